Context: an optimization exercise on an open-source flow, tuned for small area and a short achievable clock period. The choices shown serve that exercise and are no tape-out recipe.
RTL that was checked went through simulation tests only; none was proved equivalent to the original.
Order is by start time. A run may have started before the one above it ended, and the first run may already hold edits.
Not every run is shown, and edits may drop behaviour that the tests do not exercise.
For runs 1 to 5, 11, 12 and 15 to 17, only the layout was checked, not whether the RTL still works.
Power figures rest on the tool's default switching activity, not on a simulated workload.

### design/flow/run.sh
#!/bin/bash
# synth_recipe.tcl (not shown) runs the flow's synth.tcl, then flattens the netlist and writes it again
# the make line also repeats each setting of config.mk as NAME=value (left out here)
make -C /OpenROAD-flow-scripts/flow DESIGN_CONFIG=/design/flow/config.mk WORK_HOME=/design/flow/orfs CLKGATE_MAP_FILE= SYNTH_SCRIPT=/design/flow/synth_recipe.tcl finish
### design/flow/config.mk
export PLATFORM = sky130hd
export DESIGN_NAME = ChecksumRTL_noparam
export DESIGN_NICKNAME = ChecksumRTL_noparam
export VERILOG_FILES = /design/flow/design.v
export SDC_FILE = /design/flow/constraint.sdc
export NUM_CORES = 4
export LEC_CHECK = 0
export CAP_MARGIN = 20
export CORE_MARGIN = 2
export CORE_UTILIZATION = 40
export SLEW_MARGIN = 20
### design/flow/constraint.sdc
create_clock -name core_clock -period 16.0 [get_ports {clk}]
set_input_delay 3.2000 -clock core_clock [delete_from_list [all_inputs] [get_ports {clk}]]
set_output_delay 3.2000 -clock core_clock [all_outputs]
set_load 0.01 [all_outputs]
### design/flow/design.v
module PipeQueue1EntryRTL__EntryType_Bits128
(
  input  logic [0:0] clk ,
  output logic [0:0] count ,
  input  logic [0:0] reset ,
  input logic [0:0] deq__en  ,
  output logic [0:0] deq__rdy  ,
  output logic [127:0] deq__ret  ,
  input logic [0:0] enq__en  ,
  input logic [127:0] enq__msg  ,
  output logic [0:0] enq__rdy  
);
  logic [127:0] entry;
  logic [0:0] full;
  always_comb begin : _lambda__s_in_q_q_deq_rdy
    deq__rdy = full & ( ~reset );
  end
  always_comb begin : _lambda__s_in_q_q_enq_rdy
    enq__rdy = ( ~reset ) & ( ( ~full ) | deq__en );
  end
  always_ff @(posedge clk) begin : ff_pipe1
    full <= ( ~reset ) & ( enq__en | ( full & ( ~deq__en ) ) );
    if ( enq__en ) begin
      entry <= enq__msg;
    end
  end
  assign count = full;
  assign deq__ret = entry;
endmodule
module PipeQueueRTL__EntryType_Bits128__num_entries_1
(
  input  logic [0:0] clk ,
  output logic [0:0] count ,
  input  logic [0:0] reset ,
  input logic [0:0] deq__en  ,
  output logic [0:0] deq__rdy  ,
  output logic [127:0] deq__ret  ,
  input logic [0:0] enq__en  ,
  input logic [127:0] enq__msg  ,
  output logic [0:0] enq__rdy  
);
  logic [0:0] q__clk;
  logic [0:0] q__count;
  logic [0:0] q__reset;
  logic [0:0] q__deq__en;
  logic [0:0] q__deq__rdy;
  logic [127:0] q__deq__ret;
  logic [0:0] q__enq__en;
  logic [127:0] q__enq__msg;
  logic [0:0] q__enq__rdy;
  PipeQueue1EntryRTL__EntryType_Bits128 q
  (
    .clk( q__clk ),
    .count( q__count ),
    .reset( q__reset ),
    .deq__en( q__deq__en ),
    .deq__rdy( q__deq__rdy ),
    .deq__ret( q__deq__ret ),
    .enq__en( q__enq__en ),
    .enq__msg( q__enq__msg ),
    .enq__rdy( q__enq__rdy )
  );
  assign q__clk = clk;
  assign q__reset = reset;
  assign q__enq__en = enq__en;
  assign q__enq__msg = enq__msg;
  assign enq__rdy = q__enq__rdy;
  assign q__deq__en = deq__en;
  assign deq__rdy = q__deq__rdy;
  assign deq__ret = q__deq__ret;
  assign count = q__count;
endmodule
module StepUnit_noparam
(
  input  logic [0:0] clk ,
  input  logic [0:0] reset ,
  input  logic [31:0] sum1_in ,
  output logic [31:0] sum1_out ,
  input  logic [31:0] sum2_in ,
  output logic [31:0] sum2_out ,
  input  logic [15:0] word_in 
);
  logic [31:0] __tmpvar__up_step_temp1;
  logic [31:0] __tmpvar__up_step_temp2;
  always_comb begin : up_step
    __tmpvar__up_step_temp1 = { { 16 { 1'b0 } }, word_in } + sum1_in;
    sum1_out = __tmpvar__up_step_temp1 & 32'd65535;
    __tmpvar__up_step_temp2 = sum1_out + sum2_in;
    sum2_out = __tmpvar__up_step_temp2 & 32'd65535;
  end
endmodule
module ChecksumRTL_noparam
(
  input  logic [0:0] clk ,
  input  logic [0:0] reset ,
  input logic [0:0] recv__en  ,
  input logic [127:0] recv__msg  ,
  output logic [0:0] recv__rdy  ,
  output logic [0:0] send__en  ,
  output logic [31:0] send__msg  ,
  input logic [0:0] send__rdy  
);
  logic [31:0] sum1;
  logic [31:0] sum2;
  logic [15:0] words [0:7];
  logic [0:0] in_q__clk;
  logic [0:0] in_q__count;
  logic [0:0] in_q__reset;
  logic [0:0] in_q__deq__en;
  logic [0:0] in_q__deq__rdy;
  logic [127:0] in_q__deq__ret;
  logic [0:0] in_q__enq__en;
  logic [127:0] in_q__enq__msg;
  logic [0:0] in_q__enq__rdy;
  PipeQueueRTL__EntryType_Bits128__num_entries_1 in_q
  (
    .clk( in_q__clk ),
    .count( in_q__count ),
    .reset( in_q__reset ),
    .deq__en( in_q__deq__en ),
    .deq__rdy( in_q__deq__rdy ),
    .deq__ret( in_q__deq__ret ),
    .enq__en( in_q__enq__en ),
    .enq__msg( in_q__enq__msg ),
    .enq__rdy( in_q__enq__rdy )
  );
  logic [0:0] steps__clk [0:7];
  logic [0:0] steps__reset [0:7];
  logic [31:0] steps__sum1_in [0:7];
  logic [31:0] steps__sum1_out [0:7];
  logic [31:0] steps__sum2_in [0:7];
  logic [31:0] steps__sum2_out [0:7];
  logic [15:0] steps__word_in [0:7];
  StepUnit_noparam steps__0
  (
    .clk( steps__clk[0] ),
    .reset( steps__reset[0] ),
    .sum1_in( steps__sum1_in[0] ),
    .sum1_out( steps__sum1_out[0] ),
    .sum2_in( steps__sum2_in[0] ),
    .sum2_out( steps__sum2_out[0] ),
    .word_in( steps__word_in[0] )
  );
  StepUnit_noparam steps__1
  (
    .clk( steps__clk[1] ),
    .reset( steps__reset[1] ),
    .sum1_in( steps__sum1_in[1] ),
    .sum1_out( steps__sum1_out[1] ),
    .sum2_in( steps__sum2_in[1] ),
    .sum2_out( steps__sum2_out[1] ),
    .word_in( steps__word_in[1] )
  );
  StepUnit_noparam steps__2
  (
    .clk( steps__clk[2] ),
    .reset( steps__reset[2] ),
    .sum1_in( steps__sum1_in[2] ),
    .sum1_out( steps__sum1_out[2] ),
    .sum2_in( steps__sum2_in[2] ),
    .sum2_out( steps__sum2_out[2] ),
    .word_in( steps__word_in[2] )
  );
  StepUnit_noparam steps__3
  (
    .clk( steps__clk[3] ),
    .reset( steps__reset[3] ),
    .sum1_in( steps__sum1_in[3] ),
    .sum1_out( steps__sum1_out[3] ),
    .sum2_in( steps__sum2_in[3] ),
    .sum2_out( steps__sum2_out[3] ),
    .word_in( steps__word_in[3] )
  );
  StepUnit_noparam steps__4
  (
    .clk( steps__clk[4] ),
    .reset( steps__reset[4] ),
    .sum1_in( steps__sum1_in[4] ),
    .sum1_out( steps__sum1_out[4] ),
    .sum2_in( steps__sum2_in[4] ),
    .sum2_out( steps__sum2_out[4] ),
    .word_in( steps__word_in[4] )
  );
  StepUnit_noparam steps__5
  (
    .clk( steps__clk[5] ),
    .reset( steps__reset[5] ),
    .sum1_in( steps__sum1_in[5] ),
    .sum1_out( steps__sum1_out[5] ),
    .sum2_in( steps__sum2_in[5] ),
    .sum2_out( steps__sum2_out[5] ),
    .word_in( steps__word_in[5] )
  );
  StepUnit_noparam steps__6
  (
    .clk( steps__clk[6] ),
    .reset( steps__reset[6] ),
    .sum1_in( steps__sum1_in[6] ),
    .sum1_out( steps__sum1_out[6] ),
    .sum2_in( steps__sum2_in[6] ),
    .sum2_out( steps__sum2_out[6] ),
    .word_in( steps__word_in[6] )
  );
  StepUnit_noparam steps__7
  (
    .clk( steps__clk[7] ),
    .reset( steps__reset[7] ),
    .sum1_in( steps__sum1_in[7] ),
    .sum1_out( steps__sum1_out[7] ),
    .sum2_in( steps__sum2_in[7] ),
    .sum2_out( steps__sum2_out[7] ),
    .word_in( steps__word_in[7] )
  );
  logic [0:0] __tmpvar__up_rtl_send_go;
  always_comb begin : up_rtl_send
    __tmpvar__up_rtl_send_go = in_q__deq__rdy & send__rdy;
    send__en = __tmpvar__up_rtl_send_go;
    in_q__deq__en = __tmpvar__up_rtl_send_go;
  end
  always_comb begin : up_rtl_sum
    send__msg = ( sum2 << 5'd16 ) | sum1;
  end
  assign in_q__clk = clk;
  assign in_q__reset = reset;
  assign steps__clk[0] = clk;
  assign steps__reset[0] = reset;
  assign steps__clk[1] = clk;
  assign steps__reset[1] = reset;
  assign steps__clk[2] = clk;
  assign steps__reset[2] = reset;
  assign steps__clk[3] = clk;
  assign steps__reset[3] = reset;
  assign steps__clk[4] = clk;
  assign steps__reset[4] = reset;
  assign steps__clk[5] = clk;
  assign steps__reset[5] = reset;
  assign steps__clk[6] = clk;
  assign steps__reset[6] = reset;
  assign steps__clk[7] = clk;
  assign steps__reset[7] = reset;
  assign in_q__enq__en = recv__en;
  assign in_q__enq__msg = recv__msg;
  assign recv__rdy = in_q__enq__rdy;
  assign words[0] = in_q__deq__ret[15:0];
  assign words[1] = in_q__deq__ret[31:16];
  assign words[2] = in_q__deq__ret[47:32];
  assign words[3] = in_q__deq__ret[63:48];
  assign words[4] = in_q__deq__ret[79:64];
  assign words[5] = in_q__deq__ret[95:80];
  assign words[6] = in_q__deq__ret[111:96];
  assign words[7] = in_q__deq__ret[127:112];
  assign steps__word_in[0] = words[0];
  assign steps__sum1_in[0] = 32'd0;
  assign steps__sum2_in[0] = 32'd0;
  assign steps__word_in[1] = words[1];
  assign steps__sum1_in[1] = steps__sum1_out[0];
  assign steps__sum2_in[1] = steps__sum2_out[0];
  assign steps__word_in[2] = words[2];
  assign steps__sum1_in[2] = steps__sum1_out[1];
  assign steps__sum2_in[2] = steps__sum2_out[1];
  assign steps__word_in[3] = words[3];
  assign steps__sum1_in[3] = steps__sum1_out[2];
  assign steps__sum2_in[3] = steps__sum2_out[2];
  assign steps__word_in[4] = words[4];
  assign steps__sum1_in[4] = steps__sum1_out[3];
  assign steps__sum2_in[4] = steps__sum2_out[3];
  assign steps__word_in[5] = words[5];
  assign steps__sum1_in[5] = steps__sum1_out[4];
  assign steps__sum2_in[5] = steps__sum2_out[4];
  assign steps__word_in[6] = words[6];
  assign steps__sum1_in[6] = steps__sum1_out[5];
  assign steps__sum2_in[6] = steps__sum2_out[5];
  assign steps__word_in[7] = words[7];
  assign steps__sum1_in[7] = steps__sum1_out[6];
  assign steps__sum2_in[7] = steps__sum2_out[6];
  assign sum1 = steps__sum1_out[7];
  assign sum2 = steps__sum2_out[7];
endmodule
==> run notes, run 1 <==
CTS buffer count 17; final worst-path cycle share 95.84%; placer congestion estimate 0.8278; Worst Path Max Fanout 6; grt ovf 0; worst skew pair latency 0.43 ns; Layout Nets 1602; Remaining DRCs 0; sequential-to-total area share from yosys stat 33.78%; drt first-iter violations 409; WP data arrival 12.14 ns; crit path time final 15.34 ns; Syn Inst Count 1064; register area 3864 µm²; commonest non-fill, non-tap cell in the layout inv_1; clock sinks 129; max_cap viols 0; Synth top area share 33.60%; CP max stage delay 0.59 ns; Avg Inst Size Synth 10.75 µm²; DR vias/cell 4.917; worst setup path class reg2out; share of cells above drive strength 1 4.992%; Cell variety after synth 63; hold_buf cts 0; Synthesized Nets 1417; CP required 12.80 ns; largest net degree at the start of global routing 73; Core ar. 27930 µm²; multi-input logic area 6953 µm²; f_max 65.21 MHz; Max-Slew Margin vs Limit 34.66%; setup_tns 0 ns; io pins 166; #FFs+latches synth 129; Slew @ Worst Pin 0.9800 ns; WL per Instance 16.27 µm; Detail Route Antenna Nets 0; drt pass-1 iters 4; first-pass GRT wire length 42420 µm; Most used DFF post-synth edfxtp_1; Post-Syn Area 11440 µm²; critical path launch point type register; Crit. End Element output port; Buffers on Ports 165; CP max stage cell or4b_1; HPWL Detailed 21560 µm; CTS clock-pin slew for the worst setup and hold paths 0.06 ns; final setup vio count 0; initial antenna violation count 0; Cell Rows 61; drt total wl 26680 µm; Synth area leaders edfxtp_1 34%, fa_1 16%, ha_1 14%; most frequent cells in the layout 183 x inv_1, 163 x clkdlybuf4s50_1, 128 x ha_1, 128 x edfxtp_1, 92 x fa_1; FFs w/ async S/R, synth 0%; Root Buffer clkbuf_16; Layout fillers 2607; number of synthesized flops with an enable pin 128; most used cell, CP ha_1; Die Area 29970 µm²; diode count 0; htree depth 4; GRT Overall Usage 18.31%; CTS tree done; clk_skew 0 ns; area grow syn2layout 24.59%; DIE WIDTH 173.1 µm; Warnings, synthesis 17; worst hold path type reg2reg; Initial Util 40.95%; Pins Over Slew Limit 0; Via Count 8064; Synth area leader edfxtp_1; clock buffer depth 2; status complete, no violations; vias in the first global route 8210; final hold viol count 0; Die Ht 173.1 µm
worst max-delay path: cells and delay by family (launching register included):
family,cells,cell delay [ns]
xor+xnor,5,0.80
simple gates,13,2.56
compound gates,15,2.87
buf+inv,4,0.45
mux,3,0.42
flops,1,0.40
fa+ha+maj,11,4.22
layout make-up:
class	count	area share [%]
Multi-Input combinational cell	751	48.79
Tap cell	378	3.319
Inverter	183	4.820
Sequential cell	129	27.11
Timing Repair Buffer	167	11.69
Clock buffer	18	3.011
Clock inverter	14	1.255
through the flow:
stage	std cells	utilization, %	hold WS (ns)	cell area [µm²]	worst slack (ns)
floorplan	1064	-	0.5679	11440	2.074
global placement	1607	48.56	0.5857	13560	0.8331
detailed placement	1607	48.56	0.6003	13560	0.5457
CTS	1639	50.73	0.6113	14170	0.07910
global route	1640	51.02	0.6362	14250	-0.03027
finish	1640	51.02	0.6082	14250	0.6650
layer usage:
metal | wire (µm) | global-route usage, % | part of all wire, %
met1 | 11760 | 22.73 | 44
met2 | 13730 | 32.98 | 51
met3 | 965 | 3.452 | 3.6
met4 | 233 | 4.061 | 0.87
met5 | 0 | 0 | 0
path summary, 6_finish.rpt:
check	from	to	slack, ns	cells after the start
worst min-delay path	in_q.q.full$_DFF_P_	in_q.q.full$_DFF_P_	0.61	3
worst min register to register	in_q.q.full$_DFF_P_	in_q.q.full$_DFF_P_	0.61	3
worst max register to register	in_q.q.full$_DFF_P_	in_q.q.full$_DFF_P_	15.28	3
worst max-delay path	in_q.q.entry[0]$_DFFE_PP_	send__msg[31]	0.66	51
logic make-up (layout without fill, tap and decap cells):
group                      after synthesis  in the layout  synth area share (%)
muxes                                    7              7                0.6344
and+or+nand+nor                        206            206                 8.827
adders and majority gates              221            221                 30.21
AOI/OAI and AO/OA                      210            210                 12.20
DFF                                    129            129                 33.78
xor gates and xnor gates               107            107                 8.313
buffers and inverters                  184            382                 6.038
cell usage after synthesis, drive strengths merged, types with 3 or more instances:
master  instances
or3             3
nand4           4
or4             3
a21oi          55
inv           183
a21o           23
o21a           10
nand2b         10
a21boi         16
nand3          12
xor2           34
and3            4
nor3b           3
nor4            3
fa             92
nand3b          3
a31oi           6
xnor2          72
a211oi          6
nor2b          22
edfxtp        128
o31a            3
o21bai          7
ha            129
o31ai           4
nor3           18
o21ai          55
or2             7
a221oi          3
mux2i           5
nand2          38
nor2           69
o41ai           4
registers in the layout, indices dropped and copies added (netlist names):
signal	count
in_q.q.entry	128
in_q.q.full	1
what timing repair did:
item	in CTS	in global routing
endpoints found under the hold margin	0	0
buffers inserted	0	1
endpoints found under the setup margin	1	2
pin swaps	0	3
gates resized for setup	1	15
Power of run 1 is not shown: default switching activity piles up to over one toggle a cycle in this logic, so the estimate is an artifact.
==> run 2: changes to the inputs <==
==> design/flow/design.v (replaced) <==
module ChecksumRTL_noparam
(
  input  logic [0:0] clk ,
  input  logic [0:0] reset ,
  input  logic [0:0] recv__en  ,
  input  logic [127:0] recv__msg  ,
  output logic [0:0] recv__rdy  ,
  output logic [0:0] send__en  ,
  output logic [31:0] send__msg  ,
  input  logic [0:0] send__rdy
);
  logic [0:0]  full;
  logic [15:0] sum1_q, sum2_q;
  logic [15:0] s1, s2;
  always_comb begin
    s1 = 16'd0;
    s2 = 16'd0;
    for (int k = 0; k < 8; k = k + 1) begin
      s1 = s1 + recv__msg[16*k +: 16];
      s2 = s2 + s1;
    end
  end
  assign send__en  = full & ~reset & send__rdy;
  assign recv__rdy = ~reset & (~full | send__en);
  always_ff @(posedge clk) begin
    full <= ~reset & (recv__en | (full & ~send__en));
    if (recv__en) begin
      sum1_q <= s1;
      sum2_q <= s2;
    end
  end
  assign send__msg = {sum2_q, sum1_q};
endmodule
==> run 2 against run 1 <==
  * Worst setup slack better by 0.28 ns
  * Register-to-register slack hardly changed
  * Largest cell class unchanged
  * Global-route usage is 2.7 points higher
  * Count of clock-buffer cells in the layout is 12 lower
  * Design area is 25% lower
  * Sequential cell count is 96 lower
  * Synthesized cell count is 8.5% lower
  * Fmax is 1.8% higher
  * Die area is 25% lower
==> run notes, run 2 <==
final setup vio count 0 (unchanged); max_cap viols 0 (unchanged); Core ar. 20960 µm² (-25%); HPWL Detailed 19630 µm (-9.0%); largest net degree at the start of global routing 34 (-53%); Die Ht 149.7 µm (-14%); worst setup path class in2reg; CP max stage cell fa_1; Synth area leader fa_1; Cell variety after synth 55 (-13%); Pins Over Slew Limit 0 (unchanged); R2R depth 3 (unchanged); DR vias/cell 4.978 (+1.2%); CTS tree done; fin worst setup slack 0.9401 ns (+0.2752 ns); number of synthesized flops with an enable pin 32 (-75%); Die Area 22420 µm² (-25%); Reg-to-Reg Start full$_DFF_P_; Worst path depth 49 (-3.9%); Detail Route Antenna Nets 0 (unchanged); delay-heaviest family, CP adder cells; Crit. End Element register; vias in the first global route 7262 (-12%); initial antenna violation count 0 (unchanged); GRT Overall Usage 21.06% (+2.7 points); Reg-to-Reg End full$_DFF_P_; clock sinks 33 (-74%); CP max stage delay 0.49 ns (-0.10 ns); hold_buf cts 0 (unchanged); #FFs+latches synth 33 (-74%); Synth top cells by count 190 x inv_1, 129 x ha_1, 92 x fa_1, 84 x xnor2_1, 67 x nor2_1; commonest non-fill, non-tap cell in the layout inv_1; setup_tns 0 ns (unchanged); slack of the worst reg-to-reg path 15.29 ns (about the same); Post-CTS Setup Bufs 0 (unchanged); status complete, no violations; DIE WIDTH 149.7 µm (-14%); Synthesized Nets 1327 (-6.4%); io pins 166 (unchanged); Most used DFF post-synth edfxtp_1; top-count cell post-synth inv_1; Remaining DRCs 0 (unchanged); Slew @ Worst Pin 0.9158 ns (-0.06428 ns); clock buffer depth 2 (unchanged); drt first-iter violations 242 (-41%); final worst-path cycle share 94.12% (-1.7 points); worst skew pair latency 0.29 ns (-0.14 ns); crit path time final 15.06 ns (-0.2752 ns); Post-Place Setup Slack 0.5726 ns (+0.02692 ns); CTS clock-pin slew for the worst setup and hold paths 0.06 ns (about the same); CTS buffer count 5 (-12); clk_skew 0 ns (unchanged); top flop regs sum1_q x16, sum2_q x16, full x1; drt total wl 22190 µm (-17%); Via Count 7074 (-12%); most frequent cells in the layout 190 x inv_1, 164 x clkdlybuf4s50_1, 129 x ha_1, 92 x fa_1, 84 x xnor2_1; most used cell, CP xnor2_1; Worst Path Max Fanout 7 (+1); Syn Inst Count 974 (-8.5%); final hold viol count 0 (unchanged); CP startpoint recv__msg[0]; share of cells above drive strength 1 2.356% (-2.6 points); grt ovf 0 (unchanged); worst path bufs/invs 3 (-1); CP required 16.04 ns (+3.24 ns); drt pass-1 iters 4 (unchanged); Avg Inst Size Synth 8.722 µm² (-19%); Max-Slew Margin vs Limit 38.95% (+4.3 points); FFs w/ async S/R, synth 0% (unchanged); area grow syn2layout 25.10%; Buffers on Ports 165 (unchanged); f_max 66.40 MHz (+1.8%); RSZ-0062 raised after global routing false; placer congestion estimate 0.8546 (+3.2%); Warnings, synthesis 1 (-16); CP endpoint sum2_q[15]$_DFFE_PP_; sequential-to-total area share from yosys stat 11.55% (-22 points); WL per Instance 15.61 µm (-4.0%); Cell Rows 53 (-13%); WP data arrival 15.10 ns (+2.96 ns); Layout Nets 1498 (-6.5%); worst hold path type reg2reg; Synth area leaders fa_1 22%, ha_1 19%, edfxtp_1 11%; Post-Syn Area 8496 µm² (-26%); Initial Util 40.54% (-0.41 points); Root Buffer clkbuf_16; Synth top area share 21.68% (-12 points); critical path launch point type primary input; htree depth 2 (-2); diode count 0 (unchanged); first-pass GRT wire length 36180 µm (-15%)
run 2: changes by cell type in the layout (fill, tap and decap cells not counted), sizes merged, moves of 5 or more:
cell / delta
and3: +5
o211ai: +7
nand2b: -6
edfxtp: -96
o21ai: -5
nor2b: -7
xor2: -8
xnor2: +13
clkbuf: -12
nor3: +9
nand2: +13
run 2: cell families after synthesis:
family / share of synthesized area [%]
adder cells (fa/ha/maj): 40.68
multiplexers: 0.2357
buffers and inverters: 8.439
AO/OA/AOI/OAI: 15.41
XOR/XNOR: 12.06
AND/OR/NAND/NOR: 11.63
flip-flops: 11.55
run 2: per-layer routing:
metal,track usage [%],vias to the layer above,wire (µm),share of wire (%)
li1,-,3590,-,-
met1,26.78,3283,9676,44
met2,37.34,176,10920,49
met3,2.744,25,1061,4.8
met4,6.179,0,532,2.4
met5,0,-,0,0
run 2: stage by stage:
stage | cell area, µm² | std cells | utilization, % | hold WS (ns)
after CTS | 10620 | 1421 | 50.69 | 0.6040
after global placement | 10480 | 1413 | 50.02 | 0.5850
after floorplan | 8496 | 974 | - | 0.5679
after detailed placement | 10480 | 1413 | 50.02 | 0.5940
after global routing | 10630 | 1421 | 50.72 | 0.6470
final | 10630 | 1421 | 50.72 | 0.6027
run 2: cell type report:
type	instances	area (µm²)
Timing Repair Buffer	165	1647
Tap cell	275	344.1
Fill cell	2015	10330
Sequential cell	33	980.9
Inverter	190	713.2
Multi-Input combinational cell	750	6804
Clock inverter	2	10.01
Clock buffer	6	128.9
run 2: worst min path at each step:
stage | endpoint | from | cells past startpoint | slack [ns]
2_1_floorplan | full$_DFF_P_ | full$_DFF_P_ | 3 | 0.57
3_3_place_gp | full$_DFF_P_ | full$_DFF_P_ | 3 | 0.59
3_5_place_dp | full$_DFF_P_ | full$_DFF_P_ | 3 | 0.59
4_1_cts | full$_DFF_P_ | full$_DFF_P_ | 3 | 0.60
5_1_grt | full$_DFF_P_ | full$_DFF_P_ | 3 | 0.65
6_report | full$_DFF_P_ | full$_DFF_P_ | 3 | 0.60
run 2: worst reg2reg max path: cells and delay by family, from the launching register on:
family           cells  cell delay [ns]
AND/OR/NAND/NOR      3             0.34
flip-flops           1             0.32
run 2: repair_timing:
action,in CTS,in global routing
resized for setup,0,2
endpoints found under the setup margin,0,1
endpoints found under the hold margin,0,0
Power of run 2 is left out for the same reason.
==> run 3: changes to the inputs <==
==> design/flow/design.v (replaced) <==
module ChecksumRTL_noparam
(
  input  logic [0:0] clk ,
  input  logic [0:0] reset ,
  input  logic [0:0] recv__en  ,
  input  logic [127:0] recv__msg  ,
  output logic [0:0] recv__rdy  ,
  output logic [0:0] send__en  ,
  output logic [31:0] send__msg  ,
  input  logic [0:0] send__rdy
);
  logic [0:0]  full;
  logic [15:0] sum1_q, sum2_q;
  wire a_s1, a_c2;
  assign a_s1 = recv__msg[0] ^ recv__msg[16] ^ recv__msg[32];
  assign a_c2 = (recv__msg[0] & recv__msg[16]) | (recv__msg[0] & recv__msg[32]) | (recv__msg[16] & recv__msg[32]);
  wire a_s3, a_c4;
  assign a_s3 = recv__msg[48] ^ recv__msg[64] ^ recv__msg[80];
  assign a_c4 = (recv__msg[48] & recv__msg[64]) | (recv__msg[48] & recv__msg[80]) | (recv__msg[64] & recv__msg[80]);
  wire a_s5, a_c6;
  assign a_s5 = recv__msg[96] ^ recv__msg[112] ^ a_s1;
  assign a_c6 = (recv__msg[96] & recv__msg[112]) | (recv__msg[96] & a_s1) | (recv__msg[112] & a_s1);
  wire a_s7, a_c8;
  assign a_s7 = recv__msg[1] ^ recv__msg[17] ^ recv__msg[33];
  assign a_c8 = (recv__msg[1] & recv__msg[17]) | (recv__msg[1] & recv__msg[33]) | (recv__msg[17] & recv__msg[33]);
  wire a_s9, a_c10;
  assign a_s9 = recv__msg[49] ^ recv__msg[65] ^ recv__msg[81];
  assign a_c10 = (recv__msg[49] & recv__msg[65]) | (recv__msg[49] & recv__msg[81]) | (recv__msg[65] & recv__msg[81]);
  wire a_s11, a_c12;
  assign a_s11 = recv__msg[97] ^ recv__msg[113] ^ a_c2;
  assign a_c12 = (recv__msg[97] & recv__msg[113]) | (recv__msg[97] & a_c2) | (recv__msg[113] & a_c2);
  wire a_s13, a_c14;
  assign a_s13 = a_c4 ^ a_s7 ^ a_s9;
  assign a_c14 = (a_c4 & a_s7) | (a_c4 & a_s9) | (a_s7 & a_s9);
  wire a_s15, a_c16;
  assign a_s15 = a_c6 ^ a_s11 ^ a_s13;
  assign a_c16 = (a_c6 & a_s11) | (a_c6 & a_s13) | (a_s11 & a_s13);
  wire a_s17, a_c18;
  assign a_s17 = recv__msg[2] ^ recv__msg[18] ^ recv__msg[34];
  assign a_c18 = (recv__msg[2] & recv__msg[18]) | (recv__msg[2] & recv__msg[34]) | (recv__msg[18] & recv__msg[34]);
  wire a_s19, a_c20;
  assign a_s19 = recv__msg[50] ^ recv__msg[66] ^ recv__msg[82];
  assign a_c20 = (recv__msg[50] & recv__msg[66]) | (recv__msg[50] & recv__msg[82]) | (recv__msg[66] & recv__msg[82]);
  wire a_s21, a_c22;
  assign a_s21 = recv__msg[98] ^ recv__msg[114] ^ a_c8;
  assign a_c22 = (recv__msg[98] & recv__msg[114]) | (recv__msg[98] & a_c8) | (recv__msg[114] & a_c8);
  wire a_s23, a_c24;
  assign a_s23 = a_c10 ^ a_s17 ^ a_s19;
  assign a_c24 = (a_c10 & a_s17) | (a_c10 & a_s19) | (a_s17 & a_s19);
  wire a_s25, a_c26;
  assign a_s25 = a_c12 ^ a_c14 ^ a_s21;
  assign a_c26 = (a_c12 & a_c14) | (a_c12 & a_s21) | (a_c14 & a_s21);
  wire a_s27, a_c28;
  assign a_s27 = a_s23 ^ a_c16 ^ a_s25;
  assign a_c28 = (a_s23 & a_c16) | (a_s23 & a_s25) | (a_c16 & a_s25);
  wire a_s29, a_c30;
  assign a_s29 = recv__msg[3] ^ recv__msg[19] ^ recv__msg[35];
  assign a_c30 = (recv__msg[3] & recv__msg[19]) | (recv__msg[3] & recv__msg[35]) | (recv__msg[19] & recv__msg[35]);
  wire a_s31, a_c32;
  assign a_s31 = recv__msg[51] ^ recv__msg[67] ^ recv__msg[83];
  assign a_c32 = (recv__msg[51] & recv__msg[67]) | (recv__msg[51] & recv__msg[83]) | (recv__msg[67] & recv__msg[83]);
  wire a_s33, a_c34;
  assign a_s33 = recv__msg[99] ^ recv__msg[115] ^ a_c18;
  assign a_c34 = (recv__msg[99] & recv__msg[115]) | (recv__msg[99] & a_c18) | (recv__msg[115] & a_c18);
  wire a_s35, a_c36;
  assign a_s35 = a_c20 ^ a_s29 ^ a_s31;
  assign a_c36 = (a_c20 & a_s29) | (a_c20 & a_s31) | (a_s29 & a_s31);
  wire a_s37, a_c38;
  assign a_s37 = a_c22 ^ a_c24 ^ a_s33;
  assign a_c38 = (a_c22 & a_c24) | (a_c22 & a_s33) | (a_c24 & a_s33);
  wire a_s39, a_c40;
  assign a_s39 = a_s35 ^ a_c26 ^ a_s37;
  assign a_c40 = (a_s35 & a_c26) | (a_s35 & a_s37) | (a_c26 & a_s37);
  wire a_s41, a_c42;
  assign a_s41 = recv__msg[4] ^ recv__msg[20] ^ recv__msg[36];
  assign a_c42 = (recv__msg[4] & recv__msg[20]) | (recv__msg[4] & recv__msg[36]) | (recv__msg[20] & recv__msg[36]);
  wire a_s43, a_c44;
  assign a_s43 = recv__msg[52] ^ recv__msg[68] ^ recv__msg[84];
  assign a_c44 = (recv__msg[52] & recv__msg[68]) | (recv__msg[52] & recv__msg[84]) | (recv__msg[68] & recv__msg[84]);
  wire a_s45, a_c46;
  assign a_s45 = recv__msg[100] ^ recv__msg[116] ^ a_c30;
  assign a_c46 = (recv__msg[100] & recv__msg[116]) | (recv__msg[100] & a_c30) | (recv__msg[116] & a_c30);
  wire a_s47, a_c48;
  assign a_s47 = a_c32 ^ a_s41 ^ a_s43;
  assign a_c48 = (a_c32 & a_s41) | (a_c32 & a_s43) | (a_s41 & a_s43);
  wire a_s49, a_c50;
  assign a_s49 = a_c34 ^ a_c36 ^ a_s45;
  assign a_c50 = (a_c34 & a_c36) | (a_c34 & a_s45) | (a_c36 & a_s45);
  wire a_s51, a_c52;
  assign a_s51 = a_s47 ^ a_c38 ^ a_s49;
  assign a_c52 = (a_s47 & a_c38) | (a_s47 & a_s49) | (a_c38 & a_s49);
  wire a_s53, a_c54;
  assign a_s53 = recv__msg[5] ^ recv__msg[21] ^ recv__msg[37];
  assign a_c54 = (recv__msg[5] & recv__msg[21]) | (recv__msg[5] & recv__msg[37]) | (recv__msg[21] & recv__msg[37]);
  wire a_s55, a_c56;
  assign a_s55 = recv__msg[53] ^ recv__msg[69] ^ recv__msg[85];
  assign a_c56 = (recv__msg[53] & recv__msg[69]) | (recv__msg[53] & recv__msg[85]) | (recv__msg[69] & recv__msg[85]);
  wire a_s57, a_c58;
  assign a_s57 = recv__msg[101] ^ recv__msg[117] ^ a_c42;
  assign a_c58 = (recv__msg[101] & recv__msg[117]) | (recv__msg[101] & a_c42) | (recv__msg[117] & a_c42);
  wire a_s59, a_c60;
  assign a_s59 = a_c44 ^ a_s53 ^ a_s55;
  assign a_c60 = (a_c44 & a_s53) | (a_c44 & a_s55) | (a_s53 & a_s55);
  wire a_s61, a_c62;
  assign a_s61 = a_c46 ^ a_c48 ^ a_s57;
  assign a_c62 = (a_c46 & a_c48) | (a_c46 & a_s57) | (a_c48 & a_s57);
  wire a_s63, a_c64;
  assign a_s63 = a_s59 ^ a_c50 ^ a_s61;
  assign a_c64 = (a_s59 & a_c50) | (a_s59 & a_s61) | (a_c50 & a_s61);
  wire a_s65, a_c66;
  assign a_s65 = recv__msg[6] ^ recv__msg[22] ^ recv__msg[38];
  assign a_c66 = (recv__msg[6] & recv__msg[22]) | (recv__msg[6] & recv__msg[38]) | (recv__msg[22] & recv__msg[38]);
  wire a_s67, a_c68;
  assign a_s67 = recv__msg[54] ^ recv__msg[70] ^ recv__msg[86];
  assign a_c68 = (recv__msg[54] & recv__msg[70]) | (recv__msg[54] & recv__msg[86]) | (recv__msg[70] & recv__msg[86]);
  wire a_s69, a_c70;
  assign a_s69 = recv__msg[102] ^ recv__msg[118] ^ a_c54;
  assign a_c70 = (recv__msg[102] & recv__msg[118]) | (recv__msg[102] & a_c54) | (recv__msg[118] & a_c54);
  wire a_s71, a_c72;
  assign a_s71 = a_c56 ^ a_s65 ^ a_s67;
  assign a_c72 = (a_c56 & a_s65) | (a_c56 & a_s67) | (a_s65 & a_s67);
  wire a_s73, a_c74;
  assign a_s73 = a_c58 ^ a_c60 ^ a_s69;
  assign a_c74 = (a_c58 & a_c60) | (a_c58 & a_s69) | (a_c60 & a_s69);
  wire a_s75, a_c76;
  assign a_s75 = a_s71 ^ a_c62 ^ a_s73;
  assign a_c76 = (a_s71 & a_c62) | (a_s71 & a_s73) | (a_c62 & a_s73);
  wire a_s77, a_c78;
  assign a_s77 = recv__msg[7] ^ recv__msg[23] ^ recv__msg[39];
  assign a_c78 = (recv__msg[7] & recv__msg[23]) | (recv__msg[7] & recv__msg[39]) | (recv__msg[23] & recv__msg[39]);
  wire a_s79, a_c80;
  assign a_s79 = recv__msg[55] ^ recv__msg[71] ^ recv__msg[87];
  assign a_c80 = (recv__msg[55] & recv__msg[71]) | (recv__msg[55] & recv__msg[87]) | (recv__msg[71] & recv__msg[87]);
  wire a_s81, a_c82;
  assign a_s81 = recv__msg[103] ^ recv__msg[119] ^ a_c66;
  assign a_c82 = (recv__msg[103] & recv__msg[119]) | (recv__msg[103] & a_c66) | (recv__msg[119] & a_c66);
  wire a_s83, a_c84;
  assign a_s83 = a_c68 ^ a_s77 ^ a_s79;
  assign a_c84 = (a_c68 & a_s77) | (a_c68 & a_s79) | (a_s77 & a_s79);
  wire a_s85, a_c86;
  assign a_s85 = a_c70 ^ a_c72 ^ a_s81;
  assign a_c86 = (a_c70 & a_c72) | (a_c70 & a_s81) | (a_c72 & a_s81);
  wire a_s87, a_c88;
  assign a_s87 = a_s83 ^ a_c74 ^ a_s85;
  assign a_c88 = (a_s83 & a_c74) | (a_s83 & a_s85) | (a_c74 & a_s85);
  wire a_s89, a_c90;
  assign a_s89 = recv__msg[8] ^ recv__msg[24] ^ recv__msg[40];
  assign a_c90 = (recv__msg[8] & recv__msg[24]) | (recv__msg[8] & recv__msg[40]) | (recv__msg[24] & recv__msg[40]);
  wire a_s91, a_c92;
  assign a_s91 = recv__msg[56] ^ recv__msg[72] ^ recv__msg[88];
  assign a_c92 = (recv__msg[56] & recv__msg[72]) | (recv__msg[56] & recv__msg[88]) | (recv__msg[72] & recv__msg[88]);
  wire a_s93, a_c94;
  assign a_s93 = recv__msg[104] ^ recv__msg[120] ^ a_c78;
  assign a_c94 = (recv__msg[104] & recv__msg[120]) | (recv__msg[104] & a_c78) | (recv__msg[120] & a_c78);
  wire a_s95, a_c96;
  assign a_s95 = a_c80 ^ a_s89 ^ a_s91;
  assign a_c96 = (a_c80 & a_s89) | (a_c80 & a_s91) | (a_s89 & a_s91);
  wire a_s97, a_c98;
  assign a_s97 = a_c82 ^ a_c84 ^ a_s93;
  assign a_c98 = (a_c82 & a_c84) | (a_c82 & a_s93) | (a_c84 & a_s93);
  wire a_s99, a_c100;
  assign a_s99 = a_s95 ^ a_c86 ^ a_s97;
  assign a_c100 = (a_s95 & a_c86) | (a_s95 & a_s97) | (a_c86 & a_s97);
  wire a_s101, a_c102;
  assign a_s101 = recv__msg[9] ^ recv__msg[25] ^ recv__msg[41];
  assign a_c102 = (recv__msg[9] & recv__msg[25]) | (recv__msg[9] & recv__msg[41]) | (recv__msg[25] & recv__msg[41]);
  wire a_s103, a_c104;
  assign a_s103 = recv__msg[57] ^ recv__msg[73] ^ recv__msg[89];
  assign a_c104 = (recv__msg[57] & recv__msg[73]) | (recv__msg[57] & recv__msg[89]) | (recv__msg[73] & recv__msg[89]);
  wire a_s105, a_c106;
  assign a_s105 = recv__msg[105] ^ recv__msg[121] ^ a_c90;
  assign a_c106 = (recv__msg[105] & recv__msg[121]) | (recv__msg[105] & a_c90) | (recv__msg[121] & a_c90);
  wire a_s107, a_c108;
  assign a_s107 = a_c92 ^ a_s101 ^ a_s103;
  assign a_c108 = (a_c92 & a_s101) | (a_c92 & a_s103) | (a_s101 & a_s103);
  wire a_s109, a_c110;
  assign a_s109 = a_c94 ^ a_c96 ^ a_s105;
  assign a_c110 = (a_c94 & a_c96) | (a_c94 & a_s105) | (a_c96 & a_s105);
  wire a_s111, a_c112;
  assign a_s111 = a_s107 ^ a_c98 ^ a_s109;
  assign a_c112 = (a_s107 & a_c98) | (a_s107 & a_s109) | (a_c98 & a_s109);
  wire a_s113, a_c114;
  assign a_s113 = recv__msg[10] ^ recv__msg[26] ^ recv__msg[42];
  assign a_c114 = (recv__msg[10] & recv__msg[26]) | (recv__msg[10] & recv__msg[42]) | (recv__msg[26] & recv__msg[42]);
  wire a_s115, a_c116;
  assign a_s115 = recv__msg[58] ^ recv__msg[74] ^ recv__msg[90];
  assign a_c116 = (recv__msg[58] & recv__msg[74]) | (recv__msg[58] & recv__msg[90]) | (recv__msg[74] & recv__msg[90]);
  wire a_s117, a_c118;
  assign a_s117 = recv__msg[106] ^ recv__msg[122] ^ a_c102;
  assign a_c118 = (recv__msg[106] & recv__msg[122]) | (recv__msg[106] & a_c102) | (recv__msg[122] & a_c102);
  wire a_s119, a_c120;
  assign a_s119 = a_c104 ^ a_s113 ^ a_s115;
  assign a_c120 = (a_c104 & a_s113) | (a_c104 & a_s115) | (a_s113 & a_s115);
  wire a_s121, a_c122;
  assign a_s121 = a_c106 ^ a_c108 ^ a_s117;
  assign a_c122 = (a_c106 & a_c108) | (a_c106 & a_s117) | (a_c108 & a_s117);
  wire a_s123, a_c124;
  assign a_s123 = a_s119 ^ a_c110 ^ a_s121;
  assign a_c124 = (a_s119 & a_c110) | (a_s119 & a_s121) | (a_c110 & a_s121);
  wire a_s125, a_c126;
  assign a_s125 = recv__msg[11] ^ recv__msg[27] ^ recv__msg[43];
  assign a_c126 = (recv__msg[11] & recv__msg[27]) | (recv__msg[11] & recv__msg[43]) | (recv__msg[27] & recv__msg[43]);
  wire a_s127, a_c128;
  assign a_s127 = recv__msg[59] ^ recv__msg[75] ^ recv__msg[91];
  assign a_c128 = (recv__msg[59] & recv__msg[75]) | (recv__msg[59] & recv__msg[91]) | (recv__msg[75] & recv__msg[91]);
  wire a_s129, a_c130;
  assign a_s129 = recv__msg[107] ^ recv__msg[123] ^ a_c114;
  assign a_c130 = (recv__msg[107] & recv__msg[123]) | (recv__msg[107] & a_c114) | (recv__msg[123] & a_c114);
  wire a_s131, a_c132;
  assign a_s131 = a_c116 ^ a_s125 ^ a_s127;
  assign a_c132 = (a_c116 & a_s125) | (a_c116 & a_s127) | (a_s125 & a_s127);
  wire a_s133, a_c134;
  assign a_s133 = a_c118 ^ a_c120 ^ a_s129;
  assign a_c134 = (a_c118 & a_c120) | (a_c118 & a_s129) | (a_c120 & a_s129);
  wire a_s135, a_c136;
  assign a_s135 = a_s131 ^ a_c122 ^ a_s133;
  assign a_c136 = (a_s131 & a_c122) | (a_s131 & a_s133) | (a_c122 & a_s133);
  wire a_s137, a_c138;
  assign a_s137 = recv__msg[12] ^ recv__msg[28] ^ recv__msg[44];
  assign a_c138 = (recv__msg[12] & recv__msg[28]) | (recv__msg[12] & recv__msg[44]) | (recv__msg[28] & recv__msg[44]);
  wire a_s139, a_c140;
  assign a_s139 = recv__msg[60] ^ recv__msg[76] ^ recv__msg[92];
  assign a_c140 = (recv__msg[60] & recv__msg[76]) | (recv__msg[60] & recv__msg[92]) | (recv__msg[76] & recv__msg[92]);
  wire a_s141, a_c142;
  assign a_s141 = recv__msg[108] ^ recv__msg[124] ^ a_c126;
  assign a_c142 = (recv__msg[108] & recv__msg[124]) | (recv__msg[108] & a_c126) | (recv__msg[124] & a_c126);
  wire a_s143, a_c144;
  assign a_s143 = a_c128 ^ a_s137 ^ a_s139;
  assign a_c144 = (a_c128 & a_s137) | (a_c128 & a_s139) | (a_s137 & a_s139);
  wire a_s145, a_c146;
  assign a_s145 = a_c130 ^ a_c132 ^ a_s141;
  assign a_c146 = (a_c130 & a_c132) | (a_c130 & a_s141) | (a_c132 & a_s141);
  wire a_s147, a_c148;
  assign a_s147 = a_s143 ^ a_c134 ^ a_s145;
  assign a_c148 = (a_s143 & a_c134) | (a_s143 & a_s145) | (a_c134 & a_s145);
  wire a_s149, a_c150;
  assign a_s149 = recv__msg[13] ^ recv__msg[29] ^ recv__msg[45];
  assign a_c150 = (recv__msg[13] & recv__msg[29]) | (recv__msg[13] & recv__msg[45]) | (recv__msg[29] & recv__msg[45]);
  wire a_s151, a_c152;
  assign a_s151 = recv__msg[61] ^ recv__msg[77] ^ recv__msg[93];
  assign a_c152 = (recv__msg[61] & recv__msg[77]) | (recv__msg[61] & recv__msg[93]) | (recv__msg[77] & recv__msg[93]);
  wire a_s153, a_c154;
  assign a_s153 = recv__msg[109] ^ recv__msg[125] ^ a_c138;
  assign a_c154 = (recv__msg[109] & recv__msg[125]) | (recv__msg[109] & a_c138) | (recv__msg[125] & a_c138);
  wire a_s155, a_c156;
  assign a_s155 = a_c140 ^ a_s149 ^ a_s151;
  assign a_c156 = (a_c140 & a_s149) | (a_c140 & a_s151) | (a_s149 & a_s151);
  wire a_s157, a_c158;
  assign a_s157 = a_c142 ^ a_c144 ^ a_s153;
  assign a_c158 = (a_c142 & a_c144) | (a_c142 & a_s153) | (a_c144 & a_s153);
  wire a_s159, a_c160;
  assign a_s159 = a_s155 ^ a_c146 ^ a_s157;
  assign a_c160 = (a_s155 & a_c146) | (a_s155 & a_s157) | (a_c146 & a_s157);
  wire a_s161, a_c162;
  assign a_s161 = recv__msg[14] ^ recv__msg[30] ^ recv__msg[46];
  assign a_c162 = (recv__msg[14] & recv__msg[30]) | (recv__msg[14] & recv__msg[46]) | (recv__msg[30] & recv__msg[46]);
  wire a_s163, a_c164;
  assign a_s163 = recv__msg[62] ^ recv__msg[78] ^ recv__msg[94];
  assign a_c164 = (recv__msg[62] & recv__msg[78]) | (recv__msg[62] & recv__msg[94]) | (recv__msg[78] & recv__msg[94]);
  wire a_s165, a_c166;
  assign a_s165 = recv__msg[110] ^ recv__msg[126] ^ a_c150;
  assign a_c166 = (recv__msg[110] & recv__msg[126]) | (recv__msg[110] & a_c150) | (recv__msg[126] & a_c150);
  wire a_s167, a_c168;
  assign a_s167 = a_c152 ^ a_s161 ^ a_s163;
  assign a_c168 = (a_c152 & a_s161) | (a_c152 & a_s163) | (a_s161 & a_s163);
  wire a_s169, a_c170;
  assign a_s169 = a_c154 ^ a_c156 ^ a_s165;
  assign a_c170 = (a_c154 & a_c156) | (a_c154 & a_s165) | (a_c156 & a_s165);
  wire a_s171, a_c172;
  assign a_s171 = a_s167 ^ a_c158 ^ a_s169;
  assign a_c172 = (a_s167 & a_c158) | (a_s167 & a_s169) | (a_c158 & a_s169);
  wire a_s173;
  assign a_s173 = recv__msg[15] ^ recv__msg[31] ^ recv__msg[47];
  wire a_s174;
  assign a_s174 = recv__msg[63] ^ recv__msg[79] ^ recv__msg[95];
  wire a_s175;
  assign a_s175 = recv__msg[111] ^ recv__msg[127] ^ a_c162;
  wire a_s176;
  assign a_s176 = a_c164 ^ a_s173 ^ a_s174;
  wire a_s177;
  assign a_s177 = a_c166 ^ a_c168 ^ a_s175;
  wire a_s178;
  assign a_s178 = a_s176 ^ a_c170 ^ a_s177;
  wire b_s179, b_c180;
  assign b_s179 = recv__msg[16] ^ recv__msg[48] ^ recv__msg[80];
  assign b_c180 = (recv__msg[16] & recv__msg[48]) | (recv__msg[16] & recv__msg[80]) | (recv__msg[48] & recv__msg[80]);
  wire b_s181, b_c182;
  assign b_s181 = recv__msg[16] ^ recv__msg[32] ^ recv__msg[80];
  assign b_c182 = (recv__msg[16] & recv__msg[32]) | (recv__msg[16] & recv__msg[80]) | (recv__msg[32] & recv__msg[80]);
  wire b_s183, b_c184;
  assign b_s183 = recv__msg[96] ^ recv__msg[17] ^ recv__msg[49];
  assign b_c184 = (recv__msg[96] & recv__msg[17]) | (recv__msg[96] & recv__msg[49]) | (recv__msg[17] & recv__msg[49]);
  wire b_s185, b_c186;
  assign b_s185 = recv__msg[81] ^ recv__msg[113] ^ b_c180;
  assign b_c186 = (recv__msg[81] & recv__msg[113]) | (recv__msg[81] & b_c180) | (recv__msg[113] & b_c180);
  wire b_s187, b_c188;
  assign b_s187 = b_s181 ^ b_s183 ^ b_s185;
  assign b_c188 = (b_s181 & b_s183) | (b_s181 & b_s185) | (b_s183 & b_s185);
  wire b_s189, b_c190;
  assign b_s189 = recv__msg[16] ^ recv__msg[32] ^ recv__msg[48];
  assign b_c190 = (recv__msg[16] & recv__msg[32]) | (recv__msg[16] & recv__msg[48]) | (recv__msg[32] & recv__msg[48]);
  wire b_s191, b_c192;
  assign b_s191 = recv__msg[64] ^ recv__msg[17] ^ recv__msg[33];
  assign b_c192 = (recv__msg[64] & recv__msg[17]) | (recv__msg[64] & recv__msg[33]) | (recv__msg[17] & recv__msg[33]);
  wire b_s193, b_c194;
  assign b_s193 = recv__msg[81] ^ recv__msg[97] ^ recv__msg[18];
  assign b_c194 = (recv__msg[81] & recv__msg[97]) | (recv__msg[81] & recv__msg[18]) | (recv__msg[97] & recv__msg[18]);
  wire b_s195, b_c196;
  assign b_s195 = recv__msg[50] ^ recv__msg[82] ^ recv__msg[114];
  assign b_c196 = (recv__msg[50] & recv__msg[82]) | (recv__msg[50] & recv__msg[114]) | (recv__msg[82] & recv__msg[114]);
  wire b_s197, b_c198;
  assign b_s197 = b_c182 ^ b_c184 ^ b_s189;
  assign b_c198 = (b_c182 & b_c184) | (b_c182 & b_s189) | (b_c184 & b_s189);
  wire b_s199, b_c200;
  assign b_s199 = b_s191 ^ b_s193 ^ b_s195;
  assign b_c200 = (b_s191 & b_s193) | (b_s191 & b_s195) | (b_s193 & b_s195);
  wire b_s201, b_c202;
  assign b_s201 = b_c186 ^ b_s197 ^ b_s199;
  assign b_c202 = (b_c186 & b_s197) | (b_c186 & b_s199) | (b_s197 & b_s199);
  wire b_s203, b_c204;
  assign b_s203 = recv__msg[0] ^ recv__msg[17] ^ recv__msg[33];
  assign b_c204 = (recv__msg[0] & recv__msg[17]) | (recv__msg[0] & recv__msg[33]) | (recv__msg[17] & recv__msg[33]);
  wire b_s205, b_c206;
  assign b_s205 = recv__msg[49] ^ recv__msg[65] ^ recv__msg[18];
  assign b_c206 = (recv__msg[49] & recv__msg[65]) | (recv__msg[49] & recv__msg[18]) | (recv__msg[65] & recv__msg[18]);
  wire b_s207, b_c208;
  assign b_s207 = recv__msg[34] ^ recv__msg[82] ^ recv__msg[98];
  assign b_c208 = (recv__msg[34] & recv__msg[82]) | (recv__msg[34] & recv__msg[98]) | (recv__msg[82] & recv__msg[98]);
  wire b_s209, b_c210;
  assign b_s209 = recv__msg[19] ^ recv__msg[51] ^ recv__msg[83];
  assign b_c210 = (recv__msg[19] & recv__msg[51]) | (recv__msg[19] & recv__msg[83]) | (recv__msg[51] & recv__msg[83]);
  wire b_s211, b_c212;
  assign b_s211 = recv__msg[115] ^ b_c190 ^ b_c192;
  assign b_c212 = (recv__msg[115] & b_c190) | (recv__msg[115] & b_c192) | (b_c190 & b_c192);
  wire b_s213, b_c214;
  assign b_s213 = b_c194 ^ b_c196 ^ b_s203;
  assign b_c214 = (b_c194 & b_c196) | (b_c194 & b_s203) | (b_c196 & b_s203);
  wire b_s215, b_c216;
  assign b_s215 = b_s205 ^ b_s207 ^ b_s209;
  assign b_c216 = (b_s205 & b_s207) | (b_s205 & b_s209) | (b_s207 & b_s209);
  wire b_s217, b_c218;
  assign b_s217 = b_c198 ^ b_c200 ^ b_s211;
  assign b_c218 = (b_c198 & b_c200) | (b_c198 & b_s211) | (b_c200 & b_s211);
  wire b_s219, b_c220;
  assign b_s219 = b_s213 ^ b_s215 ^ b_c202;
  assign b_c220 = (b_s213 & b_s215) | (b_s213 & b_c202) | (b_s215 & b_c202);
  wire b_s221, b_c222;
  assign b_s221 = recv__msg[1] ^ recv__msg[18] ^ recv__msg[34];
  assign b_c222 = (recv__msg[1] & recv__msg[18]) | (recv__msg[1] & recv__msg[34]) | (recv__msg[18] & recv__msg[34]);
  wire b_s223, b_c224;
  assign b_s223 = recv__msg[50] ^ recv__msg[66] ^ recv__msg[19];
  assign b_c224 = (recv__msg[50] & recv__msg[66]) | (recv__msg[50] & recv__msg[19]) | (recv__msg[66] & recv__msg[19]);
  wire b_s225, b_c226;
  assign b_s225 = recv__msg[35] ^ recv__msg[83] ^ recv__msg[99];
  assign b_c226 = (recv__msg[35] & recv__msg[83]) | (recv__msg[35] & recv__msg[99]) | (recv__msg[83] & recv__msg[99]);
  wire b_s227, b_c228;
  assign b_s227 = recv__msg[20] ^ recv__msg[52] ^ recv__msg[84];
  assign b_c228 = (recv__msg[20] & recv__msg[52]) | (recv__msg[20] & recv__msg[84]) | (recv__msg[52] & recv__msg[84]);
  wire b_s229, b_c230;
  assign b_s229 = recv__msg[116] ^ b_c204 ^ b_c206;
  assign b_c230 = (recv__msg[116] & b_c204) | (recv__msg[116] & b_c206) | (b_c204 & b_c206);
  wire b_s231, b_c232;
  assign b_s231 = b_c208 ^ b_c210 ^ b_s221;
  assign b_c232 = (b_c208 & b_c210) | (b_c208 & b_s221) | (b_c210 & b_s221);
  wire b_s233, b_c234;
  assign b_s233 = b_s223 ^ b_s225 ^ b_s227;
  assign b_c234 = (b_s223 & b_s225) | (b_s223 & b_s227) | (b_s225 & b_s227);
  wire b_s235, b_c236;
  assign b_s235 = b_c212 ^ b_c214 ^ b_c216;
  assign b_c236 = (b_c212 & b_c214) | (b_c212 & b_c216) | (b_c214 & b_c216);
  wire b_s237, b_c238;
  assign b_s237 = b_s229 ^ b_s231 ^ b_s233;
  assign b_c238 = (b_s229 & b_s231) | (b_s229 & b_s233) | (b_s231 & b_s233);
  wire b_s239, b_c240;
  assign b_s239 = b_c218 ^ b_s235 ^ b_s237;
  assign b_c240 = (b_c218 & b_s235) | (b_c218 & b_s237) | (b_s235 & b_s237);
  wire b_s241, b_c242;
  assign b_s241 = recv__msg[2] ^ recv__msg[19] ^ recv__msg[35];
  assign b_c242 = (recv__msg[2] & recv__msg[19]) | (recv__msg[2] & recv__msg[35]) | (recv__msg[19] & recv__msg[35]);
  wire b_s243, b_c244;
  assign b_s243 = recv__msg[51] ^ recv__msg[67] ^ recv__msg[20];
  assign b_c244 = (recv__msg[51] & recv__msg[67]) | (recv__msg[51] & recv__msg[20]) | (recv__msg[67] & recv__msg[20]);
  wire b_s245, b_c246;
  assign b_s245 = recv__msg[36] ^ recv__msg[84] ^ recv__msg[100];
  assign b_c246 = (recv__msg[36] & recv__msg[84]) | (recv__msg[36] & recv__msg[100]) | (recv__msg[84] & recv__msg[100]);
  wire b_s247, b_c248;
  assign b_s247 = recv__msg[21] ^ recv__msg[53] ^ recv__msg[85];
  assign b_c248 = (recv__msg[21] & recv__msg[53]) | (recv__msg[21] & recv__msg[85]) | (recv__msg[53] & recv__msg[85]);
  wire b_s249, b_c250;
  assign b_s249 = recv__msg[117] ^ b_c222 ^ b_c224;
  assign b_c250 = (recv__msg[117] & b_c222) | (recv__msg[117] & b_c224) | (b_c222 & b_c224);
  wire b_s251, b_c252;
  assign b_s251 = b_c226 ^ b_c228 ^ b_s241;
  assign b_c252 = (b_c226 & b_c228) | (b_c226 & b_s241) | (b_c228 & b_s241);
  wire b_s253, b_c254;
  assign b_s253 = b_s243 ^ b_s245 ^ b_s247;
  assign b_c254 = (b_s243 & b_s245) | (b_s243 & b_s247) | (b_s245 & b_s247);
  wire b_s255, b_c256;
  assign b_s255 = b_c230 ^ b_c232 ^ b_c234;
  assign b_c256 = (b_c230 & b_c232) | (b_c230 & b_c234) | (b_c232 & b_c234);
  wire b_s257, b_c258;
  assign b_s257 = b_s249 ^ b_s251 ^ b_s253;
  assign b_c258 = (b_s249 & b_s251) | (b_s249 & b_s253) | (b_s251 & b_s253);
  wire b_s259, b_c260;
  assign b_s259 = b_c236 ^ b_c238 ^ b_s255;
  assign b_c260 = (b_c236 & b_c238) | (b_c236 & b_s255) | (b_c238 & b_s255);
  wire b_s261, b_c262;
  assign b_s261 = b_s257 ^ b_s259 ^ b_c240;
  assign b_c262 = (b_s257 & b_s259) | (b_s257 & b_c240) | (b_s259 & b_c240);
  wire b_s263, b_c264;
  assign b_s263 = recv__msg[3] ^ recv__msg[20] ^ recv__msg[36];
  assign b_c264 = (recv__msg[3] & recv__msg[20]) | (recv__msg[3] & recv__msg[36]) | (recv__msg[20] & recv__msg[36]);
  wire b_s265, b_c266;
  assign b_s265 = recv__msg[52] ^ recv__msg[68] ^ recv__msg[21];
  assign b_c266 = (recv__msg[52] & recv__msg[68]) | (recv__msg[52] & recv__msg[21]) | (recv__msg[68] & recv__msg[21]);
  wire b_s267, b_c268;
  assign b_s267 = recv__msg[37] ^ recv__msg[85] ^ recv__msg[101];
  assign b_c268 = (recv__msg[37] & recv__msg[85]) | (recv__msg[37] & recv__msg[101]) | (recv__msg[85] & recv__msg[101]);
  wire b_s269, b_c270;
  assign b_s269 = recv__msg[22] ^ recv__msg[54] ^ recv__msg[86];
  assign b_c270 = (recv__msg[22] & recv__msg[54]) | (recv__msg[22] & recv__msg[86]) | (recv__msg[54] & recv__msg[86]);
  wire b_s271, b_c272;
  assign b_s271 = recv__msg[118] ^ b_c242 ^ b_c244;
  assign b_c272 = (recv__msg[118] & b_c242) | (recv__msg[118] & b_c244) | (b_c242 & b_c244);
  wire b_s273, b_c274;
  assign b_s273 = b_c246 ^ b_c248 ^ b_s263;
  assign b_c274 = (b_c246 & b_c248) | (b_c246 & b_s263) | (b_c248 & b_s263);
  wire b_s275, b_c276;
  assign b_s275 = b_s265 ^ b_s267 ^ b_s269;
  assign b_c276 = (b_s265 & b_s267) | (b_s265 & b_s269) | (b_s267 & b_s269);
  wire b_s277, b_c278;
  assign b_s277 = b_c250 ^ b_c252 ^ b_c254;
  assign b_c278 = (b_c250 & b_c252) | (b_c250 & b_c254) | (b_c252 & b_c254);
  wire b_s279, b_c280;
  assign b_s279 = b_s271 ^ b_s273 ^ b_s275;
  assign b_c280 = (b_s271 & b_s273) | (b_s271 & b_s275) | (b_s273 & b_s275);
  wire b_s281, b_c282;
  assign b_s281 = b_c256 ^ b_c258 ^ b_s277;
  assign b_c282 = (b_c256 & b_c258) | (b_c256 & b_s277) | (b_c258 & b_s277);
  wire b_s283, b_c284;
  assign b_s283 = b_s279 ^ b_c260 ^ b_s281;
  assign b_c284 = (b_s279 & b_c260) | (b_s279 & b_s281) | (b_c260 & b_s281);
  wire b_s285, b_c286;
  assign b_s285 = recv__msg[4] ^ recv__msg[21] ^ recv__msg[37];
  assign b_c286 = (recv__msg[4] & recv__msg[21]) | (recv__msg[4] & recv__msg[37]) | (recv__msg[21] & recv__msg[37]);
  wire b_s287, b_c288;
  assign b_s287 = recv__msg[53] ^ recv__msg[69] ^ recv__msg[22];
  assign b_c288 = (recv__msg[53] & recv__msg[69]) | (recv__msg[53] & recv__msg[22]) | (recv__msg[69] & recv__msg[22]);
  wire b_s289, b_c290;
  assign b_s289 = recv__msg[38] ^ recv__msg[86] ^ recv__msg[102];
  assign b_c290 = (recv__msg[38] & recv__msg[86]) | (recv__msg[38] & recv__msg[102]) | (recv__msg[86] & recv__msg[102]);
  wire b_s291, b_c292;
  assign b_s291 = recv__msg[23] ^ recv__msg[55] ^ recv__msg[87];
  assign b_c292 = (recv__msg[23] & recv__msg[55]) | (recv__msg[23] & recv__msg[87]) | (recv__msg[55] & recv__msg[87]);
  wire b_s293, b_c294;
  assign b_s293 = recv__msg[119] ^ b_c264 ^ b_c266;
  assign b_c294 = (recv__msg[119] & b_c264) | (recv__msg[119] & b_c266) | (b_c264 & b_c266);
  wire b_s295, b_c296;
  assign b_s295 = b_c268 ^ b_c270 ^ b_s285;
  assign b_c296 = (b_c268 & b_c270) | (b_c268 & b_s285) | (b_c270 & b_s285);
  wire b_s297, b_c298;
  assign b_s297 = b_s287 ^ b_s289 ^ b_s291;
  assign b_c298 = (b_s287 & b_s289) | (b_s287 & b_s291) | (b_s289 & b_s291);
  wire b_s299, b_c300;
  assign b_s299 = b_c272 ^ b_c274 ^ b_c276;
  assign b_c300 = (b_c272 & b_c274) | (b_c272 & b_c276) | (b_c274 & b_c276);
  wire b_s301, b_c302;
  assign b_s301 = b_s293 ^ b_s295 ^ b_s297;
  assign b_c302 = (b_s293 & b_s295) | (b_s293 & b_s297) | (b_s295 & b_s297);
  wire b_s303, b_c304;
  assign b_s303 = b_c278 ^ b_c280 ^ b_s299;
  assign b_c304 = (b_c278 & b_c280) | (b_c278 & b_s299) | (b_c280 & b_s299);
  wire b_s305, b_c306;
  assign b_s305 = b_s301 ^ b_c282 ^ b_s303;
  assign b_c306 = (b_s301 & b_c282) | (b_s301 & b_s303) | (b_c282 & b_s303);
  wire b_s307, b_c308;
  assign b_s307 = recv__msg[5] ^ recv__msg[22] ^ recv__msg[38];
  assign b_c308 = (recv__msg[5] & recv__msg[22]) | (recv__msg[5] & recv__msg[38]) | (recv__msg[22] & recv__msg[38]);
  wire b_s309, b_c310;
  assign b_s309 = recv__msg[54] ^ recv__msg[70] ^ recv__msg[23];
  assign b_c310 = (recv__msg[54] & recv__msg[70]) | (recv__msg[54] & recv__msg[23]) | (recv__msg[70] & recv__msg[23]);
  wire b_s311, b_c312;
  assign b_s311 = recv__msg[39] ^ recv__msg[87] ^ recv__msg[103];
  assign b_c312 = (recv__msg[39] & recv__msg[87]) | (recv__msg[39] & recv__msg[103]) | (recv__msg[87] & recv__msg[103]);
  wire b_s313, b_c314;
  assign b_s313 = recv__msg[24] ^ recv__msg[56] ^ recv__msg[88];
  assign b_c314 = (recv__msg[24] & recv__msg[56]) | (recv__msg[24] & recv__msg[88]) | (recv__msg[56] & recv__msg[88]);
  wire b_s315, b_c316;
  assign b_s315 = recv__msg[120] ^ b_c286 ^ b_c288;
  assign b_c316 = (recv__msg[120] & b_c286) | (recv__msg[120] & b_c288) | (b_c286 & b_c288);
  wire b_s317, b_c318;
  assign b_s317 = b_c290 ^ b_c292 ^ b_s307;
  assign b_c318 = (b_c290 & b_c292) | (b_c290 & b_s307) | (b_c292 & b_s307);
  wire b_s319, b_c320;
  assign b_s319 = b_s309 ^ b_s311 ^ b_s313;
  assign b_c320 = (b_s309 & b_s311) | (b_s309 & b_s313) | (b_s311 & b_s313);
  wire b_s321, b_c322;
  assign b_s321 = b_c294 ^ b_c296 ^ b_c298;
  assign b_c322 = (b_c294 & b_c296) | (b_c294 & b_c298) | (b_c296 & b_c298);
  wire b_s323, b_c324;
  assign b_s323 = b_s315 ^ b_s317 ^ b_s319;
  assign b_c324 = (b_s315 & b_s317) | (b_s315 & b_s319) | (b_s317 & b_s319);
  wire b_s325, b_c326;
  assign b_s325 = b_c300 ^ b_c302 ^ b_s321;
  assign b_c326 = (b_c300 & b_c302) | (b_c300 & b_s321) | (b_c302 & b_s321);
  wire b_s327, b_c328;
  assign b_s327 = b_s323 ^ b_c304 ^ b_s325;
  assign b_c328 = (b_s323 & b_c304) | (b_s323 & b_s325) | (b_c304 & b_s325);
  wire b_s329, b_c330;
  assign b_s329 = recv__msg[6] ^ recv__msg[23] ^ recv__msg[39];
  assign b_c330 = (recv__msg[6] & recv__msg[23]) | (recv__msg[6] & recv__msg[39]) | (recv__msg[23] & recv__msg[39]);
  wire b_s331, b_c332;
  assign b_s331 = recv__msg[55] ^ recv__msg[71] ^ recv__msg[24];
  assign b_c332 = (recv__msg[55] & recv__msg[71]) | (recv__msg[55] & recv__msg[24]) | (recv__msg[71] & recv__msg[24]);
  wire b_s333, b_c334;
  assign b_s333 = recv__msg[40] ^ recv__msg[88] ^ recv__msg[104];
  assign b_c334 = (recv__msg[40] & recv__msg[88]) | (recv__msg[40] & recv__msg[104]) | (recv__msg[88] & recv__msg[104]);
  wire b_s335, b_c336;
  assign b_s335 = recv__msg[25] ^ recv__msg[57] ^ recv__msg[89];
  assign b_c336 = (recv__msg[25] & recv__msg[57]) | (recv__msg[25] & recv__msg[89]) | (recv__msg[57] & recv__msg[89]);
  wire b_s337, b_c338;
  assign b_s337 = recv__msg[121] ^ b_c308 ^ b_c310;
  assign b_c338 = (recv__msg[121] & b_c308) | (recv__msg[121] & b_c310) | (b_c308 & b_c310);
  wire b_s339, b_c340;
  assign b_s339 = b_c312 ^ b_c314 ^ b_s329;
  assign b_c340 = (b_c312 & b_c314) | (b_c312 & b_s329) | (b_c314 & b_s329);
  wire b_s341, b_c342;
  assign b_s341 = b_s331 ^ b_s333 ^ b_s335;
  assign b_c342 = (b_s331 & b_s333) | (b_s331 & b_s335) | (b_s333 & b_s335);
  wire b_s343, b_c344;
  assign b_s343 = b_c316 ^ b_c318 ^ b_c320;
  assign b_c344 = (b_c316 & b_c318) | (b_c316 & b_c320) | (b_c318 & b_c320);
  wire b_s345, b_c346;
  assign b_s345 = b_s337 ^ b_s339 ^ b_s341;
  assign b_c346 = (b_s337 & b_s339) | (b_s337 & b_s341) | (b_s339 & b_s341);
  wire b_s347, b_c348;
  assign b_s347 = b_c322 ^ b_c324 ^ b_s343;
  assign b_c348 = (b_c322 & b_c324) | (b_c322 & b_s343) | (b_c324 & b_s343);
  wire b_s349, b_c350;
  assign b_s349 = b_s345 ^ b_c326 ^ b_s347;
  assign b_c350 = (b_s345 & b_c326) | (b_s345 & b_s347) | (b_c326 & b_s347);
  wire b_s351, b_c352;
  assign b_s351 = recv__msg[7] ^ recv__msg[24] ^ recv__msg[40];
  assign b_c352 = (recv__msg[7] & recv__msg[24]) | (recv__msg[7] & recv__msg[40]) | (recv__msg[24] & recv__msg[40]);
  wire b_s353, b_c354;
  assign b_s353 = recv__msg[56] ^ recv__msg[72] ^ recv__msg[25];
  assign b_c354 = (recv__msg[56] & recv__msg[72]) | (recv__msg[56] & recv__msg[25]) | (recv__msg[72] & recv__msg[25]);
  wire b_s355, b_c356;
  assign b_s355 = recv__msg[41] ^ recv__msg[89] ^ recv__msg[105];
  assign b_c356 = (recv__msg[41] & recv__msg[89]) | (recv__msg[41] & recv__msg[105]) | (recv__msg[89] & recv__msg[105]);
  wire b_s357, b_c358;
  assign b_s357 = recv__msg[26] ^ recv__msg[58] ^ recv__msg[90];
  assign b_c358 = (recv__msg[26] & recv__msg[58]) | (recv__msg[26] & recv__msg[90]) | (recv__msg[58] & recv__msg[90]);
  wire b_s359, b_c360;
  assign b_s359 = recv__msg[122] ^ b_c330 ^ b_c332;
  assign b_c360 = (recv__msg[122] & b_c330) | (recv__msg[122] & b_c332) | (b_c330 & b_c332);
  wire b_s361, b_c362;
  assign b_s361 = b_c334 ^ b_c336 ^ b_s351;
  assign b_c362 = (b_c334 & b_c336) | (b_c334 & b_s351) | (b_c336 & b_s351);
  wire b_s363, b_c364;
  assign b_s363 = b_s353 ^ b_s355 ^ b_s357;
  assign b_c364 = (b_s353 & b_s355) | (b_s353 & b_s357) | (b_s355 & b_s357);
  wire b_s365, b_c366;
  assign b_s365 = b_c338 ^ b_c340 ^ b_c342;
  assign b_c366 = (b_c338 & b_c340) | (b_c338 & b_c342) | (b_c340 & b_c342);
  wire b_s367, b_c368;
  assign b_s367 = b_s359 ^ b_s361 ^ b_s363;
  assign b_c368 = (b_s359 & b_s361) | (b_s359 & b_s363) | (b_s361 & b_s363);
  wire b_s369, b_c370;
  assign b_s369 = b_c344 ^ b_c346 ^ b_s365;
  assign b_c370 = (b_c344 & b_c346) | (b_c344 & b_s365) | (b_c346 & b_s365);
  wire b_s371, b_c372;
  assign b_s371 = b_s367 ^ b_c348 ^ b_s369;
  assign b_c372 = (b_s367 & b_c348) | (b_s367 & b_s369) | (b_c348 & b_s369);
  wire b_s373, b_c374;
  assign b_s373 = recv__msg[8] ^ recv__msg[25] ^ recv__msg[41];
  assign b_c374 = (recv__msg[8] & recv__msg[25]) | (recv__msg[8] & recv__msg[41]) | (recv__msg[25] & recv__msg[41]);
  wire b_s375, b_c376;
  assign b_s375 = recv__msg[57] ^ recv__msg[73] ^ recv__msg[26];
  assign b_c376 = (recv__msg[57] & recv__msg[73]) | (recv__msg[57] & recv__msg[26]) | (recv__msg[73] & recv__msg[26]);
  wire b_s377, b_c378;
  assign b_s377 = recv__msg[42] ^ recv__msg[90] ^ recv__msg[106];
  assign b_c378 = (recv__msg[42] & recv__msg[90]) | (recv__msg[42] & recv__msg[106]) | (recv__msg[90] & recv__msg[106]);
  wire b_s379, b_c380;
  assign b_s379 = recv__msg[27] ^ recv__msg[59] ^ recv__msg[91];
  assign b_c380 = (recv__msg[27] & recv__msg[59]) | (recv__msg[27] & recv__msg[91]) | (recv__msg[59] & recv__msg[91]);
  wire b_s381, b_c382;
  assign b_s381 = recv__msg[123] ^ b_c352 ^ b_c354;
  assign b_c382 = (recv__msg[123] & b_c352) | (recv__msg[123] & b_c354) | (b_c352 & b_c354);
  wire b_s383, b_c384;
  assign b_s383 = b_c356 ^ b_c358 ^ b_s373;
  assign b_c384 = (b_c356 & b_c358) | (b_c356 & b_s373) | (b_c358 & b_s373);
  wire b_s385, b_c386;
  assign b_s385 = b_s375 ^ b_s377 ^ b_s379;
  assign b_c386 = (b_s375 & b_s377) | (b_s375 & b_s379) | (b_s377 & b_s379);
  wire b_s387, b_c388;
  assign b_s387 = b_c360 ^ b_c362 ^ b_c364;
  assign b_c388 = (b_c360 & b_c362) | (b_c360 & b_c364) | (b_c362 & b_c364);
  wire b_s389, b_c390;
  assign b_s389 = b_s381 ^ b_s383 ^ b_s385;
  assign b_c390 = (b_s381 & b_s383) | (b_s381 & b_s385) | (b_s383 & b_s385);
  wire b_s391, b_c392;
  assign b_s391 = b_c366 ^ b_c368 ^ b_s387;
  assign b_c392 = (b_c366 & b_c368) | (b_c366 & b_s387) | (b_c368 & b_s387);
  wire b_s393, b_c394;
  assign b_s393 = b_s389 ^ b_c370 ^ b_s391;
  assign b_c394 = (b_s389 & b_c370) | (b_s389 & b_s391) | (b_c370 & b_s391);
  wire b_s395, b_c396;
  assign b_s395 = recv__msg[9] ^ recv__msg[26] ^ recv__msg[42];
  assign b_c396 = (recv__msg[9] & recv__msg[26]) | (recv__msg[9] & recv__msg[42]) | (recv__msg[26] & recv__msg[42]);
  wire b_s397, b_c398;
  assign b_s397 = recv__msg[58] ^ recv__msg[74] ^ recv__msg[27];
  assign b_c398 = (recv__msg[58] & recv__msg[74]) | (recv__msg[58] & recv__msg[27]) | (recv__msg[74] & recv__msg[27]);
  wire b_s399, b_c400;
  assign b_s399 = recv__msg[43] ^ recv__msg[91] ^ recv__msg[107];
  assign b_c400 = (recv__msg[43] & recv__msg[91]) | (recv__msg[43] & recv__msg[107]) | (recv__msg[91] & recv__msg[107]);
  wire b_s401, b_c402;
  assign b_s401 = recv__msg[28] ^ recv__msg[60] ^ recv__msg[92];
  assign b_c402 = (recv__msg[28] & recv__msg[60]) | (recv__msg[28] & recv__msg[92]) | (recv__msg[60] & recv__msg[92]);
  wire b_s403, b_c404;
  assign b_s403 = recv__msg[124] ^ b_c374 ^ b_c376;
  assign b_c404 = (recv__msg[124] & b_c374) | (recv__msg[124] & b_c376) | (b_c374 & b_c376);
  wire b_s405, b_c406;
  assign b_s405 = b_c378 ^ b_c380 ^ b_s395;
  assign b_c406 = (b_c378 & b_c380) | (b_c378 & b_s395) | (b_c380 & b_s395);
  wire b_s407, b_c408;
  assign b_s407 = b_s397 ^ b_s399 ^ b_s401;
  assign b_c408 = (b_s397 & b_s399) | (b_s397 & b_s401) | (b_s399 & b_s401);
  wire b_s409, b_c410;
  assign b_s409 = b_c382 ^ b_c384 ^ b_c386;
  assign b_c410 = (b_c382 & b_c384) | (b_c382 & b_c386) | (b_c384 & b_c386);
  wire b_s411, b_c412;
  assign b_s411 = b_s403 ^ b_s405 ^ b_s407;
  assign b_c412 = (b_s403 & b_s405) | (b_s403 & b_s407) | (b_s405 & b_s407);
  wire b_s413, b_c414;
  assign b_s413 = b_c388 ^ b_c390 ^ b_s409;
  assign b_c414 = (b_c388 & b_c390) | (b_c388 & b_s409) | (b_c390 & b_s409);
  wire b_s415, b_c416;
  assign b_s415 = b_s411 ^ b_c392 ^ b_s413;
  assign b_c416 = (b_s411 & b_c392) | (b_s411 & b_s413) | (b_c392 & b_s413);
  wire b_s417, b_c418;
  assign b_s417 = recv__msg[10] ^ recv__msg[27] ^ recv__msg[43];
  assign b_c418 = (recv__msg[10] & recv__msg[27]) | (recv__msg[10] & recv__msg[43]) | (recv__msg[27] & recv__msg[43]);
  wire b_s419, b_c420;
  assign b_s419 = recv__msg[59] ^ recv__msg[75] ^ recv__msg[28];
  assign b_c420 = (recv__msg[59] & recv__msg[75]) | (recv__msg[59] & recv__msg[28]) | (recv__msg[75] & recv__msg[28]);
  wire b_s421, b_c422;
  assign b_s421 = recv__msg[44] ^ recv__msg[92] ^ recv__msg[108];
  assign b_c422 = (recv__msg[44] & recv__msg[92]) | (recv__msg[44] & recv__msg[108]) | (recv__msg[92] & recv__msg[108]);
  wire b_s423, b_c424;
  assign b_s423 = recv__msg[29] ^ recv__msg[61] ^ recv__msg[93];
  assign b_c424 = (recv__msg[29] & recv__msg[61]) | (recv__msg[29] & recv__msg[93]) | (recv__msg[61] & recv__msg[93]);
  wire b_s425, b_c426;
  assign b_s425 = recv__msg[125] ^ b_c396 ^ b_c398;
  assign b_c426 = (recv__msg[125] & b_c396) | (recv__msg[125] & b_c398) | (b_c396 & b_c398);
  wire b_s427, b_c428;
  assign b_s427 = b_c400 ^ b_c402 ^ b_s417;
  assign b_c428 = (b_c400 & b_c402) | (b_c400 & b_s417) | (b_c402 & b_s417);
  wire b_s429, b_c430;
  assign b_s429 = b_s419 ^ b_s421 ^ b_s423;
  assign b_c430 = (b_s419 & b_s421) | (b_s419 & b_s423) | (b_s421 & b_s423);
  wire b_s431, b_c432;
  assign b_s431 = b_c404 ^ b_c406 ^ b_c408;
  assign b_c432 = (b_c404 & b_c406) | (b_c404 & b_c408) | (b_c406 & b_c408);
  wire b_s433, b_c434;
  assign b_s433 = b_s425 ^ b_s427 ^ b_s429;
  assign b_c434 = (b_s425 & b_s427) | (b_s425 & b_s429) | (b_s427 & b_s429);
  wire b_s435, b_c436;
  assign b_s435 = b_c410 ^ b_c412 ^ b_s431;
  assign b_c436 = (b_c410 & b_c412) | (b_c410 & b_s431) | (b_c412 & b_s431);
  wire b_s437, b_c438;
  assign b_s437 = b_s433 ^ b_c414 ^ b_s435;
  assign b_c438 = (b_s433 & b_c414) | (b_s433 & b_s435) | (b_c414 & b_s435);
  wire b_s439, b_c440;
  assign b_s439 = recv__msg[11] ^ recv__msg[28] ^ recv__msg[44];
  assign b_c440 = (recv__msg[11] & recv__msg[28]) | (recv__msg[11] & recv__msg[44]) | (recv__msg[28] & recv__msg[44]);
  wire b_s441, b_c442;
  assign b_s441 = recv__msg[60] ^ recv__msg[76] ^ recv__msg[29];
  assign b_c442 = (recv__msg[60] & recv__msg[76]) | (recv__msg[60] & recv__msg[29]) | (recv__msg[76] & recv__msg[29]);
  wire b_s443, b_c444;
  assign b_s443 = recv__msg[45] ^ recv__msg[93] ^ recv__msg[109];
  assign b_c444 = (recv__msg[45] & recv__msg[93]) | (recv__msg[45] & recv__msg[109]) | (recv__msg[93] & recv__msg[109]);
  wire b_s445, b_c446;
  assign b_s445 = recv__msg[30] ^ recv__msg[62] ^ recv__msg[94];
  assign b_c446 = (recv__msg[30] & recv__msg[62]) | (recv__msg[30] & recv__msg[94]) | (recv__msg[62] & recv__msg[94]);
  wire b_s447, b_c448;
  assign b_s447 = recv__msg[126] ^ b_c418 ^ b_c420;
  assign b_c448 = (recv__msg[126] & b_c418) | (recv__msg[126] & b_c420) | (b_c418 & b_c420);
  wire b_s449, b_c450;
  assign b_s449 = b_c422 ^ b_c424 ^ b_s439;
  assign b_c450 = (b_c422 & b_c424) | (b_c422 & b_s439) | (b_c424 & b_s439);
  wire b_s451, b_c452;
  assign b_s451 = b_s441 ^ b_s443 ^ b_s445;
  assign b_c452 = (b_s441 & b_s443) | (b_s441 & b_s445) | (b_s443 & b_s445);
  wire b_s453, b_c454;
  assign b_s453 = b_c426 ^ b_c428 ^ b_c430;
  assign b_c454 = (b_c426 & b_c428) | (b_c426 & b_c430) | (b_c428 & b_c430);
  wire b_s455, b_c456;
  assign b_s455 = b_s447 ^ b_s449 ^ b_s451;
  assign b_c456 = (b_s447 & b_s449) | (b_s447 & b_s451) | (b_s449 & b_s451);
  wire b_s457, b_c458;
  assign b_s457 = b_c432 ^ b_c434 ^ b_s453;
  assign b_c458 = (b_c432 & b_c434) | (b_c432 & b_s453) | (b_c434 & b_s453);
  wire b_s459, b_c460;
  assign b_s459 = b_s455 ^ b_c436 ^ b_s457;
  assign b_c460 = (b_s455 & b_c436) | (b_s455 & b_s457) | (b_c436 & b_s457);
  wire b_s461;
  assign b_s461 = recv__msg[12] ^ recv__msg[29] ^ recv__msg[45];
  wire b_s462;
  assign b_s462 = recv__msg[61] ^ recv__msg[77] ^ recv__msg[30];
  wire b_s463;
  assign b_s463 = recv__msg[46] ^ recv__msg[94] ^ recv__msg[110];
  wire b_s464;
  assign b_s464 = recv__msg[31] ^ recv__msg[63] ^ recv__msg[95];
  wire b_s465;
  assign b_s465 = recv__msg[127] ^ b_c440 ^ b_c442;
  wire b_s466;
  assign b_s466 = b_c444 ^ b_c446 ^ b_s461;
  wire b_s467;
  assign b_s467 = b_s462 ^ b_s463 ^ b_s464;
  wire b_s468;
  assign b_s468 = b_c448 ^ b_c450 ^ b_c452;
  wire b_s469;
  assign b_s469 = b_s465 ^ b_s466 ^ b_s467;
  wire b_s470;
  assign b_s470 = b_c454 ^ b_c456 ^ b_s468;
  wire b_s471;
  assign b_s471 = b_s469 ^ b_c458 ^ b_s470;
  wire [15:0] s1_a = {a_c172, a_c160, a_c148, a_c136, a_c124, a_c112, a_c100, a_c88, a_c76, a_c64, a_c52, a_c40, a_c28, a_s27, a_s15, a_s3};
  wire [15:0] s1_b = {a_s178, a_s171, a_s159, a_s147, a_s135, a_s123, a_s111, a_s99, a_s87, a_s75, a_s63, a_s51, a_s39, 1'b0, 1'b0, a_s5};
  wire [15:0] s1_r;
  assign s1_r = s1_a + s1_b;
  wire [15:0] s2_a = {b_c460, b_c438, b_c416, b_c394, b_c372, b_c350, b_c328, b_c306, b_c284, b_c262, b_s261, b_c220, b_s217, b_c188, b_s187, recv__msg[112]};
  wire [15:0] s2_b = {b_s471, b_s459, b_s437, b_s415, b_s393, b_s371, b_s349, b_s327, b_s305, b_s283, 1'b0, b_s239, b_s219, b_s201, 1'b0, b_s179};
  wire [15:0] s2_r;
  assign s2_r = s2_a + s2_b;
  assign send__en  = full & ~reset & send__rdy;
  assign recv__rdy = ~reset & (~full | send__en);
  always_ff @(posedge clk) begin
    full <= ~reset & (recv__en | (full & ~send__en));
    if (recv__en) begin
      sum1_q <= s1_r;
      sum2_q <= s2_r;
    end
  end
  assign send__msg = {sum2_q, sum1_q};
endmodule
==> run 3 against run 2 <==
  * Synthesized cell count shrank 26%
  * Utilization grew 1.2 points
  * Global-route usage shrank 4.8 points
  * Sequential cell count is the same
  * Highest routed layer unchanged
  * Via count shrank 29%
  * Count of clock-buffer cells in the layout shrank 1
  * Non-clock buffer count grew 1
  * Critical path depth shrank 34
  * Fmax grew 87%
  * Still clean on timing, DRC and antenna
  * Cell count shrank 19%
  * Sequential share of layout area grew 0.41 points
  * Critical path type unchanged
  * First-iteration DRC count shrank 57%
==> run notes, run 3 <==
status complete, no violations; HPWL Detailed 16160 µm (-18%); Avg Inst Size Synth 11.23 µm² (+29%); Remaining DRCs 0 (unchanged); final worst-path cycle share 50.28% (-44 points); share of cells above drive strength 1 1.573% (-0.78 points); Initial Util 41.06% (+0.52 points); DIE WIDTH 145.8 µm (-2.6%); Post-Syn Area 8044 µm² (-5.3%); crit-path cells clkdlybuf4s50_1, inv_1, fa_1, fa_1, fa_1, inv_1, fa_1, fa_1, ha_1, and4b_1, a221oi_2, a21boi_1, a221oi_2, o21ai_1, xnor2_1; WP data arrival 8.06 ns (-7.04 ns); sequential-to-total area share from yosys stat 12.19% (+0.65 points); CP max stage cell clkdlybuf4s50_1; hold_buf cts 0 (unchanged); Post-CTS Setup Bufs 0 (unchanged); RSZ-0062 raised after global routing false; slack of the worst reg-to-reg path 15.31 ns (+0.02 ns); Layout Nets 1277 (-15%); Pins Over Slew Limit 0 (unchanged); CP endpoint sum2_q[15]$_DFFE_PP_; number of synthesized flops with an enable pin 32 (unchanged); diode count 0 (unchanged); htree depth 2 (unchanged); setup_tns 0 ns (unchanged); worst skew pair latency 0.27 ns (-0.02 ns); Root Buffer clkbuf_16; io pins 166 (unchanged); drt first-iter violations 104 (-57%); CTS clock-pin slew for the worst setup and hold paths 0.05 ns (about the same); drt total wl 16790 µm (-24%); commonest non-fill, non-tap cell in the layout inv_1; R2R depth 3 (unchanged); Max-Slew Margin vs Limit 71.63% (+33 points); first-pass GRT wire length 27880 µm (-23%); Layout fillers 1770 (-12%); CP required 16.02 ns (-0.02 ns); largest net degree at the start of global routing 34 (unchanged); Synth top area share 56.49% (+35 points); multi-input logic area 6027 µm² (-11%); Crit. End Element register; cell depth of the worst hold path 3 (unchanged); clk_skew 0 ns (unchanged); Core ar. 19590 µm² (-6.5%); clock buffer depth 2 (unchanged); placer congestion estimate 0.8099 (-5.2%); worst hold path type reg2reg; WL per Instance 14.54 µm (-6.9%); DR vias/cell 4.351 (-13%); fin worst setup slack 7.955 ns (+7.015 ns); most frequent cells in the layout 276 x inv_1, 227 x fa_1, 165 x clkdlybuf4s50_1, 45 x xnor2_1, 32 x edfxtp_1; Post-Place Setup Slack 7.665 ns (+7.092 ns); Synthesized Nets 1104 (-17%); final core utilization 51.93% (+1.2 points); Buffers on Ports 165 (unchanged); Synth area leaders fa_1 56%, inv_1 13%, edfxtp_1 12%; GRT Overall Usage 16.29% (-4.8 points); Die Ht 145.8 µm (-2.6%); final setup vio count 0 (unchanged); f_max 124.3 MHz (+87%); Cell variety after synth 39 (-29%); Slew @ Worst Pin 0.4256 ns (-0.4902 ns); area grow syn2layout 26.46%; Reg-to-Reg End full$_DFF_P_; Synth top cells by count 276 x inv_1, 227 x fa_1, 45 x xnor2_1, 32 x edfxtp_1, 29 x ha_1; Worst Path Max Fanout 5 (-2); CTS tree done; Most used DFF post-synth edfxtp_1; Reg-to-Reg Start full$_DFF_P_; Synth area leader fa_1; max_cap viols 0 (unchanged); final hold viol count 0 (unchanged); most used cell, CP fa_1; #FFs+latches synth 33 (unchanged); crit path time final 8.045 ns (-7.015 ns); Detail Route Antenna Nets 0 (unchanged); FFs w/ async S/R, synth 0% (unchanged); worst setup path class in2reg; critical path launch point type primary input; CP startpoint recv__msg[21]; Cell Rows 51 (-3.8%); CP max stage delay 0.61 ns (+0.12 ns); initial antenna violation count 0 (unchanged); drt pass-1 iters 4 (unchanged); Resize count post-CTS 0 (unchanged); CTS buffer count 5 (unchanged); vias in the first global route 5608 (-23%); top-count cell post-synth inv_1; Via Count 5025 (-29%); register area 980.9 µm² (unchanged); Syn Inst Count 716 (-26%); top flop regs sum1_q x16, sum2_q x16, full x1; clock sinks 33 (unchanged); grt ovf 0 (unchanged); Die Area 21260 µm² (-5.2%); Warnings, synthesis 1 (unchanged)
[run 3: layout make-up]
class	instances	area share, %
multi-input combinational	407	59.25
timing repair buffer	166	16.31
inverter	276	10.18
sequential	33	9.643
tap	265	3.260
clock buffer	5	1.230
clock inverter	3	0.1230
[run 3: logic make-up after synthesis]
logic type / count (synthesis) / synth area share (%)
AOI/OAI and AO/OA: 50 / 4.775
xor gates and xnor gates: 57 / 6.206
adders and majority gates: 256 / 61.00
buffers and inverters: 276 / 12.88
DFF: 33 / 12.19
and+or+nand+nor: 44 / 2.940
[run 3: stage by stage]
step                hold slack (ns)  cell area [µm²]  std cells
floorplan                    0.5679             8044        716
global placement             0.5851            10030       1147
detailed placement           0.6036            10030       1147
CTS                          0.6104            10170       1155
global route                 0.6281            10170       1155
finish                       0.6048            10170       1155
[run 3: worst max-delay path: cells and delay by family]
family / cells / cell delay, ns
xor+xnor: 1 / 0.13
buf+inv: 3 / 0.76
compound gates: 4 / 0.92
simple gates: 1 / 0.26
fa+ha+maj: 6 / 2.79
[run 3: per-layer routing]
metal	wire length, µm	vias up	part of all wire [%]	GRT usage, %
met4	101	0	0.60	1.618
met3	752	9	4.5	2.571
met1	7405	2517	44	22.32
li1	-	2383	-	-
met5	0	-	0	0
met2	8529	116	51	28.49
[run 3: worst min-delay path by stage]
stage	from	endpoint	slack (ns)
2_1_floorplan	full$_DFF_P_	full$_DFF_P_	0.57
3_3_place_gp	full$_DFF_P_	full$_DFF_P_	0.59
3_5_place_dp	full$_DFF_P_	full$_DFF_P_	0.60
4_1_cts	full$_DFF_P_	full$_DFF_P_	0.61
5_1_grt	full$_DFF_P_	full$_DFF_P_	0.63
6_report	full$_DFF_P_	full$_DFF_P_	0.60
Power of run 3 is not shown: the default activity estimate is doubtful for this run.
## Run 4: large edit since run 3, in outline
design/flow/design.v: 747 -> 703 lines; modules unchanged: 0
  ChecksumRTL_noparam: edited, 747 -> 703 lines, shown in part
==> module ChecksumRTL_noparam, changes in run 4, first 25 of 725 lines <==
@@ -284,214 +284,214 @@
   wire b_s179, b_c180;
-  assign b_s179 = recv__msg[16] ^ recv__msg[48] ^ recv__msg[80];
-  assign b_c180 = (recv__msg[16] & recv__msg[48]) | (recv__msg[16] & recv__msg[80]) | (recv__msg[48] & recv__msg[80]);
+  assign b_s179 = recv__msg[48] ^ recv__msg[112] ^ ~recv__msg[16];
+  assign b_c180 = (recv__msg[48] & recv__msg[112]) | (recv__msg[48] & ~recv__msg[16]) | (recv__msg[112] & ~recv__msg[16]);
   wire b_s181, b_c182;
-  assign b_s181 = recv__msg[16] ^ recv__msg[32] ^ recv__msg[80];
-  assign b_c182 = (recv__msg[16] & recv__msg[32]) | (recv__msg[16] & recv__msg[80]) | (recv__msg[32] & recv__msg[80]);
+  assign b_s181 = recv__msg[96] ^ recv__msg[49] ^ recv__msg[113];
+  assign b_c182 = (recv__msg[96] & recv__msg[49]) | (recv__msg[96] & recv__msg[113]) | (recv__msg[49] & recv__msg[113]);
   wire b_s183, b_c184;
-  assign b_s183 = recv__msg[96] ^ recv__msg[17] ^ recv__msg[49];
-  assign b_c184 = (recv__msg[96] & recv__msg[17]) | (recv__msg[96] & recv__msg[49]) | (recv__msg[17] & recv__msg[49]);
+  assign b_s183 = ~recv__msg[17] ^ ~recv__msg[81] ^ ~recv__msg[32];
+  assign b_c184 = (~recv__msg[17] & ~recv__msg[81]) | (~recv__msg[17] & ~recv__msg[32]) | (~recv__msg[81] & ~recv__msg[32]);
   wire b_s185, b_c186;
-  assign b_s185 = recv__msg[81] ^ recv__msg[113] ^ b_c180;
-  assign b_c186 = (recv__msg[81] & recv__msg[113]) | (recv__msg[81] & b_c180) | (recv__msg[113] & b_c180);
+  assign b_s185 = b_c180 ^ b_s181 ^ b_s183;
+  assign b_c186 = (b_c180 & b_s181) | (b_c180 & b_s183) | (b_s181 & b_s183);
   wire b_s187, b_c188;
-  assign b_s187 = b_s181 ^ b_s183 ^ b_s185;
-  assign b_c188 = (b_s181 & b_s183) | (b_s181 & b_s185) | (b_s183 & b_s185);
+  assign b_s187 = recv__msg[48] ^ recv__msg[64] ^ recv__msg[80];
==> run 4 against run 3 <==
  * Global-route usage grew 1.3 points
  * Count of clock-buffer cells in the layout grew 1
  * Still clean
  * Worst hold slack is essentially flat
  * Critical endpoint unchanged
  * Register-to-register slack is essentially flat
  * Area after synthesis shrank 9.8%
  * Worst setup slack gained 0.21 ns
  * Utilization grew 0.25 points
==> run notes, run 4 <==
most frequent cells in the layout 237 x inv_1, 174 x fa_1, 165 x clkdlybuf4s50_1, 55 x xnor2_1, 34 x ha_1; worst setup path class in2reg; cell depth of the worst hold path 3 (unchanged); register area 980.9 µm² (unchanged); WL per Instance 14.65 µm (+0.77%); vias in the first global route 5777 (+3.0%); clk_skew 0 ns (unchanged); CTS buffer count 5 (unchanged); io pins 166 (unchanged); Pins Over Slew Limit 0 (unchanged); f_max 127.6 MHz (+2.7%); crit path time final 7.837 ns (-0.2082 ns); hold_buf cts 0 (unchanged); Synth top cells by count 237 x inv_1, 174 x fa_1, 55 x xnor2_1, 34 x ha_1, 32 x edfxtp_1; Post-Syn Area 7256 µm² (-9.8%); critical path launch point type primary input; CTS clock-pin slew for the worst setup and hold paths 0.05 ns (about the same); Initial Util 40.53% (-0.53 points); Synth area leader fa_1; Warnings, synthesis 1 (unchanged); area grow syn2layout 28.73%; Worst Path Max Fanout 4 (-1); Die Area 19230 µm² (-9.5%); CTS tree done; Root Buffer clkbuf_16; commonest non-fill, non-tap cell in the layout inv_1; Most used DFF post-synth edfxtp_1; initial antenna violation count 0 (unchanged); share of cells above drive strength 1 2.336% (+0.76 points); Syn Inst Count 682 (-4.7%); sequential-to-total area share from yosys stat 13.52% (+1.3 points); GRT Overall Usage 17.55% (+1.3 points); Buffers on Ports 165 (unchanged); diode count 0 (unchanged); htree depth 2 (unchanged); Synth top area share 48.01% (-8.5 points); clock buffer depth 2 (unchanged); Layout fillers 1644 (-7.1%); #FFs+latches synth 33 (unchanged); largest net degree at the start of global routing 34 (unchanged); Post-CTS Setup Bufs 0 (unchanged); grt ovf 0 (unchanged); Cell Rows 49 (-3.9%); R2R depth 3 (unchanged); CP required 16.02 ns (about the same); final hold viol count 0 (unchanged); worst hold path type reg2reg; top-count cell post-synth inv_1; FFs w/ async S/R, synth 0% (unchanged); Avg Inst Size Synth 10.64 µm² (-5.3%); max_cap viols 0 (unchanged); first-pass GRT wire length 27740 µm (-0.52%); status complete, no violations; DR vias/cell 4.500 (+3.4%); Layout Nets 1195 (-6.4%); Crit. End Element register; top flop regs sum1_q x16, sum2_q x16, full x1; Die Ht 138.7 µm (-4.9%); drt first-iter violations 98 (-5.8%); drt total wl 15890 µm (-5.3%); final worst-path cycle share 48.98% (-1.3 points); final setup vio count 0 (unchanged); RSZ-0062 raised after global routing false; placer congestion estimate 0.8192 (+1.1%); Synth area leaders fa_1 48%, edfxtp_1 13%, inv_1 12%; Core ar. 17900 µm² (-8.6%); Max-Slew Margin vs Limit 71.52% (-0.11 points); Cell variety after synth 43 (+10%); Remaining DRCs 0 (unchanged); HPWL Detailed 14990 µm (-7.3%); drt pass-1 iters 4 (unchanged); Detail Route Antenna Nets 0 (unchanged); number of synthesized flops with an enable pin 32 (unchanged); Synthesized Nets 1022 (-7.4%); worst skew pair latency 0.26 ns (about the same); DIE WIDTH 138.7 µm (-4.9%); WP data arrival 7.85 ns (-0.21 ns); Slew @ Worst Pin 0.4165 ns (-0.009086 ns); setup_tns 0 ns (unchanged); clock sinks 33 (unchanged); Resize count post-CTS 0 (unchanged); Via Count 4882 (-2.8%); multi-input logic area 5385 µm² (-11%)
[run 4: cell count changes in the layout (fill, tap and decap cells not counted), moves of 5 or more]
| cell | previous run | this run |
|---|---|---|
| fa_1 | 227 | 174 |
| inv_1 | 276 | 237 |
| a21oi_1 | 8 | 19 |
| o21ai_0 | 1 | 12 |
| xnor2_1 | 45 | 55 |
| nand2b_1 | 1 | 7 |
| o21bai_1 | 1 | 7 |
| ha_1 | 29 | 34 |
| xor2_1 | 12 | 17 |
[run 4: metal layers]
metal	GRT usage (%)	up-vias	share of wire [%]
met1	23.02	2404	43
met2	32.49	117	52
met3	2.244	10	3.9
li1	-	2351	-
met4	1.595	0	0.50
met5	0	-	0
[run 4: final cells by class]
| cell class | count | area share (%) |
|---|---|---|
| Tap cell | 229 | 3.068 |
| Sequential cell | 33 | 10.50 |
| Inverter | 237 | 9.524 |
| Timing Repair Buffer | 166 | 17.76 |
| Clock inverter | 2 | 0.1072 |
| Multi-Input combinational cell | 412 | 57.66 |
| Clock buffer | 6 | 1.380 |
[run 4: cell families after synthesis]
group	count (synthesis)	synth area share, %
buffers and inverters	237	12.26
adders and majority gates	209	54.01
AOI/OAI and AO/OA	79	7.657
xor gates and xnor gates	72	8.691
and+or+nand+nor	52	3.863
DFF	33	13.52
[run 4: worst paths after layout]
path                       from                   end  slack, ns
setup / recovery  recv__msg[50]  sum2_q[15]$_DFFE_PP_       8.16
hold / removal     full$_DFF_P_          full$_DFF_P_       0.60
setup reg to reg   full$_DFF_P_          full$_DFF_P_      15.31
hold reg to reg    full$_DFF_P_          full$_DFF_P_       0.60
[run 4: metrics by stage]
stage / setup slack [ns] / area [µm²] / hold slack [ns] / instances / util, %
after CTS: 8.177 / 9340 / 0.6094 / 1085 / 52.17
after global placement: 7.997 / 9201 / 0.5849 / 1077 / 51.40
after floorplan: 8.748 / 7256 / 0.5679 / 682 / -
after detailed placement: 7.905 / 9201 / 0.5996 / 1077 / 51.40
final: 8.163 / 9340 / 0.6046 / 1085 / 52.17
after global routing: 7.928 / 9340 / 0.6363 / 1085 / 52.17
[run 4: critical path, stage by stage]
cell and delay, ns:
clkdlybuf4s50_1 0.49, fa_1 0.65, inv_1 0.09, fa_1 0.54, inv_1 0.06, fa_1 0.50, fa_1 0.46, fa_1 0.43
ha_1 0.38, a31oi_1 0.32, a31oi_1 0.16, o31ai_1 0.30, o21ai_1 0.13, xnor2_1 0.13
Power of run 4 is not shown: the default activity estimate is doubtful for this run.
==> run 5: changes to the inputs <==
==> design/flow/design.v (replaced) <==
module ChecksumRTL_noparam
(
  input  logic [0:0] clk ,
  input  logic [0:0] reset ,
  input  logic [0:0] recv__en  ,
  input  logic [127:0] recv__msg  ,
  output logic [0:0] recv__rdy  ,
  output logic [0:0] send__en  ,
  output logic [31:0] send__msg  ,
  input  logic [0:0] send__rdy
);
  logic [0:0]  full;
  logic [15:0] sum1_q, sum2_q;
  wire a_s1, a_c2;
  csa_fa u_a_s1 (.a(recv__msg[0]), .b(recv__msg[16]), .c(recv__msg[32]), .s(a_s1), .co(a_c2));
  wire a_s3, a_c4;
  csa_fa u_a_s3 (.a(recv__msg[48]), .b(recv__msg[64]), .c(recv__msg[80]), .s(a_s3), .co(a_c4));
  wire a_s5, a_c6;
  csa_fa u_a_s5 (.a(recv__msg[96]), .b(recv__msg[112]), .c(a_s1), .s(a_s5), .co(a_c6));
  wire a_s7, a_c8;
  csa_fa u_a_s7 (.a(recv__msg[1]), .b(recv__msg[17]), .c(recv__msg[33]), .s(a_s7), .co(a_c8));
  wire a_s9, a_c10;
  csa_fa u_a_s9 (.a(recv__msg[49]), .b(recv__msg[65]), .c(recv__msg[81]), .s(a_s9), .co(a_c10));
  wire a_s11, a_c12;
  csa_fa u_a_s11 (.a(recv__msg[97]), .b(recv__msg[113]), .c(a_c2), .s(a_s11), .co(a_c12));
  wire a_s13, a_c14;
  csa_fa u_a_s13 (.a(a_c4), .b(a_s7), .c(a_s9), .s(a_s13), .co(a_c14));
  wire a_s15, a_c16;
  csa_fa u_a_s15 (.a(a_c6), .b(a_s11), .c(a_s13), .s(a_s15), .co(a_c16));
  wire a_s17, a_c18;
  csa_fa u_a_s17 (.a(recv__msg[2]), .b(recv__msg[18]), .c(recv__msg[34]), .s(a_s17), .co(a_c18));
  wire a_s19, a_c20;
  csa_fa u_a_s19 (.a(recv__msg[50]), .b(recv__msg[66]), .c(recv__msg[82]), .s(a_s19), .co(a_c20));
  wire a_s21, a_c22;
  csa_fa u_a_s21 (.a(recv__msg[98]), .b(recv__msg[114]), .c(a_c8), .s(a_s21), .co(a_c22));
  wire a_s23, a_c24;
  csa_fa u_a_s23 (.a(a_c10), .b(a_s17), .c(a_s19), .s(a_s23), .co(a_c24));
  wire a_s25, a_c26;
  csa_fa u_a_s25 (.a(a_c12), .b(a_c14), .c(a_s21), .s(a_s25), .co(a_c26));
  wire a_s27, a_c28;
  csa_fa u_a_s27 (.a(a_s23), .b(a_c16), .c(a_s25), .s(a_s27), .co(a_c28));
  wire a_s29, a_c30;
  csa_fa u_a_s29 (.a(recv__msg[3]), .b(recv__msg[19]), .c(recv__msg[35]), .s(a_s29), .co(a_c30));
  wire a_s31, a_c32;
  csa_fa u_a_s31 (.a(recv__msg[51]), .b(recv__msg[67]), .c(recv__msg[83]), .s(a_s31), .co(a_c32));
  wire a_s33, a_c34;
  csa_fa u_a_s33 (.a(recv__msg[99]), .b(recv__msg[115]), .c(a_c18), .s(a_s33), .co(a_c34));
  wire a_s35, a_c36;
  csa_fa u_a_s35 (.a(a_c20), .b(a_s29), .c(a_s31), .s(a_s35), .co(a_c36));
  wire a_s37, a_c38;
  csa_fa u_a_s37 (.a(a_c22), .b(a_c24), .c(a_s33), .s(a_s37), .co(a_c38));
  wire a_s39, a_c40;
  csa_fa u_a_s39 (.a(a_s35), .b(a_c26), .c(a_s37), .s(a_s39), .co(a_c40));
  wire a_s41, a_c42;
  csa_fa u_a_s41 (.a(recv__msg[4]), .b(recv__msg[20]), .c(recv__msg[36]), .s(a_s41), .co(a_c42));
  wire a_s43, a_c44;
  csa_fa u_a_s43 (.a(recv__msg[52]), .b(recv__msg[68]), .c(recv__msg[84]), .s(a_s43), .co(a_c44));
  wire a_s45, a_c46;
  csa_fa u_a_s45 (.a(recv__msg[100]), .b(recv__msg[116]), .c(a_c30), .s(a_s45), .co(a_c46));
  wire a_s47, a_c48;
  csa_fa u_a_s47 (.a(a_c32), .b(a_s41), .c(a_s43), .s(a_s47), .co(a_c48));
  wire a_s49, a_c50;
  csa_fa u_a_s49 (.a(a_c34), .b(a_c36), .c(a_s45), .s(a_s49), .co(a_c50));
  wire a_s51, a_c52;
  csa_fa u_a_s51 (.a(a_s47), .b(a_c38), .c(a_s49), .s(a_s51), .co(a_c52));
  wire a_s53, a_c54;
  csa_fa u_a_s53 (.a(recv__msg[5]), .b(recv__msg[21]), .c(recv__msg[37]), .s(a_s53), .co(a_c54));
  wire a_s55, a_c56;
  csa_fa u_a_s55 (.a(recv__msg[53]), .b(recv__msg[69]), .c(recv__msg[85]), .s(a_s55), .co(a_c56));
  wire a_s57, a_c58;
  csa_fa u_a_s57 (.a(recv__msg[101]), .b(recv__msg[117]), .c(a_c42), .s(a_s57), .co(a_c58));
  wire a_s59, a_c60;
  csa_fa u_a_s59 (.a(a_c44), .b(a_s53), .c(a_s55), .s(a_s59), .co(a_c60));
  wire a_s61, a_c62;
  csa_fa u_a_s61 (.a(a_c46), .b(a_c48), .c(a_s57), .s(a_s61), .co(a_c62));
  wire a_s63, a_c64;
  csa_fa u_a_s63 (.a(a_s59), .b(a_c50), .c(a_s61), .s(a_s63), .co(a_c64));
  wire a_s65, a_c66;
  csa_fa u_a_s65 (.a(recv__msg[6]), .b(recv__msg[22]), .c(recv__msg[38]), .s(a_s65), .co(a_c66));
  wire a_s67, a_c68;
  csa_fa u_a_s67 (.a(recv__msg[54]), .b(recv__msg[70]), .c(recv__msg[86]), .s(a_s67), .co(a_c68));
  wire a_s69, a_c70;
  csa_fa u_a_s69 (.a(recv__msg[102]), .b(recv__msg[118]), .c(a_c54), .s(a_s69), .co(a_c70));
  wire a_s71, a_c72;
  csa_fa u_a_s71 (.a(a_c56), .b(a_s65), .c(a_s67), .s(a_s71), .co(a_c72));
  wire a_s73, a_c74;
  csa_fa u_a_s73 (.a(a_c58), .b(a_c60), .c(a_s69), .s(a_s73), .co(a_c74));
  wire a_s75, a_c76;
  csa_fa u_a_s75 (.a(a_s71), .b(a_c62), .c(a_s73), .s(a_s75), .co(a_c76));
  wire a_s77, a_c78;
  csa_fa u_a_s77 (.a(recv__msg[7]), .b(recv__msg[23]), .c(recv__msg[39]), .s(a_s77), .co(a_c78));
  wire a_s79, a_c80;
  csa_fa u_a_s79 (.a(recv__msg[55]), .b(recv__msg[71]), .c(recv__msg[87]), .s(a_s79), .co(a_c80));
  wire a_s81, a_c82;
  csa_fa u_a_s81 (.a(recv__msg[103]), .b(recv__msg[119]), .c(a_c66), .s(a_s81), .co(a_c82));
  wire a_s83, a_c84;
  csa_fa u_a_s83 (.a(a_c68), .b(a_s77), .c(a_s79), .s(a_s83), .co(a_c84));
  wire a_s85, a_c86;
  csa_fa u_a_s85 (.a(a_c70), .b(a_c72), .c(a_s81), .s(a_s85), .co(a_c86));
  wire a_s87, a_c88;
  csa_fa u_a_s87 (.a(a_s83), .b(a_c74), .c(a_s85), .s(a_s87), .co(a_c88));
  wire a_s89, a_c90;
  csa_fa u_a_s89 (.a(recv__msg[8]), .b(recv__msg[24]), .c(recv__msg[40]), .s(a_s89), .co(a_c90));
  wire a_s91, a_c92;
  csa_fa u_a_s91 (.a(recv__msg[56]), .b(recv__msg[72]), .c(recv__msg[88]), .s(a_s91), .co(a_c92));
  wire a_s93, a_c94;
  csa_fa u_a_s93 (.a(recv__msg[104]), .b(recv__msg[120]), .c(a_c78), .s(a_s93), .co(a_c94));
  wire a_s95, a_c96;
  csa_fa u_a_s95 (.a(a_c80), .b(a_s89), .c(a_s91), .s(a_s95), .co(a_c96));
  wire a_s97, a_c98;
  csa_fa u_a_s97 (.a(a_c82), .b(a_c84), .c(a_s93), .s(a_s97), .co(a_c98));
  wire a_s99, a_c100;
  csa_fa u_a_s99 (.a(a_s95), .b(a_c86), .c(a_s97), .s(a_s99), .co(a_c100));
  wire a_s101, a_c102;
  csa_fa u_a_s101 (.a(recv__msg[9]), .b(recv__msg[25]), .c(recv__msg[41]), .s(a_s101), .co(a_c102));
  wire a_s103, a_c104;
  csa_fa u_a_s103 (.a(recv__msg[57]), .b(recv__msg[73]), .c(recv__msg[89]), .s(a_s103), .co(a_c104));
  wire a_s105, a_c106;
  csa_fa u_a_s105 (.a(recv__msg[105]), .b(recv__msg[121]), .c(a_c90), .s(a_s105), .co(a_c106));
  wire a_s107, a_c108;
  csa_fa u_a_s107 (.a(a_c92), .b(a_s101), .c(a_s103), .s(a_s107), .co(a_c108));
  wire a_s109, a_c110;
  csa_fa u_a_s109 (.a(a_c94), .b(a_c96), .c(a_s105), .s(a_s109), .co(a_c110));
  wire a_s111, a_c112;
  csa_fa u_a_s111 (.a(a_s107), .b(a_c98), .c(a_s109), .s(a_s111), .co(a_c112));
  wire a_s113, a_c114;
  csa_fa u_a_s113 (.a(recv__msg[10]), .b(recv__msg[26]), .c(recv__msg[42]), .s(a_s113), .co(a_c114));
  wire a_s115, a_c116;
  csa_fa u_a_s115 (.a(recv__msg[58]), .b(recv__msg[74]), .c(recv__msg[90]), .s(a_s115), .co(a_c116));
  wire a_s117, a_c118;
  csa_fa u_a_s117 (.a(recv__msg[106]), .b(recv__msg[122]), .c(a_c102), .s(a_s117), .co(a_c118));
  wire a_s119, a_c120;
  csa_fa u_a_s119 (.a(a_c104), .b(a_s113), .c(a_s115), .s(a_s119), .co(a_c120));
  wire a_s121, a_c122;
  csa_fa u_a_s121 (.a(a_c106), .b(a_c108), .c(a_s117), .s(a_s121), .co(a_c122));
  wire a_s123, a_c124;
  csa_fa u_a_s123 (.a(a_s119), .b(a_c110), .c(a_s121), .s(a_s123), .co(a_c124));
  wire a_s125, a_c126;
  csa_fa u_a_s125 (.a(recv__msg[11]), .b(recv__msg[27]), .c(recv__msg[43]), .s(a_s125), .co(a_c126));
  wire a_s127, a_c128;
  csa_fa u_a_s127 (.a(recv__msg[59]), .b(recv__msg[75]), .c(recv__msg[91]), .s(a_s127), .co(a_c128));
  wire a_s129, a_c130;
  csa_fa u_a_s129 (.a(recv__msg[107]), .b(recv__msg[123]), .c(a_c114), .s(a_s129), .co(a_c130));
  wire a_s131, a_c132;
  csa_fa u_a_s131 (.a(a_c116), .b(a_s125), .c(a_s127), .s(a_s131), .co(a_c132));
  wire a_s133, a_c134;
  csa_fa u_a_s133 (.a(a_c118), .b(a_c120), .c(a_s129), .s(a_s133), .co(a_c134));
  wire a_s135, a_c136;
  csa_fa u_a_s135 (.a(a_s131), .b(a_c122), .c(a_s133), .s(a_s135), .co(a_c136));
  wire a_s137, a_c138;
  csa_fa u_a_s137 (.a(recv__msg[12]), .b(recv__msg[28]), .c(recv__msg[44]), .s(a_s137), .co(a_c138));
  wire a_s139, a_c140;
  csa_fa u_a_s139 (.a(recv__msg[60]), .b(recv__msg[76]), .c(recv__msg[92]), .s(a_s139), .co(a_c140));
  wire a_s141, a_c142;
  csa_fa u_a_s141 (.a(recv__msg[108]), .b(recv__msg[124]), .c(a_c126), .s(a_s141), .co(a_c142));
  wire a_s143, a_c144;
  csa_fa u_a_s143 (.a(a_c128), .b(a_s137), .c(a_s139), .s(a_s143), .co(a_c144));
  wire a_s145, a_c146;
  csa_fa u_a_s145 (.a(a_c130), .b(a_c132), .c(a_s141), .s(a_s145), .co(a_c146));
  wire a_s147, a_c148;
  csa_fa u_a_s147 (.a(a_s143), .b(a_c134), .c(a_s145), .s(a_s147), .co(a_c148));
  wire a_s149, a_c150;
  csa_fa u_a_s149 (.a(recv__msg[13]), .b(recv__msg[29]), .c(recv__msg[45]), .s(a_s149), .co(a_c150));
  wire a_s151, a_c152;
  csa_fa u_a_s151 (.a(recv__msg[61]), .b(recv__msg[77]), .c(recv__msg[93]), .s(a_s151), .co(a_c152));
  wire a_s153, a_c154;
  csa_fa u_a_s153 (.a(recv__msg[109]), .b(recv__msg[125]), .c(a_c138), .s(a_s153), .co(a_c154));
  wire a_s155, a_c156;
  csa_fa u_a_s155 (.a(a_c140), .b(a_s149), .c(a_s151), .s(a_s155), .co(a_c156));
  wire a_s157, a_c158;
  csa_fa u_a_s157 (.a(a_c142), .b(a_c144), .c(a_s153), .s(a_s157), .co(a_c158));
  wire a_s159, a_c160;
  csa_fa u_a_s159 (.a(a_s155), .b(a_c146), .c(a_s157), .s(a_s159), .co(a_c160));
  wire a_s161, a_c162;
  csa_fa u_a_s161 (.a(recv__msg[14]), .b(recv__msg[30]), .c(recv__msg[46]), .s(a_s161), .co(a_c162));
  wire a_s163, a_c164;
  csa_fa u_a_s163 (.a(recv__msg[62]), .b(recv__msg[78]), .c(recv__msg[94]), .s(a_s163), .co(a_c164));
  wire a_s165, a_c166;
  csa_fa u_a_s165 (.a(recv__msg[110]), .b(recv__msg[126]), .c(a_c150), .s(a_s165), .co(a_c166));
  wire a_s167, a_c168;
  csa_fa u_a_s167 (.a(a_c152), .b(a_s161), .c(a_s163), .s(a_s167), .co(a_c168));
  wire a_s169, a_c170;
  csa_fa u_a_s169 (.a(a_c154), .b(a_c156), .c(a_s165), .s(a_s169), .co(a_c170));
  wire a_s171, a_c172;
  csa_fa u_a_s171 (.a(a_s167), .b(a_c158), .c(a_s169), .s(a_s171), .co(a_c172));
  wire a_s173;
  assign a_s173 = recv__msg[15] ^ recv__msg[31] ^ recv__msg[47];
  wire a_s174;
  assign a_s174 = recv__msg[63] ^ recv__msg[79] ^ recv__msg[95];
  wire a_s175;
  assign a_s175 = recv__msg[111] ^ recv__msg[127] ^ a_c162;
  wire a_s176;
  assign a_s176 = a_c164 ^ a_s173 ^ a_s174;
  wire a_s177;
  assign a_s177 = a_c166 ^ a_c168 ^ a_s175;
  wire a_s178;
  assign a_s178 = a_s176 ^ a_c170 ^ a_s177;
  wire b_s179, b_c180;
  csa_fa u_b_s179 (.a(recv__msg[48]), .b(recv__msg[112]), .c(~recv__msg[16]), .s(b_s179), .co(b_c180));
  wire b_s181, b_c182;
  csa_fa u_b_s181 (.a(recv__msg[96]), .b(recv__msg[49]), .c(recv__msg[113]), .s(b_s181), .co(b_c182));
  wire b_s183, b_c184;
  csa_fa u_b_s183 (.a(~recv__msg[17]), .b(~recv__msg[81]), .c(~recv__msg[32]), .s(b_s183), .co(b_c184));
  wire b_s185, b_c186;
  csa_fa u_b_s185 (.a(b_c180), .b(b_s181), .c(b_s183), .s(b_s185), .co(b_c186));
  wire b_s187, b_c188;
  csa_fa u_b_s187 (.a(recv__msg[48]), .b(recv__msg[64]), .c(recv__msg[80]), .s(b_s187), .co(b_c188));
  wire b_s189, b_c190;
  csa_fa u_b_s189 (.a(recv__msg[97]), .b(recv__msg[50]), .c(recv__msg[114]), .s(b_s189), .co(b_c190));
  wire b_s191, b_c192;
  csa_fa u_b_s191 (.a(~recv__msg[18]), .b(~recv__msg[82]), .c(~recv__msg[33]), .s(b_s191), .co(b_c192));
  wire b_s193, b_c194;
  csa_fa u_b_s193 (.a(1'b1), .b(b_c182), .c(b_c184), .s(b_s193), .co(b_c194));
  wire b_s195, b_c196;
  csa_fa u_b_s195 (.a(b_s187), .b(b_s189), .c(b_s191), .s(b_s195), .co(b_c196));
  wire b_s197, b_c198;
  csa_fa u_b_s197 (.a(b_c186), .b(b_s193), .c(b_s195), .s(b_s197), .co(b_c198));
  wire b_s199, b_c200;
  csa_fa u_b_s199 (.a(recv__msg[0]), .b(recv__msg[16]), .c(recv__msg[32]), .s(b_s199), .co(b_c200));
  wire b_s201, b_c202;
  csa_fa u_b_s201 (.a(recv__msg[49]), .b(recv__msg[65]), .c(recv__msg[81]), .s(b_s201), .co(b_c202));
  wire b_s203, b_c204;
  csa_fa u_b_s203 (.a(recv__msg[98]), .b(recv__msg[51]), .c(recv__msg[115]), .s(b_s203), .co(b_c204));
  wire b_s205, b_c206;
  csa_fa u_b_s205 (.a(~recv__msg[19]), .b(~recv__msg[83]), .c(~recv__msg[34]), .s(b_s205), .co(b_c206));
  wire b_s207, b_c208;
  csa_fa u_b_s207 (.a(b_c188), .b(b_c190), .c(b_c192), .s(b_s207), .co(b_c208));
  wire b_s209, b_c210;
  csa_fa u_b_s209 (.a(b_s199), .b(b_s201), .c(b_s203), .s(b_s209), .co(b_c210));
  wire b_s211, b_c212;
  csa_fa u_b_s211 (.a(b_s205), .b(b_c194), .c(b_c196), .s(b_s211), .co(b_c212));
  wire b_s213, b_c214;
  csa_fa u_b_s213 (.a(b_s207), .b(b_s209), .c(b_c198), .s(b_s213), .co(b_c214));
  wire b_s215, b_c216;
  csa_fa u_b_s215 (.a(recv__msg[1]), .b(recv__msg[17]), .c(recv__msg[33]), .s(b_s215), .co(b_c216));
  wire b_s217, b_c218;
  csa_fa u_b_s217 (.a(recv__msg[50]), .b(recv__msg[66]), .c(recv__msg[82]), .s(b_s217), .co(b_c218));
  wire b_s219, b_c220;
  csa_fa u_b_s219 (.a(recv__msg[99]), .b(recv__msg[52]), .c(recv__msg[116]), .s(b_s219), .co(b_c220));
  wire b_s221, b_c222;
  csa_fa u_b_s221 (.a(~recv__msg[20]), .b(~recv__msg[84]), .c(~recv__msg[35]), .s(b_s221), .co(b_c222));
  wire b_s223, b_c224;
  csa_fa u_b_s223 (.a(b_c200), .b(b_c202), .c(b_c204), .s(b_s223), .co(b_c224));
  wire b_s225, b_c226;
  csa_fa u_b_s225 (.a(b_c206), .b(b_s215), .c(b_s217), .s(b_s225), .co(b_c226));
  wire b_s227, b_c228;
  csa_fa u_b_s227 (.a(b_s219), .b(b_s221), .c(b_c208), .s(b_s227), .co(b_c228));
  wire b_s229, b_c230;
  csa_fa u_b_s229 (.a(b_c210), .b(b_s223), .c(b_s225), .s(b_s229), .co(b_c230));
  wire b_s231, b_c232;
  csa_fa u_b_s231 (.a(b_c212), .b(b_s227), .c(b_s229), .s(b_s231), .co(b_c232));
  wire b_s233, b_c234;
  csa_fa u_b_s233 (.a(recv__msg[2]), .b(recv__msg[18]), .c(recv__msg[34]), .s(b_s233), .co(b_c234));
  wire b_s235, b_c236;
  csa_fa u_b_s235 (.a(recv__msg[51]), .b(recv__msg[67]), .c(recv__msg[83]), .s(b_s235), .co(b_c236));
  wire b_s237, b_c238;
  csa_fa u_b_s237 (.a(recv__msg[100]), .b(recv__msg[53]), .c(recv__msg[117]), .s(b_s237), .co(b_c238));
  wire b_s239, b_c240;
  csa_fa u_b_s239 (.a(~recv__msg[21]), .b(~recv__msg[85]), .c(~recv__msg[36]), .s(b_s239), .co(b_c240));
  wire b_s241, b_c242;
  csa_fa u_b_s241 (.a(b_c216), .b(b_c218), .c(b_c220), .s(b_s241), .co(b_c242));
  wire b_s243, b_c244;
  csa_fa u_b_s243 (.a(b_c222), .b(b_s233), .c(b_s235), .s(b_s243), .co(b_c244));
  wire b_s245, b_c246;
  csa_fa u_b_s245 (.a(b_s237), .b(b_s239), .c(b_c224), .s(b_s245), .co(b_c246));
  wire b_s247, b_c248;
  csa_fa u_b_s247 (.a(b_c226), .b(b_s241), .c(b_s243), .s(b_s247), .co(b_c248));
  wire b_s249, b_c250;
  csa_fa u_b_s249 (.a(b_c228), .b(b_s245), .c(b_c230), .s(b_s249), .co(b_c250));
  wire b_s251, b_c252;
  csa_fa u_b_s251 (.a(b_s247), .b(b_s249), .c(b_c232), .s(b_s251), .co(b_c252));
  wire b_s253, b_c254;
  csa_fa u_b_s253 (.a(recv__msg[3]), .b(recv__msg[19]), .c(recv__msg[35]), .s(b_s253), .co(b_c254));
  wire b_s255, b_c256;
  csa_fa u_b_s255 (.a(recv__msg[52]), .b(recv__msg[68]), .c(recv__msg[84]), .s(b_s255), .co(b_c256));
  wire b_s257, b_c258;
  csa_fa u_b_s257 (.a(recv__msg[101]), .b(recv__msg[54]), .c(recv__msg[118]), .s(b_s257), .co(b_c258));
  wire b_s259, b_c260;
  csa_fa u_b_s259 (.a(~recv__msg[22]), .b(~recv__msg[86]), .c(~recv__msg[37]), .s(b_s259), .co(b_c260));
  wire b_s261, b_c262;
  csa_fa u_b_s261 (.a(b_c234), .b(b_c236), .c(b_c238), .s(b_s261), .co(b_c262));
  wire b_s263, b_c264;
  csa_fa u_b_s263 (.a(b_c240), .b(b_s253), .c(b_s255), .s(b_s263), .co(b_c264));
  wire b_s265, b_c266;
  csa_fa u_b_s265 (.a(b_s257), .b(b_s259), .c(b_c242), .s(b_s265), .co(b_c266));
  wire b_s267, b_c268;
  csa_fa u_b_s267 (.a(b_c244), .b(b_s261), .c(b_s263), .s(b_s267), .co(b_c268));
  wire b_s269, b_c270;
  csa_fa u_b_s269 (.a(b_c246), .b(b_s265), .c(b_c248), .s(b_s269), .co(b_c270));
  wire b_s271, b_c272;
  csa_fa u_b_s271 (.a(b_s267), .b(b_c250), .c(b_s269), .s(b_s271), .co(b_c272));
  wire b_s273, b_c274;
  csa_fa u_b_s273 (.a(recv__msg[4]), .b(recv__msg[20]), .c(recv__msg[36]), .s(b_s273), .co(b_c274));
  wire b_s275, b_c276;
  csa_fa u_b_s275 (.a(recv__msg[53]), .b(recv__msg[69]), .c(recv__msg[85]), .s(b_s275), .co(b_c276));
  wire b_s277, b_c278;
  csa_fa u_b_s277 (.a(recv__msg[102]), .b(recv__msg[55]), .c(recv__msg[119]), .s(b_s277), .co(b_c278));
  wire b_s279, b_c280;
  csa_fa u_b_s279 (.a(~recv__msg[23]), .b(~recv__msg[87]), .c(~recv__msg[38]), .s(b_s279), .co(b_c280));
  wire b_s281, b_c282;
  csa_fa u_b_s281 (.a(b_c254), .b(b_c256), .c(b_c258), .s(b_s281), .co(b_c282));
  wire b_s283, b_c284;
  csa_fa u_b_s283 (.a(b_c260), .b(b_s273), .c(b_s275), .s(b_s283), .co(b_c284));
  wire b_s285, b_c286;
  csa_fa u_b_s285 (.a(b_s277), .b(b_s279), .c(b_c262), .s(b_s285), .co(b_c286));
  wire b_s287, b_c288;
  csa_fa u_b_s287 (.a(b_c264), .b(b_s281), .c(b_s283), .s(b_s287), .co(b_c288));
  wire b_s289, b_c290;
  csa_fa u_b_s289 (.a(b_c266), .b(b_s285), .c(b_c268), .s(b_s289), .co(b_c290));
  wire b_s291, b_c292;
  csa_fa u_b_s291 (.a(b_s287), .b(b_c270), .c(b_s289), .s(b_s291), .co(b_c292));
  wire b_s293, b_c294;
  csa_fa u_b_s293 (.a(recv__msg[5]), .b(recv__msg[21]), .c(recv__msg[37]), .s(b_s293), .co(b_c294));
  wire b_s295, b_c296;
  csa_fa u_b_s295 (.a(recv__msg[54]), .b(recv__msg[70]), .c(recv__msg[86]), .s(b_s295), .co(b_c296));
  wire b_s297, b_c298;
  csa_fa u_b_s297 (.a(recv__msg[103]), .b(recv__msg[56]), .c(recv__msg[120]), .s(b_s297), .co(b_c298));
  wire b_s299, b_c300;
  csa_fa u_b_s299 (.a(~recv__msg[24]), .b(~recv__msg[88]), .c(~recv__msg[39]), .s(b_s299), .co(b_c300));
  wire b_s301, b_c302;
  csa_fa u_b_s301 (.a(b_c274), .b(b_c276), .c(b_c278), .s(b_s301), .co(b_c302));
  wire b_s303, b_c304;
  csa_fa u_b_s303 (.a(b_c280), .b(b_s293), .c(b_s295), .s(b_s303), .co(b_c304));
  wire b_s305, b_c306;
  csa_fa u_b_s305 (.a(b_s297), .b(b_s299), .c(b_c282), .s(b_s305), .co(b_c306));
  wire b_s307, b_c308;
  csa_fa u_b_s307 (.a(b_c284), .b(b_s301), .c(b_s303), .s(b_s307), .co(b_c308));
  wire b_s309, b_c310;
  csa_fa u_b_s309 (.a(b_c286), .b(b_s305), .c(b_c288), .s(b_s309), .co(b_c310));
  wire b_s311, b_c312;
  csa_fa u_b_s311 (.a(b_s307), .b(b_c290), .c(b_s309), .s(b_s311), .co(b_c312));
  wire b_s313, b_c314;
  csa_fa u_b_s313 (.a(recv__msg[6]), .b(recv__msg[22]), .c(recv__msg[38]), .s(b_s313), .co(b_c314));
  wire b_s315, b_c316;
  csa_fa u_b_s315 (.a(recv__msg[55]), .b(recv__msg[71]), .c(recv__msg[87]), .s(b_s315), .co(b_c316));
  wire b_s317, b_c318;
  csa_fa u_b_s317 (.a(recv__msg[104]), .b(recv__msg[57]), .c(recv__msg[121]), .s(b_s317), .co(b_c318));
  wire b_s319, b_c320;
  csa_fa u_b_s319 (.a(~recv__msg[25]), .b(~recv__msg[89]), .c(~recv__msg[40]), .s(b_s319), .co(b_c320));
  wire b_s321, b_c322;
  csa_fa u_b_s321 (.a(b_c294), .b(b_c296), .c(b_c298), .s(b_s321), .co(b_c322));
  wire b_s323, b_c324;
  csa_fa u_b_s323 (.a(b_c300), .b(b_s313), .c(b_s315), .s(b_s323), .co(b_c324));
  wire b_s325, b_c326;
  csa_fa u_b_s325 (.a(b_s317), .b(b_s319), .c(b_c302), .s(b_s325), .co(b_c326));
  wire b_s327, b_c328;
  csa_fa u_b_s327 (.a(b_c304), .b(b_s321), .c(b_s323), .s(b_s327), .co(b_c328));
  wire b_s329, b_c330;
  csa_fa u_b_s329 (.a(b_c306), .b(b_s325), .c(b_c308), .s(b_s329), .co(b_c330));
  wire b_s331, b_c332;
  csa_fa u_b_s331 (.a(b_s327), .b(b_c310), .c(b_s329), .s(b_s331), .co(b_c332));
  wire b_s333, b_c334;
  csa_fa u_b_s333 (.a(recv__msg[7]), .b(recv__msg[23]), .c(recv__msg[39]), .s(b_s333), .co(b_c334));
  wire b_s335, b_c336;
  csa_fa u_b_s335 (.a(recv__msg[56]), .b(recv__msg[72]), .c(recv__msg[88]), .s(b_s335), .co(b_c336));
  wire b_s337, b_c338;
  csa_fa u_b_s337 (.a(recv__msg[105]), .b(recv__msg[58]), .c(recv__msg[122]), .s(b_s337), .co(b_c338));
  wire b_s339, b_c340;
  csa_fa u_b_s339 (.a(~recv__msg[26]), .b(~recv__msg[90]), .c(~recv__msg[41]), .s(b_s339), .co(b_c340));
  wire b_s341, b_c342;
  csa_fa u_b_s341 (.a(b_c314), .b(b_c316), .c(b_c318), .s(b_s341), .co(b_c342));
  wire b_s343, b_c344;
  csa_fa u_b_s343 (.a(b_c320), .b(b_s333), .c(b_s335), .s(b_s343), .co(b_c344));
  wire b_s345, b_c346;
  csa_fa u_b_s345 (.a(b_s337), .b(b_s339), .c(b_c322), .s(b_s345), .co(b_c346));
  wire b_s347, b_c348;
  csa_fa u_b_s347 (.a(b_c324), .b(b_s341), .c(b_s343), .s(b_s347), .co(b_c348));
  wire b_s349, b_c350;
  csa_fa u_b_s349 (.a(b_c326), .b(b_s345), .c(b_c328), .s(b_s349), .co(b_c350));
  wire b_s351, b_c352;
  csa_fa u_b_s351 (.a(b_s347), .b(b_c330), .c(b_s349), .s(b_s351), .co(b_c352));
  wire b_s353, b_c354;
  csa_fa u_b_s353 (.a(recv__msg[8]), .b(recv__msg[24]), .c(recv__msg[40]), .s(b_s353), .co(b_c354));
  wire b_s355, b_c356;
  csa_fa u_b_s355 (.a(recv__msg[57]), .b(recv__msg[73]), .c(recv__msg[89]), .s(b_s355), .co(b_c356));
  wire b_s357, b_c358;
  csa_fa u_b_s357 (.a(recv__msg[106]), .b(recv__msg[59]), .c(recv__msg[123]), .s(b_s357), .co(b_c358));
  wire b_s359, b_c360;
  csa_fa u_b_s359 (.a(~recv__msg[27]), .b(~recv__msg[91]), .c(~recv__msg[42]), .s(b_s359), .co(b_c360));
  wire b_s361, b_c362;
  csa_fa u_b_s361 (.a(b_c334), .b(b_c336), .c(b_c338), .s(b_s361), .co(b_c362));
  wire b_s363, b_c364;
  csa_fa u_b_s363 (.a(b_c340), .b(b_s353), .c(b_s355), .s(b_s363), .co(b_c364));
  wire b_s365, b_c366;
  csa_fa u_b_s365 (.a(b_s357), .b(b_s359), .c(b_c342), .s(b_s365), .co(b_c366));
  wire b_s367, b_c368;
  csa_fa u_b_s367 (.a(b_c344), .b(b_s361), .c(b_s363), .s(b_s367), .co(b_c368));
  wire b_s369, b_c370;
  csa_fa u_b_s369 (.a(b_c346), .b(b_s365), .c(b_c348), .s(b_s369), .co(b_c370));
  wire b_s371, b_c372;
  csa_fa u_b_s371 (.a(b_s367), .b(b_c350), .c(b_s369), .s(b_s371), .co(b_c372));
  wire b_s373, b_c374;
  csa_fa u_b_s373 (.a(recv__msg[9]), .b(recv__msg[25]), .c(recv__msg[41]), .s(b_s373), .co(b_c374));
  wire b_s375, b_c376;
  csa_fa u_b_s375 (.a(recv__msg[58]), .b(recv__msg[74]), .c(recv__msg[90]), .s(b_s375), .co(b_c376));
  wire b_s377, b_c378;
  csa_fa u_b_s377 (.a(recv__msg[107]), .b(recv__msg[60]), .c(recv__msg[124]), .s(b_s377), .co(b_c378));
  wire b_s379, b_c380;
  csa_fa u_b_s379 (.a(~recv__msg[28]), .b(~recv__msg[92]), .c(~recv__msg[43]), .s(b_s379), .co(b_c380));
  wire b_s381, b_c382;
  csa_fa u_b_s381 (.a(b_c354), .b(b_c356), .c(b_c358), .s(b_s381), .co(b_c382));
  wire b_s383, b_c384;
  csa_fa u_b_s383 (.a(b_c360), .b(b_s373), .c(b_s375), .s(b_s383), .co(b_c384));
  wire b_s385, b_c386;
  csa_fa u_b_s385 (.a(b_s377), .b(b_s379), .c(b_c362), .s(b_s385), .co(b_c386));
  wire b_s387, b_c388;
  csa_fa u_b_s387 (.a(b_c364), .b(b_s381), .c(b_s383), .s(b_s387), .co(b_c388));
  wire b_s389, b_c390;
  csa_fa u_b_s389 (.a(b_c366), .b(b_s385), .c(b_c368), .s(b_s389), .co(b_c390));
  wire b_s391, b_c392;
  csa_fa u_b_s391 (.a(b_s387), .b(b_c370), .c(b_s389), .s(b_s391), .co(b_c392));
  wire b_s393, b_c394;
  csa_fa u_b_s393 (.a(recv__msg[10]), .b(recv__msg[26]), .c(recv__msg[42]), .s(b_s393), .co(b_c394));
  wire b_s395, b_c396;
  csa_fa u_b_s395 (.a(recv__msg[59]), .b(recv__msg[75]), .c(recv__msg[91]), .s(b_s395), .co(b_c396));
  wire b_s397, b_c398;
  csa_fa u_b_s397 (.a(recv__msg[108]), .b(recv__msg[61]), .c(recv__msg[125]), .s(b_s397), .co(b_c398));
  wire b_s399, b_c400;
  csa_fa u_b_s399 (.a(~recv__msg[29]), .b(~recv__msg[93]), .c(~recv__msg[44]), .s(b_s399), .co(b_c400));
  wire b_s401, b_c402;
  csa_fa u_b_s401 (.a(b_c374), .b(b_c376), .c(b_c378), .s(b_s401), .co(b_c402));
  wire b_s403, b_c404;
  csa_fa u_b_s403 (.a(b_c380), .b(b_s393), .c(b_s395), .s(b_s403), .co(b_c404));
  wire b_s405, b_c406;
  csa_fa u_b_s405 (.a(b_s397), .b(b_s399), .c(b_c382), .s(b_s405), .co(b_c406));
  wire b_s407, b_c408;
  csa_fa u_b_s407 (.a(b_c384), .b(b_s401), .c(b_s403), .s(b_s407), .co(b_c408));
  wire b_s409, b_c410;
  csa_fa u_b_s409 (.a(b_c386), .b(b_s405), .c(b_c388), .s(b_s409), .co(b_c410));
  wire b_s411, b_c412;
  csa_fa u_b_s411 (.a(b_s407), .b(b_c390), .c(b_s409), .s(b_s411), .co(b_c412));
  wire b_s413, b_c414;
  csa_fa u_b_s413 (.a(recv__msg[11]), .b(recv__msg[27]), .c(recv__msg[43]), .s(b_s413), .co(b_c414));
  wire b_s415, b_c416;
  csa_fa u_b_s415 (.a(recv__msg[60]), .b(recv__msg[76]), .c(recv__msg[92]), .s(b_s415), .co(b_c416));
  wire b_s417, b_c418;
  csa_fa u_b_s417 (.a(recv__msg[109]), .b(recv__msg[62]), .c(recv__msg[126]), .s(b_s417), .co(b_c418));
  wire b_s419, b_c420;
  csa_fa u_b_s419 (.a(~recv__msg[30]), .b(~recv__msg[94]), .c(~recv__msg[45]), .s(b_s419), .co(b_c420));
  wire b_s421, b_c422;
  csa_fa u_b_s421 (.a(b_c394), .b(b_c396), .c(b_c398), .s(b_s421), .co(b_c422));
  wire b_s423, b_c424;
  csa_fa u_b_s423 (.a(b_c400), .b(b_s413), .c(b_s415), .s(b_s423), .co(b_c424));
  wire b_s425, b_c426;
  csa_fa u_b_s425 (.a(b_s417), .b(b_s419), .c(b_c402), .s(b_s425), .co(b_c426));
  wire b_s427, b_c428;
  csa_fa u_b_s427 (.a(b_c404), .b(b_s421), .c(b_s423), .s(b_s427), .co(b_c428));
  wire b_s429, b_c430;
  csa_fa u_b_s429 (.a(b_c406), .b(b_s425), .c(b_c408), .s(b_s429), .co(b_c430));
  wire b_s431, b_c432;
  csa_fa u_b_s431 (.a(b_s427), .b(b_c410), .c(b_s429), .s(b_s431), .co(b_c432));
  wire b_s433;
  assign b_s433 = recv__msg[12] ^ recv__msg[28] ^ recv__msg[44];
  wire b_s434;
  assign b_s434 = recv__msg[61] ^ recv__msg[77] ^ recv__msg[93];
  wire b_s435;
  assign b_s435 = recv__msg[110] ^ recv__msg[63] ^ recv__msg[127];
  wire b_s436;
  assign b_s436 = ~recv__msg[31] ^ ~recv__msg[95] ^ ~recv__msg[46];
  wire b_s437;
  assign b_s437 = b_c414 ^ b_c416 ^ b_c418;
  wire b_s438;
  assign b_s438 = b_c420 ^ b_s433 ^ b_s434;
  wire b_s439;
  assign b_s439 = b_s435 ^ b_s436 ^ b_c422;
  wire b_s440;
  assign b_s440 = b_c424 ^ b_s437 ^ b_s438;
  wire b_s441;
  assign b_s441 = b_c426 ^ b_s439 ^ b_c428;
  wire b_s442;
  assign b_s442 = b_s440 ^ b_c430 ^ b_s441;
  wire [15:0] s1_a = {a_c172, a_c160, a_c148, a_c136, a_c124, a_c112, a_c100, a_c88, a_c76, a_c64, a_c52, a_c40, a_c28, a_s27, a_s15, a_s3};
  wire [15:0] s1_b = {a_s178, a_s171, a_s159, a_s147, a_s135, a_s123, a_s111, a_s99, a_s87, a_s75, a_s63, a_s51, a_s39, 1'b0, 1'b0, a_s5};
  wire [15:0] s1_r;
  assign s1_r = s1_a + s1_b;
  wire [15:0] s2_a = {b_c432, b_c412, b_c392, b_c372, b_c352, b_c332, b_c312, b_c292, b_c272, b_c252, b_s251, b_c214, b_s211, b_s197, b_s185, ~recv__msg[80]};
  wire [15:0] s2_b = {b_s442, b_s431, b_s411, b_s391, b_s371, b_s351, b_s331, b_s311, b_s291, b_s271, 1'b0, b_s231, b_s213, 1'b0, 1'b0, b_s179};
  wire [15:0] s2_r;
  assign s2_r = s2_a + s2_b;
  assign send__en  = full & ~reset & send__rdy;
  assign recv__rdy = ~reset & (~full | send__en);
  always_ff @(posedge clk) begin
    full <= ~reset & (recv__en | (full & ~send__en));
    if (recv__en) begin
      sum1_q <= s1_r;
      sum2_q <= s2_r;
    end
  end
  assign send__msg = {sum2_q, sum1_q};
endmodule
module csa_fa (input logic a, input logic b, input logic c, output logic s, output logic co);
  assign s  = a ^ b ^ c;
  assign co = (a & b) | (a & c) | (b & c);
endmodule
--- a/design/flow/config.mk
+++ b/design/flow/config.mk
@@ -11 +11,2 @@
 export SLEW_MARGIN = 20
+export SYNTH_HIERARCHICAL = 1
==> run 5 against run 4 <==
  * Largest cell class unchanged
  * Register-to-register slack barely moved
  * Still clean
  * Critical path type unchanged
  * Highest routed layer unchanged
  * Sequential share of layout area rose by 0.45 points
  * Critical endpoint unchanged
  * Count of clock-buffer cells in the layout rose by 1
==> run notes, run 5 <==
Synth area leader fa_1; commonest non-fill, non-tap cell in the layout fa_1; Max-Slew Margin vs Limit 45.12% (-26 points); drt total wl 17120 µm (+7.7%); Slew @ Worst Pin 0.8232 ns (+0.4068 ns); clock sinks 33 (unchanged); Reg-to-Reg End full$_DFF_P_; Core ar. 16700 µm² (-6.7%); CTS buffer count 5 (unchanged); Via Count 4280 (-12%); CTS clock-pin slew for the worst setup and hold paths 0.06 ns (about the same); DIE WIDTH 135.2 µm (-2.5%); htree depth 2 (unchanged); WHS Endpoint full$_DFF_P_; Pins Over Slew Limit 0 (unchanged); status complete, no violations; Synth top cells by count 213 x fa_1, 49 x inv_1, 49 x xnor2_1, 32 x edfxtp_1, 27 x ha_1; setup_tns 0 ns (unchanged); Reg-to-Reg Start full$_DFF_P_; Initial Util 41.24% (+0.71 points); fin worst setup slack 8.236 ns (+0.07258 ns); grt ovf 0 (unchanged); final setup vio count 0 (unchanged); largest net degree at the start of global routing 34 (unchanged); Most used DFF post-synth edfxtp_1; Synth top area share 61.91% (+14 points); clk_skew 0 ns (unchanged); hold_buf cts 0 (unchanged); CP required 16.03 ns (about the same); Warnings, synthesis 7 (+6); most frequent cells in the layout 213 x fa_1, 164 x clkdlybuf4s50_1, 49 x inv_1, 49 x xnor2_1, 32 x edfxtp_1; GRT Overall Usage 20.52% (+3.0 points); clock buffer depth 2 (unchanged); PwrDens 232.8 nW/µm²; Cell variety after synth 44 (+2.3%); worst setup path class in2reg; slack of the worst reg-to-reg path 15.30 ns (about the same); Post-Place Setup Slack 7.895 ns (-0.009800 ns); DR vias/cell 4.948 (+10%); sequential-to-total area share from yosys stat 14.24% (+0.72 points); Buffers on Ports 165 (unchanged); WHS 0.6012 ns (-0.003397 ns); Resize count post-CTS 0 (unchanged); Detail Route Antenna Nets 0 (unchanged); cell depth of the worst hold path 3 (unchanged); WL per Instance 19.79 µm (+35%); WP data arrival 7.80 ns (-0.05 ns); top-count cell post-synth fa_1; drt first-iter violations 152 (+55%); share of cells above drive strength 1 2.946% (+0.61 points); crit path time final 7.764 ns (-0.07258 ns); Cell Rows 47 (-4.1%); Die Area 18290 µm² (-4.9%); Synthesized Nets 847 (-17%); Power Total 2.085 mW; #FFs+latches synth 33 (unchanged); drt pass-1 iters 4 (unchanged); Root Buffer clkbuf_16; final core utilization 53.63% (+1.5 points); Die Ht 135.2 µm (-2.5%); vias in the first global route 5183 (-10%); io pins 166 (unchanged); CTS tree done; first-pass GRT wire length 27410 µm (-1.2%); critical path launch point type primary input; final worst-path cycle share 48.53% (-0.45 points); Post-CTS Setup Bufs 0 (unchanged); initial antenna violation count 0 (unchanged); number of synthesized flops with an enable pin 32 (unchanged); worst hold path type reg2reg; Avg Inst Size Synth 14.50 µm² (+36%); f_max 128.8 MHz (+0.93%); Worst Min Path Start full$_DFF_P_; top flop regs sum1_q x16, sum2_q x16, full x1; Pleak 3.482 nW; RSZ-0062 raised after global routing false; Worst Path Max Fanout 4 (unchanged); Layout Nets 1016 (-15%); max_cap viols 0 (unchanged); Remaining DRCs 0 (unchanged); diode count 0 (unchanged); FFs w/ async S/R, synth 0% (unchanged); Syn Inst Count 475 (-30%); HPWL Detailed 16220 µm (+8.2%); final hold viol count 0 (unchanged); R2R depth 3 (unchanged); worst skew pair latency 0.29 ns (+0.03 ns); placer congestion estimate 0.9273 (+13%); Post-Syn Area 6888 µm² (-5.1%); peak supply drop 0.1764 mV; Synth area leaders fa_1 62%, edfxtp_1 14%, xnor2_1 6.2%; Crit. End Element register; area grow syn2layout 30.03%
==> run 5: final cells by class <==
class / count / area (µm²)
Timing Repair Buffer: 165 / 1647
Inverter: 49 / 183.9
Multi-Input combinational cell: 390 / 5712
Fill cell: 1409 / 7745
Clock buffer: 7 / 152.6
Clock inverter: 1 / 5.005
Tap cell: 220 / 275.3
Sequential cell: 33 / 980.9
==> run 5: worst max path at each step <==
| stage | cells after the start | endpoint | start |
|---|---|---|---|
| 3_3_place_gp | 14 | sum2_q[12]$_DFFE_PP_ | recv__msg[22] |
| 2_1_floorplan | 12 | sum2_q[15]$_DFFE_PP_ | recv__msg[25] |
| 4_1_cts | 13 | sum2_q[15]$_DFFE_PP_ | recv__msg[25] |
| 6_report | 13 | sum2_q[15]$_DFFE_PP_ | recv__msg[25] |
| 3_5_place_dp | 13 | sum2_q[15]$_DFFE_PP_ | recv__msg[25] |
| 5_1_grt | 13 | sum2_q[15]$_DFFE_PP_ | recv__msg[25] |
==> run 5: per-module statistics from Yosys (local to each module, per instance) <==
module	times used	cells
csa_fa	213	1
ChecksumRTL_noparam	1	262
==> run 5: logic make-up (layout without fill, tap and decap cells) <==
kind of cell / Yosys count / in the layout / share of synthesized area (%)
adders and majority gates: 240 / 240 / 66.81
AOI/OAI and AO/OA: 59 / 59 / 6.285
xor gates and xnor gates: 59 / 59 / 7.502
buffers and inverters: 52 / 222 / 2.834
DFF: 33 / 33 / 14.24
and+or+nand+nor: 30 / 30 / 2.125
other: 1 / 1 / 0.05444
muxes: 1 / 1 / 0.1453
==> run 5: worst max-delay path: stages <==
cell	delay, ns
clkdlybuf4s50_1	0.57
inv_1	0.09
fa_1	0.46
fa_1	0.47
fa_1	0.44
fa_1	0.51
fa_1	0.42
ha_1	0.33
a21oi_1	0.28
or2b_1	0.26
or4_4	0.50
a31oi_4	0.17
xnor2_1	0.09
==> run 5: stage by stage <==
step | std cells | cell area (µm²)
2_1_floorplan | 475 | 6888
3_3_place_gp | 857 | 8798
3_5_place_dp | 857 | 8798
4_1_cts | 865 | 8956
5_1_grt | 865 | 8956
6_report | 865 | 8956
==> run 5: routing by layer <==
layer	vias to the layer above	global-route usage, %	wire length (µm)
met4	0	4.282	242
met3	13	3.217	947
li1	1871	-	-
met1	2239	26.25	6908
met5	-	0	0
met2	157	37.11	9023
==> run 5: report_power, final <==
group / internal (mW) / switching, mW
sequential: 0.243 / 0.0114
combinational: 0.841 / 0.884
clock: 0.0659 / 0.0384
total: 1.15 / 0.934
## Run 6: large edit since run 5, in outline
design/flow/design.v: 494 -> 719 lines; modules unchanged: 1
  ChecksumRTL_noparam: edited, 490 -> 715 lines, shown in part
==> module ChecksumRTL_noparam as of run 6, first 40 of 715 lines <==
module ChecksumRTL_noparam
(
  input  logic [0:0] clk ,
  input  logic [0:0] reset ,
  input  logic [0:0] recv__en  ,
  input  logic [127:0] recv__msg  ,
  output logic [0:0] recv__rdy  ,
  output logic [0:0] send__en  ,
  output logic [31:0] send__msg  ,
  input  logic [0:0] send__rdy
);
  logic [0:0]  full;
  logic [15:0] sum1_q, sum2_q;
  wire s1, c2;
  csa_fa u_s1 (.a(recv__msg[0]), .b(recv__msg[16]), .c(recv__msg[32]), .s(s1), .co(c2));
  wire s3, c4;
  csa_fa u_s3 (.a(recv__msg[1]), .b(recv__msg[17]), .c(recv__msg[33]), .s(s3), .co(c4));
  wire s5, c6;
  csa_fa u_s5 (.a(recv__msg[2]), .b(recv__msg[18]), .c(recv__msg[34]), .s(s5), .co(c6));
  wire s7, c8;
  csa_fa u_s7 (.a(recv__msg[3]), .b(recv__msg[19]), .c(recv__msg[35]), .s(s7), .co(c8));
  wire s9, c10;
  csa_fa u_s9 (.a(recv__msg[4]), .b(recv__msg[20]), .c(recv__msg[36]), .s(s9), .co(c10));
  wire s11, c12;
  csa_fa u_s11 (.a(recv__msg[5]), .b(recv__msg[21]), .c(recv__msg[37]), .s(s11), .co(c12));
  wire s13, c14;
  csa_fa u_s13 (.a(recv__msg[6]), .b(recv__msg[22]), .c(recv__msg[38]), .s(s13), .co(c14));
  wire s15, c16;
  csa_fa u_s15 (.a(recv__msg[7]), .b(recv__msg[23]), .c(recv__msg[39]), .s(s15), .co(c16));
  wire s17, c18;
  csa_fa u_s17 (.a(recv__msg[8]), .b(recv__msg[24]), .c(recv__msg[40]), .s(s17), .co(c18));
  wire s19, c20;
  csa_fa u_s19 (.a(recv__msg[9]), .b(recv__msg[25]), .c(recv__msg[41]), .s(s19), .co(c20));
  wire s21, c22;
  csa_fa u_s21 (.a(recv__msg[10]), .b(recv__msg[26]), .c(recv__msg[42]), .s(s21), .co(c22));
  wire s23, c24;
  csa_fa u_s23 (.a(recv__msg[11]), .b(recv__msg[27]), .c(recv__msg[43]), .s(s23), .co(c24));
  wire s25, c26;
  csa_fa u_s25 (.a(recv__msg[12]), .b(recv__msg[28]), .c(recv__msg[44]), .s(s25), .co(c26));
  wire s27, c28;
==> run 6 against run 5 <==
  * Via count shrank 12%
  * Die area is 8.9% lower
  * Worst setup slack gained 0.17 ns
  * Global-route usage down 2.5 points
  * Worst hold slack gained 0.0088 ns
  * Critical path type unchanged
==> run notes, run 6 <==
drt first-iter violations 103 (-32%); clock buffer depth 2 (unchanged); Initial Util 41.01% (-0.23 points); Synth area leader fa_1; Synth top cells by count 191 x fa_1, 54 x inv_1, 36 x xnor2_1, 32 x edfxtp_1, 30 x ha_1; Resize count post-CTS 0 (unchanged); hold_buf cts 0 (unchanged); Syn Inst Count 434 (-8.6%); crit-path cells clkdlybuf4s50_1, fa_1, fa_1, inv_1, fa_1, inv_1, fa_1, fa_1, ha_1, o21a_1, o2111ai_1, a21oi_1, a21bo_2, a311oi_2, xor2_1; Max-Slew Margin vs Limit 72.23% (+27 points); Post-Syn Area 6257 µm² (-9.2%); top flop regs sum1_q x16, sum2_q x16, full x1; final setup vio count 0 (unchanged); WP data arrival 7.61 ns (-0.19 ns); CP startpoint recv__msg[21]; CTS buffer count 5 (unchanged); crit path time final 7.592 ns (-0.1720 ns); Layout Nets 960 (-5.5%); first-pass GRT wire length 23050 µm (-16%); drt pass-1 iters 4 (unchanged); f_max 131.7 MHz (+2.3%); Synth top area share 61.11% (-0.80 points); Remaining DRCs 0 (unchanged); top-count cell post-synth fa_1; status complete, no violations; clk_skew 0 ns (unchanged); CP required 16.02 ns (about the same); vias in the first global route 4728 (-8.8%); Detail Route Antenna Nets 0 (unchanged); Cell Rows 45 (-4.3%); slack of the worst reg-to-reg path 15.30 ns (about the same); Buffers on Ports 165 (unchanged); Most used DFF post-synth edfxtp_1; critical path launch point type primary input; Slew @ Worst Pin 0.4165 ns (-0.4067 ns); most frequent cells in the layout 191 x fa_1, 165 x clkdlybuf4s50_1, 54 x inv_1, 36 x xnor2_1, 32 x edfxtp_1; initial antenna violation count 0 (unchanged); RSZ-0062 raised after global routing false; placer congestion estimate 0.7999 (-14%); Reg-to-Reg Start full$_DFF_P_; Die Ht 129.1 µm (-4.6%); worst setup path class in2reg; CP max stage cell fa_1; Via Count 3780 (-12%); largest net degree at the start of global routing 34 (unchanged); number of synthesized flops with an enable pin 32 (unchanged); CTS clock-pin slew for the worst setup and hold paths 0.05 ns (about the same); share of cells above drive strength 1 3.125% (+0.18 points); worst skew pair latency 0.27 ns (-0.02 ns); CP max stage delay 0.56 ns (about the same); final worst-path cycle share 47.45% (-1.1 points); FFs w/ async S/R, synth 0% (unchanged); max_cap viols 0 (unchanged); Worst Path Max Fanout 5 (+1); area grow syn2layout 33.09%; Synthesized Nets 787 (-7.1%); most used cell, CP fa_1; clock sinks 33 (unchanged); Worst Min Path Start full$_DFF_P_; Warnings, synthesis 7 (unchanged); DIE WIDTH 129.1 µm (-4.6%); Avg Inst Size Synth 14.42 µm² (-0.57%); Root Buffer clkbuf_16; setup_tns 0 ns (unchanged); sequential-to-total area share from yosys stat 15.68% (+1.4 points); htree depth 2 (unchanged); diode count 0 (unchanged); HPWL Detailed 13090 µm (-19%); Synth area leaders fa_1 61%, edfxtp_1 15%, ha_1 6.0%; Die Area 16660 µm² (-8.9%); DR vias/cell 4.615 (-6.7%); worst hold path type reg2reg; WL per Instance 16.60 µm (-16%); GRT Overall Usage 17.99% (-2.5 points); Core ar. 15260 µm² (-8.6%); commonest non-fill, non-tap cell in the layout fa_1; CTS tree done; #FFs+latches synth 33 (unchanged); io pins 166 (unchanged); final hold viol count 0 (unchanged); drt total wl 13600 µm (-21%); Pins Over Slew Limit 0 (unchanged); grt ovf 0 (unchanged); Crit. End Element register; Cell variety after synth 37 (-16%); Post-CTS Setup Bufs 0 (unchanged)
==> run 6: cell count changes in the layout (fill, tap and decap cells not counted), moves of 5 or more <==
cell and delta:
fa_1 -22, a21o_1 -7, inv_1 +5, xnor2_1 -13, nor2_1 +9, a21oi_1 -10
==> run 6: stage by stage <==
step / utilization (%) / area, µm² / setup WS [ns] / hold slack (ns) / cells
final: 54.58 / 8328 / 8.408 / 0.6099 / 819
after global routing: 54.58 / 8328 / 8.197 / 0.6645 / 819
after CTS: 54.58 / 8328 / 8.370 / 0.6164 / 819
after detailed placement: 53.61 / 8180 / 8.086 / 0.6090 / 811
after global placement: 53.61 / 8180 / 8.122 / 0.5855 / 811
after floorplan: - / 6257 / 8.871 / 0.5679 / 434
==> run 6: final cells by class <==
class / instances / area, µm²
clock inverter: 3 / 22.52
sequential: 33 / 980.9
fill: 1295 / 6930
multi-input combinational: 347 / 5074
timing repair buffer: 166 / 1659
tap: 211 / 264.0
inverter: 54 / 202.7
clock buffer: 5 / 125.1
==> run 6: routing by layer <==
metal | wire [µm] | track usage, % | vias to the layer above
met5 | 0 | 0 | -
li1 | - | - | 1727
met4 | 128 | 2.430 | 0
met2 | 7145 | 33.30 | 122
met1 | 5645 | 23.17 | 1920
met3 | 679 | 2.601 | 11
==> run 6: worst max-delay path: cells and delay by family <==
family          cells  cell delay [ns]
compound gates      5             0.91
xor+xnor            1             0.10
fa+ha+maj           6             2.71
buf+inv             3             0.68
==> run 6: worst paths after layout <==
kind	to	cells past startpoint
hold / removal	full$_DFF_P_	3
setup / recovery	sum2_q[15]$_DFFE_PP_	15
setup reg to reg	full$_DFF_P_	3
hold reg to reg	full$_DFF_P_	3
==> run 6: cells by family (layout without fill, tap and decap cells) <==
logic type | after synthesis | count (layout) | synth area share (%)
flops | 33 | 33 | 15.68
compound gates | 33 | 33 | 3.999
buf+inv | 54 | 228 | 3.239
xor+xnor | 45 | 45 | 6.299
simple gates | 48 | 48 | 3.680
fa+ha+maj | 221 | 221 | 67.11
==> run 6: Yosys stat by module, one instance, submodules excluded <==
module / flops+latches / cells / times used
ChecksumRTL_noparam: 33 / 247 / 1
csa_fa: 0 / 1 / 187
Power of run 6 is not shown: the default activity estimate is doubtful for this run.
==> run 7: changes to the inputs <==
--- a/design/flow/config.mk
+++ b/design/flow/config.mk
@@ -7,2 +7,3 @@
 export LEC_CHECK = 0
+export ABC_AREA = 1
 export CAP_MARGIN = 20
@@ -10,2 +11,3 @@
 export CORE_UTILIZATION = 40
+export CTS_BUF_LIST = sky130_fd_sc_hd__clkbuf_4
 export SLEW_MARGIN = 20
==> run 7 against run 6 <==
  * Still clean
  * Sequential cell count unchanged
  * Via count up 18%
  * Critical path depth fell by 11
  * Count of clock-buffer cells in the layout up 1
  * Sequential share of layout area is 0.50 points lower
  * Critical endpoint is now recv__rdy[0]
==> run notes, run 7 <==
Pins Over Slew Limit 0 (unchanged); Synth top cells by count 191 x fa_1, 115 x nand2_1, 112 x inv_1, 32 x edfxtp_1, 30 x ha_1; fin worst setup slack 8.374 ns (-0.03357 ns); number of synthesized flops with an enable pin 32 (unchanged); Slew @ Worst Pin 0.4748 ns (+0.05832 ns); first-pass GRT wire length 26720 µm (+16%); Post-Syn Area 6710 µm² (+7.2%); top flop regs sum1_q x16, sum2_q x16, full x1; cell depth of the worst hold path 2 (-1); Most used DFF post-synth edfxtp_1; vias in the first global route 5308 (+12%); drt total wl 15420 µm (+13%); Root Buffer clkbuf_4; max_cap viols 0 (unchanged); Buffers on Ports 165 (unchanged); io pins 166 (unchanged); most frequent cells in the layout 191 x fa_1, 165 x clkdlybuf4s50_1, 115 x nand2_1, 112 x inv_1, 32 x edfxtp_1; largest net degree at the start of global routing 34 (unchanged); Synth top area share 56.98% (-4.1 points); share of cells above drive strength 1 1.708% (-1.4 points); HPWL Detailed 14810 µm (+13%); slack of the worst reg-to-reg path 15.36 ns (+0.06 ns); final setup vio count 0 (unchanged); Syn Inst Count 587 (+35%); Post-CTS Setup Bufs 0 (unchanged); RSZ-0062 raised after global routing false; DIE WIDTH 133.5 µm (+3.4%); worst skew pair latency 0.32 ns (+0.05 ns); Via Count 4452 (+18%); area grow syn2layout 29.65%; register area 980.9 µm² (unchanged); Core ar. 16470 µm² (+7.9%); Synthesized Nets 940 (+19%); placer congestion estimate 0.8254 (+3.2%); commonest non-fill, non-tap cell in the layout fa_1; CTS tree done; Reg-to-Reg End full$_DFF_P_; CTS clock-pin slew for the worst setup and hold paths 0.10 ns (+0.05 ns); CP required 12.80 ns (-3.22 ns); Max-Slew Margin vs Limit 68.01% (-4.2 points); WHS 0.5149 ns (-0.09500 ns); clk_skew 0 ns (unchanged); Synth area leader fa_1; DR vias/cell 4.538 (-1.7%); Cell variety after synth 24 (-35%); top-count cell post-synth fa_1; grt ovf 0 (unchanged); f_max 131.1 MHz (-0.44%); CTS buffer count 5 (unchanged); WP data arrival 4.43 ns (-3.18 ns); Placed Instances 973 (+20%); Synth area leaders fa_1 57%, edfxtp_1 14%, nand2_1 6.4%; GRT Overall Usage 18.97% (+0.97 points); hold_buf cts 0 (unchanged); Layout fillers 1441 (+11%); diode count 0 (unchanged); Worst Min Path Start full$_DFF_P_; Remaining DRCs 0 (unchanged); worst setup path class in2out; final non-filler cell total 981 (+20%); Detail Route Antenna Nets 0 (unchanged); Cell Rows 47 (+4.4%); initial antenna violation count 0 (unchanged); Initial Util 40.75% (-0.26 points); Worst Path Max Fanout 2 (-3); clock buffer depth 2 (unchanged); crit path time final 7.626 ns (+0.03357 ns); drt first-iter violations 123 (+19%); htree depth 2 (unchanged); WL per Instance 15.72 µm (-5.3%); drt pass-1 iters 4 (unchanged); Layout Nets 1113 (+16%); Reg-to-Reg Start full$_DFF_P_; worst hold path type reg2reg; Die Ht 133.5 µm (+3.4%); Resize count post-CTS 0 (unchanged); FFs w/ async S/R, synth 0% (unchanged); sequential-to-total area share from yosys stat 14.62% (-1.1 points); Die Area 17830 µm² (+7.0%); Crit. End Element output port; Avg Inst Size Synth 11.43 µm² (-21%); WHS Endpoint full$_DFF_P_; critical path launch point type primary input; multi-input logic area 5309 µm² (+4.6%); final worst-path cycle share 47.66% (+0.21 points); final hold viol count 0 (unchanged); R2R depth 2 (-1); status complete, no violations; Post-Place Setup Slack 8.171 ns (+0.08504 ns); Warnings, synthesis 7 (unchanged); setup_tns 0 ns (unchanged); #FFs+latches synth 33 (unchanged); clock sinks 33 (unchanged)
## run 7: how the worst max path moves through the flow
stage	to	from	slack [ns]	depth (start not counted)
2_1_floorplan	sum2_q[8]$_DFFE_PP_	recv__msg[2]	8.91	13
6_report	recv__rdy[0]	send__rdy[0]	8.37	4
4_1_cts	recv__rdy[0]	send__rdy[0]	8.35	4
3_5_place_dp	sum2_q[9]$_DFFE_PP_	recv__msg[52]	8.17	14
3_3_place_gp	sum2_q[8]$_DFFE_PP_	recv__msg[18]	8.23	14
5_1_grt	recv__rdy[0]	send__rdy[0]	8.28	4
## run 7: logic make-up (layout without fill, tap and decap cells)
kind of cell | Yosys count | count (layout) | share of synthesized area (%)
fa+ha+maj | 221 | 221 | 62.58
flops | 33 | 33 | 14.62
simple gates | 161 | 161 | 9.733
xor+xnor | 30 | 30 | 3.916
compound gates | 30 | 30 | 2.890
buf+inv | 112 | 286 | 6.265
## run 7: layout make-up
class / count / area share [%]
timing repair buffer: 166 / 19.07
tap: 220 / 3.164
sequential: 33 / 11.28
clock inverter: 2 / 0.1151
clock buffer: 6 / 0.5178
inverter: 112 / 4.832
multi-input combinational: 442 / 61.02
## run 7: modules after synthesis (local to each module, per instance)
module	cells inside	cell area (µm²)	times used
csa_fa	1	20.02	187
ChecksumRTL_noparam	400	2967	1
## run 7: routing by layer
layer	GRT usage (%)	wire [µm]
met5	0	0
met4	2.128	97
met3	1.636	532
met2	33.71	7839
met1	26.44	6949
## run 7: metrics by stage
step / cell area [µm²] / utilization [%]
after global placement: 8645 / 52.50
after global routing: 8700 / 52.83
after detailed placement: 8645 / 52.50
final: 8700 / 52.83
after floorplan: 6710 / -
after CTS: 8700 / 52.83
## run 7: worst max-delay path, stage by stage
cell	delay [ns]
clkdlybuf4s50_1	0.50
inv_1	0.06
a21oi_1	0.11
clkdlybuf4s50_1	0.55
Power of run 7 is not shown: the default activity estimate is doubtful for this run.
==> run 8: changes to the inputs <==
--- a/design/flow/config.mk
+++ b/design/flow/config.mk
@@ -7,3 +7,2 @@
 export LEC_CHECK = 0
-export ABC_AREA = 1
 export CAP_MARGIN = 20
==> run 8 against run 7 <==
  * Fmax is 0.78% higher
  * Utilization increased by 1.2 points
  * Worst hold slack improved by 0.10 ns
  * Synthesized cell count shrank 26%
  * Non-clock buffer count unchanged
  * Count of clock-buffer cells in the layout down 1
  * Sequential cell count unchanged
  * Wire length down 12%
  * Cell count is 17% lower
  * Global-route usage shrank 1.0 points
  * Critical endpoint unchanged
==> run notes, run 8 <==
critical path launch point type primary input; CP startpoint send__rdy[0]; CP endpoint recv__rdy[0]; worst setup path class in2out; Synth top cells by count 191 x fa_1, 54 x inv_1, 36 x xnor2_1, 32 x edfxtp_1, 30 x ha_1; register area 980.9 µm² (unchanged); htree depth 2 (unchanged); top-count cell post-synth fa_1; RSZ-0062 raised after global routing false; CTS buffer count 5 (unchanged); Cell variety after synth 37 (+54%); worst hold path type reg2reg; CTS tree done; Root Buffer clkbuf_4; WL per Instance 16.60 µm (+5.6%); drt pass-1 iters 4 (unchanged); largest family of logic cells by synthesized area adder cells; Synth top area share 61.11% (+4.1 points); Worst Path Max Fanout 2 (unchanged); most frequent cells in the layout 191 x fa_1, 165 x clkdlybuf4s50_1, 54 x inv_1, 36 x xnor2_1, 32 x edfxtp_1; Resize count post-CTS 0 (unchanged); Die Ht 129.1 µm (-3.3%); DIE WIDTH 129.1 µm (-3.3%); fin area 8240 µm² (-5.3%); Most used DFF post-synth edfxtp_1; Reg-to-Reg Start full$_DFF_P_; share of cells above drive strength 1 3.125% (+1.4 points); Remaining DRCs 0 (unchanged); Max-Slew Margin vs Limit 72.20% (+4.2 points); worst path bufs/invs 2 (-1); status complete, no violations; Core ar. 15260 µm² (-7.3%); drt total wl 13600 µm (-12%); vias in the first global route 4730 (-11%); Layout Nets 960 (-14%); diode count 0 (unchanged); Synth area leaders fa_1 61%, edfxtp_1 15%, ha_1 6.0%; clk_skew 0 ns (unchanged); top flop regs sum1_q x16, sum2_q x16, full x1; sequential-to-total area share from yosys stat 15.68% (+1.1 points); delay-heaviest family, CP buffers and inverters; Initial Util 41.01% (+0.26 points); WP data arrival 4.37 ns (-0.06 ns); Pins Over Slew Limit 0 (unchanged); Cell Rows 45 (-4.3%); Layout fillers 1302 (-9.6%); simple-gate share of the synthesized area 3.679% (-6.1 points); clock sinks 33 (unchanged); adder-cell share of the synthesized area 67.11% (+4.5 points); Post-CTS Setup Bufs 0 (unchanged); CP max stage cell clkdlybuf4s50_1; GRT Overall Usage 17.96% (-1.0 points); CP required 12.80 ns (about the same); Synth Area in XOR/XNOR 6.299% (+2.4 points); #FFs+latches synth 33 (unchanged); Syn Inst Count 434 (-26%); FFs w/ async S/R, synth 0% (unchanged); largest net degree at the start of global routing 34 (unchanged); Crit. End Element output port; commonest non-fill, non-tap cell in the layout fa_1; final hold viol count 0 (unchanged); placer congestion estimate 0.7999 (-3.1%); most used cell, CP clkdlybuf4s50_1; Reg-to-Reg End full$_DFF_P_; Post-Syn Area 6257 µm² (-6.7%); fraction of the mapped netlist area in compound gates 3.999% (+1.1 points); Synth area leader fa_1; slack of the worst reg-to-reg path 15.29 ns (-0.07 ns); WHS 0.6172 ns (+0.1023 ns); grt ovf 0 (unchanged); Buffers on Ports 165 (unchanged); Avg Inst Size Synth 14.42 µm² (+26%); Warnings, synthesis 7 (unchanged); f_max 132.2 MHz (+0.78%); Placement Cell Area 8180 µm² (-5.4%); DR vias/cell 4.639 (+2.2%); mux share of post-synthesis cell area 0% (unchanged); drt first-iter violations 77 (-37%); final worst-path cycle share 47.29% (-0.37 points); Via Count 3799 (-15%); multi-input logic area 5074 µm² (-4.4%); HPWL Detailed 13090 µm (-12%); first-pass GRT wire length 23050 µm (-14%); area grow syn2layout 31.69%; initial antenna violation count 0 (unchanged); io pins 166 (unchanged); worst skew pair latency 0.33 ns (about the same); crit path time final 7.567 ns (-0.05924 ns); hold_buf cts 0 (unchanged); Detail Route Antenna Nets 0 (unchanged); Slew @ Worst Pin 0.4169 ns (-0.05789 ns); Synthesized Nets 787 (-16%); CP max stage delay 0.54 ns (about the same); final setup vio count 0 (unchanged); max_cap viols 0 (unchanged); crit-path cells clkdlybuf4s50_1, nor2b_1, nor2_1, clkdlybuf4s50_1; clock buffer depth 2 (unchanged); CTS clock-pin slew for the worst setup and hold paths 0.10 ns (about the same); number of synthesized flops with an enable pin 32 (unchanged); Die Area 16660 µm² (-6.6%); Worst path depth 4 (unchanged); setup_tns 0 ns (unchanged); R2R depth 3 (+1)
==> run 8: final cells by class <==
| class | count | share of cell area [%] |
|---|---|---|
| clock buffers | 5 | 0.4555 |
| clock inverters | 3 | 0.2733 |
| inverters | 54 | 2.460 |
| multi-input cells | 347 | 61.57 |
| flip-flops and latches | 33 | 11.90 |
| well taps | 211 | 3.204 |
| repair buffers | 166 | 20.13 |
==> run 8: how the worst min path moves through the flow <==
stage          slack, ns    startpoint           end  cells after the start
2_1_floorplan       0.57  full$_DFF_P_  full$_DFF_P_                      3
3_3_place_gp        0.59  full$_DFF_P_  full$_DFF_P_                      3
3_5_place_dp        0.61  full$_DFF_P_  full$_DFF_P_                      3
4_1_cts             0.62  full$_DFF_P_  full$_DFF_P_                      3
5_1_grt             0.67  full$_DFF_P_  full$_DFF_P_                      3
6_report            0.62  full$_DFF_P_  full$_DFF_P_                      3
==> run 8: Yosys stat by module (local to each module, per instance) <==
| module | copies in the design | cell area [µm²] |
|---|---|---|
| csa_fa | 187 | 20.02 |
| ChecksumRTL_noparam | 1 | 2514 |
==> run 8: kinds of logic after synthesis <==
group,count (synthesis)
AOI/OAI and AO/OA,33
xor gates and xnor gates,45
adders and majority gates,221
buffers and inverters,54
DFF,33
and+or+nand+nor,48
==> run 8: routing by layer <==
layer  vias to the layer above  track usage, %  part of all wire [%]
met5                         -               0                     0
met4                         0           2.430                  0.98
met3                        12           2.642                   5.0
met2                       123           33.30                    52
met1                      1938           23.03                    42
li1                       1726               -                     -
==> run 8: stage by stage <==
| step | cells | setup slack [ns] | util [%] |
|---|---|---|---|
| floorplan | 434 | 8.871 | - |
| finish | 819 | 8.433 | 54.01 |
| global route | 819 | 8.298 | 54.01 |
| global placement | 811 | 8.122 | 53.61 |
| detailed placement | 811 | 8.086 | 53.61 |
| CTS | 819 | 8.413 | 54.01 |
==> run 8: worst register-to-register path: cells and delay by family (launching register included) <==
| kind | cells | cell delay, ns |
|---|---|---|
| DFF | 1 | 0.33 |
| and+or+nand+nor | 3 | 0.33 |
Power of run 8 is not shown: the default activity estimate is doubtful for this run.
==> run 9: changes to the inputs <==
--- a/design/flow/config.mk
+++ b/design/flow/config.mk
@@ -10,3 +10,5 @@
 export CORE_UTILIZATION = 40
-export CTS_BUF_LIST = sky130_fd_sc_hd__clkbuf_4
+export CTS_BUF_LIST = sky130_fd_sc_hd__clkbuf_8
+export CTS_CLUSTER_DIAMETER = 200
+export CTS_CLUSTER_SIZE = 40
 export SLEW_MARGIN = 20
==> run 9 against run 8 <==
  * Worst hold slack worse by 0.0051 ns
  * Sequential share of layout area about the same
  * Non-clock buffer count unchanged
  * Worst setup slack worse by 0.016 ns
  * Count of clock-buffer cells in the layout unchanged
  * Design area up 0.38%
  * Die area unchanged
  * Critical endpoint is now sum2_q[15]$_DFFE_PP_
==> run notes, run 9 <==
status complete, no violations; Warnings, synthesis 7 (unchanged); hold_buf cts 0 (unchanged); Post-Syn Area 6257 µm² (unchanged); Max-Slew Margin vs Limit 72.29% (+0.084 points); R2R depth 3 (unchanged); Via Count 3769 (-0.79%); #FFs+latches synth 33 (unchanged); Pins Over Slew Limit 0 (unchanged); FFs w/ async S/R, synth 0% (unchanged); Remaining DRCs 0 (unchanged); Cell variety after synth 37 (unchanged); max_cap viols 0 (unchanged); area grow syn2layout 32.19%; Crit. End Element register; crit path time final 7.583 ns (+0.01617 ns); clock sinks 33 (unchanged); Cell Rows 45 (unchanged); htree depth 2 (unchanged); most used cell, CP fa_1; worst skew pair latency 0.28 ns (-0.05 ns); Slew @ Worst Pin 0.4157 ns (-0.001260 ns); critical path launch point type primary input; Worst Path Max Fanout 5 (+3); CP max stage delay 0.56 ns (+0.02 ns); Synth area leader fa_1; top flop regs sum1_q x16, sum2_q x16, full x1; Placement Cell Area 8180 µm² (unchanged); Root Buffer clkbuf_8; GRT Overall Usage 17.97% (about the same); WL per Instance 16.61 µm (about the same); vias in the first global route 4729 (-0.021%); worst path bufs/invs 3 (+1); slack of the worst reg-to-reg path 15.30 ns (about the same); Detail Route Antenna Nets 0 (unchanged); sequential-to-total area share from yosys stat 15.68% (unchanged); Die Ht 129.1 µm (unchanged); placer congestion estimate 0.7999 (unchanged); worst hold path type reg2reg; final hold viol count 0 (unchanged); initial antenna violation count 0 (unchanged); drt first-iter violations 85 (+10%); drt pass-1 iters 4 (unchanged); clk_skew 0 ns (unchanged); Layout fillers 1302 (unchanged); Initial Util 41.01% (unchanged); RSZ-0062 raised after global routing false; Synth top area share 61.11% (unchanged); CTS clock-pin slew for the worst setup and hold paths 0.07 ns (-0.03 ns); final setup vio count 0 (unchanged); diode count 0 (unchanged); HPWL Detailed 13090 µm (unchanged); number of synthesized flops with an enable pin 32 (unchanged); share of cells above drive strength 1 3.125% (unchanged); Reg-to-Reg End full$_DFF_P_; most frequent cells in the layout 191 x fa_1, 165 x clkdlybuf4s50_1, 54 x inv_1, 36 x xnor2_1, 32 x edfxtp_1; Synthesized Nets 787 (unchanged); Die Area 16660 µm² (unchanged); Avg Inst Size Synth 14.42 µm² (unchanged); first-pass GRT wire length 23040 µm (about the same); WP data arrival 7.62 ns (+3.25 ns); io pins 166 (unchanged); DIE WIDTH 129.1 µm (unchanged); Worst Min Path Start full$_DFF_P_; setup_tns 0 ns (unchanged); delay-heaviest family, CP adder cells; DR vias/cell 4.602 (-0.79%); final core utilization 54.21% (+0.20 points); Resize count post-CTS 0 (unchanged); Buffers on Ports 165 (unchanged); Most used DFF post-synth edfxtp_1; worst setup path class in2reg; crit-path cells clkdlybuf4s50_1, fa_1, fa_1, inv_1, fa_1, inv_1, fa_1, fa_1, ha_1, o21a_1, o2111ai_1, a21oi_1, a21bo_2, a311oi_2, xor2_1; Synth area leaders fa_1 61%, edfxtp_1 15%, ha_1 6.0%; commonest non-fill, non-tap cell in the layout fa_1; Syn Inst Count 434 (unchanged); Layout Nets 960 (unchanged); CP required 16.03 ns (+3.23 ns); f_max 131.9 MHz (-0.21%); Core ar. 15260 µm² (unchanged); clock buffer depth 2 (unchanged); top-count cell post-synth fa_1; CTS buffer count 5 (unchanged); Synth top cells by count 191 x fa_1, 54 x inv_1, 36 x xnor2_1, 32 x edfxtp_1, 30 x ha_1; largest net degree at the start of global routing 34 (unchanged); drt total wl 13600 µm (about the same); WHS Endpoint full$_DFF_P_; Post-CTS Setup Bufs 0 (unchanged); fin area 8272 µm² (+0.38%); grt ovf 0 (unchanged); CP max stage cell fa_1; Reg-to-Reg Start full$_DFF_P_; CTS tree done; final worst-path cycle share 47.39% (+0.10 points); cell depth of the worst hold path 3 (unchanged)
run 9: cell counts after synthesis:
Identical to the previous run, type by type.
run 9: area by class of cell:
type | count | area, µm² | area share [%]
Timing Repair Buffer | 166 | 1659 | 20.06
Sequential cell | 33 | 980.9 | 11.86
Clock buffer | 5 | 68.82 | 0.8319
Inverter | 54 | 202.7 | 2.450
Multi-Input combinational cell | 347 | 5074 | 61.34
Clock inverter | 3 | 22.52 | 0.2723
Tap cell | 211 | 264.0 | 3.192
run 9: layer usage:
| layer | share of wire, % | track usage, % |
|---|---|---|
| met1 | 42 | 23.08 |
| met2 | 52 | 33.30 |
| met3 | 4.9 | 2.601 |
| met4 | 0.94 | 2.430 |
| met5 | 0 | 0 |
run 9: worst max-delay path by stage:
stage                   from                   end  slack (ns)  cells past startpoint
4_1_cts        recv__msg[21]  sum2_q[15]$_DFFE_PP_        8.39                     15
5_1_grt        recv__msg[21]  sum2_q[15]$_DFFE_PP_        8.22                     15
3_3_place_gp   recv__msg[21]  sum2_q[15]$_DFFE_PP_        8.12                     13
3_5_place_dp   recv__msg[21]  sum2_q[15]$_DFFE_PP_        8.09                     15
6_report       recv__msg[21]  sum2_q[15]$_DFFE_PP_        8.42                     15
2_1_floorplan   recv__msg[5]  sum2_q[15]$_DFFE_PP_        8.87                     12
run 9: through the flow:
stage,worst slack [ns],cells,hold slack (ns)
2_1_floorplan,8.871,434,0.5679
3_3_place_gp,8.122,811,0.5855
3_5_place_dp,8.086,811,0.6090
4_1_cts,8.388,819,0.6189
5_1_grt,8.219,819,0.6676
6_report,8.417,819,0.6121
run 9: tightest hold or removal path: stages (launching register included):
cell	delay, ns
dfxtp_1	0.31
nor2b_1	0.14
nor2_1	0.09
nor2_1	0.04
run 9: kinds of logic after synthesis:
logic type | share of synthesized area (%)
adder cells (fa/ha/maj) | 67.11
buffers and inverters | 3.239
AND/OR/NAND/NOR | 3.680
XOR/XNOR | 6.299
AO/OA/AOI/OAI | 3.999
flip-flops | 15.68
run 9: per-module statistics from Yosys (local to each module, per instance):
module / cell area (µm²) / cells inside / flops+latches
csa_fa: 20.02 / 1 / 0
ChecksumRTL_noparam: 2514 / 247 / 33
Power of run 9 is not shown: the default activity estimate is doubtful for this run.
==> run 10: too many edits to list; what changed since run 9 <==
design/flow/design.v: 719 -> 710 lines; modules unchanged: 1
  ChecksumRTL_noparam: edited, 715 -> 706 lines, shown in part
==> module ChecksumRTL_noparam, changes in run 10, first 27 of 1026 lines <==
@@ -46,85 +46,117 @@
   wire s32, c33;
-  csa_fa u_s32 (.a(recv__msg[48]), .b(recv__msg[64]), .c(recv__msg[80]), .s(s32), .co(c33));
+  csa_fa u_s32 (.a(recv__msg[48]), .b(recv__msg[80]), .c(recv__msg[112]), .s(s32), .co(c33));
   wire s34, c35;
-  csa_fa u_s34 (.a(recv__msg[49]), .b(recv__msg[65]), .c(recv__msg[81]), .s(s34), .co(c35));
+  csa_fa u_s34 (.a(recv__msg[49]), .b(recv__msg[81]), .c(recv__msg[113]), .s(s34), .co(c35));
   wire s36, c37;
-  csa_fa u_s36 (.a(recv__msg[50]), .b(recv__msg[66]), .c(recv__msg[82]), .s(s36), .co(c37));
+  csa_fa u_s36 (.a(recv__msg[50]), .b(recv__msg[82]), .c(recv__msg[114]), .s(s36), .co(c37));
   wire s38, c39;
-  csa_fa u_s38 (.a(recv__msg[51]), .b(recv__msg[67]), .c(recv__msg[83]), .s(s38), .co(c39));
+  csa_fa u_s38 (.a(recv__msg[51]), .b(recv__msg[83]), .c(recv__msg[115]), .s(s38), .co(c39));
   wire s40, c41;
-  csa_fa u_s40 (.a(recv__msg[52]), .b(recv__msg[68]), .c(recv__msg[84]), .s(s40), .co(c41));
+  csa_fa u_s40 (.a(recv__msg[52]), .b(recv__msg[84]), .c(recv__msg[116]), .s(s40), .co(c41));
   wire s42, c43;
-  csa_fa u_s42 (.a(recv__msg[53]), .b(recv__msg[69]), .c(recv__msg[85]), .s(s42), .co(c43));
+  csa_fa u_s42 (.a(recv__msg[53]), .b(recv__msg[85]), .c(recv__msg[117]), .s(s42), .co(c43));
   wire s44, c45;
-  csa_fa u_s44 (.a(recv__msg[54]), .b(recv__msg[70]), .c(recv__msg[86]), .s(s44), .co(c45));
+  csa_fa u_s44 (.a(recv__msg[54]), .b(recv__msg[86]), .c(recv__msg[118]), .s(s44), .co(c45));
   wire s46, c47;
-  csa_fa u_s46 (.a(recv__msg[55]), .b(recv__msg[71]), .c(recv__msg[87]), .s(s46), .co(c47));
+  csa_fa u_s46 (.a(recv__msg[55]), .b(recv__msg[87]), .c(recv__msg[119]), .s(s46), .co(c47));
   wire s48, c49;
-  csa_fa u_s48 (.a(recv__msg[56]), .b(recv__msg[72]), .c(recv__msg[88]), .s(s48), .co(c49));
--- a/design/flow/config.mk
+++ b/design/flow/config.mk
@@ -10,5 +10,3 @@
 export CORE_UTILIZATION = 40
-export CTS_BUF_LIST = sky130_fd_sc_hd__clkbuf_8
-export CTS_CLUSTER_DIAMETER = 200
-export CTS_CLUSTER_SIZE = 40
+export CTS_BUF_LIST = sky130_fd_sc_hd__clkbuf_4
 export SLEW_MARGIN = 20
==> run 10 against run 9 <==
  * Still clean on timing, DRC and antenna
  * Non-clock buffer count stayed put
  * Sequential share of layout area is 0.29 points higher
  * Wire length hardly changed
  * Fmax is 0.42% higher
  * Worst hold slack worse by 0.0010 ns
  * Area after synthesis is 2.1% lower
  * Worst setup slack better by 0.032 ns
  * Global-route usage is 0.39 points higher
  * Register-to-register slack hardly changed
  * First-iteration DRC count is 1.2% lower
  * Sequential cell count stayed put
==> run notes, run 10 <==
status complete, no violations; CTS buffer count 5 (unchanged); Cell variety after synth 30 (-19%); Core ar. 15090 µm² (-1.1%); commonest non-fill, non-tap cell in the layout fa_1; clock sinks 33 (unchanged); GRT Overall Usage 18.36% (+0.39 points); busiest grt layer met2; DIE WIDTH 127.7 µm (-1.0%); final non-filler cell total 768 (-6.2%); fin worst setup slack 8.449 ns (+0.03174 ns); clock buffer depth 2 (unchanged); Synth area leader fa_1; number of synthesized flops with an enable pin 32 (unchanged); max_cap viols 0 (unchanged); initial antenna violation count 0 (unchanged); Synth area leaders fa_1 62%, edfxtp_1 16%, ha_1 5.7%; Post-CTS Setup Bufs 0 (unchanged); worst hold path type reg2reg; placer congestion estimate 0.8385 (+4.8%); Syn Inst Count 406 (-6.5%); Cell Rows 45 (unchanged); sequential-to-total area share from yosys stat 16.02% (+0.34 points); f_max 132.4 MHz (+0.42%); worst setup path class in2out; cell depth of the worst hold path 3 (unchanged); Reg-to-Reg Start full$_DFF_P_; Layout Nets 930 (-3.1%); WP data arrival 4.35 ns (-3.27 ns); final worst-path cycle share 47.19% (-0.20 points); crit path time final 7.551 ns (-0.03174 ns); Slew @ Worst Pin 0.4766 ns (+0.06090 ns); hold_buf cts 0 (unchanged); final setup vio count 0 (unchanged); Buffers on Ports 165 (unchanged); Root Buffer clkbuf_4; Max-Slew Margin vs Limit 68.08% (-4.2 points); Synth top area share 62.44% (+1.3 points); grt ovf 0 (unchanged); diode count 0 (unchanged); first-pass GRT wire length 23100 µm (+0.27%); Internal 1.003 mW; Sw Pwr 0.8038 mW; Sw Ratio 44.50%; Reg-to-Reg End full$_DFF_P_; Most used DFF post-synth edfxtp_1; Pleak 3.143 nW; worst skew pair latency 0.32 ns (+0.04 ns); slack of the worst reg-to-reg path 15.30 ns (about the same); area grow syn2layout 31.83%; GR Util met1 23.99% (+0.90 points); Clock power frac 2.5%; critical path launch point type primary input; Placed Instances 760 (-6.3%); top-count cell post-synth fa_1; RSZ-0062 raised after global routing false; Die Ht 127.7 µm (-1.0%); Synth top cells by count 191 x fa_1, 45 x inv_1, 38 x xnor2_1, 32 x edfxtp_1, 28 x ha_1; drt first-iter violations 84 (-1.2%); CP required 12.80 ns (-3.23 ns); HPWL Detailed 13230 µm (+1.1%); WHS Endpoint full$_DFF_P_; io pins 166 (unchanged); Crit. End Element output port; drt total wl 13600 µm (about the same); CTS clock-pin slew for the worst setup and hold paths 0.10 ns (+0.03 ns); Worst Path Max Fanout 2 (-3); vias in the first global route 4591 (-2.9%); top flop regs sum1_q x16, sum2_q x16, full x1; Die Area 16310 µm² (-2.1%); htree depth 2 (unchanged); Synthesized Nets 757 (-3.8%); logic gate share of total power 83.1%; drt pass-1 iters 4 (unchanged); Resize count post-CTS 0 (unchanged); final hold viol count 0 (unchanged); Remaining DRCs 0 (unchanged); setup_tns 0 ns (unchanged); Detail Route Antenna Nets 0 (unchanged); Initial Util 40.58% (-0.43 points); clk_skew 0 ns (unchanged); peak supply drop 0.09968 mV; sequential power share 14.4%; Warnings, synthesis 7 (unchanged); largest net degree at the start of global routing 34 (unchanged); met2 Use GR 33.88% (+0.58 points); DR vias/cell 4.723 (+2.6%); GR Util met3 2.379% (-0.22 points); Via Count 3627 (-3.8%); R2R depth 3 (unchanged); most frequent cells in the layout 191 x fa_1, 165 x clkdlybuf4s50_1, 45 x inv_1, 38 x xnor2_1, 32 x edfxtp_1; Layout fillers 1282 (-1.5%); Pins Over Slew Limit 0 (unchanged); Post-Syn Area 6123 µm² (-2.1%); #FFs+latches synth 33 (unchanged); WL per Instance 17.71 µm (+6.7%); share of cells above drive strength 1 2.759% (-0.37 points); final core utilization 53.50% (-0.71 points); PwrDens 223.8 nW/µm²; Post-Place Setup Slack 8.119 ns (+0.03365 ns); CTS tree done; FFs w/ async S/R, synth 0% (unchanged); Avg Inst Size Synth 15.08 µm² (+4.6%); Worst Min Path Start full$_DFF_P_
run 10: changes by cell type after synthesis, sizes merged, moves of 3 or more:
cell	change
a21o	+6
inv	-9
nand2	-6
nand3	-3
nor2	-5
nor3	-3
o21a	-3
o21ai	-3
or2	-3
xor2	+3
run 10: cells by family after synthesis:
family	count (synthesis)	synth area share (%)
buffers and inverters	45	2.758
flip-flops	33	16.02
XOR/XNOR	50	7.152
AND/OR/NAND/NOR	29	2.472
AO/OA/AOI/OAI	30	3.433
adder cells (fa/ha/maj)	219	68.17
run 10: routing by layer:
layer | share of wire, % | up-vias
li1 | - | 1635
met1 | 42 | 1867
met2 | 53 | 117
met3 | 4.4 | 8
met4 | 0.60 | 0
met5 | 0 | -
run 10: worst max-delay path by stage:
| stage | start | end | depth (start not counted) |
|---|---|---|---|
| 2_1_floorplan | recv__msg[3] | sum1_q[8]$_DFFE_PP_ | 13 |
| 3_3_place_gp | recv__msg[20] | sum1_q[8]$_DFFE_PP_ | 14 |
| 3_5_place_dp | recv__msg[50] | sum1_q[8]$_DFFE_PP_ | 14 |
| 4_1_cts | send__rdy[0] | recv__rdy[0] | 4 |
| 5_1_grt | recv__msg[19] | sum1_q[8]$_DFFE_PP_ | 14 |
| 6_report | send__rdy[0] | recv__rdy[0] | 4 |
run 10: worst max-delay path, stage by stage:
cell,delay [ns]
clkdlybuf4s50_1,0.47
nor2b_1,0.06
nor2_1,0.08
clkdlybuf4s50_1,0.54
run 10: area by class of cell:
type                       count  area [µm²]  share of cell area (%)
tap                          188       235.2                   2.914
inverter                      45       168.9                   2.092
clock buffer                   5       37.54                  0.4650
multi-input combinational    328        4974                   61.61
timing repair buffer         166        1659                   20.55
clock inverter                 3       17.52                  0.2170
sequential                    33       980.9                   12.15
run 10: power groups by stage:
stage,Sequential [mW],Combinational [mW],Clock (mW)
2_1_floorplan,0.282,1.08,0
3_3_place_gp,0.263,1.50,0
3_5_place_dp,0.263,1.53,0
4_1_cts,0.261,1.53,0.0468
5_1_grt,0.265,1.72,0.0515
6_report,0.260,1.50,0.0446
run 10: Yosys stat by module (local to each module, per instance):
module | cells inside | copies in the design | flip-flops and latches | cell area [µm²]
csa_fa | 1 | 187 | 0 | 20.02
ChecksumRTL_noparam | 219 | 1 | 33 | 2380
run 10: metrics by stage:
| stage | hold WS [ns] | cell area (µm²) | total power [mW] |
|---|---|---|---|
| 2_1_floorplan | 0.5679 | 6123 | 1.360 |
| 3_3_place_gp | 0.5863 | 8018 | 1.760 |
| 3_5_place_dp | 0.6029 | 8018 | 1.790 |
| 4_1_cts | 0.6172 | 8073 | 1.840 |
| 5_1_grt | 0.6966 | 8073 | 2.040 |
| 6_report | 0.6111 | 8073 | 1.807 |
--- run 11: outline of the changes from run 10 ---
design/flow/design.v: 710 -> 858 lines; modules unchanged: 1
  ChecksumRTL_noparam: edited, 706 -> 854 lines, shown in part
==> module ChecksumRTL_noparam as of run 11, first 40 of 854 lines <==
module ChecksumRTL_noparam
(
  input  logic [0:0] clk ,
  input  logic [0:0] reset ,
  input  logic [0:0] recv__en  ,
  input  logic [127:0] recv__msg  ,
  output logic [0:0] recv__rdy  ,
  output logic [0:0] send__en  ,
  output logic [31:0] send__msg  ,
  input  logic [0:0] send__rdy
);
  logic [0:0]  full;
  logic [15:0] sum1_q, sum2_q;
  wire s1, c2;
  csa_fa u_s1 (.a(recv__msg[0]), .b(recv__msg[16]), .c(recv__msg[32]), .s(s1), .co(c2));
  wire s3, c4;
  csa_fa u_s3 (.a(recv__msg[1]), .b(recv__msg[17]), .c(recv__msg[33]), .s(s3), .co(c4));
  wire s5, c6;
  csa_fa u_s5 (.a(recv__msg[2]), .b(recv__msg[18]), .c(recv__msg[34]), .s(s5), .co(c6));
  wire s7, c8;
  csa_fa u_s7 (.a(recv__msg[3]), .b(recv__msg[19]), .c(recv__msg[35]), .s(s7), .co(c8));
  wire s9, c10;
  csa_fa u_s9 (.a(recv__msg[4]), .b(recv__msg[20]), .c(recv__msg[36]), .s(s9), .co(c10));
  wire s11, c12;
  csa_fa u_s11 (.a(recv__msg[5]), .b(recv__msg[21]), .c(recv__msg[37]), .s(s11), .co(c12));
  wire s13, c14;
  csa_fa u_s13 (.a(recv__msg[6]), .b(recv__msg[22]), .c(recv__msg[38]), .s(s13), .co(c14));
  wire s15, c16;
  csa_fa u_s15 (.a(recv__msg[7]), .b(recv__msg[23]), .c(recv__msg[39]), .s(s15), .co(c16));
  wire s17, c18;
  csa_fa u_s17 (.a(recv__msg[8]), .b(recv__msg[24]), .c(recv__msg[40]), .s(s17), .co(c18));
  wire s19, c20;
  csa_fa u_s19 (.a(recv__msg[9]), .b(recv__msg[25]), .c(recv__msg[41]), .s(s19), .co(c20));
  wire s21, c22;
  csa_fa u_s21 (.a(recv__msg[10]), .b(recv__msg[26]), .c(recv__msg[42]), .s(s21), .co(c22));
  wire s23, c24;
  csa_fa u_s23 (.a(recv__msg[11]), .b(recv__msg[27]), .c(recv__msg[43]), .s(s23), .co(c24));
  wire s25, c26;
  csa_fa u_s25 (.a(recv__msg[12]), .b(recv__msg[28]), .c(recv__msg[44]), .s(s25), .co(c26));
  wire s27, c28;
==> run 11 against run 10 <==
  * Power decreased by 2.2%
  * Non-clock buffer count unchanged
  * Worst setup slack got worse by 0.11 ns
  * Die area fell by 1.3%
  * Register-to-register slack barely moved
  * Count of clock-buffer cells in the layout is the same
  * Synthesized cell count fell by 4.7%
  * Sequential cell count did not move
  * Area after synthesis shrank 1.4%
  * Critical endpoint is now sum2_q[15]$_DFFE_PP_
  * Largest cell class unchanged
==> run notes, run 11 <==
status complete, no violations; worst path bufs/invs 1 (-1); WHS 0.6137 ns (+0.002639 ns); Detail Route Antenna Nets 0 (unchanged); crit-path cells clkdlybuf4s50_1, fa_1, fa_1, fa_1, fa_1, fa_1, ha_1, a21o_1, a21o_1, a221o_1, a221oi_2, xnor2_1; fin worst setup slack 8.340 ns (-0.1084 ns); Warnings, synthesis 7 (unchanged); Die Ht 126.9 µm (-0.67%); most frequent cells in the layout 191 x fa_1, 165 x clkdlybuf4s50_1, 34 x inv_1, 34 x xnor2_1, 32 x edfxtp_1; worst skew pair latency 0.33 ns (about the same); sequential-to-total area share from yosys stat 16.25% (+0.23 points); Post-Syn Area 6038 µm² (-1.4%); slack of the worst reg-to-reg path 15.29 ns (about the same); setup_tns 0 ns (unchanged); area grow syn2layout 32.59%; htree depth 2 (unchanged); crit path time final 7.660 ns (+0.1084 ns); CP max stage cell fa_1; io pins 166 (unchanged); FFs w/ async S/R, synth 0% (unchanged); Post-Place Setup Slack 7.951 ns (-0.1680 ns); first-pass GRT wire length 22990 µm (-0.48%); DIE WIDTH 126.9 µm (-0.67%); Placement Cell Area 7928 µm² (-1.1%); Syn Inst Count 387 (-4.7%); hold_buf cts 0 (unchanged); Post-CTS Setup Bufs 0 (unchanged); Resize count post-CTS 0 (unchanged); clock buffer depth 2 (unchanged); Power Total 1.768 mW (-2.2%); worst setup path class in2reg; Synth area leader fa_1; grt ovf 0 (unchanged); Remaining DRCs 0 (unchanged); peak supply drop 0.1037 mV (+4.0%); clk_skew 0 ns (unchanged); WP data arrival 7.74 ns (+3.39 ns); top-count cell post-synth fa_1; Layout Nets 911 (-2.0%); share of cells above drive strength 1 2.496% (-0.26 points); critical path launch point type primary input; drt first-iter violations 82 (-2.4%); Synth top area share 63.32% (+0.88 points); final core utilization 54.67% (+1.2 points); Avg Inst Size Synth 15.60 µm² (+3.5%); Most used DFF post-synth edfxtp_1; number of synthesized flops with an enable pin 32 (unchanged); Cell variety after synth 31 (+3.3%); Pleak 3.083 nW (-1.9%); CP required 16.08 ns (+3.28 ns); drt total wl 13660 µm (+0.41%); fin area 8006 µm² (-0.82%); largest net degree at the start of global routing 34 (unchanged); CTS tree done; Cell Rows 44 (-2.2%); Die Area 16090 µm² (-1.3%); WL per Instance 18.33 µm (+3.5%); DR vias/cell 4.854 (+2.8%); HPWL Detailed 13220 µm (about the same); Buffers on Ports 165 (unchanged); drt pass-1 iters 4 (unchanged); final setup vio count 0 (unchanged); Synth area leaders fa_1 63%, edfxtp_1 16%, ha_1 5.8%; initial antenna violation count 0 (unchanged); top flop regs sum1_q x16, sum2_q x16, full x1; f_max 130.6 MHz (-1.4%); PwrDens 220.8 nW/µm² (-1.3%); Via Count 3616 (-0.30%); final non-filler cell total 745 (-3.0%); Worst Path Max Fanout 5 (+3); final hold viol count 0 (unchanged); Synth top cells by count 191 x fa_1, 34 x inv_1, 34 x xnor2_1, 32 x edfxtp_1, 28 x ha_1; #FFs+latches synth 33 (unchanged); Synthesized Nets 738 (-2.5%); Slew @ Worst Pin 0.4082 ns (-0.06840 ns); Layout fillers 1198 (-6.6%); clock sinks 33 (unchanged); vias in the first global route 4488 (-2.2%); most used cell, CP fa_1; Crit. End Element register; RSZ-0062 raised after global routing false; CTS clock-pin slew for the worst setup and hold paths 0.10 ns (about the same); Core ar. 14640 µm² (-3.0%); delay-heaviest family, CP adder cells; placer congestion estimate 0.8292 (-1.1%); commonest non-fill, non-tap cell in the layout fa_1; CP max stage delay 0.66 ns (+0.12 ns); Pins Over Slew Limit 0 (unchanged); GRT Overall Usage 18.48% (+0.12 points); final worst-path cycle share 47.87% (+0.68 points); max_cap viols 0 (unchanged); Placed Instances 737 (-3.0%); Max-Slew Margin vs Limit 72.79% (+4.7 points); worst hold path type reg2reg; Root Buffer clkbuf_4; diode count 0 (unchanged); CTS buffer count 5 (unchanged); Initial Util 41.23% (+0.65 points)
## run 11: cell count changes after synthesis, moves of 3 or more
cell     before  now
nand4_1       3    0
nor2_1       12    7
inv_1        45   34
xor2_1       12   15
nand3_1       1    4
xnor2_1      38   34
## run 11: logic make-up (layout without fill, tap and decap cells)
logic type	after synthesis	in the layout	share of synthesized area (%)
adders and majority gates	219	219	69.13
xor gates and xnor gates	49	49	7.107
buffers and inverters	34	208	2.114
DFF	33	33	16.25
AOI/OAI and AO/OA	32	32	3.792
and+or+nand+nor	20	20	1.617
## run 11: cell type report
| type | count | area (µm²) | area share [%] |
|---|---|---|---|
| clock buffers | 5 | 37.54 | 0.4688 |
| clock inverters | 3 | 41.29 | 0.5157 |
| inverters | 34 | 127.6 | 1.594 |
| multi-input cells | 320 | 4930 | 61.57 |
| flip-flops and latches | 33 | 980.9 | 12.25 |
| well taps | 184 | 230.2 | 2.875 |
| repair buffers | 166 | 1659 | 20.72 |
## run 11: worst paths after layout
kind | endpoint | startpoint | cells after the start
worst max-delay path | sum2_q[15]$_DFFE_PP_ | recv__msg[56] | 12
worst min-delay path | full$_DFF_P_ | full$_DFF_P_ | 3
worst max register to register | full$_DFF_P_ | full$_DFF_P_ | 3
worst min register to register | full$_DFF_P_ | full$_DFF_P_ | 3
## run 11: routing by layer
| metal | part of all wire [%] | global-route usage (%) | vias up | wire (µm) |
|---|---|---|---|---|
| met3 | 3.9 | 2.024 | 14 | 536 |
| met5 | 0 | 0 | - | 0 |
| met1 | 42 | 24.31 | 1884 | 5693 |
| li1 | - | - | 1598 | - |
| met2 | 54 | 34.28 | 120 | 7322 |
| met4 | 0.78 | 2.004 | 0 | 106 |
## run 11: Yosys stat by module, one instance, submodules excluded
| module | flops+latches | area [µm²] |
|---|---|---|
| ChecksumRTL_noparam | 33 | 2295 |
| csa_fa | 0 | 20.02 |
## run 11: power by group
group | total [mW] | internal (mW) | switching (mW)
combinational | 1.45 | 0.714 | 0.732
clock | 0.0615 | 0.0323 | 0.0292
sequential | 0.260 | 0.245 | 0.0144
total | 1.77 | 0.992 | 0.776
## run 11: worst min-delay path, stage by stage (launching register included)
cell and delay, ns:
dfxtp_1 0.32, nor2b_1 0.13, nor2_1 0.08, nor2_1 0.04
==> run 12: changes to the inputs <==
==> design/flow/design.v (replaced) <==
module ChecksumRTL_noparam
(
  input  logic [0:0] clk ,
  input  logic [0:0] reset ,
  input  logic [0:0] recv__en  ,
  input  logic [127:0] recv__msg  ,
  output logic [0:0] recv__rdy  ,
  output logic [0:0] send__en  ,
  output logic [31:0] send__msg  ,
  input  logic [0:0] send__rdy
);
  logic [0:0]  full;
  logic [15:0] sum1_q, sum2_q;
  wire s1, c2;
  csa_fa u_s1 (.a(recv__msg[0]), .b(recv__msg[16]), .c(recv__msg[32]), .s(s1), .co(c2));
  wire s3, c4;
  csa_fa u_s3 (.a(recv__msg[1]), .b(recv__msg[17]), .c(recv__msg[33]), .s(s3), .co(c4));
  wire s5, c6;
  csa_fa u_s5 (.a(recv__msg[2]), .b(recv__msg[18]), .c(recv__msg[34]), .s(s5), .co(c6));
  wire s7, c8;
  csa_fa u_s7 (.a(recv__msg[3]), .b(recv__msg[19]), .c(recv__msg[35]), .s(s7), .co(c8));
  wire s9, c10;
  csa_fa u_s9 (.a(recv__msg[4]), .b(recv__msg[20]), .c(recv__msg[36]), .s(s9), .co(c10));
  wire s11, c12;
  csa_fa u_s11 (.a(recv__msg[5]), .b(recv__msg[21]), .c(recv__msg[37]), .s(s11), .co(c12));
  wire s13, c14;
  csa_fa u_s13 (.a(recv__msg[6]), .b(recv__msg[22]), .c(recv__msg[38]), .s(s13), .co(c14));
  wire s15, c16;
  csa_fa u_s15 (.a(recv__msg[7]), .b(recv__msg[23]), .c(recv__msg[39]), .s(s15), .co(c16));
  wire s17, c18;
  csa_fa u_s17 (.a(recv__msg[8]), .b(recv__msg[24]), .c(recv__msg[40]), .s(s17), .co(c18));
  wire s19, c20;
  csa_fa u_s19 (.a(recv__msg[9]), .b(recv__msg[25]), .c(recv__msg[41]), .s(s19), .co(c20));
  wire s21, c22;
  csa_fa u_s21 (.a(recv__msg[10]), .b(recv__msg[26]), .c(recv__msg[42]), .s(s21), .co(c22));
  wire s23, c24;
  csa_fa u_s23 (.a(recv__msg[11]), .b(recv__msg[27]), .c(recv__msg[43]), .s(s23), .co(c24));
  wire s25, c26;
  csa_fa u_s25 (.a(recv__msg[12]), .b(recv__msg[28]), .c(recv__msg[44]), .s(s25), .co(c26));
  wire s27, c28;
  csa_fa u_s27 (.a(recv__msg[13]), .b(recv__msg[29]), .c(recv__msg[45]), .s(s27), .co(c28));
  wire s29, c30;
  csa_fa u_s29 (.a(recv__msg[14]), .b(recv__msg[30]), .c(recv__msg[46]), .s(s29), .co(c30));
  wire s31;
  assign s31 = recv__msg[15] ^ recv__msg[31] ^ recv__msg[47];
  wire s32, c33;
  csa_fa u_s32 (.a(recv__msg[48]), .b(recv__msg[80]), .c(recv__msg[112]), .s(s32), .co(c33));
  wire s34, c35;
  csa_fa u_s34 (.a(recv__msg[49]), .b(recv__msg[81]), .c(recv__msg[113]), .s(s34), .co(c35));
  wire s36, c37;
  csa_fa u_s36 (.a(recv__msg[50]), .b(recv__msg[82]), .c(recv__msg[114]), .s(s36), .co(c37));
  wire s38, c39;
  csa_fa u_s38 (.a(recv__msg[51]), .b(recv__msg[83]), .c(recv__msg[115]), .s(s38), .co(c39));
  wire s40, c41;
  csa_fa u_s40 (.a(recv__msg[52]), .b(recv__msg[84]), .c(recv__msg[116]), .s(s40), .co(c41));
  wire s42, c43;
  csa_fa u_s42 (.a(recv__msg[53]), .b(recv__msg[85]), .c(recv__msg[117]), .s(s42), .co(c43));
  wire s44, c45;
  csa_fa u_s44 (.a(recv__msg[54]), .b(recv__msg[86]), .c(recv__msg[118]), .s(s44), .co(c45));
  wire s46, c47;
  csa_fa u_s46 (.a(recv__msg[55]), .b(recv__msg[87]), .c(recv__msg[119]), .s(s46), .co(c47));
  wire s48, c49;
  csa_fa u_s48 (.a(recv__msg[56]), .b(recv__msg[88]), .c(recv__msg[120]), .s(s48), .co(c49));
  wire s50, c51;
  csa_fa u_s50 (.a(recv__msg[57]), .b(recv__msg[89]), .c(recv__msg[121]), .s(s50), .co(c51));
  wire s52, c53;
  csa_fa u_s52 (.a(recv__msg[58]), .b(recv__msg[90]), .c(recv__msg[122]), .s(s52), .co(c53));
  wire s54, c55;
  csa_fa u_s54 (.a(recv__msg[59]), .b(recv__msg[91]), .c(recv__msg[123]), .s(s54), .co(c55));
  wire s56, c57;
  csa_fa u_s56 (.a(recv__msg[60]), .b(recv__msg[92]), .c(recv__msg[124]), .s(s56), .co(c57));
  wire s58, c59;
  csa_fa u_s58 (.a(recv__msg[61]), .b(recv__msg[93]), .c(recv__msg[125]), .s(s58), .co(c59));
  wire s60, c61;
  csa_fa u_s60 (.a(recv__msg[62]), .b(recv__msg[94]), .c(recv__msg[126]), .s(s60), .co(c61));
  wire s62;
  assign s62 = recv__msg[63] ^ recv__msg[95] ^ recv__msg[127];
  wire ni63;
  assign ni63 = ~recv__msg[16];
  wire ni64;
  assign ni64 = ~recv__msg[17];
  wire ni65;
  assign ni65 = ~recv__msg[18];
  wire ni66;
  assign ni66 = ~recv__msg[19];
  wire ni67;
  assign ni67 = ~recv__msg[20];
  wire ni68;
  assign ni68 = ~recv__msg[21];
  wire ni69;
  assign ni69 = ~recv__msg[22];
  wire ni70;
  assign ni70 = ~recv__msg[23];
  wire ni71;
  assign ni71 = ~recv__msg[24];
  wire ni72;
  assign ni72 = ~recv__msg[25];
  wire ni73;
  assign ni73 = ~recv__msg[26];
  wire ni74;
  assign ni74 = ~recv__msg[27];
  wire ni75;
  assign ni75 = ~recv__msg[28];
  wire ni76;
  assign ni76 = ~recv__msg[29];
  wire ni77;
  assign ni77 = ~recv__msg[30];
  wire ni78;
  assign ni78 = ~recv__msg[31];
  wire ni79;
  assign ni79 = ~recv__msg[32];
  wire ni80;
  assign ni80 = ~recv__msg[33];
  wire ni81;
  assign ni81 = ~recv__msg[34];
  wire ni82;
  assign ni82 = ~recv__msg[35];
  wire ni83;
  assign ni83 = ~recv__msg[36];
  wire ni84;
  assign ni84 = ~recv__msg[37];
  wire ni85;
  assign ni85 = ~recv__msg[38];
  wire ni86;
  assign ni86 = ~recv__msg[39];
  wire ni87;
  assign ni87 = ~recv__msg[40];
  wire ni88;
  assign ni88 = ~recv__msg[41];
  wire ni89;
  assign ni89 = ~recv__msg[42];
  wire ni90;
  assign ni90 = ~recv__msg[43];
  wire ni91;
  assign ni91 = ~recv__msg[44];
  wire ni92;
  assign ni92 = ~recv__msg[45];
  wire ni93;
  assign ni93 = ~recv__msg[46];
  wire ni94;
  assign ni94 = ~recv__msg[47];
  wire s95, c96;
  csa_fa u_s95 (.a(recv__msg[64]), .b(recv__msg[96]), .c(s1), .s(s95), .co(c96));
  wire s97, c98;
  csa_fa u_s97 (.a(recv__msg[65]), .b(recv__msg[97]), .c(c2), .s(s97), .co(c98));
  wire s99, c100;
  csa_fa u_s99 (.a(c33), .b(s3), .c(s34), .s(s99), .co(c100));
  wire s101, c102;
  csa_fa u_s101 (.a(c96), .b(s97), .c(s99), .s(s101), .co(c102));
  wire s103, c104;
  csa_fa u_s103 (.a(recv__msg[66]), .b(recv__msg[98]), .c(c4), .s(s103), .co(c104));
  wire s105, c106;
  csa_fa u_s105 (.a(c35), .b(s5), .c(s36), .s(s105), .co(c106));
  wire s107, c108;
  csa_fa u_s107 (.a(c98), .b(c100), .c(s103), .s(s107), .co(c108));
  wire s109, c110;
  csa_fa u_s109 (.a(s105), .b(c102), .c(s107), .s(s109), .co(c110));
  wire s111, c112;
  csa_fa u_s111 (.a(recv__msg[67]), .b(recv__msg[99]), .c(c6), .s(s111), .co(c112));
  wire s113, c114;
  csa_fa u_s113 (.a(c37), .b(s7), .c(s38), .s(s113), .co(c114));
  wire s115, c116;
  csa_fa u_s115 (.a(c104), .b(c106), .c(s111), .s(s115), .co(c116));
  wire s117, c118;
  csa_fa u_s117 (.a(s113), .b(c108), .c(s115), .s(s117), .co(c118));
  wire s119, c120;
  csa_fa u_s119 (.a(recv__msg[68]), .b(recv__msg[100]), .c(c8), .s(s119), .co(c120));
  wire s121, c122;
  csa_fa u_s121 (.a(c39), .b(s9), .c(s40), .s(s121), .co(c122));
  wire s123, c124;
  csa_fa u_s123 (.a(c112), .b(c114), .c(s119), .s(s123), .co(c124));
  wire s125, c126;
  csa_fa u_s125 (.a(s121), .b(c116), .c(s123), .s(s125), .co(c126));
  wire s127, c128;
  csa_fa u_s127 (.a(recv__msg[69]), .b(recv__msg[101]), .c(c10), .s(s127), .co(c128));
  wire s129, c130;
  csa_fa u_s129 (.a(c41), .b(s11), .c(s42), .s(s129), .co(c130));
  wire s131, c132;
  csa_fa u_s131 (.a(c120), .b(c122), .c(s127), .s(s131), .co(c132));
  wire s133, c134;
  csa_fa u_s133 (.a(s129), .b(c124), .c(s131), .s(s133), .co(c134));
  wire s135, c136;
  csa_fa u_s135 (.a(recv__msg[70]), .b(recv__msg[102]), .c(c12), .s(s135), .co(c136));
  wire s137, c138;
  csa_fa u_s137 (.a(c43), .b(s13), .c(s44), .s(s137), .co(c138));
  wire s139, c140;
  csa_fa u_s139 (.a(c128), .b(c130), .c(s135), .s(s139), .co(c140));
  wire s141, c142;
  csa_fa u_s141 (.a(s137), .b(c132), .c(s139), .s(s141), .co(c142));
  wire s143, c144;
  csa_fa u_s143 (.a(recv__msg[71]), .b(recv__msg[103]), .c(c14), .s(s143), .co(c144));
  wire s145, c146;
  csa_fa u_s145 (.a(c45), .b(s15), .c(s46), .s(s145), .co(c146));
  wire s147, c148;
  csa_fa u_s147 (.a(c136), .b(c138), .c(s143), .s(s147), .co(c148));
  wire s149, c150;
  csa_fa u_s149 (.a(s145), .b(c140), .c(s147), .s(s149), .co(c150));
  wire s151, c152;
  csa_fa u_s151 (.a(recv__msg[72]), .b(recv__msg[104]), .c(c16), .s(s151), .co(c152));
  wire s153, c154;
  csa_fa u_s153 (.a(c47), .b(s17), .c(s48), .s(s153), .co(c154));
  wire s155, c156;
  csa_fa u_s155 (.a(c144), .b(c146), .c(s151), .s(s155), .co(c156));
  wire s157, c158;
  csa_fa u_s157 (.a(s153), .b(c148), .c(s155), .s(s157), .co(c158));
  wire s159, c160;
  csa_fa u_s159 (.a(recv__msg[73]), .b(recv__msg[105]), .c(c18), .s(s159), .co(c160));
  wire s161, c162;
  csa_fa u_s161 (.a(c49), .b(s19), .c(s50), .s(s161), .co(c162));
  wire s163, c164;
  csa_fa u_s163 (.a(c152), .b(c154), .c(s159), .s(s163), .co(c164));
  wire s165, c166;
  csa_fa u_s165 (.a(s161), .b(c156), .c(s163), .s(s165), .co(c166));
  wire s167, c168;
  csa_fa u_s167 (.a(recv__msg[74]), .b(recv__msg[106]), .c(c20), .s(s167), .co(c168));
  wire s169, c170;
  csa_fa u_s169 (.a(c51), .b(s21), .c(s52), .s(s169), .co(c170));
  wire s171, c172;
  csa_fa u_s171 (.a(c160), .b(c162), .c(s167), .s(s171), .co(c172));
  wire s173, c174;
  csa_fa u_s173 (.a(s169), .b(c164), .c(s171), .s(s173), .co(c174));
  wire s175, c176;
  csa_fa u_s175 (.a(recv__msg[75]), .b(recv__msg[107]), .c(c22), .s(s175), .co(c176));
  wire s177, c178;
  csa_fa u_s177 (.a(c53), .b(s23), .c(s54), .s(s177), .co(c178));
  wire s179, c180;
  csa_fa u_s179 (.a(c168), .b(c170), .c(s175), .s(s179), .co(c180));
  wire s181, c182;
  csa_fa u_s181 (.a(s177), .b(c172), .c(s179), .s(s181), .co(c182));
  wire s183, c184;
  csa_fa u_s183 (.a(recv__msg[76]), .b(recv__msg[108]), .c(c24), .s(s183), .co(c184));
  wire s185, c186;
  csa_fa u_s185 (.a(c55), .b(s25), .c(s56), .s(s185), .co(c186));
  wire s187, c188;
  csa_fa u_s187 (.a(c176), .b(c178), .c(s183), .s(s187), .co(c188));
  wire s189, c190;
  csa_fa u_s189 (.a(s185), .b(c180), .c(s187), .s(s189), .co(c190));
  wire s191, c192;
  csa_fa u_s191 (.a(recv__msg[77]), .b(recv__msg[109]), .c(c26), .s(s191), .co(c192));
  wire s193, c194;
  csa_fa u_s193 (.a(c57), .b(s27), .c(s58), .s(s193), .co(c194));
  wire s195, c196;
  csa_fa u_s195 (.a(c184), .b(c186), .c(s191), .s(s195), .co(c196));
  wire s197, c198;
  csa_fa u_s197 (.a(s193), .b(c188), .c(s195), .s(s197), .co(c198));
  wire s199, c200;
  csa_fa u_s199 (.a(recv__msg[78]), .b(recv__msg[110]), .c(c28), .s(s199), .co(c200));
  wire s201, c202;
  csa_fa u_s201 (.a(c59), .b(s29), .c(s60), .s(s201), .co(c202));
  wire s203, c204;
  csa_fa u_s203 (.a(c192), .b(c194), .c(s199), .s(s203), .co(c204));
  wire s205, c206;
  csa_fa u_s205 (.a(s201), .b(c196), .c(s203), .s(s205), .co(c206));
  wire s207;
  assign s207 = recv__msg[79] ^ recv__msg[111] ^ c30;
  wire s208;
  assign s208 = c61 ^ s31 ^ s62;
  wire s209;
  assign s209 = c200 ^ c202 ^ s207;
  wire s210;
  assign s210 = s208 ^ c204 ^ s209;
  wire x211, x212;
  assign x211 = (s32) & (s95); assign x212 = (s32) ^ (s95);
  wire x213, x214;
  assign x213 = (c110) & (s117); assign x214 = (c110) ^ (s117);
  wire x215, x216;
  assign x215 = (c118) & (s125); assign x216 = (c118) ^ (s125);
  wire x217, x218;
  assign x217 = (c126) & (s133); assign x218 = (c126) ^ (s133);
  wire x219, x220;
  assign x219 = (c134) & (s141); assign x220 = (c134) ^ (s141);
  wire x221, x222;
  assign x221 = (c142) & (s149); assign x222 = (c142) ^ (s149);
  wire x223, x224;
  assign x223 = (c150) & (s157); assign x224 = (c150) ^ (s157);
  wire x225, x226;
  assign x225 = (c158) & (s165); assign x226 = (c158) ^ (s165);
  wire x227, x228;
  assign x227 = (c166) & (s173); assign x228 = (c166) ^ (s173);
  wire x229, x230;
  assign x229 = (c174) & (s181); assign x230 = (c174) ^ (s181);
  wire x231, x232;
  assign x231 = (c182) & (s189); assign x232 = (c182) ^ (s189);
  wire x233, x234;
  assign x233 = (c190) & (s197); assign x234 = (c190) ^ (s197);
  wire x235, x236;
  assign x235 = (c198) & (s205); assign x236 = (c198) ^ (s205);
  wire x237;
  assign x237 = (c206) ^ (s210);
  wire x238;
  assign x238 = ~((s101) & (x211));
  wire x239;
  assign x239 = ~((x214) & (s109));
  wire x240;
  assign x240 = ~(((x218) & (x215)) | (x217));
  wire x241;
  assign x241 = ~((x218) & (x216));
  wire x242;
  assign x242 = ~(((x222) & (x219)) | (x221));
  wire x243;
  assign x243 = ~((x222) & (x220));
  wire x244;
  assign x244 = ~(((x226) & (x223)) | (x225));
  wire x245;
  assign x245 = ~((x226) & (x224));
  wire x246;
  assign x246 = ~(((x230) & (x227)) | (x229));
  wire x247;
  assign x247 = ~((x230) & (x228));
  wire x248;
  assign x248 = ~(((x234) & (x231)) | (x233));
  wire x249;
  assign x249 = ~((x234) & (x232));
  wire x250;
  assign x250 = ~(x213);
  wire x251;
  assign x251 = ~(((x239) | (x238)) & (x250));
  wire x252;
  assign x252 = ~(((x243) | (x240)) & (x242));
  wire x253;
  assign x253 = ~((x243) | (x241));
  wire x254;
  assign x254 = ~(((x247) | (x244)) & (x246));
  wire x255;
  assign x255 = ~((x247) | (x245));
  wire x256;
  assign x256 = ~(((x253) & (x251)) | (x252));
  wire x257;
  assign x257 = ~(x256);
  wire x258;
  assign x258 = ~(((x255) & (x257)) | (x254));
  wire x259;
  assign x259 = ~(x251);
  wire x260;
  assign x260 = ~(((x241) | (x259)) & (x240));
  wire x261;
  assign x261 = ~(((x245) | (x256)) & (x244));
  wire x262;
  assign x262 = ~(((x249) | (x258)) & (x248));
  wire x263;
  assign x263 = (s109) & ~(x238);
  wire x264;
  assign x264 = ~(((x216) & (x251)) | (x215));
  wire x265;
  assign x265 = ~(((x220) & (x260)) | (x219));
  wire x266;
  assign x266 = ~(x256);
  wire x267;
  assign x267 = ~(((x224) & (x266)) | (x223));
  wire x268;
  assign x268 = ~(((x228) & (x261)) | (x227));
  wire x269;
  assign x269 = ~(x258);
  wire x270;
  assign x270 = ~(((x232) & (x269)) | (x231));
  wire x271;
  assign x271 = ~(((x236) & (x262)) | (x235));
  wire x272;
  assign x272 = (s101) ^ (x211);
  wire x273;
  assign x273 = ~((s109) ^ (x238));
  wire x274;
  assign x274 = (x214) ^ (x263);
  wire x275;
  assign x275 = (x216) ^ (x251);
  wire x276;
  assign x276 = ~((x218) ^ (x264));
  wire x277;
  assign x277 = (x220) ^ (x260);
  wire x278;
  assign x278 = ~((x222) ^ (x265));
  wire x279;
  assign x279 = ~((x224) ^ (x256));
  wire x280;
  assign x280 = ~((x226) ^ (x267));
  wire x281;
  assign x281 = (x228) ^ (x261);
  wire x282;
  assign x282 = ~((x230) ^ (x268));
  wire x283;
  assign x283 = ~((x232) ^ (x258));
  wire x284;
  assign x284 = ~((x234) ^ (x270));
  wire x285;
  assign x285 = (x236) ^ (x262);
  wire x286;
  assign x286 = ~((x237) ^ (x271));
  wire [15:0] s1_r;
  assign s1_r[0] = x212;
  assign s1_r[1] = x272;
  assign s1_r[2] = x273;
  assign s1_r[3] = x274;
  assign s1_r[4] = x275;
  assign s1_r[5] = x276;
  assign s1_r[6] = x277;
  assign s1_r[7] = x278;
  assign s1_r[8] = x279;
  assign s1_r[9] = x280;
  assign s1_r[10] = x281;
  assign s1_r[11] = x282;
  assign s1_r[12] = x283;
  assign s1_r[13] = x284;
  assign s1_r[14] = x285;
  assign s1_r[15] = x286;
  wire s287;
  assign s287 = ni63 ^ s32;
  wire c288;
  assign c288 = ni63 | s32;
  wire s289, c290;
  csa_fa u_s289 (.a(recv__msg[80]), .b(recv__msg[96]), .c(ni64), .s(s289), .co(c290));
  wire s291, c292;
  csa_fa u_s291 (.a(ni79), .b(c33), .c(s34), .s(s291), .co(c292));
  wire s293, c294;
  csa_fa u_s293 (.a(s289), .b(c288), .c(s291), .s(s293), .co(c294));
  wire s295, c296;
  csa_fa u_s295 (.a(recv__msg[48]), .b(recv__msg[64]), .c(recv__msg[81]), .s(s295), .co(c296));
  wire s297, c298;
  csa_fa u_s297 (.a(recv__msg[97]), .b(ni65), .c(ni80), .s(s297), .co(c298));
  wire s299, c300;
  csa_fa u_s299 (.a(c35), .b(s36), .c(s295), .s(s299), .co(c300));
  wire s301, c302;
  csa_fa u_s301 (.a(c290), .b(s297), .c(c292), .s(s301), .co(c302));
  wire s303, c304;
  csa_fa u_s303 (.a(s299), .b(c294), .c(s301), .s(s303), .co(c304));
  wire s305, c306;
  csa_fa u_s305 (.a(recv__msg[49]), .b(recv__msg[65]), .c(recv__msg[82]), .s(s305), .co(c306));
  wire s307, c308;
  csa_fa u_s307 (.a(recv__msg[98]), .b(ni66), .c(ni81), .s(s307), .co(c308));
  wire s309, c310;
  csa_fa u_s309 (.a(c37), .b(c296), .c(s1), .s(s309), .co(c310));
  wire s311, c312;
  csa_fa u_s311 (.a(s38), .b(s305), .c(c298), .s(s311), .co(c312));
  wire s313, c314;
  csa_fa u_s313 (.a(s307), .b(c300), .c(s309), .s(s313), .co(c314));
  wire s315, c316;
  csa_fa u_s315 (.a(s311), .b(c302), .c(s313), .s(s315), .co(c316));
  wire s317, c318;
  csa_fa u_s317 (.a(recv__msg[50]), .b(recv__msg[66]), .c(recv__msg[83]), .s(s317), .co(c318));
  wire s319, c320;
  csa_fa u_s319 (.a(recv__msg[99]), .b(ni67), .c(ni82), .s(s319), .co(c320));
  wire s321, c322;
  csa_fa u_s321 (.a(c2), .b(c39), .c(c306), .s(s321), .co(c322));
  wire s323, c324;
  csa_fa u_s323 (.a(s3), .b(s40), .c(s317), .s(s323), .co(c324));
  wire s325, c326;
  csa_fa u_s325 (.a(c308), .b(s319), .c(c310), .s(s325), .co(c326));
  wire s327, c328;
  csa_fa u_s327 (.a(s321), .b(c312), .c(s323), .s(s327), .co(c328));
  wire s329, c330;
  csa_fa u_s329 (.a(c314), .b(s325), .c(s327), .s(s329), .co(c330));
  wire s331, c332;
  csa_fa u_s331 (.a(recv__msg[51]), .b(recv__msg[67]), .c(recv__msg[84]), .s(s331), .co(c332));
  wire s333, c334;
  csa_fa u_s333 (.a(recv__msg[100]), .b(ni68), .c(ni83), .s(s333), .co(c334));
  wire s335, c336;
  csa_fa u_s335 (.a(c4), .b(c41), .c(c318), .s(s335), .co(c336));
  wire s337, c338;
  csa_fa u_s337 (.a(s5), .b(s42), .c(s331), .s(s337), .co(c338));
  wire s339, c340;
  csa_fa u_s339 (.a(c320), .b(s333), .c(c322), .s(s339), .co(c340));
  wire s341, c342;
  csa_fa u_s341 (.a(c324), .b(s335), .c(s337), .s(s341), .co(c342));
  wire s343, c344;
  csa_fa u_s343 (.a(c326), .b(s339), .c(c328), .s(s343), .co(c344));
  wire s345, c346;
  csa_fa u_s345 (.a(s341), .b(c330), .c(s343), .s(s345), .co(c346));
  wire s347, c348;
  csa_fa u_s347 (.a(recv__msg[52]), .b(recv__msg[68]), .c(recv__msg[85]), .s(s347), .co(c348));
  wire s349, c350;
  csa_fa u_s349 (.a(recv__msg[101]), .b(ni69), .c(ni84), .s(s349), .co(c350));
  wire s351, c352;
  csa_fa u_s351 (.a(c6), .b(c43), .c(c332), .s(s351), .co(c352));
  wire s353, c354;
  csa_fa u_s353 (.a(s7), .b(s44), .c(s347), .s(s353), .co(c354));
  wire s355, c356;
  csa_fa u_s355 (.a(c334), .b(s349), .c(c336), .s(s355), .co(c356));
  wire s357, c358;
  csa_fa u_s357 (.a(c338), .b(s351), .c(s353), .s(s357), .co(c358));
  wire s359, c360;
  csa_fa u_s359 (.a(c340), .b(s355), .c(c342), .s(s359), .co(c360));
  wire s361, c362;
  csa_fa u_s361 (.a(s357), .b(c344), .c(s359), .s(s361), .co(c362));
  wire s363, c364;
  csa_fa u_s363 (.a(recv__msg[53]), .b(recv__msg[69]), .c(recv__msg[86]), .s(s363), .co(c364));
  wire s365, c366;
  csa_fa u_s365 (.a(recv__msg[102]), .b(ni70), .c(ni85), .s(s365), .co(c366));
  wire s367, c368;
  csa_fa u_s367 (.a(c8), .b(c45), .c(c348), .s(s367), .co(c368));
  wire s369, c370;
  csa_fa u_s369 (.a(s9), .b(s46), .c(s363), .s(s369), .co(c370));
  wire s371, c372;
  csa_fa u_s371 (.a(c350), .b(s365), .c(c352), .s(s371), .co(c372));
  wire s373, c374;
  csa_fa u_s373 (.a(c354), .b(s367), .c(s369), .s(s373), .co(c374));
  wire s375, c376;
  csa_fa u_s375 (.a(c356), .b(s371), .c(c358), .s(s375), .co(c376));
  wire s377, c378;
  csa_fa u_s377 (.a(s373), .b(c360), .c(s375), .s(s377), .co(c378));
  wire s379, c380;
  csa_fa u_s379 (.a(recv__msg[54]), .b(recv__msg[70]), .c(recv__msg[87]), .s(s379), .co(c380));
  wire s381, c382;
  csa_fa u_s381 (.a(recv__msg[103]), .b(ni71), .c(ni86), .s(s381), .co(c382));
  wire s383, c384;
  csa_fa u_s383 (.a(c10), .b(c47), .c(c364), .s(s383), .co(c384));
  wire s385, c386;
  csa_fa u_s385 (.a(s11), .b(s48), .c(s379), .s(s385), .co(c386));
  wire s387, c388;
  csa_fa u_s387 (.a(c366), .b(s381), .c(c368), .s(s387), .co(c388));
  wire s389, c390;
  csa_fa u_s389 (.a(c370), .b(s383), .c(s385), .s(s389), .co(c390));
  wire s391, c392;
  csa_fa u_s391 (.a(c372), .b(s387), .c(c374), .s(s391), .co(c392));
  wire s393, c394;
  csa_fa u_s393 (.a(s389), .b(c376), .c(s391), .s(s393), .co(c394));
  wire s395, c396;
  csa_fa u_s395 (.a(recv__msg[55]), .b(recv__msg[71]), .c(recv__msg[88]), .s(s395), .co(c396));
  wire s397, c398;
  csa_fa u_s397 (.a(recv__msg[104]), .b(ni72), .c(ni87), .s(s397), .co(c398));
  wire s399, c400;
  csa_fa u_s399 (.a(c12), .b(c49), .c(c380), .s(s399), .co(c400));
  wire s401, c402;
  csa_fa u_s401 (.a(s13), .b(s50), .c(s395), .s(s401), .co(c402));
  wire s403, c404;
  csa_fa u_s403 (.a(c382), .b(s397), .c(c384), .s(s403), .co(c404));
  wire s405, c406;
  csa_fa u_s405 (.a(c386), .b(s399), .c(s401), .s(s405), .co(c406));
  wire s407, c408;
  csa_fa u_s407 (.a(c388), .b(s403), .c(c390), .s(s407), .co(c408));
  wire s409, c410;
  csa_fa u_s409 (.a(s405), .b(c392), .c(s407), .s(s409), .co(c410));
  wire s411, c412;
  csa_fa u_s411 (.a(recv__msg[56]), .b(recv__msg[72]), .c(recv__msg[89]), .s(s411), .co(c412));
  wire s413, c414;
  csa_fa u_s413 (.a(recv__msg[105]), .b(ni73), .c(ni88), .s(s413), .co(c414));
  wire s415, c416;
  csa_fa u_s415 (.a(c14), .b(c51), .c(c396), .s(s415), .co(c416));
  wire s417, c418;
  csa_fa u_s417 (.a(s15), .b(s52), .c(s411), .s(s417), .co(c418));
  wire s419, c420;
  csa_fa u_s419 (.a(c398), .b(s413), .c(c400), .s(s419), .co(c420));
  wire s421, c422;
  csa_fa u_s421 (.a(c402), .b(s415), .c(s417), .s(s421), .co(c422));
  wire s423, c424;
  csa_fa u_s423 (.a(c404), .b(s419), .c(c406), .s(s423), .co(c424));
  wire s425, c426;
  csa_fa u_s425 (.a(s421), .b(c408), .c(s423), .s(s425), .co(c426));
  wire s427, c428;
  csa_fa u_s427 (.a(recv__msg[57]), .b(recv__msg[73]), .c(recv__msg[90]), .s(s427), .co(c428));
  wire s429, c430;
  csa_fa u_s429 (.a(recv__msg[106]), .b(ni74), .c(ni89), .s(s429), .co(c430));
  wire s431, c432;
  csa_fa u_s431 (.a(c16), .b(c53), .c(c412), .s(s431), .co(c432));
  wire s433, c434;
  csa_fa u_s433 (.a(s17), .b(s54), .c(s427), .s(s433), .co(c434));
  wire s435, c436;
  csa_fa u_s435 (.a(c414), .b(s429), .c(c416), .s(s435), .co(c436));
  wire s437, c438;
  csa_fa u_s437 (.a(c418), .b(s431), .c(s433), .s(s437), .co(c438));
  wire s439, c440;
  csa_fa u_s439 (.a(c420), .b(s435), .c(c422), .s(s439), .co(c440));
  wire s441, c442;
  csa_fa u_s441 (.a(s437), .b(c424), .c(s439), .s(s441), .co(c442));
  wire s443, c444;
  csa_fa u_s443 (.a(recv__msg[58]), .b(recv__msg[74]), .c(recv__msg[91]), .s(s443), .co(c444));
  wire s445, c446;
  csa_fa u_s445 (.a(recv__msg[107]), .b(ni75), .c(ni90), .s(s445), .co(c446));
  wire s447, c448;
  csa_fa u_s447 (.a(c18), .b(c55), .c(c428), .s(s447), .co(c448));
  wire s449, c450;
  csa_fa u_s449 (.a(s19), .b(s56), .c(s443), .s(s449), .co(c450));
  wire s451, c452;
  csa_fa u_s451 (.a(c430), .b(s445), .c(c432), .s(s451), .co(c452));
  wire s453, c454;
  csa_fa u_s453 (.a(c434), .b(s447), .c(s449), .s(s453), .co(c454));
  wire s455, c456;
  csa_fa u_s455 (.a(c436), .b(s451), .c(c438), .s(s455), .co(c456));
  wire s457, c458;
  csa_fa u_s457 (.a(s453), .b(c440), .c(s455), .s(s457), .co(c458));
  wire s459, c460;
  csa_fa u_s459 (.a(recv__msg[59]), .b(recv__msg[75]), .c(recv__msg[92]), .s(s459), .co(c460));
  wire s461, c462;
  csa_fa u_s461 (.a(recv__msg[108]), .b(ni76), .c(ni91), .s(s461), .co(c462));
  wire s463, c464;
  csa_fa u_s463 (.a(c20), .b(c57), .c(c444), .s(s463), .co(c464));
  wire s465, c466;
  csa_fa u_s465 (.a(s21), .b(s58), .c(s459), .s(s465), .co(c466));
  wire s467, c468;
  csa_fa u_s467 (.a(c446), .b(s461), .c(c448), .s(s467), .co(c468));
  wire s469, c470;
  csa_fa u_s469 (.a(c450), .b(s463), .c(s465), .s(s469), .co(c470));
  wire s471, c472;
  csa_fa u_s471 (.a(c452), .b(s467), .c(c454), .s(s471), .co(c472));
  wire s473, c474;
  csa_fa u_s473 (.a(s469), .b(c456), .c(s471), .s(s473), .co(c474));
  wire s475, c476;
  csa_fa u_s475 (.a(recv__msg[60]), .b(recv__msg[76]), .c(recv__msg[93]), .s(s475), .co(c476));
  wire s477, c478;
  csa_fa u_s477 (.a(recv__msg[109]), .b(ni77), .c(ni92), .s(s477), .co(c478));
  wire s479, c480;
  csa_fa u_s479 (.a(c22), .b(c59), .c(c460), .s(s479), .co(c480));
  wire s481, c482;
  csa_fa u_s481 (.a(s23), .b(s60), .c(s475), .s(s481), .co(c482));
  wire s483, c484;
  csa_fa u_s483 (.a(c462), .b(s477), .c(c464), .s(s483), .co(c484));
  wire s485, c486;
  csa_fa u_s485 (.a(c466), .b(s479), .c(s481), .s(s485), .co(c486));
  wire s487, c488;
  csa_fa u_s487 (.a(c468), .b(s483), .c(c470), .s(s487), .co(c488));
  wire s489, c490;
  csa_fa u_s489 (.a(s485), .b(c472), .c(s487), .s(s489), .co(c490));
  wire s491;
  assign s491 = recv__msg[61] ^ recv__msg[77] ^ recv__msg[94];
  wire s492;
  assign s492 = recv__msg[110] ^ ni78 ^ ni93;
  wire s493;
  assign s493 = c24 ^ c61 ^ c476;
  wire s494;
  assign s494 = s25 ^ s62 ^ s491;
  wire s495;
  assign s495 = c478 ^ s492 ^ c480;
  wire s496;
  assign s496 = c482 ^ s493 ^ s494;
  wire s497;
  assign s497 = c484 ^ s495 ^ c486;
  wire s498;
  assign s498 = s496 ^ c488 ^ s497;
  wire x499, x500;
  assign x499 = (c304) & (s315); assign x500 = (c304) ^ (s315);
  wire x501, x502;
  assign x501 = (c316) & (s329); assign x502 = (c316) ^ (s329);
  wire x503, x504;
  assign x503 = (c346) & (s361); assign x504 = (c346) ^ (s361);
  wire x505, x506;
  assign x505 = (c362) & (s377); assign x506 = (c362) ^ (s377);
  wire x507, x508;
  assign x507 = (c378) & (s393); assign x508 = (c378) ^ (s393);
  wire x509, x510;
  assign x509 = (c394) & (s409); assign x510 = (c394) ^ (s409);
  wire x511, x512;
  assign x511 = (c410) & (s425); assign x512 = (c410) ^ (s425);
  wire x513, x514;
  assign x513 = (c426) & (s441); assign x514 = (c426) ^ (s441);
  wire x515, x516;
  assign x515 = (c442) & (s457); assign x516 = (c442) ^ (s457);
  wire x517, x518;
  assign x517 = (c458) & (s473); assign x518 = (c458) ^ (s473);
  wire x519, x520;
  assign x519 = (c474) & (s489); assign x520 = (c474) ^ (s489);
  wire x521;
  assign x521 = (c490) ^ (s498);
  wire x522;
  assign x522 = ~((x500) & (s303));
  wire x523;
  assign x523 = ~((s345) & (x501));
  wire x524;
  assign x524 = ~((s345) & (x502));
  wire x525;
  assign x525 = ~(((x506) & (x503)) | (x505));
  wire x526;
  assign x526 = ~((x506) & (x504));
  wire x527;
  assign x527 = ~(((x510) & (x507)) | (x509));
  wire x528;
  assign x528 = ~((x510) & (x508));
  wire x529;
  assign x529 = ~(((x514) & (x511)) | (x513));
  wire x530;
  assign x530 = ~((x514) & (x512));
  wire x531;
  assign x531 = ~(((x518) & (x515)) | (x517));
  wire x532;
  assign x532 = ~((x518) & (x516));
  wire x533;
  assign x533 = ~(x522);
  wire x534;
  assign x534 = ~(((x533) & (s293)) | (x499));
  wire x535;
  assign x535 = ~(((x526) | (x523)) & (x525));
  wire x536;
  assign x536 = ~((x526) | (x524));
  wire x537;
  assign x537 = ~(((x530) | (x527)) & (x529));
  wire x538;
  assign x538 = ~((x530) | (x528));
  wire x539;
  assign x539 = ~(x534);
  wire x540;
  assign x540 = ~(((x536) & (x539)) | (x535));
  wire x541;
  assign x541 = ~(x540);
  wire x542;
  assign x542 = ~(((x538) & (x541)) | (x537));
  wire x543;
  assign x543 = ~(((x524) | (x534)) & (x523));
  wire x544;
  assign x544 = ~(((x528) | (x540)) & (x527));
  wire x545;
  assign x545 = ~(((x532) | (x542)) & (x531));
  wire x546;
  assign x546 = ~((s303) & (s293));
  wire x547;
  assign x547 = ~(x534);
  wire x548;
  assign x548 = ~(((x502) & (x547)) | (x501));
  wire x549;
  assign x549 = ~(((x504) & (x543)) | (x503));
  wire x550;
  assign x550 = ~(x540);
  wire x551;
  assign x551 = ~(((x508) & (x550)) | (x507));
  wire x552;
  assign x552 = ~(((x512) & (x544)) | (x511));
  wire x553;
  assign x553 = ~(x542);
  wire x554;
  assign x554 = ~(((x516) & (x553)) | (x515));
  wire x555;
  assign x555 = ~(((x520) & (x545)) | (x519));
  wire x556;
  assign x556 = ~(s287);
  wire x557;
  assign x557 = ~(s293);
  wire x558;
  assign x558 = (s303) ^ (s293);
  wire x559;
  assign x559 = ~((x500) ^ (x546));
  wire x560;
  assign x560 = ~((x502) ^ (x534));
  wire x561;
  assign x561 = ~((s345) ^ (x548));
  wire x562;
  assign x562 = (x504) ^ (x543);
  wire x563;
  assign x563 = ~((x506) ^ (x549));
  wire x564;
  assign x564 = ~((x508) ^ (x540));
  wire x565;
  assign x565 = ~((x510) ^ (x551));
  wire x566;
  assign x566 = (x512) ^ (x544);
  wire x567;
  assign x567 = ~((x514) ^ (x552));
  wire x568;
  assign x568 = ~((x516) ^ (x542));
  wire x569;
  assign x569 = ~((x518) ^ (x554));
  wire x570;
  assign x570 = (x520) ^ (x545);
  wire x571;
  assign x571 = ~((x521) ^ (x555));
  wire [15:0] s2_r;
  assign s2_r[0] = x556;
  assign s2_r[1] = x557;
  assign s2_r[2] = x558;
  assign s2_r[3] = x559;
  assign s2_r[4] = x560;
  assign s2_r[5] = x561;
  assign s2_r[6] = x562;
  assign s2_r[7] = x563;
  assign s2_r[8] = x564;
  assign s2_r[9] = x565;
  assign s2_r[10] = x566;
  assign s2_r[11] = x567;
  assign s2_r[12] = x568;
  assign s2_r[13] = x569;
  assign s2_r[14] = x570;
  assign s2_r[15] = x571;
  assign send__en  = full & ~reset & send__rdy;
  assign recv__rdy = ~reset & (~full | send__en);
  always_ff @(posedge clk) begin
    full <= ~reset & (recv__en | (full & ~send__en));
    if (recv__en) begin
      sum1_q <= s1_r;
      sum2_q <= s2_r;
    end
  end
  assign send__msg = {sum2_q, sum1_q};
endmodule
module csa_fa (input logic a, input logic b, input logic c, output logic s, output logic co);
  assign s  = a ^ b ^ c;
  assign co = (a & b) | (a & c) | (b & c);
endmodule
==> run 12 against run 11 <==
  * First-iteration DRC count grew 1.2%
  * Design area about the same
  * Power shrank 3.7%
  * Non-clock buffer count unchanged
  * Sequential cell count stayed put
  * Utilization barely moved
  * Synthesized cell count decreased by 2.1%
  * Wire length fell by 1.7%
  * Critical path type unchanged
  * Largest power group unchanged
  * Highest routed layer unchanged
==> run notes, run 12 <==
GRT Overall Usage 18.05% (-0.43 points); critical path launch point type primary input; Die Area 16080 µm² (-0.10%); Resize count post-CTS 0 (unchanged); Root Buffer clkbuf_4; Synth top area share 66.04% (+2.7 points); top-count cell post-synth fa_1; initial antenna violation count 0 (unchanged); Avg Inst Size Synth 15.92 µm² (+2.0%); WHS Endpoint full$_DFF_P_; Layout Nets 909 (-0.22%); DIE WIDTH 126.8 µm (about the same); Worst Path Max Fanout 4 (-1); CP max stage delay 0.65 ns (about the same); share of cells above drive strength 1 2.170% (-0.33 points); placer congestion estimate 0.8021 (-3.3%); Synthesized Nets 736 (-0.27%); worst setup path class in2reg; Cell variety after synth 22 (-29%); crit path time final 8.329 ns (+0.6699 ns); Crit. End Element register; most frequent cells in the layout 199 x fa_1, 165 x clkdlybuf4s50_1, 33 x inv_1, 32 x edfxtp_1, 28 x xnor2_1; largest net degree at the start of global routing 34 (unchanged); CP max stage cell fa_1; Layout fillers 1249 (+4.3%); CTS clock-pin slew for the worst setup and hold paths 0.11 ns (about the same); sequential-to-total area share from yosys stat 16.26% (+0.017 points); number of synthesized flops with an enable pin 32 (unchanged); Via Count 3459 (-4.3%); register area 980.9 µm² (unchanged); WP data arrival 8.42 ns (+0.68 ns); Max-Slew Margin vs Limit 71.55% (-1.2 points); grt ovf 0 (unchanged); Reg-to-Reg Start full$_DFF_P_; Initial Util 41.19% (-0.043 points); Cell Rows 44 (unchanged); Syn Inst Count 379 (-2.1%); Die Ht 126.8 µm (about the same); Detail Route Antenna Nets 0 (unchanged); Synth area leaders fa_1 66%, edfxtp_1 16%, ha_1 5.4%; CTS buffer count 5 (unchanged); Pins Over Slew Limit 0 (unchanged); Post-CTS Setup Bufs 0 (unchanged); FFs w/ async S/R, synth 0% (unchanged); Placed Instances 729 (-1.1%); CP required 16.09 ns (about the same); PwrDens 212.8 nW/µm² (-3.6%); clock buffer depth 2 (unchanged); CTS tree done; fin worst setup slack 7.671 ns (-0.6699 ns); worst skew pair latency 0.32 ns (about the same); Worst Min Path Start full$_DFF_P_; htree depth 2 (unchanged); final hold viol count 0 (unchanged); first-pass GRT wire length 22470 µm (-2.3%); worst hold path type reg2reg; drt pass-1 iters 4 (unchanged); Pleak 3.079 nW (-0.12%); final non-filler cell total 737 (-1.1%); top flop regs sum1_q x16, sum2_q x16, full x1; Core ar. 14640 µm² (unchanged); area grow syn2layout 32.63% (about the same); commonest non-fill, non-tap cell in the layout fa_1; drt first-iter violations 83 (+1.2%); hold_buf cts 0 (unchanged); RSZ-0062 raised after global routing false; WL per Instance 18.22 µm (-0.62%); diode count 0 (unchanged); clock sinks 33 (unchanged); vias in the first global route 4450 (-0.85%); R2R depth 3 (unchanged); WHS 0.6073 ns (-0.006410 ns); Warnings, synthesis 7 (unchanged); DR vias/cell 4.693 (-3.3%); #FFs+latches synth 33 (unchanged); Reg-to-Reg End full$_DFF_P_; slack of the worst reg-to-reg path 15.31 ns (+0.02 ns); Synth top cells by count 199 x fa_1, 33 x inv_1, 32 x edfxtp_1, 28 x xnor2_1, 26 x ha_1; cell depth of the worst hold path 3 (unchanged); Synth area leader fa_1; HPWL Detailed 13060 µm (-1.2%); clk_skew 0 ns (unchanged); io pins 166 (unchanged); most used cell, CP fa_1; Most used DFF post-synth edfxtp_1; final worst-path cycle share 52.06% (+4.2 points); setup_tns 0 ns (unchanged); peak supply drop 0.1232 mV (+19%); drt total wl 13430 µm (-1.7%); multi-input logic area 4927 µm² (about the same); max_cap viols 0 (unchanged); Remaining DRCs 0 (unchanged); Buffers on Ports 165 (unchanged); final setup vio count 0 (unchanged); crit-path cells clkdlybuf4s50_1, fa_1, fa_1, fa_1, fa_1, fa_1, ha_1, a21o_1, a21o_1, a211oi_1, a21oi_1, fa_1, xnor2_1, xnor2_1, xnor2_1, xnor2_1, xnor2_1; f_max 120.1 MHz (-8.0%); Slew @ Worst Pin 0.4268 ns (+0.01859 ns); status complete, no violations; Post-Syn Area 6032 µm² (-0.10%); Post-Place Setup Slack 7.306 ns (-0.6454 ns)
-- run 12: changes by cell type after synthesis, sizes merged, moves of 2 or more --
cell	before	now
a21o	5	3
ha	28	26
nand3	4	1
a31oi	3	0
o21a	2	0
xnor2	34	28
nand2	3	5
nor2b	1	3
a41oi	2	0
fa	191	199
nor3	1	3
nand2b	0	2
-- run 12: logic make-up (layout without fill, tap and decap cells) --
kind of cell             count (synthesis)  count (layout)  synth area share (%)
AO/OA/AOI/OAI                           21              21                 2.137
XOR/XNOR                                42              42                 6.098
adder cells (fa/ha/maj)                225             225                 71.44
buffers and inverters                   33             207                 2.054
flip-flops                              33              33                 16.26
AND/OR/NAND/NOR                         25              25                 2.012
-- run 12: report_power, final --
part / switching, mW / total (mW) / internal [mW]
Combinational: 0.698 / 1.38 / 0.685
Clock: 0.0280 / 0.0623 / 0.0342
Sequential: 0.0122 / 0.257 / 0.245
-- run 12: cell type report --
type                    count  share of cell area, %
multi-input cells         313                  61.59
clock buffers               6                 0.5630
inverters                  33                  1.548
flip-flops and latches     33                  12.26
well taps                 184                  2.878
clock inverters             2                 0.4223
repair buffers            166                  20.74
-- run 12: worst max path at each step --
stage | slack (ns) | from | to
3_5_place_dp | 7.31 | recv__msg[55] | sum2_q[15]$_DFFE_PP_
5_1_grt | 7.43 | recv__msg[55] | sum2_q[15]$_DFFE_PP_
6_report | 7.67 | recv__msg[56] | sum2_q[15]$_DFFE_PP_
2_1_floorplan | 8.07 | recv__msg[4] | sum2_q[15]$_DFFE_PP_
4_1_cts | 7.67 | recv__msg[55] | sum2_q[15]$_DFFE_PP_
3_3_place_gp | 7.35 | recv__msg[56] | sum2_q[15]$_DFFE_PP_
-- run 12: worst max-delay path, delay by kind of cell --
kind	cells	cell delay [ns]
compound gates	4	0.83
xor+xnor	5	0.73
fa+ha+maj	7	3.18
buf+inv	1	0.48
-- run 12: per-module statistics from Yosys, one instance, submodules excluded --
module | copies in the design | cell area, µm² | cells inside | flops+latches
csa_fa | 187 | 20.02 | 1 | 0
ChecksumRTL_noparam | 1 | 2288 | 192 | 33
-- run 12: metal layers --
layer / GRT usage [%] / up-vias / routed length (µm)
li1: - / 1547 / -
met1: 23.02 / 1797 / 5394
met2: 33.93 / 108 / 7285
met3: 2.699 / 7 / 692
met4: 1.616 / 0 / 56
met5: 0 / - / 0
-- run 12: through the flow --
step	area [µm²]	power (mW)	utilization (%)
2_1_floorplan	6032	1.247	-
3_3_place_gp	7921	1.652	54.09
3_5_place_dp	7921	1.674	54.09
4_1_cts	8000	1.741	54.63
5_1_grt	8000	1.925	54.63
6_report	8000	1.703	54.63
==> run 13: changes to the inputs <==
==> design/flow/design.v: back to that of run 10 <==
--- a/design/flow/config.mk
+++ b/design/flow/config.mk
@@ -9,3 +9,3 @@
 export CORE_MARGIN = 2
-export CORE_UTILIZATION = 40
+export CORE_UTILIZATION = 60
 export CTS_BUF_LIST = sky130_fd_sc_hd__clkbuf_4
==> run 13 against run 12 <==
  * Clock skew unchanged
  * First-iteration DRC count up 54%
  * Count of clock-buffer cells in the layout stayed put
  * Critical path depth is 13 lower
  * Non-clock buffer count is the same
  * Wire length up 3.8%
  * Global-route usage up 9.8 points
  * Area after synthesis up 1.5%
  * Clock power fell by 24%
==> run notes, run 13 <==
status complete, no violations; Synth top area share 62.44% (-3.6 points); Cell Rows 36 (-18%); Post-Place Setup Slack 8.116 ns (+0.8104 ns); Worst Path Max Fanout 2 (-2); PwrDens 228.0 nW/µm² (+7.1%); placer congestion estimate 0.9026 (+13%); sequential-to-total area share from yosys stat 16.02% (-0.24 points); Layout Nets 930 (+2.3%); fin worst setup slack 8.430 ns (+0.7597 ns); htree depth 2 (unchanged); Synth top cells by count 191 x fa_1, 45 x inv_1, 38 x xnor2_1, 32 x edfxtp_1, 28 x ha_1; CP startpoint send__rdy[0]; hold_buf cts 0 (unchanged); setup_tns 0 ns (unchanged); Max-Slew Margin vs Limit 68.31% (-3.2 points); CP endpoint recv__rdy[0]; most frequent cells in the layout 191 x fa_1, 165 x clkdlybuf4s50_1, 45 x inv_1, 38 x xnor2_1, 32 x edfxtp_1; crit path time final 7.570 ns (-0.7597 ns); Root Buffer clkbuf_4; GRT Overall Usage 27.83% (+9.8 points); Resize count post-CTS 0 (unchanged); Pins Over Slew Limit 0 (unchanged); Via Count 3775 (+9.1%); DR vias/cell 5.295 (+13%); Pleak 3.147 nW (+2.2%); DIE WIDTH 105.0 µm (-17%); Die Ht 105.0 µm (-17%); Buffers on Ports 165 (unchanged); Die Area 11030 µm² (-31%); critical path launch point type primary input; CP required 12.80 ns (-3.29 ns); Synth area leaders fa_1 62%, edfxtp_1 16%, ha_1 5.7%; Synthesized Nets 757 (+2.9%); Detail Route Antenna Nets 0 (unchanged); drt first-iter violations 128 (+54%); Syn Inst Count 406 (+7.1%); fin area 8004 µm² (about the same); CP max stage cell clkdlybuf4s50_1; Crit. End Element output port; f_max 132.1 MHz (+10%); WP data arrival 4.37 ns (-4.05 ns); Initial Util 62.36% (+21 points); Core ar. 9819 µm² (-33%); drt total wl 13940 µm (+3.8%); Slew @ Worst Pin 0.4731 ns (+0.04630 ns); crit-path cells clkdlybuf4s50_1, nor2b_1, nor2_1, clkdlybuf4s50_1; vias in the first global route 4701 (+5.6%); Reg-to-Reg End full$_DFF_P_; CTS clock-pin slew for the worst setup and hold paths 0.10 ns (about the same); area grow syn2layout 30.71%; grt ovf 0 (unchanged); R2R depth 3 (unchanged); WHS 0.6154 ns (+0.008061 ns); WL per Instance 19.55 µm (+7.3%); worst hold path type reg2reg; peak supply drop 0.1807 mV (+47%); Post-Syn Area 6123 µm² (+1.5%); first-pass GRT wire length 23190 µm (+3.2%); worst setup path class in2out; final hold viol count 0 (unchanged); final setup vio count 0 (unchanged); clk_skew 0 ns (unchanged); slack of the worst reg-to-reg path 15.29 ns (-0.02 ns); CTS tree done; Avg Inst Size Synth 15.08 µm² (-5.2%); HPWL Detailed 13320 µm (+1.9%); #FFs+latches synth 33 (unchanged); Post-CTS Setup Bufs 0 (unchanged); Synth area leader fa_1; Placement Cell Area 7949 µm² (+0.35%); drt pass-1 iters 4 (unchanged); commonest non-fill, non-tap cell in the layout fa_1; top flop regs sum1_q x16, sum2_q x16, full x1; Reg-to-Reg Start full$_DFF_P_; initial antenna violation count 0 (unchanged); number of synthesized flops with an enable pin 32 (unchanged); Warnings, synthesis 7 (unchanged); max_cap viols 0 (unchanged); top-count cell post-synth fa_1; clock buffer depth 2 (unchanged); RSZ-0062 raised after global routing false; CP max stage delay 0.54 ns (-0.11 ns); CTS buffer count 5 (unchanged); io pins 166 (unchanged); Most used DFF post-synth edfxtp_1; final core utilization 81.51% (+27 points); largest net degree at the start of global routing 34 (unchanged); diode count 0 (unchanged); final worst-path cycle share 47.31% (-4.7 points); worst skew pair latency 0.32 ns (about the same); FFs w/ async S/R, synth 0% (unchanged); share of cells above drive strength 1 2.759% (+0.59 points); clock sinks 33 (unchanged); Cell variety after synth 30 (+36%); Remaining DRCs 0 (unchanged); most used cell, CP clkdlybuf4s50_1
-- run 13: changes by cell type in the layout (fill, tap and decap cells not counted), moves of 4 or more --
cell / delta
inv_1: +12
xnor2_1: +10
fa_1: -8
nor2_1: +4
-- run 13: final cells by class --
cell class                      count  area (µm²)
Sequential cell                    33       980.9
Inverter                           45       168.9
Tap cell                          133       166.4
Clock buffer                        6       45.04
Clock inverter                      2       10.01
Timing Repair Buffer              166        1659
Fill cell                         604        1815
Multi-Input combinational cell    328        4974
-- run 13: worst min-delay path by stage --
stage	from	end	slack, ns	cells after the start
2_1_floorplan	full$_DFF_P_	full$_DFF_P_	0.57	3
3_3_place_gp	full$_DFF_P_	full$_DFF_P_	0.58	3
3_5_place_dp	full$_DFF_P_	full$_DFF_P_	0.60	3
4_1_cts	full$_DFF_P_	full$_DFF_P_	0.62	3
5_1_grt	full$_DFF_P_	full$_DFF_P_	0.65	3
6_report	full$_DFF_P_	full$_DFF_P_	0.62	3
-- run 13: cell families after synthesis --
kind of cell | synth area share (%)
flip-flops | 16.02
adder cells (fa/ha/maj) | 68.17
XOR/XNOR | 7.152
buffers and inverters | 2.758
AO/OA/AOI/OAI | 3.433
AND/OR/NAND/NOR | 2.472
-- run 13: per-layer routing --
metal	track usage, %	routed length (µm)	up-vias
met5	0	0	-
met3	4.304	713	23
met1	32.33	5035	1977
met4	7.333	352	0
met2	53.34	7837	140
li1	-	-	1635
-- run 13: Yosys stat by module (local to each module, per instance) --
module	flops+latches	copies in the design	cell area [µm²]
csa_fa	0	187	20.02
ChecksumRTL_noparam	33	1	2380
-- run 13: per-stage QoR --
| step | std cells | total power [mW] |
|---|---|---|
| global route | 713 | 2.021 |
| global placement | 705 | 1.717 |
| floorplan | 406 | 1.360 |
| CTS | 713 | 1.833 |
| finish | 713 | 1.825 |
| detailed placement | 705 | 1.780 |
-- run 13: worst max-delay path, delay by kind of cell --
kind	cells	cell delay, ns
buffers and inverters	2	1.02
AND/OR/NAND/NOR	2	0.14
-- run 13: power breakdown --
group          internal [mW]  switching [mW]  leakage, nW
logic                  0.743           0.775         2.79
registers              0.246          0.0134        0.322
clock network         0.0185          0.0289       0.0354
total                   1.01           0.817         3.15
==> run 14: changes to the inputs <==
--- a/design/flow/config.mk
+++ b/design/flow/config.mk
@@ -9,3 +9,3 @@
 export CORE_MARGIN = 2
-export CORE_UTILIZATION = 60
+export CORE_UTILIZATION = 75
 export CTS_BUF_LIST = sky130_fd_sc_hd__clkbuf_4
==> run 14 against run 13 <==
  * The run now fails in 3_3_place_gp
  * Area after synthesis unchanged
  * Synthesized cell count unchanged
==> run notes, run 14 <==
status aborted with a tool error; Halt Stage 3_3_place_gp; Run Error [ERROR GPL-0301] Utilization 103.736 % exceeds 100%.; Cell variety after synth 30 (unchanged); Initial Util 78.43% (+16 points); FFs w/ async S/R, synth 0% (unchanged); Synthesized Nets 757 (unchanged); number of synthesized flops with an enable pin 32 (unchanged); DIE WIDTH 94.36 µm (-10%); Post-Syn Area 6123 µm² (unchanged); sequential-to-total area share from yosys stat 16.02% (unchanged); Die Ht 94.36 µm (-10%); Synth area leaders fa_1 62%, edfxtp_1 16%, ha_1 5.7%; Synth area leader fa_1; Synth top area share 62.44% (unchanged); Avg Inst Size Synth 15.08 µm² (unchanged); #FFs+latches synth 33 (unchanged); Syn Inst Count 406 (unchanged); top-count cell post-synth fa_1; Warnings, synthesis 7 (unchanged); Cell Rows 32 (-11%); Buffers on Ports 165 (unchanged); Most used DFF post-synth edfxtp_1; io pins 166 (unchanged); Synth top cells by count 191 x fa_1, 45 x inv_1, 38 x xnor2_1, 32 x edfxtp_1, 28 x ha_1
-- run 14: cell counts after synthesis --
No cell type changed its count.
-- run 14: kinds of logic after synthesis --
| group | synth area share (%) |
|---|---|
| and+or+nand+nor | 2.472 |
| buffers and inverters | 2.758 |
| adders and majority gates | 68.17 |
| DFF | 16.02 |
| xor gates and xnor gates | 7.152 |
| AOI/OAI and AO/OA | 3.433 |
-- run 14: per-module statistics from Yosys, one instance, submodules excluded --
module | copies in the design | flops+latches | cell area [µm²]
ChecksumRTL_noparam | 1 | 33 | 2380
csa_fa | 187 | 0 | 20.02
==> run 15: changes to the inputs <==
==> design/flow/design.v (replaced) <==
module ChecksumRTL_noparam
(
  input  logic [0:0] clk ,
  input  logic [0:0] reset ,
  input  logic [0:0] recv__en  ,
  input  logic [127:0] recv__msg  ,
  output logic [0:0] recv__rdy  ,
  output logic [0:0] send__en  ,
  output logic [31:0] send__msg  ,
  input  logic [0:0] send__rdy
);
  logic [0:0]  full;
  logic [15:0] sum1_q, sum2_q;
  wire s1, c2;
  csa_fa u_s1 (.a(recv__msg[0]), .b(recv__msg[16]), .c(recv__msg[32]), .s(s1), .co(c2));
  wire s3, c4;
  csa_fa u_s3 (.a(recv__msg[1]), .b(recv__msg[17]), .c(recv__msg[33]), .s(s3), .co(c4));
  wire s5, c6;
  csa_fa u_s5 (.a(recv__msg[2]), .b(recv__msg[18]), .c(recv__msg[34]), .s(s5), .co(c6));
  wire s7, c8;
  csa_fa u_s7 (.a(recv__msg[3]), .b(recv__msg[19]), .c(recv__msg[35]), .s(s7), .co(c8));
  wire s9, c10;
  csa_fa u_s9 (.a(recv__msg[4]), .b(recv__msg[20]), .c(recv__msg[36]), .s(s9), .co(c10));
  wire s11, c12;
  csa_fa u_s11 (.a(recv__msg[5]), .b(recv__msg[21]), .c(recv__msg[37]), .s(s11), .co(c12));
  wire s13, c14;
  csa_fa u_s13 (.a(recv__msg[6]), .b(recv__msg[22]), .c(recv__msg[38]), .s(s13), .co(c14));
  wire s15, c16;
  csa_fa u_s15 (.a(recv__msg[7]), .b(recv__msg[23]), .c(recv__msg[39]), .s(s15), .co(c16));
  wire s17, c18;
  csa_fa u_s17 (.a(recv__msg[8]), .b(recv__msg[24]), .c(recv__msg[40]), .s(s17), .co(c18));
  wire s19, c20;
  csa_fa u_s19 (.a(recv__msg[9]), .b(recv__msg[25]), .c(recv__msg[41]), .s(s19), .co(c20));
  wire s21, c22;
  csa_fa u_s21 (.a(recv__msg[10]), .b(recv__msg[26]), .c(recv__msg[42]), .s(s21), .co(c22));
  wire s23, c24;
  csa_fa u_s23 (.a(recv__msg[11]), .b(recv__msg[27]), .c(recv__msg[43]), .s(s23), .co(c24));
  wire s25, c26;
  csa_fa u_s25 (.a(recv__msg[12]), .b(recv__msg[28]), .c(recv__msg[44]), .s(s25), .co(c26));
  wire s27, c28;
  csa_fa u_s27 (.a(recv__msg[13]), .b(recv__msg[29]), .c(recv__msg[45]), .s(s27), .co(c28));
  wire s29, c30;
  csa_fa u_s29 (.a(recv__msg[14]), .b(recv__msg[30]), .c(recv__msg[46]), .s(s29), .co(c30));
  wire s31;
  assign s31 = recv__msg[15] ^ recv__msg[31] ^ recv__msg[47];
  wire s32, c33;
  csa_fa u_s32 (.a(recv__msg[48]), .b(recv__msg[80]), .c(recv__msg[112]), .s(s32), .co(c33));
  wire s34, c35;
  csa_fa u_s34 (.a(recv__msg[49]), .b(recv__msg[81]), .c(recv__msg[113]), .s(s34), .co(c35));
  wire s36, c37;
  csa_fa u_s36 (.a(recv__msg[50]), .b(recv__msg[82]), .c(recv__msg[114]), .s(s36), .co(c37));
  wire s38, c39;
  csa_fa u_s38 (.a(recv__msg[51]), .b(recv__msg[83]), .c(recv__msg[115]), .s(s38), .co(c39));
  wire s40, c41;
  csa_fa u_s40 (.a(recv__msg[52]), .b(recv__msg[84]), .c(recv__msg[116]), .s(s40), .co(c41));
  wire s42, c43;
  csa_fa u_s42 (.a(recv__msg[53]), .b(recv__msg[85]), .c(recv__msg[117]), .s(s42), .co(c43));
  wire s44, c45;
  csa_fa u_s44 (.a(recv__msg[54]), .b(recv__msg[86]), .c(recv__msg[118]), .s(s44), .co(c45));
  wire s46, c47;
  csa_fa u_s46 (.a(recv__msg[55]), .b(recv__msg[87]), .c(recv__msg[119]), .s(s46), .co(c47));
  wire s48, c49;
  csa_fa u_s48 (.a(recv__msg[56]), .b(recv__msg[88]), .c(recv__msg[120]), .s(s48), .co(c49));
  wire s50, c51;
  csa_fa u_s50 (.a(recv__msg[57]), .b(recv__msg[89]), .c(recv__msg[121]), .s(s50), .co(c51));
  wire s52, c53;
  csa_fa u_s52 (.a(recv__msg[58]), .b(recv__msg[90]), .c(recv__msg[122]), .s(s52), .co(c53));
  wire s54, c55;
  csa_fa u_s54 (.a(recv__msg[59]), .b(recv__msg[91]), .c(recv__msg[123]), .s(s54), .co(c55));
  wire s56, c57;
  csa_fa u_s56 (.a(recv__msg[60]), .b(recv__msg[92]), .c(recv__msg[124]), .s(s56), .co(c57));
  wire s58, c59;
  csa_fa u_s58 (.a(recv__msg[61]), .b(recv__msg[93]), .c(recv__msg[125]), .s(s58), .co(c59));
  wire s60, c61;
  csa_fa u_s60 (.a(recv__msg[62]), .b(recv__msg[94]), .c(recv__msg[126]), .s(s60), .co(c61));
  wire s62;
  assign s62 = recv__msg[63] ^ recv__msg[95] ^ recv__msg[127];
  wire ni63;
  assign ni63 = ~recv__msg[16];
  wire ni64;
  assign ni64 = ~recv__msg[17];
  wire ni65;
  assign ni65 = ~recv__msg[18];
  wire ni66;
  assign ni66 = ~recv__msg[19];
  wire ni67;
  assign ni67 = ~recv__msg[20];
  wire ni68;
  assign ni68 = ~recv__msg[21];
  wire ni69;
  assign ni69 = ~recv__msg[22];
  wire ni70;
  assign ni70 = ~recv__msg[23];
  wire ni71;
  assign ni71 = ~recv__msg[24];
  wire ni72;
  assign ni72 = ~recv__msg[25];
  wire ni73;
  assign ni73 = ~recv__msg[26];
  wire ni74;
  assign ni74 = ~recv__msg[27];
  wire ni75;
  assign ni75 = ~recv__msg[28];
  wire ni76;
  assign ni76 = ~recv__msg[29];
  wire ni77;
  assign ni77 = ~recv__msg[30];
  wire ni78;
  assign ni78 = ~recv__msg[31];
  wire ni79;
  assign ni79 = ~recv__msg[32];
  wire ni80;
  assign ni80 = ~recv__msg[33];
  wire ni81;
  assign ni81 = ~recv__msg[34];
  wire ni82;
  assign ni82 = ~recv__msg[35];
  wire ni83;
  assign ni83 = ~recv__msg[36];
  wire ni84;
  assign ni84 = ~recv__msg[37];
  wire ni85;
  assign ni85 = ~recv__msg[38];
  wire ni86;
  assign ni86 = ~recv__msg[39];
  wire ni87;
  assign ni87 = ~recv__msg[40];
  wire ni88;
  assign ni88 = ~recv__msg[41];
  wire ni89;
  assign ni89 = ~recv__msg[42];
  wire ni90;
  assign ni90 = ~recv__msg[43];
  wire ni91;
  assign ni91 = ~recv__msg[44];
  wire ni92;
  assign ni92 = ~recv__msg[45];
  wire ni93;
  assign ni93 = ~recv__msg[46];
  wire ni94;
  assign ni94 = ~recv__msg[47];
  wire s95, c96;
  csa_fa u_s95 (.a(recv__msg[64]), .b(recv__msg[96]), .c(s1), .s(s95), .co(c96));
  wire s97, c98;
  csa_fa u_s97 (.a(recv__msg[65]), .b(recv__msg[97]), .c(c2), .s(s97), .co(c98));
  wire s99, c100;
  csa_fa u_s99 (.a(c33), .b(s3), .c(s34), .s(s99), .co(c100));
  wire s101, c102;
  csa_fa u_s101 (.a(c96), .b(s97), .c(s99), .s(s101), .co(c102));
  wire s103, c104;
  csa_fa u_s103 (.a(recv__msg[66]), .b(recv__msg[98]), .c(c4), .s(s103), .co(c104));
  wire s105, c106;
  csa_fa u_s105 (.a(c35), .b(s5), .c(s36), .s(s105), .co(c106));
  wire s107, c108;
  csa_fa u_s107 (.a(c98), .b(c100), .c(s103), .s(s107), .co(c108));
  wire s109, c110;
  csa_fa u_s109 (.a(s105), .b(c102), .c(s107), .s(s109), .co(c110));
  wire s111, c112;
  csa_fa u_s111 (.a(recv__msg[67]), .b(recv__msg[99]), .c(c6), .s(s111), .co(c112));
  wire s113, c114;
  csa_fa u_s113 (.a(c37), .b(s7), .c(s38), .s(s113), .co(c114));
  wire s115, c116;
  csa_fa u_s115 (.a(c104), .b(c106), .c(s111), .s(s115), .co(c116));
  wire s117, c118;
  csa_fa u_s117 (.a(s113), .b(c108), .c(s115), .s(s117), .co(c118));
  wire s119, c120;
  csa_fa u_s119 (.a(recv__msg[68]), .b(recv__msg[100]), .c(c8), .s(s119), .co(c120));
  wire s121, c122;
  csa_fa u_s121 (.a(c39), .b(s9), .c(s40), .s(s121), .co(c122));
  wire s123, c124;
  csa_fa u_s123 (.a(c112), .b(c114), .c(s119), .s(s123), .co(c124));
  wire s125, c126;
  csa_fa u_s125 (.a(s121), .b(c116), .c(s123), .s(s125), .co(c126));
  wire s127, c128;
  csa_fa u_s127 (.a(recv__msg[69]), .b(recv__msg[101]), .c(c10), .s(s127), .co(c128));
  wire s129, c130;
  csa_fa u_s129 (.a(c41), .b(s11), .c(s42), .s(s129), .co(c130));
  wire s131, c132;
  csa_fa u_s131 (.a(c120), .b(c122), .c(s127), .s(s131), .co(c132));
  wire s133, c134;
  csa_fa u_s133 (.a(s129), .b(c124), .c(s131), .s(s133), .co(c134));
  wire s135, c136;
  csa_fa u_s135 (.a(recv__msg[70]), .b(recv__msg[102]), .c(c12), .s(s135), .co(c136));
  wire s137, c138;
  csa_fa u_s137 (.a(c43), .b(s13), .c(s44), .s(s137), .co(c138));
  wire s139, c140;
  csa_fa u_s139 (.a(c128), .b(c130), .c(s135), .s(s139), .co(c140));
  wire s141, c142;
  csa_fa u_s141 (.a(s137), .b(c132), .c(s139), .s(s141), .co(c142));
  wire s143, c144;
  csa_fa u_s143 (.a(recv__msg[71]), .b(recv__msg[103]), .c(c14), .s(s143), .co(c144));
  wire s145, c146;
  csa_fa u_s145 (.a(c45), .b(s15), .c(s46), .s(s145), .co(c146));
  wire s147, c148;
  csa_fa u_s147 (.a(c136), .b(c138), .c(s143), .s(s147), .co(c148));
  wire s149, c150;
  csa_fa u_s149 (.a(s145), .b(c140), .c(s147), .s(s149), .co(c150));
  wire s151, c152;
  csa_fa u_s151 (.a(recv__msg[72]), .b(recv__msg[104]), .c(c16), .s(s151), .co(c152));
  wire s153, c154;
  csa_fa u_s153 (.a(c47), .b(s17), .c(s48), .s(s153), .co(c154));
  wire s155, c156;
  csa_fa u_s155 (.a(c144), .b(c146), .c(s151), .s(s155), .co(c156));
  wire s157, c158;
  csa_fa u_s157 (.a(s153), .b(c148), .c(s155), .s(s157), .co(c158));
  wire s159, c160;
  csa_fa u_s159 (.a(recv__msg[73]), .b(recv__msg[105]), .c(c18), .s(s159), .co(c160));
  wire s161, c162;
  csa_fa u_s161 (.a(c49), .b(s19), .c(s50), .s(s161), .co(c162));
  wire s163, c164;
  csa_fa u_s163 (.a(c152), .b(c154), .c(s159), .s(s163), .co(c164));
  wire s165, c166;
  csa_fa u_s165 (.a(s161), .b(c156), .c(s163), .s(s165), .co(c166));
  wire s167, c168;
  csa_fa u_s167 (.a(recv__msg[74]), .b(recv__msg[106]), .c(c20), .s(s167), .co(c168));
  wire s169, c170;
  csa_fa u_s169 (.a(c51), .b(s21), .c(s52), .s(s169), .co(c170));
  wire s171, c172;
  csa_fa u_s171 (.a(c160), .b(c162), .c(s167), .s(s171), .co(c172));
  wire s173, c174;
  csa_fa u_s173 (.a(s169), .b(c164), .c(s171), .s(s173), .co(c174));
  wire s175, c176;
  csa_fa u_s175 (.a(recv__msg[75]), .b(recv__msg[107]), .c(c22), .s(s175), .co(c176));
  wire s177, c178;
  csa_fa u_s177 (.a(c53), .b(s23), .c(s54), .s(s177), .co(c178));
  wire s179, c180;
  csa_fa u_s179 (.a(c168), .b(c170), .c(s175), .s(s179), .co(c180));
  wire s181, c182;
  csa_fa u_s181 (.a(s177), .b(c172), .c(s179), .s(s181), .co(c182));
  wire s183, c184;
  csa_fa u_s183 (.a(recv__msg[76]), .b(recv__msg[108]), .c(c24), .s(s183), .co(c184));
  wire s185, c186;
  csa_fa u_s185 (.a(c55), .b(s25), .c(s56), .s(s185), .co(c186));
  wire s187, c188;
  csa_fa u_s187 (.a(c176), .b(c178), .c(s183), .s(s187), .co(c188));
  wire s189, c190;
  csa_fa u_s189 (.a(s185), .b(c180), .c(s187), .s(s189), .co(c190));
  wire s191, c192;
  csa_fa u_s191 (.a(recv__msg[77]), .b(recv__msg[109]), .c(c26), .s(s191), .co(c192));
  wire s193, c194;
  csa_fa u_s193 (.a(c57), .b(s27), .c(s58), .s(s193), .co(c194));
  wire s195, c196;
  csa_fa u_s195 (.a(c184), .b(c186), .c(s191), .s(s195), .co(c196));
  wire s197, c198;
  csa_fa u_s197 (.a(s193), .b(c188), .c(s195), .s(s197), .co(c198));
  wire s199, c200;
  csa_fa u_s199 (.a(recv__msg[78]), .b(recv__msg[110]), .c(c28), .s(s199), .co(c200));
  wire s201, c202;
  csa_fa u_s201 (.a(c59), .b(s29), .c(s60), .s(s201), .co(c202));
  wire s203, c204;
  csa_fa u_s203 (.a(c192), .b(c194), .c(s199), .s(s203), .co(c204));
  wire s205, c206;
  csa_fa u_s205 (.a(s201), .b(c196), .c(s203), .s(s205), .co(c206));
  wire s207;
  assign s207 = recv__msg[79] ^ recv__msg[111] ^ c30;
  wire s208;
  assign s208 = c61 ^ s31 ^ s62;
  wire s209;
  assign s209 = c200 ^ c202 ^ s207;
  wire s210;
  assign s210 = s208 ^ c204 ^ s209;
  wire [15:0] s1_a = {c206, c198, c190, c182, c174, c166, c158, c150, c142, c134, c126, c118, c110, s109, s101, s32};
  wire [15:0] s1_b = {s210, s205, s197, s189, s181, s173, s165, s157, s149, s141, s133, s125, s117, 1'b0, 1'b0, s95};
  wire [15:0] s1_r = s1_a + s1_b;
  wire s211;
  assign s211 = ni63 ^ s32;
  wire c212;
  assign c212 = ni63 | s32;
  wire s213, c214;
  csa_fa u_s213 (.a(recv__msg[80]), .b(recv__msg[96]), .c(ni64), .s(s213), .co(c214));
  wire s215, c216;
  csa_fa u_s215 (.a(ni79), .b(c33), .c(s34), .s(s215), .co(c216));
  wire s217, c218;
  csa_fa u_s217 (.a(s213), .b(c212), .c(s215), .s(s217), .co(c218));
  wire s219, c220;
  csa_fa u_s219 (.a(recv__msg[48]), .b(recv__msg[64]), .c(recv__msg[81]), .s(s219), .co(c220));
  wire s221, c222;
  csa_fa u_s221 (.a(recv__msg[97]), .b(ni65), .c(ni80), .s(s221), .co(c222));
  wire s223, c224;
  csa_fa u_s223 (.a(c35), .b(s36), .c(s219), .s(s223), .co(c224));
  wire s225, c226;
  csa_fa u_s225 (.a(c214), .b(s221), .c(c216), .s(s225), .co(c226));
  wire s227, c228;
  csa_fa u_s227 (.a(s223), .b(c218), .c(s225), .s(s227), .co(c228));
  wire s229, c230;
  csa_fa u_s229 (.a(recv__msg[49]), .b(recv__msg[65]), .c(recv__msg[82]), .s(s229), .co(c230));
  wire s231, c232;
  csa_fa u_s231 (.a(recv__msg[98]), .b(ni66), .c(ni81), .s(s231), .co(c232));
  wire s233, c234;
  csa_fa u_s233 (.a(c37), .b(c220), .c(s1), .s(s233), .co(c234));
  wire s235, c236;
  csa_fa u_s235 (.a(s38), .b(s229), .c(c222), .s(s235), .co(c236));
  wire s237, c238;
  csa_fa u_s237 (.a(s231), .b(c224), .c(s233), .s(s237), .co(c238));
  wire s239, c240;
  csa_fa u_s239 (.a(s235), .b(c226), .c(s237), .s(s239), .co(c240));
  wire s241, c242;
  csa_fa u_s241 (.a(recv__msg[50]), .b(recv__msg[66]), .c(recv__msg[83]), .s(s241), .co(c242));
  wire s243, c244;
  csa_fa u_s243 (.a(recv__msg[99]), .b(ni67), .c(ni82), .s(s243), .co(c244));
  wire s245, c246;
  csa_fa u_s245 (.a(c2), .b(c39), .c(c230), .s(s245), .co(c246));
  wire s247, c248;
  csa_fa u_s247 (.a(s3), .b(s40), .c(s241), .s(s247), .co(c248));
  wire s249, c250;
  csa_fa u_s249 (.a(c232), .b(s243), .c(c234), .s(s249), .co(c250));
  wire s251, c252;
  csa_fa u_s251 (.a(s245), .b(c236), .c(s247), .s(s251), .co(c252));
  wire s253, c254;
  csa_fa u_s253 (.a(c238), .b(s249), .c(s251), .s(s253), .co(c254));
  wire s255, c256;
  csa_fa u_s255 (.a(recv__msg[51]), .b(recv__msg[67]), .c(recv__msg[84]), .s(s255), .co(c256));
  wire s257, c258;
  csa_fa u_s257 (.a(recv__msg[100]), .b(ni68), .c(ni83), .s(s257), .co(c258));
  wire s259, c260;
  csa_fa u_s259 (.a(c4), .b(c41), .c(c242), .s(s259), .co(c260));
  wire s261, c262;
  csa_fa u_s261 (.a(s5), .b(s42), .c(s255), .s(s261), .co(c262));
  wire s263, c264;
  csa_fa u_s263 (.a(c244), .b(s257), .c(c246), .s(s263), .co(c264));
  wire s265, c266;
  csa_fa u_s265 (.a(c248), .b(s259), .c(s261), .s(s265), .co(c266));
  wire s267, c268;
  csa_fa u_s267 (.a(c250), .b(s263), .c(c252), .s(s267), .co(c268));
  wire s269, c270;
  csa_fa u_s269 (.a(s265), .b(c254), .c(s267), .s(s269), .co(c270));
  wire s271, c272;
  csa_fa u_s271 (.a(recv__msg[52]), .b(recv__msg[68]), .c(recv__msg[85]), .s(s271), .co(c272));
  wire s273, c274;
  csa_fa u_s273 (.a(recv__msg[101]), .b(ni69), .c(ni84), .s(s273), .co(c274));
  wire s275, c276;
  csa_fa u_s275 (.a(c6), .b(c43), .c(c256), .s(s275), .co(c276));
  wire s277, c278;
  csa_fa u_s277 (.a(s7), .b(s44), .c(s271), .s(s277), .co(c278));
  wire s279, c280;
  csa_fa u_s279 (.a(c258), .b(s273), .c(c260), .s(s279), .co(c280));
  wire s281, c282;
  csa_fa u_s281 (.a(c262), .b(s275), .c(s277), .s(s281), .co(c282));
  wire s283, c284;
  csa_fa u_s283 (.a(c264), .b(s279), .c(c266), .s(s283), .co(c284));
  wire s285, c286;
  csa_fa u_s285 (.a(s281), .b(c268), .c(s283), .s(s285), .co(c286));
  wire s287, c288;
  csa_fa u_s287 (.a(recv__msg[53]), .b(recv__msg[69]), .c(recv__msg[86]), .s(s287), .co(c288));
  wire s289, c290;
  csa_fa u_s289 (.a(recv__msg[102]), .b(ni70), .c(ni85), .s(s289), .co(c290));
  wire s291, c292;
  csa_fa u_s291 (.a(c8), .b(c45), .c(c272), .s(s291), .co(c292));
  wire s293, c294;
  csa_fa u_s293 (.a(s9), .b(s46), .c(s287), .s(s293), .co(c294));
  wire s295, c296;
  csa_fa u_s295 (.a(c274), .b(s289), .c(c276), .s(s295), .co(c296));
  wire s297, c298;
  csa_fa u_s297 (.a(c278), .b(s291), .c(s293), .s(s297), .co(c298));
  wire s299, c300;
  csa_fa u_s299 (.a(c280), .b(s295), .c(c282), .s(s299), .co(c300));
  wire s301, c302;
  csa_fa u_s301 (.a(s297), .b(c284), .c(s299), .s(s301), .co(c302));
  wire s303, c304;
  csa_fa u_s303 (.a(recv__msg[54]), .b(recv__msg[70]), .c(recv__msg[87]), .s(s303), .co(c304));
  wire s305, c306;
  csa_fa u_s305 (.a(recv__msg[103]), .b(ni71), .c(ni86), .s(s305), .co(c306));
  wire s307, c308;
  csa_fa u_s307 (.a(c10), .b(c47), .c(c288), .s(s307), .co(c308));
  wire s309, c310;
  csa_fa u_s309 (.a(s11), .b(s48), .c(s303), .s(s309), .co(c310));
  wire s311, c312;
  csa_fa u_s311 (.a(c290), .b(s305), .c(c292), .s(s311), .co(c312));
  wire s313, c314;
  csa_fa u_s313 (.a(c294), .b(s307), .c(s309), .s(s313), .co(c314));
  wire s315, c316;
  csa_fa u_s315 (.a(c296), .b(s311), .c(c298), .s(s315), .co(c316));
  wire s317, c318;
  csa_fa u_s317 (.a(s313), .b(c300), .c(s315), .s(s317), .co(c318));
  wire s319, c320;
  csa_fa u_s319 (.a(recv__msg[55]), .b(recv__msg[71]), .c(recv__msg[88]), .s(s319), .co(c320));
  wire s321, c322;
  csa_fa u_s321 (.a(recv__msg[104]), .b(ni72), .c(ni87), .s(s321), .co(c322));
  wire s323, c324;
  csa_fa u_s323 (.a(c12), .b(c49), .c(c304), .s(s323), .co(c324));
  wire s325, c326;
  csa_fa u_s325 (.a(s13), .b(s50), .c(s319), .s(s325), .co(c326));
  wire s327, c328;
  csa_fa u_s327 (.a(c306), .b(s321), .c(c308), .s(s327), .co(c328));
  wire s329, c330;
  csa_fa u_s329 (.a(c310), .b(s323), .c(s325), .s(s329), .co(c330));
  wire s331, c332;
  csa_fa u_s331 (.a(c312), .b(s327), .c(c314), .s(s331), .co(c332));
  wire s333, c334;
  csa_fa u_s333 (.a(s329), .b(c316), .c(s331), .s(s333), .co(c334));
  wire s335, c336;
  csa_fa u_s335 (.a(recv__msg[56]), .b(recv__msg[72]), .c(recv__msg[89]), .s(s335), .co(c336));
  wire s337, c338;
  csa_fa u_s337 (.a(recv__msg[105]), .b(ni73), .c(ni88), .s(s337), .co(c338));
  wire s339, c340;
  csa_fa u_s339 (.a(c14), .b(c51), .c(c320), .s(s339), .co(c340));
  wire s341, c342;
  csa_fa u_s341 (.a(s15), .b(s52), .c(s335), .s(s341), .co(c342));
  wire s343, c344;
  csa_fa u_s343 (.a(c322), .b(s337), .c(c324), .s(s343), .co(c344));
  wire s345, c346;
  csa_fa u_s345 (.a(c326), .b(s339), .c(s341), .s(s345), .co(c346));
  wire s347, c348;
  csa_fa u_s347 (.a(c328), .b(s343), .c(c330), .s(s347), .co(c348));
  wire s349, c350;
  csa_fa u_s349 (.a(s345), .b(c332), .c(s347), .s(s349), .co(c350));
  wire s351, c352;
  csa_fa u_s351 (.a(recv__msg[57]), .b(recv__msg[73]), .c(recv__msg[90]), .s(s351), .co(c352));
  wire s353, c354;
  csa_fa u_s353 (.a(recv__msg[106]), .b(ni74), .c(ni89), .s(s353), .co(c354));
  wire s355, c356;
  csa_fa u_s355 (.a(c16), .b(c53), .c(c336), .s(s355), .co(c356));
  wire s357, c358;
  csa_fa u_s357 (.a(s17), .b(s54), .c(s351), .s(s357), .co(c358));
  wire s359, c360;
  csa_fa u_s359 (.a(c338), .b(s353), .c(c340), .s(s359), .co(c360));
  wire s361, c362;
  csa_fa u_s361 (.a(c342), .b(s355), .c(s357), .s(s361), .co(c362));
  wire s363, c364;
  csa_fa u_s363 (.a(c344), .b(s359), .c(c346), .s(s363), .co(c364));
  wire s365, c366;
  csa_fa u_s365 (.a(s361), .b(c348), .c(s363), .s(s365), .co(c366));
  wire s367, c368;
  csa_fa u_s367 (.a(recv__msg[58]), .b(recv__msg[74]), .c(recv__msg[91]), .s(s367), .co(c368));
  wire s369, c370;
  csa_fa u_s369 (.a(recv__msg[107]), .b(ni75), .c(ni90), .s(s369), .co(c370));
  wire s371, c372;
  csa_fa u_s371 (.a(c18), .b(c55), .c(c352), .s(s371), .co(c372));
  wire s373, c374;
  csa_fa u_s373 (.a(s19), .b(s56), .c(s367), .s(s373), .co(c374));
  wire s375, c376;
  csa_fa u_s375 (.a(c354), .b(s369), .c(c356), .s(s375), .co(c376));
  wire s377, c378;
  csa_fa u_s377 (.a(c358), .b(s371), .c(s373), .s(s377), .co(c378));
  wire s379, c380;
  csa_fa u_s379 (.a(c360), .b(s375), .c(c362), .s(s379), .co(c380));
  wire s381, c382;
  csa_fa u_s381 (.a(s377), .b(c364), .c(s379), .s(s381), .co(c382));
  wire s383, c384;
  csa_fa u_s383 (.a(recv__msg[59]), .b(recv__msg[75]), .c(recv__msg[92]), .s(s383), .co(c384));
  wire s385, c386;
  csa_fa u_s385 (.a(recv__msg[108]), .b(ni76), .c(ni91), .s(s385), .co(c386));
  wire s387, c388;
  csa_fa u_s387 (.a(c20), .b(c57), .c(c368), .s(s387), .co(c388));
  wire s389, c390;
  csa_fa u_s389 (.a(s21), .b(s58), .c(s383), .s(s389), .co(c390));
  wire s391, c392;
  csa_fa u_s391 (.a(c370), .b(s385), .c(c372), .s(s391), .co(c392));
  wire s393, c394;
  csa_fa u_s393 (.a(c374), .b(s387), .c(s389), .s(s393), .co(c394));
  wire s395, c396;
  csa_fa u_s395 (.a(c376), .b(s391), .c(c378), .s(s395), .co(c396));
  wire s397, c398;
  csa_fa u_s397 (.a(s393), .b(c380), .c(s395), .s(s397), .co(c398));
  wire s399, c400;
  csa_fa u_s399 (.a(recv__msg[60]), .b(recv__msg[76]), .c(recv__msg[93]), .s(s399), .co(c400));
  wire s401, c402;
  csa_fa u_s401 (.a(recv__msg[109]), .b(ni77), .c(ni92), .s(s401), .co(c402));
  wire s403, c404;
  csa_fa u_s403 (.a(c22), .b(c59), .c(c384), .s(s403), .co(c404));
  wire s405, c406;
  csa_fa u_s405 (.a(s23), .b(s60), .c(s399), .s(s405), .co(c406));
  wire s407, c408;
  csa_fa u_s407 (.a(c386), .b(s401), .c(c388), .s(s407), .co(c408));
  wire s409, c410;
  csa_fa u_s409 (.a(c390), .b(s403), .c(s405), .s(s409), .co(c410));
  wire s411, c412;
  csa_fa u_s411 (.a(c392), .b(s407), .c(c394), .s(s411), .co(c412));
  wire s413, c414;
  csa_fa u_s413 (.a(s409), .b(c396), .c(s411), .s(s413), .co(c414));
  wire s415;
  assign s415 = recv__msg[61] ^ recv__msg[77] ^ recv__msg[94];
  wire s416;
  assign s416 = recv__msg[110] ^ ni78 ^ ni93;
  wire s417;
  assign s417 = c24 ^ c61 ^ c400;
  wire s418;
  assign s418 = s25 ^ s62 ^ s415;
  wire s419;
  assign s419 = c402 ^ s416 ^ c404;
  wire s420;
  assign s420 = c406 ^ s417 ^ s418;
  wire s421;
  assign s421 = c408 ^ s419 ^ c410;
  wire s422;
  assign s422 = s420 ^ c412 ^ s421;
  wire [15:0] s2_a = {c414, c398, c382, c366, c350, c334, c318, c302, c286, c270, s269, c240, c228, s227, s217, ~s211};
  wire [15:0] s2_b = {s422, s413, s397, s381, s365, s349, s333, s317, s301, s285, 1'b0, s253, s239, 1'b0, 1'b1, 1'b0};
  wire [15:0] s2_r = s2_a + s2_b;
  assign send__en  = full & ~reset & send__rdy;
  assign recv__rdy = ~reset & (~full | send__en);
  always_ff @(posedge clk) begin
    full <= ~reset & (recv__en | (full & ~send__en));
    if (recv__en) begin
      sum1_q <= s1_r;
      sum2_q <= s2_r;
    end
  end
  assign send__msg = {sum2_q, sum1_q};
endmodule
module csa_fa (input logic a, input logic b, input logic c, output logic s, output logic co);
  assign s  = a ^ b ^ c;
  assign co = (a & b) | (a & c) | (b & c);
endmodule
--- a/design/flow/config.mk
+++ b/design/flow/config.mk
@@ -9,3 +9,3 @@
 export CORE_MARGIN = 2
-export CORE_UTILIZATION = 75
+export CORE_UTILIZATION = 40
 export CTS_BUF_LIST = sky130_fd_sc_hd__clkbuf_4
==> run 15 against run 14 <==
  * Area after synthesis is 1.2% higher
  * Synthesized cell count is 4.4% higher
  * Now clean on timing, DRC and antenna
==> run notes, run 15 <==
#FFs+latches synth 33 (unchanged); most frequent cells in the layout 187 x fa_1, 165 x clkdlybuf4s50_1, 40 x xnor2_1, 35 x inv_1, 32 x edfxtp_1; DIE WIDTH 128.5 µm (+36%); Buffers on Ports 165 (unchanged); number of synthesized flops with an enable pin 32 (unchanged); Die Ht 128.5 µm (+36%); Most used DFF post-synth edfxtp_1; area grow syn2layout 31.83%; slack of the worst reg-to-reg path 15.31 ns; DR vias/cell 4.892; CP max stage delay 0.63 ns; Layout fillers 1279; HPWL Detailed 13390 µm; Layout Nets 943; Synth top cells by count 187 x fa_1, 40 x xnor2_1, 35 x inv_1, 32 x edfxtp_1, 27 x ha_1; initial antenna violation count 0; sequential-to-total area share from yosys stat 15.82% (-0.20 points); crit-path cells clkdlybuf4s50_1, fa_1, fa_1, fa_1, fa_1, fa_1, ha_1, and3_4, a22o_1, a311o_2, nand3_1, o21ai_0, xnor2_1; share of cells above drive strength 1 2.341%; most used cell, CP fa_1; setup_tns 0 ns; final worst-path cycle share 47.41%; Root Buffer clkbuf_4; CTS buffer count 5; Crit. End Element register; Resize count post-CTS 0; hold_buf cts 0; GRT Overall Usage 18.67%; top-count cell post-synth fa_1; worst skew pair latency 0.32 ns; Post-CTS Setup Bufs 0; worst setup path class in2reg; clock buffer depth 2; worst path bufs/invs 1; Core ar. 15150 µm²; CTS clock-pin slew for the worst setup and hold paths 0.10 ns; vias in the first global route 4748; clock sinks 33; multi-input logic area 5087 µm²; Slew @ Worst Pin 0.6341 ns; Warnings, synthesis 7 (unchanged); final hold viol count 0; drt pass-1 iters 4; Cell variety after synth 36 (+20%); WL per Instance 17.78 µm; Placement Cell Area 8094 µm²; Synth area leader fa_1; register area 980.9 µm²; drt total wl 13980 µm; commonest non-fill, non-tap cell in the layout fa_1; Detail Route Antenna Nets 0; Avg Inst Size Synth 14.62 µm² (-3.1%); Placed Instances 778; CP required 16.08 ns; grt ovf 0; largest net degree at the start of global routing 34; Synthesized Nets 770 (+1.7%); CP startpoint recv__msg[55]; Synth area leaders fa_1 60%, edfxtp_1 15%, xnor2_1 5.7%; Worst Min Path Start full$_DFF_P_; final setup vio count 0; Synth top area share 60.38% (-2.1 points); diode count 0; Via Count 3845; f_max 131.8 MHz; Cell Rows 45 (+41%); CTS tree done; first-pass GRT wire length 23870 µm; CP max stage cell fa_1; delay-heaviest family, CP adder cells; final non-filler cell total 786; crit path time final 7.585 ns; io pins 166 (unchanged); WHS 0.6040 ns; Initial Util 40.93% (-37 points); htree depth 2; Die Area 16510 µm²; WP data arrival 7.66 ns; RSZ-0062 raised after global routing false; Worst Path Max Fanout 4; Syn Inst Count 424 (+4.4%); Post-Syn Area 6200 µm² (+1.2%); Reg-to-Reg Start full$_DFF_P_; Pins Over Slew Limit 0; fin area 8173 µm²; placer congestion estimate 0.8581; status complete, no violations; top flop regs sum1_q x16, sum2_q x16, full x1; FFs w/ async S/R, synth 0% (unchanged); critical path launch point type primary input; Remaining DRCs 0; Max-Slew Margin vs Limit 56.64%; worst hold path type reg2reg; drt first-iter violations 161; clk_skew 0 ns; max_cap viols 0
==> run 15: tightest hold or removal path: stages (launching register included) <==
cell     delay, ns
dfxtp_1       0.32
nor2b_1       0.13
nor2_1        0.08
nor2_1        0.04
==> run 15: modules after synthesis, one instance, submodules excluded <==
module,flip-flops and latches,area [µm²],times used
ChecksumRTL_noparam,33,2456,1
csa_fa,0,20.02,187
==> run 15: layer usage <==
layer / share of wire, % / global-route usage [%]
met1: 41 / 24.04
met2: 53 / 34.11
met3: 4.1 / 2.245
met4: 2.3 / 4.156
met5: 0 / 0
==> run 15: final cells by class <==
class | instances | share of cell area, %
Tap cell | 188 | 2.878
Clock inverter | 2 | 0.4133
Timing Repair Buffer | 166 | 20.30
Inverter | 35 | 1.607
Sequential cell | 33 | 12.00
Multi-Input combinational cell | 356 | 62.25
Clock buffer | 6 | 0.5511
==> run 15: through the flow <==
| step | utilization (%) | worst slack, ns |
|---|---|---|
| after CTS | 53.96 | 8.377 |
| final | 53.96 | 8.415 |
| after floorplan | - | 8.762 |
| after global placement | 53.44 | 8.056 |
| after global routing | 53.96 | 8.247 |
| after detailed placement | 53.44 | 8.014 |
==> run 15: path summary, 6_finish.rpt <==
path / to / cells after the start
hold reg to reg: full$_DFF_P_ / 3
setup reg to reg: full$_DFF_P_ / 3
hold / removal: full$_DFF_P_ / 3
setup / recovery: sum2_q[15]$_DFFE_PP_ / 13
==> run 15: cells by family (layout without fill, tap and decap cells) <==
logic type      Yosys count  count (layout)  share of synthesized area (%)
fa+ha+maj               214             214                          65.83
compound gates           53              53                          5.853
xor+xnor                 52              52                          7.346
simple gates             37              37                          3.027
buf+inv                  35             209                          2.119
flops                    33              33                          15.82
Power of run 15 is not shown: the default activity estimate is doubtful for this run.
==> run 16: changes to the inputs <==
--- a/design/flow/design.v
+++ b/design/flow/design.v
@@ -261,230 +261,410 @@
   assign s210 = s208 ^ c204 ^ s209;
-  wire [15:0] s1_a = {c206, c198, c190, c182, c174, c166, c158, c150, c142, c134, c126, c118, c110, s109, s101, s32};
-  wire [15:0] s1_b = {s210, s205, s197, s189, s181, s173, s165, s157, s149, s141, s133, s125, s117, 1'b0, 1'b0, s95};
-  wire [15:0] s1_r = s1_a + s1_b;
-  wire s211;
-  assign s211 = ni63 ^ s32;
-  wire c212;
-  assign c212 = ni63 | s32;
-  wire s213, c214;
-  csa_fa u_s213 (.a(recv__msg[80]), .b(recv__msg[96]), .c(ni64), .s(s213), .co(c214));
-  wire s215, c216;
-  csa_fa u_s215 (.a(ni79), .b(c33), .c(s34), .s(s215), .co(c216));
-  wire s217, c218;
-  csa_fa u_s217 (.a(s213), .b(c212), .c(s215), .s(s217), .co(c218));
-  wire s219, c220;
-  csa_fa u_s219 (.a(recv__msg[48]), .b(recv__msg[64]), .c(recv__msg[81]), .s(s219), .co(c220));
-  wire s221, c222;
-  csa_fa u_s221 (.a(recv__msg[97]), .b(ni65), .c(ni80), .s(s221), .co(c222));
-  wire s223, c224;
-  csa_fa u_s223 (.a(c35), .b(s36), .c(s219), .s(s223), .co(c224));
-  wire s225, c226;
-  csa_fa u_s225 (.a(c214), .b(s221), .c(c216), .s(s225), .co(c226));
-  wire s227, c228;
-  csa_fa u_s227 (.a(s223), .b(c218), .c(s225), .s(s227), .co(c228));
-  wire s229, c230;
-  csa_fa u_s229 (.a(recv__msg[49]), .b(recv__msg[65]), .c(recv__msg[82]), .s(s229), .co(c230));
-  wire s231, c232;
-  csa_fa u_s231 (.a(recv__msg[98]), .b(ni66), .c(ni81), .s(s231), .co(c232));
-  wire s233, c234;
-  csa_fa u_s233 (.a(c37), .b(c220), .c(s1), .s(s233), .co(c234));
-  wire s235, c236;
-  csa_fa u_s235 (.a(s38), .b(s229), .c(c222), .s(s235), .co(c236));
-  wire s237, c238;
-  csa_fa u_s237 (.a(s231), .b(c224), .c(s233), .s(s237), .co(c238));
-  wire s239, c240;
-  csa_fa u_s239 (.a(s235), .b(c226), .c(s237), .s(s239), .co(c240));
+  wire g211, p212;
+  csa_ha u_g211 (.a(s32), .b(s95), .g(g211), .p(p212));
+  wire g213, p214;
+  csa_ha u_g213 (.a(c110), .b(s117), .g(g213), .p(p214));
+  wire g215, p216;
+  csa_ha u_g215 (.a(c118), .b(s125), .g(g215), .p(p216));
+  wire g217, p218;
+  csa_ha u_g217 (.a(c126), .b(s133), .g(g217), .p(p218));
+  wire g219, p220;
+  csa_ha u_g219 (.a(c134), .b(s141), .g(g219), .p(p220));
+  wire g221, p222;
+  csa_ha u_g221 (.a(c142), .b(s149), .g(g221), .p(p222));
+  wire g223, p224;
+  csa_ha u_g223 (.a(c150), .b(s157), .g(g223), .p(p224));
+  wire g225, p226;
+  csa_ha u_g225 (.a(c158), .b(s165), .g(g225), .p(p226));
+  wire g227, p228;
+  csa_ha u_g227 (.a(c166), .b(s173), .g(g227), .p(p228));
+  wire g229, p230;
+  csa_ha u_g229 (.a(c174), .b(s181), .g(g229), .p(p230));
+  wire g231, p232;
+  csa_ha u_g231 (.a(c182), .b(s189), .g(g231), .p(p232));
+  wire g233, p234;
+  csa_ha u_g233 (.a(c190), .b(s197), .g(g233), .p(p234));
+  wire g235, p236;
+  csa_ha u_g235 (.a(c198), .b(s205), .g(g235), .p(p236));
+  wire g237, p238;
+  csa_ha u_g237 (.a(c206), .b(s210), .g(g237), .p(p238));
+  wire [15:0] s1_p = {p238, p236, p234, p232, p230, p228, p226, p224, p222, p220, p218, p216, p214, s109, s101, p212};
+  wire s1_G1_1 = 1'b0 | (s1_p[1] & g211);
+  wire s1_G1_3 = g213 | (s1_p[3] & 1'b0);
+  wire s1_P1_3 = s1_p[3] & s1_p[2];
+  wire s1_G1_5 = g217 | (s1_p[5] & g215);
+  wire s1_P1_5 = s1_p[5] & s1_p[4];
+  wire s1_G1_7 = g221 | (s1_p[7] & g219);
+  wire s1_P1_7 = s1_p[7] & s1_p[6];
+  wire s1_G1_9 = g225 | (s1_p[9] & g223);
+  wire s1_P1_9 = s1_p[9] & s1_p[8];
+  wire s1_G1_11 = g229 | (s1_p[11] & g227);
+  wire s1_P1_11 = s1_p[11] & s1_p[10];
+  wire s1_G1_13 = g233 | (s1_p[13] & g231);
+  wire s1_P1_13 = s1_p[13] & s1_p[12];
+  wire s1_G1_15 = g237 | (s1_p[15] & g235);
+  wire s1_P1_15 = s1_p[15] & s1_p[14];
+  wire s1_G2_2 = 1'b0 | (s1_p[2] & s1_G1_1);
+  wire s1_G2_3 = s1_G1_3 | (s1_P1_3 & s1_G1_1);
+  wire s1_G2_6 = g219 | (s1_p[6] & s1_G1_5);
+  wire s1_P2_6 = s1_p[6] & s1_P1_5;
+  wire s1_G2_7 = s1_G1_7 | (s1_P1_7 & s1_G1_5);
+  wire s1_P2_7 = s1_P1_7 & s1_P1_5;
+  wire s1_G2_10 = g227 | (s1_p[10] & s1_G1_9);
+  wire s1_P2_10 = s1_p[10] & s1_P1_9;
+  wire s1_G2_11 = s1_G1_11 | (s1_P1_11 & s1_G1_9);
+  wire s1_P2_11 = s1_P1_11 & s1_P1_9;
+  wire s1_G2_14 = g235 | (s1_p[14] & s1_G1_13);
+  wire s1_P2_14 = s1_p[14] & s1_P1_13;
+  wire s1_G2_15 = s1_G1_15 | (s1_P1_15 & s1_G1_13);
+  wire s1_P2_15 = s1_P1_15 & s1_P1_13;
+  wire s1_G3_4 = g215 | (s1_p[4] & s1_G2_3);
+  wire s1_G3_5 = s1_G1_5 | (s1_P1_5 & s1_G2_3);
+  wire s1_G3_6 = s1_G2_6 | (s1_P2_6 & s1_G2_3);
+  wire s1_G3_7 = s1_G2_7 | (s1_P2_7 & s1_G2_3);
+  wire s1_G3_12 = g231 | (s1_p[12] & s1_G2_11);
+  wire s1_P3_12 = s1_p[12] & s1_P2_11;
+  wire s1_G3_13 = s1_G1_13 | (s1_P1_13 & s1_G2_11);
+  wire s1_P3_13 = s1_P1_13 & s1_P2_11;
+  wire s1_G3_14 = s1_G2_14 | (s1_P2_14 & s1_G2_11);
+  wire s1_P3_14 = s1_P2_14 & s1_P2_11;
+  wire s1_G3_15 = s1_G2_15 | (s1_P2_15 & s1_G2_11);
+  wire s1_P3_15 = s1_P2_15 & s1_P2_11;
+  wire s1_G4_8 = g223 | (s1_p[8] & s1_G3_7);
+  wire s1_G4_9 = s1_G1_9 | (s1_P1_9 & s1_G3_7);
+  wire s1_G4_10 = s1_G2_10 | (s1_P2_10 & s1_G3_7);
+  wire s1_G4_11 = s1_G2_11 | (s1_P2_11 & s1_G3_7);
+  wire s1_G4_12 = s1_G3_12 | (s1_P3_12 & s1_G3_7);
+  wire s1_G4_13 = s1_G3_13 | (s1_P3_13 & s1_G3_7);
+  wire s1_G4_14 = s1_G3_14 | (s1_P3_14 & s1_G3_7);
+  wire s1_G4_15 = s1_G3_15 | (s1_P3_15 & s1_G3_7);
+  wire [15:0] s1_r;
+  assign s1_r[0] = s1_p[0];
+  assign s1_r[1] = s1_p[1] ^ g211;
+  assign s1_r[2] = s1_p[2] ^ s1_G1_1;
+  assign s1_r[3] = s1_p[3] ^ s1_G2_2;
+  assign s1_r[4] = s1_p[4] ^ s1_G2_3;
+  assign s1_r[5] = s1_p[5] ^ s1_G3_4;
+  assign s1_r[6] = s1_p[6] ^ s1_G3_5;
+  assign s1_r[7] = s1_p[7] ^ s1_G3_6;
+  assign s1_r[8] = s1_p[8] ^ s1_G3_7;
+  assign s1_r[9] = s1_p[9] ^ s1_G4_8;
+  assign s1_r[10] = s1_p[10] ^ s1_G4_9;
+  assign s1_r[11] = s1_p[11] ^ s1_G4_10;
+  assign s1_r[12] = s1_p[12] ^ s1_G4_11;
+  assign s1_r[13] = s1_p[13] ^ s1_G4_12;
+  assign s1_r[14] = s1_p[14] ^ s1_G4_13;
+  assign s1_r[15] = s1_p[15] ^ s1_G4_14;
+  wire s239;
+  assign s239 = ni63 ^ s32;
+  wire c240;
+  assign c240 = ni63 | s32;
   wire s241, c242;
-  csa_fa u_s241 (.a(recv__msg[50]), .b(recv__msg[66]), .c(recv__msg[83]), .s(s241), .co(c242));
+  csa_fa u_s241 (.a(recv__msg[80]), .b(recv__msg[96]), .c(ni64), .s(s241), .co(c242));
   wire s243, c244;
-  csa_fa u_s243 (.a(recv__msg[99]), .b(ni67), .c(ni82), .s(s243), .co(c244));
+  csa_fa u_s243 (.a(ni79), .b(c33), .c(s34), .s(s243), .co(c244));
   wire s245, c246;
-  csa_fa u_s245 (.a(c2), .b(c39), .c(c230), .s(s245), .co(c246));
+  csa_fa u_s245 (.a(s241), .b(c240), .c(s243), .s(s245), .co(c246));
   wire s247, c248;
-  csa_fa u_s247 (.a(s3), .b(s40), .c(s241), .s(s247), .co(c248));
+  csa_fa u_s247 (.a(recv__msg[48]), .b(recv__msg[64]), .c(recv__msg[81]), .s(s247), .co(c248));
   wire s249, c250;
-  csa_fa u_s249 (.a(c232), .b(s243), .c(c234), .s(s249), .co(c250));
+  csa_fa u_s249 (.a(recv__msg[97]), .b(ni65), .c(ni80), .s(s249), .co(c250));
   wire s251, c252;
-  csa_fa u_s251 (.a(s245), .b(c236), .c(s247), .s(s251), .co(c252));
+  csa_fa u_s251 (.a(c35), .b(s36), .c(s247), .s(s251), .co(c252));
   wire s253, c254;
-  csa_fa u_s253 (.a(c238), .b(s249), .c(s251), .s(s253), .co(c254));
+  csa_fa u_s253 (.a(c242), .b(s249), .c(c244), .s(s253), .co(c254));
   wire s255, c256;
-  csa_fa u_s255 (.a(recv__msg[51]), .b(recv__msg[67]), .c(recv__msg[84]), .s(s255), .co(c256));
+  csa_fa u_s255 (.a(s251), .b(c246), .c(s253), .s(s255), .co(c256));
   wire s257, c258;
-  csa_fa u_s257 (.a(recv__msg[100]), .b(ni68), .c(ni83), .s(s257), .co(c258));
+  csa_fa u_s257 (.a(recv__msg[49]), .b(recv__msg[65]), .c(recv__msg[82]), .s(s257), .co(c258));
   wire s259, c260;
-  csa_fa u_s259 (.a(c4), .b(c41), .c(c242), .s(s259), .co(c260));
+  csa_fa u_s259 (.a(recv__msg[98]), .b(ni66), .c(ni81), .s(s259), .co(c260));
   wire s261, c262;
-  csa_fa u_s261 (.a(s5), .b(s42), .c(s255), .s(s261), .co(c262));
+  csa_fa u_s261 (.a(c37), .b(c248), .c(s1), .s(s261), .co(c262));
   wire s263, c264;
-  csa_fa u_s263 (.a(c244), .b(s257), .c(c246), .s(s263), .co(c264));
+  csa_fa u_s263 (.a(s38), .b(s257), .c(c250), .s(s263), .co(c264));
   wire s265, c266;
-  csa_fa u_s265 (.a(c248), .b(s259), .c(s261), .s(s265), .co(c266));
+  csa_fa u_s265 (.a(s259), .b(c252), .c(s261), .s(s265), .co(c266));
   wire s267, c268;
-  csa_fa u_s267 (.a(c250), .b(s263), .c(c252), .s(s267), .co(c268));
+  csa_fa u_s267 (.a(s263), .b(c254), .c(s265), .s(s267), .co(c268));
   wire s269, c270;
-  csa_fa u_s269 (.a(s265), .b(c254), .c(s267), .s(s269), .co(c270));
+  csa_fa u_s269 (.a(recv__msg[50]), .b(recv__msg[66]), .c(recv__msg[83]), .s(s269), .co(c270));
   wire s271, c272;
-  csa_fa u_s271 (.a(recv__msg[52]), .b(recv__msg[68]), .c(recv__msg[85]), .s(s271), .co(c272));
+  csa_fa u_s271 (.a(recv__msg[99]), .b(ni67), .c(ni82), .s(s271), .co(c272));
   wire s273, c274;
-  csa_fa u_s273 (.a(recv__msg[101]), .b(ni69), .c(ni84), .s(s273), .co(c274));
+  csa_fa u_s273 (.a(c2), .b(c39), .c(c258), .s(s273), .co(c274));
   wire s275, c276;
-  csa_fa u_s275 (.a(c6), .b(c43), .c(c256), .s(s275), .co(c276));
+  csa_fa u_s275 (.a(s3), .b(s40), .c(s269), .s(s275), .co(c276));
   wire s277, c278;
-  csa_fa u_s277 (.a(s7), .b(s44), .c(s271), .s(s277), .co(c278));
+  csa_fa u_s277 (.a(c260), .b(s271), .c(c262), .s(s277), .co(c278));
   wire s279, c280;
-  csa_fa u_s279 (.a(c258), .b(s273), .c(c260), .s(s279), .co(c280));
+  csa_fa u_s279 (.a(s273), .b(c264), .c(s275), .s(s279), .co(c280));
   wire s281, c282;
-  csa_fa u_s281 (.a(c262), .b(s275), .c(s277), .s(s281), .co(c282));
+  csa_fa u_s281 (.a(c266), .b(s277), .c(s279), .s(s281), .co(c282));
   wire s283, c284;
-  csa_fa u_s283 (.a(c264), .b(s279), .c(c266), .s(s283), .co(c284));
+  csa_fa u_s283 (.a(recv__msg[51]), .b(recv__msg[67]), .c(recv__msg[84]), .s(s283), .co(c284));
   wire s285, c286;
-  csa_fa u_s285 (.a(s281), .b(c268), .c(s283), .s(s285), .co(c286));
+  csa_fa u_s285 (.a(recv__msg[100]), .b(ni68), .c(ni83), .s(s285), .co(c286));
   wire s287, c288;
-  csa_fa u_s287 (.a(recv__msg[53]), .b(recv__msg[69]), .c(recv__msg[86]), .s(s287), .co(c288));
+  csa_fa u_s287 (.a(c4), .b(c41), .c(c270), .s(s287), .co(c288));
   wire s289, c290;
-  csa_fa u_s289 (.a(recv__msg[102]), .b(ni70), .c(ni85), .s(s289), .co(c290));
+  csa_fa u_s289 (.a(s5), .b(s42), .c(s283), .s(s289), .co(c290));
   wire s291, c292;
-  csa_fa u_s291 (.a(c8), .b(c45), .c(c272), .s(s291), .co(c292));
+  csa_fa u_s291 (.a(c272), .b(s285), .c(c274), .s(s291), .co(c292));
   wire s293, c294;
-  csa_fa u_s293 (.a(s9), .b(s46), .c(s287), .s(s293), .co(c294));
+  csa_fa u_s293 (.a(c276), .b(s287), .c(s289), .s(s293), .co(c294));
   wire s295, c296;
-  csa_fa u_s295 (.a(c274), .b(s289), .c(c276), .s(s295), .co(c296));
+  csa_fa u_s295 (.a(c278), .b(s291), .c(c280), .s(s295), .co(c296));
   wire s297, c298;
-  csa_fa u_s297 (.a(c278), .b(s291), .c(s293), .s(s297), .co(c298));
+  csa_fa u_s297 (.a(s293), .b(c282), .c(s295), .s(s297), .co(c298));
   wire s299, c300;
-  csa_fa u_s299 (.a(c280), .b(s295), .c(c282), .s(s299), .co(c300));
+  csa_fa u_s299 (.a(recv__msg[52]), .b(recv__msg[68]), .c(recv__msg[85]), .s(s299), .co(c300));
   wire s301, c302;
-  csa_fa u_s301 (.a(s297), .b(c284), .c(s299), .s(s301), .co(c302));
+  csa_fa u_s301 (.a(recv__msg[101]), .b(ni69), .c(ni84), .s(s301), .co(c302));
   wire s303, c304;
-  csa_fa u_s303 (.a(recv__msg[54]), .b(recv__msg[70]), .c(recv__msg[87]), .s(s303), .co(c304));
+  csa_fa u_s303 (.a(c6), .b(c43), .c(c284), .s(s303), .co(c304));
   wire s305, c306;
-  csa_fa u_s305 (.a(recv__msg[103]), .b(ni71), .c(ni86), .s(s305), .co(c306));
+  csa_fa u_s305 (.a(s7), .b(s44), .c(s299), .s(s305), .co(c306));
   wire s307, c308;
-  csa_fa u_s307 (.a(c10), .b(c47), .c(c288), .s(s307), .co(c308));
+  csa_fa u_s307 (.a(c286), .b(s301), .c(c288), .s(s307), .co(c308));
   wire s309, c310;
-  csa_fa u_s309 (.a(s11), .b(s48), .c(s303), .s(s309), .co(c310));
+  csa_fa u_s309 (.a(c290), .b(s303), .c(s305), .s(s309), .co(c310));
   wire s311, c312;
-  csa_fa u_s311 (.a(c290), .b(s305), .c(c292), .s(s311), .co(c312));
+  csa_fa u_s311 (.a(c292), .b(s307), .c(c294), .s(s311), .co(c312));
   wire s313, c314;
-  csa_fa u_s313 (.a(c294), .b(s307), .c(s309), .s(s313), .co(c314));
+  csa_fa u_s313 (.a(s309), .b(c296), .c(s311), .s(s313), .co(c314));
   wire s315, c316;
-  csa_fa u_s315 (.a(c296), .b(s311), .c(c298), .s(s315), .co(c316));
+  csa_fa u_s315 (.a(recv__msg[53]), .b(recv__msg[69]), .c(recv__msg[86]), .s(s315), .co(c316));
   wire s317, c318;
-  csa_fa u_s317 (.a(s313), .b(c300), .c(s315), .s(s317), .co(c318));
+  csa_fa u_s317 (.a(recv__msg[102]), .b(ni70), .c(ni85), .s(s317), .co(c318));
   wire s319, c320;
-  csa_fa u_s319 (.a(recv__msg[55]), .b(recv__msg[71]), .c(recv__msg[88]), .s(s319), .co(c320));
+  csa_fa u_s319 (.a(c8), .b(c45), .c(c300), .s(s319), .co(c320));
   wire s321, c322;
-  csa_fa u_s321 (.a(recv__msg[104]), .b(ni72), .c(ni87), .s(s321), .co(c322));
+  csa_fa u_s321 (.a(s9), .b(s46), .c(s315), .s(s321), .co(c322));
   wire s323, c324;
-  csa_fa u_s323 (.a(c12), .b(c49), .c(c304), .s(s323), .co(c324));
+  csa_fa u_s323 (.a(c302), .b(s317), .c(c304), .s(s323), .co(c324));
   wire s325, c326;
-  csa_fa u_s325 (.a(s13), .b(s50), .c(s319), .s(s325), .co(c326));
+  csa_fa u_s325 (.a(c306), .b(s319), .c(s321), .s(s325), .co(c326));
   wire s327, c328;
-  csa_fa u_s327 (.a(c306), .b(s321), .c(c308), .s(s327), .co(c328));
+  csa_fa u_s327 (.a(c308), .b(s323), .c(c310), .s(s327), .co(c328));
   wire s329, c330;
-  csa_fa u_s329 (.a(c310), .b(s323), .c(s325), .s(s329), .co(c330));
+  csa_fa u_s329 (.a(s325), .b(c312), .c(s327), .s(s329), .co(c330));
   wire s331, c332;
-  csa_fa u_s331 (.a(c312), .b(s327), .c(c314), .s(s331), .co(c332));
+  csa_fa u_s331 (.a(recv__msg[54]), .b(recv__msg[70]), .c(recv__msg[87]), .s(s331), .co(c332));
   wire s333, c334;
-  csa_fa u_s333 (.a(s329), .b(c316), .c(s331), .s(s333), .co(c334));
+  csa_fa u_s333 (.a(recv__msg[103]), .b(ni71), .c(ni86), .s(s333), .co(c334));
   wire s335, c336;
-  csa_fa u_s335 (.a(recv__msg[56]), .b(recv__msg[72]), .c(recv__msg[89]), .s(s335), .co(c336));
+  csa_fa u_s335 (.a(c10), .b(c47), .c(c316), .s(s335), .co(c336));
   wire s337, c338;
-  csa_fa u_s337 (.a(recv__msg[105]), .b(ni73), .c(ni88), .s(s337), .co(c338));
+  csa_fa u_s337 (.a(s11), .b(s48), .c(s331), .s(s337), .co(c338));
   wire s339, c340;
-  csa_fa u_s339 (.a(c14), .b(c51), .c(c320), .s(s339), .co(c340));
+  csa_fa u_s339 (.a(c318), .b(s333), .c(c320), .s(s339), .co(c340));
   wire s341, c342;
-  csa_fa u_s341 (.a(s15), .b(s52), .c(s335), .s(s341), .co(c342));
+  csa_fa u_s341 (.a(c322), .b(s335), .c(s337), .s(s341), .co(c342));
   wire s343, c344;
-  csa_fa u_s343 (.a(c322), .b(s337), .c(c324), .s(s343), .co(c344));
+  csa_fa u_s343 (.a(c324), .b(s339), .c(c326), .s(s343), .co(c344));
   wire s345, c346;
-  csa_fa u_s345 (.a(c326), .b(s339), .c(s341), .s(s345), .co(c346));
+  csa_fa u_s345 (.a(s341), .b(c328), .c(s343), .s(s345), .co(c346));
   wire s347, c348;
-  csa_fa u_s347 (.a(c328), .b(s343), .c(c330), .s(s347), .co(c348));
+  csa_fa u_s347 (.a(recv__msg[55]), .b(recv__msg[71]), .c(recv__msg[88]), .s(s347), .co(c348));
   wire s349, c350;
-  csa_fa u_s349 (.a(s345), .b(c332), .c(s347), .s(s349), .co(c350));
+  csa_fa u_s349 (.a(recv__msg[104]), .b(ni72), .c(ni87), .s(s349), .co(c350));
   wire s351, c352;
-  csa_fa u_s351 (.a(recv__msg[57]), .b(recv__msg[73]), .c(recv__msg[90]), .s(s351), .co(c352));
+  csa_fa u_s351 (.a(c12), .b(c49), .c(c332), .s(s351), .co(c352));
   wire s353, c354;
-  csa_fa u_s353 (.a(recv__msg[106]), .b(ni74), .c(ni89), .s(s353), .co(c354));
+  csa_fa u_s353 (.a(s13), .b(s50), .c(s347), .s(s353), .co(c354));
   wire s355, c356;
-  csa_fa u_s355 (.a(c16), .b(c53), .c(c336), .s(s355), .co(c356));
+  csa_fa u_s355 (.a(c334), .b(s349), .c(c336), .s(s355), .co(c356));
   wire s357, c358;
-  csa_fa u_s357 (.a(s17), .b(s54), .c(s351), .s(s357), .co(c358));
+  csa_fa u_s357 (.a(c338), .b(s351), .c(s353), .s(s357), .co(c358));
   wire s359, c360;
-  csa_fa u_s359 (.a(c338), .b(s353), .c(c340), .s(s359), .co(c360));
+  csa_fa u_s359 (.a(c340), .b(s355), .c(c342), .s(s359), .co(c360));
   wire s361, c362;
-  csa_fa u_s361 (.a(c342), .b(s355), .c(s357), .s(s361), .co(c362));
+  csa_fa u_s361 (.a(s357), .b(c344), .c(s359), .s(s361), .co(c362));
   wire s363, c364;
-  csa_fa u_s363 (.a(c344), .b(s359), .c(c346), .s(s363), .co(c364));
+  csa_fa u_s363 (.a(recv__msg[56]), .b(recv__msg[72]), .c(recv__msg[89]), .s(s363), .co(c364));
   wire s365, c366;
-  csa_fa u_s365 (.a(s361), .b(c348), .c(s363), .s(s365), .co(c366));
+  csa_fa u_s365 (.a(recv__msg[105]), .b(ni73), .c(ni88), .s(s365), .co(c366));
   wire s367, c368;
-  csa_fa u_s367 (.a(recv__msg[58]), .b(recv__msg[74]), .c(recv__msg[91]), .s(s367), .co(c368));
+  csa_fa u_s367 (.a(c14), .b(c51), .c(c348), .s(s367), .co(c368));
   wire s369, c370;
-  csa_fa u_s369 (.a(recv__msg[107]), .b(ni75), .c(ni90), .s(s369), .co(c370));
+  csa_fa u_s369 (.a(s15), .b(s52), .c(s363), .s(s369), .co(c370));
   wire s371, c372;
-  csa_fa u_s371 (.a(c18), .b(c55), .c(c352), .s(s371), .co(c372));
+  csa_fa u_s371 (.a(c350), .b(s365), .c(c352), .s(s371), .co(c372));
   wire s373, c374;
-  csa_fa u_s373 (.a(s19), .b(s56), .c(s367), .s(s373), .co(c374));
+  csa_fa u_s373 (.a(c354), .b(s367), .c(s369), .s(s373), .co(c374));
   wire s375, c376;
-  csa_fa u_s375 (.a(c354), .b(s369), .c(c356), .s(s375), .co(c376));
+  csa_fa u_s375 (.a(c356), .b(s371), .c(c358), .s(s375), .co(c376));
   wire s377, c378;
-  csa_fa u_s377 (.a(c358), .b(s371), .c(s373), .s(s377), .co(c378));
+  csa_fa u_s377 (.a(s373), .b(c360), .c(s375), .s(s377), .co(c378));
   wire s379, c380;
-  csa_fa u_s379 (.a(c360), .b(s375), .c(c362), .s(s379), .co(c380));
+  csa_fa u_s379 (.a(recv__msg[57]), .b(recv__msg[73]), .c(recv__msg[90]), .s(s379), .co(c380));
   wire s381, c382;
-  csa_fa u_s381 (.a(s377), .b(c364), .c(s379), .s(s381), .co(c382));
+  csa_fa u_s381 (.a(recv__msg[106]), .b(ni74), .c(ni89), .s(s381), .co(c382));
   wire s383, c384;
-  csa_fa u_s383 (.a(recv__msg[59]), .b(recv__msg[75]), .c(recv__msg[92]), .s(s383), .co(c384));
+  csa_fa u_s383 (.a(c16), .b(c53), .c(c364), .s(s383), .co(c384));
   wire s385, c386;
-  csa_fa u_s385 (.a(recv__msg[108]), .b(ni76), .c(ni91), .s(s385), .co(c386));
+  csa_fa u_s385 (.a(s17), .b(s54), .c(s379), .s(s385), .co(c386));
   wire s387, c388;
-  csa_fa u_s387 (.a(c20), .b(c57), .c(c368), .s(s387), .co(c388));
+  csa_fa u_s387 (.a(c366), .b(s381), .c(c368), .s(s387), .co(c388));
   wire s389, c390;
-  csa_fa u_s389 (.a(s21), .b(s58), .c(s383), .s(s389), .co(c390));
+  csa_fa u_s389 (.a(c370), .b(s383), .c(s385), .s(s389), .co(c390));
   wire s391, c392;
-  csa_fa u_s391 (.a(c370), .b(s385), .c(c372), .s(s391), .co(c392));
+  csa_fa u_s391 (.a(c372), .b(s387), .c(c374), .s(s391), .co(c392));
   wire s393, c394;
-  csa_fa u_s393 (.a(c374), .b(s387), .c(s389), .s(s393), .co(c394));
+  csa_fa u_s393 (.a(s389), .b(c376), .c(s391), .s(s393), .co(c394));
   wire s395, c396;
-  csa_fa u_s395 (.a(c376), .b(s391), .c(c378), .s(s395), .co(c396));
+  csa_fa u_s395 (.a(recv__msg[58]), .b(recv__msg[74]), .c(recv__msg[91]), .s(s395), .co(c396));
   wire s397, c398;
-  csa_fa u_s397 (.a(s393), .b(c380), .c(s395), .s(s397), .co(c398));
+  csa_fa u_s397 (.a(recv__msg[107]), .b(ni75), .c(ni90), .s(s397), .co(c398));
   wire s399, c400;
-  csa_fa u_s399 (.a(recv__msg[60]), .b(recv__msg[76]), .c(recv__msg[93]), .s(s399), .co(c400));
+  csa_fa u_s399 (.a(c18), .b(c55), .c(c380), .s(s399), .co(c400));
   wire s401, c402;
-  csa_fa u_s401 (.a(recv__msg[109]), .b(ni77), .c(ni92), .s(s401), .co(c402));
+  csa_fa u_s401 (.a(s19), .b(s56), .c(s395), .s(s401), .co(c402));
   wire s403, c404;
-  csa_fa u_s403 (.a(c22), .b(c59), .c(c384), .s(s403), .co(c404));
+  csa_fa u_s403 (.a(c382), .b(s397), .c(c384), .s(s403), .co(c404));
   wire s405, c406;
-  csa_fa u_s405 (.a(s23), .b(s60), .c(s399), .s(s405), .co(c406));
+  csa_fa u_s405 (.a(c386), .b(s399), .c(s401), .s(s405), .co(c406));
   wire s407, c408;
-  csa_fa u_s407 (.a(c386), .b(s401), .c(c388), .s(s407), .co(c408));
+  csa_fa u_s407 (.a(c388), .b(s403), .c(c390), .s(s407), .co(c408));
   wire s409, c410;
-  csa_fa u_s409 (.a(c390), .b(s403), .c(s405), .s(s409), .co(c410));
+  csa_fa u_s409 (.a(s405), .b(c392), .c(s407), .s(s409), .co(c410));
   wire s411, c412;
-  csa_fa u_s411 (.a(c392), .b(s407), .c(c394), .s(s411), .co(c412));
+  csa_fa u_s411 (.a(recv__msg[59]), .b(recv__msg[75]), .c(recv__msg[92]), .s(s411), .co(c412));
   wire s413, c414;
-  csa_fa u_s413 (.a(s409), .b(c396), .c(s411), .s(s413), .co(c414));
-  wire s415;
-  assign s415 = recv__msg[61] ^ recv__msg[77] ^ recv__msg[94];
-  wire s416;
-  assign s416 = recv__msg[110] ^ ni78 ^ ni93;
-  wire s417;
-  assign s417 = c24 ^ c61 ^ c400;
-  wire s418;
-  assign s418 = s25 ^ s62 ^ s415;
-  wire s419;
-  assign s419 = c402 ^ s416 ^ c404;
-  wire s420;
-  assign s420 = c406 ^ s417 ^ s418;
-  wire s421;
-  assign s421 = c408 ^ s419 ^ c410;
-  wire s422;
-  assign s422 = s420 ^ c412 ^ s421;
-  wire [15:0] s2_a = {c414, c398, c382, c366, c350, c334, c318, c302, c286, c270, s269, c240, c228, s227, s217, ~s211};
-  wire [15:0] s2_b = {s422, s413, s397, s381, s365, s349, s333, s317, s301, s285, 1'b0, s253, s239, 1'b0, 1'b1, 1'b0};
-  wire [15:0] s2_r = s2_a + s2_b;
+  csa_fa u_s413 (.a(recv__msg[108]), .b(ni76), .c(ni91), .s(s413), .co(c414));
+  wire s415, c416;
+  csa_fa u_s415 (.a(c20), .b(c57), .c(c396), .s(s415), .co(c416));
+  wire s417, c418;
+  csa_fa u_s417 (.a(s21), .b(s58), .c(s411), .s(s417), .co(c418));
+  wire s419, c420;
+  csa_fa u_s419 (.a(c398), .b(s413), .c(c400), .s(s419), .co(c420));
+  wire s421, c422;
+  csa_fa u_s421 (.a(c402), .b(s415), .c(s417), .s(s421), .co(c422));
+  wire s423, c424;
+  csa_fa u_s423 (.a(c404), .b(s419), .c(c406), .s(s423), .co(c424));
+  wire s425, c426;
+  csa_fa u_s425 (.a(s421), .b(c408), .c(s423), .s(s425), .co(c426));
+  wire s427, c428;
+  csa_fa u_s427 (.a(recv__msg[60]), .b(recv__msg[76]), .c(recv__msg[93]), .s(s427), .co(c428));
+  wire s429, c430;
+  csa_fa u_s429 (.a(recv__msg[109]), .b(ni77), .c(ni92), .s(s429), .co(c430));
+  wire s431, c432;
+  csa_fa u_s431 (.a(c22), .b(c59), .c(c412), .s(s431), .co(c432));
+  wire s433, c434;
+  csa_fa u_s433 (.a(s23), .b(s60), .c(s427), .s(s433), .co(c434));
+  wire s435, c436;
+  csa_fa u_s435 (.a(c414), .b(s429), .c(c416), .s(s435), .co(c436));
+  wire s437, c438;
+  csa_fa u_s437 (.a(c418), .b(s431), .c(s433), .s(s437), .co(c438));
+  wire s439, c440;
+  csa_fa u_s439 (.a(c420), .b(s435), .c(c422), .s(s439), .co(c440));
+  wire s441, c442;
+  csa_fa u_s441 (.a(s437), .b(c424), .c(s439), .s(s441), .co(c442));
+  wire s443;
+  assign s443 = recv__msg[61] ^ recv__msg[77] ^ recv__msg[94];
+  wire s444;
+  assign s444 = recv__msg[110] ^ ni78 ^ ni93;
+  wire s445;
+  assign s445 = c24 ^ c61 ^ c428;
+  wire s446;
+  assign s446 = s25 ^ s62 ^ s443;
+  wire s447;
+  assign s447 = c430 ^ s444 ^ c432;
+  wire s448;
+  assign s448 = c434 ^ s445 ^ s446;
+  wire s449;
+  assign s449 = c436 ^ s447 ^ c438;
+  wire s450;
+  assign s450 = s448 ^ c440 ^ s449;
+  wire g451, p452;
+  csa_ha u_g451 (.a(c256), .b(s267), .g(g451), .p(p452));
+  wire g453, p454;
+  csa_ha u_g453 (.a(c268), .b(s281), .g(g453), .p(p454));
+  wire g455, p456;
+  csa_ha u_g455 (.a(c298), .b(s313), .g(g455), .p(p456));
+  wire g457, p458;
+  csa_ha u_g457 (.a(c314), .b(s329), .g(g457), .p(p458));
+  wire g459, p460;
+  csa_ha u_g459 (.a(c330), .b(s345), .g(g459), .p(p460));
+  wire g461, p462;
+  csa_ha u_g461 (.a(c346), .b(s361), .g(g461), .p(p462));
+  wire g463, p464;
+  csa_ha u_g463 (.a(c362), .b(s377), .g(g463), .p(p464));
+  wire g465, p466;
+  csa_ha u_g465 (.a(c378), .b(s393), .g(g465), .p(p466));
+  wire g467, p468;
+  csa_ha u_g467 (.a(c394), .b(s409), .g(g467), .p(p468));
+  wire g469, p470;
+  csa_ha u_g469 (.a(c410), .b(s425), .g(g469), .p(p470));
+  wire g471, p472;
+  csa_ha u_g471 (.a(c426), .b(s441), .g(g471), .p(p472));
+  wire g473, p474;
+  csa_ha u_g473 (.a(c442), .b(s450), .g(g473), .p(p474));
+  wire [15:0] s2_p = {p474, p472, p470, p468, p466, p464, p462, p460, p458, p456, s297, p454, p452, s255, ~(s245), ~s239};
+  wire s2_G1_1 = s245 | (s2_p[1] & 1'b0);
+  wire s2_G1_3 = g451 | (s2_p[3] & 1'b0);
+  wire s2_P1_3 = s2_p[3] & s2_p[2];
+  wire s2_G1_5 = 1'b0 | (s2_p[5] & g453);
+  wire s2_P1_5 = s2_p[5] & s2_p[4];
+  wire s2_G1_7 = g457 | (s2_p[7] & g455);
+  wire s2_P1_7 = s2_p[7] & s2_p[6];
+  wire s2_G1_9 = g461 | (s2_p[9] & g459);
+  wire s2_P1_9 = s2_p[9] & s2_p[8];
+  wire s2_G1_11 = g465 | (s2_p[11] & g463);
+  wire s2_P1_11 = s2_p[11] & s2_p[10];
+  wire s2_G1_13 = g469 | (s2_p[13] & g467);
+  wire s2_P1_13 = s2_p[13] & s2_p[12];
+  wire s2_G1_15 = g473 | (s2_p[15] & g471);
+  wire s2_P1_15 = s2_p[15] & s2_p[14];
+  wire s2_G2_2 = 1'b0 | (s2_p[2] & s2_G1_1);
+  wire s2_G2_3 = s2_G1_3 | (s2_P1_3 & s2_G1_1);
+  wire s2_G2_6 = g455 | (s2_p[6] & s2_G1_5);
+  wire s2_P2_6 = s2_p[6] & s2_P1_5;
+  wire s2_G2_7 = s2_G1_7 | (s2_P1_7 & s2_G1_5);
+  wire s2_P2_7 = s2_P1_7 & s2_P1_5;
+  wire s2_G2_10 = g463 | (s2_p[10] & s2_G1_9);
+  wire s2_P2_10 = s2_p[10] & s2_P1_9;
+  wire s2_G2_11 = s2_G1_11 | (s2_P1_11 & s2_G1_9);
+  wire s2_P2_11 = s2_P1_11 & s2_P1_9;
+  wire s2_G2_14 = g471 | (s2_p[14] & s2_G1_13);
+  wire s2_P2_14 = s2_p[14] & s2_P1_13;
+  wire s2_G2_15 = s2_G1_15 | (s2_P1_15 & s2_G1_13);
+  wire s2_P2_15 = s2_P1_15 & s2_P1_13;
+  wire s2_G3_4 = g453 | (s2_p[4] & s2_G2_3);
+  wire s2_G3_5 = s2_G1_5 | (s2_P1_5 & s2_G2_3);
+  wire s2_G3_6 = s2_G2_6 | (s2_P2_6 & s2_G2_3);
+  wire s2_G3_7 = s2_G2_7 | (s2_P2_7 & s2_G2_3);
+  wire s2_G3_12 = g467 | (s2_p[12] & s2_G2_11);
+  wire s2_P3_12 = s2_p[12] & s2_P2_11;
+  wire s2_G3_13 = s2_G1_13 | (s2_P1_13 & s2_G2_11);
+  wire s2_P3_13 = s2_P1_13 & s2_P2_11;
+  wire s2_G3_14 = s2_G2_14 | (s2_P2_14 & s2_G2_11);
+  wire s2_P3_14 = s2_P2_14 & s2_P2_11;
+  wire s2_G3_15 = s2_G2_15 | (s2_P2_15 & s2_G2_11);
+  wire s2_P3_15 = s2_P2_15 & s2_P2_11;
+  wire s2_G4_8 = g459 | (s2_p[8] & s2_G3_7);
+  wire s2_G4_9 = s2_G1_9 | (s2_P1_9 & s2_G3_7);
+  wire s2_G4_10 = s2_G2_10 | (s2_P2_10 & s2_G3_7);
+  wire s2_G4_11 = s2_G2_11 | (s2_P2_11 & s2_G3_7);
+  wire s2_G4_12 = s2_G3_12 | (s2_P3_12 & s2_G3_7);
+  wire s2_G4_13 = s2_G3_13 | (s2_P3_13 & s2_G3_7);
+  wire s2_G4_14 = s2_G3_14 | (s2_P3_14 & s2_G3_7);
+  wire s2_G4_15 = s2_G3_15 | (s2_P3_15 & s2_G3_7);
+  wire [15:0] s2_r;
+  assign s2_r[0] = s2_p[0];
+  assign s2_r[1] = s2_p[1] ^ 1'b0;
+  assign s2_r[2] = s2_p[2] ^ s2_G1_1;
+  assign s2_r[3] = s2_p[3] ^ s2_G2_2;
+  assign s2_r[4] = s2_p[4] ^ s2_G2_3;
+  assign s2_r[5] = s2_p[5] ^ s2_G3_4;
+  assign s2_r[6] = s2_p[6] ^ s2_G3_5;
+  assign s2_r[7] = s2_p[7] ^ s2_G3_6;
+  assign s2_r[8] = s2_p[8] ^ s2_G3_7;
+  assign s2_r[9] = s2_p[9] ^ s2_G4_8;
+  assign s2_r[10] = s2_p[10] ^ s2_G4_9;
+  assign s2_r[11] = s2_p[11] ^ s2_G4_10;
+  assign s2_r[12] = s2_p[12] ^ s2_G4_11;
+  assign s2_r[13] = s2_p[13] ^ s2_G4_12;
+  assign s2_r[14] = s2_p[14] ^ s2_G4_13;
+  assign s2_r[15] = s2_p[15] ^ s2_G4_14;
   assign send__en  = full & ~reset & send__rdy;
@@ -504 +684,5 @@
 endmodule
+module csa_ha (input logic a, input logic b, output logic g, output logic p);
+  assign g = a & b;
+  assign p = a ^ b;
+endmodule
==> run 16 against run 15 <==
  * Utilization down 0.45 points
  * Still clean
  * Count of clock-buffer cells in the layout is 1 lower
  * Highest routed layer unchanged
  * First-iteration DRC count shrank 33%
  * Register-to-register slack about the same
  * Area after synthesis is 1.1% lower
  * Die area down 1.1%
  * Largest cell class unchanged
  * Sequential share of layout area grew 0.15 points
  * Worst hold slack lost 0.0073 ns
  * Worst setup slack worse by 0.0098 ns
  * Global-route usage about the same
  * Via count shrank 4.3%
  * Fmax decreased by 0.13%
==> run notes, run 16 <==
DR vias/cell 4.787 (-2.1%); worst skew pair latency 0.31 ns (about the same); Avg Inst Size Synth 15.03 µm² (+2.8%); io pins 166 (unchanged); top-count cell post-synth fa_1; worst path bufs/invs 2 (+1); Core ar. 15090 µm² (-0.37%); commonest non-fill, non-tap cell in the layout fa_1; Resize count post-CTS 0 (unchanged); HPWL Detailed 13380 µm (about the same); Post-Syn Area 6132 µm² (-1.1%); Post-CTS Setup Bufs 0 (unchanged); Synth top cells by count 187 x fa_1, 36 x inv_1, 35 x xnor2_1, 34 x ha_1, 32 x edfxtp_1; vias in the first global route 4712 (-0.76%); status complete, no violations; CP max stage cell clkdlybuf4s50_1; RSZ-0062 raised after global routing false; CP max stage delay 0.53 ns (-0.10 ns); max_cap viols 0 (unchanged); first-pass GRT wire length 23690 µm (-0.75%); Slew @ Worst Pin 0.4567 ns (-0.1773 ns); Buffers on Ports 165 (unchanged); WP data arrival 4.40 ns (-3.26 ns); Worst Path Max Fanout 3 (-1); CTS clock-pin slew for the worst setup and hold paths 0.08 ns (-0.02 ns); delay-heaviest family, CP buffers and inverters; Cell Rows 45 (unchanged); FFs w/ async S/R, synth 0% (unchanged); setup_tns 0 ns (unchanged); Cell variety after synth 39 (+8.3%); Reg-to-Reg End full$_DFF_P_; most used cell, CP clkdlybuf4s50_1; largest net degree at the start of global routing 34 (unchanged); Max-Slew Margin vs Limit 69.55% (+13 points); worst setup path class in2out; hold_buf cts 0 (unchanged); clock sinks 33 (unchanged); drt pass-1 iters 4 (unchanged); cell depth of the worst hold path 3 (unchanged); number of synthesized flops with an enable pin 32 (unchanged); top flop regs sum1_q x16, sum2_q x16, full x1; placer congestion estimate 0.8509 (-0.84%); Most used DFF post-synth edfxtp_1; Synth area leaders fa_1 61%, edfxtp_1 16%, ha_1 6.9%; crit path time final 7.595 ns (+0.009820 ns); GRT Overall Usage 18.71% (+0.035 points); clock buffer depth 2 (unchanged); CTS tree done; Synth top area share 61.05% (+0.67 points); R2R depth 3 (unchanged); worst hold path type reg2reg; grt ovf 0 (unchanged); final setup vio count 0 (unchanged); CP startpoint reset[0]; Die Ht 127.8 µm (-0.53%); Initial Util 40.64% (-0.30 points); CP required 12.80 ns (-3.28 ns); most frequent cells in the layout 187 x fa_1, 165 x clkdlybuf4s50_1, 36 x inv_1, 35 x xnor2_1, 34 x ha_1; Pins Over Slew Limit 0 (unchanged); CP endpoint send__en[0]; Placement Cell Area 8026 µm² (-0.83%); critical path launch point type primary input; final hold viol count 0 (unchanged); Via Count 3681 (-4.3%); drt first-iter violations 108 (-33%); final worst-path cycle share 47.47% (+0.061 points); DIE WIDTH 127.8 µm (-0.53%); Remaining DRCs 0 (unchanged); Reg-to-Reg Start full$_DFF_P_; area grow syn2layout 31.69%; fin area 8075 µm² (-1.2%); crit-path cells clkdlybuf4s50_1, and3b_1, clkdlybuf4s50_1; Root Buffer clkbuf_4; #FFs+latches synth 33 (unchanged); Synth area leader fa_1; Worst path depth 3 (-10); Layout Nets 934 (-0.95%); Synthesized Nets 761 (-1.2%); diode count 0 (unchanged); slack of the worst reg-to-reg path 15.32 ns (about the same); initial antenna violation count 0 (unchanged); clk_skew 0 ns (unchanged); htree depth 2 (unchanged); Detail Route Antenna Nets 0 (unchanged); WL per Instance 17.99 µm (+1.2%); Warnings, synthesis 7 (unchanged); share of cells above drive strength 1 2.065% (-0.28 points); drt total wl 13840 µm (-1.0%); Syn Inst Count 408 (-3.8%); f_max 131.7 MHz (-0.13%); Die Area 16340 µm² (-1.1%); Crit. End Element output port; CTS buffer count 5 (unchanged); sequential-to-total area share from yosys stat 16.00% (+0.17 points)
run 16: cell types whose count changed in the layout (fill, tap and decap cells not counted), moves of 3 or more:
cell / before / now
a211oi_1: 5 / 2
a21o_1: 10 / 3
ha_1: 27 / 34
nand2_1: 6 / 2
nand2b_1: 5 / 2
nor2_1: 11 / 16
nor3_1: 4 / 1
o21ai_0: 10 / 1
xnor2_1: 40 / 35
xor2_1: 12 / 9
run 16: layout make-up:
| cell class | instances | area (µm²) |
|---|---|---|
| Clock inverter | 2 | 11.26 |
| Sequential cell | 33 | 980.9 |
| Inverter | 38 | 142.6 |
| Clock buffer | 5 | 37.54 |
| Tap cell | 188 | 235.2 |
| Fill cell | 1279 | 7014 |
| Timing Repair Buffer | 166 | 1659 |
| Multi-Input combinational cell | 337 | 5009 |
run 16: kinds of logic (layout without fill, tap and decap cells):
logic type / Yosys count / in the layout / synth area share [%]
XOR/XNOR: 44 / 44 / 6.284
buffers and inverters: 38 / 211 / 2.326
AO/OA/AOI/OAI: 36 / 36 / 4.387
adder cells (fa/ha/maj): 221 / 221 / 67.99
AND/OR/NAND/NOR: 36 / 36 / 3.020
flip-flops: 33 / 33 / 16.00
run 16: how the worst min path moves through the flow:
stage | from | endpoint | slack [ns]
5_1_grt | full$_DFF_P_ | full$_DFF_P_ | 0.64
3_5_place_dp | full$_DFF_P_ | full$_DFF_P_ | 0.59
6_report | full$_DFF_P_ | full$_DFF_P_ | 0.60
3_3_place_gp | full$_DFF_P_ | full$_DFF_P_ | 0.58
2_1_floorplan | full$_DFF_P_ | full$_DFF_P_ | 0.56
4_1_cts | full$_DFF_P_ | full$_DFF_P_ | 0.61
run 16: worst reg2reg max path: cells and delay by family (launching register included):
family | cells | cell delay, ns
AND/OR/NAND/NOR | 3 | 0.30
flip-flops | 1 | 0.32
run 16: per-module statistics from Yosys (local to each module, per instance):
| module | copies in the design | cells inside | flops+latches |
|---|---|---|---|
| ChecksumRTL_noparam | 1 | 195 | 33 |
| csa_fa | 187 | 1 | 0 |
| csa_ha | 26 | 1 | 0 |
run 16: metrics by stage:
stage | cells | hold WS [ns] | util (%) | setup WS, ns
after detailed placement | 762 | 0.5912 | 53.19 | 8.146
after global placement | 762 | 0.5797 | 53.19 | 8.221
after global routing | 769 | 0.6394 | 53.52 | 8.254
after floorplan | 408 | 0.5627 | - | 9.025
after CTS | 769 | 0.6060 | 53.52 | 8.393
final | 769 | 0.5967 | 53.52 | 8.405
run 16: routing by layer:
metal / wire (µm) / track usage (%) / vias to the layer above
met1: 6019 / 25.39 / 1895
met3: 524 / 1.711 / 4
met5: 0 / 0 / -
li1: - / - / 1669
met4: 42 / 1.745 / 0
met2: 7248 / 34.19 / 113
Power of run 16 is not shown: the default activity estimate is doubtful for this run.
==> run 17: changes to the inputs <==
--- a/design/flow/design.v
+++ b/design/flow/design.v
@@ -261,215 +261,215 @@
   assign s210 = s208 ^ c204 ^ s209;
-  wire g211, p212;
-  csa_ha u_g211 (.a(s32), .b(s95), .g(g211), .p(p212));
-  wire g213, p214;
-  csa_ha u_g213 (.a(c110), .b(s117), .g(g213), .p(p214));
-  wire g215, p216;
-  csa_ha u_g215 (.a(c118), .b(s125), .g(g215), .p(p216));
-  wire g217, p218;
-  csa_ha u_g217 (.a(c126), .b(s133), .g(g217), .p(p218));
-  wire g219, p220;
-  csa_ha u_g219 (.a(c134), .b(s141), .g(g219), .p(p220));
-  wire g221, p222;
-  csa_ha u_g221 (.a(c142), .b(s149), .g(g221), .p(p222));
-  wire g223, p224;
-  csa_ha u_g223 (.a(c150), .b(s157), .g(g223), .p(p224));
-  wire g225, p226;
-  csa_ha u_g225 (.a(c158), .b(s165), .g(g225), .p(p226));
-  wire g227, p228;
-  csa_ha u_g227 (.a(c166), .b(s173), .g(g227), .p(p228));
-  wire g229, p230;
-  csa_ha u_g229 (.a(c174), .b(s181), .g(g229), .p(p230));
-  wire g231, p232;
-  csa_ha u_g231 (.a(c182), .b(s189), .g(g231), .p(p232));
-  wire g233, p234;
-  csa_ha u_g233 (.a(c190), .b(s197), .g(g233), .p(p234));
-  wire g235, p236;
-  csa_ha u_g235 (.a(c198), .b(s205), .g(g235), .p(p236));
-  wire g237, p238;
-  csa_ha u_g237 (.a(c206), .b(s210), .g(g237), .p(p238));
-  wire [15:0] s1_p = {p238, p236, p234, p232, p230, p228, p226, p224, p222, p220, p218, p216, p214, s109, s101, p212};
-  wire s1_G1_1 = 1'b0 | (s1_p[1] & g211);
-  wire s1_G1_3 = g213 | (s1_p[3] & 1'b0);
-  wire s1_P1_3 = s1_p[3] & s1_p[2];
-  wire s1_G1_5 = g217 | (s1_p[5] & g215);
-  wire s1_P1_5 = s1_p[5] & s1_p[4];
-  wire s1_G1_7 = g221 | (s1_p[7] & g219);
-  wire s1_P1_7 = s1_p[7] & s1_p[6];
-  wire s1_G1_9 = g225 | (s1_p[9] & g223);
-  wire s1_P1_9 = s1_p[9] & s1_p[8];
-  wire s1_G1_11 = g229 | (s1_p[11] & g227);
-  wire s1_P1_11 = s1_p[11] & s1_p[10];
-  wire s1_G1_13 = g233 | (s1_p[13] & g231);
-  wire s1_P1_13 = s1_p[13] & s1_p[12];
-  wire s1_G1_15 = g237 | (s1_p[15] & g235);
-  wire s1_P1_15 = s1_p[15] & s1_p[14];
-  wire s1_G2_2 = 1'b0 | (s1_p[2] & s1_G1_1);
-  wire s1_G2_3 = s1_G1_3 | (s1_P1_3 & s1_G1_1);
-  wire s1_G2_6 = g219 | (s1_p[6] & s1_G1_5);
-  wire s1_P2_6 = s1_p[6] & s1_P1_5;
-  wire s1_G2_7 = s1_G1_7 | (s1_P1_7 & s1_G1_5);
-  wire s1_P2_7 = s1_P1_7 & s1_P1_5;
-  wire s1_G2_10 = g227 | (s1_p[10] & s1_G1_9);
-  wire s1_P2_10 = s1_p[10] & s1_P1_9;
-  wire s1_G2_11 = s1_G1_11 | (s1_P1_11 & s1_G1_9);
-  wire s1_P2_11 = s1_P1_11 & s1_P1_9;
-  wire s1_G2_14 = g235 | (s1_p[14] & s1_G1_13);
-  wire s1_P2_14 = s1_p[14] & s1_P1_13;
-  wire s1_G2_15 = s1_G1_15 | (s1_P1_15 & s1_G1_13);
-  wire s1_P2_15 = s1_P1_15 & s1_P1_13;
-  wire s1_G3_4 = g215 | (s1_p[4] & s1_G2_3);
-  wire s1_G3_5 = s1_G1_5 | (s1_P1_5 & s1_G2_3);
-  wire s1_G3_6 = s1_G2_6 | (s1_P2_6 & s1_G2_3);
-  wire s1_G3_7 = s1_G2_7 | (s1_P2_7 & s1_G2_3);
-  wire s1_G3_12 = g231 | (s1_p[12] & s1_G2_11);
-  wire s1_P3_12 = s1_p[12] & s1_P2_11;
-  wire s1_G3_13 = s1_G1_13 | (s1_P1_13 & s1_G2_11);
-  wire s1_P3_13 = s1_P1_13 & s1_P2_11;
-  wire s1_G3_14 = s1_G2_14 | (s1_P2_14 & s1_G2_11);
-  wire s1_P3_14 = s1_P2_14 & s1_P2_11;
-  wire s1_G3_15 = s1_G2_15 | (s1_P2_15 & s1_G2_11);
-  wire s1_P3_15 = s1_P2_15 & s1_P2_11;
-  wire s1_G4_8 = g223 | (s1_p[8] & s1_G3_7);
-  wire s1_G4_9 = s1_G1_9 | (s1_P1_9 & s1_G3_7);
-  wire s1_G4_10 = s1_G2_10 | (s1_P2_10 & s1_G3_7);
-  wire s1_G4_11 = s1_G2_11 | (s1_P2_11 & s1_G3_7);
-  wire s1_G4_12 = s1_G3_12 | (s1_P3_12 & s1_G3_7);
-  wire s1_G4_13 = s1_G3_13 | (s1_P3_13 & s1_G3_7);
-  wire s1_G4_14 = s1_G3_14 | (s1_P3_14 & s1_G3_7);
-  wire s1_G4_15 = s1_G3_15 | (s1_P3_15 & s1_G3_7);
+  wire x211, x212;
+  assign x211 = (s32) & (s95); assign x212 = (s32) ^ (s95);
+  wire x213, x214;
+  assign x213 = (c110) & (s117); assign x214 = (c110) ^ (s117);
+  wire x215, x216;
+  assign x215 = (c118) & (s125); assign x216 = (c118) ^ (s125);
+  wire x217, x218;
+  assign x217 = (c126) & (s133); assign x218 = (c126) ^ (s133);
+  wire x219, x220;
+  assign x219 = (c134) & (s141); assign x220 = (c134) ^ (s141);
+  wire x221, x222;
+  assign x221 = (c142) & (s149); assign x222 = (c142) ^ (s149);
+  wire x223, x224;
+  assign x223 = (c150) & (s157); assign x224 = (c150) ^ (s157);
+  wire x225, x226;
+  assign x225 = (c158) & (s165); assign x226 = (c158) ^ (s165);
+  wire x227, x228;
+  assign x227 = (c166) & (s173); assign x228 = (c166) ^ (s173);
+  wire x229, x230;
+  assign x229 = (c174) & (s181); assign x230 = (c174) ^ (s181);
+  wire x231, x232;
+  assign x231 = (c182) & (s189); assign x232 = (c182) ^ (s189);
+  wire x233, x234;
+  assign x233 = (c190) & (s197); assign x234 = (c190) ^ (s197);
+  wire x235, x236;
+  assign x235 = (c198) & (s205); assign x236 = (c198) ^ (s205);
+  wire x237;
+  assign x237 = (c206) ^ (s210);
+  wire x238;
+  assign x238 = ~((s101) & (x211));
+  wire x239;
+  assign x239 = ~((x214) & (s109));
+  wire x240;
+  assign x240 = ~(((x218) & (x215)) | (x217));
+  wire x241;
+  assign x241 = ~((x218) & (x216));
+  wire x242;
+  assign x242 = ~(((x222) & (x219)) | (x221));
+  wire x243;
+  assign x243 = ~((x222) & (x220));
+  wire x244;
+  assign x244 = ~(((x226) & (x223)) | (x225));
+  wire x245;
+  assign x245 = ~((x226) & (x224));
+  wire x246;
+  assign x246 = ~(((x230) & (x227)) | (x229));
+  wire x247;
+  assign x247 = ~((x230) & (x228));
+  wire x248;
+  assign x248 = ~(((x234) & (x231)) | (x233));
+  wire x249;
+  assign x249 = ~((x234) & (x232));
+  wire x250;
+  assign x250 = ~(x213);
+  wire x251;
+  assign x251 = ~(((x239) | (x238)) & (x250));
+  wire x252;
+  assign x252 = ~(((x243) | (x240)) & (x242));
+  wire x253;
+  assign x253 = ~((x243) | (x241));
+  wire x254;
+  assign x254 = ~(((x247) | (x244)) & (x246));
+  wire x255;
+  assign x255 = ~((x247) | (x245));
+  wire x256;
+  assign x256 = ~(((x253) & (x251)) | (x252));
+  wire x257;
+  assign x257 = ~(x256);
+  wire x258;
+  assign x258 = ~(((x255) & (x257)) | (x254));
+  wire x259;
+  assign x259 = ~(x251);
+  wire x260;
+  assign x260 = ~(((x241) | (x259)) & (x240));
+  wire x261;
+  assign x261 = ~(((x245) | (x256)) & (x244));
+  wire x262;
+  assign x262 = ~(((x249) | (x258)) & (x248));
+  wire x263;
+  assign x263 = (s109) & ~(x238);
+  wire x264;
+  assign x264 = ~(((x216) & (x251)) | (x215));
+  wire x265;
+  assign x265 = ~(((x220) & (x260)) | (x219));
+  wire x266;
+  assign x266 = ~(x256);
+  wire x267;
+  assign x267 = ~(((x224) & (x266)) | (x223));
+  wire x268;
+  assign x268 = ~(((x228) & (x261)) | (x227));
+  wire x269;
+  assign x269 = ~(x258);
+  wire x270;
+  assign x270 = ~(((x232) & (x269)) | (x231));
+  wire x271;
+  assign x271 = ~(((x236) & (x262)) | (x235));
+  wire x272;
+  assign x272 = (s101) ^ (x211);
+  wire x273;
+  assign x273 = ~((s109) ^ (x238));
+  wire x274;
+  assign x274 = (x214) ^ (x263);
+  wire x275;
+  assign x275 = (x216) ^ (x251);
+  wire x276;
+  assign x276 = ~((x218) ^ (x264));
+  wire x277;
+  assign x277 = (x220) ^ (x260);
+  wire x278;
+  assign x278 = ~((x222) ^ (x265));
+  wire x279;
+  assign x279 = ~((x224) ^ (x256));
+  wire x280;
+  assign x280 = ~((x226) ^ (x267));
+  wire x281;
+  assign x281 = (x228) ^ (x261);
+  wire x282;
+  assign x282 = ~((x230) ^ (x268));
+  wire x283;
+  assign x283 = ~((x232) ^ (x258));
+  wire x284;
+  assign x284 = ~((x234) ^ (x270));
+  wire x285;
+  assign x285 = (x236) ^ (x262);
+  wire x286;
+  assign x286 = ~((x237) ^ (x271));
   wire [15:0] s1_r;
-  assign s1_r[0] = s1_p[0];
-  assign s1_r[1] = s1_p[1] ^ g211;
-  assign s1_r[2] = s1_p[2] ^ s1_G1_1;
-  assign s1_r[3] = s1_p[3] ^ s1_G2_2;
-  assign s1_r[4] = s1_p[4] ^ s1_G2_3;
-  assign s1_r[5] = s1_p[5] ^ s1_G3_4;
-  assign s1_r[6] = s1_p[6] ^ s1_G3_5;
-  assign s1_r[7] = s1_p[7] ^ s1_G3_6;
-  assign s1_r[8] = s1_p[8] ^ s1_G3_7;
-  assign s1_r[9] = s1_p[9] ^ s1_G4_8;
-  assign s1_r[10] = s1_p[10] ^ s1_G4_9;
-  assign s1_r[11] = s1_p[11] ^ s1_G4_10;
-  assign s1_r[12] = s1_p[12] ^ s1_G4_11;
-  assign s1_r[13] = s1_p[13] ^ s1_G4_12;
-  assign s1_r[14] = s1_p[14] ^ s1_G4_13;
-  assign s1_r[15] = s1_p[15] ^ s1_G4_14;
-  wire s239;
-  assign s239 = ni63 ^ s32;
-  wire c240;
-  assign c240 = ni63 | s32;
-  wire s241, c242;
-  csa_fa u_s241 (.a(recv__msg[80]), .b(recv__msg[96]), .c(ni64), .s(s241), .co(c242));
-  wire s243, c244;
-  csa_fa u_s243 (.a(ni79), .b(c33), .c(s34), .s(s243), .co(c244));
-  wire s245, c246;
-  csa_fa u_s245 (.a(s241), .b(c240), .c(s243), .s(s245), .co(c246));
-  wire s247, c248;
-  csa_fa u_s247 (.a(recv__msg[48]), .b(recv__msg[64]), .c(recv__msg[81]), .s(s247), .co(c248));
-  wire s249, c250;
-  csa_fa u_s249 (.a(recv__msg[97]), .b(ni65), .c(ni80), .s(s249), .co(c250));
-  wire s251, c252;
-  csa_fa u_s251 (.a(c35), .b(s36), .c(s247), .s(s251), .co(c252));
-  wire s253, c254;
-  csa_fa u_s253 (.a(c242), .b(s249), .c(c244), .s(s253), .co(c254));
-  wire s255, c256;
-  csa_fa u_s255 (.a(s251), .b(c246), .c(s253), .s(s255), .co(c256));
-  wire s257, c258;
-  csa_fa u_s257 (.a(recv__msg[49]), .b(recv__msg[65]), .c(recv__msg[82]), .s(s257), .co(c258));
-  wire s259, c260;
-  csa_fa u_s259 (.a(recv__msg[98]), .b(ni66), .c(ni81), .s(s259), .co(c260));
-  wire s261, c262;
-  csa_fa u_s261 (.a(c37), .b(c248), .c(s1), .s(s261), .co(c262));
-  wire s263, c264;
-  csa_fa u_s263 (.a(s38), .b(s257), .c(c250), .s(s263), .co(c264));
-  wire s265, c266;
-  csa_fa u_s265 (.a(s259), .b(c252), .c(s261), .s(s265), .co(c266));
-  wire s267, c268;
-  csa_fa u_s267 (.a(s263), .b(c254), .c(s265), .s(s267), .co(c268));
-  wire s269, c270;
-  csa_fa u_s269 (.a(recv__msg[50]), .b(recv__msg[66]), .c(recv__msg[83]), .s(s269), .co(c270));
-  wire s271, c272;
-  csa_fa u_s271 (.a(recv__msg[99]), .b(ni67), .c(ni82), .s(s271), .co(c272));
-  wire s273, c274;
-  csa_fa u_s273 (.a(c2), .b(c39), .c(c258), .s(s273), .co(c274));
-  wire s275, c276;
-  csa_fa u_s275 (.a(s3), .b(s40), .c(s269), .s(s275), .co(c276));
-  wire s277, c278;
-  csa_fa u_s277 (.a(c260), .b(s271), .c(c262), .s(s277), .co(c278));
-  wire s279, c280;
-  csa_fa u_s279 (.a(s273), .b(c264), .c(s275), .s(s279), .co(c280));
-  wire s281, c282;
-  csa_fa u_s281 (.a(c266), .b(s277), .c(s279), .s(s281), .co(c282));
-  wire s283, c284;
-  csa_fa u_s283 (.a(recv__msg[51]), .b(recv__msg[67]), .c(recv__msg[84]), .s(s283), .co(c284));
-  wire s285, c286;
-  csa_fa u_s285 (.a(recv__msg[100]), .b(ni68), .c(ni83), .s(s285), .co(c286));
-  wire s287, c288;
-  csa_fa u_s287 (.a(c4), .b(c41), .c(c270), .s(s287), .co(c288));
+  assign s1_r[0] = x212;
+  assign s1_r[1] = x272;
+  assign s1_r[2] = x273;
+  assign s1_r[3] = x274;
+  assign s1_r[4] = x275;
+  assign s1_r[5] = x276;
+  assign s1_r[6] = x277;
+  assign s1_r[7] = x278;
+  assign s1_r[8] = x279;
+  assign s1_r[9] = x280;
+  assign s1_r[10] = x281;
+  assign s1_r[11] = x282;
+  assign s1_r[12] = x283;
+  assign s1_r[13] = x284;
+  assign s1_r[14] = x285;
+  assign s1_r[15] = x286;
+  wire s287;
+  assign s287 = ni63 ^ s32;
+  wire c288;
+  assign c288 = ni63 | s32;
   wire s289, c290;
-  csa_fa u_s289 (.a(s5), .b(s42), .c(s283), .s(s289), .co(c290));
+  csa_fa u_s289 (.a(recv__msg[80]), .b(recv__msg[96]), .c(ni64), .s(s289), .co(c290));
   wire s291, c292;
-  csa_fa u_s291 (.a(c272), .b(s285), .c(c274), .s(s291), .co(c292));
+  csa_fa u_s291 (.a(ni79), .b(c33), .c(s34), .s(s291), .co(c292));
   wire s293, c294;
-  csa_fa u_s293 (.a(c276), .b(s287), .c(s289), .s(s293), .co(c294));
+  csa_fa u_s293 (.a(s289), .b(c288), .c(s291), .s(s293), .co(c294));
   wire s295, c296;
-  csa_fa u_s295 (.a(c278), .b(s291), .c(c280), .s(s295), .co(c296));
+  csa_fa u_s295 (.a(recv__msg[48]), .b(recv__msg[64]), .c(recv__msg[81]), .s(s295), .co(c296));
   wire s297, c298;
-  csa_fa u_s297 (.a(s293), .b(c282), .c(s295), .s(s297), .co(c298));
+  csa_fa u_s297 (.a(recv__msg[97]), .b(ni65), .c(ni80), .s(s297), .co(c298));
   wire s299, c300;
-  csa_fa u_s299 (.a(recv__msg[52]), .b(recv__msg[68]), .c(recv__msg[85]), .s(s299), .co(c300));
+  csa_fa u_s299 (.a(c35), .b(s36), .c(s295), .s(s299), .co(c300));
   wire s301, c302;
-  csa_fa u_s301 (.a(recv__msg[101]), .b(ni69), .c(ni84), .s(s301), .co(c302));
+  csa_fa u_s301 (.a(c290), .b(s297), .c(c292), .s(s301), .co(c302));
   wire s303, c304;
-  csa_fa u_s303 (.a(c6), .b(c43), .c(c284), .s(s303), .co(c304));
+  csa_fa u_s303 (.a(s299), .b(c294), .c(s301), .s(s303), .co(c304));
   wire s305, c306;
-  csa_fa u_s305 (.a(s7), .b(s44), .c(s299), .s(s305), .co(c306));
+  csa_fa u_s305 (.a(recv__msg[49]), .b(recv__msg[65]), .c(recv__msg[82]), .s(s305), .co(c306));
   wire s307, c308;
-  csa_fa u_s307 (.a(c286), .b(s301), .c(c288), .s(s307), .co(c308));
+  csa_fa u_s307 (.a(recv__msg[98]), .b(ni66), .c(ni81), .s(s307), .co(c308));
   wire s309, c310;
-  csa_fa u_s309 (.a(c290), .b(s303), .c(s305), .s(s309), .co(c310));
+  csa_fa u_s309 (.a(c37), .b(c296), .c(s1), .s(s309), .co(c310));
   wire s311, c312;
-  csa_fa u_s311 (.a(c292), .b(s307), .c(c294), .s(s311), .co(c312));
+  csa_fa u_s311 (.a(s38), .b(s305), .c(c298), .s(s311), .co(c312));
   wire s313, c314;
-  csa_fa u_s313 (.a(s309), .b(c296), .c(s311), .s(s313), .co(c314));
+  csa_fa u_s313 (.a(s307), .b(c300), .c(s309), .s(s313), .co(c314));
   wire s315, c316;
-  csa_fa u_s315 (.a(recv__msg[53]), .b(recv__msg[69]), .c(recv__msg[86]), .s(s315), .co(c316));
+  csa_fa u_s315 (.a(s311), .b(c302), .c(s313), .s(s315), .co(c316));
   wire s317, c318;
-  csa_fa u_s317 (.a(recv__msg[102]), .b(ni70), .c(ni85), .s(s317), .co(c318));
+  csa_fa u_s317 (.a(recv__msg[50]), .b(recv__msg[66]), .c(recv__msg[83]), .s(s317), .co(c318));
   wire s319, c320;
-  csa_fa u_s319 (.a(c8), .b(c45), .c(c300), .s(s319), .co(c320));
+  csa_fa u_s319 (.a(recv__msg[99]), .b(ni67), .c(ni82), .s(s319), .co(c320));
   wire s321, c322;
-  csa_fa u_s321 (.a(s9), .b(s46), .c(s315), .s(s321), .co(c322));
+  csa_fa u_s321 (.a(c2), .b(c39), .c(c306), .s(s321), .co(c322));
   wire s323, c324;
-  csa_fa u_s323 (.a(c302), .b(s317), .c(c304), .s(s323), .co(c324));
+  csa_fa u_s323 (.a(s3), .b(s40), .c(s317), .s(s323), .co(c324));
   wire s325, c326;
-  csa_fa u_s325 (.a(c306), .b(s319), .c(s321), .s(s325), .co(c326));
+  csa_fa u_s325 (.a(c308), .b(s319), .c(c310), .s(s325), .co(c326));
   wire s327, c328;
-  csa_fa u_s327 (.a(c308), .b(s323), .c(c310), .s(s327), .co(c328));
+  csa_fa u_s327 (.a(s321), .b(c312), .c(s323), .s(s327), .co(c328));
   wire s329, c330;
-  csa_fa u_s329 (.a(s325), .b(c312), .c(s327), .s(s329), .co(c330));
+  csa_fa u_s329 (.a(c314), .b(s325), .c(s327), .s(s329), .co(c330));
   wire s331, c332;
-  csa_fa u_s331 (.a(recv__msg[54]), .b(recv__msg[70]), .c(recv__msg[87]), .s(s331), .co(c332));
+  csa_fa u_s331 (.a(recv__msg[51]), .b(recv__msg[67]), .c(recv__msg[84]), .s(s331), .co(c332));
   wire s333, c334;
-  csa_fa u_s333 (.a(recv__msg[103]), .b(ni71), .c(ni86), .s(s333), .co(c334));
+  csa_fa u_s333 (.a(recv__msg[100]), .b(ni68), .c(ni83), .s(s333), .co(c334));
   wire s335, c336;
-  csa_fa u_s335 (.a(c10), .b(c47), .c(c316), .s(s335), .co(c336));
+  csa_fa u_s335 (.a(c4), .b(c41), .c(c318), .s(s335), .co(c336));
   wire s337, c338;
-  csa_fa u_s337 (.a(s11), .b(s48), .c(s331), .s(s337), .co(c338));
+  csa_fa u_s337 (.a(s5), .b(s42), .c(s331), .s(s337), .co(c338));
   wire s339, c340;
-  csa_fa u_s339 (.a(c318), .b(s333), .c(c320), .s(s339), .co(c340));
+  csa_fa u_s339 (.a(c320), .b(s333), .c(c322), .s(s339), .co(c340));
   wire s341, c342;
-  csa_fa u_s341 (.a(c322), .b(s335), .c(s337), .s(s341), .co(c342));
+  csa_fa u_s341 (.a(c324), .b(s335), .c(s337), .s(s341), .co(c342));
   wire s343, c344;
-  csa_fa u_s343 (.a(c324), .b(s339), .c(c326), .s(s343), .co(c344));
+  csa_fa u_s343 (.a(c326), .b(s339), .c(c328), .s(s343), .co(c344));
   wire s345, c346;
-  csa_fa u_s345 (.a(s341), .b(c328), .c(s343), .s(s345), .co(c346));
+  csa_fa u_s345 (.a(s341), .b(c330), .c(s343), .s(s345), .co(c346));
   wire s347, c348;
-  csa_fa u_s347 (.a(recv__msg[55]), .b(recv__msg[71]), .c(recv__msg[88]), .s(s347), .co(c348));
+  csa_fa u_s347 (.a(recv__msg[52]), .b(recv__msg[68]), .c(recv__msg[85]), .s(s347), .co(c348));
   wire s349, c350;
-  csa_fa u_s349 (.a(recv__msg[104]), .b(ni72), .c(ni87), .s(s349), .co(c350));
+  csa_fa u_s349 (.a(recv__msg[101]), .b(ni69), .c(ni84), .s(s349), .co(c350));
   wire s351, c352;
-  csa_fa u_s351 (.a(c12), .b(c49), .c(c332), .s(s351), .co(c352));
+  csa_fa u_s351 (.a(c6), .b(c43), .c(c332), .s(s351), .co(c352));
   wire s353, c354;
-  csa_fa u_s353 (.a(s13), .b(s50), .c(s347), .s(s353), .co(c354));
+  csa_fa u_s353 (.a(s7), .b(s44), .c(s347), .s(s353), .co(c354));
   wire s355, c356;
@@ -483,9 +483,9 @@
   wire s363, c364;
-  csa_fa u_s363 (.a(recv__msg[56]), .b(recv__msg[72]), .c(recv__msg[89]), .s(s363), .co(c364));
+  csa_fa u_s363 (.a(recv__msg[53]), .b(recv__msg[69]), .c(recv__msg[86]), .s(s363), .co(c364));
   wire s365, c366;
-  csa_fa u_s365 (.a(recv__msg[105]), .b(ni73), .c(ni88), .s(s365), .co(c366));
+  csa_fa u_s365 (.a(recv__msg[102]), .b(ni70), .c(ni85), .s(s365), .co(c366));
   wire s367, c368;
-  csa_fa u_s367 (.a(c14), .b(c51), .c(c348), .s(s367), .co(c368));
+  csa_fa u_s367 (.a(c8), .b(c45), .c(c348), .s(s367), .co(c368));
   wire s369, c370;
-  csa_fa u_s369 (.a(s15), .b(s52), .c(s363), .s(s369), .co(c370));
+  csa_fa u_s369 (.a(s9), .b(s46), .c(s363), .s(s369), .co(c370));
   wire s371, c372;
@@ -499,9 +499,9 @@
   wire s379, c380;
-  csa_fa u_s379 (.a(recv__msg[57]), .b(recv__msg[73]), .c(recv__msg[90]), .s(s379), .co(c380));
+  csa_fa u_s379 (.a(recv__msg[54]), .b(recv__msg[70]), .c(recv__msg[87]), .s(s379), .co(c380));
   wire s381, c382;
-  csa_fa u_s381 (.a(recv__msg[106]), .b(ni74), .c(ni89), .s(s381), .co(c382));
+  csa_fa u_s381 (.a(recv__msg[103]), .b(ni71), .c(ni86), .s(s381), .co(c382));
   wire s383, c384;
-  csa_fa u_s383 (.a(c16), .b(c53), .c(c364), .s(s383), .co(c384));
+  csa_fa u_s383 (.a(c10), .b(c47), .c(c364), .s(s383), .co(c384));
   wire s385, c386;
-  csa_fa u_s385 (.a(s17), .b(s54), .c(s379), .s(s385), .co(c386));
+  csa_fa u_s385 (.a(s11), .b(s48), .c(s379), .s(s385), .co(c386));
   wire s387, c388;
@@ -515,9 +515,9 @@
   wire s395, c396;
-  csa_fa u_s395 (.a(recv__msg[58]), .b(recv__msg[74]), .c(recv__msg[91]), .s(s395), .co(c396));
+  csa_fa u_s395 (.a(recv__msg[55]), .b(recv__msg[71]), .c(recv__msg[88]), .s(s395), .co(c396));
   wire s397, c398;
-  csa_fa u_s397 (.a(recv__msg[107]), .b(ni75), .c(ni90), .s(s397), .co(c398));
+  csa_fa u_s397 (.a(recv__msg[104]), .b(ni72), .c(ni87), .s(s397), .co(c398));
   wire s399, c400;
-  csa_fa u_s399 (.a(c18), .b(c55), .c(c380), .s(s399), .co(c400));
+  csa_fa u_s399 (.a(c12), .b(c49), .c(c380), .s(s399), .co(c400));
   wire s401, c402;
-  csa_fa u_s401 (.a(s19), .b(s56), .c(s395), .s(s401), .co(c402));
+  csa_fa u_s401 (.a(s13), .b(s50), .c(s395), .s(s401), .co(c402));
   wire s403, c404;
@@ -531,9 +531,9 @@
   wire s411, c412;
-  csa_fa u_s411 (.a(recv__msg[59]), .b(recv__msg[75]), .c(recv__msg[92]), .s(s411), .co(c412));
+  csa_fa u_s411 (.a(recv__msg[56]), .b(recv__msg[72]), .c(recv__msg[89]), .s(s411), .co(c412));
   wire s413, c414;
-  csa_fa u_s413 (.a(recv__msg[108]), .b(ni76), .c(ni91), .s(s413), .co(c414));
+  csa_fa u_s413 (.a(recv__msg[105]), .b(ni73), .c(ni88), .s(s413), .co(c414));
   wire s415, c416;
-  csa_fa u_s415 (.a(c20), .b(c57), .c(c396), .s(s415), .co(c416));
+  csa_fa u_s415 (.a(c14), .b(c51), .c(c396), .s(s415), .co(c416));
   wire s417, c418;
-  csa_fa u_s417 (.a(s21), .b(s58), .c(s411), .s(s417), .co(c418));
+  csa_fa u_s417 (.a(s15), .b(s52), .c(s411), .s(s417), .co(c418));
   wire s419, c420;
@@ -547,9 +547,9 @@
   wire s427, c428;
-  csa_fa u_s427 (.a(recv__msg[60]), .b(recv__msg[76]), .c(recv__msg[93]), .s(s427), .co(c428));
+  csa_fa u_s427 (.a(recv__msg[57]), .b(recv__msg[73]), .c(recv__msg[90]), .s(s427), .co(c428));
   wire s429, c430;
-  csa_fa u_s429 (.a(recv__msg[109]), .b(ni77), .c(ni92), .s(s429), .co(c430));
+  csa_fa u_s429 (.a(recv__msg[106]), .b(ni74), .c(ni89), .s(s429), .co(c430));
   wire s431, c432;
-  csa_fa u_s431 (.a(c22), .b(c59), .c(c412), .s(s431), .co(c432));
+  csa_fa u_s431 (.a(c16), .b(c53), .c(c412), .s(s431), .co(c432));
   wire s433, c434;
-  csa_fa u_s433 (.a(s23), .b(s60), .c(s427), .s(s433), .co(c434));
+  csa_fa u_s433 (.a(s17), .b(s54), .c(s427), .s(s433), .co(c434));
   wire s435, c436;
@@ -562,57 +562,117 @@
   csa_fa u_s441 (.a(s437), .b(c424), .c(s439), .s(s441), .co(c442));
-  wire s443;
-  assign s443 = recv__msg[61] ^ recv__msg[77] ^ recv__msg[94];
-  wire s444;
-  assign s444 = recv__msg[110] ^ ni78 ^ ni93;
-  wire s445;
-  assign s445 = c24 ^ c61 ^ c428;
-  wire s446;
-  assign s446 = s25 ^ s62 ^ s443;
-  wire s447;
-  assign s447 = c430 ^ s444 ^ c432;
-  wire s448;
-  assign s448 = c434 ^ s445 ^ s446;
-  wire s449;
-  assign s449 = c436 ^ s447 ^ c438;
-  wire s450;
-  assign s450 = s448 ^ c440 ^ s449;
-  wire g451, p452;
-  csa_ha u_g451 (.a(c256), .b(s267), .g(g451), .p(p452));
-  wire g453, p454;
-  csa_ha u_g453 (.a(c268), .b(s281), .g(g453), .p(p454));
-  wire g455, p456;
-  csa_ha u_g455 (.a(c298), .b(s313), .g(g455), .p(p456));
-  wire g457, p458;
-  csa_ha u_g457 (.a(c314), .b(s329), .g(g457), .p(p458));
-  wire g459, p460;
-  csa_ha u_g459 (.a(c330), .b(s345), .g(g459), .p(p460));
-  wire g461, p462;
-  csa_ha u_g461 (.a(c346), .b(s361), .g(g461), .p(p462));
-  wire g463, p464;
-  csa_ha u_g463 (.a(c362), .b(s377), .g(g463), .p(p464));
-  wire g465, p466;
-  csa_ha u_g465 (.a(c378), .b(s393), .g(g465), .p(p466));
-  wire g467, p468;
-  csa_ha u_g467 (.a(c394), .b(s409), .g(g467), .p(p468));
-  wire g469, p470;
-  csa_ha u_g469 (.a(c410), .b(s425), .g(g469), .p(p470));
-  wire g471, p472;
-  csa_ha u_g471 (.a(c426), .b(s441), .g(g471), .p(p472));
-  wire g473, p474;
-  csa_ha u_g473 (.a(c442), .b(s450), .g(g473), .p(p474));
-  wire [15:0] s2_p = {p474, p472, p470, p468, p466, p464, p462, p460, p458, p456, s297, p454, p452, s255, ~(s245), ~s239};
-  wire s2_G1_1 = s245 | (s2_p[1] & 1'b0);
-  wire s2_G1_3 = g451 | (s2_p[3] & 1'b0);
+  wire s443, c444;
+  csa_fa u_s443 (.a(recv__msg[58]), .b(recv__msg[74]), .c(recv__msg[91]), .s(s443), .co(c444));
+  wire s445, c446;
+  csa_fa u_s445 (.a(recv__msg[107]), .b(ni75), .c(ni90), .s(s445), .co(c446));
+  wire s447, c448;
+  csa_fa u_s447 (.a(c18), .b(c55), .c(c428), .s(s447), .co(c448));
+  wire s449, c450;
+  csa_fa u_s449 (.a(s19), .b(s56), .c(s443), .s(s449), .co(c450));
+  wire s451, c452;
+  csa_fa u_s451 (.a(c430), .b(s445), .c(c432), .s(s451), .co(c452));
+  wire s453, c454;
+  csa_fa u_s453 (.a(c434), .b(s447), .c(s449), .s(s453), .co(c454));
+  wire s455, c456;
+  csa_fa u_s455 (.a(c436), .b(s451), .c(c438), .s(s455), .co(c456));
+  wire s457, c458;
+  csa_fa u_s457 (.a(s453), .b(c440), .c(s455), .s(s457), .co(c458));
+  wire s459, c460;
+  csa_fa u_s459 (.a(recv__msg[59]), .b(recv__msg[75]), .c(recv__msg[92]), .s(s459), .co(c460));
+  wire s461, c462;
+  csa_fa u_s461 (.a(recv__msg[108]), .b(ni76), .c(ni91), .s(s461), .co(c462));
+  wire s463, c464;
+  csa_fa u_s463 (.a(c20), .b(c57), .c(c444), .s(s463), .co(c464));
+  wire s465, c466;
+  csa_fa u_s465 (.a(s21), .b(s58), .c(s459), .s(s465), .co(c466));
+  wire s467, c468;
+  csa_fa u_s467 (.a(c446), .b(s461), .c(c448), .s(s467), .co(c468));
+  wire s469, c470;
+  csa_fa u_s469 (.a(c450), .b(s463), .c(s465), .s(s469), .co(c470));
+  wire s471, c472;
+  csa_fa u_s471 (.a(c452), .b(s467), .c(c454), .s(s471), .co(c472));
+  wire s473, c474;
+  csa_fa u_s473 (.a(s469), .b(c456), .c(s471), .s(s473), .co(c474));
+  wire s475, c476;
+  csa_fa u_s475 (.a(recv__msg[60]), .b(recv__msg[76]), .c(recv__msg[93]), .s(s475), .co(c476));
+  wire s477, c478;
+  csa_fa u_s477 (.a(recv__msg[109]), .b(ni77), .c(ni92), .s(s477), .co(c478));
+  wire s479, c480;
+  csa_fa u_s479 (.a(c22), .b(c59), .c(c460), .s(s479), .co(c480));
+  wire s481, c482;
+  csa_fa u_s481 (.a(s23), .b(s60), .c(s475), .s(s481), .co(c482));
+  wire s483, c484;
+  csa_fa u_s483 (.a(c462), .b(s477), .c(c464), .s(s483), .co(c484));
+  wire s485, c486;
+  csa_fa u_s485 (.a(c466), .b(s479), .c(s481), .s(s485), .co(c486));
+  wire s487, c488;
+  csa_fa u_s487 (.a(c468), .b(s483), .c(c470), .s(s487), .co(c488));
+  wire s489, c490;
+  csa_fa u_s489 (.a(s485), .b(c472), .c(s487), .s(s489), .co(c490));
+  wire s491;
+  assign s491 = recv__msg[61] ^ recv__msg[77] ^ recv__msg[94];
+  wire s492;
+  assign s492 = recv__msg[110] ^ ni78 ^ ni93;
+  wire s493;
+  assign s493 = c24 ^ c61 ^ c476;
+  wire s494;
+  assign s494 = s25 ^ s62 ^ s491;
+  wire s495;
+  assign s495 = c478 ^ s492 ^ c480;
+  wire s496;
+  assign s496 = c482 ^ s493 ^ s494;
+  wire s497;
+  assign s497 = c484 ^ s495 ^ c486;
+  wire s498;
+  assign s498 = s496 ^ c488 ^ s497;
+  wire g499, p500;
+  assign g499 = c304 & s315;
+  assign p500 = c304 ^ s315;
+  wire g501, p502;
+  assign g501 = c316 & s329;
+  assign p502 = c316 ^ s329;
+  wire g503, p504;
+  assign g503 = c346 & s361;
+  assign p504 = c346 ^ s361;
+  wire g505, p506;
+  assign g505 = c362 & s377;
+  assign p506 = c362 ^ s377;
+  wire g507, p508;
+  assign g507 = c378 & s393;
+  assign p508 = c378 ^ s393;
+  wire g509, p510;
+  assign g509 = c394 & s409;
+  assign p510 = c394 ^ s409;
+  wire g511, p512;
+  assign g511 = c410 & s425;
+  assign p512 = c410 ^ s425;
+  wire g513, p514;
+  assign g513 = c426 & s441;
+  assign p514 = c426 ^ s441;
+  wire g515, p516;
+  assign g515 = c442 & s457;
+  assign p516 = c442 ^ s457;
+  wire g517, p518;
+  assign g517 = c458 & s473;
+  assign p518 = c458 ^ s473;
+  wire g519, p520;
+  assign g519 = c474 & s489;
+  assign p520 = c474 ^ s489;
+  wire g521, p522;
+  assign g521 = c490 & s498;
+  assign p522 = c490 ^ s498;
+  wire [15:0] s2_p = {p522, p520, p518, p516, p514, p512, p510, p508, p506, p504, s345, p502, p500, s303, ~(s293), ~s287};
+  wire s2_G1_1 = s293 | (s2_p[1] & 1'b0);
+  wire s2_G1_3 = g499 | (s2_p[3] & 1'b0);
   wire s2_P1_3 = s2_p[3] & s2_p[2];
-  wire s2_G1_5 = 1'b0 | (s2_p[5] & g453);
+  wire s2_G1_5 = 1'b0 | (s2_p[5] & g501);
   wire s2_P1_5 = s2_p[5] & s2_p[4];
-  wire s2_G1_7 = g457 | (s2_p[7] & g455);
+  wire s2_G1_7 = g505 | (s2_p[7] & g503);
   wire s2_P1_7 = s2_p[7] & s2_p[6];
-  wire s2_G1_9 = g461 | (s2_p[9] & g459);
+  wire s2_G1_9 = g509 | (s2_p[9] & g507);
   wire s2_P1_9 = s2_p[9] & s2_p[8];
-  wire s2_G1_11 = g465 | (s2_p[11] & g463);
+  wire s2_G1_11 = g513 | (s2_p[11] & g511);
   wire s2_P1_11 = s2_p[11] & s2_p[10];
-  wire s2_G1_13 = g469 | (s2_p[13] & g467);
+  wire s2_G1_13 = g517 | (s2_p[13] & g515);
   wire s2_P1_13 = s2_p[13] & s2_p[12];
-  wire s2_G1_15 = g473 | (s2_p[15] & g471);
+  wire s2_G1_15 = g521 | (s2_p[15] & g519);
   wire s2_P1_15 = s2_p[15] & s2_p[14];
@@ -620,3 +680,3 @@
   wire s2_G2_3 = s2_G1_3 | (s2_P1_3 & s2_G1_1);
-  wire s2_G2_6 = g455 | (s2_p[6] & s2_G1_5);
+  wire s2_G2_6 = g503 | (s2_p[6] & s2_G1_5);
   wire s2_P2_6 = s2_p[6] & s2_P1_5;
@@ -624,3 +684,3 @@
   wire s2_P2_7 = s2_P1_7 & s2_P1_5;
-  wire s2_G2_10 = g463 | (s2_p[10] & s2_G1_9);
+  wire s2_G2_10 = g511 | (s2_p[10] & s2_G1_9);
   wire s2_P2_10 = s2_p[10] & s2_P1_9;
@@ -628,3 +688,3 @@
   wire s2_P2_11 = s2_P1_11 & s2_P1_9;
-  wire s2_G2_14 = g471 | (s2_p[14] & s2_G1_13);
+  wire s2_G2_14 = g519 | (s2_p[14] & s2_G1_13);
   wire s2_P2_14 = s2_p[14] & s2_P1_13;
@@ -632,3 +692,3 @@
   wire s2_P2_15 = s2_P1_15 & s2_P1_13;
-  wire s2_G3_4 = g453 | (s2_p[4] & s2_G2_3);
+  wire s2_G3_4 = g501 | (s2_p[4] & s2_G2_3);
   wire s2_G3_5 = s2_G1_5 | (s2_P1_5 & s2_G2_3);
@@ -636,3 +696,3 @@
   wire s2_G3_7 = s2_G2_7 | (s2_P2_7 & s2_G2_3);
-  wire s2_G3_12 = g467 | (s2_p[12] & s2_G2_11);
+  wire s2_G3_12 = g515 | (s2_p[12] & s2_G2_11);
   wire s2_P3_12 = s2_p[12] & s2_P2_11;
@@ -644,3 +704,3 @@
   wire s2_P3_15 = s2_P2_15 & s2_P2_11;
-  wire s2_G4_8 = g459 | (s2_p[8] & s2_G3_7);
+  wire s2_G4_8 = g507 | (s2_p[8] & s2_G3_7);
   wire s2_G4_9 = s2_G1_9 | (s2_P1_9 & s2_G3_7);
@@ -684,5 +744 @@
 endmodule
-module csa_ha (input logic a, input logic b, output logic g, output logic p);
-  assign g = a & b;
-  assign p = a ^ b;
-endmodule
==> run 17 against run 16 <==
  * Cell count shrank 2.1%
  * Worst setup slack lost 0.46 ns
  * Sequential share of layout area is essentially flat
  * Fmax shrank 5.7%
  * Worst hold slack gained 0.023 ns
  * Wire length shrank 2.4%
  * Register-to-register slack lost 0.03 ns
  * Clock skew is the same
  * Area after synthesis shrank 0.75%
  * Critical endpoint is now sum1_q[15]$_DFFE_PP_
==> run notes, run 17 <==
vias in the first global route 4552 (-3.4%); sequential-to-total area share from yosys stat 16.12% (+0.12 points); CTS tree done; final worst-path cycle share 50.32% (+2.9 points); Warnings, synthesis 7 (unchanged); crit path time final 8.051 ns (+0.4560 ns); most frequent cells in the layout 195 x fa_1, 165 x clkdlybuf4s50_1, 40 x inv_1, 33 x xnor2_1, 32 x edfxtp_1; diode count 0 (unchanged); largest net degree at the start of global routing 34 (unchanged); Synth top cells by count 195 x fa_1, 40 x inv_1, 33 x xnor2_1, 32 x edfxtp_1, 27 x ha_1; Worst Min Path Start full$_DFF_P_; DIE WIDTH 127.3 µm (-0.37%); number of synthesized flops with an enable pin 32 (unchanged); Worst Path Max Fanout 2 (-1); CTS clock-pin slew for the worst setup and hold paths 0.10 ns (+0.02 ns); Cell Rows 45 (unchanged); Die Area 16220 µm² (-0.73%); top flop regs sum1_q x16, sum2_q x16, full x1; clock buffer depth 2 (unchanged); Root Buffer clkbuf_4; Reg-to-Reg End full$_DFF_P_; Placed Instances 745 (-2.2%); Most used DFF post-synth edfxtp_1; Die Ht 127.3 µm (-0.37%); slack of the worst reg-to-reg path 15.29 ns (-0.03 ns); CP required 16.08 ns (+3.28 ns); Core ar. 15030 µm² (-0.37%); Post-Syn Area 6086 µm² (-0.75%); Slew @ Worst Pin 0.4161 ns (-0.04068 ns); Via Count 3572 (-3.0%); initial antenna violation count 0 (unchanged); Reg-to-Reg Start full$_DFF_P_; R2R depth 3 (unchanged); clock sinks 33 (unchanged); Synth area leaders fa_1 64%, edfxtp_1 16%, ha_1 5.6%; Initial Util 40.48% (-0.16 points); Syn Inst Count 391 (-4.2%); hold_buf cts 0 (unchanged); Synth top area share 64.14% (+3.1 points); Pleak 3.114 nW; critical path launch point type primary input; grt ovf 0 (unchanged); final hold viol count 0 (unchanged); RSZ-0062 raised after global routing false; Remaining DRCs 0 (unchanged); final non-filler cell total 753 (-2.1%); drt first-iter violations 81 (-25%); drt total wl 13510 µm (-2.4%); Buffers on Ports 165 (unchanged); htree depth 2 (unchanged); HPWL Detailed 13150 µm (-1.8%); worst skew pair latency 0.33 ns (+0.02 ns); worst hold path type reg2reg; peak supply drop 0.1608 mV; WL per Instance 17.94 µm (-0.30%); Pins Over Slew Limit 0 (unchanged); FFs w/ async S/R, synth 0% (unchanged); WHS Endpoint full$_DFF_P_; Detail Route Antenna Nets 0 (unchanged); WP data arrival 8.13 ns (+3.73 ns); WHS 0.6199 ns (+0.02318 ns); Cell variety after synth 30 (-23%); Resize count post-CTS 0 (unchanged); Crit. End Element register; cell depth of the worst hold path 3 (unchanged); CTS buffer count 5 (unchanged); clk_skew 0 ns (unchanged); PwrDens 224.1 nW/µm²; setup_tns 0 ns (unchanged); share of cells above drive strength 1 3.009% (+0.94 points); final setup vio count 0 (unchanged); Max-Slew Margin vs Limit 72.26% (+2.7 points); DR vias/cell 4.744 (-0.90%); Synthesized Nets 745 (-2.1%); drt pass-1 iters 4 (unchanged); #FFs+latches synth 33 (unchanged); status complete, no violations; placer congestion estimate 0.8394 (-1.4%); top-count cell post-synth fa_1; Layout fillers 1266 (-1.0%); worst setup path class in2reg; io pins 166 (unchanged); f_max 124.2 MHz (-5.7%); first-pass GRT wire length 23090 µm (-2.6%); max_cap viols 0 (unchanged); commonest non-fill, non-tap cell in the layout fa_1; Layout Nets 918 (-1.7%); Post-CTS Setup Bufs 0 (unchanged); Synth area leader fa_1; GRT Overall Usage 18.43% (-0.27 points); Avg Inst Size Synth 15.56 µm² (+3.6%); area grow syn2layout 32.42%
==> run 17: cell types whose count changed after synthesis, sizes merged, moves of 3 or more <==
cell   delta
inv       +4
nor2      -8
nand3     -3
o21ai     +4
ha        -7
fa        +8
a21oi     -3
xor2      +3
==> run 17: cell families after synthesis <==
group	after synthesis	synth area share [%]
buffers and inverters	40	2.467
adders and majority gates	222	69.70
and+or+nand+nor	20	1.542
xor gates and xnor gates	45	6.476
AOI/OAI and AO/OA	31	3.701
DFF	33	16.12
==> run 17: layout make-up <==
cell class                      instances  area, µm²  share of cell area [%]
Sequential cell                        33      980.9                   12.17
Inverter                               40      150.1                   1.863
Multi-Input combinational cell        318       4955                   61.48
Clock buffer                            6      45.04                  0.5589
Clock inverter                          2      33.78                  0.4192
Timing Repair Buffer                  166       1659                   20.59
Tap cell                              188      235.2                   2.919
==> run 17: power breakdown <==
part,leakage [nW],switching [mW],internal [mW],total [mW]
combinational,2.75,0.756,0.733,1.49
clock,0.0433,0.0274,0.0342,0.0617
sequential,0.322,0.0126,0.244,0.256
total,3.11,0.796,1.01,1.81
==> run 17: layer usage <==
layer  part of all wire [%]  wire [µm]  vias up  global-route usage (%)
met1                     41       5478     1860                   23.82
met5                      0          0        -                       0
met4                    1.1        146        0                   2.909
met3                    3.3        447       12                   1.633
li1                       -          -     1595                       -
met2                     55       7434      105                   34.54
==> run 17: how the worst max path moves through the flow <==
stage,startpoint,end,slack [ns],cells past startpoint
6_report,recv__msg[49],sum1_q[15]$_DFFE_PP_,7.95,17
5_1_grt,recv__msg[49],sum1_q[15]$_DFFE_PP_,7.63,17
4_1_cts,recv__msg[49],sum1_q[15]$_DFFE_PP_,7.87,17
3_5_place_dp,recv__msg[49],sum1_q[15]$_DFFE_PP_,7.51,17
3_3_place_gp,recv__msg[49],sum1_q[15]$_DFFE_PP_,7.59,17
2_1_floorplan,recv__msg[2],sum1_q[15]$_DFFE_PP_,8.41,16
==> run 17: metrics by stage <==
step / power (mW) / setup WS (ns) / utilization (%) / cell area (µm²)
floorplan: 1.330 / 8.407 / - / 6086
global placement: 1.771 / 7.589 / 53.08 / 7980
detailed placement: 1.781 / 7.514 / 53.08 / 7980
CTS: 1.850 / 7.875 / 53.61 / 8059
global route: 2.024 / 7.626 / 53.61 / 8059
finish: 1.806 / 7.949 / 53.61 / 8059
==> run 17: critical path, cell delays in order <==
cell and delay [ns]:
clkdlybuf4s50_1 0.48, fa_1 0.52, fa_1 0.47, fa_1 0.56
fa_1 0.42, ha_1 0.32, a31o_2 0.27, a21oi_1 0.18
o21ai_0 0.11, a31o_2 0.27, a21oi_1 0.22, o21ai_0 0.15
fa_1 0.39, xnor2_1 0.19, xnor2_1 0.15, xnor2_1 0.15
xnor2_1 0.08
==> run 17: Yosys stat by module (local to each module, per instance) <==
module | cells | copies in the design
ChecksumRTL_noparam | 204 | 1
csa_fa | 1 | 187
--- run 18: outline of the changes from run 17 ---
design/flow/design.v: 744 -> 786 lines; modules unchanged: 1
  ChecksumRTL_noparam: edited, 740 -> 782 lines, shown in part
==> module ChecksumRTL_noparam as of run 18, first 40 of 782 lines <==
module ChecksumRTL_noparam
(
  input  logic [0:0] clk ,
  input  logic [0:0] reset ,
  input  logic [0:0] recv__en  ,
  input  logic [127:0] recv__msg  ,
  output logic [0:0] recv__rdy  ,
  output logic [0:0] send__en  ,
  output logic [31:0] send__msg  ,
  input  logic [0:0] send__rdy
);
  logic [0:0]  full;
  logic [15:0] sum1_q, sum2_q;
  wire s1, c2;
  csa_fa u_s1 (.a(recv__msg[0]), .b(recv__msg[16]), .c(recv__msg[32]), .s(s1), .co(c2));
  wire s3, c4;
  csa_fa u_s3 (.a(recv__msg[1]), .b(recv__msg[17]), .c(recv__msg[33]), .s(s3), .co(c4));
  wire s5, c6;
  csa_fa u_s5 (.a(recv__msg[2]), .b(recv__msg[18]), .c(recv__msg[34]), .s(s5), .co(c6));
  wire s7, c8;
  csa_fa u_s7 (.a(recv__msg[3]), .b(recv__msg[19]), .c(recv__msg[35]), .s(s7), .co(c8));
  wire s9, c10;
  csa_fa u_s9 (.a(recv__msg[4]), .b(recv__msg[20]), .c(recv__msg[36]), .s(s9), .co(c10));
  wire s11, c12;
  csa_fa u_s11 (.a(recv__msg[5]), .b(recv__msg[21]), .c(recv__msg[37]), .s(s11), .co(c12));
  wire s13, c14;
  csa_fa u_s13 (.a(recv__msg[6]), .b(recv__msg[22]), .c(recv__msg[38]), .s(s13), .co(c14));
  wire s15, c16;
  csa_fa u_s15 (.a(recv__msg[7]), .b(recv__msg[23]), .c(recv__msg[39]), .s(s15), .co(c16));
  wire s17, c18;
  csa_fa u_s17 (.a(recv__msg[8]), .b(recv__msg[24]), .c(recv__msg[40]), .s(s17), .co(c18));
  wire s19, c20;
  csa_fa u_s19 (.a(recv__msg[9]), .b(recv__msg[25]), .c(recv__msg[41]), .s(s19), .co(c20));
  wire s21, c22;
  csa_fa u_s21 (.a(recv__msg[10]), .b(recv__msg[26]), .c(recv__msg[42]), .s(s21), .co(c22));
  wire s23, c24;
  csa_fa u_s23 (.a(recv__msg[11]), .b(recv__msg[27]), .c(recv__msg[43]), .s(s23), .co(c24));
  wire s25, c26;
  csa_fa u_s25 (.a(recv__msg[12]), .b(recv__msg[28]), .c(recv__msg[44]), .s(s25), .co(c26));
  wire s27, c28;
==> run 18 against run 17 <==
  * Sequential share of layout area about the same
  * Largest power group unchanged
  * Clock skew unchanged
  * Still clean
  * Worst hold slack worse by 0.0064 ns
==> run notes, run 18 <==
Reg-to-Reg Start full$_DFF_P_; CTS buffer count 5 (unchanged); Layout Nets 928 (+1.1%); Post-CTS Setup Bufs 0 (unchanged); Most used DFF post-synth edfxtp_1; Synth area leaders fa_1 63%, edfxtp_1 16%, ha_1 5.7%; first-pass GRT wire length 23270 µm (+0.81%); final hold viol count 0 (unchanged); top flop regs sum1_q x16, sum2_q x16, full x1; Synth Area in XOR/XNOR 6.467% (-0.0093 points); Post-Syn Area 6095 µm² (+0.14%); FFs w/ async S/R, synth 0% (unchanged); diode count 0 (unchanged); Crit. End Element output port; CP startpoint send__rdy[0]; Pins Over Slew Limit 0 (unchanged); Syn Inst Count 404 (+3.3%); Die Ht 127.4 µm (about the same); drt first-iter violations 85 (+4.9%); worst skew pair latency 0.31 ns (-0.02 ns); Synth top cells by count 191 x fa_1, 39 x inv_1, 35 x xnor2_1, 32 x edfxtp_1, 28 x ha_1; area grow syn2layout 31.88%; mux share of post-synthesis cell area 0% (unchanged); fraction of the mapped netlist area in compound gates 3.942% (+0.24 points); critical path launch point type primary input; most frequent cells in the layout 191 x fa_1, 165 x clkdlybuf4s50_1, 39 x inv_1, 35 x xnor2_1, 32 x edfxtp_1; top-count cell post-synth fa_1; drt pass-1 iters 4 (unchanged); final worst-path cycle share 47.35% (-3.0 points); placer congestion estimate 0.8579 (+2.2%); share of cells above drive strength 1 1.906% (-1.1 points); Power Total 1.783 mW (-1.3%); CP endpoint recv__rdy[0]; crit path time final 7.576 ns (-0.4751 ns); Cell variety after synth 29 (-3.3%); Core ar. 15030 µm² (unchanged); clock sinks 33 (unchanged); Synth area leader fa_1; CTS tree done; Die Area 16240 µm² (+0.14%); Detail Route Antenna Nets 0 (unchanged); simple-gate share of the synthesized area 2.607% (+1.1 points); largest family of logic cells by synthesized area adder cells; slack of the worst reg-to-reg path 15.30 ns (about the same); Resize count post-CTS 0 (unchanged); commonest non-fill, non-tap cell in the layout fa_1; adder-cell share of the synthesized area 68.49% (-1.2 points); f_max 132.0 MHz (+6.3%); peak supply drop 0.1235 mV (-23%); Root Buffer clkbuf_4; WL per Instance 18.08 µm (+0.78%); largest net degree at the start of global routing 34 (unchanged); htree depth 2 (unchanged); worst hold path type reg2reg; worst setup path class in2out; Avg Inst Size Synth 15.09 µm² (-3.1%); number of synthesized flops with an enable pin 32 (unchanged); Via Count 3676 (+2.9%); Synth top area share 62.74% (-1.4 points); vias in the first global route 4641 (+2.0%); initial antenna violation count 0 (unchanged); setup_tns 0 ns (unchanged); DR vias/cell 4.805 (+1.3%); max_cap viols 0 (unchanged); CTS clock-pin slew for the worst setup and hold paths 0.08 ns (-0.02 ns); final setup vio count 0 (unchanged); RSZ-0062 raised after global routing false; Layout fillers 1270 (+0.32%); Worst Path Max Fanout 2 (unchanged); drt total wl 13830 µm (+2.4%); io pins 166 (unchanged); Reg-to-Reg End full$_DFF_P_; sequential-to-total area share from yosys stat 16.10% (-0.023 points); clock buffer depth 2 (unchanged); DIE WIDTH 127.4 µm (about the same); Slew @ Worst Pin 0.4238 ns (+0.007790 ns); Synthesized Nets 755 (+1.3%); PwrDens 221.9 nW/µm² (-1.0%); grt ovf 0 (unchanged); Buffers on Ports 165 (unchanged); GRT Overall Usage 18.75% (+0.32 points); Max-Slew Margin vs Limit 71.74% (-0.52 points); HPWL Detailed 13500 µm (+2.7%); Pleak 3.084 nW (-0.96%); status complete, no violations; hold_buf cts 0 (unchanged); Initial Util 40.54% (+0.058 points); CP required 12.80 ns (-3.28 ns); Cell Rows 45 (unchanged); #FFs+latches synth 33 (unchanged); clk_skew 0 ns (unchanged); R2R depth 3 (unchanged); Warnings, synthesis 7 (unchanged); Remaining DRCs 0 (unchanged); WP data arrival 4.38 ns (-3.75 ns)
==> run 18: changes by cell type in the layout (fill, tap and decap cells not counted), sizes merged, moves of 2 or more <==
cell	delta
a21oi	+4
fa	-4
nand2b	-3
nor2	+9
nor2b	+3
nor3	+3
xnor2	+2
xor2	-2
==> run 18: modules after synthesis (local to each module, per instance) <==
module | flip-flops and latches | cell area (µm²)
csa_fa | 0 | 20.02
ChecksumRTL_noparam | 33 | 2351
==> run 18: critical path, cell delays in order <==
cell and delay, ns:
clkdlybuf4s50_1 0.49, nor2b_1 0.06, nor2_1 0.08, clkdlybuf4s50_1 0.54
==> run 18: cell type report <==
type	count	area, µm²	area share, %
Multi-Input combinational cell	332	4967	61.80
Timing Repair Buffer	166	1659	20.64
Sequential cell	33	980.9	12.20
Tap cell	188	235.2	2.927
Inverter	39	146.4	1.821
Clock buffer	6	45.04	0.5604
Clock inverter	1	3.754	0.04670
==> run 18: how the worst min path moves through the flow <==
stage,start,endpoint,slack [ns],cells past startpoint
2_1_floorplan,full$_DFF_P_,full$_DFF_P_,0.57,3
3_3_place_gp,full$_DFF_P_,full$_DFF_P_,0.59,3
3_5_place_dp,full$_DFF_P_,full$_DFF_P_,0.61,3
4_1_cts,full$_DFF_P_,full$_DFF_P_,0.62,3
5_1_grt,full$_DFF_P_,full$_DFF_P_,0.66,3
6_report,full$_DFF_P_,full$_DFF_P_,0.61,3
==> run 18: cell families after synthesis <==
group	Yosys count
and+or+nand+nor	34
adders and majority gates	219
DFF	33
AOI/OAI and AO/OA	34
buffers and inverters	39
xor gates and xnor gates	45
==> run 18: power by group <==
| part | internal (mW) | switching [mW] | total, mW | leakage [nW] |
|---|---|---|---|---|
| clock | 0.0176 | 0.0251 | 0.0427 | 0.0292 |
| combinational | 0.715 | 0.769 | 1.48 | 2.73 |
| sequential | 0.241 | 0.0155 | 0.257 | 0.322 |
==> run 18: metal layers <==
metal	share of wire [%]	vias to the layer above	track usage, %	routed length [µm]
li1	-	1642	-	-
met1	39	1917	22.87	5388
met2	56	108	36.58	7717
met3	4.5	9	2.261	628
met4	0.69	0	2.069	95
met5	0	-	0	0
==> run 18: stage by stage <==
stage / worst slack, ns / util [%] / area (µm²) / hold WS (ns) / std cells
6_report: 8.424 / 53.47 / 8038 / 0.6135 / 765
5_1_grt: 8.346 / 53.47 / 8038 / 0.6637 / 765
4_1_cts: 8.411 / 53.47 / 8038 / 0.6242 / 765
3_5_place_dp: 8.277 / 53.14 / 7989 / 0.6100 / 758
3_3_place_gp: 8.381 / 53.14 / 7989 / 0.5880 / 758
2_1_floorplan: 9.042 / - / 6095 / 0.5679 / 404
